What follows belongs to an exercise in optimizing a design on an open flow for small area; a production flow would make more cautious choices.
Where RTL was checked, it was by simulation tests only, not by an equivalence proof against the original.
The runs stand in the order in which they began. Some may have run side by side, so a run need not build on the results above it, and the first need not be the original design.
The series may have gaps, and a smaller design here may also do less where the tests do not look.
Only the layout flow was run in runs 2, 4 to 6, 24, 25, 27, 28, 34, 37, 39 and 40; the RTL was not checked for function there.
Power is estimated from default activity; no workload was simulated.

**flow/constraint.sdc**
```tcl
create_clock -name core_clock -period 6.0 [get_ports {clk}]
set_input_delay 1.2000 -clock core_clock [delete_from_list [all_inputs] [get_ports {clk}]]
set_output_delay 1.2000 -clock core_clock [all_outputs]
set_load 0.01 [all_outputs]
```
**flow/config.mk**
```make
export PLATFORM = sky130hd
export DESIGN_NAME = moving_average_v5
export DESIGN_NICKNAME = moving_average_v5
export VERILOG_FILES = /design/flow/design.v
export SDC_FILE = /design/flow/constraint.sdc
export NUM_CORES = 4
export LEC_CHECK = 0
export CAP_MARGIN = 20
export CORE_MARGIN = 2
export CORE_UTILIZATION = 40
export SLEW_MARGIN = 20
```
**flow/design.v**
```verilog
`timescale 1ns / 1ps
module moving_average_v5 (
    input wire clk,           
    input wire rst_n,         
    input wire enable,        
    input wire data_refresh,  
    input wire output_refresh_mode,  
    input wire signed [15:0] din,    
    input wire [2:0] mode,    
    output reg signed [15:0] dout,   
    output reg output_pulse   
);
reg signed [27:0] sum;     
reg signed [15:0] history [0:3];  
reg [3:0] cnt;            
reg init_flag;            
wire signed [16:0] din_ext = {din[15], din};  
always @(posedge clk or negedge rst_n) begin
    if (!rst_n) begin
        sum <= 28'b0;
        cnt <= 4'b0;
        for (integer i=0; i<4; i=i+1) begin
            history[i] <= 16'b0;
        end
        init_flag <= 1'b0;
        dout <= 16'b0;
        output_pulse <= 1'b0;
    end else if (enable) begin
        if (data_refresh) begin
            for (integer i=3; i>0; i=i-1) begin
                history[i] <= history[i-1];
            end
            history[0] <= din;
            if (!init_flag) begin
                if (cnt == 0) begin
                sum <= $signed(din) << 12;   
                end else if (cnt <= 15) begin
                    sum <= sum + ($signed(din) << 8);   
                end
                if (cnt == 15) init_flag <= 1'b1;   
                cnt <= cnt + 1;
            end else begin
                sum <= sum + ($signed(din) << 4) - ($signed(history[3]) << 4);   
            end
        end
        output_pulse <= 1'b0;
        if (enable && data_refresh) begin
            if (output_refresh_mode) begin
                output_pulse <= 1'b1;
            end else begin
                case (mode)
                    3'b000: output_pulse <= 1'b1;
                    3'b001: output_pulse <= (cnt[0] == 1'b1);
                    3'b010: output_pulse <= (cnt[1:0] == 2'b10);
                    3'b011: output_pulse <= (cnt[1:0] == 2'b11);
                    3'b100: output_pulse <= (cnt == 4'b0111);
                    3'b101: output_pulse <= (cnt == 4'b1111);
                    default: output_pulse <= 1'b1;
                endcase
            end
        end
        case (mode)
            3'b000: dout <= din;
            3'b001: dout <= ($signed(history[0]) + $signed(history[1])) >>> 1;
            3'b010: dout <= (($signed(history[0]) + 
                           ($signed(history[1]) << 1) + 
                           ($signed(history[2]))) >>> 2);
            3'b011: dout <= ($signed(history[0]) + $signed(history[1]) + 
                          $signed(history[2]) + $signed(sum[27:12])) >>> 2;
            3'b100: dout <= sum[27:12];
            3'b101: dout <= sum[27:12];
            default: dout <= din;
        endcase
    end
end
endmodule
```
**flow/run.sh**
```bash
#!/bin/bash
# synth_recipe.tcl (not shown) runs the flow's synth.tcl, then flattens the netlist and writes it again
# the make line also repeats each setting of config.mk as NAME=value (left out here)
make -C /OpenROAD-flow-scripts/flow DESIGN_CONFIG=/design/flow/config.mk WORK_HOME=/design/flow/orfs CLKGATE_MAP_FILE= SYNTH_SCRIPT=/design/flow/synth_recipe.tcl finish
```
==> results of run 1 <==
[layout make-up]
class                   count  area [µm²]  area share [%]
inverters                 116       435.4           3.822
well taps                 330       412.9           3.624
flip-flops and latches    112        2803           24.60
repair buffers             50       473.0           4.152
multi-input cells         965        6985           61.32
clock buffers              10       239.0           2.098
clock inverters             6       43.79          0.3844
[cells in the mapped netlist (5+ instances only)]
| cell | number | area, µm² |
|---|---|---|
| sky130_fd_sc_hd__nand2_1 | 223 | 837.1 |
| sky130_fd_sc_hd__inv_1 | 115 | 431.7 |
| sky130_fd_sc_hd__dfrtp_1 | 112 | 2803 |
| sky130_fd_sc_hd__a21oi_1 | 91 | 455.4 |
| sky130_fd_sc_hd__ha_1 | 91 | 1139 |
| sky130_fd_sc_hd__o21ai_0 | 88 | 440.4 |
| sky130_fd_sc_hd__nor2_1 | 64 | 240.2 |
| sky130_fd_sc_hd__fa_1 | 55 | 1101 |
| sky130_fd_sc_hd__xnor2_1 | 53 | 464.2 |
| sky130_fd_sc_hd__clkbuf_1 | 39 | 146.4 |
| sky130_fd_sc_hd__a21o_1 | 24 | 180.2 |
| sky130_fd_sc_hd__nand3_1 | 23 | 115.1 |
| sky130_fd_sc_hd__xor2_1 | 23 | 201.4 |
| sky130_fd_sc_hd__a211oi_1 | 11 | 82.58 |
| sky130_fd_sc_hd__nor2b_1 | 11 | 68.82 |
| sky130_fd_sc_hd__nor3_1 | 11 | 55.05 |
| sky130_fd_sc_hd__o211ai_1 | 11 | 82.58 |
| sky130_fd_sc_hd__o21a_1 | 11 | 82.58 |
| sky130_fd_sc_hd__a31oi_1 | 10 | 62.56 |
| sky130_fd_sc_hd__o22ai_1 | 10 | 62.56 |
| sky130_fd_sc_hd__nand2b_1 | 8 | 50.05 |
| sky130_fd_sc_hd__mux2i_1 | 7 | 70.07 |
| sky130_fd_sc_hd__o31ai_1 | 7 | 52.55 |
| sky130_fd_sc_hd__nand4_1 | 6 | 37.54 |
| sky130_fd_sc_hd__nor3b_1 | 6 | 45.04 |
| sky130_fd_sc_hd__o21ai_1 | 6 | 30.03 |
| sky130_fd_sc_hd__o221ai_1 | 6 | 52.55 |
| sky130_fd_sc_hd__a221oi_1 | 5 | 43.79 |
| sky130_fd_sc_hd__mux2_2 | 5 | 56.30 |
| sky130_fd_sc_hd__or3_1 | 5 | 31.28 |
| sky130_fd_sc_hd__or4_1 | 5 | 37.54 |
[state kept, by name, indices dropped and copies added, names as in the netlist]
register	count
history	64
init_flag	1
cnt	4
dout	16
sum	26
output_pulse	1
[worst max path at each step]
| stage | startpoint | end | slack, ns | cells past startpoint |
|---|---|---|---|---|
| 3_5_place_dp | din[15] | sum[26]$_DFFE_PN0P_ | 1.12 | 14 |
| 4_1_cts | history[0][0]$_DFFE_PN0P_ | dout[14]$_DFFE_PN0P_ | 1.41 | 17 |
| 3_3_place_gp | din[1] | sum[26]$_DFFE_PN0P_ | 1.19 | 14 |
| 5_1_grt | history[0][0]$_DFFE_PN0P_ | dout[10]$_DFFE_PN0P_ | 1.14 | 16 |
| 2_1_floorplan | history[0][0]$_DFFE_PN0P_ | dout[7]$_DFFE_PN0P_ | 1.97 | 17 |
| 6_report | history[0][0]$_DFFE_PN0P_ | dout[14]$_DFFE_PN0P_ | 1.40 | 17 |
[power by group]
group / internal, mW / switching, mW
Clock: 0.296 / 0.320
Sequential: 0.963 / 0.298
Combinational: 2.03 / 2.57
Total: 3.29 / 3.18
[worst max-delay path: cells and delay by family, from the launching register on]
family | cells | cell delay, ns
fa+ha+maj | 4 | 1.37
simple gates | 2 | 0.40
xor+xnor | 3 | 0.61
flops | 1 | 0.42
compound gates | 8 | 1.72
[through the flow]
stage                     hold WS, ns  cell area, µm²
after floorplan                0.4485           10360
after detailed placement       0.4764           11110
after global routing           0.5298           11390
after CTS                      0.4954           11390
after global placement         0.4782           11110
final                          0.4930           11390
[kinds of logic after synthesis]
family / count (synthesis) / share of synthesized area (%)
DFF: 112 / 27.05
and+or+nand+nor: 388 / 16.49
adders and majority gates: 146 / 21.62
buffers and inverters: 156 / 5.652
AOI/OAI and AO/OA: 343 / 21.55
xor gates and xnor gates: 76 / 6.425
muxes: 12 / 1.220
[metal layers]
| layer | wire length, µm | vias up |
|---|---|---|
| met5 | 0 | - |
| met4 | 824 | 0 |
| met3 | 1716 | 41 |
| met2 | 13610 | 285 |
| met1 | 13840 | 4357 |
| li1 | - | 4319 |
==> summary.txt, run 1 <==
Status:
- The flow ran to the end and the layout has no timing, DRC or antenna violations.

Clock tree:
- The clock tree synthesis step divided the H-tree into 3 levels.
- The TritonCTS clock tree is yes.
- No sink is reached through more buffers than the 2 on the longest clock path.
- The clock input transition at the sequential cells of the worst setup and hold paths is 0.08 ns.
- Clock tree synthesis inserted a total of 9 buffers.
- The number of sinks on the clock net is 112.
- Clock latency on the worst-skew pair, taken at its later pin, is roughly 0.37 ns.
- The number of hold buffers added after cts is 0.
- The library cell used as clock root buffer is sky130_fd_sc_hd__clkbuf_16.
- The number of gates resized after CTS was 0.
- The setup fix buffers added after clock tree synthesis is 0.

Placed design:
- The number of I/O port buffers is 40.
- The global placement routability congestion is 0.9297.
- Timing analysis after detailed placement gives a worst setup slack of about 1.1 ns.
- The half-perimeter wire length of the detailed placement result is between 20,000 and 25,000 µm.
- In this run, placement finished with an instance count of 1,573.

Flow run:
- Across the run, the number of max-cap violations was 0.

Setup path:
- Along the worst path, the maximum fanout reaches 5.
- The worst register-to-register path begins at history[0][0]$_DFFE_PN0P_.
- The largest individual stage delay along the critical path comes from the cell sky130_fd_sc_hd__fa_1.
- The setup check on the worst reg-to-reg path leaves a slack of 1.40 ns.
- The worst setup path is of the reg2reg kind.
- The worst register-to-register path ends at dout[14]$_DFFE_PN0P_.
- The critical path data arrival time is 4.90 ns.
- STA puts the critical path data required time at 6.30 ns.
- The worst reg2reg path depth is 17.
- The worst setup path is launched from a flip-flop.
- The kind of capture point of the worst setup path is a flip-flop.
- The critical path goes through ha_1 > fa_1 > a21oi_1 > o211ai_1 > o21ai_0 > o21bai_1 > a21oi_1 > o21ai_0 > xor2_1 > fa_1 > ha_1 > or2_2 > o221ai_1 > xnor2_1 > xnor2_1 > nand2_1 > a31oi_1.
- For this run, the slowest stage of the critical path takes 0.49 ns.

Min path:
- The cell count of the worst hold path is 2.
- The min-delay analysis places its worst path in the category reg2reg.
- The destination of the worst hold path is sum[7]$_DFFE_PN0P_.
- In this run the most critical hold path is launched from sum[7]$_DFFE_PN0P_.

Routing:
- The per-cell routed wire length is 18.88 µm.
- The aggregate routed wire length is ~30,000 µm.
- The per-cell via count in the routed design is 5.665.
- In this run, the number of DRC markers left after iteration 0 of detailed routing was 743.
- The number of iterations in the first detailed-routing pass is 5.
- The final route contains about 9,000 vias.
- The remaining routing DRC violations is 0.
- The number of antenna-violating nets in the routed design is 0.

STA:
- The setup-violating endpoint count in the final report is 0.
- The remaining max-slew budget at the tightest pin is 39.16%.
- After layout, the worst path uses 76.71% of the clock period.
- Setup repair after global routing left no endpoint under its margin.
- Summed over all failing endpoints, the final setup total negative slack is 0 ns.
- The count of final max-slew check failures is 0.
- For the final database, setup skew stands at 0.007813 ns.
- The post-layout worst setup margin is ~1.4 ns.
- The transition time at the pin with the least slew margin is between 0.9 and 1 ns.
- The post-route minimum period is 4.602 ns.
- The maximum clock frequency is 217.3 MHz.
- The total count of hold-check failures in the final report was 0.

GRT:
- The met1 track utilization from global routing is 32.87%.
- The number of global-route vias before repair is between 8,000 and 9,000.
- After global routing the overflow that remains totals 0.
- The pin count of the biggest net entering global routing is 90.
- The first global-routing pass estimated a little under 50,000 µm of wire.
- The met2 usage in global routing is 36.63%.
- For this run, global-route usage on met3 was measured as 2.687%.
- The global-route total usage across every layer is 23.19%.
- The busiest layer in global routing is met2.
- The initial antenna violation count was 0.

Cells and area:
- The final standard cell utilization of the core is approximately 45%.
- The filler cells instantiated in the layout total around 2,500.
- The post-synthesis to final-layout area growth is 9.964%.
- 0 antenna diodes ended up in the layout.
- The library cell used most frequently in the layout, excluding fill and tap cells, is sky130_fd_sc_hd__nand2_1.
- The top cell types in the final layout, fill and taps aside, are sky130_fd_sc_hd__nand2_1 (222), sky130_fd_sc_hd__inv_1 (115), sky130_fd_sc_hd__dfrtp_1 (112).
- The final layout contains 1,424 nets.
- Cells with a size suffix above 1 make up 4.607% of the layout.
- The final cell count without fillers is roughly 1,600.

Synthesis:
- The net count after synthesis is 1,403.
- The Yosys step of the flow raised 2 warnings.
- The number of distinct standard cells referenced by the synthesized netlist is 78.
- The sequential share of the synthesized area is ~27%.
- The number of synthesized register bits is between 100 and 150.
- Dividing the synthesized area by the synthesized cell count gives 8.402 µm².
- The post-synth design cell area is just over 0.01 mm².
- The number of enable-type register cells in the synthesized netlist is 0.
- The proportion of synthesized flip-flops having asynchronous set or reset is 100.0%.
- The cell count after synthesis is 1,233.
- The prevailing post-synth register cell is sky130_fd_sc_hd__dfrtp_1.

Power:
- Across the VDD grid, the largest voltage drop is 0.2432 mV.
- The ratio of total power to cell area is 568.1 mW/mm².
- The overall power consumption is ~6.5 mW.
- The analysis attributes to cell leakage a power of about 5.4 nW.

Die:
- The die covers 0.02720 mm².
- In this run the core area contains 58 standard-cell rows.
- 41 I/O pins were placed.
- In this run the vertical extent of the chip is 164.9 µm.
- Once the floorplan was initialized, standard cells occupied 40.91% of the core.
- The core box area is 0.02533 mm².
- The die boundary width is about 160 µm.
==> inputs of run 2 (changes only) <==
==> flow/design.v (replaced) <==
`timescale 1ns / 1ps
module moving_average_v5 (
    input wire clk,
    input wire rst_n,
    input wire enable,
    input wire data_refresh,
    input wire output_refresh_mode,
    input wire signed [15:0] din,
    input wire [2:0] mode,
    output reg signed [15:0] dout,
    output reg output_pulse
);
reg [27:4] acc;
reg [15:0] h0, h1, h2, h3;
reg [3:0] cnt;
reg init_flag;
wire upd  = enable & data_refresh;
wire load = ~init_flag & (cnt == 4'd0);
reg [23:0] opa, opb;    
reg        cin;
reg [23:0] s1, c1, acc_sum;
reg        cy;
integer i;
always @* begin
    if (init_flag) begin
        opa = {{8{din[15]}}, din};
        opb = ~{{8{h3[15]}}, h3};
        cin = 1'b1;
    end else begin
        opa = {{4{din[15]}}, din, 4'b0};
        opb = 24'b0;
        cin = 1'b0;
    end
    for (i = 0; i < 24; i = i + 1) begin
        s1[i] = acc[i+4] ^ opa[i] ^ opb[i];
        c1[i] = (acc[i+4] & opa[i]) | (acc[i+4] & opb[i]) | (opa[i] & opb[i]);
    end
    cy = cin;
    acc_sum[0] = s1[0] ^ cy;
    cy = s1[0] & cy;
    for (i = 1; i < 24; i = i + 1) begin
        acc_sum[i] = s1[i] ^ c1[i-1] ^ cy;
        cy = (s1[i] & c1[i-1]) | (s1[i] & cy) | (c1[i-1] & cy);
    end
end
reg [15:0] u, z, s2, c2, w;
reg        cu, cw;
always @* begin
    cu = 1'b0;
    for (i = 0; i < 16; i = i + 1) begin
        u[i] = h0[i] ^ h1[i] ^ cu;
        cu = (h0[i] & h1[i]) | (h0[i] & cu) | (h1[i] & cu);
    end
    z = (mode[0]) ? acc[27:12] : h1;    
    for (i = 0; i < 16; i = i + 1) begin
        s2[i] = u[i] ^ h2[i] ^ z[i];
        c2[i] = (u[i] & h2[i]) | (u[i] & z[i]) | (h2[i] & z[i]);
    end
    cw = 1'b0;
    w[0] = s2[0];
    for (i = 1; i < 16; i = i + 1) begin
        w[i] = s2[i] ^ c2[i-1] ^ cw;
        cw = (s2[i] & c2[i-1]) | (s2[i] & cw) | (c2[i-1] & cw);
    end
end
reg [15:0] dnext;
always @* begin
    case (mode)
        3'b001:         dnext = {u[15], u[15:1]};
        3'b010, 3'b011: dnext = {{2{w[15]}}, w[15:2]};
        3'b100, 3'b101: dnext = acc[27:12];
        default:        dnext = din;
    endcase
end
reg pnext;
always @* begin
    case (mode)
        3'b001:  pnext = cnt[0];
        3'b010:  pnext = (cnt[1:0] == 2'b10);
        3'b011:  pnext = (cnt[1:0] == 2'b11);
        3'b100:  pnext = (cnt == 4'b0111);
        3'b101:  pnext = (cnt == 4'b1111);
        default: pnext = 1'b1;
    endcase
end
always @(posedge clk or negedge rst_n) begin
    if (!rst_n) begin
        acc <= 24'b0;
        h0 <= 16'b0; h1 <= 16'b0; h2 <= 16'b0; h3 <= 16'b0;
        cnt <= 4'b0;
        init_flag <= 1'b0;
        dout <= 16'b0;
        output_pulse <= 1'b0;
    end else if (enable) begin
        if (data_refresh) begin
            h0 <= din; h1 <= h0; h2 <= h1; h3 <= h2;
            acc <= load ? {din, 8'b0} : acc_sum;
            if (!init_flag) begin
                cnt <= cnt + 4'd1;
                if (cnt == 4'd15) init_flag <= 1'b1;
            end
        end
        output_pulse <= data_refresh & (output_refresh_mode | pnext);
        dout <= dnext;
    end
end
endmodule
==> run 2 against run 1 <==
The layout now fails its checks (setup timing). Sequential power shrank 9%. Clock-buffer cell count grew 1. Non-clock buffer count grew 41. First-iteration DRC count shrank 50%. Flip-flop and latch count shrank 2. Critical path depth grew 18. Sequential share of layout area grew 7.1 points. Total power shrank 28%. Synthesized area shrank 30%. Routed wire length shrank 42%. Core utilization grew 3.5 points. Setup slack lost 5.6 ns. Critical path type is now in2reg. Critical endpoint is now acc[27]$_DFFE_PN0P_.
==> summary.txt, run 2 <==
Synthesis:
- Yosys instantiated no cell more often than sky130_fd_sc_hd__nand2_1.
- In this run, synthesis inferred 0 flip-flops with an integrated enable.
- Among all flip-flop cells after synthesis, the most frequent one is sky130_fd_sc_hd__dfrtp_1.
- The count of synthesis-stage warnings from yosys is 1.
- Yosys attributes the largest share of cell area to sky130_fd_sc_hd__dfrtp_1 (38%), sky130_fd_sc_hd__fa_1 (24%), sky130_fd_sc_hd__nand2_1 (7.8%).
- The top cell type by area accounts for 37.94% of the synthesized area.
- The commonest cells after synthesis are sky130_fd_sc_hd__nand2_1 (150), sky130_fd_sc_hd__dfrtp_1 (110), sky130_fd_sc_hd__o21ai_0 (92), sky130_fd_sc_hd__fa_1 (86), sky130_fd_sc_hd__inv_1 (86).
- The top cell type by total area after synthesis is sky130_fd_sc_hd__dfrtp_1.
- Counting flops and latches in the post-synthesis netlist gives 110.
- In the synthesized netlist the async set-or-reset flop fraction comes to 100.0%.
- The average cell area after synthesis is 10.16 µm².
- When the netlist entered floorplanning its net count stood at 830.
- The number of distinct standard cells referenced by the synthesized netlist is 44.
- The cell count after synthesis is 714.
- The post-synth design cell area is 0.007254 mm².
- The sequential share of the synthesized area is 37.94%.

Cells and area:
- The number of nets at the end of the flow is 891.
- The library cell used most frequently in the layout, excluding fill and tap cells, is sky130_fd_sc_hd__nand2_1.
- The final cell count without fillers is 1,009.
- The number of antenna diodes in the final layout is 0.
- The register with the most flip-flops in the layout has 24 of them.
- Compared with the post-synthesis result, the final layout area differs by 19.75%.
- Cells with a size suffix above 1 make up 20.00% of the layout.
- For this run, the share of the core covered by cells in the final layout is 48.53%.
- The finished cells cover 0.008687 mm².
- In the layout the commonest cells are sky130_fd_sc_hd__nand2_1 (148), sky130_fd_sc_hd__dfrtp_1 (110), sky130_fd_sc_hd__inv_1 (77).
- The largest register by flop count is acc.

Clock tree:
- The number of CTS-inserted buffers is 9.
- The library cell used as clock root buffer is sky130_fd_sc_hd__clkbuf_16.
- The count of H-tree levels built during CTS is 3.
- The clock input transition at the sequential cells of the worst setup and hold paths is 0.07 ns.
- TritonCTS built the clock tree.
- Clock latency on the worst-skew pair, taken at its later pin, is 0.36 ns.
- The largest buffer count on any clock path is 2.
- CTS saw between 100 and 150 sinks.

Setup path:
- The startpoint identified for the worst register-to-register timing path is init_flag$_DFFE_PN0P_.
- The worst setup path is launched from an input pin.
- The start point of the critical path is din[0].
- The critical path endpoint is acc[27]$_DFFE_PN0P_.
- STA classifies the critical path endpoint as a flip-flop.
- The kind of critical path is in2reg.
- The library cell contributing the largest single delay on the critical path is sky130_fd_sc_hd__fa_1.
- The endpoint identified for the worst register-to-register timing path is acc[27]$_DFFE_PN0P_.
- In this run the worst path has a maximum fanout of 2.
- The delay of the slowest critical-path stage is around 0.50 ns.
- The slack of the worst reg-to-reg path is -3.95 ns.
- STA puts the critical path data arrival time at ~10 ns.
- At the worst endpoint, the required time is 6.27 ns.
- The critical path's most frequent cell is sky130_fd_sc_hd__fa_2.
- The worst register-to-register path has a depth of 34.

Routing:
- The number of DRC violations after detailed-routing iteration 0 is 373.
- The number of iterations in the first detailed-routing pass is 7.
- The count of nets left with antenna violations once routing finished came out at 0.
- For this block, the routed nets add up to 17,460 µm of wire.
- For this run, design rule violations remaining after detail routing come to 0.
- Detailed routing inserted a total of 5,178 vias.
- After detailed routing, the average wire length per cell comes to 17.30 µm.
- The per-cell via count in the routed design is 5.132.

STA:
- Setup repair after global routing could not meet its margin everywhere.
- The count of final max-slew check failures was 0.
- At the pin with the least slew margin, the transition time is 0.9569 ns.
- The total count of hold-check failures in the final report is 0.
- On the final layout, the worst clock skew is 0.01216 ns.
- The smallest clock period supported by the final layout is computed as 10.22 ns.
- For this run, the top clock speed supported by timing is between 90 and 100 MHz.
- Once routing completed, OpenROAD measured the worst setup slack at -4.223 ns.
- Setup violations remaining at the end of the flow were counted as 19.
- The final critical-path share of the clock period is 170.4%.
- The remaining max-slew budget at the tightest pin is 36.21%.

Status:
- The flow ran to the end, but the layout failed its checks.
- The run did not pass the layout checks because of setup timing.

Placed design:
- The post-placement cell count is approximately 1,000.
- The number of I/O port buffers is 40.
- The global placement routability congestion is ~0.80.
- Summed over all nets, the half-perimeter wirelength after detailed placement is around 13,000 µm.
- The placed instances occupy a cell area of 0.008252 mm².
- The setup slack after placement is -5.123 ns.

GRT:
- The initial antenna violation count is 0.
- The pin count of the biggest net entering global routing is 77.
- The first-pass GRT wire length is 29,620 µm.
- After global routing the overflow that remains totals 0.
- The global-route total usage across every layer is 19.49%.
- The number of global-route vias before repair was 5,700.

Power:
- The fraction of power consumed by sequential logic is 24.7%.
- The peak ir drop on the vdd network is 0.2646 mV.
- Of the total power, the share spent switching nets is 40.21%.
- Cell internal power was estimated by the tool at ~2.8 mW.
- Dividing total power by cell area gives a power density of 535.7 mW/mm².
- For this design the static power due to leakage is 3.838 nW.
- The net switching power of the design is 1.871 mW.
- Total power for the finished layout comes to between 4 and 5 mW.
- The clock network is responsible for 15.3% of the overall power.
- The combinational power share is 60.0%.

Min path:
- The tightest min-delay check is of the reg2reg type.
- The startpoint of the tightest hold check path is h3[4]$_DFFE_PN0P_.

Die:
- From left edge to right edge, the die measures 138.7 µm.
- The area of the die is between 0.015 and 0.02 mm².
- The core box area is ~0.018 mm².
- In this run the vertical extent of the chip is 138.7 µm.
- The number of placed I/O pins is 41.
- The starting utilization of the core area is 40.52%.
- The floorplan has 49 rows.

Flow run:
- The number of maximum-capacitance violations is 0.
run 2: cell count changes after synthesis, sizes merged, moves of 21 or more:
cell,delta
a21o,-23
a21oi,-90
fa,+31
ha,-85
inv,-29
nand2,-72
nand3,-22
nor2,-58
xnor2,-44
xor2,-21
run 2: worst min-delay path by stage:
stage	to	slack (ns)	cells after the start
detailed placement	h3[4]$_DFFE_PN0P_	0.46	2
floorplan	h3[0]$_DFFE_PN0P_	0.44	2
finish	h3[4]$_DFFE_PN0P_	0.47	2
CTS	h3[0]$_DFFE_PN0P_	0.48	2
global placement	h1[14]$_DFFE_PN0P_	0.46	2
global route	h3[4]$_DFFE_PN0P_	0.50	2
run 2: through the flow:
stage	TNS, ns	hold WS [ns]
floorplan	-31.65	0.4371
global placement	-44.58	0.4580
detailed placement	-47.05	0.4640
CTS	-34.13	0.4806
global route	-37.69	0.5029
finish	-33.35	0.4740
run 2: area by class of cell:
class                   count  area, µm²
clock inverters             5      105.1
multi-input cells         477       4172
clock buffers              11      252.7
inverters                  86      322.8
repair buffers             91      795.8
fillers                  1653       9215
flip-flops and latches    110       2753
well taps                 229      286.5
run 2: timing repair:
action                     in CTS  in global routing
resized for setup              27                  7
setup endpoints to repair      21                 21
buffers inserted                1                  0
hold buffers                    0                  0
pin swaps                      10                  6
run 2: per-layer routing:
metal	vias up	global-route usage (%)	part of all wire, %
li1	2408	-	-
met1	2673	25.12	44
met2	80	34.24	52
met3	17	2.970	3.0
met4	0	5.848	1.6
met5	-	0	0
run 2: cell families after synthesis:
| logic type | after synthesis | synth area share [%] |
|---|---|---|
| compound gates | 148 | 12.16 |
| fa+ha+maj | 93 | 24.91 |
| buf+inv | 127 | 7.123 |
| xor+xnor | 12 | 1.742 |
| simple gates | 189 | 11.06 |
| mux | 35 | 5.071 |
| flops | 110 | 37.94 |
run 2: worst max-delay path: cells and delay by family:
family	cells	cell delay [ns]
fa+ha+maj	24	8.10
buf+inv	5	0.38
xor+xnor	2	0.32
compound gates	2	0.25
simple gates	2	0.24
run 2: power groups by stage:
stage / Clock (mW) / Combinational [mW] / Sequential [mW]
after floorplan: 0 / 2.00 / 1.12
after global placement: 0 / 2.64 / 1.15
after detailed placement: 0 / 2.74 / 1.16
after CTS: 0.730 / 2.81 / 1.15
after global routing: 0.764 / 3.19 / 1.18
final: 0.714 / 2.79 / 1.15
==> inputs of run 3 (changes only) <==
--- a/flow/design.v
+++ b/flow/design.v
@@ -18,49 +18,8 @@
 wire load = ~init_flag & (cnt == 4'd0);
-reg [23:0] opa, opb;    
-reg        cin;
-reg [23:0] s1, c1, acc_sum;
-reg        cy;
-integer i;
-always @* begin
-    if (init_flag) begin
-        opa = {{8{din[15]}}, din};
-        opb = ~{{8{h3[15]}}, h3};
-        cin = 1'b1;
-    end else begin
-        opa = {{4{din[15]}}, din, 4'b0};
-        opb = 24'b0;
-        cin = 1'b0;
-    end
-    for (i = 0; i < 24; i = i + 1) begin
-        s1[i] = acc[i+4] ^ opa[i] ^ opb[i];
-        c1[i] = (acc[i+4] & opa[i]) | (acc[i+4] & opb[i]) | (opa[i] & opb[i]);
-    end
-    cy = cin;
-    acc_sum[0] = s1[0] ^ cy;
-    cy = s1[0] & cy;
-    for (i = 1; i < 24; i = i + 1) begin
-        acc_sum[i] = s1[i] ^ c1[i-1] ^ cy;
-        cy = (s1[i] & c1[i-1]) | (s1[i] & cy) | (c1[i-1] & cy);
-    end
-end
-reg [15:0] u, z, s2, c2, w;
-reg        cu, cw;
-always @* begin
-    cu = 1'b0;
-    for (i = 0; i < 16; i = i + 1) begin
-        u[i] = h0[i] ^ h1[i] ^ cu;
-        cu = (h0[i] & h1[i]) | (h0[i] & cu) | (h1[i] & cu);
-    end
-    z = (mode[0]) ? acc[27:12] : h1;    
-    for (i = 0; i < 16; i = i + 1) begin
-        s2[i] = u[i] ^ h2[i] ^ z[i];
-        c2[i] = (u[i] & h2[i]) | (u[i] & z[i]) | (h2[i] & z[i]);
-    end
-    cw = 1'b0;
-    w[0] = s2[0];
-    for (i = 1; i < 16; i = i + 1) begin
-        w[i] = s2[i] ^ c2[i-1] ^ cw;
-        cw = (s2[i] & c2[i-1]) | (s2[i] & cw) | (c2[i-1] & cw);
-    end
-end
+wire [23:0] opa = init_flag ? {{8{din[15]}}, din} : {{4{din[15]}}, din, 4'b0};
+wire [23:0] opb = init_flag ? ~{{8{h3[15]}}, h3} : 24'b0;
+wire [23:0] acc_sum = acc + opa + opb + {23'b0, init_flag};
+wire [15:0] u = h0 + h1;
+wire [15:0] z = mode[0] ? acc[27:12] : h1;
+wire [15:0] w = u + h2 + z;
 reg [15:0] dnext;
==> run 3 against run 2 <==
The run now finishes clean. Global-route usage increased by 2.1 points. Critical path depth is 17 lower. Clock power is 12% lower. Setup slack improved by 5.2 ns. Synthesized cell count is 31% higher. Critical path type is now reg2reg. Largest power group unchanged.
==> summary.txt, run 3 <==
Die:
- The total area inside the core boundary comes to just over 0.02 mm².
- The die covers 0.02196 mm².
- The height of the chip is roughly 150 µm.
- The die boundary width is 148.2 µm.
- The number of placed I/O pins is 41.
- The initial utilization of the core area, before any placement, comes to 40.98%.
- The row count is 52.

Placed design:
- The HPWL after detailed placement is 17,160 µm.
- The global placement routability congestion is 0.8930.
- The number of I/O port buffers is 40.
- Once placement finished, the instance area stood at ~0.009 mm².

Synthesis:
- The most numerous cell in the Yosys netlist is sky130_fd_sc_hd__nand2_1.
- The synthesized design devotes to its leading area cell type 33.09% of total area.
- Counting every net in the synthesized netlist gives 1,054.
- The post-synth design cell area is 0.008318 mm².
- The number of distinct standard cells referenced by the synthesized netlist is 58.
- After synthesis the netlist holds a flip-flop and latch count of 110.
- The prevailing post-synth register cell is sky130_fd_sc_hd__dfrtp_1.
- Summed over all instances, the cell type with the most area after synthesis is sky130_fd_sc_hd__dfrtp_1.
- The number of enable-type register cells in the synthesized netlist is 0.
- Sorting the synthesized cells by area gives the leading types as sky130_fd_sc_hd__dfrtp_1 (33%), sky130_fd_sc_hd__nand2_1 (10%), sky130_fd_sc_hd__fa_1 (9.6%).
- Sequential elements use 33.09% of the synthesized area.
- Each instance of the synthesized netlist takes up on average 8.906 µm².
- The cell count after synthesis is 934.
- For this run, the number of Yosys warnings is 1.
- By count the netlist is led by sky130_fd_sc_hd__nand2_1 (231), sky130_fd_sc_hd__dfrtp_1 (110), sky130_fd_sc_hd__a21oi_1 (63), sky130_fd_sc_hd__ha_1 (56), sky130_fd_sc_hd__o21ai_0 (46).
- Of all flip-flops after synthesis, the portion carrying an async set or reset was between 90% and 100%.

STA:
- The maximum clock frequency is ~200 MHz.
- The total count of hold-check failures in the final report was 0.
- The remaining max-slew budget at the tightest pin is about two fifths.
- The transition time at the pin with the least slew margin is between 0.9 and 1 ns.
- Setup repair after global routing left no endpoint under its margin.
- For the final database, setup skew stands at 0.01156 ns.
- Setup violations remaining at the end of the flow were counted as 0.
- The count of final max-slew check failures is 0.
- Of the available clock period, the critical path in the final layout requires roughly 83%.
- Setup total negative slack on the finished layout was measured at 0 ns.
- The clock period could shrink to 4.999 ns.

Clock tree:
- Clock latency on the worst-skew pair, taken at its later pin, is approximately 0.37 ns.
- The number of gates resized after CTS was 0.
- The library cell used as clock root buffer is sky130_fd_sc_hd__clkbuf_16.
- The clock input transition at the sequential cells of the worst setup and hold paths is 0.08 ns.
- The TritonCTS clock tree is yes.
- CTS built an H-tree with a depth of 3.
- After clock tree synthesis, the flow added hold-fix buffers numbering 0.
- The number of CTS-inserted buffers is 9.
- Buffers added to address setup during post-CTS repair amount to 0.
- Counting every sink on the clock net gives 110.
- The largest buffer count on any clock path is 2.

Setup path:
- Counting buffers and inverters, the worst setup path is 18 cells deep.
- The required time of the critical path is 6.28 ns.
- STA classifies the critical path startpoint as a flip-flop.
- The start point of the critical path is h1[0]$_DFFE_PN0P_.
- The number of buffers and inverters on the critical path is 0.
- The slack of the worst reg-to-reg path is 1.00 ns.
- STA puts the critical path data arrival time at about 5.3 ns.
- The highest net fanout along the worst path is 4.
- The worst register-to-register path begins at h1[0]$_DFFE_PN0P_.
- For this run, the slowest stage of the critical path takes 0.46 ns.
- The critical path endpoint is dout[13]$_DFFE_PN0P_.
- For this design, the slowest cell found on the critical path is sky130_fd_sc_hd__fa_1.
- The kind of cell with the highest combined delay on the critical path is compound AO/OA/AOI/OAI gates.
- The kind of critical path is reg2reg.
- The worst reg2reg path depth is 18.
- The endpoint identified for the worst register-to-register timing path is dout[13]$_DFFE_PN0P_.
- The worst setup path is captured at a flip-flop.
- The signal on the critical path passes through ha_1 > fa_1 > a211oi_1 > o21ai_0 > nand3b_1 > o211ai_1 > xor2_1 > fa_1 > ha_1 > a21o_1 > a2111oi_2 > o21ai_1 > a31o_2 > a21oi_1 > xnor2_1 > xnor2_1 > a221oi_1 > nor3_1.

Cells and area:
- The number of antenna diodes in the final layout is 0.
- acc holds more flip-flops than any other register.
- The post-route netlist has roughly 8.1% of its cells at a drive strength greater than 1.
- The cell area after layout is 0.009336 mm².
- The commonest non-fill, non-tap cell in the layout is sky130_fd_sc_hd__nand2_1.
- Leaving out fill and tap cells, the most frequent cells in the layout are sky130_fd_sc_hd__nand2_1 (230), sky130_fd_sc_hd__dfrtp_1 (110), sky130_fd_sc_hd__a21oi_1 (63).
- At the end of the flow, the number of nets in the layout was 1,081.
- Compared with the post-synthesis result, the final layout area differs by 12.24%.
- The flip-flop count of the largest register, all copies and words added is 24.
- The number of inserted filler cells in the final layout is 1,989.

GRT:
- The total grt overflow is 0.
- The first global-routing pass estimated 36,920 µm of wire.
- Entering global routing, the biggest net connects 69 pins.
- The number of global-route vias before repair came to 6,565.
- The global-route total usage across every layer is 21.58%.
- The initial antenna violation count is 0.

Routing:
- Wires add up to 22,980 µm.
- The detail route stage leaves a number of antenna-violating nets equal to 0.
- The number of iterations in the first detailed-routing pass is 5.
- In the final routed layout, each cell accounts on average for 18.61 µm.
- The per-cell via count in the routed design is 5.460.
- For this run, design rule violations remaining after detail routing come to 0.
- The routed layout has 6,743 vias.
- The number of DRC violations after detailed-routing iteration 0 is roughly 440.

Min path:
- The class of the most critical hold timing path is reg2reg.

Power:
- The ratio of total power to cell area is 630.4 mW/mm².
- In this run the static leakage power is about 4.4 nW.
- The overall power consumption is 5.886 mW.
- IR analysis of the VDD net gives a maximum drop of 0.3116 mV.

Status:
- The flow ran to the end and the layout has no timing, DRC or antenna violations.

Flow run:
- The number of maximum-capacitance violations is 0.
-- run 3: worst min path at each step --
stage                             from                 end  slack (ns)  depth (start not counted)
floorplan            h3[0]$_DFFE_PN0P_   h3[0]$_DFFE_PN0P_        0.45                          2
global placement    h3[15]$_DFFE_PN0P_  h3[15]$_DFFE_PN0P_        0.46                          2
detailed placement  h3[15]$_DFFE_PN0P_  h3[15]$_DFFE_PN0P_        0.47                          2
CTS                 h3[15]$_DFFE_PN0P_  h3[15]$_DFFE_PN0P_        0.49                          2
global route        h3[11]$_DFFE_PN0P_  h3[11]$_DFFE_PN0P_        0.51                          2
finish               h3[0]$_DFFE_PN0P_   h3[0]$_DFFE_PN0P_        0.49                          2
-- run 3: metal layers --
layer / wire length [µm] / GRT usage [%] / vias up
li1: - / - / 3278
met4: 541 / 6.381 / 0
met5: 0 / 0 / -
met3: 924 / 2.945 / 27
met2: 10550 / 33.77 / 152
met1: 10960 / 31.32 / 3286
-- run 3: power breakdown --
part | total (mW) | switching, mW | leakage [nW] | internal [mW]
Sequential | 1.22 | 0.273 | 1.38 | 0.948
Combinational | 4.04 | 2.19 | 2.93 | 1.85
Clock | 0.629 | 0.304 | 0.142 | 0.325
Total | 5.89 | 2.77 | 4.44 | 3.12
-- run 3: final cells by class --
| type | instances | area (µm²) | share of cell area, % |
|---|---|---|---|
| tap | 270 | 337.8 | 3.618 |
| clock inverter | 6 | 68.82 | 0.7371 |
| multi-input combinational | 752 | 5310 | 56.87 |
| timing repair buffer | 57 | 525.5 | 5.629 |
| sequential | 110 | 2753 | 29.48 |
| clock buffer | 9 | 225.2 | 2.412 |
| inverter | 31 | 116.4 | 1.246 |
-- run 3: tightest hold or removal path, delay by kind of cell (launching register included) --
family           cells  cell delay (ns)
flip-flops           1             0.35
AND/OR/NAND/NOR      2             0.11
-- run 3: logic make-up (layout without fill, tap and decap cells) --
family                     Yosys count  in the layout  synth area share, %
buffers and inverters               72            103                3.249
xor gates and xnor gates            55             55                5.791
and+or+nand+nor                    347            347                17.49
adders and majority gates           96             96                18.05
muxes                               32             32                4.272
DFF                                110            110                33.09
AOI/OAI and AO/OA                  222            222                18.05
-- run 3: metrics by stage --
stage | utilization (%) | std cells | hold WS [ns] | setup WS [ns]
after global placement | 44.55 | 1220 | 0.4618 | 0.8143
after detailed placement | 44.55 | 1220 | 0.4676 | 0.7936
after CTS | 45.99 | 1235 | 0.4870 | 1.065
after global routing | 45.99 | 1235 | 0.5098 | 0.7094
after floorplan | - | 934 | 0.4464 | 1.180
final | 45.99 | 1235 | 0.4859 | 1.001
==> inputs of run 4 (changes only) <==
--- a/flow/design.v
+++ b/flow/design.v
@@ -1,2 +1,37 @@
 `timescale 1ns / 1ps
+module ma5_add #(parameter W = 16, parameter B = 8) (
+    input  wire [W-1:0] a,
+    input  wire [W-1:0] b,
+    input  wire         cin,
+    output wire [W-1:0] s
+);
+    wire [W:0] c0;       
+    wire [W-1:0] s0;     
+    wire [W:0] pa;       
+    wire [W/B:0] bc;     
+    assign bc[0] = cin;
+    genvar i;
+    generate
+        for (i = 0; i < W; i = i + 1) begin : g_bit
+            wire ci = (i % B == 0) ? ((i == 0) ? cin : 1'b0) : c0[i];
+            assign s0[i]   = a[i] ^ b[i] ^ ci;
+            assign c0[i+1] = (a[i] & b[i]) | (a[i] & ci) | (b[i] & ci);
+            if (i < B) begin : g_first
+                assign s[i] = s0[i];
+                assign pa[i+1] = 1'b0;
+            end else begin : g_upper
+                wire p_in = (i % B == 0) ? 1'b1 : pa[i];
+                assign pa[i+1] = p_in & s0[i];
+                assign s[i] = s0[i] ^ (bc[i/B] & p_in);
+            end
+            if (i % B == B - 1) begin : g_bc
+                if (i < B) begin : g_bc0
+                    assign bc[i/B+1] = c0[i+1];
+                end else begin : g_bcn
+                    assign bc[i/B+1] = c0[i+1] | (bc[i/B] & pa[i+1]);
+                end
+            end
+        end
+    endgenerate
+endmodule
 module moving_average_v5 (
@@ -18,8 +53,33 @@
 wire load = ~init_flag & (cnt == 4'd0);
-wire [23:0] opa = init_flag ? {{8{din[15]}}, din} : {{4{din[15]}}, din, 4'b0};
-wire [23:0] opb = init_flag ? ~{{8{h3[15]}}, h3} : 24'b0;
-wire [23:0] acc_sum = acc + opa + opb + {23'b0, init_flag};
-wire [15:0] u = h0 + h1;
-wire [15:0] z = mode[0] ? acc[27:12] : h1;
-wire [15:0] w = u + h2 + z;
+reg [23:0] x, y;
+always @* begin
+    if (!upd)
+        x = 24'b0;
+    else if (init_flag)
+        x = {{8{din[15]}}, din};
+    else if (load)
+        x = {din, 8'b0};
+    else
+        x = {{4{din[15]}}, din, 4'b0};
+    y = (upd & init_flag) ? ~{{8{h3[15]}}, h3} : 24'b0;
+end
+wire cin_a = upd & init_flag;
+wire [23:0] xs = acc ^ x ^ y;
+wire [23:0] xc = (acc & x) | (acc & y) | (x & y);
+wire [23:0] acc_next;
+ma5_add #(.W(24), .B(8)) u_acc_add (
+    .a(xs), .b({xc[22:0], cin_a}), .cin(1'b0), .s(acc_next)
+);
+wire m2 = (mode[1:0] == 2'b10) & ~mode[2];
+wire m3 = (mode[1:0] == 2'b11) & ~mode[2];
+wire [15:0] p = ({16{m2}} & h1) | ({16{m3}} & h2);
+wire [15:0] q = ({16{m2}} & h2) | ({16{m3}} & acc[27:12]);
+wire [15:0] t1s = h0 ^ h1 ^ p;
+wire [15:0] t1c = (h0 & h1) | (h0 & p) | (h1 & p);
+wire [15:0] t2s = t1s ^ {t1c[14:0], 1'b0} ^ q;
+wire [15:0] t2c = (t1s & {t1c[14:0], 1'b0}) | (t1s & q) | ({t1c[14:0], 1'b0} & q);
+wire [15:0] w;
+ma5_add #(.W(16), .B(8)) u_out_add (
+    .a(t2s), .b({t2c[14:0], 1'b0}), .cin(1'b0), .s(w)
+);
 reg [15:0] dnext;
@@ -27,3 +87,3 @@
     case (mode)
-        3'b001:         dnext = {u[15], u[15:1]};
+        3'b001:         dnext = {w[15], w[15:1]};
         3'b010, 3'b011: dnext = {{2{w[15]}}, w[15:2]};
@@ -47,3 +107,9 @@
         acc <= 24'b0;
-        h0 <= 16'b0; h1 <= 16'b0; h2 <= 16'b0; h3 <= 16'b0;
+    end else begin
+        acc <= acc_next;
+    end
+end
+always @(posedge clk or negedge rst_n) begin
+    if (!rst_n) begin
+        h0 <= 16'b0; h1 <= 16'b0; h2 <= 16'b0;
         cnt <= 4'b0;
@@ -54,4 +120,3 @@
         if (data_refresh) begin
-            h0 <= din; h1 <= h0; h2 <= h1; h3 <= h2;
-            acc <= load ? {din, 8'b0} : acc_sum;
+            h0 <= din; h1 <= h0; h2 <= h1;
             if (!init_flag) begin
@@ -65,2 +130,5 @@
 end
+always @(posedge clk) begin
+    if (enable & data_refresh) h3 <= h2;
+end
 endmodule
==> run 4 against run 3 <==
Synthesized area down 9.2%. Largest power group unchanged. Synthesized cell count is 20% lower. Highest routed layer unchanged. Global-route usage shrank 0.64 points. Still clean on timing, DRC and antenna. Maximum frequency decreased by 15%.
==> summary.txt, run 4 <==
Synthesis:
- For this run, the leading register cell type out of synthesis is sky130_fd_sc_hd__dfrtp_1.
- After synthesis, the cell types taking the most area are sky130_fd_sc_hd__dfrtp_1 (31%), sky130_fd_sc_hd__fa_1 (22%), sky130_fd_sc_hd__nand2_1 (8.0%).
- The commonest cells after synthesis are sky130_fd_sc_hd__nand2_1 (161), sky130_fd_sc_hd__inv_1 (103), sky130_fd_sc_hd__dfrtp_1 (94), sky130_fd_sc_hd__fa_1 (84), sky130_fd_sc_hd__nor2_1 (41).
- The count of synthesis-stage warnings from yosys is 1.
- The number of enable-type register cells in the synthesized netlist is 16.
- The number of synthesized register bits is 110.
- The most numerous cell in the Yosys netlist is sky130_fd_sc_hd__nand2_1.
- The sequential share of the synthesized area is between 30% and 40%.
- Counting every instance in the synthesized netlist gives 747.
- A synthesized cell averages 10.11 µm².
- The number of nets handed over by synthesis was 867.
- The proportion of synthesized flip-flops having asynchronous set or reset is 85.45%.
- The synthesized design spends more area on one cell type than any other, namely sky130_fd_sc_hd__dfrtp_1.
- The number of distinct standard cells referenced by the synthesized netlist is between 50 and 60.
- In this run the cell area of the synthesized design comes to 0.007551 mm².
- The top cell type by area accounts for a little under a third of the synthesized area.

GRT:
- Global routing used a little over a fifth of the available tracks.
- The met1 track utilization from global routing is 26.76%.
- The number of global-route vias before repair is 5,976.
- The initial antenna violation count is 0.
- For met2 alone, demand over resource in global routing was 35.97%.
- The pin count of the biggest net entering global routing is 53.
- Global routing used 3.881% of the available met3 tracks.
- After global routing, the most crowded layer is met2.
- The total overflow left after global routing is 0.
- The first global-routing pass estimated 31,780 µm of wire.

Clock tree:
- For the worst-skew pair, the clock arrives at the later sink with an insertion delay of 0.36 ns.
- In this run the clock root is driven by a sky130_fd_sc_hd__clkbuf_16.
- The largest buffer count on any clock path is 2.
- The number of sinks on the clock net is 110.
- Clock tree synthesis inserted a total of 9 buffers.
- TritonCTS built the clock tree.
- The clock input transition at the sequential cells of the worst setup and hold paths is 0.07 ns.
- The count of H-tree levels built during CTS is 3.
- The number of hold buffers added after cts is 0.

Routing:
- Dividing the detail-routed via count by the number of cells gives 5.262.
- The per-cell routed wire length is ~18 µm.
- In this run, the number of DRC markers left after iteration 0 of detailed routing was 359.
- After detailed routing, the number of remaining DRC violations is 0.
- The number of antenna-violating nets in the routed design is 0.
- Summed over all layers, the routed wires come to 19,490 µm.
- Before antenna repair, the detailed router went through 5 iterations.
- The total vias in the final route is 5,688.

Flow run:
- Across the run, the number of max-cap violations was 0.

Min path:
- The startpoint of the tightest hold check path is h0[14]$_DFFE_PN0N_.
- The class of the most critical hold timing path is reg2reg.
- The cell count of the worst hold path is 2.
- The path with the worst hold slack has its endpoint at h1[14]$_DFFE_PN0N_.

STA:
- The maximum clock frequency is ~170 MHz.
- The final critical-path share of the clock period is 97.85%.
- The worst hold-check slack is 0.5000 ns.
- The count of final max-slew check failures is 0.
- Setup violations remaining at the end of the flow were counted as 0.
- Setup repair after global routing could not meet its margin everywhere.
- The clock period could shrink to approximately 5.9 ns.
- The total count of hold-check failures in the final report was 0.
- The clock skew is approximately 0.0086 ns.
- At the pin with the least slew margin, the transition time is roughly 0.76 ns.
- The worst pin sits at a relative slew slack of 49.19%.
- Across all setup checks in the final design, the least slack found is between 0.1 and 0.15 ns.

Setup path:
- In this run the worst setup path begins at mode[1].
- The required time of the critical path is 6.23 ns.
- Counting stages on the worst path, the most repeated cell is sky130_fd_sc_hd__fa_2.
- Data on the critical path arrives at its endpoint at approximately 6.1 ns.
- The critical path in this run is classified as in2reg.
- The worst setup path is launched from an input pin.
- The kind of cell with the highest combined delay on the critical path is adder cells.
- The worst register-to-register path begins at cnt[1]$_DFFE_PN0P_.
- In this run the register-to-register setup slack is 0.28 ns.
- The signal on the critical path passes through buf_8 > inv_6 > nor3_4 > buf_6 > buf_8 > a22o_1 > fa_1 > inv_2 > fa_1 > inv_2 > fa_2 > fa_2 > fa_2 > fa_2 > fa_2 > inv_2 > fa_2 > buf_4 > and4b_1 > nand4_1 > xor2_2 > a221oi_2 > o22ai_1.
- For this run, the slowest stage of the critical path takes 0.56 ns.
- For this design, the slowest cell found on the critical path is sky130_fd_sc_hd__fa_1.
- In this run the critical register-to-register path is captured at acc[26]$_DFF_PN0_.
- The worst setup path is captured at a flip-flop.
- The worst reg2reg path depth is 22.
- The buffer and inverter count on the worst path is 8.
- The highest net fanout along the worst path is 4.

Status:
- The run finished with no timing, DRC or antenna violations.

Cells and area:
- The fraction of layout cells with a size suffix above 1 is 20.19%.
- Cells fill 49.42% of the core in the end.
- The top cell types in the final layout, fill and taps aside, are sky130_fd_sc_hd__nand2_1 (159), sky130_fd_sc_hd__dfrtp_1 (94), sky130_fd_sc_hd__inv_1 (90).
- The number of nets at the end of the flow is 962.
- The flip-flop count of the largest register, all copies and words added is 24.
- The area growth from synthesis to layout is 22.01%.
- The library cell used most frequently in the layout, excluding fill and tap cells, is sky130_fd_sc_hd__nand2_1.
- The antenna diode count is 0.
- The largest register by flop count is acc.

Die:
- The die is 141.4 µm wide.
- The area of the die is 0.01999 mm².
- For this configuration, the core starts out at a cell density of between 40% and 50%.
- The core box area is 0.01864 mm².
- Row generation in the floorplan step produced 50 rows.
- In this run the vertical extent of the chip is between 100 and 150 µm.
- The number of placed I/O pins is 41.

Placed design:
- At the placement stage, the worst setup path has a slack of -0.8524 ns.
- The HPWL after detailed placement is 15,010 µm.
- Routability-driven placement finished with a final weighted congestion of around 0.9.
- Input and output buffers added on the ports amount to 40.

Power:
- The peak ir drop on the vdd network is 0.2344 mV.
- The ratio of total power to cell area is 393.0 mW/mm².
- The leakage power figure is around 4.2 nW.
==> run 4: cell count changes after synthesis, moves of 17 or more <==
cell,delta
sky130_fd_sc_hd__a21oi_1,-51
sky130_fd_sc_hd__a21o_1,-19
sky130_fd_sc_hd__fa_1,+44
sky130_fd_sc_hd__nand2_1,-70
sky130_fd_sc_hd__ha_1,-44
sky130_fd_sc_hd__nor2b_1,-17
sky130_fd_sc_hd__xnor2_1,-19
sky130_fd_sc_hd__mux2_2,-22
sky130_fd_sc_hd__inv_1,+72
==> run 4: where the power goes <==
| part | internal [mW] | switching (mW) |
|---|---|---|
| logic | 0.904 | 0.966 |
| clock network | 0.292 | 0.276 |
| registers | 0.964 | 0.218 |
| total | 2.16 | 1.46 |
==> run 4: area by class of cell <==
class                      count  area (µm²)
inverter                     103       394.1
fill                        1713        9430
sequential                   110        2833
clock inverter                 4       21.27
tap                          234       292.8
clock buffer                  12       246.5
timing repair buffer         120        1046
multi-input combinational    498        4379
==> run 4: tightest hold or removal path, cell delays in order, from the launching register on <==
cell and delay, ns:
sky130_fd_sc_hd__dfrtp_1 0.36, sky130_fd_sc_hd__nand2_1 0.05, sky130_fd_sc_hd__o21ai_0 0.06
==> run 4: worst max path at each step <==
stage	end	cells after the start	slack, ns
after floorplan	dout[13]$_DFFE_PN0P_	18	-0.09
after global placement	dout[12]$_DFFE_PN0P_	20	-0.65
after detailed placement	dout[14]$_DFFE_PN0P_	18	-0.85
after CTS	dout[7]$_DFFE_PN0P_	22	0.009
after global routing	dout[7]$_DFFE_PN0P_	22	-0.09
final	dout[12]$_DFFE_PN0P_	23	0.13
==> run 4: what timing repair did <==
item	4_1_cts	5_1_grt
setup buffers	9	8
resized for setup	33	41
pin swaps	24	39
endpoints found under the setup margin	22	17
==> run 4: cell families after synthesis <==
kind of cell | synth area share, %
adders and majority gates | 24.26
buffers and inverters | 6.976
DFF | 37.51
and+or+nand+nor | 13.92
AOI/OAI and AO/OA | 10.74
muxes | 2.750
xor gates and xnor gates | 3.844
==> run 4: per-stage QoR <==
step / TNS [ns] / cell area (µm²) / instances / power [mW]
finish: 0 / 9213 / 1081 / 3.621
floorplan: -0.1497 / 7686 / 747 / 2.361
global route: -0.3759 / 9213 / 1081 / 3.935
global placement: -11.63 / 8656 / 1048 / 2.897
CTS: 0 / 9057 / 1073 / 3.607
detailed placement: -14.36 / 8656 / 1048 / 2.974
==> run 4: per-layer routing <==
layer,vias to the layer above,share of wire [%]
li1,2598,-
met1,2890,41
met2,162,50
met3,38,5.4
met4,0,3.0
met5,-,0
==> inputs of run 5 (changes only) <==
==> flow/flow/run.sh (new file) <==
#!/bin/bash
export BUFFER_PORTS_ARGS="-buffer_cell sky130_fd_sc_hd__buf_1"
bash standard.sh > standard.log 2>&1
==> flow/standard.sh (new file) <==
#!/bin/bash
# synth_recipe.tcl (not shown) runs the flow's synth.tcl, then flattens the netlist and writes it again
# the make line also repeats each setting of config.mk as NAME=value (left out here)
make -C /OpenROAD-flow-scripts/flow DESIGN_CONFIG=/design/flow/config.mk WORK_HOME=/design/flow/orfs CLKGATE_MAP_FILE= SYNTH_SCRIPT=/design/flow/synth_recipe.tcl "${@:-finish}"
--- a/flow/config.mk
+++ b/flow/config.mk
@@ -10,2 +10,3 @@
 export CORE_UTILIZATION = 40
+export GPL_TIMING_DRIVEN = 0
 export SLEW_MARGIN = 20
removed: flow/run.sh
==> run 5 against run 4 <==
Cell area is 2.6% lower. Critical path type unchanged. Sequential share of layout area rose by 0.82 points. Die area is the same. Critical path depth is 4 lower. Total power decreased by 0.21%. Synthesized area stayed put. Core utilization shrank 1.3 points. Now fails the layout checks on setup timing. Routed wire length increased by 7.3%. Sequential power hardly changed. Non-clock buffer count fell by 16.
==> summary.txt, run 5 <==
Status:
- The run finished, with violations left.
- The layout checks failed on setup timing.

Routing:
- The number of iterations in the first detailed-routing pass is 6.
- Summed over all layers, the routed wires come to 20,910 µm.
- The per-cell via count in the routed design is about 5.3.
- For this block, the via count after detailed routing is 5,663.
- The per-cell routed wire length is 19.63 µm.
- For this block, the initial DRC count from the detailed router was 514.
- The number of antenna-violating nets in the routed design is 0.
- After detailed routing, the number of remaining DRC violations is 0.

GRT:
- The first-pass GRT wire length is 32,460 µm.
- The global-route total usage across every layer is 21.70%.
- The number of global-route vias before repair is 5,754.
- The pin count of the biggest net entering global routing is 31.
- The initial antenna violation count is 0.
- The total grt overflow is 0.

Die:
- Row generation in the floorplan step produced 50 rows.
- The height of the chip is 141.4 µm.
- For this configuration, the core starts out at a cell density of about two fifths.
- The die covers 0.01999 mm².
- In this run the standard cell core region covers about 0.019 mm².
- The die boundary width is 141.4 µm.
- The number of placed I/O pins is 41.

Synthesis:
- The count of synthesis-stage warnings from yosys is 1.
- The prevailing post-synth register cell is sky130_fd_sc_hd__dfrtp_1.
- Summing every instance area after synthesis gives 0.007551 mm².
- In the synthesized netlist the async set-or-reset flop fraction comes to 85.45%.
- Summed over its instances, the top area cell type makes up roughly 31% of the synthesized netlist area.
- In the post-synthesis netlist, the biggest area contributors are sky130_fd_sc_hd__dfrtp_1 (31%), sky130_fd_sc_hd__fa_1 (22%), sky130_fd_sc_hd__nand2_1 (8.0%).
- In this run, distinct cell masters in the synthesized netlist total 55.
- After synthesis, the most frequently instantiated cells are sky130_fd_sc_hd__nand2_1 (161), sky130_fd_sc_hd__inv_1 (103), sky130_fd_sc_hd__dfrtp_1 (94), sky130_fd_sc_hd__fa_1 (84), sky130_fd_sc_hd__nor2_1 (41).
- Synthesis inferred 110 register bits.
- The number of enable-type register cells in the synthesized netlist is 16.
- The average instance in the mapped netlist occupies 10.11 µm².
- The most numerous cell in the Yosys netlist is sky130_fd_sc_hd__nand2_1.
- The net count after synthesis is 867.
- The cell count after synthesis is 747.
- Of all cell types, the one taking the most synthesized area is sky130_fd_sc_hd__dfrtp_1.
- The sequential share of the synthesized area is 37.51%.

Setup path:
- Data on the critical path arrives at its endpoint at 6.28 ns.
- STA classifies the critical path startpoint as an input pin.
- STA classifies the critical path endpoint as a flip-flop.
- At the worst endpoint, the required time is 6.25 ns.
- The worst setup path is of the in2reg kind.
- Of all nets on the critical path, the largest fanout is 10.

Cells and area:
- The total area of multi-input combinational cells is 0.004423 mm².
- The repair_antennas step left the layout with diodes totalling 0.
- Leaving out fill and tap cells, the most frequent cell in the layout is sky130_fd_sc_hd__nand2_1.
- The register with the most flip-flops in the layout has 24 of them.
- The final layout contains 946 nets.
- Excluding fillers, the count of instances in the completed layout stands at 1,065.
- Leaving out fill and tap cells, the most frequent cells in the layout are sky130_fd_sc_hd__nand2_1 (159), sky130_fd_sc_hd__dfrtp_1 (93), sky130_fd_sc_hd__inv_1 (91).
- The post-synthesis to final-layout area growth is 18.87%.
- The number of inserted filler cells in the final layout is 1,747.
- The post-route netlist has 16.97% of its cells at a drive strength greater than 1.
- Summing all flip-flop and latch instances after layout gives 0.002834 mm².
- The largest register by flop count is acc.

STA:
- The maximum clock frequency is 166.0 MHz.
- The transition time at the pin with the least slew margin is a little under 0.7 ns.
- The worst hold-check slack is between 0.4 and 0.5 ns.
- The setup-violating endpoint count in the final report is 1.
- For the final database, setup skew stands at approximately 0.012 ns.
- Subtracting the final worst setup slack from the clock period gives 6.025 ns.
- The count of final max-slew check failures is 0.
- The total count of hold-check failures in the final report is 0.
- Across all setup checks in the final design, the least slack found is -0.02470 ns.
- Setup repair after global routing could not meet its margin everywhere.
- The final critical-path share of the clock period is 100.4%.
- Headroom to the max-slew limit came out at 53.62%.

Placed design:
- The half-perimeter wire length of the detailed placement result is between 15,000 and 20,000 µm.
- The global placement routability congestion is slightly below 0.9.
- The post-placement cell count is around 1,000.
- The number of I/O port buffers is 39.

Clock tree:
- The TritonCTS clock tree is yes.
- The clock passes through at most 2 buffers.
- The later-pin clock latency in the skew report is between 0.3 and 0.4 ns.
- The number of hold buffers added after CTS was 0.
- The H-tree was split into 3 levels.
- The library cell used as clock root buffer is sky130_fd_sc_hd__clkbuf_16.
- The number of clock buffers added by TritonCTS is 9.
- The clock input transition at the sequential cells of the worst setup and hold paths is ~0.07 ns.
- The clock drives 110 sinks.

Flow run:
- Across the run, the number of max-cap violations was 0.

Power:
- The ratio of total power to cell area is 402.5 mW/mm².
- Summed over all cells, the static leakage comes to about 4.0 nW.
- The worst-case IR drop observed on VDD is 0.2658 mV.

Min path:
- The class of the most critical hold timing path is reg2reg.
run 5: report_power, final:
| part | internal, mW | switching [mW] | total [mW] | leakage (nW) |
|---|---|---|---|---|
| clock network | 0.325 | 0.286 | 0.611 | 0.140 |
| registers | 0.964 | 0.206 | 1.17 | 1.31 |
| logic | 0.824 | 1.01 | 1.83 | 2.53 |
run 5: per-stage QoR:
stage	setup WS [ns]	setup TNS (ns)	utilization [%]	power, mW	area (µm²)
finish	-0.02470	-0.02470	48.15	3.613	8976
floorplan	-0.09145	-0.1497	-	2.361	7686
detailed placement	-0.7771	-13.04	43.95	2.823	8194
global route	-0.1771	-0.6694	48.15	3.876	8976
global placement	-0.7521	-62.19	43.58	2.785	8125
CTS	-0.09272	-0.2836	46.77	3.497	8718
run 5: worst max-delay path: stages:
cell                       delay, ns
sky130_fd_sc_hd__buf_12         0.11
sky130_fd_sc_hd__nor3_4         0.25
sky130_fd_sc_hd__clkbuf_1       0.53
sky130_fd_sc_hd__a22oi_1        0.24
sky130_fd_sc_hd__fa_1           0.58
sky130_fd_sc_hd__inv_2          0.05
sky130_fd_sc_hd__fa_2           0.38
sky130_fd_sc_hd__fa_2           0.39
sky130_fd_sc_hd__fa_2           0.38
sky130_fd_sc_hd__fa_2           0.37
sky130_fd_sc_hd__fa_2           0.37
sky130_fd_sc_hd__inv_2          0.06
sky130_fd_sc_hd__fa_2           0.22
sky130_fd_sc_hd__inv_2          0.05
sky130_fd_sc_hd__ha_4           0.15
sky130_fd_sc_hd__xor2_2         0.14
sky130_fd_sc_hd__a222oi_1       0.35
sky130_fd_sc_hd__a21oi_1        0.16
sky130_fd_sc_hd__mux2_4         0.28
run 5: cells by family after synthesis:
family	share of synthesized area (%)
AO/OA/AOI/OAI	10.74
XOR/XNOR	3.844
adder cells (fa/ha/maj)	24.26
buffers and inverters	6.976
flip-flops	37.51
multiplexers	2.750
AND/OR/NAND/NOR	13.92
run 5: layer usage:
metal	up-vias	global-route usage (%)	part of all wire, %
met1	2859	30.26	44
met2	191	34.70	47
met5	-	0	0
met3	39	3.645	6.2
met4	0	7.368	3.1
li1	2574	-	-
run 5: cell type report:
| class | instances | area share (%) |
|---|---|---|
| inverter | 103 | 4.447 |
| tap | 234 | 3.262 |
| clock inverter | 5 | 0.6691 |
| multi-input combinational | 498 | 49.28 |
| clock buffer | 11 | 2.593 |
| sequential | 110 | 31.57 |
| timing repair buffer | 70 | 5.506 |
| buffer | 34 | 2.676 |
run 5: worst paths after layout:
path | startpoint | to | slack [ns] | cells past startpoint
hold reg to reg | h0[0]$_DFFE_PN0N_ | h1[0]$_DFFE_PN0N_ | 0.49 | 2
max in group asynchronous | rst_n | acc[19]$_DFF_PN0_ | 4.49 | 3
min in group asynchronous | rst_n | cnt[1]$_DFFE_PN0P_ | 0.80 | 1
hold / removal | h0[0]$_DFFE_PN0N_ | h1[0]$_DFFE_PN0N_ | 0.49 | 2
setup / recovery | mode[2] | dout[8]$_DFFE_PN0P_ | -0.02 | 19
setup reg to reg | cnt[0]$_DFFE_PN0P_ | acc[27]$_DFF_PN0_ | 0.15 | 22
run 5: repair_timing:
action,CTS,global route
setup endpoints to repair,21,21
gates resized for setup,30,46
cloned,0,1
pin swaps,17,31
buffers inserted,15,12
==> inputs of run 6 (changes only) <==
==> flow/run.sh (new file) <==
#!/bin/bash
# synth_recipe.tcl (not shown) runs the flow's synth.tcl, then flattens the netlist and writes it again
# the make line also repeats each setting of config.mk as NAME=value (left out here)
make -C /OpenROAD-flow-scripts/flow DESIGN_CONFIG=/design/flow/config.mk WORK_HOME=/design/flow/orfs CLKGATE_MAP_FILE= SYNTH_SCRIPT=/design/flow/synth_recipe.tcl finish
removed: flow/flow/run.sh
removed: flow/standard.sh
==> run 6 against run 5 <==
Still fails the layout checks on setup timing. Core utilization rose by 1.7 points. Global-route usage rose by 1.0 points. Synthesized area did not move. Largest cell class unchanged. Critical endpoint is now dout[13]$_DFFE_PN0P_.
==> summary.txt, run 6 <==
Setup path:
- The highest net fanout along the worst path is 6.
- Counting stages on the worst path, the most repeated cell is sky130_fd_sc_hd__fa_2.
- At the worst endpoint, the required time is ~6.2 ns.
- The library cell contributing the largest single delay on the critical path is sky130_fd_sc_hd__fa_1.
- Traced cell by cell, the critical path runs through buf_12 > inv_6 > nor3_4 > buf_4 > buf_8 > buf_4 > a22o_1 > fa_1 > inv_1 > fa_1 > inv_1 > fa_2 > fa_2 > fa_2 > fa_2 > fa_2 > inv_2 > fa_2 > nor4_4 > xnor3_1 > a221oi_2 > a211oi_1.
- The critical path data arrival time is 6.26 ns.
- The launching element type of the critical path is an input pin.
- The worst setup path is of the in2reg kind.
- The worst setup path is captured at a flip-flop.
- The delay of the slowest critical-path stage is 0.47 ns.

Clock tree:
- The largest buffer count on any clock path is 2.
- Counting every sink on the clock net gives 110.
- The clock tree synthesis step divided the H-tree into 3 levels.
- The number of hold buffers added after CTS was 0.
- The number of CTS-inserted buffers is 9.
- After clock tree synthesis, the clock-pin slew on the worst setup and hold paths is about 0.080 ns.
- The later pin in the worst-skew pair is clocked with a latency of 0.37 ns.
- The TritonCTS clock tree is yes.
- The tree is rooted in a sky130_fd_sc_hd__clkbuf_16.

Placed design:
- The global placement routability congestion is slightly below 0.9.
- The placed instance area is approximately 0.0084 mm².
- After legalization and detailed placement, the total HPWL measured about 15,000 µm.
- The number of I/O port buffers is 39.
- The setup slack after placement is -1.209 ns.

Synthesis:
- The number of nets handed over by synthesis was 867.
- Of all cell types, the one taking the most synthesized area is sky130_fd_sc_hd__dfrtp_1.
- Sequential elements use 37.51% of the synthesized area.
- The cell count after synthesis is roughly 750.
- For this run, asynchronously set or reset flops after synthesis account for 85.45%.
- The count of synthesis-stage warnings from yosys is 1.
- The synthesized netlist contains between 50 and 60 unique library cells.
- The commonest cells after synthesis are sky130_fd_sc_hd__nand2_1 (161), sky130_fd_sc_hd__inv_1 (103), sky130_fd_sc_hd__dfrtp_1 (94), sky130_fd_sc_hd__fa_1 (84), sky130_fd_sc_hd__nor2_1 (41).
- The prevailing post-synth register cell is sky130_fd_sc_hd__dfrtp_1.
- The post-synth design cell area is 0.007551 mm².
- The number of enable-type register cells in the synthesized netlist is 16.
- In the post-synthesis netlist, the cell with the most instances is sky130_fd_sc_hd__nand2_1.
- The number of synthesized register bits is 110.
- In the post-synthesis netlist, the biggest area contributors are sky130_fd_sc_hd__dfrtp_1 (31%), sky130_fd_sc_hd__fa_1 (22%), sky130_fd_sc_hd__nand2_1 (8.0%).
- Dividing the synthesized area by the synthesized cell count gives ~10 µm².
- The area share of the largest cell type after synthesis is 31.15%.

STA:
- The post-layout worst setup margin is -0.04205 ns.
- The worst hold-check slack is between 0.4 and 0.5 ns.
- The smallest clock period supported by the final layout is computed as 6.042 ns.
- Measured against its own limit, the worst slew margin works out to 54.98%.
- Clock skew on the completed layout was measured at 0.009169 ns.
- Setup violations remaining at the end of the flow were counted as 2.
- The transition time at the pin with the least slew margin is 0.6753 ns.
- The total count of hold-check failures in the final report is 0.
- Of the available clock period, the critical path in the final layout requires 100.7%.
- Based on the critical path, the design can be clocked at up to 165.5 MHz.
- Setup repair after global routing could not meet its margin everywhere.
- The count of final max-slew check failures came to 0.

Power:
- Power spread over the standard cell area amounts to 395.7 mW/mm².
- The leakage power figure is around 4.2 nW.
- The peak ir drop on the vdd network is 0.2122 mV.
- The overall power consumption is about 3.7 mW.

Die:
- The row count is 50.
- Pin placement for this block handled 41 I/O pins.
- The region available for standard cell placement spans 0.01864 mm².
- The area of the die is roughly 0.020 mm².
- The starting utilization of the core area is 40.50%.
- The height of the chip is 141.4 µm.
- The die boundary width is between 100 and 150 µm.

Flow run:
- The number of maximum-capacitance violations is 0.

Cells and area:
- The final standard cell utilization of the core is around half.
- The antenna diode count is 0.
- The cell area after layout is between 0.009 and 0.01 mm².
- The fraction of layout cells with a size suffix above 1 is 17.74%.
- Ranked by flip-flop count, first place goes to acc.
- The flip-flop count of the largest register, all copies and words added is 24.
- The post-synthesis to final-layout area growth is 23.08%.
- The filler cells instantiated in the layout total 1,752.
- The library cell used most frequently in the layout, excluding fill and tap cells, is sky130_fd_sc_hd__nand2_1.
- Leaving out fill and tap cells, the most frequent cells in the layout are sky130_fd_sc_hd__nand2_1 (159), sky130_fd_sc_hd__inv_1 (92), sky130_fd_sc_hd__dfrtp_1 (92).
- For this run, the post-layout net count is 955.

Routing:
- The remaining routing DRC violations is 0.
- The per-cell via count in the routed design is between 5 and 6.
- Once detail routing completed, the nets flagged for antenna violations numbered 0.
- The number of DRC violations after detailed-routing iteration 0 is roughly 480.
- The per-cell routed wire length is about 20 µm.
- The number of iterations in the first detailed-routing pass is 5.
- The total vias in the final route is 5,692.
- For this block, the routed nets add up to 21,240 µm of wire.

GRT:
- The initial antenna violation count came to 0.
- The total grt overflow is 0.
- The pin count of the biggest net entering global routing is 63.
- The first global-routing pass estimated ~34,000 µm of wire.
- The number of global-route vias before repair is 5,847.
- The global-route total usage across every layer is about 23%.

Status:
- The run finished, with violations left.
- The layout checks failed on setup timing.

Min path:
- The path class of the tightest hold or removal check is reg2reg.
==> run 6: cell count changes in the layout (fill, tap and decap cells not counted), moves of 3 or more <==
cell / previous run / this run
sky130_fd_sc_hd__buf_1: 38 / 3
sky130_fd_sc_hd__clkdlybuf4s50_1: 0 / 27
sky130_fd_sc_hd__buf_4: 26 / 32
sky130_fd_sc_hd__dlymetal6s2s_1: 0 / 6
sky130_fd_sc_hd__clkbuf_2: 0 / 4
sky130_fd_sc_hd__inv_4: 3 / 0
==> run 6: area by class of cell <==
class | count | area (µm²) | share of cell area, %
Clock buffer | 12 | 246.5 | 2.652
Buffer | 35 | 284.0 | 3.056
Timing Repair Buffer | 78 | 774.5 | 8.333
Clock inverter | 4 | 31.28 | 0.3366
Multi-Input combinational cell | 498 | 4420 | 47.56
Sequential cell | 110 | 2835 | 30.51
Tap cell | 234 | 292.8 | 3.150
Inverter | 103 | 409.1 | 4.402
==> run 6: layer usage <==
layer	wire length, µm	GRT usage, %	share of wire [%]	vias to the layer above
met5	0	0	0	-
met4	555	8.421	2.6	0
met3	1367	4.556	6.4	34
met2	10110	35.90	48	177
met1	9208	31.26	43	2889
li1	-	-	-	2592
==> run 6: cell families after synthesis <==
family	synth area share, %
AO/OA/AOI/OAI	10.74
AND/OR/NAND/NOR	13.92
multiplexers	2.750
buffers and inverters	6.976
adder cells (fa/ha/maj)	24.26
flip-flops	37.51
XOR/XNOR	3.844
==> run 6: worst paths after layout <==
path                               startpoint              endpoint  slack, ns  cells past startpoint
setup / recovery                      mode[1]  dout[13]$_DFFE_PN0P_      -0.04                     22
hold / removal             h0[14]$_DFFE_PN0N_    h1[14]$_DFFE_PN0N_       0.49                      2
setup reg to reg           cnt[1]$_DFFE_PN0P_     acc[27]$_DFF_PN0_       0.19                     22
hold reg to reg            h0[14]$_DFFE_PN0N_    h1[14]$_DFFE_PN0N_       0.49                      2
max in group asynchronous               rst_n     acc[20]$_DFF_PN0_       4.64                      2
min in group asynchronous               rst_n   dout[4]$_DFFE_PN0P_       0.72                      1
==> run 6: through the flow <==
stage	cells	TNS (ns)
2_1_floorplan	747	-0.1497
3_3_place_gp	1020	-34.70
3_5_place_dp	1021	-21.75
4_1_cts	1057	-0.3213
5_1_grt	1074	-0.9263
6_report	1074	-0.06036
==> run 6: what timing repair did <==
item,CTS,global route
setup endpoints to repair,26,21
resized for setup,58,54
gates cloned,1,0
buffers inserted,20,17
pin swaps,32,33
==> run 6: power breakdown <==
part	leakage (nW)	total, mW	internal (mW)	switching [mW]
clock	0.125	0.589	0.296	0.293
combinational	2.74	1.92	0.901	1.02
sequential	1.31	1.17	0.965	0.205
total	4.17	3.68	2.16	1.52
==> run 6: critical path: cells and delay by family <==
kind	cells	cell delay (ns)
adders and majority gates	8	3.13
buffers and inverters	8	0.71
AOI/OAI and AO/OA	3	0.59
xor gates and xnor gates	1	0.40
and+or+nand+nor	2	0.21
==> inputs of run 7 (changes only) <==
--- a/flow/design.v
+++ b/flow/design.v
@@ -1,3 +1,3 @@
 `timescale 1ns / 1ps
-module ma5_add #(parameter W = 16, parameter B = 8) (
+module ma5_add #(parameter W = 16, parameter F = 6, parameter B = 5) (
     input  wire [W-1:0] a,
@@ -5,32 +5,26 @@
     input  wire         cin,
-    output wire [W-1:0] s
+    output reg  [W-1:0] s
 );
-    wire [W:0] c0;       
-    wire [W-1:0] s0;     
-    wire [W:0] pa;       
-    wire [W/B:0] bc;     
-    assign bc[0] = cin;
-    genvar i;
-    generate
-        for (i = 0; i < W; i = i + 1) begin : g_bit
-            wire ci = (i % B == 0) ? ((i == 0) ? cin : 1'b0) : c0[i];
-            assign s0[i]   = a[i] ^ b[i] ^ ci;
-            assign c0[i+1] = (a[i] & b[i]) | (a[i] & ci) | (b[i] & ci);
-            if (i < B) begin : g_first
-                assign s[i] = s0[i];
-                assign pa[i+1] = 1'b0;
-            end else begin : g_upper
-                wire p_in = (i % B == 0) ? 1'b1 : pa[i];
-                assign pa[i+1] = p_in & s0[i];
-                assign s[i] = s0[i] ^ (bc[i/B] & p_in);
+    reg [W-1:0] s0;
+    reg c, bc, pa;
+    integer i, k;
+    always @* begin
+        c = cin;
+        for (i = 0; i < F; i = i + 1) begin
+            s[i] = a[i] ^ b[i] ^ c;
+            c = (a[i] & b[i]) | (a[i] & c) | (b[i] & c);
+        end
+        bc = c;
+        for (k = F; k < W; k = k + B) begin
+            c = 1'b0;
+            pa = 1'b1;
+            for (i = k; i < k + B && i < W; i = i + 1) begin
+                s0[i] = a[i] ^ b[i] ^ c;
+                c = (a[i] & b[i]) | (a[i] & c) | (b[i] & c);
+                s[i] = s0[i] ^ (bc & pa);
+                pa = pa & s0[i];
             end
-            if (i % B == B - 1) begin : g_bc
-                if (i < B) begin : g_bc0
-                    assign bc[i/B+1] = c0[i+1];
-                end else begin : g_bcn
-                    assign bc[i/B+1] = c0[i+1] | (bc[i/B] & pa[i+1]);
-                end
-            end
+            bc = c | (bc & pa);
         end
-    endgenerate
+    end
 endmodule
@@ -69,16 +63,17 @@
 wire [23:0] acc_next;
-ma5_add #(.W(24), .B(8)) u_acc_add (
+ma5_add #(.W(24), .F(6), .B(6)) u_acc_add (
     .a(xs), .b({xc[22:0], cin_a}), .cin(1'b0), .s(acc_next)
 );
-wire m2 = (mode[1:0] == 2'b10) & ~mode[2];
-wire m3 = (mode[1:0] == 2'b11) & ~mode[2];
-wire [15:0] p = ({16{m2}} & h1) | ({16{m3}} & h2);
-wire [15:0] q = ({16{m2}} & h2) | ({16{m3}} & acc[27:12]);
-wire [15:0] t1s = h0 ^ h1 ^ p;
-wire [15:0] t1c = (h0 & h1) | (h0 & p) | (h1 & p);
-wire [15:0] t2s = t1s ^ {t1c[14:0], 1'b0} ^ q;
-wire [15:0] t2c = (t1s & {t1c[14:0], 1'b0}) | (t1s & q) | ({t1c[14:0], 1'b0} & q);
+wire m1 = (mode == 3'b001);
+wire m2 = (mode == 3'b010);
+wire m3 = (mode == 3'b011);
+wire [15:0] q = ({16{m1}} & ~h2) | ({16{m2}} & h1) | ({16{m3}} & acc[27:12]);
+wire [15:0] t1s = h0 ^ h1 ^ h2;
+wire [15:0] t1c = (h0 & h1) | (h0 & h2) | (h1 & h2);
+wire [15:0] t1cs = {t1c[14:0], 1'b0};
+wire [15:0] t2s = t1s ^ t1cs ^ q;
+wire [15:0] t2c = (t1s & t1cs) | (t1s & q) | (t1cs & q);
 wire [15:0] w;
-ma5_add #(.W(16), .B(8)) u_out_add (
-    .a(t2s), .b({t2c[14:0], 1'b0}), .cin(1'b0), .s(w)
+ma5_add #(.W(16), .F(6), .B(5)) u_out_add (
+    .a(t2s), .b({t2c[14:0], m1}), .cin(1'b0), .s(w)
 );
==> flow/flow/run.sh (new file) <==
#!/bin/bash
export BUFFER_PORTS_ARGS="-buffer_cell sky130_fd_sc_hd__buf_1"
bash standard.sh > standard.log 2>&1
==> flow/standard.sh (new file) <==
#!/bin/bash
# synth_recipe.tcl (not shown) runs the flow's synth.tcl, then flattens the netlist and writes it again
# the make line also repeats each setting of config.mk as NAME=value (left out here)
make -C /OpenROAD-flow-scripts/flow DESIGN_CONFIG=/design/flow/config.mk WORK_HOME=/design/flow/orfs CLKGATE_MAP_FILE= SYNTH_SCRIPT=/design/flow/synth_recipe.tcl "${@:-finish}"
--- a/flow/config.mk
+++ b/flow/config.mk
@@ -10,3 +10,3 @@
 export CORE_UTILIZATION = 40
-export GPL_TIMING_DRIVEN = 0
+export CTS_BUF_LIST = sky130_fd_sc_hd__clkbuf_8
 export SLEW_MARGIN = 20
removed: flow/run.sh
==> run 7 against run 6 <==
The run now finishes clean. Highest routed layer unchanged. Register-to-register slack better by 0.07 ns. First-iteration DRC count is 24% higher. Synthesized cell count grew 2.3%. Hold slack about the same. Via count shrank 1.8%. Clock-buffer cell count shrank 3. Cell count decreased by 1.6%. Largest cell class unchanged.
==> summary.txt, run 7 <==
Status:
- The run finished with no timing, DRC or antenna violations.

Setup path:
- Together, buffers and inverters on the worst path number 3.
- Data arrives at the worst endpoint at 6.02 ns.
- For this run, the slowest stage of the critical path takes 0.56 ns.
- In this run the critical register-to-register path is launched from cnt[0]$_DFFE_PN0P_.
- The critical path's most frequent cell is sky130_fd_sc_hd__fa_1.
- In this run the worst setup path begins at cnt[0]$_DFFE_PN0P_.
- Traced cell by cell, the critical path runs through inv_1 > ha_1 > nor4b_4 > mux2i_1 > nor2_1 > a21oi_1 > nor2_1 > fa_1 > ha_1 > fa_1 > inv_1 > fa_1 > fa_1 > fa_1 > fa_1 > or4_1 > o31ai_4 > buf_4 > nand3_1 > xor2_1.
- The kind of cell with the highest combined delay on the critical path is adder cells.
- The worst setup path is of the reg2reg kind.
- For the worst setup path, the data required time is between 6 and 7 ns.
- The library cell contributing the largest single delay on the critical path is sky130_fd_sc_hd__fa_1.
- The worst setup path is launched from a flip-flop.
- The worst setup path is captured at a flip-flop.
- Of all nets on the critical path, the largest fanout is 4.

Routing:
- The number of antenna-violating nets in the routed design is 0.
- The per-cell via count in the routed design is around 5.3.
- The total vias in the final route is 5,589.
- The routed design has 20,300 µm of wire.
- The remaining routing DRC violations is 0.
- The number of iterations in the first detailed-routing pass is 5.
- The number of DRC violations after detailed-routing iteration 0 is 593.
- Dividing the detail-routed wire length by the instance count gives 19.20 µm.

Synthesis:
- Sorting the synthesized cells by area gives the leading types as sky130_fd_sc_hd__dfrtp_1 (31%), sky130_fd_sc_hd__fa_1 (22%), sky130_fd_sc_hd__nand2_1 (8.0%).
- Synthesis instantiated 60 different standard cells from the library.
- For this run, the number of Yosys warnings is 3.
- After synthesis, flip-flops and latches occupy 36.80% of the total area.
- Of all cell types, the one taking the most synthesized area is sky130_fd_sc_hd__dfrtp_1.
- Yosys instantiated no cell more often than sky130_fd_sc_hd__nand2_1.
- The number of enable-type register cells in the synthesized netlist is 16.
- The mapped netlist covers 0.007699 mm².
- The area share of the largest cell type after synthesis is just over 30%.
- Counting flops and latches in the post-synthesis netlist gives between 100 and 150.
- For this run, the leading register cell type out of synthesis is sky130_fd_sc_hd__dfrtp_1.
- The commonest cells after synthesis are sky130_fd_sc_hd__nand2_1 (164), sky130_fd_sc_hd__dfrtp_1 (94), sky130_fd_sc_hd__inv_1 (84), sky130_fd_sc_hd__fa_1 (83), sky130_fd_sc_hd__nor2_1 (46).
- Synthesis produced a netlist with a net count of ~890.
- Counting flops with an async set or reset pin after synthesis yields a share of 85.45%.
- The cell count after synthesis is 764.
- The average cell area after synthesis is 10.08 µm².

Power:
- Net switching is 42.61% of the power.
- In this run, the clock network consumes 13.3% of the power.
- The internal portion of the total power is ~1.9 mW.
- For this design the total switching power over the nets is 1.414 mW.
- The fraction of power consumed by sequential logic is 34.8%.
- The combinational power share is 51.8%.
- The ratio of total power to cell area is 389.0 mW/mm².
- The peak ir drop on the vdd network is 0.1625 mV.
- The leakage power figure is 3.916 nW.

Die:
- The die covers 0.02037 mm².
- The floorplan step defined a core boundary enclosing 0.01877 mm².
- For this configuration, the core starts out at a cell density of about two fifths.
- In this run the count of I/O pins placed on the die edge is 41.
- The row count is 50.
- From left edge to right edge, the die measures 142.7 µm.
- The height of the chip is about 140 µm.

STA:
- The clock skew is 0.01527 ns.
- In the finished design, the share of the clock period the worst path needs comes to 95.67%.
- The count of final max-slew check failures was 0.
- The transition time at the pin with the least slew margin is 0.7405 ns.
- The setup-violating endpoint count in the final report is 0.
- Across all setup checks in the final design, the least slack found is 0.2599 ns.
- The remaining max-slew budget at the tightest pin is about half.
- The total negative slack for setup checks is 0 ns.
- The smallest clock period supported by the final layout is computed as 5.740 ns.
- Setup repair after global routing left no endpoint under its margin.
- Derived from the worst setup path, the maximum achievable clock frequency is roughly 170 MHz.
- The total count of hold-check failures in the final report was 0.

Clock tree:
- In this run the deepest clock path goes through 2 buffers.
- The number of hold buffers added after cts is 0.
- The clock input transition at the sequential cells of the worst setup and hold paths is between 0.1 and 0.15 ns.
- The library cell used as clock root buffer is sky130_fd_sc_hd__clkbuf_8.
- The later-pin clock latency in the skew report is approximately 0.40 ns.
- The count of H-tree levels built during CTS is 3.
- In this run, CTS created clock tree buffers numbering 9.
- TritonCTS built the clock tree.
- Clock tree synthesis found a total of 110 sinks.

Cells and area:
- The fraction of layout cells with a size suffix above 1 is between 8 and 9%.
- The register with the most flip-flops in the layout has 24 of them.
- The number of antenna diodes in the final layout is 0.
- The post-synthesis to final-layout area growth is 10.76%.
- More flip-flops sit in one register than any other, and that register is acc.
- The layout has 1,763 filler cells.
- Leaving out fill and tap cells, the most frequent cell in the layout is sky130_fd_sc_hd__nand2_1.
- In the layout the commonest cells are sky130_fd_sc_hd__nand2_1 (163), sky130_fd_sc_hd__dfrtp_1 (94), sky130_fd_sc_hd__inv_1 (84).
- After the last flow step, the layout net total stands at around 940.

Placed design:
- Prior to clock tree synthesis, the placed netlist has a worst setup slack of -0.1043 ns.
- In this run the tool buffered the top-level ports with 40 buffer cells.
- The congestion estimate from routability-driven global placement came to 0.8515.
- Detailed placement finished with a half-perimeter wire length of roughly 15,000 µm.

GRT:
- Summed over all layers, the global routing overflow is 0.
- The global-route total usage across every layer is around a fifth.
- The first global-routing pass estimated 32,260 µm of wire.
- The initial antenna violation count is 0.
- Entering global routing, the biggest net connects 56 pins.
- The number of global-route vias before repair is 5,650.

Min path:
- The class of the most critical hold timing path is reg2reg.
- In this run the most critical hold path is launched from dout[6]$_DFFE_PN0P_.

Flow run:
- The number of maximum-capacitance violations is 0.
[run 7: layer usage]
metal | track usage, % | vias up | routed length [µm]
met4 | 9.484 | 0 | 654
met5 | 0 | - | 0
li1 | - | 2603 | -
met1 | 30.70 | 2791 | 9485
met2 | 31.43 | 153 | 9128
met3 | 3.454 | 42 | 1031
[run 7: worst paths after layout]
kind	end	slack [ns]	depth (start not counted)
max	acc[24]$_DFF_PN0_	0.26	20
min	dout[6]$_DFFE_PN0P_	0.49	1
max reg2reg	acc[24]$_DFF_PN0_	0.26	20
min reg2reg	dout[6]$_DFFE_PN0P_	0.49	1
max in group asynchronous	h0[15]$_DFFE_PN0N_	4.04	2
min in group asynchronous	acc[6]$_DFF_PN0_	0.81	1
[run 7: per-stage QoR]
step                      hold WS [ns]  power (mW)  std cells  instance area [µm²]  util (%)
after floorplan                 0.4472       2.396        764                 7699         -
after global placement          0.4580       2.858       1041                 8338     44.43
after detailed placement        0.4706       2.884       1041                 8338     44.43
after CTS                       0.4948       3.338       1057                 8518     45.39
after global routing            0.5026       3.635       1057                 8527     45.43
final                           0.4918       3.317       1057                 8527     45.43
[run 7: repair_timing]
action	in CTS	in global routing
setup endpoints to repair	0	4
buffers inserted	0	0
resized for setup	0	1
[run 7: cell type report]
type                            count  area [µm²]  share of cell area [%]
Multi-Input combinational cell    532        4410                   51.72
Sequential cell                   110        2833                   33.22
Timing Repair Buffer               80       491.7                   5.767
Inverter                           85       319.1                   3.742
Tap cell                          234       292.8                   3.434
Clock buffer                        9       123.9                   1.453
Clock inverter                      7       56.30                  0.6603
[run 7: cells by family (layout without fill, tap and decap cells)]
family	Yosys count	after routing	share of synthesized area (%)
compound gates	107	107	9.833
fa+ha+maj	99	99	24.18
buf+inv	122	181	6.143
flops	110	110	36.80
xor+xnor	31	31	3.705
mux	33	33	4.339
simple gates	262	262	15.00
[run 7: power by group through the flow]
stage | registers (mW) | logic, mW | clock network (mW)
floorplan | 1.10 | 1.29 | 0
global placement | 1.17 | 1.69 | 0
detailed placement | 1.17 | 1.71 | 0
CTS | 1.16 | 1.73 | 0.451
global route | 1.18 | 1.97 | 0.484
finish | 1.16 | 1.72 | 0.443
==> inputs of run 8 (changes only) <==
==> flow/flow/run.sh (replaced) <==
#!/bin/bash
# The standard layout, with two changes:
#  * each port gets the smallest buffer (buf_1) instead of the default choice;
#  * after the standard synthesis, fa_polarity.py picks each full adder's
#    polarity (a full adder is self-dual) to drop the inverters synthesis
#    left around them. Registers and logic function are unchanged.
set -euo pipefail
export BUFFER_PORTS_ARGS="-buffer_cell sky130_fd_sc_hd__buf_1"
R=orfs/results/sky130hd/moving_average_v5/base
bash standard.sh synth > synth.log 2>&1
cp $R/1_2_yosys.v yosys_standard.v
python3 flow/fa_polarity.py yosys_standard.v yosys_fapol.v > fa_polarity.log 2>&1
cp yosys_fapol.v $R/1_2_yosys.v
rm -f $R/1_synth.odb
bash standard.sh > standard.log 2>&1
==> flow/flow/fa_polarity.py (new file) <==
#!/usr/bin/env python3
"""Remove inverters around full adders by choosing each full adder's polarity.

A full adder is self-dual: FA(~a, ~b, ~c) gives ~SUM and ~COUT. Synthesis
often maps adder chains with every input inverted; this picks, for each
sky130 fa cell, whether to use it as is or with all pins complemented, so
that the fewest inverters are needed, and rewrites the netlist. Buffers and
inverters are dissolved and one inverter is put back per net that needs its
complement. The logic function and every register are unchanged.

usage: fa_polarity.py in.v out.v
"""
import math
import random
import re
import sys

OUT_PINS = {'X', 'Y', 'Q', 'Q_N', 'SUM', 'COUT', 'HI', 'LO', 'GCLK'}
INV_RE = re.compile(r'^sky130_fd_sc_hd__(inv|clkinv)_\d+$')
BUF_RE = re.compile(r'^sky130_fd_sc_hd__(buf|clkbuf)_\d+$')
FA_RE = re.compile(r'^sky130_fd_sc_hd__fa_\d+$')
CONST = {"1'h0": "1'h1", "1'h1": "1'h0", "1'b0": "1'b1", "1'b1": "1'b0"}

src = open(sys.argv[1]).read()
cell_re = re.compile(r'^(\s*)(sky130_fd_sc_hd__\w+)\s+(\S+)\s*\((.*?)\);\n', re.S | re.M)
pin_re = re.compile(r'\.(\w+)\(([^()]*)\)')

cells = []
for m in cell_re.finditer(src):
    pins = [(p, n.strip()) for p, n in pin_re.findall(m.group(4))]
    cells.append({'type': m.group(2), 'name': m.group(3), 'pins': pins,
                  'span': m.span()})

# output ports (their nets keep their drivers)
hdr = src[:src.index(');')]
out_ports = set()
for m in re.finditer(r'^\s*output\s+(\[(\d+):(\d+)\]\s+)?(\S+?)\s*;', src, re.M):
    if m.group(1):
        hi, lo = int(m.group(2)), int(m.group(3))
        for i in range(min(hi, lo), max(hi, lo) + 1):
            out_ports.add('%s[%d]' % (m.group(4), i))
    else:
        out_ports.add(m.group(4))

driver = {}
for idx, c in enumerate(cells):
    for p, n in c['pins']:
        if p in OUT_PINS:
            driver[n] = (idx, p)

def transparent(c):
    if INV_RE.match(c['type']) or BUF_RE.match(c['type']):
        outn = [n for p, n in c['pins'] if p in OUT_PINS][0]
        return outn not in out_ports
    return False

trans = [transparent(c) for c in cells]
inv_par = [1 if INV_RE.match(c['type']) else 0 for c in cells]

root_cache = {}
def root(n):
    if n in root_cache:
        return root_cache[n]
    par = 0
    cur = n
    seen = 0
    while cur in driver and trans[driver[cur][0]] and seen < 1000:
        idx = driver[cur][0]
        par ^= inv_par[idx]
        cur = [x for p, x in cells[idx]['pins'] if p == 'A'][0]
        seen += 1
    root_cache[n] = (cur, par)
    return root_cache[n]

fa_idx = [i for i, c in enumerate(cells) if FA_RE.match(c['type'])]
fa_var = {i: k for k, i in enumerate(fa_idx)}

# consumers: (cell idx, pin, root, parity)
consumers = []
for idx, c in enumerate(cells):
    if trans[idx]:
        continue
    for p, n in c['pins']:
        if p in OUT_PINS:
            continue
        r, par = root(n)
        consumers.append((idx, p, r, par))
for n in sorted(out_ports):
    if n in driver and trans[driver[n][0]]:
        pass  # cannot happen: such drivers are kept
    r, par = root(n)
    if r != n:
        consumers.append((-1, n, r, par))

roots = sorted(set(x[2] for x in consumers))
root_id = {r: i for i, r in enumerate(roots)}
root_cons = [[] for _ in roots]
for k, (idx, p, r, par) in enumerate(consumers):
    root_cons[root_id[r]].append(k)
root_drv_fa = []
for r in roots:
    d = driver.get(r)
    root_drv_fa.append(fa_var.get(d[0]) if d else None)

fa_roots = [set() for _ in fa_idx]
for k, (idx, p, r, par) in enumerate(consumers):
    if idx in fa_var:
        fa_roots[fa_var[idx]].add(root_id[r])
for ri, v in enumerate(root_drv_fa):
    if v is not None:
        fa_roots[v].add(ri)

flip = [0] * len(fa_idx)

def need(k):
    idx, p, r, par = consumers[k]
    v = fa_var.get(idx)
    return par ^ (flip[v] if v is not None else 0)

def root_cost(ri):
    r = roots[ri]
    if r in CONST:
        return 0
    v = root_drv_fa[ri]
    prov = flip[v] if v is not None else 0
    for k in root_cons[ri]:
        if need(k) != prov:
            return 1
    return 0

def total():
    return sum(root_cost(i) for i in range(len(roots)))

def delta(v):
    rs = fa_roots[v]
    before = sum(root_cost(i) for i in rs)
    flip[v] ^= 1
    after = sum(root_cost(i) for i in rs)
    flip[v] ^= 1
    return after - before

orig_inv = sum(1 for i, c in enumerate(cells) if trans[i] and inv_par[i])
orig_buf = sum(1 for i, c in enumerate(cells) if trans[i] and not inv_par[i])
cost = total()
start = cost
best = cost
best_flip = flip[:]
random.seed(1)
n = len(fa_idx)
if n:
    T = 2.0
    steps = 40000
    for s in range(steps):
        T = 2.0 * (1 - s / steps) + 0.01
        v = random.randrange(n)
        d = delta(v)
        if d <= 0 or random.random() < math.exp(-d / T):
            flip[v] ^= 1
            cost += d
            if cost < best:
                best = cost
                best_flip = flip[:]
    flip = best_flip[:]
    # final greedy descent
    improved = True
    while improved:
        improved = False
        for v in range(n):
            if delta(v) < 0:
                flip[v] ^= 1
                improved = True
    best = total()

sys.stderr.write('fa_polarity: %d full adders, %d flipped; inverters %d -> %d '
                 '(buffers dissolved: %d)\n' % (n, sum(flip), orig_inv, best, orig_buf))

# ---- rewrite ----
inv_net = {}
new_cells = []
ninv = 0
def inv_of(r):
    global ninv
    if r in CONST:
        return CONST[r]
    if r not in inv_net:
        name = '_fapol_n%d_' % ninv
        inv_net[r] = name
        new_cells.append('  sky130_fd_sc_hd__inv_1 _fapol_i%d_ (\n    .A(%s),\n    .Y(%s)\n  );\n'
                         % (ninv, r if r.startswith('\\') is False else r + ' ', name))
        ninv += 1
    return inv_net[r]

def ref(r):
    return r + ' ' if r.startswith('\\') else r

new_pins = {}
for k, (idx, p, r, par) in enumerate(consumers):
    ri = root_id[r]
    v = root_drv_fa[ri]
    prov = flip[v] if v is not None else 0
    net = ref(r) if need(k) == prov else inv_of(r)
    new_pins[(idx, p)] = net

out = []
pos = 0
extra_assign = []
for idx, c in enumerate(cells):
    a, b = c['span']
    out.append(src[pos:a])
    pos = b
    if trans[idx]:
        continue
    lines = []
    for p, nn in c['pins']:
        if p in OUT_PINS:
            lines.append('    .%s(%s)' % (p, ref(nn) if not nn.startswith('\\') else nn + ' '))
        else:
            lines.append('    .%s(%s)' % (p, new_pins[(idx, p)]))
    out.append('  %s %s (\n%s\n  );\n' % (c['type'], c['name'], ',\n'.join(lines)))
out.append(src[pos:])
text = ''.join(out)
# output ports fed through a dissolved buffer/inverter chain
for k, (idx, p, r, par) in enumerate(consumers):
    if idx == -1:
        extra_assign.append('  assign %s = %s;\n' % (p, new_pins[(idx, p)]))
decl = ''.join('  wire %s;\n' % n for n in inv_net.values())
ins = text.index('  sky130_fd_sc_hd__')
text = text[:ins] + decl + ''.join(new_cells) + ''.join(extra_assign) + text[ins:]
open(sys.argv[2], 'w').write(text)
--- a/flow/config.mk
+++ b/flow/config.mk
@@ -7,2 +7,3 @@
 export LEC_CHECK = 0
+export ABC_AREA = 1
 export CAP_MARGIN = 20
==> run 8 against run 7 <==
Synthesized cell count decreased by 3.1%. Highest routed layer unchanged. Register-to-register slack improved by 0.55 ns. Still clean on timing, DRC and antenna. Clock skew increased by 0.0037 ns. Sequential power decreased by 3%. Critical path depth unchanged. Largest power group unchanged. Die area decreased by 5.6%. Total power decreased by 2.3%. Critical endpoint is now dout[11]$_DFFE_PN0P_. Cell count increased by 0.57%. Synthesized area decreased by 5.8%.
==> summary.txt, run 8 <==
Status:
- The run finished with no timing, DRC or antenna violations.

Clock tree:
- The setup fix buffers added after clock tree synthesis is 0.
- The cell sitting at the root of the clock tree is a sky130_fd_sc_hd__clkbuf_8.
- The post-cts repair resize count is 0.
- In this run the number of H-tree levels came out at 3.
- The clock reaches the later pin of the worst-skew pair after 0.40 ns.
- The TritonCTS clock tree is yes.
- The clock input transition at the sequential cells of the worst setup and hold paths is 0.12 ns.
- The number of sinks on the clock net is 110.
- No sink is reached through more buffers than the 2 on the longest clock path.
- The number of hold buffers added after cts is 0.
- The number of CTS-inserted buffers is 9.

Setup path:
- Of all nets on the critical path, the largest fanout is 5.
- The worst reg2reg path depth is 19.
- The slack of the worst reg-to-reg path is 0.81 ns.
- The worst setup path is captured at a flip-flop.
- The launching element type of the critical path is an input pin.
- In this run the critical register-to-register path is launched from init_flag$_DFFE_PN0N_.
- At the worst endpoint, the required time is ~6.3 ns.
- Data on the critical path arrives at its endpoint at 5.93 ns.
- The critical path in this run is classified as in2reg.
- In this run the critical register-to-register path is captured at acc[27]$_DFF_PN0_.

STA:
- The total count of hold-check failures in the final report is 0.
- The final critical path takes up about 94% of the cycle.
- The post-route minimum period is about 5.6 ns.
- The clock skew is 0.01897 ns.
- The setup-violating endpoint count in the final report is 0.
- The transition time at the pin with the least slew margin is a little under 0.9 ns.
- Setup repair after global routing left no endpoint under its margin.
- The count of final max-slew check failures was 0.
- Summed over all failing endpoints, the final setup total negative slack is 0 ns.
- The maximum clock frequency is roughly 180 MHz.
- The remaining max-slew budget at the tightest pin is roughly 42%.

Cells and area:
- The fraction of layout cells with a size suffix above 1 is under 10%.
- The repair_antennas step left the layout with diodes totalling 0.
- From synthesis to final layout, the design area changed by 13.47%.
- The final layout contains 952 nets.
- The filler cells instantiated in the layout total 1,722.
- The flip-flop count of the largest register, all copies and words added is 24.
- In the layout the commonest cells are sky130_fd_sc_hd__nand2_1 (168), sky130_fd_sc_hd__inv_1 (111), sky130_fd_sc_hd__dfrtp_1 (94).
- The commonest non-fill, non-tap cell in the layout is sky130_fd_sc_hd__nand2_1.
- Summing all multi-input logic gate instances after layout gives 0.004015 mm².
- Counting flops per register, the top entry is acc.
- In the final layout, flip-flops and latches occupy 0.002833 mm².

Die:
- Row generation in the floorplan step produced 49 rows.
- The floorplan step set the die width to 138.7 µm.
- The core box area is 0.01790 mm².
- The starting utilization of the core area is 40.52%.
- The floorplan step defined a die boundary enclosing between 0.015 and 0.02 mm².
- During I/O placement, the number of pins put on the boundary was 41.
- The height of the chip is 138.7 µm.

Routing:
- In this run, the number of DRC markers left after iteration 0 of detailed routing was 475.
- The per-cell via count in the routed design is 5.177.
- Before antenna repair, the detailed router went through 5 iterations.
- In the routed design, unresolved DRC markers number 0.
- The detail route stage leaves a number of antenna-violating nets equal to 0.
- The per-cell routed wire length is between 15 and 20 µm.
- Across all layers, the routed design uses ~5,500 vias.
- The aggregate routed wire length is 19,600 µm.

Power:
- The ratio of total power to cell area is 393.8 mW/mm².
- In this run the static leakage power is 3.888 nW.
- The overall power consumption is 3.242 mW.
- IR analysis of the VDD net gives a maximum drop of 0.1802 mV.

Synthesis:
- The net count after synthesis is roughly 860.
- The post-synth design cell area is 0.007254 mm².
- The cell count after synthesis came out at 740.
- A synthesized cell averages 9.803 µm².
- Yosys printed 3 warnings.

Placed design:
- The global placement routability congestion is 0.9136.
- Summed over all nets, the half-perimeter wirelength after detailed placement is 14,950 µm.
- The number of I/O port buffers is 40.

Flow run:
- The number of maximum-capacitance violations is 0.

GRT:
- Global routing used 21.62% of the available tracks across all layers.
- Entering global routing, the biggest net connects about 60 pins.
- For this run the aggregate overflow at the end of global routing stands at 0.
- The initial antenna violation count came to 0.
- The first-pass GRT wire length is 31,790 µm.
- The number of global-route vias before repair is 5,678.

Min path:
- The cell count of the worst hold path is 2.
- The destination of the worst hold path is dout[8]$_DFFE_PN0P_.
- The path class of the tightest hold or removal check is reg2reg.
- The startpoint identified for the worst hold timing path is dout[8]$_DFFE_PN0P_.
run 8: cell count changes in the layout (fill, tap and decap cells not counted), sizes merged, moves of 7 or more:
| cell | previous run | this run |
|---|---|---|
| inv | 88 | 112 |
| o21ai | 30 | 76 |
| xor2 | 10 | 19 |
| a21oi | 13 | 23 |
| xnor2 | 20 | 7 |
| nand3 | 7 | 22 |
| or3 | 10 | 0 |
| mux2i | 30 | 0 |
| o221ai | 1 | 15 |
| o22a | 12 | 0 |
| a211oi | 7 | 0 |
run 8: power by group:
part	switching, mW	internal [mW]
logic	0.944	0.701
clock network	0.281	0.194
registers	0.172	0.949
run 8: stage by stage:
stage	util (%)	setup WS [ns]	std cells	hold slack [ns]	cell area [µm²]
2_1_floorplan	-	0.1125	740	0.4530	7272
4_1_cts	45.98	0.3804	1063	0.4920	8232
6_report	45.98	0.3727	1063	0.4878	8232
3_3_place_gp	44.88	0.01294	1047	0.4635	8035
3_5_place_dp	44.88	-0.08987	1047	0.4649	8035
5_1_grt	45.98	0.02719	1063	0.5291	8232
run 8: worst max-delay path by stage:
stage / from / end / cells past startpoint
2_1_floorplan: enable / acc[23]$_DFF_PN0_ / 20
3_3_place_gp: mode[0] / dout[11]$_DFFE_PN0P_ / 20
3_5_place_dp: mode[0] / dout[11]$_DFFE_PN0P_ / 20
4_1_cts: mode[0] / dout[11]$_DFFE_PN0P_ / 20
5_1_grt: mode[0] / dout[10]$_DFFE_PN0P_ / 21
6_report: mode[0] / dout[11]$_DFFE_PN0P_ / 20
run 8: layer usage:
| layer | up-vias | track usage [%] | wire, µm |
|---|---|---|---|
| li1 | 2583 | - | - |
| met1 | 2684 | 30.99 | 8615 |
| met2 | 201 | 33.95 | 9104 |
| met3 | 35 | 4.247 | 1445 |
| met4 | 0 | 5.954 | 434 |
| met5 | - | 0 | 0 |
run 8: area by class of cell:
| type | count | area share (%) |
|---|---|---|
| repair buffers | 78 | 5.791 |
| clock inverters | 7 | 0.8816 |
| flip-flops and latches | 110 | 34.41 |
| inverters | 112 | 5.153 |
| multi-input cells | 518 | 48.78 |
| well taps | 229 | 3.481 |
| clock buffers | 9 | 1.505 |
run 8: critical path, stage by stage:
cell and delay, ns:
sky130_fd_sc_hd__buf_1 0.20, sky130_fd_sc_hd__inv_1 0.11, sky130_fd_sc_hd__nor3_2 0.25, sky130_fd_sc_hd__nand2_1 0.09
sky130_fd_sc_hd__o221ai_1 0.11, sky130_fd_sc_hd__fa_1 0.46, sky130_fd_sc_hd__fa_1 0.40, sky130_fd_sc_hd__fa_1 0.46
sky130_fd_sc_hd__fa_1 0.46, sky130_fd_sc_hd__fa_1 0.46, sky130_fd_sc_hd__fa_1 0.48, sky130_fd_sc_hd__nand4_1 0.14
sky130_fd_sc_hd__nor2_1 0.07, sky130_fd_sc_hd__nand2_1 0.09, sky130_fd_sc_hd__nand2_1 0.11, sky130_fd_sc_hd__ha_1 0.21
sky130_fd_sc_hd__xnor2_1 0.14, sky130_fd_sc_hd__a221oi_1 0.28, sky130_fd_sc_hd__a21o_1 0.16, sky130_fd_sc_hd__nand2_1 0.05
==> inputs of run 9 (changes only) <==
--- a/flow/config.mk
+++ b/flow/config.mk
@@ -7,3 +7,2 @@
 export LEC_CHECK = 0
-export ABC_AREA = 1
 export CAP_MARGIN = 20
==> run 9 against run 8 <==
Via count rose by 1.0%. Core utilization rose by 0.61 points. Cell area rose by 2.7%. Flip-flop and latch count did not move. Clock power fell by 13%. Non-clock buffer count rose by 3. Global-route usage rose by 0.32 points. Die area rose by 2.8%. Maximum frequency fell by 1.8%. Cell count fell by 2.9%. Routed wire length rose by 3.8%. Sequential share of layout area fell by 0.91 points. Critical endpoint is now dout[10]$_DFFE_PN0P_.
==> summary.txt, run 9 <==
Setup path:
- The highest net fanout along the worst path is 5.
- The kind of capture point of the worst setup path is a flip-flop.
- The worst setup path is of the in2reg kind.
- The required time of the critical path is 6.34 ns.
- STA classifies the critical path startpoint as an input pin.
- Data on the critical path arrives at its endpoint at 6.08 ns.

Die:
- The core box area is 0.01815 mm².
- The area of the die is about 0.020 mm².
- 41 I/O pins were placed.
- The die boundary width is 140.6 µm.
- The starting utilization of the core area is 41.14%.
- The floorplan step set the die height to 140.6 µm.
- The floorplan has roughly 50 rows.

Routing:
- Wires add up to a little over 20,000 µm.
- The number of DRC violations after detailed-routing iteration 0 is ~500.
- In the final routed layout, each cell accounts on average for 19.71 µm.
- The routed layout has between 5,000 and 6,000 vias.
- The per-cell via count in the routed design is 5.387.
- Once detail routing completed, the nets flagged for antenna violations numbered 0.
- Before antenna repair, the detailed router went through 5 iterations.
- The remaining routing DRC violations is 0.

Power:
- Power spread over the standard cell area amounts to about 390 mW/mm².
- The analysis attributes to cell leakage a power of 3.931 nW.
- The overall power consumption is 3.283 mW.
- The worst-case IR drop observed on VDD is 0.1631 mV.

STA:
- In this run the tightest slew margin relative to its limit is 51.29%.
- The clock skew is 0.01021 ns.
- The clock period could shrink to 5.732 ns.
- The count of final max-slew check failures is 0.
- The maximum clock frequency is approximately 170 MHz.
- The final critical-path share of the clock period is 95.54%.
- The total count of hold-check failures in the final report is 0.
- Setup violations remaining at the end of the flow were counted as 0.
- For the pin with the worst max-slew slack, the measured transition is ~0.73 ns.
- Setup repair after global routing left no endpoint under its margin.

Cells and area:
- The number of nets at the end of the flow is 921.
- The post-synthesis to final-layout area growth is 13.24%.
- The final standard cell utilization of the core is 46.59%.
- For this run, the number of standard cells in the final layout without fillers is just over 1,000.
- The antenna diode count is 0.
- The commonest non-fill, non-tap cell in the layout is sky130_fd_sc_hd__nand2_1.
- The fraction of layout cells with a size suffix above 1 is 10.46%.
- In the layout the commonest cells are sky130_fd_sc_hd__nand2_1 (162), sky130_fd_sc_hd__dfrtp_1 (94), sky130_fd_sc_hd__fa_1 (75).
- The register with the most flip-flops in the layout has 24 of them.
- The largest register by flop count is acc.
- Counting the fill cells in the layout gives 1,713.

GRT:
- The first global-routing pass estimated roughly 33,000 µm of wire.
- The total grt overflow is 0.
- The pin count of the biggest net entering global routing is 50.
- The number of global-route vias before repair is 5,953.
- The initial antenna violation count is 0.
- The global-route total usage across every layer is 21.94%.

Min path:
- In this run the worst hold path is classified as reg2reg.

Placed design:
- The half-perimeter wire length of the detailed placement result is 15,570 µm.
- The number of I/O port buffers is 40.
- The global placement routability congestion is 0.8865.
- Counting tap cells, the placed design contains a total of just over 1,000 instances.

Synthesis:
- The synthesized netlist occupies a cell area of 0.007466 mm².
- The cell count after synthesis is 706.
- The count of synthesis-stage warnings from yosys is 3.
- Counting every net in the synthesized netlist gives 829.
- The average cell area after synthesis is 10.57 µm².

Clock tree:
- At the later pin of the worst-skew pair, clock insertion delay measures ~0.40 ns.
- The number of sinks on the clock net is 110.
- CTS built an H-tree with a depth of 3.
- Clock tree synthesis selected as its root buffer the cell sky130_fd_sc_hd__clkbuf_8.
- The number of CTS-inserted buffers is 9.
- The number of hold buffers added after cts is 0.
- The TritonCTS clock tree is yes.
- The largest buffer count on any clock path is 2.
- The clock input transition at the sequential cells of the worst setup and hold paths is 0.11 ns.

Flow run:
- Across the run, the number of max-cap violations was 0.

Status:
- The flow ran to the end and the layout has no timing, DRC or antenna violations.
-- run 9: worst max-delay path, stage by stage --
cell                       delay, ns
sky130_fd_sc_hd__clkbuf_2       0.14
sky130_fd_sc_hd__buf_4          0.17
sky130_fd_sc_hd__mux2i_1        0.18
sky130_fd_sc_hd__o22a_1         0.15
sky130_fd_sc_hd__nor2_1         0.05
sky130_fd_sc_hd__fa_1           0.52
sky130_fd_sc_hd__fa_1           0.41
sky130_fd_sc_hd__fa_1           0.46
sky130_fd_sc_hd__fa_1           0.47
sky130_fd_sc_hd__fa_1           0.46
sky130_fd_sc_hd__fa_1           0.46
sky130_fd_sc_hd__inv_1          0.08
sky130_fd_sc_hd__nand3b_1       0.13
sky130_fd_sc_hd__or3_4          0.15
sky130_fd_sc_hd__nand2_1        0.07
sky130_fd_sc_hd__ha_1           0.20
sky130_fd_sc_hd__xnor2_1        0.19
sky130_fd_sc_hd__a22o_1         0.18
sky130_fd_sc_hd__mux2i_1        0.07
sky130_fd_sc_hd__a211oi_1       0.24
sky130_fd_sc_hd__a21o_1         0.11
-- run 9: repair_timing --
action,4_1_cts,5_1_grt
setup buffers,0,0
endpoints found under the hold margin,0,0
endpoints found under the setup margin,0,3
resized for setup,0,2
-- run 9: final cells by class --
class                           instances  area, µm²  share of cell area (%)
Multi-Input combinational cell        532       4464                   52.80
Sequential cell                       110       2833                   33.51
Timing Repair Buffer                   81      462.9                   5.476
Tap cell                              229      286.5                   3.389
Inverter                               64      244.0                   2.886
Clock buffer                            9      123.9                   1.465
Clock inverter                          7      40.04                  0.4736
-- run 9: final timing paths --
| path | slack, ns | depth (start not counted) | end | start |
|---|---|---|---|---|
| setup / recovery | 0.27 | 21 | dout[10]$_DFFE_PN0P_ | mode[0] |
| hold / removal | 0.49 | 1 | dout[2]$_DFFE_PN0P_ | dout[2]$_DFFE_PN0P_ |
| setup reg to reg | 0.36 | 19 | acc[23]$_DFF_PN0_ | cnt[0]$_DFFE_PN0P_ |
| hold reg to reg | 0.49 | 1 | dout[2]$_DFFE_PN0P_ | dout[2]$_DFFE_PN0P_ |
| max in group asynchronous | 4.03 | 2 | dout[7]$_DFFE_PN0P_ | rst_n |
| min in group asynchronous | 0.84 | 1 | acc[5]$_DFF_PN0_ | rst_n |
-- run 9: where the power goes --
part | internal [mW] | total, mW | switching, mW
clock | 0.149 | 0.414 | 0.266
sequential | 0.954 | 1.17 | 0.214
combinational | 0.782 | 1.70 | 0.920
-- run 9: stage by stage --
step	TNS (ns)	hold slack [ns]	instance area [µm²]	setup slack, ns
2_1_floorplan	-2.902	0.4809	7527	-0.3604
3_3_place_gp	-0.4244	0.4629	8284	-0.1660
3_5_place_dp	-1.038	0.4768	8284	-0.2539
4_1_cts	0	0.5021	8448	0.1772
5_1_grt	0	0.5200	8454	0.002505
6_report	0	0.4942	8454	0.2679
-- run 9: routing by layer --
metal,up-vias,share of wire (%),track usage [%]
met4,0,2.9,6.842
li1,2553,-,-
met2,160,48,35.82
met5,-,0,0
met3,43,5.9,5.265
met1,2803,43,29.19
==> inputs of run 10 (changes only) <==
==> flow/flow/run.sh (replaced) <==
#!/bin/bash
# The standard layout with an area pass after its standard synthesis:
#  * each port gets the smallest buffer (buf_1);
#  * the synthesized netlist is improved without touching its registers:
#    fa_polarity.py picks each full adder's polarity (a full adder is
#    self-dual) to drop inverters, and abc re-maps the remaining logic for
#    area (reabc.ys), twice over; the result replaces 1_2_yosys.v and the
#    standard flow continues from there. Timing is then repaired by the flow.
set -euo pipefail
export BUFFER_PORTS_ARGS="-buffer_cell sky130_fd_sc_hd__buf_1"
R=orfs/results/sky130hd/moving_average_v5/base
L=orfs/logs/sky130hd/moving_average_v5/base
LIB=$FLOW_HOME/platforms/sky130hd/lib/sky130_fd_sc_hd__tt_025C_1v80.lib
bash standard.sh synth > synth.log 2>&1
cp $R/1_2_yosys.v yosys_standard.v
DONTUSE=$(grep -o -- "-dont_use [^ ]*" $L/1_2_yosys.log | sort -u | tr '\n' ' ')
cur=yosys_standard.v
for i in 1 2 3; do
  python3 flow/fa_polarity.py $cur pol$i.v >> fa_polarity.log 2>&1
  sed -e "s#@LIB@#$LIB#g" -e "s#@IN@#pol$i.v#" -e "s#@OUT@#abc$i.v#" \
      -e "s#@SCRIPT@#flow/amap.script#" -e "s#@TOP@#$FLOW_TOP#" \
      -e "s#@DONTUSE@#$DONTUSE#" flow/reabc.ys > reabc$i.ys
  yosys -l reabc$i.log reabc$i.ys > /dev/null
  cur=abc$i.v
done
python3 flow/fa_polarity.py $cur yosys_final.v >> fa_polarity.log 2>&1
cp yosys_final.v $R/1_2_yosys.v
rm -f $R/1_synth.odb
bash standard.sh > standard.log 2>&1
==> flow/flow/amap.script (new file) <==
strash
dch -f
amap
==> flow/flow/reabc.ys (new file) <==
# Re-map the logic between registers and adder cells for area.
# Registers, full and half adders and tie cells stay as they are (black boxes);
# every other cell is read as its liberty function and mapped again by abc.
read_liberty -overwrite -ignore_miss_func @LIB@
blackbox sky130_fd_sc_hd__fa_* sky130_fd_sc_hd__ha_* sky130_fd_sc_hd__df* sky130_fd_sc_hd__edf* sky130_fd_sc_hd__sdf* sky130_fd_sc_hd__dl* sky130_fd_sc_hd__conb_*
read_verilog @IN@
hierarchy -check -top @TOP@
flatten
rename -hide w:*.*
opt_clean -purge
abc -script @SCRIPT@ -liberty @LIB@ @DONTUSE@
splitnets
opt_clean -purge
write_verilog -noattr -nohex -nodec -selected @OUT@.tmp.v
design -reset
read_liberty -lib @LIB@
read_verilog @OUT@.tmp.v
hierarchy -check -top @TOP@
hilomap -singleton -hicell sky130_fd_sc_hd__conb_1 HI -locell sky130_fd_sc_hd__conb_1 LO
opt_clean -purge
check -assert -mapped
stat -liberty @LIB@
write_verilog -noattr -nohex -nodec @OUT@
--- a/flow/config.mk
+++ b/flow/config.mk
@@ -7,2 +7,3 @@
 export LEC_CHECK = 0
+export ABC_AREA = 1
 export CAP_MARGIN = 20
==> run 10 against run 9 <==
Now fails the layout checks on setup timing. Clock power is 4% higher. Maximum frequency is 8.5% lower. Die area is 9.3% lower. Register-to-register slack worse by 0.28 ns. Critical path depth is 5 higher. Via count is 1.0% lower. Critical endpoint is now dout[12]$_DFFE_PN0P_. Largest power group unchanged.
==> summary.txt, run 10 <==
Status:
- The run finished, with violations left.
- The checks that failed: setup timing.

Clock tree:
- TritonCTS built the clock tree.
- The number of CTS-inserted buffers is 9.
- After clock tree synthesis, the clock-pin slew on the worst setup and hold paths is 0.09 ns.
- The cell sitting at the root of the clock tree is a sky130_fd_sc_hd__clkbuf_8.
- The number of hold buffers added after cts is 0.
- The largest buffer count on any clock path is 2.
- The number of sinks on the clock net is 109.
- The later-pin clock latency in the skew report is 0.41 ns.
- The H-tree was split into 3 levels.

GRT:
- The total grt overflow is 0.
- Global routing used 23.92% of the available tracks.
- The first-pass GRT wire length is 32,350 µm.
- The number of global-route vias before repair is 5,866.
- The initial antenna violation count is 0.
- Entering global routing, the biggest net connects 61 pins.

Routing:
- The number of iterations in the first detailed-routing pass is 5.
- The total vias in the final route is 5,502.
- In this run, the number of DRC markers left after iteration 0 of detailed routing was 469.
- Dividing the detail-routed via count by the number of cells gives 5.552.
- The detail route stage leaves a number of antenna-violating nets equal to 0.
- The aggregate routed wire length is slightly above 20,000 µm.
- The remaining routing DRC violations is 0.
- The per-cell routed wire length is 20.57 µm.

Die:
- The core box area is 0.01652 mm².
- The starting utilization of the core area is approximately 40%.
- The number of placed I/O pins is 41.
- The row count is 47.
- The floorplan step defined a die boundary enclosing 0.01794 mm².
- The height of the chip is 133.9 µm.
- From left edge to right edge, the die measures 133.9 µm.

Cells and area:
- The largest register by flop count is acc.
- The number of nets at the end of the flow is ~890.
- The fraction of layout cells with a size suffix above 1 is 28.02%.
- Leaving out fill and tap cells, the most frequent cells in the layout are sky130_fd_sc_hd__dfrtp_1 (94), sky130_fd_sc_hd__buf_4 (88), sky130_fd_sc_hd__nor2_1 (74).
- After filler insertion, the fill cell instance count of the layout stands at 1,481.
- The library cell used most frequently in the layout, excluding fill and tap cells, is sky130_fd_sc_hd__dfrtp_1.
- The repair_antennas step left the layout with diodes totalling 0.
- The area growth from synthesis to layout is 29.03%.
- The count of cells in the finished layout, fillers not included, comes to roughly 990.
- The flip-flop count of the largest register, all copies and words added is 24.

STA:
- Setup repair after global routing could not meet its margin everywhere.
- The count of final max-slew check failures is 0.
- Across all setup checks in the final design, the least slack found is -0.2643 ns.
- At the pin with the least slew margin, the transition time is 0.7953 ns.
- The final critical-path share of the clock period is 104.4%.
- Final hold analysis gives a worst-case slack of around 0.47 ns.
- The post-route minimum period is 6.264 ns.
- Setup violations remaining at the end of the flow were counted as 8.
- The total count of hold-check failures in the final report was 0.
- Derived from the worst setup path, the maximum achievable clock frequency is 159.6 MHz.
- The remaining max-slew budget at the tightest pin is 46.98%.
- For the final database, setup skew stands at ~0.013 ns.

Setup path:
- The critical path data arrival time is 6.59 ns.
- The worst setup path is launched from an input pin.
- In this run the critical register-to-register path is launched from cnt[0]$_DFFE_PN0P_.
- The worst reg2reg path depth is 31.
- The critical path in this run is classified as in2reg.
- The setup check on the worst reg-to-reg path leaves a slack of 0.08 ns.
- The capture point of the worst reg-to-reg path is acc[27]$_DFF_PN0_.
- Along the worst path, the maximum fanout reaches 5.
- The worst setup path is captured at a flip-flop.
- The required time of the critical path is 6.33 ns.

Placed design:
- The setup slack after placement is -1.043 ns.
- The wire-length estimate of the detail-placed layout is between 15,000 and 20,000 µm.
- Including well taps, the total number of placed cells is around 950.
- Routability-driven placement finished with a final weighted congestion of 0.9696.
- Buffers placed on the I/O ports in this run total 40.

Synthesis:
- The number of nets handed over by synthesis was 738.
- The average cell area after synthesis is 10.98 µm².
- In the synthesized netlist, the number of instances is about 620.
- Yosys printed 3 warnings.
- The post-synth design cell area is 0.006753 mm².

Min path:
- The cell count of the worst hold path is 0.
- The class of the most critical hold timing path is reg2reg.
- In this run the most critical hold path is launched from h2[15]$_DFFE_PN0N_.
- The destination of the worst hold path is h3[15]$_DFFE_PN_.

Power:
- The share of total power in the clock network is 9.8%.
- The peak ir drop on the vdd network is between 0.2 and 0.3 mV.
- The overall power consumption is 4.415 mW.
- In this run switching power makes up 43.20% of total power.
- Per report_power, the sequential group accounts for between 20% and 30% of the total.
- Dividing total power by cell area gives a power density of 506.7 mW/mm².
- The combinational power share is 64.4%.
- The analysis attributes to cell leakage a power of 3.598 nW.
- The internal power of the cells totals 2.508 mW.
- The net switching power of the design is 1.908 mW.

Flow run:
- Across the run, the number of max-cap violations was 0.
==> run 10: cell count changes in the layout (fill, tap and decap cells not counted), sizes merged, moves of 27 or more <==
| cell | before | now |
|---|---|---|
| o21ai | 30 | 60 |
| mux2i | 30 | 0 |
| a21oi | 13 | 40 |
| nand2 | 165 | 39 |
| nor2 | 46 | 96 |
| buf | 79 | 139 |
==> run 10: how the worst max path moves through the flow <==
stage,start,endpoint,depth (start not counted)
finish,mode[1],dout[12]$_DFFE_PN0P_,26
global route,mode[1],dout[11]$_DFFE_PN0P_,23
CTS,mode[1],dout[12]$_DFFE_PN0P_,25
detailed placement,mode[1],dout[14]$_DFFE_PN0P_,24
global placement,mode[1],dout[11]$_DFFE_PN0P_,23
floorplan,enable,acc[27]$_DFF_PN0_,27
==> run 10: area by class of cell <==
cell class              count  area, µm²  share of cell area, %
clock inverters             5      26.28                 0.3016
well taps                 220      275.3                  3.159
inverters                  66      257.7                  2.958
clock buffers              11      151.4                  1.738
flip-flops and latches    109       2803                  32.17
multi-input cells         440       4168                  47.83
repair buffers            140       1032                  11.85
==> run 10: critical path, cell delays in order <==
cell and delay, ns:
sky130_fd_sc_hd__buf_8 0.08, sky130_fd_sc_hd__clkinvlp_4 0.10, sky130_fd_sc_hd__buf_6 0.13, sky130_fd_sc_hd__nor2_4 0.15, sky130_fd_sc_hd__a22oi_2 0.08, sky130_fd_sc_hd__o21ai_2 0.07
sky130_fd_sc_hd__fa_1 0.45, sky130_fd_sc_hd__ha_2 0.20, sky130_fd_sc_hd__fa_2 0.34, sky130_fd_sc_hd__fa_2 0.34, sky130_fd_sc_hd__inv_2 0.08, sky130_fd_sc_hd__fa_1 0.43
sky130_fd_sc_hd__ha_2 0.20, sky130_fd_sc_hd__fa_2 0.34, sky130_fd_sc_hd__fa_2 0.35, sky130_fd_sc_hd__fa_2 0.34, sky130_fd_sc_hd__fa_1 0.45, sky130_fd_sc_hd__a31o_1 0.21
sky130_fd_sc_hd__and3_4 0.16, sky130_fd_sc_hd__nand2_4 0.07, sky130_fd_sc_hd__nor2_4 0.04, sky130_fd_sc_hd__buf_6 0.11, sky130_fd_sc_hd__or3_1 0.34, sky130_fd_sc_hd__o211ai_1 0.10
sky130_fd_sc_hd__o211ai_1 0.11, sky130_fd_sc_hd__o21ai_1 0.11
==> run 10: layer usage <==
metal | up-vias | GRT usage [%] | routed length, µm
met5 | - | 0 | 0
met4 | 0 | 7.683 | 554
met3 | 45 | 4.119 | 1145
met2 | 209 | 40.74 | 10340
met1 | 2796 | 31.29 | 8345
li1 | 2452 | - | -
==> run 10: repair_timing <==
| action | in CTS | in global routing |
|---|---|---|
| setup buffers | 14 | 17 |
| cloned | 0 | 0 |
| resized for setup | 46 | 65 |
| pin swaps | 29 | 51 |
| endpoints found under the setup margin | 12 | 14 |
==> run 10: per-stage QoR <==
| step | cell area (µm²) | utilization [%] | setup TNS, ns |
|---|---|---|---|
| CTS | 8406 | 50.87 | -1.896 |
| detailed placement | 7948 | 48.10 | -11.97 |
| global placement | 7948 | 48.10 | -9.915 |
| global route | 8713 | 52.73 | -3.145 |
| floorplan | 6925 | - | -5.654 |
| finish | 8713 | 52.73 | -1.573 |
==> run 10: power by group through the flow <==
stage	combinational (mW)	sequential, mW	clock [mW]
after floorplan	1.61	1.11	0
after global placement	2.28	1.15	0
after detailed placement	2.37	1.15	0
after CTS	2.64	1.14	0.448
after global routing	3.15	1.16	0.472
final	2.84	1.14	0.431
==> inputs of run 11 (changes only) <==
==> flow/flow/run.sh (replaced) <==
#!/bin/bash
# The standard layout, with two changes:
#  * each port gets the smallest buffer (buf_1) instead of the default choice;
#  * after the standard synthesis, fa_polarity.py picks each full adder's
#    polarity (a full adder is self-dual) to drop the inverters synthesis
#    left around them. Registers and logic function are unchanged.
set -euo pipefail
export BUFFER_PORTS_ARGS="-buffer_cell sky130_fd_sc_hd__buf_1"
R=orfs/results/sky130hd/moving_average_v5/base
bash standard.sh synth > synth.log 2>&1
cp $R/1_2_yosys.v yosys_standard.v
python3 flow/fa_polarity.py yosys_standard.v yosys_fapol.v > fa_polarity.log 2>&1
cp yosys_fapol.v $R/1_2_yosys.v
rm -f $R/1_synth.odb
bash standard.sh > standard.log 2>&1
--- a/flow/config.mk
+++ b/flow/config.mk
@@ -12,2 +12,3 @@
 export CTS_BUF_LIST = sky130_fd_sc_hd__clkbuf_8
+export GPL_TIMING_DRIVEN = 0
 export SLEW_MARGIN = 20
removed: flow/flow/amap.script
removed: flow/flow/reabc.ys
==> run 11 against run 10 <==
The run now finishes clean. Clock power up 23%. Cell count up 5.7%. Die area up 7.2%. Core utilization down 6.5 points. Sequential power about the same. Routed wire length up 1.6%. Critical path type unchanged.
==> summary.txt, run 11 <==
Cells and area:
- The multi-input combinational cells in the finished layout cover a total of 0.004120 mm².
- Measured on the finished design, the core utilization comes to a little under half.
- The area growth from synthesis to layout is 14.19%.
- The register with the most flip-flops in the layout has 24 of them.
- Registers take 0.002833 mm².
- The number of nets at the end of the flow is 936.
- In the final layout, the share of cells above drive strength 1 is under 10%.
- The cell area after layout is 0.008284 mm².
- The number of inserted filler cells in the final layout is 1,709.
- acc holds more flip-flops than any other register.
- In the layout the commonest cells are sky130_fd_sc_hd__nand2_1 (167), sky130_fd_sc_hd__inv_1 (106), sky130_fd_sc_hd__dfrtp_1 (94).
- The antenna diode count is 0.
- The commonest non-fill, non-tap cell in the layout is sky130_fd_sc_hd__nand2_1.

Synthesis:
- Averaged over all synthesized cells, the footprint is 9.803 µm².
- Synthesis handed over a netlist of 740 instances.
- During synthesis, Yosys emitted a total of 3 warnings.
- The net count after synthesis is 863.
- The post-synth design cell area is around 0.0073 mm².

Die:
- The row count is between 40 and 50.
- The core box area is between 0.015 and 0.02 mm².
- For this configuration, the core starts out at a cell density of 40.52%.
- The height of the chip is about 140 µm.
- The die boundary width is 138.7 µm.
- The number of placed I/O pins is 41.
- The area of the die is 0.01923 mm².

STA:
- The remaining max-slew budget at the tightest pin is 43.54%.
- The maximum clock frequency is 173.1 MHz.
- The total count of hold-check failures in the final report is 0.
- Setup repair after global routing left no endpoint under its margin.
- The setup-violating endpoint count in the final report is 0.
- The worst path meets setup with 0.2222 ns of slack.
- The count of final max-slew check failures came to 0.
- The worst hold-check slack is 0.4871 ns.
- The post-route minimum period is 5.778 ns.
- The final critical-path share of the clock period is 96.30%.
- The transition time at the pin with the least slew margin is 0.8422 ns.
- For the final database, setup skew stands at just over 0.01 ns.

Min path:
- In this run the most critical hold path is launched from output_pulse$_DFFE_PN0P_.
- The destination of the worst hold path is output_pulse$_DFFE_PN0P_.
- The min-delay analysis places its worst path in the category reg2reg.
- Along the worst hold path, the cell count comes to 2.

Setup path:
- Among all stages on the critical path, the largest delay is contributed by sky130_fd_sc_hd__fa_1.
- The worst register-to-register path has a setup slack of 0.38 ns.
- The cell count along the critical path is 21.
- Counting cells, the worst reg-to-reg path comes to 19.
- The capture point of the worst reg-to-reg path is acc[27]$_DFF_PN0_.
- The kind of cell with the highest combined delay on the critical path is adder cells.
- In this design, the critical path's most frequently occurring cell is sky130_fd_sc_hd__fa_1.
- The signal on the critical path passes through clkbuf_2 > inv_2 > nor3_4 > clkinvlp_4 > buf_4 > o22ai_1 > a21oi_1 > inv_1 > fa_1 > ha_1 > fa_1 > fa_1 > fa_1 > fa_1 > nand2_1 > nand2_2 > ha_1 > xnor2_2 > a221oi_1 > a21o_1 > nand2_1.
- In this design, the stage delay of the slowest critical-path cell is 0.50 ns.
- The critical path data arrival time is 6.07 ns.
- The worst register-to-register path begins at init_flag$_DFFE_PN0N_.
- The critical path in this run is classified as in2reg.
- The kind of capture point of the worst setup path is a flip-flop.
- The required time of the critical path is 6.29 ns.
- The launching element type of the critical path is an input pin.
- Counting both buffers and inverters, the worst setup path holds a total of 5.
- The highest net fanout along the worst path is 8.

GRT:
- Entering global routing, the biggest net connects 37 pins.
- The number of global-route vias before repair was ~5,800.
- The global-route total usage across every layer is 22.80%.
- The initial antenna violation count was 0.
- The total overflow left after global routing is 0.
- The first-pass GRT wire length is 33,340 µm.

Placed design:
- Once detailed placement completed, the half-perimeter wirelength came to 13,840 µm.
- The number of I/O port buffers is 40.
- Routability-driven placement finished with a final weighted congestion of 0.8780.
- Before CTS, the worst setup slack after placement is -1.463 ns.
- The placed instance area is roughly 0.008 mm².

Clock tree:
- The count of H-tree levels built during CTS is 3.
- TritonCTS built the clock tree.
- The clock input transition at the sequential cells of the worst setup and hold paths is 0.11 ns.
- The tree is rooted in a sky130_fd_sc_hd__clkbuf_8.
- Clock tree synthesis inserted a total of 9 buffers.
- The later-pin clock latency in the skew report is 0.40 ns.
- The largest buffer count on any clock path is 2.
- Buffers inserted to repair hold after CTS numbered 0.
- The clock drives 110 sinks.

Routing:
- The number of DRC violations after detailed-routing iteration 0 is 457.
- Summing over every cut layer, the via total after detailed routing is 5,630.
- Wires add up to 20,710 µm.
- After detailed routing, the average wire length per cell comes to 19.78 µm.
- The number of iterations in the first detailed-routing pass is 5.
- The detail route stage leaves a number of antenna-violating nets equal to 0.
- For this run, design rule violations remaining after detail routing come to 0.
- The per-cell via count in the routed design is 5.377.

Flow run:
- The tool flagged a number of max-cap violations equal to 0.

Power:
- The peak ir drop on the vdd network is between 0.2 and 0.25 mV.
- The ratio of total power to cell area is 395.7 mW/mm².
- Summed over all cells, the static leakage comes to just under 4 nW.

Status:
- The run finished with no timing, DRC or antenna violations.
==> run 11: cell count changes in the layout (fill, tap and decap cells not counted), moves of 14 or more <==
cell,delta
sky130_fd_sc_hd__nor2_4,-14
sky130_fd_sc_hd__nand3_1,+19
sky130_fd_sc_hd__nor2_1,-36
sky130_fd_sc_hd__o22a_1,-28
sky130_fd_sc_hd__buf_4,-77
sky130_fd_sc_hd__fa_1,+17
sky130_fd_sc_hd__o21ai_0,+29
sky130_fd_sc_hd__fa_2,-17
sky130_fd_sc_hd__inv_1,+50
sky130_fd_sc_hd__xor2_1,+17
sky130_fd_sc_hd__nand2_1,+134
==> run 11: layout make-up <==
type                            count  share of cell area (%)
Inverter                          112                   5.256
Sequential cell                   110                   34.19
Timing Repair Buffer               55                   4.350
Multi-Input combinational cell    522                   49.74
Clock buffer                       10                   1.661
Tap cell                          229                   3.459
Timing Repair inverter              3                  0.2114
Clock inverter                      6                   1.133
==> run 11: routing by layer <==
layer | GRT usage (%) | vias up | wire [µm]
met2 | 36.01 | 223 | 9639
met5 | 0 | - | 0
li1 | - | 2563 | -
met4 | 8.134 | 0 | 677
met3 | 4.040 | 53 | 1473
met1 | 31.96 | 2791 | 8915
==> run 11: timing repair <==
action,in CTS,in global routing
endpoints found under the setup margin,31,13
buffers inserted,5,6
gates cloned,7,0
gates resized for setup,13,14
pin swaps,5,4
==> run 11: worst reg2reg max path: stages, from the launching register on <==
cell	delay, ns
sky130_fd_sc_hd__dfrtp_1	0.53
sky130_fd_sc_hd__inv_1	0.48
sky130_fd_sc_hd__nand4_1	0.27
sky130_fd_sc_hd__inv_1	0.44
sky130_fd_sc_hd__a221oi_1	0.13
sky130_fd_sc_hd__fa_1	0.46
sky130_fd_sc_hd__ha_1	0.23
sky130_fd_sc_hd__fa_1	0.45
sky130_fd_sc_hd__fa_1	0.45
sky130_fd_sc_hd__fa_1	0.38
sky130_fd_sc_hd__fa_1	0.50
sky130_fd_sc_hd__inv_1	0.07
sky130_fd_sc_hd__nor4_2	0.32
sky130_fd_sc_hd__nand2_1	0.12
sky130_fd_sc_hd__nand2_2	0.12
sky130_fd_sc_hd__nand3_1	0.11
sky130_fd_sc_hd__nand2_2	0.13
sky130_fd_sc_hd__nand2_1	0.09
sky130_fd_sc_hd__nor2_1	0.13
sky130_fd_sc_hd__xor2_1	0.15
==> run 11: worst max path at each step <==
stage | to | from
finish | dout[11]$_DFFE_PN0P_ | mode[1]
CTS | acc[23]$_DFF_PN0_ | data_refresh
global route | acc[27]$_DFF_PN0_ | data_refresh
floorplan | acc[23]$_DFF_PN0_ | enable
detailed placement | dout[10]$_DFFE_PN0P_ | mode[1]
global placement | acc[27]$_DFF_PN0_ | enable
==> run 11: power by group <==
group	leakage [nW]	switching (mW)	total (mW)	internal (mW)
Combinational	2.44	0.949	1.63	0.677
Clock	0.113	0.283	0.532	0.250
Sequential	1.30	0.171	1.12	0.949
==> run 11: through the flow <==
| stage | power (mW) | TNS (ns) | instances |
|---|---|---|---|
| floorplan | 2.266 | 0 | 740 |
| global placement | 2.662 | -94.42 | 1009 |
| detailed placement | 2.711 | -31.83 | 1013 |
| CTS | 3.280 | 0 | 1041 |
| global route | 3.579 | 0 | 1047 |
| finish | 3.278 | 0 | 1047 |
==> inputs of run 12 (changes only) <==
==> flow/flow/run.sh (replaced) <==
#!/bin/bash
# The standard layout with an area pass after its standard synthesis:
#  * each port gets the smallest buffer (buf_1);
#  * the synthesized netlist is improved without touching its registers:
#    fa_polarity.py picks each full adder's polarity (a full adder is
#    self-dual) to drop inverters, and abc re-maps the remaining logic for
#    area (reabc.ys), twice over; the result replaces 1_2_yosys.v and the
#    standard flow continues from there. Timing is then repaired by the flow.
set -euo pipefail
export BUFFER_PORTS_ARGS="-buffer_cell sky130_fd_sc_hd__buf_1"
R=orfs/results/sky130hd/moving_average_v5/base
L=orfs/logs/sky130hd/moving_average_v5/base
LIB=$FLOW_HOME/platforms/sky130hd/lib/sky130_fd_sc_hd__tt_025C_1v80.lib
bash standard.sh synth > synth.log 2>&1
cp $R/1_2_yosys.v yosys_standard.v
DONTUSE=$(grep -o -- "-dont_use [^ ]*" $L/1_2_yosys.log | sort -u | tr '\n' ' ')
cur=yosys_standard.v
for i in 1 2 3; do
  python3 flow/fa_polarity.py $cur pol$i.v >> fa_polarity.log 2>&1
  sed -e "s#@LIB@#$LIB#g" -e "s#@IN@#pol$i.v#" -e "s#@OUT@#abc$i.v#" \
      -e "s#@SCRIPT@#flow/amap.script#" -e "s#@TOP@#$FLOW_TOP#" \
      -e "s#@DONTUSE@#$DONTUSE#" flow/reabc.ys > reabc$i.ys
  yosys -l reabc$i.log reabc$i.ys > /dev/null
  cur=abc$i.v
done
python3 flow/fa_polarity.py $cur yosys_final.v >> fa_polarity.log 2>&1
cp yosys_final.v $R/1_2_yosys.v
rm -f $R/1_synth.odb
bash standard.sh > standard.log 2>&1
==> flow/flow/amap.script (new file) <==
strash
dch -f
map
==> flow/flow/reabc.ys (new file) <==
# Re-map the logic between registers and adder cells for area.
# Registers, full and half adders and tie cells stay as they are (black boxes);
# every other cell is read as its liberty function and mapped again by abc.
read_liberty -overwrite -ignore_miss_func @LIB@
blackbox sky130_fd_sc_hd__fa_* sky130_fd_sc_hd__ha_* sky130_fd_sc_hd__df* sky130_fd_sc_hd__edf* sky130_fd_sc_hd__sdf* sky130_fd_sc_hd__dl* sky130_fd_sc_hd__conb_*
read_verilog @IN@
hierarchy -check -top @TOP@
flatten
rename -hide w:*.*
opt_clean -purge
abc -script @SCRIPT@ -liberty @LIB@ @DONTUSE@
splitnets
opt_clean -purge
write_verilog -noattr -nohex -nodec -selected @OUT@.tmp.v
design -reset
read_liberty -lib @LIB@
read_verilog @OUT@.tmp.v
hierarchy -check -top @TOP@
hilomap -singleton -hicell sky130_fd_sc_hd__conb_1 HI -locell sky130_fd_sc_hd__conb_1 LO
opt_clean -purge
check -assert -mapped
stat -liberty @LIB@
write_verilog -noattr -nohex -nodec @OUT@
--- a/flow/config.mk
+++ b/flow/config.mk
@@ -12,3 +12,2 @@
 export CTS_BUF_LIST = sky130_fd_sc_hd__clkbuf_8
-export GPL_TIMING_DRIVEN = 0
 export SLEW_MARGIN = 20
==> run 12 against run 11 <==
Cell count is 5.9% lower. Setup slack better by 0.099 ns. Hold slack better by 0.013 ns. Critical path type unchanged.
==> summary.txt, run 12 <==
Setup path:
- STA puts the critical path data arrival time at 5.97 ns.
- Counting buffers and inverters, the worst setup path is 21 cells deep.
- Across all register-to-register paths, the minimum setup slack is about 0.66 ns.
- The kind of cell with the highest combined delay on the critical path is adder cells.
- The required time of the critical path is 6.29 ns.
- Among all stages on the critical path, the largest delay is contributed by sky130_fd_sc_hd__fa_1.
- The critical path goes through buf_1 > inv_1 > nand2_1 > nor2_4 > a22oi_1 > o21ai_0 > fa_1 > fa_1 > fa_1 > fa_1 > fa_1 > fa_1 > nand4_1 > nor2_1 > nand2_1 > nand2_1 > ha_1 > xor2_1 > a221oi_1 > o21ai_0 > a22o_2.
- The critical path's most frequent cell is sky130_fd_sc_hd__fa_1.
- On the worst path, the slowest cell contributes a delay of ~0.52 ns.
- The worst reg2reg path depth is 18.
- The kind of capture point of the worst setup path is a flip-flop.
- In this run the worst path has a maximum fanout of 4.
- The kind of critical path is in2reg.
- STA classifies the critical path startpoint as an input pin.
- The buffer and inverter count on the worst path is 2.

STA:
- Setup total negative slack on the finished layout was measured at 0 ns.
- The final critical-path share of the clock period is between 90% and 100%.
- Static timing analysis puts the maximum clock frequency at 176.1 MHz.
- The total count of hold-check failures in the final report is 0.
- At the pin with the least slew margin, the transition time is a little under 0.8 ns.
- The remaining max-slew budget at the tightest pin is between 40% and 50%.
- Setup violations remaining at the end of the flow were counted as 0.
- Setup repair after global routing left no endpoint under its margin.
- The count of final max-slew check failures is 0.
- The clock skew is approximately 0.011 ns.
- The routed design could run at a clock period as short as 5.679 ns.

Clock tree:
- For this design, the sink count on the clock tree is 107.
- The number of CTS-inserted buffers is 9.
- Buffers added to address setup during post-CTS repair amount to 0.
- The library cell used as clock root buffer is sky130_fd_sc_hd__clkbuf_8.
- In this run the number of H-tree levels came out at 3.
- The TritonCTS clock tree is yes.
- The clock passes through at most 2 buffers.
- The later-pin clock latency in the skew report is 0.39 ns.
- The number of hold buffers added after cts is 0.
- The post-cts repair resize count is 0.
- Clock-pin slew was measured on the worst setup and hold paths at 0.10 ns.

Routing:
- For this block, the via count after detailed routing is 5,357.
- The remaining routing DRC violations is 0.
- Dividing the detail-routed wire length by the instance count gives 18.84 µm.
- The final layout contains routed wiring with a total length of 18,560 µm.
- The first TritonRoute pass finished after 5 iterations.
- The number of DRC violations after detailed-routing iteration 0 is 516.
- The number of antenna-violating nets in the routed design is 0.
- The per-cell via count in the routed design is between 5 and 6.

Die:
- From left edge to right edge, the die measures 135.7 µm.
- The height of the chip is between 100 and 150 µm.
- The number of placed I/O pins is 41.
- The floorplan has 48 rows.
- The starting utilization of the core area is around 41%.
- The floorplan step defined a core boundary enclosing 0.01712 mm².
- The die covers roughly 0.018 mm².

Min path:
- The class of the most critical hold timing path is reg2reg.
- The cell count of the worst hold path is 2.

Power:
- After layout, the design draws a total of 3.842 mW.
- VDD sags by at most between 0.3 and 0.4 mV.
- The leakage power figure is ~3.6 nW.
- The ratio of total power to cell area is ~490 mW/mm².

GRT:
- The initial antenna violation count is 0.
- For this run the aggregate overflow at the end of global routing stands at 0.
- The number of global-route vias before repair is 5,649.
- The global-route total usage across every layer is about 22%.
- The first-pass GRT wire length is ~30,000 µm.
- Entering global routing, the biggest net connects 53 pins.

Synthesis:
- The cell count after synthesis is 674.
- The Yosys step of the flow raised 3 warnings.
- In this run the cell area of the synthesized design comes to 0.006935 mm².
- A synthesized cell averages 10.29 µm².
- The net count after synthesis is 797.

Cells and area:
- In the layout the commonest cells are sky130_fd_sc_hd__nand2_1 (117), sky130_fd_sc_hd__dfrtp_1 (94), sky130_fd_sc_hd__fa_1 (83), sky130_fd_sc_hd__inv_1 (83), sky130_fd_sc_hd__o21ai_0 (57).
- The library cell used most frequently in the layout, excluding fill and tap cells, is sky130_fd_sc_hd__nand2_1.
- The fraction of layout cells with a size suffix above 1 is under 10%.
- The number of antenna diodes in the final layout is 0.
- The largest register by flop count is acc.
- The register with the most flip-flops in the layout has 24 of them.
- The number of nets at the end of the flow is 878.
- The final cell count without fillers is just under 1,000.
- The post-synthesis to final-layout area growth is 12.72%.
- The number of inserted filler cells in the final layout is about 1,700.
- The final standard cell utilization of the core is a little under half.

Flow run:
- Across the run, the number of max-cap violations was 0.

Placed design:
- The global placement routability congestion is 0.9243.
- Counting tap cells, the placed design contains a total of between 900 and 1,000 instances.
- The HPWL after detailed placement is around 15,000 µm.
- During placement, the flow inserted port buffers numbering 40.

Status:
- The flow ran to the end and the layout has no timing, DRC or antenna violations.
-- run 12: changes by cell type in the layout (fill, tap and decap cells not counted), sizes merged, moves of 14 or more --
cell and delta:
nand2 -55, inv -24, o21ai -19, buf +17
a22oi +14
-- run 12: path summary, 6_finish.rpt --
kind                                     start                   end
max                                    mode[2]  dout[11]$_DFFE_PN0P_
min                        dout[6]$_DFFE_PN0P_   dout[6]$_DFFE_PN0P_
max reg2reg                 cnt[3]$_DFFE_PN0P_     acc[27]$_DFF_PN0_
min reg2reg                dout[6]$_DFFE_PN0P_   dout[6]$_DFFE_PN0P_
max in group asynchronous                rst_n     acc[22]$_DFF_PN0_
min in group asynchronous                rst_n      acc[6]$_DFF_PN0_
-- run 12: worst register-to-register path: stages (launching register included) --
cell	delay, ns
sky130_fd_sc_hd__dfrtp_1	0.40
sky130_fd_sc_hd__inv_1	0.27
sky130_fd_sc_hd__inv_1	0.17
sky130_fd_sc_hd__buf_4	0.22
sky130_fd_sc_hd__o21ai_0	0.34
sky130_fd_sc_hd__fa_1	0.49
sky130_fd_sc_hd__ha_1	0.22
sky130_fd_sc_hd__fa_1	0.45
sky130_fd_sc_hd__fa_1	0.44
sky130_fd_sc_hd__fa_1	0.39
sky130_fd_sc_hd__fa_1	0.39
sky130_fd_sc_hd__fa_1	0.54
sky130_fd_sc_hd__nand4_1	0.11
sky130_fd_sc_hd__nand2_1	0.23
sky130_fd_sc_hd__a31oi_1	0.12
sky130_fd_sc_hd__nor2_1	0.27
sky130_fd_sc_hd__nand2_1	0.09
sky130_fd_sc_hd__nand3_1	0.07
sky130_fd_sc_hd__nand2_1	0.05
-- run 12: final cells by class --
| class | count | area [µm²] | area share (%) |
|---|---|---|---|
| Inverter | 82 | 307.8 | 3.937 |
| Clock inverter | 6 | 63.81 | 0.8163 |
| Sequential cell | 107 | 2743 | 35.08 |
| Tap cell | 225 | 281.5 | 3.601 |
| Clock buffer | 10 | 137.6 | 1.761 |
| Multi-Input combinational cell | 485 | 3905 | 49.95 |
| Timing Repair Buffer | 70 | 379.1 | 4.850 |
-- run 12: where the power goes --
| group | switching [mW] | internal (mW) |
|---|---|---|
| Combinational | 1.28 | 0.990 |
| Sequential | 0.176 | 0.930 |
| Clock | 0.264 | 0.206 |
| Total | 1.72 | 2.13 |
-- run 12: per-layer routing --
| metal | global-route usage [%] | share of wire [%] | vias to the layer above |
|---|---|---|---|
| met4 | 6.076 | 2.1 | 0 |
| li1 | - | - | 2444 |
| met2 | 36.00 | 48 | 202 |
| met1 | 29.55 | 42 | 2684 |
| met3 | 5.874 | 7.2 | 27 |
| met5 | 0 | 0 | - |
-- run 12: metrics by stage --
stage               hold slack, ns  setup WS, ns  instance area [µm²]
finish                      0.5002        0.3209                 7818
global route                0.5320       0.06298                 7818
CTS                         0.5033        0.3192                 7818
floorplan                   0.4668       0.02365                 6955
global placement            0.4692       0.01957                 7616
detailed placement          0.4777      -0.09227                 7616
==> inputs of run 13 (changes only) <==
==> flow/flow/amap.script (replaced) <==
&get -n
&st
&dch
&nf
&put
--- a/flow/flow/fa_polarity.py
+++ b/flow/flow/fa_polarity.py
@@ -180,2 +180,6 @@
 ninv = 0
+tag = 0
+while ('_fapol%d_' % tag) in src:
+    tag += 1
+prefix = '_fapol%d_' % tag
 def inv_of(r):
@@ -185,6 +189,6 @@
     if r not in inv_net:
-        name = '_fapol_n%d_' % ninv
+        name = '%sn%d_' % (prefix, ninv)
         inv_net[r] = name
-        new_cells.append('  sky130_fd_sc_hd__inv_1 _fapol_i%d_ (\n    .A(%s),\n    .Y(%s)\n  );\n'
-                         % (ninv, r if r.startswith('\\') is False else r + ' ', name))
+        new_cells.append('  sky130_fd_sc_hd__inv_1 %si%d_ (\n    .A(%s),\n    .Y(%s)\n  );\n'
+                         % (prefix, ninv, ref(r), name))
         ninv += 1
==> run 13 against run 12 <==
Maximum frequency fell by 1.4%. Synthesized cell count fell by 4.3%. Critical path depth fell by 5. Global-route usage rose by 1.0 points. Die area rose by 0.37%. Sequential share of layout area fell by 0.81 points. Clock skew rose by 0.0021 ns. Synthesized area rose by 0.38%. Sequential power rose by 7%. Register-to-register slack got worse by 0.29 ns. Critical path type unchanged. Largest power group unchanged.
==> summary.txt, run 13 <==
Synthesis:
- The post-synth design cell area is 0.006962 mm².
- For this run, the number of Yosys warnings is 3.
- The average cell area after synthesis is 10.79 µm².
- Synthesis produced a netlist with a net count of 768.
- The cell count after synthesis is 645.

Cells and area:
- The flip-flop count of the largest register, all copies and words added is 24.
- The final standard cell utilization of the core is around half.
- With fillers left out, the area of the finished cells amounts to 0.008265 mm².
- The fraction of layout cells with a size suffix above 1 is about 15%.
- The number of inserted filler cells in the final layout is approximately 1,600.
- In the layout the commonest cells are sky130_fd_sc_hd__nand2_1 (155), sky130_fd_sc_hd__dfrtp_1 (94), sky130_fd_sc_hd__fa_1 (73).
- After the last flow step, the layout net total stands at 888.
- Relative to the synthesized area, the layout overhead comes to 18.73%.
- The repair_antennas step left the layout with diodes totalling 0.
- The largest register by flop count is acc.
- The commonest non-fill, non-tap cell in the layout is sky130_fd_sc_hd__nand2_1.

Clock tree:
- TritonCTS created 9 clock buffers.
- Clock latency on the worst-skew pair, taken at its later pin, is 0.40 ns.
- Clock-pin slew was measured on the worst setup and hold paths at 0.11 ns.
- The largest buffer count on any clock path is 2.
- TritonCTS built the clock tree.
- The library cell used as clock root buffer is sky130_fd_sc_hd__clkbuf_8.
- The number of sinks on the clock net is 110.
- In this run the number of H-tree levels came out at 3.
- After clock tree synthesis, the setup repair step added 0 buffers.

Routing:
- The number of antenna-violating nets in the routed design is 0.
- In the routed design, unresolved DRC markers number 0.
- The number of iterations in the first detailed-routing pass is 5.
- For this block, the routed nets add up to ~20,000 µm of wire.
- For this block, wires on met1 add up to between 8000 and 9000 µm.
- The sum of met2 wire segment lengths after detailed routing is 9966 µm.
- In the final routed layout, each cell accounts on average for around 20 µm.
- The number of DRC violations after detailed-routing iteration 0 is 461.
- The wire length on met3 is 942 µm.
- The total vias in the final route is roughly 5,500.
- The per-cell via count in the routed design is between 5 and 6.
- The top layer reached by signal wires is met4.

GRT:
- The global-route total usage across every layer is between 20 and 25%.
- Entering global routing, the biggest net connects 62 pins.
- The first-pass GRT wire length is 32,090 µm.
- The initial antenna violation count came to 0.
- The total overflow left after global routing is 0.
- The number of global-route vias before repair is a little under 6,000.

Die:
- The core box area is about 0.017 mm².
- The die boundary width is 135.9 µm.
- The area of the die is 0.01848 mm².
- The initial utilization of the core area, before any placement, comes to a little over 40%.
- In this run the vertical extent of the chip is 135.9 µm.
- Row generation in the floorplan step produced 48 rows.
- The number of placed I/O pins is 41.

STA:
- The setup-violating endpoint count in the final report is 0.
- The remaining max-slew budget at the tightest pin is approximately two fifths.
- The transition time at the pin with the least slew margin is 0.8977 ns.
- The count of final max-slew check failures came to 0.
- The total negative slack for setup checks is 0 ns.
- The total count of hold-check failures in the final report is 0.
- The clock skew is 0.01344 ns.
- The worst hold-check slack is ~0.51 ns.
- Setup repair after global routing left no endpoint under its margin.
- The final critical-path share of the clock period is a little over nine tenths.
- The maximum clock frequency is 173.6 MHz.
- The post-route minimum period is 5.761 ns.

Setup path:
- Setup slack on the worst reg-to-reg path comes out at 0.37 ns.
- The worst setup path is launched from an input pin.
- By instance count, the cell type seen most on the critical path is sky130_fd_sc_hd__fa_1.
- The kind of critical path is in2reg.
- In this design, the largest share of critical-path delay is due to adder cells.
- Together, buffers and inverters on the worst path number 2.
- Traced cell by cell, the critical path runs through buf_1 > and3b_1 > buf_4 > a221o_1 > fa_1 > ha_1 > fa_1 > fa_1 > fa_1 > fa_1 > a21oi_2 > nor4_1 > nor2_1 > a221o_1 > a21oi_1 > o22ai_1.
- Along the worst path, the maximum fanout reaches 5.
- The library cell contributing the largest single delay on the critical path is sky130_fd_sc_hd__fa_1.
- For this run, the slowest stage of the critical path takes 0.61 ns.
- Measured in cells, the most critical reg-to-reg path has a length of 18.
- The capture point of the worst reg-to-reg path is acc[27]$_DFF_PN0_.
- The kind of capture point of the worst setup path is a flip-flop.
- STA puts the critical path data arrival time at 6.05 ns.
- The required time of the critical path is between 6 and 7 ns.
- The startpoint of the worst-slack reg-to-reg timing path is cnt[0]$_DFFE_PN0P_.

Placed design:
- The half-perimeter wire length of the detailed placement result is about 15,000 µm.
- Summing all placed instances gives a cell area of 0.008056 mm².
- At the end of routability-driven placement, the weighted congestion stood at 0.8926.
- Port buffering added 40 buffers.

Power:
- Overall power consumption after layout is estimated at between 3 and 4 mW.
- Power spread over the standard cell area amounts to 450.5 mW/mm².
- Across the VDD grid, the largest voltage drop is 0.2969 mV.
- The leakage power figure is 3.716 nW.

Min path:
- The class of the most critical hold timing path is reg2reg.
- The cell count of the worst hold path is 1.
- The path with the worst hold slack has its endpoint at dout[6]$_DFFE_PN0P_.
- The startpoint of the tightest hold check path is dout[6]$_DFFE_PN0P_.

Status:
- The run finished with no timing, DRC or antenna violations.

Flow run:
- The number of maximum-capacitance violations is 0.
run 13: worst register-to-register path: cells and delay by family (launching register included):
kind | cells | cell delay, ns
AO/OA/AOI/OAI | 3 | 0.87
buffers and inverters | 2 | 0.29
AND/OR/NAND/NOR | 4 | 0.83
XOR/XNOR | 1 | 0.15
adder cells (fa/ha/maj) | 8 | 3.01
flip-flops | 1 | 0.42
run 13: worst max path at each step:
| stage | slack (ns) | from | end | cells after the start |
|---|---|---|---|---|
| finish | 0.24 | mode[2] | dout[13]$_DFFE_PN0P_ | 16 |
| global route | 0.02 | mode[2] | dout[15]$_DFFE_PN0P_ | 15 |
| CTS | 0.12 | mode[2] | dout[11]$_DFFE_PN0P_ | 18 |
| detailed placement | -0.30 | mode[2] | dout[11]$_DFFE_PN0P_ | 18 |
| global placement | -0.12 | mode[2] | dout[11]$_DFFE_PN0P_ | 16 |
| floorplan | -0.60 | enable | acc[27]$_DFF_PN0_ | 17 |
run 13: area by class of cell:
cell class / instances / area [µm²] / area share [%]
Clock buffer: 9 / 123.9 / 1.499
Clock inverter: 7 / 60.06 / 0.7266
Inverter: 34 / 135.1 / 1.635
Multi-Input combinational cell: 501 / 4146 / 50.17
Sequential cell: 110 / 2833 / 34.27
Tap cell: 225 / 281.5 / 3.406
Timing Repair Buffer: 109 / 685.7 / 8.295
run 13: timing repair:
action                     in CTS  in global routing
gates resized for setup         0                  6
hold buffers                    0                  0
setup endpoints to repair       0                  8
run 13: stage by stage:
stage                     worst slack [ns]  instances
after floorplan                    -0.6038        645
after CTS                           0.1236        995
after global placement             -0.1166        979
after detailed placement           -0.2997        979
after global routing               0.02017        995
final                               0.2395        995
run 13: per-layer routing:
layer  global-route usage (%)  up-vias
met2                    39.53      172
met5                        0        -
li1                         -     2447
met4                    8.623        0
met3                    3.095       48
met1                    30.28     2797
run 13: where the power goes:
part	internal [mW]	switching (mW)	leakage [nW]
clock network	0.189	0.267	0.107
logic	0.966	1.11	2.30
registers	0.969	0.219	1.31
==> inputs of run 14 (changes only) <==
==> flow/flow/amap.script (replaced) <==
strash
dch -f
map
==> run 14 against run 13 <==
Die area rose by 2.1%. Cell area is 1.7% lower. Still clean. Highest routed layer unchanged. Total power down 7.0%. Largest power group unchanged. Core utilization fell by 1.3 points. Setup slack improved by 0.069 ns. Synthesized area is 2.2% higher. Global-route usage fell by 0.25 points. Clock-buffer cell count unchanged. First-iteration DRC count shrank 25%. Hold slack got worse by 0.014 ns.
==> summary.txt, run 14 <==
Die:
- The floorplan step set the die height to 137.4 µm.
- After floorplanning, the core was divided into 48 placement rows.
- The area of the die is around 0.019 mm².
- The die is 137.4 µm wide.
- The core region is about 0.017 mm².
- The initial utilization of the core area, before any placement, comes to 40.99%.
- The number of placed I/O pins is 41.

Cells and area:
- The register with the most flip-flops in the layout has 24 of them.
- Leaving out fill and tap cells, the most frequent cell in the layout is sky130_fd_sc_hd__nand2_1.
- Relative to the synthesized area, the layout overhead comes to 14.23%.
- Leaving out fill and tap cells, the most frequent cells in the layout are sky130_fd_sc_hd__nand2_1 (110), sky130_fd_sc_hd__dfrtp_1 (94), sky130_fd_sc_hd__fa_1 (82).
- The repair_antennas step left the layout with diodes totalling 0.
- At the end of the flow, the number of nets in the layout was 914.
- Of the cells placed in the final design, the portion with a size suffix greater than 1 is 10.43%.
- The register with the most flip-flops in the final layout is acc.

Setup path:
- The kind of capture point of the worst setup path is a flip-flop.
- In this design, the critical path's most frequently occurring cell is sky130_fd_sc_hd__fa_1.
- The signal on the critical path passes through clkbuf_2 > inv_1 > nor3_4 > a22oi_1 > o21ai_1 > fa_1 > fa_1 > fa_1 > fa_1 > fa_1 > fa_2 > nand4_1 > nor2_1 > nand2_1 > nand2_1 > ha_1 > xor2_1 > a221oi_1 > o21ai_0 > a22o_2.
- The kind of cell with the highest combined delay on the critical path is adder cells.
- The critical path data arrival time is approximately 6 ns.
- The slack of the worst reg-to-reg path is ~0.52 ns.
- The worst reg2reg path depth is 19.
- The worst register-to-register path ends at acc[21]$_DFF_PN0_.
- The required time of the critical path is 6.30 ns.
- The critical path is of the in2reg type.
- The library cell contributing the largest single delay on the critical path is sky130_fd_sc_hd__fa_1.
- Together, buffers and inverters on the worst path number 2.
- The launching element type of the critical path is an input pin.
- In this design, the stage delay of the slowest critical-path cell is 0.47 ns.
- In this run the worst path has a maximum fanout of 4.
- The startpoint of the worst-slack reg-to-reg timing path is cnt[0]$_DFFE_PN0P_.

Clock tree:
- The H-tree was split into 3 levels.
- In this run, CTS created clock tree buffers numbering 9.
- The later pin in the worst-skew pair is clocked with a latency of approximately 0.40 ns.
- The largest buffer count on any clock path is 2.
- After clock tree synthesis, the clock-pin slew on the worst setup and hold paths is around 0.11 ns.
- Counting every sink on the clock net gives 110.
- TritonCTS built the clock tree.
- The library cell used as clock root buffer is sky130_fd_sc_hd__clkbuf_8.

STA:
- Setup repair after global routing left no endpoint under its margin.
- The post-route minimum period is about 5.7 ns.
- Setup violations remaining at the end of the flow were counted as 0.
- The total negative slack for setup checks is 0 ns.
- The final critical-path share of the clock period is 94.86%.
- The clock skew is 0.01342 ns.
- The post-layout worst setup margin is 0.3081 ns.
- The total count of hold-check failures in the final report is 0.
- For the pin with the worst max-slew slack, the measured transition is 0.7315 ns.
- The remaining max-slew budget at the tightest pin is 51.18%.
- The count of final max-slew check failures came to 0.
- The maximum clock frequency is 175.7 MHz.

GRT:
- For this run the aggregate overflow at the end of global routing stands at 0.
- Entering global routing, the biggest net connects 53 pins.
- Across every metal layer, demand over resource in global routing totals 22.94%.
- The first global-routing pass estimated between 30,000 and 40,000 µm of wire.
- The initial antenna violation count is 0.
- The number of global-route vias before repair came to 5,761.

Placed design:
- Routability-driven placement finished with a final weighted congestion of between 0.9 and 1.
- The number of I/O port buffers is 40.
- The setup slack after placement is -0.1561 ns.
- Detailed placement ended at an HPWL of ~16,000 µm.

Synthesis:
- The post-synth design cell area is slightly above 0.007 mm².
- The net count after synthesis is 818.
- The count of synthesis-stage warnings from yosys is 3.
- The cell count after synthesis is a little under 700.
- The average cell area after synthesis is 10.24 µm².

Routing:
- The number of iterations in the first detailed-routing pass is 6.
- The aggregate routed wire length is roughly 20,000 µm.
- In the routed layout, each cell is associated on average with a via count of 5.395.
- Detailed routing inserted a total of 5,508 vias.
- In this run, the number of DRC markers left after iteration 0 of detailed routing was 347.
- After detailed routing, the number of remaining DRC violations is 0.
- Once detail routing completed, the nets flagged for antenna violations numbered 0.
- The per-cell routed wire length is slightly below 20 µm.

Min path:
- The class of the most critical hold timing path is reg2reg.
- The worst hold path terminates at dout[7]$_DFFE_PN0P_.
- The startpoint identified for the worst hold timing path is dout[7]$_DFFE_PN0P_.
- The worst hold path passes through 2 cells.

Power:
- The peak ir drop on the vdd network is just under 0.2 mV.
- In this run the static leakage power is 3.701 nW.
- For this design the ratio of total power to cell area is roughly 430 mW/mm².

Flow run:
- The number of maximum-capacitance violations is 0.

Status:
- The flow ran to the end and the layout has no timing, DRC or antenna violations.
-- run 14: stage by stage --
step | total power [mW] | utilization (%) | hold slack (ns) | cell area, µm² | cells
2_1_floorplan | 2.399 | - | 0.4824 | 7167 | 695
3_3_place_gp | 2.966 | 45.66 | 0.4675 | 7925 | 1003
3_5_place_dp | 3.035 | 45.66 | 0.4687 | 7925 | 1003
4_1_cts | 3.489 | 46.70 | 0.4981 | 8105 | 1019
5_1_grt | 3.788 | 46.82 | 0.5404 | 8127 | 1021
6_report | 3.464 | 46.82 | 0.4955 | 8127 | 1021
-- run 14: report_power, final --
group          internal (mW)  switching, mW
Clock                  0.157          0.287
Combinational          0.818           1.05
Sequential             0.955          0.202
-- run 14: area by class of cell --
class                      instances  area [µm²]
clock inverter                     7       56.30
fill                            1638        9230
timing repair buffer              85       498.0
inverter                          81       307.8
multi-input combinational        504        4026
clock buffer                       9       123.9
sequential                       110        2833
tap                              225       281.5
-- run 14: worst register-to-register path, stage by stage, from the launching register on --
cell and delay, ns:
sky130_fd_sc_hd__dfrtp_1 0.46, sky130_fd_sc_hd__inv_1 0.13, sky130_fd_sc_hd__ha_1 0.15, sky130_fd_sc_hd__nand4_1 0.35, sky130_fd_sc_hd__nand2_1 0.24, sky130_fd_sc_hd__nand2_1 0.07
sky130_fd_sc_hd__nand2_1 0.05, sky130_fd_sc_hd__o21ai_0 0.13, sky130_fd_sc_hd__fa_1 0.47, sky130_fd_sc_hd__ha_1 0.21, sky130_fd_sc_hd__fa_1 0.46, sky130_fd_sc_hd__fa_1 0.44
sky130_fd_sc_hd__fa_1 0.40, sky130_fd_sc_hd__fa_1 0.39, sky130_fd_sc_hd__fa_1 0.53, sky130_fd_sc_hd__nand4_1 0.11, sky130_fd_sc_hd__nand2_1 0.19, sky130_fd_sc_hd__nand3_1 0.16
sky130_fd_sc_hd__nor3_1 0.29, sky130_fd_sc_hd__xor2_1 0.17
-- run 14: what timing repair did --
action	in CTS	in global routing
setup buffers	0	2
hold endpoints to repair	0	0
gates resized for setup	0	3
hold buffers	0	0
endpoints found under the setup margin	0	1
-- run 14: how the worst max path moves through the flow --
stage	depth (start not counted)	slack (ns)	end	startpoint
after floorplan	19	0.007	dout[11]$_DFFE_PN0P_	mode[1]
after global placement	19	-0.06	dout[11]$_DFFE_PN0P_	mode[2]
after detailed placement	19	-0.16	dout[11]$_DFFE_PN0P_	mode[0]
after CTS	20	0.26	dout[11]$_DFFE_PN0P_	mode[0]
after global routing	20	0.04	dout[11]$_DFFE_PN0P_	mode[0]
final	20	0.31	dout[11]$_DFFE_PN0P_	mode[0]
-- run 14: per-layer routing --
| metal | share of wire (%) | GRT usage (%) |
|---|---|---|
| met5 | 0 | 0 |
| met4 | 2.4 | 6.529 |
| met3 | 6.3 | 4.820 |
| met2 | 48 | 36.93 |
| met1 | 44 | 31.52 |
==> inputs of run 15 (changes only) <==
--- a/flow/config.mk
+++ b/flow/config.mk
@@ -10,3 +10,3 @@
 export CORE_MARGIN = 2
-export CORE_UTILIZATION = 40
+export CORE_UTILIZATION = 65
 export CTS_BUF_LIST = sky130_fd_sc_hd__clkbuf_8
==> run 15 against run 14 <==
Synthesized area unchanged. Clock power decreased by 1%. Via count increased by 3.7%. Register-to-register slack improved by 0.11 ns. Synthesized cell count unchanged. Hold slack got worse by 0.0087 ns. Critical path depth unchanged. Flip-flop and latch count unchanged. First-iteration DRC count increased by 53%. Die area decreased by 37%. Routed wire length decreased by 3.7%. Cell count decreased by 8.6%.
==> summary.txt, run 15 <==
Status:
- The run finished with no timing, DRC or antenna violations.

Routing:
- The total vias in the final route is 5,711.
- The per-cell via count in the routed design is 6.121.
- The number of antenna-violating nets in the routed design is 0.
- The first routing iteration left 530 violations.
- The wire length on met3 is 1644 µm.
- The sum of met2 wire segment lengths after detailed routing is 8925 µm.
- The aggregate routed wire length is 18,940 µm.
- After detailed routing, the wire length on met1 is 7444 µm.
- The number of iterations in the first detailed-routing pass is 7.
- The per-cell routed wire length is 20.30 µm.
- The detailed router used layers up to and including met4.
- In the routed design, unresolved DRC markers number 0.

GRT:
- The number of global-route vias before repair came to 5,794.
- The total grt overflow is 0.
- The initial antenna violation count is 0.
- The first-pass GRT wire length is roughly 31,000 µm.
- The global-route total usage across every layer is 35.79%.
- Entering global routing, the biggest net connects 49 pins.

STA:
- The setup-violating endpoint count in the final report is 0.
- The post-route minimum period is 5.742 ns.
- The total count of hold-check failures in the final report is 0.
- The count of final max-slew check failures is 0.
- Setup repair after global routing left no endpoint under its margin.
- The clock arrives with around 0.015 ns of skew.
- Of the available clock period, the critical path in the final layout requires 95.70%.
- Setup slack on the critical path of the routed design comes to ~0.26 ns.
- At the pin with the least slew margin, the transition time is 0.6860 ns.
- Headroom to the max-slew limit came out at 54.22%.
- The maximum clock frequency is 174.1 MHz.

Clock tree:
- TritonCTS built the clock tree.
- The post-cts repair resize count is 0.
- The setup fix buffers added after clock tree synthesis is 0.
- The number of CTS-inserted buffers is 9.
- The number of sinks on the clock net is 110.
- The clock passes through at most 2 buffers.
- The count of H-tree levels built during CTS is 3.
- The later-pin clock latency in the skew report is 0.40 ns.
- The number of hold buffers added after cts is 0.
- The clock input transition at the sequential cells of the worst setup and hold paths is 0.10 ns.
- The root buffer cell chosen for the clock tree is sky130_fd_sc_hd__clkbuf_8.

Cells and area:
- The sequential cell area is between 0.002 and 0.003 mm².
- The library cell used most frequently in the layout, excluding fill and tap cells, is sky130_fd_sc_hd__nand2_1.
- The post-route netlist has ~10% of its cells at a drive strength greater than 1.
- The flip-flop count of the largest register, all copies and words added is 24.
- In the layout the commonest cells are sky130_fd_sc_hd__nand2_1 (110), sky130_fd_sc_hd__dfrtp_1 (94), sky130_fd_sc_hd__fa_1 (82).
- Summing all multi-input logic gate instances after layout gives a little over 0.004 mm².
- The number of nets at the end of the flow is 911.
- The largest register by flop count is acc.
- The antenna diode count is 0.
- The number of inserted filler cells in the final layout is roughly 800.
- The post-synthesis to final-layout area growth is 12.36%.
- The final standard cell utilization of the core is 74.39%.

Die:
- The floorplan step set the die height to 108.6 µm.
- The area of the die is 0.01180 mm².
- The core box area is 0.01075 mm².
- For this design the top-level I/O count stands at just over 40.
- For this configuration, the core starts out at a cell density of between 60% and 70%.
- The die boundary width is around 110 µm.
- The row count is 38.

Placed design:
- The setup slack after placement is -0.1478 ns.
- The global placement routability congestion is 0.9308.
- The half-perimeter wire length of the detailed placement result is 14,870 µm.
- The number of I/O port buffers is 40.

Min path:
- The destination of the worst hold path is dout[13]$_DFFE_PN0P_.
- The worst hold path was traced through 2 stages.
- The path class of the tightest hold or removal check is reg2reg.
- The startpoint identified for the worst hold timing path is dout[13]$_DFFE_PN0P_.

Setup path:
- The setup path with the least slack is of type in2reg.
- The worst reg2reg path depth is 19.
- The cell that appears most often on the critical path is sky130_fd_sc_hd__fa_1.
- The slack of the worst reg-to-reg path is about 0.63 ns.
- Broken down by cell family, the worst path's largest delay share belongs to adder cells.
- The worst setup path is launched from an input pin.
- The delay of the slowest critical-path stage is between 0.4 and 0.5 ns.
- The start point of the critical path is mode[0].
- The required time of the critical path is 6.29 ns.
- The kind of capture point of the worst setup path is a flip-flop.
- The library cell contributing the largest single delay on the critical path is sky130_fd_sc_hd__fa_1.
- The endpoint identified for the worst register-to-register timing path is acc[21]$_DFF_PN0_.
- The highest net fanout along the worst path is 5.
- The startpoint of the worst-slack reg-to-reg timing path is cnt[0]$_DFFE_PN0P_.
- For the worst setup path, the data arrival time is 6.03 ns.
- Traced cell by cell, the critical path runs through buf_1 > inv_1 > nor3_4 > a22oi_1 > o21ai_1 > fa_1 > fa_1 > fa_1 > fa_1 > fa_1 > fa_2 > nand4_1 > nor2_1 > nand2_1 > nand2_1 > ha_1 > xor2_1 > a221oi_1 > o21ai_0 > a22o_2.
- The buffer and inverter count on the worst path is 2.

Synthesis:
- The post-synth design cell area is 0.007114 mm².
- The cell count after synthesis is 695.
- The net count after synthesis is 818.
- After synthesis, the mean cell area works out to 10.24 µm².
- The count of synthesis-stage warnings from yosys is 3.

Power:
- The overall power consumption is 3.432 mW.
- The ratio of total power to cell area is 429.4 mW/mm².
- The peak ir drop on the vdd network is 0.2983 mV.
- The leakage power figure is around 3.7 nW.

Flow run:
- The number of maximum-capacitance violations is 0.
## run 15: power by group
| group | internal (mW) | switching, mW | leakage, nW |
|---|---|---|---|
| registers | 0.955 | 0.202 | 1.27 |
| clock network | 0.173 | 0.264 | 0.0955 |
| logic | 0.810 | 1.03 | 2.32 |
## run 15: how the worst max path moves through the flow
| stage | endpoint | cells past startpoint |
|---|---|---|
| CTS | dout[11]$_DFFE_PN0P_ | 20 |
| detailed placement | dout[11]$_DFFE_PN0P_ | 20 |
| global route | dout[11]$_DFFE_PN0P_ | 20 |
| finish | dout[11]$_DFFE_PN0P_ | 20 |
| global placement | dout[11]$_DFFE_PN0P_ | 20 |
| floorplan | dout[11]$_DFFE_PN0P_ | 19 |
## run 15: cell type report
type / instances / share of cell area, %
inverters: 81 / 3.850
well taps: 140 / 2.191
repair buffers: 82 / 5.869
clock buffers: 11 / 1.894
clock inverters: 5 / 0.3913
flip-flops and latches: 110 / 35.44
multi-input cells: 504 / 50.37
## run 15: per-stage QoR
stage / hold slack [ns] / TNS [ns] / cell area, µm² / cells
floorplan: 0.4824 / 0 / 7167 / 695
global placement: 0.4627 / 0 / 7811 / 917
detailed placement: 0.4647 / -0.3377 / 7811 / 917
CTS: 0.4911 / 0 / 7994 / 933
global route: 0.5389 / 0 / 7994 / 933
finish: 0.4867 / 0 / 7994 / 933
## run 15: metal layers
metal / up-vias / global-route usage, %
met1: 2815 / 47.13
li1: 2555 / -
met2: 278 / 55.49
met3: 63 / 9.683
met4: 0 / 17.58
met5: - / 0
## run 15: worst reg2reg max path, delay by kind of cell, from the launching register on
kind	cells	cell delay (ns)
DFF	1	0.44
and+or+nand+nor	8	1.37
adders and majority gates	8	3.02
AOI/OAI and AO/OA	1	0.15
xor gates and xnor gates	1	0.18
buffers and inverters	1	0.12
==> inputs of run 16 (changes only) <==
--- a/flow/design.v
+++ b/flow/design.v
@@ -63,3 +63,3 @@
 wire [23:0] acc_next;
-ma5_add #(.W(24), .F(6), .B(6)) u_acc_add (
+ma5_add #(.W(24), .F(4), .B(5)) u_acc_add (
     .a(xs), .b({xc[22:0], cin_a}), .cin(1'b0), .s(acc_next)
@@ -76,3 +76,3 @@
 wire [15:0] w;
-ma5_add #(.W(16), .F(6), .B(5)) u_out_add (
+ma5_add #(.W(16), .F(4), .B(4)) u_out_add (
     .a(t2s), .b({t2c[14:0], m1}), .cin(1'b0), .s(w)
--- a/flow/config.mk
+++ b/flow/config.mk
@@ -10,3 +10,3 @@
 export CORE_MARGIN = 2
-export CORE_UTILIZATION = 65
+export CORE_UTILIZATION = 40
 export CTS_BUF_LIST = sky130_fd_sc_hd__clkbuf_8
==> run 16 against run 15 <==
Sequential power about the same. Clock power is 11% higher. Synthesized cell count increased by 2.9%. Combinational power is 3% lower. Highest routed layer unchanged. Routed wire length increased by 0.53%. Critical path depth unchanged. Clock-buffer cell count decreased by 2.
==> summary.txt, run 16 <==
Routing:
- The total vias in the final route is 5,479.
- After detailed routing, the average wire length per cell comes to 18.68 µm.
- The first detailed-routing pass ran for 4 iterations.
- The per-cell via count in the routed design is 5.377.
- After detailed routing, the number of remaining DRC violations is 0.
- The number of DRC violations after detailed-routing iteration 0 is 517.
- The count of nets left with antenna violations once routing finished came out at 0.
- The aggregate routed wire length is approximately 19,000 µm.

Placed design:
- After detailed placement, the design holds a cell count of 1,003.
- The placed instance area is 0.007789 mm².
- Once detailed placement completed, the half-perimeter wirelength came to roughly 15,000 µm.
- The number of I/O port buffers is 40.
- The global placement routability congestion is between 0.9 and 1.

GRT:
- The initial antenna violation count is 0.
- The total overflow left after global routing is 0.
- The number of global-route vias before repair is 5,500.
- In the global route stage, overall resource usage came out at 21.13%.
- The pin count of the biggest net entering global routing is 61.
- The first global-routing pass estimated between 30,000 and 40,000 µm of wire.

Setup path:
- The delay of the slowest critical-path stage is approximately 0.56 ns.
- The worst register-to-register path ends at acc[24]$_DFF_PN0_.
- The cell family contributing the most delay on the critical path is adder cells.
- Along the worst path, the maximum fanout reaches 7.
- The slack of the worst reg-to-reg path is 0.87 ns.
- The cell that appears most often on the critical path is sky130_fd_sc_hd__fa_1.
- The worst register-to-register path has a depth of 19.
- STA classifies the critical path startpoint as an input pin.
- The kind of critical path is in2reg.
- The buffer and inverter count on the worst path is 4.
- The library cell contributing the largest single delay on the critical path is sky130_fd_sc_hd__fa_1.
- The signal on the critical path passes through buf_1 > inv_1 > nand3_1 > buf_4 > o221ai_1 > fa_1 > ha_1 > fa_1 > fa_1 > fa_1 > inv_1 > or2_2 > nand2_1 > nand4_1 > nand2_1 > ha_1 > xnor2_1 > o221ai_1 > a31oi_1 > o21ai_0.
- The startpoint of the worst-slack reg-to-reg timing path is cnt[0]$_DFFE_PN0P_.
- The critical path data arrival time is between 5 and 6 ns.
- STA classifies the critical path endpoint as a flip-flop.
- The required time of the critical path is 6.28 ns.

Power:
- The internal portion of the total power is 1.910 mW.
- Registers are responsible for between 30% and 40% of the overall power.
- Summed over all nets, the switching power comes to 1.495 mW.
- VDD sags by at most 0.1746 mV.
- After layout, the design draws a total of 3.405 mW.
- The clock network burns 14.2% of the power.
- The switching part of the total power is 43.90%.
- The ratio of total power to cell area is 425.9 mW/mm².
- Per report_power, the combinational group accounts for 52.3% of the total.
- The leakage power figure is 3.675 nW.

Die:
- The starting utilization of the core area is 40.44%.
- In this run the core area contains ~50 standard-cell rows.
- The number of placed I/O pins is between 40 and 50.
- The area of the die is 0.01906 mm².
- The core box area is about 0.018 mm².
- Measured along the x axis, the die boundary spans 138.1 µm.
- The height of the chip is ~140 µm.

Clock tree:
- At the later pin of the worst-skew pair, clock insertion delay measures approximately 0.4 ns.
- Clock-pin slew was measured on the worst setup and hold paths at 0.12 ns.
- The TritonCTS clock tree is yes.
- The number of CTS-inserted buffers is 9.
- The root buffer cell chosen for the clock tree is sky130_fd_sc_hd__clkbuf_8.
- No sink is reached through more buffers than the 2 on the longest clock path.
- The post-cts repair resize count is 0.
- The setup fix buffers added after clock tree synthesis is 0.
- After clock tree synthesis, the flow added hold-fix buffers numbering 0.
- The H-tree generated during clock tree synthesis spans 3 levels.
- Clock tree synthesis found a total of 110 sinks.

STA:
- The final critical-path share of the clock period is 89.91%.
- The transition time at the pin with the least slew margin is slightly below 0.9 ns.
- The setup-violating endpoint count in the final report is 0.
- The worst path needs 5.394 ns of the cycle, external delays included.
- Setup repair after global routing left no endpoint under its margin.
- The total count of hold-check failures in the final report is 0.
- The maximum clock frequency is 185.4 MHz.
- The clock skew is 0.02158 ns.
- The total negative slack for setup checks is 0 ns.
- The count of final max-slew check failures is 0.
- The remaining max-slew budget at the tightest pin is 41.60%.

Flow run:
- Max-cap violations in this run came to 0.

Cells and area:
- The post-synthesis to final-layout area growth is 11.19%.
- The largest register by flop count is acc.
- The final standard cell utilization of the core is 44.96%.
- The register with the most flip-flops in the layout has 24 of them.
- The commonest non-fill, non-tap cell in the layout is sky130_fd_sc_hd__nand2_1.
- Cells with a size suffix above 1 make up 6.709% of the layout.
- For this run, the post-layout net count is 910.
- The final cell count without fillers is around 1,000.
- Summing all non-filler instances in the final layout gives an area of 0.007994 mm².
- In the layout the commonest cells are sky130_fd_sc_hd__nand2_1 (119), sky130_fd_sc_hd__dfrtp_1 (94), sky130_fd_sc_hd__inv_1 (84).
- The antenna diode count is 0.

Min path:
- The class of the most critical hold timing path is reg2reg.
- The path with the worst hold slack has its endpoint at dout[5]$_DFFE_PN0P_.
- The worst hold path was traced through 2 stages.
- The worst hold path begins at dout[5]$_DFFE_PN0P_.

Synthesis:
- The count of synthesis-stage warnings from yosys is 3.
- The net count after synthesis is 840.
- The average cell area after synthesis is about 10 µm².
- The cell count after synthesis is around 720.
- The post-synth design cell area is 0.007189 mm².

Status:
- The flow ran to the end and the layout has no timing, DRC or antenna violations.
run 16: final cells by class:
| class | instances | area, µm² |
|---|---|---|
| clock buffer | 9 | 123.9 |
| clock inverter | 7 | 81.33 |
| fill | 1715 | 9786 |
| inverter | 85 | 322.8 |
| multi-input combinational | 520 | 4050 |
| sequential | 110 | 2833 |
| tap | 229 | 286.5 |
| timing repair buffer | 59 | 296.5 |
run 16: worst register-to-register path, delay by kind of cell (launching register included):
| family | cells | cell delay [ns] |
|---|---|---|
| compound gates | 4 | 0.61 |
| buf+inv | 3 | 0.46 |
| fa+ha+maj | 8 | 2.71 |
| xor+xnor | 1 | 0.15 |
| simple gates | 3 | 0.67 |
| flops | 1 | 0.48 |
run 16: power by group through the flow:
stage | Sequential [mW] | Combinational (mW) | Clock (mW)
after floorplan | 1.10 | 1.34 | 0
after detailed placement | 1.16 | 1.77 | 0
after CTS | 1.15 | 1.79 | 0.501
after global placement | 1.17 | 1.74 | 0
final | 1.14 | 1.78 | 0.483
after global routing | 1.16 | 2.07 | 0.527
run 16: worst max path at each step:
stage	start	endpoint	slack, ns	depth (start not counted)
final	mode[2]	dout[12]$_DFFE_PN0P_	0.61	20
after global routing	mode[1]	dout[10]$_DFFE_PN0P_	0.24	20
after CTS	mode[2]	dout[12]$_DFFE_PN0P_	0.68	20
after detailed placement	mode[2]	dout[10]$_DFFE_PN0P_	0.24	20
after global placement	mode[2]	dout[12]$_DFFE_PN0P_	0.35	20
after floorplan	data_refresh	acc[24]$_DFF_PN0_	0.22	16
run 16: stage by stage:
step	hold WS [ns]	worst slack (ns)
after floorplan	0.4873	0.2247
after detailed placement	0.4756	0.2370
final	0.4959	0.6055
after CTS	0.5051	0.6796
after global routing	0.5356	0.2382
after global placement	0.4679	0.3475
run 16: routing by layer:
| layer | vias up | part of all wire [%] | track usage (%) | wire length [µm] |
|---|---|---|---|---|
| met5 | - | 0 | 0 | 0 |
| met4 | 0 | 2.5 | 6.337 | 473 |
| met3 | 27 | 5.5 | 4.330 | 1055 |
| met2 | 186 | 47 | 33.04 | 8882 |
| met1 | 2692 | 45 | 30.04 | 8628 |
| li1 | 2574 | - | - | - |
==> inputs of run 17 (changes only) <==
--- a/flow/config.mk
+++ b/flow/config.mk
@@ -10,3 +10,3 @@
 export CORE_MARGIN = 2
-export CORE_UTILIZATION = 40
+export CORE_UTILIZATION = 60
 export CTS_BUF_LIST = sky130_fd_sc_hd__clkbuf_8
==> run 17 against run 16 <==
First-iteration DRC count grew 2.3%. Setup slack improved by 0.030 ns. Sequential power about the same. Sequential share of layout area increased by 0.56 points. Clock power fell by 7.7%. Critical path depth unchanged. Routed wire length increased by 2.4%. Cell count shrank 8.4%. Register-to-register slack got worse by 0.02 ns. Core utilization up 23 points. Critical path type unchanged. Largest cell class unchanged. Highest routed layer unchanged.
==> summary.txt, run 17 <==
Die:
- After floorplanning, the core was sized to cover 0.01156 mm².
- Measured along the x axis, the die boundary spans 113.5 µm.
- The floorplan has 39 rows.
- The die covers roughly 0.013 mm².
- Once the floorplan was initialized, standard cells occupied approximately 62% of the core.
- The die is 113.5 µm tall.
- In this run the count of I/O pins placed on the die edge is 41.

Min path:
- The startpoint of the tightest hold check path is dout[2]$_DFFE_PN0P_.
- The worst hold path terminates at dout[2]$_DFFE_PN0P_.
- The worst hold path belongs to the class reg2reg.
- The cell count of the worst hold path is 2.

Setup path:
- The required time of the critical path is around 6.3 ns.
- STA classifies the critical path startpoint as an input pin.
- The kind of critical path is in2reg.
- For flop-to-flop paths, the worst setup slack is 0.85 ns.
- The kind of capture point of the worst setup path is a flip-flop.
- STA puts the critical path data arrival time at 5.65 ns.
- The worst register-to-register path begins at cnt[0]$_DFFE_PN0P_.
- The worst reg2reg path depth is 18.
- The library cell contributing the largest single delay on the critical path is sky130_fd_sc_hd__fa_1.
- The endpoint identified for the worst register-to-register timing path is acc[24]$_DFF_PN0_.
- On the worst path, the slowest cell contributes a delay of roughly 0.55 ns.
- Along the worst path, the maximum fanout reaches 5.
- The signal on the critical path passes through buf_1 > inv_1 > nor3_2 > nand2_1 > o221ai_1 > fa_1 > ha_1 > fa_1 > fa_1 > fa_1 > inv_1 > or2_2 > nand2_1 > nand4_1 > nand2_1 > ha_1 > nand2_1 > o21ai_0 > a311oi_1 > o21ai_0.

Synthesis:
- The count of synthesis-stage warnings from yosys is 3.
- When the netlist entered floorplanning its net count stood at 840.
- The cell count after synthesis is 715.
- The average cell area after synthesis is slightly above 10 µm².
- The post-synth design cell area is 0.007189 mm².

Cells and area:
- The register with the most flip-flops in the final layout is acc.
- The flip-flop count of the largest register, all copies and words added is 24.
- The post-route netlist has approximately 6.7% of its cells at a drive strength greater than 1.
- In the layout the commonest cells are sky130_fd_sc_hd__nand2_1 (119), sky130_fd_sc_hd__dfrtp_1 (94), sky130_fd_sc_hd__inv_1 (84).
- The library cell used most frequently in the layout, excluding fill and tap cells, is sky130_fd_sc_hd__nand2_1.
- 0 antenna diodes ended up in the layout.
- At the end of the flow, the number of nets in the layout was between 900 and 1,000.
- The post-synthesis to final-layout area growth is 9.467%.

Placed design:
- The number of I/O port buffers is 40.
- Routability-driven placement finished with a final weighted congestion of approximately 0.93.
- The half-perimeter wire length of the detailed placement result is 15,510 µm.

Clock tree:
- The number of sinks on the clock net is 110.
- After clock tree synthesis, the setup repair step added 0 buffers.
- TritonCTS built the clock tree.
- The count of H-tree levels built during CTS is 3.
- The clock input transition at the sequential cells of the worst setup and hold paths is 0.11 ns.
- Post-CTS repair changed the size of 0 cells.
- Clock tree synthesis inserted a total of 9 buffers.
- The library cell used as clock root buffer is sky130_fd_sc_hd__clkbuf_8.
- The number of hold buffers added after cts is 0.
- Clock latency on the worst-skew pair, taken at its later pin, is approximately 0.40 ns.
- No sink is reached through more buffers than the 2 on the longest clock path.

Routing:
- The per-cell routed wire length is 20.90 µm.
- The per-cell via count in the routed design is 6.094.
- For this run, design rule violations remaining after detail routing come to 0.
- The aggregate routed wire length is 19,500 µm.
- The final route contains 5,686 vias.
- Once detail routing completed, the nets flagged for antenna violations numbered 0.
- In this run, the number of DRC markers left after iteration 0 of detailed routing was ~530.
- Before antenna repair, the detailed router went through 5 iterations.

STA:
- The count of final max-slew check failures is 0.
- Setup repair after global routing left no endpoint under its margin.
- The total count of hold-check failures in the final report is 0.
- The total negative slack for setup checks is 0 ns.
- After layout, the minimum clock period comes to roughly 5.4 ns.
- The worst hold-check slack is 0.4969 ns.
- The clock skew is 0.01241 ns.
- The remaining max-slew budget at the tightest pin is 44.68%.
- For the pin with the worst max-slew slack, the measured transition is 0.8289 ns.
- The maximum clock frequency is 186.4 MHz.
- Setup violations remaining at the end of the flow were counted as 0.
- The final critical path takes up 89.41% of the cycle.

Power:
- Net switching is between 40% and 50% of the power.
- The ratio of total power to cell area is 431.5 mW/mm².
- The share of total power in the clock network is 13.1%.
- The total internal power is 1.878 mW.
- The share of total power dissipated in combinational logic is 53.2%.
- The leakage power figure is 3.682 nW.
- Summing internal, switching and leakage power gives 3.396 mW.
- The peak ir drop on the vdd network is 0.3127 mV.
- The net switching power of the design is 1.518 mW.
- The fraction of power consumed by sequential logic is between 30 and 40%.

GRT:
- The global-route total usage across every layer is about 34%.
- Entering global routing, the biggest net connects 54 pins.
- The first global-routing pass estimated 31,910 µm of wire.
- The number of global-route vias before repair is 5,949.
- The total grt overflow is 0.
- The initial antenna violation count is 0.

Status:
- The run finished with no timing, DRC or antenna violations.

Flow run:
- The number of maximum-capacitance violations is 0.
[run 17: worst max-delay path: cells and delay by family]
family                   cells  cell delay, ns
AO/OA/AOI/OAI                4            0.55
adder cells (fa/ha/maj)      6            2.35
buffers and inverters        3            0.40
AND/OR/NAND/NOR              7            1.16
[run 17: how the worst max path moves through the flow]
stage,endpoint,cells after the start,from,slack (ns)
2_1_floorplan,acc[24]$_DFF_PN0_,16,data_refresh,0.22
3_3_place_gp,dout[12]$_DFFE_PN0P_,18,mode[0],0.38
3_5_place_dp,dout[12]$_DFFE_PN0P_,19,mode[2],0.23
4_1_cts,dout[10]$_DFFE_PN0P_,19,mode[2],0.68
5_1_grt,dout[10]$_DFFE_PN0P_,19,mode[2],0.38
6_report,dout[10]$_DFFE_PN0P_,20,mode[1],0.64
[run 17: metrics by stage]
stage,area [µm²],worst slack (ns),cells,utilization [%]
after global routing,7870,0.3754,933,68.05
final,7870,0.6356,933,68.05
after floorplan,7201,0.2247,715,-
after detailed placement,7681,0.2308,917,66.42
after global placement,7681,0.3773,917,66.42
after CTS,7870,0.6771,933,68.05
[run 17: layout make-up]
cell class                      instances  area [µm²]
Timing Repair Buffer                   59       296.5
Tap cell                              143       178.9
Inverter                               85       322.8
Sequential cell                       110        2833
Fill cell                             952        3695
Clock buffer                            9       123.9
Multi-Input combinational cell        520        4050
Clock inverter                          7       65.06
[run 17: routing by layer]
layer  track usage [%]  part of all wire (%)
met1             43.24                    39
met2             55.29                    49
met3             7.226                   7.2
met4             14.80                   4.5
met5                 0                     0
[run 17: power by group through the flow]
stage                     clock network, mW  logic (mW)  registers (mW)
after floorplan                           0        1.34            1.10
after global placement                    0        1.74            1.15
after detailed placement                  0        1.80            1.16
after CTS                             0.460        1.81            1.14
after global routing                  0.488        2.08            1.16
final                                 0.446        1.81            1.14
==> inputs of run 18 (changes only) <==
--- a/flow/config.mk
+++ b/flow/config.mk
@@ -10,4 +10,5 @@
 export CORE_MARGIN = 2
-export CORE_UTILIZATION = 60
+export CORE_UTILIZATION = 40
 export CTS_BUF_LIST = sky130_fd_sc_hd__clkbuf_8
+export CTS_CLUSTER_DIAMETER = 40
 export SLEW_MARGIN = 20
==> run 18 against run 17 <==
Still clean on timing, DRC and antenna. Die area up 48%. Setup slack worse by 0.030 ns. Cell count up 9.2%. Via count down 3.6%. Critical path depth unchanged. Register-to-register slack better by 0.02 ns. Synthesized cell count unchanged. Critical path type unchanged. Critical endpoint is now dout[12]$_DFFE_PN0P_. Largest cell class unchanged.
==> summary.txt, run 18 <==
Setup path:
- STA classifies the critical path startpoint as an input pin.
- The critical path data arrival time is 5.67 ns.
- The critical path runs through a total of 20 cells.
- The capture point of the worst reg-to-reg path is acc[24]$_DFF_PN0_.
- Walking the worst path, the cells encountered are buf_1 > inv_1 > nand3_1 > buf_4 > o221ai_1 > fa_1 > ha_1 > fa_1 > fa_1 > fa_1 > inv_1 > or2_2 > nand2_1 > nand4_1 > nand2_1 > ha_1 > xnor2_1 > o221ai_1 > a31oi_1 > o21ai_0.
- Counting cells, the worst reg-to-reg path comes to 19.
- The kind of cell with the highest combined delay on the critical path is adder cells.
- The required time of the critical path is between 6 and 7 ns.
- Together, buffers and inverters on the worst path number 4.
- The kind of capture point of the worst setup path is a flip-flop.
- The library cell contributing the largest single delay on the critical path is sky130_fd_sc_hd__fa_1.
- The worst setup path is of the in2reg kind.
- The most numerous cell type found on the critical path is sky130_fd_sc_hd__fa_1.
- The worst register-to-register path has a setup slack of 0.87 ns.
- The start point of the critical path is mode[2].
- The highest net fanout along the worst path is 7.
- The startpoint identified for the worst register-to-register timing path is cnt[0]$_DFFE_PN0P_.
- The largest single stage delay on the critical path is 0.56 ns.
- In this run the worst setup path terminates at dout[12]$_DFFE_PN0P_.

Cells and area:
- Of the cells placed in the final design, the portion with a size suffix greater than 1 is approximately 6.7%.
- acc holds more flip-flops than any other register.
- The sequential cell area is 0.002833 mm².
- The final layout contains between 900 and 1,000 nets.
- The library cells used most frequently in the layout, excluding fill and tap cells, are sky130_fd_sc_hd__nand2_1 (119), sky130_fd_sc_hd__dfrtp_1 (94), sky130_fd_sc_hd__inv_1 (84).
- From synthesis to final layout, the design area changed by 11.19%.
- The cell area after layout is 0.007994 mm².
- The repair_antennas step left the layout with diodes totalling 0.
- The total area of multi-input combinational cells is 0.004050 mm².
- Leaving out fill and tap cells, the most frequent cell in the layout is sky130_fd_sc_hd__nand2_1.
- After filler insertion, the fill cell instance count of the layout stands at 1,715.
- The flip-flop count of the largest register, all copies and words added is 24.

Routing:
- Once detail routing completed, the nets flagged for antenna violations numbered 0.
- The number of DRC violations after detailed-routing iteration 0 is 517.
- The first TritonRoute pass finished after 4 iterations.
- The total vias in the final route is 5,479.
- After detailed routing, the total wire length is ~19,000 µm.
- The remaining routing DRC violations is 0.
- After detailed routing, the average wire length per cell comes to 18.68 µm.
- After detailed routing, the number of vias per cell comes to 5.377.

GRT:
- The first global-routing pass estimated slightly above 30,000 µm of wire.
- The initial antenna violation count is 0.
- The number of global-route vias before repair is 5,500.
- For this run the aggregate overflow at the end of global routing stands at 0.
- Global routing used around a fifth of the available tracks across all layers.
- Entering global routing, the biggest net connects a little over 60 pins.

Die:
- Measured along the x axis, the die boundary spans 138.1 µm.
- The height of the chip is 138.1 µm.
- The die covers 0.01906 mm².
- The starting utilization of the core area is 40.44%.
- The row count is 49.
- The core box area is 0.01778 mm².
- For this design the top-level I/O count stands at 41.

STA:
- Dividing the final minimum period by the clock period gives 89.91%.
- Setup repair after global routing left no endpoint under its margin.
- Across all setup checks in the final design, the least slack found is 0.6055 ns.
- On the final layout, the worst hold slack is 0.4959 ns.
- The post-route minimum period is 5.394 ns.
- Setup violations remaining at the end of the flow were counted as 0.
- For this run, the top clock speed supported by timing is 185.4 MHz.
- In the final timing run, aggregate negative setup slack is 0 ns.
- The total count of hold-check failures in the final report came to 0.
- Headroom to the max-slew limit came out at approximately two fifths.
- The count of final max-slew check failures is 0.
- For the final database, setup skew stands at around 0.022 ns.
- The transition time at the pin with the least slew margin is 0.8750 ns.

Clock tree:
- No sink is reached through more buffers than the 2 on the longest clock path.
- The number of sinks on the clock net is between 100 and 150.
- Once the clock tree was built, the resizer swapped 0 gates to a different size.
- The number of hold buffers added after cts is 0.
- For the worst-skew pair, the clock arrives at the later sink with an insertion delay of 0.40 ns.
- Clock-pin slew was measured on the worst setup and hold paths at 0.12 ns.
- The count of H-tree levels built during CTS is 3.
- The library cell used as clock root buffer is sky130_fd_sc_hd__clkbuf_8.
- The number of CTS-inserted buffers is 9.
- The TritonCTS clock tree is yes.
- The setup fix buffers added after clock tree synthesis is 0.

Placed design:
- The count of buffers added on input and output ports is 40.
- The congestion estimate from routability-driven global placement came to 0.9261.
- Once detailed placement completed, the half-perimeter wirelength came to 14,930 µm.
- The placed instance area is 0.007789 mm².
- The setup slack after placement is 0.2370 ns.

Synthesis:
- After synthesis the cells add up to 0.007189 mm².
- The cell count after synthesis is 715.
- The average cell area after synthesis is 10.06 µm².
- For this run, the number of Yosys warnings is 3.
- When the netlist entered floorplanning its net count stood at 840.

Power:
- The combinational power share is a little over half.
- The internal power of the cells totals 1.910 mW.
- The net switching power of the design is 1.495 mW.
- Per report_power, the clock group accounts for 14.2% of the total.
- The switching part of the total power is between 40% and 50%.
- The fraction of power consumed by sequential logic is 33.5%.
- The ratio of total power to cell area is roughly 430 mW/mm².
- The leakage power figure is ~3.7 nW.
- The peak ir drop on the vdd network is around 0.17 mV.

Flow run:
- The number of maximum-capacitance violations is 0.

Min path:
- The tightest min-delay check is of the reg2reg type.
- In this run the most critical hold path is launched from dout[5]$_DFFE_PN0P_.
- The cell count of the worst hold path is 2.

Status:
- The flow ran to the end and the layout has no timing, DRC or antenna violations.
-- run 18: stage by stage --
stage / power [mW] / utilization, % / cells
after floorplan: 2.444 / - / 715
after global placement: 2.909 / 43.81 / 1003
after detailed placement: 2.930 / 43.81 / 1003
after CTS: 3.441 / 44.96 / 1019
after global routing: 3.757 / 44.96 / 1019
final: 3.405 / 44.96 / 1019
-- run 18: area by class of cell --
cell class              count  share of cell area (%)
multi-input cells         520                   50.67
flip-flops and latches    110                   35.44
repair buffers             59                   3.709
well taps                 229                   3.584
inverters                  85                   4.038
clock buffers               9                   1.550
clock inverters             7                   1.017
-- run 18: worst min-delay path by stage --
stage	end	slack, ns
floorplan	h3[0]$_DFFE_PN_	0.49
global placement	dout[5]$_DFFE_PN0P_	0.47
detailed placement	dout[1]$_DFFE_PN0P_	0.48
CTS	dout[5]$_DFFE_PN0P_	0.51
global route	dout[4]$_DFFE_PN0P_	0.54
finish	dout[5]$_DFFE_PN0P_	0.50
-- run 18: worst reg2reg max path: cells and delay by family, from the launching register on --
kind,cells,cell delay (ns)
buffers and inverters,3,0.46
XOR/XNOR,1,0.15
AO/OA/AOI/OAI,4,0.61
adder cells (fa/ha/maj),8,2.71
flip-flops,1,0.48
AND/OR/NAND/NOR,3,0.67
-- run 18: power by group through the flow --
stage               sequential (mW)  combinational (mW)  clock, mW
floorplan                      1.10                1.34          0
global placement               1.17                1.74          0
detailed placement             1.16                1.77          0
CTS                            1.15                1.79      0.501
global route                   1.16                2.07      0.527
finish                         1.14                1.78      0.483
-- run 18: per-layer routing --
metal  GRT usage (%)  part of all wire, %  vias up
li1                -                    -     2574
met1           30.04                   45     2692
met2           33.04                   47      186
met3           4.330                  5.5       27
met4           6.337                  2.5        0
met5               0                    0        -
==> inputs of run 19 (changes only) <==
--- a/flow/flow/run.sh
+++ b/flow/flow/run.sh
@@ -3,2 +3,3 @@
 #  * each port gets the smallest buffer (buf_1);
+#  * clock tree synthesis inserts no dummy loads;
 #  * the synthesized netlist is improved without touching its registers:
@@ -10,2 +11,3 @@
 export BUFFER_PORTS_ARGS="-buffer_cell sky130_fd_sc_hd__buf_1"
+export CTS_ARGS="-sink_clustering_enable -repair_clock_nets -buf_list sky130_fd_sc_hd__clkbuf_8 -dont_use_dummy_load"
 R=orfs/results/sky130hd/moving_average_v5/base
--- a/flow/config.mk
+++ b/flow/config.mk
@@ -12,3 +12,2 @@
 export CTS_BUF_LIST = sky130_fd_sc_hd__clkbuf_8
-export CTS_CLUSTER_DIAMETER = 40
 export SLEW_MARGIN = 20
==> run 19 against run 18 <==
Synthesized cell count unchanged. Clock skew rose by 0.018 ns. Synthesized area stayed put. First-iteration DRC count decreased by 14%. Combinational power is essentially flat. Core utilization fell by 0.46 points.
==> summary.txt, run 19 <==
STA:
- Hold timing on the final database bottoms out at a slack of around 0.49 ns.
- The transition time at the pin with the least slew margin is 0.8652 ns.
- The setup-violating endpoint count in the final report is 0.
- For this run, the top clock speed supported by timing is 185.4 MHz.
- The clock arrives with approximately 0.040 ns of skew.
- Of the available clock period, the critical path in the final layout requires 89.92%.
- Setup repair after global routing left no endpoint under its margin.
- The post-layout worst setup margin is between 0.6 and 0.7 ns.
- The count of final max-slew check failures is 0.
- In the final timing run, aggregate negative setup slack is 0 ns.
- The post-route minimum period is approximately 5.4 ns.
- The worst pin sits at a relative slew slack of 42.25%.
- The total count of hold-check failures in the final report came to 0.

GRT:
- The global-route total usage across every layer is between 20% and 30%.
- The pin count of the biggest net entering global routing is 61.
- For met2 alone, demand over resource in global routing was 32.99%.
- The busiest layer in global routing is met2.
- The global-route met3 utilization is 4.330%.
- The met1 track utilization from global routing is 29.89%.
- The number of global-route vias before repair is approximately 5,500.
- The total overflow left after global routing is 0.
- The first global-routing pass estimated 31,040 µm of wire.
- The initial antenna violation count is 0.

Placed design:
- Prior to clock tree synthesis, the placed netlist has a worst setup slack of about 0.24 ns.
- The global placement routability congestion is between 0.9 and 1.
- The number of I/O port buffers is 40.
- The HPWL after detailed placement is roughly 15,000 µm.

Synthesis:
- During synthesis, Yosys emitted a total of 3 warnings.
- In this run the mean area of a mapped cell was 10.06 µm².
- Synthesis produced a netlist with a net count of between 800 and 900.
- The post-synth design cell area is 0.007189 mm².
- Counting every instance in the synthesized netlist gives around 700.

Setup path:
- STA classifies the critical path startpoint as an input pin.
- At the worst endpoint, the arrival time is 5.66 ns.
- The kind of critical path is in2reg.
- The required time of the critical path is 6.26 ns.
- STA classifies the critical path endpoint as a flip-flop.
- The highest net fanout along the worst path is 7.

Cells and area:
- The fraction of layout cells with a size suffix above 1 is under 10%.
- The library cells used most frequently in the layout, excluding fill and tap cells, are sky130_fd_sc_hd__nand2_1 (119), sky130_fd_sc_hd__dfrtp_1 (94), sky130_fd_sc_hd__inv_1 (84).
- The commonest non-fill, non-tap cell in the layout is sky130_fd_sc_hd__nand2_1.
- The flip-flop count of the largest register, all copies and words added is 24.
- For this run, the post-layout net count is 910.
- The post-synthesis to final-layout area growth is 10.06%.
- Ranked by flip-flop count, first place goes to acc.
- 0 antenna diodes ended up in the layout.

Clock tree:
- TritonCTS built the clock tree.
- The number of CTS-inserted buffers is 9.
- The later-pin clock latency in the skew report is roughly 0.40 ns.
- Clock tree synthesis selected as its root buffer the cell sky130_fd_sc_hd__clkbuf_8.
- Hold repair after CTS inserted 0 buffers.
- The clock net in this run drives a total of 110 sinks.
- Once the clock tree was built, the resizer swapped 0 gates to a different size.
- The count of H-tree levels built during CTS is 3.
- The largest buffer count on any clock path is 2.
- After clock tree synthesis, the clock-pin slew on the worst setup and hold paths is 0.09 ns.
- In this run the post-CTS setup repair buffer count came out at 0.

Die:
- The die covers 0.01906 mm².
- After floorplanning, the core was sized to cover 0.01778 mm².
- Measured along the y axis, the die boundary spans 138.1 µm.
- After floorplanning, the core was divided into 49 placement rows.
- The initial utilization of the core area, before any placement, comes to 40.44%.
- The die boundary width is roughly 140 µm.
- The number of placed I/O pins is 41.

Min path:
- In this run the worst hold path is classified as reg2reg.

Routing:
- The per-cell via count in the routed design is 5.403.
- The number of antenna-violating nets in the routed design is 0.
- The aggregate routed wire length is roughly 19,000 µm.
- The number of DRC violations after detailed-routing iteration 0 is ~450.
- The per-cell routed wire length is 18.71 µm.
- For this block, the via count after detailed routing is 5,468.
- The number of iterations in the first detailed-routing pass is 5.
- The remaining routing DRC violations is 0.

Power:
- In this run the power density over the cells is 416.6 mW/mm².
- In this run the static leakage power is 3.646 nW.
- After layout, the design draws a total of roughly 3.3 mW.
- Across the VDD grid, the largest voltage drop is 0.1767 mV.

Flow run:
- The number of maximum-capacitance violations is 0.

Status:
- The run finished with no timing, DRC or antenna violations.
run 19: metrics by stage:
stage | area [µm²] | instances | utilization, %
finish | 7913 | 1012 | 44.50
CTS | 7913 | 1012 | 44.50
floorplan | 7201 | 715 | -
global placement | 7789 | 1003 | 43.81
global route | 7913 | 1012 | 44.50
detailed placement | 7789 | 1003 | 43.81
run 19: final timing paths:
kind                       depth (start not counted)              endpoint  slack, ns                 from
setup / recovery                                  20  dout[12]$_DFFE_PN0P_       0.60              mode[2]
hold / removal                                     2   dout[7]$_DFFE_PN0P_       0.49  dout[7]$_DFFE_PN0P_
setup reg to reg                                  19     acc[24]$_DFF_PN0_       0.86   cnt[0]$_DFFE_PN0P_
hold reg to reg                                    2   dout[7]$_DFFE_PN0P_       0.49  dout[7]$_DFFE_PN0P_
max in group asynchronous                          2     acc[27]$_DFF_PN0_       4.04                rst_n
min in group asynchronous                          1     h2[3]$_DFFE_PN0N_       0.93                rst_n
run 19: critical path: stages:
cell and delay, ns:
sky130_fd_sc_hd__buf_1 0.22, sky130_fd_sc_hd__inv_1 0.10, sky130_fd_sc_hd__nand3_1 0.15, sky130_fd_sc_hd__buf_4 0.18, sky130_fd_sc_hd__o221ai_1 0.15, sky130_fd_sc_hd__fa_1 0.45, sky130_fd_sc_hd__ha_1 0.23, sky130_fd_sc_hd__fa_1 0.45
sky130_fd_sc_hd__fa_1 0.46, sky130_fd_sc_hd__fa_1 0.56, sky130_fd_sc_hd__inv_1 0.06, sky130_fd_sc_hd__or2_2 0.30, sky130_fd_sc_hd__nand2_1 0.14, sky130_fd_sc_hd__nand4_1 0.17, sky130_fd_sc_hd__nand2_1 0.11, sky130_fd_sc_hd__ha_1 0.16
sky130_fd_sc_hd__xnor2_1 0.14, sky130_fd_sc_hd__o221ai_1 0.13, sky130_fd_sc_hd__a31oi_1 0.20, sky130_fd_sc_hd__o21ai_0 0.09
run 19: power breakdown:
group | total [mW] | internal, mW | switching, mW
Combinational | 1.78 | 0.759 | 1.02
Clock | 0.375 | 0.136 | 0.240
Sequential | 1.14 | 0.953 | 0.186
run 19: area by class of cell:
cell class,count,area [µm²]
well taps,229,286.5
fillers,1721,9867
flip-flops and latches,110,2833
inverters,85,322.8
multi-input cells,520,4050
clock buffers,9,123.9
repair buffers,59,296.5
run 19: routing by layer:
| layer | up-vias | wire [µm] |
|---|---|---|
| li1 | 2564 | - |
| met1 | 2677 | 8398 |
| met2 | 200 | 8852 |
| met3 | 27 | 1203 |
| met4 | 0 | 483 |
| met5 | - | 0 |
==> inputs of run 20 (changes only) <==
==> flow/flow/amap.script (replaced) <==
strash
dch -f
map -a
--- a/flow/config.mk
+++ b/flow/config.mk
@@ -10,3 +10,3 @@
 export CORE_MARGIN = 2
-export CORE_UTILIZATION = 40
+export CORE_UTILIZATION = 60
 export CTS_BUF_LIST = sky130_fd_sc_hd__clkbuf_8
==> run 20 against run 19 <==
Still clean on timing, DRC and antenna. Sequential share of layout area barely moved. Total power rose by 2.5%. Hold slack improved by 0.00085 ns. Clock power fell by 1%. Combinational power rose by 4%. Cell area barely moved. Routed wire length fell by 0.81%. Core utilization rose by 25 points. Synthesized area fell by 2.9%. Register-to-register slack got worse by 0.51 ns. Clock-buffer cell count did not move. Largest cell class unchanged.
==> summary.txt, run 20 <==
Cells and area:
- Measured on the finished design, the core utilization comes to between 60% and 70%.
- The number of nets at the end of the flow is 896.
- The cell area after layout is approximately 0.0079 mm².
- The commonest non-fill, non-tap cell in the layout is sky130_fd_sc_hd__dfrtp_1.
- The post-synthesis to final-layout area growth is 13.28%.
- The antenna diode count is 0.
- The register with the most flip-flops in the layout has 24 of them.
- The register with the most flip-flops in the final layout is acc.
- Cells with a size suffix above 1 make up 11.96% of the layout.
- Leaving out fill and tap cells, the most frequent cells in the layout are sky130_fd_sc_hd__dfrtp_1 (94), sky130_fd_sc_hd__nand2_1 (87), sky130_fd_sc_hd__inv_1 (81).

GRT:
- The number of global-route vias before repair is approximately 5,700.
- The initial antenna violation count is 0.
- Across every metal layer, demand over resource in global routing totals 33.01%.
- The total grt overflow is 0.
- Entering global routing, the biggest net connects 57 pins.
- The first-pass GRT wire length is slightly above 30,000 µm.

Setup path:
- Of all nets on the critical path, the largest fanout is 7.
- Across all register-to-register paths, the minimum setup slack is around 0.35 ns.
- By startpoint and endpoint, the worst setup path is classified as in2reg.
- The worst setup path is launched from an input pin.
- Among all stages on the critical path, the largest delay is contributed by sky130_fd_sc_hd__fa_1.
- The required time of the critical path is 6.30 ns.
- The worst setup path is captured at a flip-flop.
- The largest single stage delay on the critical path is 0.55 ns.
- The critical path's most frequent cell is sky130_fd_sc_hd__inv_1.
- Data on the critical path arrives at its endpoint at 5.99 ns.

Placed design:
- The congestion estimate from routability-driven global placement came to 0.9521.
- The placed instance area is 0.007732 mm².
- The count of buffers added on input and output ports is 40.
- The wire-length estimate of the detail-placed layout is 14,950 µm.

Routing:
- The number of DRC violations after detailed-routing iteration 0 is 417.
- The remaining routing DRC violations is 0.
- The detail route stage leaves a number of antenna-violating nets equal to 0.
- Using the TritonRoute via totals, the vias-per-cell ratio works out to 5.929.
- The per-cell routed wire length is 20.60 µm.
- The pre-antenna-repair detailed-routing pass consisted of 6 iterations.
- The total vias in the final route is 5,407.
- The aggregate routed wire length is ~19,000 µm.

Clock tree:
- In this run the post-CTS setup repair buffer count came out at 0.
- The TritonCTS clock tree is yes.
- The number of hold buffers added after cts is 0.
- The tree built by TritonCTS fans out to 110 sinks.
- The clock input transition at the sequential cells of the worst setup and hold paths is ~0.090 ns.
- The number of CTS-inserted buffers is 9.
- The count of H-tree levels built during CTS is 3.
- Gates resized during post-CTS repair numbered 0.
- The largest buffer count on any clock path is 2.
- The later-pin clock latency in the skew report is 0.40 ns.
- Clock tree synthesis selected as its root buffer the cell sky130_fd_sc_hd__clkbuf_8.

STA:
- The maximum clock frequency is 175.8 MHz.
- Of the available clock period, the critical path in the final layout requires 94.82%.
- The worst hold-check slack is 0.4952 ns.
- The count of final max-slew check failures came to 0.
- Setup repair after global routing could not meet its margin everywhere.
- The total count of hold-check failures in the final report is 0.
- The transition time at the pin with the least slew margin is 0.8586 ns.
- The setup-violating endpoint count in the final report is 0.
- On the final layout, the worst clock skew is ~0.025 ns.
- The remaining max-slew budget at the tightest pin is 42.62%.
- The total negative slack for setup checks is 0 ns.
- The worst path in the final design needs a cycle of 5.689 ns, including I/O delays and setup.

Synthesis:
- Synthesis produced between 600 and 700 cells.
- The post-synth design cell area is 0.006982 mm².
- The average cell area after synthesis is 10.39 µm².
- The count of synthesis-stage warnings from yosys is 3.
- Counting every net in the synthesized netlist gives 797.

Die:
- The height of the chip is 111.9 µm.
- The number of placed I/O pins is just over 40.
- The die covers 0.01251 mm².
- From left edge to right edge, the die measures between 100 and 150 µm.
- In this run the standard cell core region covers 0.01137 mm².
- The row count is 39.
- For this configuration, the core starts out at a cell density of between 60% and 70%.

Power:
- VDD sags by at most between 0.3 and 0.4 mV.
- The design draws 3.379 mW.
- The leakage power figure is about 3.6 nW.
- The ratio of total power to cell area is approximately 430 mW/mm².

Min path:
- The class of the most critical hold timing path is reg2reg.

Status:
- The run finished with no timing, DRC or antenna violations.

Flow run:
- The number of maximum-capacitance violations is 0.
-- run 20: metrics by stage --
stage	std cells	setup WS [ns]
2_1_floorplan	672	-0.1704
3_3_place_gp	903	-0.1175
3_5_place_dp	903	-0.3482
4_1_cts	912	0.02772
5_1_grt	912	-0.002380
6_report	912	0.3108
-- run 20: cell type report --
cell class | instances | area, µm²
flip-flops and latches | 110 | 2833
fillers | 878 | 3461
multi-input cells | 479 | 3936
clock buffers | 9 | 123.9
inverters | 83 | 315.3
repair buffers | 88 | 521.8
well taps | 143 | 178.9
-- run 20: power by group --
| group | internal, mW | switching [mW] | total (mW) | leakage [nW] |
|---|---|---|---|---|
| Clock | 0.135 | 0.235 | 0.370 | 0.0647 |
| Combinational | 0.805 | 1.06 | 1.86 | 2.30 |
| Sequential | 0.957 | 0.187 | 1.14 | 1.27 |
| Total | 1.90 | 1.48 | 3.38 | 3.64 |
-- run 20: worst max-delay path, delay by kind of cell --
family | cells | cell delay, ns
and+or+nand+nor | 13 | 1.47
buffers and inverters | 6 | 0.61
xor gates and xnor gates | 1 | 0.19
AOI/OAI and AO/OA | 2 | 0.26
adders and majority gates | 6 | 2.24
-- run 20: routing by layer --
metal / share of wire, % / vias to the layer above / GRT usage [%]
li1: - / 2432 / -
met1: 38 / 2676 / 43.17
met2: 50 / 243 / 55.31
met3: 6.9 / 56 / 5.716
met4: 4.6 / 0 / 13.50
met5: 0 / - / 0
-- run 20: worst paths after layout --
kind	start	depth (start not counted)	end
worst min register to register	dout[0]$_DFFE_PN0P_	2	dout[0]$_DFFE_PN0P_
min in group asynchronous	rst_n	1	h1[1]$_DFFE_PN0N_
max in group asynchronous	rst_n	2	h1[8]$_DFFE_PN0N_
worst max register to register	cnt[0]$_DFFE_PN0P_	27	acc[27]$_DFF_PN0_
worst min-delay path	dout[0]$_DFFE_PN0P_	2	dout[0]$_DFFE_PN0P_
worst max-delay path	enable	28	acc[27]$_DFF_PN0_
==> inputs of run 21 (changes only) <==
==> flow/flow/amap.script (replaced) <==
strash
dch -f
map
==> run 21 against run 20 <==
Still clean on timing, DRC and antenna. Maximum frequency up 5.9%. First-iteration DRC count up 42%. Register-to-register slack better by 0.50 ns. Cell area down 1.3%. Critical path type unchanged.
==> summary.txt, run 21 <==
Synthesis:
- The net count after synthesis is 840.
- After technology mapping, the gate count stands at 715.
- The Yosys step of the flow raised 3 warnings.
- The average cell area after synthesis is 10.06 µm².
- After synthesis the cells add up to 0.007189 mm².

Placed design:
- The global placement routability congestion is 0.9341.
- The setup slack after placement is 0.2308 ns.
- Once placement finished, the instance area stood at between 0.007 and 0.008 mm².
- The half-perimeter wire length of the detailed placement result is roughly 16,000 µm.
- The number of I/O port buffers is 40.
- The post-placement cell count is 917.

Setup path:
- The required time of the critical path is 6.27 ns.
- The kind of critical path is in2reg.
- The startpoint identified for the worst register-to-register timing path is cnt[0]$_DFFE_PN0P_.
- The kind of capture point of the worst setup path is a flip-flop.
- The critical path data arrival time is 5.64 ns.
- The worst reg2reg path depth is 18.
- The launching element type of the critical path is an input pin.
- Setup slack on the worst reg-to-reg path comes out at 0.85 ns.
- The capture point of the worst reg-to-reg path is acc[24]$_DFF_PN0_.
- In this run the worst path has a maximum fanout of 7.

Min path:
- The cell count of the worst hold path is 2.
- The class of the most critical hold timing path is reg2reg.
- The worst hold path terminates at dout[2]$_DFFE_PN0P_.
- The worst hold path begins at dout[2]$_DFFE_PN0P_.

Cells and area:
- The largest register by flop count is acc.
- The commonest non-fill, non-tap cell in the layout is sky130_fd_sc_hd__nand2_1.
- For this run, the number of standard cells in the final layout without fillers is 926.
- The antenna diode count is 0.
- The register with the most flip-flops in the layout has 24 of them.
- After filler insertion, the fill cell instance count of the layout stands at 956.
- After routing the design area is about 0.0078 mm².
- The library cells used most frequently in the layout, excluding fill and tap cells, are sky130_fd_sc_hd__nand2_1 (119), sky130_fd_sc_hd__dfrtp_1 (94), sky130_fd_sc_hd__inv_1 (84).
- The number of nets at the end of the flow is 910.
- At the end of the flow the core is filled with cells to 67.49%.
- The area growth from synthesis to layout is 8.563%.
- The post-route netlist has between 5 and 6% of its cells at a drive strength greater than 1.
- The total area of multi-input combinational cells is 0.004050 mm².
- The sequential cell area is 0.002833 mm².

STA:
- The total count of hold-check failures in the final report is 0.
- The setup-violating endpoint count in the final report is 0.
- The final critical path takes up 89.57% of the cycle.
- The total negative slack for setup checks is 0 ns.
- At the pin with the least slew margin, the transition time is between 0.8 and 0.9 ns.
- The post-route minimum period is roughly 5.4 ns.
- The count of final max-slew check failures was 0.
- Setup repair after global routing left no endpoint under its margin.
- The worst hold-check slack is approximately 0.5 ns.
- The clock skew is 0.02251 ns.
- Static timing analysis puts the maximum clock frequency at 186.1 MHz.
- Once routing completed, OpenROAD measured the worst setup slack at about 0.63 ns.
- The remaining max-slew budget at the tightest pin is around 46%.

Die:
- The number of placed I/O pins is 41.
- From bottom edge to top edge, the die measures 113.5 µm.
- The initial utilization of the core area, before any placement, comes to roughly 62%.
- The die boundary width is 113.5 µm.
- The floorplan has 39 rows.
- The die covers 0.01287 mm².
- The core region is 0.01156 mm².

Clock tree:
- The largest buffer count on any clock path is 2.
- The clock input transition at the sequential cells of the worst setup and hold paths is 0.10 ns.
- The count of H-tree levels built during CTS is 3.
- The TritonCTS clock tree is yes.
- The setup fix buffers added after clock tree synthesis is 0.
- In this run, post-CTS hold repair placed 0 buffers.
- The number of sinks on the clock net is 110.
- Once the clock tree was built, the resizer swapped 0 gates to a different size.
- At the later pin of the worst-skew pair, clock insertion delay measures around 0.4 ns.
- The number of CTS-inserted buffers is 9.
- The cell sitting at the root of the clock tree is a sky130_fd_sc_hd__clkbuf_8.

Routing:
- In this run the remaining antenna-violating nets after routing total 0.
- The aggregate routed wire length is 19,560 µm.
- The number of iterations in the first detailed-routing pass is 5.
- After the first detailed-routing iteration, the DRC count stood at a little under 600.
- The total vias in the final route is 5,646.
- The remaining routing DRC violations is 0.
- The per-cell routed wire length is 21.13 µm.
- Dividing the detail-routed via count by the number of cells gives 6.097.

Power:
- The overall power consumption is ~3.3 mW.
- The ratio of total power to cell area is 425.9 mW/mm².
- Summed over all cells, the static leakage comes to 3.647 nW.
- Across the VDD grid, the largest voltage drop is 0.2926 mV.

Status:
- The run finished with no timing, DRC or antenna violations.

GRT:
- The first-pass GRT wire length is 31,950 µm.
- The total grt overflow is 0.
- Global routing used about a third of the available tracks across all layers.
- In the global route stage, met3 resource usage came out at 7.279%.
- Entering global routing, the biggest net connects 54 pins.
- The number of global-route vias before repair is roughly 5,900.
- The busiest layer in global routing is met2.
- The met1 track utilization from global routing is 43.66%.
- The initial antenna violation count is 0.
- For this run, global-route usage on met2 was measured as 55.21%.

Flow run:
- The number of maximum-capacitance violations is 0.
## run 21: power by group
part | switching [mW] | internal [mW]
clock network | 0.235 | 0.135
logic | 1.05 | 0.765
registers | 0.190 | 0.953
## run 21: how the worst max path moves through the flow
stage | startpoint | end
floorplan | data_refresh | acc[24]$_DFF_PN0_
global placement | mode[0] | dout[12]$_DFFE_PN0P_
detailed placement | mode[2] | dout[12]$_DFFE_PN0P_
CTS | mode[2] | dout[10]$_DFFE_PN0P_
global route | mode[2] | dout[10]$_DFFE_PN0P_
finish | mode[2] | dout[10]$_DFFE_PN0P_
## run 21: per-layer routing
| layer | up-vias | part of all wire, % |
|---|---|---|
| met5 | - | 0 |
| met4 | 0 | 4.4 |
| met3 | 54 | 7.0 |
| met2 | 237 | 49 |
| met1 | 2795 | 40 |
| li1 | 2560 | - |
## run 21: layout make-up
cell class                 instances  share of cell area [%]
timing repair buffer              59                   3.799
sequential                       110                   36.29
clock buffer                       9                   1.587
multi-input combinational        520                   51.89
tap                              143                   2.292
inverter                          85                   4.136
## run 21: critical path, stage by stage
cell                       delay, ns
sky130_fd_sc_hd__buf_1          0.22
sky130_fd_sc_hd__nor2_1         0.11
sky130_fd_sc_hd__nand2_1        0.25
sky130_fd_sc_hd__o221ai_1       0.19
sky130_fd_sc_hd__fa_1           0.50
sky130_fd_sc_hd__ha_1           0.22
sky130_fd_sc_hd__fa_1           0.45
sky130_fd_sc_hd__fa_1           0.46
sky130_fd_sc_hd__fa_1           0.55
sky130_fd_sc_hd__inv_1          0.06
sky130_fd_sc_hd__or2_2          0.30
sky130_fd_sc_hd__nand2_1        0.13
sky130_fd_sc_hd__nand4_1        0.16
sky130_fd_sc_hd__nand2_1        0.10
sky130_fd_sc_hd__ha_1           0.24
sky130_fd_sc_hd__nand2_1        0.07
sky130_fd_sc_hd__o21ai_0        0.09
sky130_fd_sc_hd__a311oi_1       0.22
sky130_fd_sc_hd__o21ai_0        0.13
==> inputs of run 22 (changes only) <==
--- a/flow/flow/run.sh
+++ b/flow/flow/run.sh
@@ -7,3 +7,3 @@
 #    self-dual) to drop inverters, and abc re-maps the remaining logic for
-#    area (reabc.ys), twice over; the result replaces 1_2_yosys.v and the
+#    area (reabc.ys), three times over; the result replaces 1_2_yosys.v and the
 #    standard flow continues from there. Timing is then repaired by the flow.
--- a/flow/config.mk
+++ b/flow/config.mk
@@ -12,2 +12,3 @@
 export CTS_BUF_LIST = sky130_fd_sc_hd__clkbuf_8
+export GPL_TIMING_DRIVEN = 0
 export SLEW_MARGIN = 20
==> run 22 against run 21 <==
Clock power up 2%. Core utilization grew 1.1 points. Routed wire length increased by 1.9%. Largest power group unchanged. Highest routed layer unchanged. Clock skew down 0.0086 ns. Critical path depth is 1 lower.
==> summary.txt, run 22 <==
STA:
- Dividing the final minimum period by the clock period gives between 90% and 100%.
- The transition time at the pin with the least slew margin is 0.9191 ns.
- The total count of hold-check failures in the final report is 0.
- The maximum clock frequency is 171.5 MHz.
- The routed design could run at a clock period as short as 5.830 ns.
- The setup-violating endpoint count in the final report is 0.
- Setup slack closes at 0.1703 ns.
- The count of final max-slew check failures is 0.
- The worst hold-check slack is 0.4928 ns.
- The clock skew is 0.01393 ns.
- The remaining max-slew budget at the tightest pin is 38.39%.

Cells and area:
- The commonest non-fill, non-tap cell in the layout is sky130_fd_sc_hd__nand2_1.
- The multi-input combinational cells in the finished layout cover a total of 0.004140 mm².
- Counting flops per register, the top entry is acc.
- The cell area after layout is 0.007930 mm².
- The flip-flop count of the largest register, all copies and words added is 24.
- The top cell types in the final layout, fill and taps aside, are sky130_fd_sc_hd__nand2_1 (118), sky130_fd_sc_hd__dfrtp_1 (94), sky130_fd_sc_hd__inv_1 (83).
- The fraction of layout cells with a size suffix above 1 is 7.407%.
- The number of inserted filler cells in the final layout is 930.
- The post-synthesis to final-layout area growth is 10.30%.
- The sequential cell area is ~0.0028 mm².
- The final standard cell utilization of the core is 68.57%.
- The final cell count without fillers is a little over 900.
- The number of nets at the end of the flow is 910.
- The antenna diode count is 0.

Routing:
- For this run, the detailed router's first-pass iteration total came to 7.
- The remaining routing DRC violations is 0.
- The number of DRC violations after detailed-routing iteration 0 is approximately 400.
- Dividing the detail-routed via count by the number of cells gives 6.230.
- The number of antenna-violating nets in the routed design is 0.
- The total vias in the final route is about 5,800.
- The per-cell routed wire length is 21.52 µm.
- The aggregate routed wire length is around 20,000 µm.

Die:
- The area of the die is 0.01287 mm².
- The row count is 39.
- The core box area is 0.01156 mm².
- From bottom edge to top edge, the die measures 113.5 µm.
- From left edge to right edge, the die measures approximately 110 µm.
- The number of placed I/O pins is 41.
- Once the floorplan was initialized, standard cells occupied between 60% and 70% of the core.

Clock tree:
- TritonCTS built the clock tree.
- The number of sinks on the clock net is 110.
- The later pin in the worst-skew pair is clocked with a latency of 0.40 ns.
- The longest clock path from root to sink contains 2 buffers.
- The count of H-tree levels built during CTS is 3.
- For this design, the CTS-stage hold fixing added 0 buffers.
- The clock input transition at the sequential cells of the worst setup and hold paths is 0.10 ns.
- The library cell used as clock root buffer is sky130_fd_sc_hd__clkbuf_8.
- The number of CTS-inserted buffers is 9.

Synthesis:
- The net count after synthesis is 840.
- After synthesis, the mean cell area works out to 10.06 µm².
- Synthesis produced a netlist whose cell count is roughly 720.
- The count of synthesis-stage warnings from yosys is 3.
- The synthesized netlist occupies a cell area of 0.007189 mm².

Power:
- Combinational logic burns 55.6% of the power.
- Summed over all cells, the static leakage comes to 3.678 nW.
- VDD sags by at most 0.2562 mV.
- Cell internal power was estimated by the tool at roughly 1.9 mW.
- The fraction of power consumed by sequential logic is 33.2%.
- The net switching power of the design is 1.511 mW.
- The ratio of total power to cell area is between 400 and 500 mW/mm².
- Of the total power, the share spent switching nets is between 40% and 50%.
- The share of total power in the clock network is 11.2%.

Placed design:
- Counting tap cells, the placed design contains a total of 902 instances.
- Detailed placement finished with a half-perimeter wire length of 14,240 µm.
- The global placement routability congestion is ~0.88.
- In this run the cell area measured after placement is 0.007622 mm².
- Port buffering added 40 buffers.
- Before CTS, the worst setup slack after placement is -1.382 ns.

Status:
- The run finished with no timing, DRC or antenna violations.

Setup path:
- The required time of the critical path is between 6 and 7 ns.
- The kind of capture point of the worst setup path is a flip-flop.
- Along the worst path, the maximum fanout reaches 23.
- Data arrives at the worst endpoint at 6.11 ns.
- STA classifies the critical path startpoint as an input pin.
- By startpoint and endpoint, the worst setup path is classified as in2reg.
- The worst register-to-register path has a depth of 17.

GRT:
- The number of global-route vias before repair was 5,978.
- The first global-routing pass estimated 31,250 µm of wire.
- The pin count of the biggest net entering global routing is between 90 and 100.
- The global-route total usage across every layer is 32.40%.
- The initial antenna violation count was 0.
- For this run the aggregate overflow at the end of global routing stands at 0.

Min path:
- The cell count of the worst hold path is 2.
- In this run the worst hold path is classified as reg2reg.

Flow run:
- The number of maximum-capacitance violations is 0.
run 22: per-layer routing:
metal  track usage, %  vias to the layer above  part of all wire [%]
met5                0                        -                     0
met4            13.01                        0                   4.3
met3            6.642                       62                   7.4
met2            53.49                      265                    49
met1            42.58                     2874                    39
li1                 -                     2568                     -
run 22: layout make-up:
class	count	area share, %
Sequential cell	110	35.72
Timing Repair Buffer	54	4.008
Tap cell	143	2.256
Multi-Input combinational cell	523	52.21
Timing Repair inverter	2	0.1262
Inverter	85	4.118
Clock buffer	9	1.562
run 22: power groups by stage:
| stage | sequential (mW) | combinational (mW) | clock [mW] |
|---|---|---|---|
| 4_1_cts | 1.12 | 1.87 | 0.387 |
| 3_5_place_dp | 1.13 | 1.85 | 0 |
| 2_1_floorplan | 1.10 | 1.34 | 0 |
| 3_3_place_gp | 1.13 | 1.76 | 0 |
| 6_report | 1.12 | 1.88 | 0.378 |
| 5_1_grt | 1.14 | 2.14 | 0.409 |
run 22: per-stage QoR:
stage / TNS, ns / power (mW)
5_1_grt: -0.01292 / 3.688
2_1_floorplan: 0 / 2.444
3_3_place_gp: -47.13 / 2.884
4_1_cts: 0 / 3.370
3_5_place_dp: -22.88 / 2.982
6_report: 0 / 3.376
run 22: path summary, 6_finish.rpt:
| check | startpoint | endpoint | slack, ns |
|---|---|---|---|
| worst max-delay path | enable | acc[24]$_DFF_PN0_ | 0.17 |
| worst min-delay path | dout[6]$_DFFE_PN0P_ | dout[6]$_DFFE_PN0P_ | 0.49 |
| worst max register to register | init_flag$_DFFE_PN0N_ | acc[24]$_DFF_PN0_ | 0.83 |
| worst min register to register | dout[6]$_DFFE_PN0P_ | dout[6]$_DFFE_PN0P_ | 0.49 |
| max in group asynchronous | rst_n | h2[9]$_DFFE_PN0N_ | 4.42 |
| min in group asynchronous | rst_n | dout[0]$_DFFE_PN0P_ | 0.80 |
run 22: timing repair:
| item | CTS | global route |
|---|---|---|
| resized for setup | 10 | 9 |
| setup buffers | 2 | 8 |
| cloned | 2 | 3 |
| endpoints found under the setup margin | 21 | 13 |
| pin swaps | 2 | 5 |
run 22: critical path: stages:
cell,delay (ns)
sky130_fd_sc_hd__buf_2,0.34
sky130_fd_sc_hd__nand2_8,0.26
sky130_fd_sc_hd__nor2_4,0.33
sky130_fd_sc_hd__clkinvlp_4,0.15
sky130_fd_sc_hd__buf_4,0.19
sky130_fd_sc_hd__nor2_2,0.12
sky130_fd_sc_hd__fa_1,0.43
sky130_fd_sc_hd__ha_1,0.22
sky130_fd_sc_hd__fa_1,0.44
sky130_fd_sc_hd__fa_1,0.39
sky130_fd_sc_hd__fa_1,0.39
sky130_fd_sc_hd__fa_1,0.48
sky130_fd_sc_hd__a21oi_1,0.33
sky130_fd_sc_hd__o21ai_0,0.17
sky130_fd_sc_hd__nand4_1,0.14
sky130_fd_sc_hd__nand2_1,0.14
sky130_fd_sc_hd__ha_1,0.23
sky130_fd_sc_hd__xor2_1,0.14
==> inputs of run 23 (changes only) <==
--- a/flow/config.mk
+++ b/flow/config.mk
@@ -12,3 +12,2 @@
 export CTS_BUF_LIST = sky130_fd_sc_hd__clkbuf_8
-export GPL_TIMING_DRIVEN = 0
 export SLEW_MARGIN = 20
==> run 23 against run 22 <==
Still clean. Clock-buffer cell count did not move. Clock skew is 0.0086 ns higher. Synthesized area is the same. First-iteration DRC count increased by 48%. Synthesized cell count stayed put. Critical endpoint is now dout[10]$_DFFE_PN0P_. Largest power group unchanged.
==> summary.txt, run 23 <==
Synthesis:
- The cell area that synthesis handed to floorplanning was 0.007189 mm².
- The count of synthesis-stage warnings from yosys is 3.
- The net count after synthesis is 840.
- Synthesis handed over a netlist of 715 instances.
- The average cell area after synthesis is 10.06 µm².

Die:
- The area of the die is ~0.013 mm².
- The row count is 39.
- For this design the top-level I/O count stands at 41.
- The floorplan step set the die width to 113.5 µm.
- The height of the chip is between 100 and 150 µm.
- The starting utilization of the core area is roughly 62%.
- The core box area is 0.01156 mm².

GRT:
- The first global-routing pass estimated approximately 32,000 µm of wire.
- The initial antenna violation count is 0.
- The pin count of the biggest net entering global routing is 54.
- Summed over all layers, the global routing overflow is 0.
- The number of global-route vias before repair is 5,935.
- The global-route total usage across every layer is 33.60%.

STA:
- The worst hold-check slack is 0.4916 ns.
- The count of final max-slew check failures is 0.
- Across the routed clock network, the largest skew measured is approximately 0.023 ns.
- The worst pin sits at a relative slew slack of 45.70%.
- In the final timing run, aggregate negative setup slack is 0 ns.
- At the pin with the least slew margin, the transition time is 0.8137 ns.
- The maximum clock frequency is 186.1 MHz.
- The final critical-path share of the clock period is between 80% and 90%.
- Subtracting the final worst setup slack from the clock period gives 5.374 ns.
- Setup repair after global routing left no endpoint under its margin.
- Setup violations remaining at the end of the flow were counted as 0.
- The total count of hold-check failures in the final report is 0.

Power:
- The peak ir drop on the vdd network is 0.2926 mV.
- Per report_power, the sequential group accounts for approximately a third of the total.
- The ratio of total power to cell area is 425.9 mW/mm².
- The clock network is responsible for ~11% of the overall power.
- The combinational power share is a little over half.
- The leakage power figure is around 3.6 nW.
- The total internal power is 1.853 mW.
- The switching part of the total power is approximately 44%.
- In this run the power spent charging and discharging nets is 1.471 mW.
- The overall power consumption is 3.324 mW.

Clock tree:
- The number of sinks on the clock net is 110.
- The post-cts repair resize count is 0.
- The TritonCTS clock tree is yes.
- The count of H-tree levels built during CTS is 3.
- The setup fix buffers added after clock tree synthesis is 0.
- The largest buffer count on any clock path is 2.
- The number of hold buffers added after cts is 0.
- The clock reaches the later pin of the worst-skew pair after roughly 0.4 ns.
- The library cell used as clock root buffer is sky130_fd_sc_hd__clkbuf_8.
- Clock-pin slew was measured on the worst setup and hold paths at 0.10 ns.
- Clock tree synthesis inserted a total of 9 buffers.

Setup path:
- At the worst endpoint, the required time is about 6.3 ns.
- In this run the worst path has a maximum fanout of 7.
- The launching element type of the critical path is an input pin.
- The signal on the critical path passes through buf_1 > nor2_1 > nand2_1 > o221ai_1 > fa_1 > ha_1 > fa_1 > fa_1 > fa_1 > inv_1 > or2_2 > nand2_1 > nand4_1 > nand2_1 > ha_1 > nand2_1 > o21ai_0 > a311oi_1 > o21ai_0.
- The delay of the slowest critical-path stage is 0.55 ns.
- Data arrives at the worst endpoint at ~5.6 ns.
- The kind of capture point of the worst setup path is a flip-flop.
- The slowest stage of the critical path belongs to the cell sky130_fd_sc_hd__fa_1.
- The kind of critical path is in2reg.

Min path:
- The class of the most critical hold timing path is reg2reg.

Cells and area:
- The library cell used most frequently in the layout, excluding fill and tap cells, is sky130_fd_sc_hd__nand2_1.
- The fraction of layout cells with a size suffix above 1 is 5.875%.
- The register with the most flip-flops in the layout has 24 of them.
- Summing all flip-flop and latch instances after layout gives approximately 0.0028 mm².
- The post-synthesis to final-layout area growth is 8.563%.
- Leaving out fill and tap cells, the most frequent cells in the layout are sky130_fd_sc_hd__nand2_1 (119), sky130_fd_sc_hd__dfrtp_1 (94), sky130_fd_sc_hd__inv_1 (84).
- The largest register by flop count is acc.
- 0 antenna diodes ended up in the layout.
- The multi-input combinational cells in the finished layout cover a total of between 0.004 and 0.005 mm².
- The number of inserted filler cells in the final layout is 956.
- For this run, the post-layout net count is 910.
- Cells fill 67.49% of the core in the end.

Placed design:
- The number of I/O port buffers is 40.
- The half-perimeter wire length of the detailed placement result is about 16,000 µm.
- The global placement routability congestion is roughly 0.93.

Routing:
- The final layout contains routed wiring with a total length of 19,560 µm.
- Once detail routing completed, the nets flagged for antenna violations numbered 0.
- The per-cell via count in the routed design is 6.097.
- Before antenna repair, the detailed router went through 5 iterations.
- Dividing the detail-routed wire length by the instance count gives 21.13 µm.
- The number of DRC violations after detailed-routing iteration 0 is 594.
- The remaining routing DRC violations is 0.
- The total vias in the final route is between 5,000 and 6,000.

Flow run:
- The tool flagged a number of max-cap violations equal to 0.

Status:
- The flow ran to the end and the layout has no timing, DRC or antenna violations.
==> run 23: power by group through the flow <==
stage / Clock, mW / Combinational [mW] / Sequential [mW]
after CTS: 0.380 / 1.82 / 1.14
final: 0.370 / 1.81 / 1.14
after floorplan: 0 / 1.34 / 1.10
after global placement: 0 / 1.74 / 1.15
after global routing: 0.408 / 2.08 / 1.16
after detailed placement: 0 / 1.80 / 1.16
==> run 23: area by class of cell <==
cell class              instances  share of cell area [%]
clock buffers                   9                   1.587
inverters                      85                   4.136
multi-input cells             520                   51.89
flip-flops and latches        110                   36.29
well taps                     143                   2.292
repair buffers                 59                   3.799
==> run 23: final timing paths <==
kind	startpoint	end	slack [ns]	cells past startpoint
max in group asynchronous	rst_n	acc[18]$_DFF_PN0_	4.03	2
min in group asynchronous	rst_n	h0[13]$_DFFE_PN0N_	0.84	1
min	dout[2]$_DFFE_PN0P_	dout[2]$_DFFE_PN0P_	0.49	2
min reg2reg	dout[2]$_DFFE_PN0P_	dout[2]$_DFFE_PN0P_	0.49	2
max reg2reg	cnt[0]$_DFFE_PN0P_	acc[24]$_DFF_PN0_	0.85	18
max	mode[2]	dout[10]$_DFFE_PN0P_	0.63	19
==> run 23: worst max-delay path: cells and delay by family <==
family | cells | cell delay, ns
and+or+nand+nor | 7 | 1.12
adders and majority gates | 6 | 2.42
buffers and inverters | 2 | 0.28
AOI/OAI and AO/OA | 4 | 0.63
==> run 23: layer usage <==
metal,share of wire (%),GRT usage (%)
met5,0,0
met4,4.4,14.47
met3,7.0,7.279
met2,49,55.21
met1,40,43.66
==> run 23: stage by stage <==
step / setup slack [ns] / area (µm²) / std cells
2_1_floorplan: 0.2247 / 7201 / 715
3_3_place_gp: 0.3773 / 7681 / 917
3_5_place_dp: 0.2308 / 7681 / 917
4_1_cts: 0.6455 / 7805 / 926
5_1_grt: 0.3395 / 7805 / 926
6_report: 0.6259 / 7805 / 926
==> inputs of run 24 (changes only) <==
--- a/flow/design.v
+++ b/flow/design.v
@@ -63,3 +63,3 @@
 wire [23:0] acc_next;
-ma5_add #(.W(24), .F(4), .B(5)) u_acc_add (
+ma5_add #(.W(24), .F(4), .B(4)) u_acc_add (
     .a(xs), .b({xc[22:0], cin_a}), .cin(1'b0), .s(acc_next)
==> run 24 against run 23 <==
Clock skew down 0.0025 ns. Synthesized area up 0.31%. Critical path type unchanged. Largest power group unchanged. Maximum frequency decreased by 1.3%. Hold slack worse by 0.0019 ns. Highest routed layer unchanged.
==> summary.txt, run 24 <==
STA:
- Timing would allow up to 183.6 MHz.
- The post-route minimum period is ~5.4 ns.
- The worst hold-check slack is 0.4897 ns.
- After layout, the worst path uses between 90% and 100% of the clock period.
- The total count of hold-check failures in the final report is 0.
- Setup violations remaining at the end of the flow were counted as 0.
- Setup repair after global routing left no endpoint under its margin.
- The clock skew is 0.02004 ns.
- The count of final max-slew check failures came to 0.
- The remaining max-slew budget at the tightest pin is 42.47%.
- For the pin with the worst max-slew slack, the measured transition is 0.8609 ns.
- After routing, the total negative slack on setup checks comes to 0 ns.

Placed design:
- The half-perimeter wire length of the detailed placement result is about 15,000 µm.
- The count of buffers added on input and output ports is 40.
- Routability-driven placement finished with a final weighted congestion of 0.9605.
- The post-placement cell count is 916.

Routing:
- Using the TritonRoute via totals, the vias-per-cell ratio works out to 6.097.
- Summed over all layers, the routed wires come to 19,400 µm.
- After detailed routing, the number of remaining DRC violations is 0.
- For this block, the via count after detailed routing is 5,640.
- In the final routed layout, each cell accounts on average for between 20 and 25 µm.
- The count of nets left with antenna violations once routing finished came out at 0.
- In this run, the number of DRC markers left after iteration 0 of detailed routing was 411.
- The number of iterations in the first detailed-routing pass is 5.

GRT:
- Global routing used 32.70% of the available tracks.
- After global routing the overflow that remains totals 0.
- The initial antenna violation count was 0.
- Entering global routing, the biggest net connects slightly below 80 pins.
- The first-pass GRT wire length is roughly 32,000 µm.
- The number of global-route vias before repair is 5,970.

Min path:
- The class of the most critical hold timing path is reg2reg.
- The worst hold path passes through 2 cells.

Synthesis:
- The count of synthesis-stage warnings from yosys is 3.
- Dividing the synthesized area by the synthesized cell count gives 10.17 µm².
- The net count after synthesis is roughly 840.
- The synthesized netlist occupies a cell area of 0.007212 mm².
- The cell count after synthesis is 709.

Setup path:
- The kind of critical path is in2reg.
- The worst setup path is launched from an input pin.
- By instance count, the cell type seen most on the critical path is sky130_fd_sc_hd__fa_1.
- The buffer and inverter count on the worst path is 6.
- In this design, the stage delay of the slowest critical-path cell is 0.54 ns.
- In this run the number of cells on the critical path is 21.
- The library cell contributing the largest single delay on the critical path is sky130_fd_sc_hd__fa_1.
- The worst reg2reg path depth is 17.
- Grouping stages by cell kind, the critical path spends the most delay in adder cells.
- Along the worst path, the maximum fanout reaches 8.
- STA puts the critical path data required time at 6.26 ns.
- Traced cell by cell, the critical path runs through buf_1 > inv_1 > nor3_2 > buf_4 > buf_4 > nand2_1 > o221ai_1 > fa_1 > fa_1 > fa_1 > fa_1 > inv_1 > o21ai_0 > nand4_1 > or2_2 > nand2_1 > ha_1 > inv_1 > o221ai_1 > a31oi_1 > o21ai_0.
- The kind of capture point of the worst setup path is a flip-flop.
- The critical path data arrival time is 5.70 ns.

Cells and area:
- After the flow finishes, the layout carries non-filler instances totaling 925.
- Of the cells placed in the final design, the portion with a size suffix greater than 1 is under 10%.
- The register with the most flip-flops in the layout has 24 of them.
- The top cell types in the final layout, fill and taps aside, are sky130_fd_sc_hd__nand2_1 (107), sky130_fd_sc_hd__dfrtp_1 (94), sky130_fd_sc_hd__inv_1 (92).
- The final layout contains 906 nets.
- Compared with the post-synthesis result, the final layout area differs by 8.709%.
- The commonest non-fill, non-tap cell in the layout is sky130_fd_sc_hd__nand2_1.
- The number of antenna diodes in the final layout is 0.
- Counting flops per register, the top entry is acc.
- The number of inserted filler cells in the final layout is roughly 1,000.

Die:
- The starting utilization of the core area is 60.80%.
- The area of the die is 0.01291 mm².
- After floorplanning, the core was divided into 40 placement rows.
- The number of placed I/O pins is 41.
- The core box area is approximately 0.012 mm².
- The die is 113.6 µm wide.
- Measured along the y axis, the die boundary spans roughly 110 µm.

Clock tree:
- CTS built an H-tree with a depth of 3.
- After clock tree synthesis, the setup repair step added 0 buffers.
- Post-CTS repair changed the size of 0 cells.
- The later pin in the worst-skew pair is clocked with a latency of between 0.3 and 0.4 ns.
- CTS placed an instance of sky130_fd_sc_hd__clkbuf_8 at the clock tree root.
- The TritonCTS clock tree is yes.
- The clock passes through at most 2 buffers.
- The number of CTS-inserted buffers is 9.
- Clock-pin slew was measured on the worst setup and hold paths at roughly 0.09 ns.
- The number of hold buffers added after cts is 0.
- The clock drives 110 sinks.

Power:
- The analysis attributes to cell leakage a power of 3.638 nW.
- The ratio of total power to cell area is 422.4 mW/mm².
- The peak ir drop on the vdd network is between 0.2 and 0.25 mV.
- The design draws 3.312 mW.

Flow run:
- The number of maximum-capacitance violations is 0.

Status:
- The flow ran to the end and the layout has no timing, DRC or antenna violations.
[run 24: power breakdown]
group	internal, mW	total [mW]	switching (mW)
Sequential	0.953	1.13	0.178
Clock	0.135	0.365	0.229
Combinational	0.774	1.82	1.04
[run 24: cell type report]
type / count / area, µm² / area share (%)
Tap cell: 147 / 183.9 / 2.346
Sequential cell: 110 / 2833 / 36.13
Multi-Input combinational cell: 506 / 4043 / 51.56
Timing Repair Buffer: 60 / 304.0 / 3.878
Clock buffer: 9 / 123.9 / 1.580
Inverter: 93 / 352.8 / 4.500
[run 24: final timing paths]
path / slack [ns] / from / to
max in group asynchronous: 4.04 / rst_n / acc[9]$_DFF_PN0_
min in group asynchronous: 0.80 / rst_n / h1[1]$_DFFE_PN0N_
worst min-delay path: 0.49 / dout[0]$_DFFE_PN0P_ / dout[0]$_DFFE_PN0P_
worst max-delay path: 0.55 / mode[1] / dout[10]$_DFFE_PN0P_
worst min register to register: 0.49 / dout[0]$_DFFE_PN0P_ / dout[0]$_DFFE_PN0P_
worst max register to register: 1.00 / cnt[0]$_DFFE_PN0P_ / acc[25]$_DFF_PN0_
[run 24: worst register-to-register path, cell delays in order (launching register included)]
cell and delay, ns:
sky130_fd_sc_hd__dfrtp_1 0.47, sky130_fd_sc_hd__inv_1 0.09, sky130_fd_sc_hd__ha_1 0.14, sky130_fd_sc_hd__nand4_1 0.35, sky130_fd_sc_hd__nand2_1 0.20, sky130_fd_sc_hd__inv_1 0.13
sky130_fd_sc_hd__a221oi_1 0.46, sky130_fd_sc_hd__fa_1 0.52, sky130_fd_sc_hd__fa_1 0.45, sky130_fd_sc_hd__fa_1 0.39, sky130_fd_sc_hd__fa_1 0.47, sky130_fd_sc_hd__nand3_1 0.09
sky130_fd_sc_hd__nor2_1 0.05, sky130_fd_sc_hd__a21oi_1 0.29, sky130_fd_sc_hd__o21ai_0 0.19, sky130_fd_sc_hd__a31o_2 0.27, sky130_fd_sc_hd__ha_1 0.19, sky130_fd_sc_hd__xor2_1 0.13
[run 24: routing by layer]
metal,up-vias,wire (µm),part of all wire [%],track usage [%]
li1,2545,-,-,-
met1,2802,7888,41,43.41
met2,235,9334,48,52.73
met3,58,1235,6.4,6.801
met4,0,945,4.9,14.39
met5,-,0,0,0
[run 24: stage by stage]
| stage | area, µm² | utilization [%] | setup WS, ns |
|---|---|---|---|
| floorplan | 7223 | - | 0.06403 |
| global placement | 7716 | 65.05 | 0.3128 |
| detailed placement | 7716 | 65.05 | 0.2055 |
| CTS | 7840 | 66.10 | 0.6102 |
| global route | 7840 | 66.10 | 0.2254 |
| finish | 7840 | 66.10 | 0.5530 |
==> inputs of run 25 (changes only) <==
--- a/flow/design.v
+++ b/flow/design.v
@@ -63,3 +63,3 @@
 wire [23:0] acc_next;
-ma5_add #(.W(24), .F(4), .B(4)) u_acc_add (
+ma5_add #(.W(24), .F(5), .B(5)) u_acc_add (
     .a(xs), .b({xc[22:0], cin_a}), .cin(1'b0), .s(acc_next)
==> run 25 against run 24 <==
Sequential share of layout area increased by 0.12 points. Setup slack got worse by 0.21 ns. First-iteration DRC count increased by 51%. Synthesized cell count decreased by 0.14%. Combinational power about the same. Largest cell class unchanged. Highest routed layer unchanged.
==> summary.txt, run 25 <==
Setup path:
- Data on the critical path arrives at its endpoint at 5.92 ns.
- The launching element type of the critical path is an input pin.
- Counting cells, the worst reg-to-reg path comes to 22.
- The highest net fanout along the worst path is 7.
- The startpoint identified for the worst register-to-register timing path is cnt[0]$_DFFE_PN0P_.
- The required time of the critical path is approximately 6.3 ns.
- The slack of the worst reg-to-reg path is 0.62 ns.
- In this run the critical register-to-register path is captured at acc[25]$_DFF_PN0_.
- The setup path with the least slack is of type in2reg.
- STA classifies the critical path endpoint as a flip-flop.

Placed design:
- Timing analysis after detailed placement gives a worst setup slack of -0.05081 ns.
- In this run, placement finished with an instance count of 913.
- The half-perimeter wire length of the detailed placement result is roughly 15,000 µm.
- After detailed placement, the total cell area comes to 0.007687 mm².
- Input and output buffers added on the ports amount to 40.
- The global placement routability congestion is 0.9242.

Die:
- The core region is 0.01152 mm².
- From left edge to right edge, the die measures 113.3 µm.
- The row count is 39.
- The starting utilization of the core area is between 60% and 70%.
- The area of the die is 0.01283 mm².
- The die is around 110 µm tall.
- In this run the count of I/O pins placed on the die edge is 41.

Clock tree:
- The number of CTS-inserted buffers is 9.
- The root buffer cell chosen for the clock tree is sky130_fd_sc_hd__clkbuf_8.
- The H-tree was split into 3 levels.
- The setup fix buffers added after clock tree synthesis is 0.
- After clock tree synthesis, the flow added hold-fix buffers numbering 0.
- The later-pin clock latency in the skew report is 0.39 ns.
- The number of sinks on the clock net is 110.
- The clock passes through at most 2 buffers.
- The TritonCTS clock tree is yes.
- The clock input transition at the sequential cells of the worst setup and hold paths is 0.09 ns.

STA:
- The remaining max-slew budget at the tightest pin is roughly half.
- The total count of hold-check failures in the final report is 0.
- The tightest hold path in the finished design has a slack of 0.5157 ns.
- At the pin with the least slew margin, the transition time is 0.7254 ns.
- Between clock sinks in the finished design, the worst skew comes to 0.01781 ns.
- The final critical-path share of the clock period is 94.29%.
- The total negative slack for setup checks is 0 ns.
- The maximum clock frequency is 176.8 MHz.
- Setup repair after global routing left no endpoint under its margin.
- The post-layout worst setup margin is 0.3428 ns.
- The setup-violating endpoint count in the final report is 0.
- The count of final max-slew check failures is 0.
- The post-route minimum period is 5.657 ns.

Power:
- The peak ir drop on the vdd network is about 0.26 mV.
- The leakage power figure is around 3.6 nW.
- Dividing total power by cell area gives a power density of ~430 mW/mm².
- The overall power consumption is 3.339 mW.
- The net switching power of the design is 1.477 mW.
- Of the total power, the share spent switching nets is 44.23%.
- The share of total power dissipated in combinational logic is a little under three fifths.
- The internal power of the cells totals ~1.9 mW.
- Of the total power, registers draw about 34%.
- The clock network is responsible for between 10% and 20% of the overall power.

Routing:
- After the first detailed-routing iteration, the DRC count stood at 620.
- The met1 layer wirelength in the final routing is 7623 µm.
- In the routed design, unresolved DRC markers number 0.
- The aggregate routed wire length is 18,830 µm.
- Wire segments on met3 add up to roughly 1400 µm in the final route.
- The detailed router placed 5,544 vias in this run.
- Using the TritonRoute via totals, the vias-per-cell ratio works out to 6.013.
- The number of antenna-violating nets in the routed design is 0.
- After detailed routing, the average wire length per cell comes to 20.42 µm.
- For this run, the detailed router's first-pass iteration total came to 5.
- In this run the top signal layer used is met4.
- The sum of met2 wire segment lengths after detailed routing is 9010 µm.

Cells and area:
- More flip-flops sit in one register than any other, and that register is acc.
- Leaving out fill and tap cells, the most frequent cells in the layout are sky130_fd_sc_hd__nand2_1 (136), sky130_fd_sc_hd__dfrtp_1 (94), sky130_fd_sc_hd__inv_1 (87).
- The fraction of layout cells with a size suffix above 1 is about 6%.
- Cells fill 67.86% of the core in the end.
- In the final design database the tool counted 906 nets.
- The flip-flop count of the largest register, all copies and words added is 24.
- The commonest non-fill, non-tap cell in the layout is sky130_fd_sc_hd__nand2_1.
- The cell area after layout is 0.007815 mm².
- The finished layout holds slightly above 900 standard cells, fillers aside.
- The repair_antennas step left the layout with diodes totalling 0.
- Fill cells in the final layout number 913.
- Compared with the post-synthesis result, the final layout area differs by 9.081%.

Synthesis:
- The count of synthesis-stage warnings from yosys is 3.
- Synthesis produced 708 cells.
- The post-synth design cell area is 0.007164 mm².
- The average cell area after synthesis is 10.12 µm².
- The net count after synthesis is 833.

GRT:
- The first global-routing pass estimated a little over 30,000 µm of wire.
- The initial antenna violation count is 0.
- For this run the aggregate overflow at the end of global routing stands at 0.
- Global routing used 32.39% of the available tracks across all layers.
- Entering global routing, the biggest net connects 50 pins.
- The number of global-route vias before repair is 5,745.

Min path:
- The class of the most critical hold timing path is reg2reg.
- The destination of the worst hold path is dout[13]$_DFFE_PN0P_.
- The startpoint identified for the worst hold timing path is dout[13]$_DFFE_PN0P_.
- The cell count of the worst hold path is 2.

Flow run:
- The number of maximum-capacitance violations is 0.

Status:
- The flow ran to the end and the layout has no timing, DRC or antenna violations.
[run 25: changes by cell type in the layout (fill, tap and decap cells not counted), moves of 3 or more]
cell	delta
sky130_fd_sc_hd__a221oi_1	-4
sky130_fd_sc_hd__xor2_1	-5
sky130_fd_sc_hd__xnor2_1	+3
sky130_fd_sc_hd__nand2_1	+29
sky130_fd_sc_hd__nand4_1	-3
sky130_fd_sc_hd__inv_1	-5
sky130_fd_sc_hd__nor2_1	-6
sky130_fd_sc_hd__o221ai_1	+3
sky130_fd_sc_hd__o21ai_0	-11
[run 25: area by class of cell]
| type | instances | area, µm² | area share, % |
|---|---|---|---|
| multi-input combinational | 510 | 4026 | 51.52 |
| sequential | 110 | 2833 | 36.25 |
| inverter | 88 | 334.1 | 4.275 |
| timing repair buffer | 62 | 319.1 | 4.083 |
| tap | 143 | 178.9 | 2.289 |
| clock buffer | 9 | 123.9 | 1.585 |
[run 25: what timing repair did]
| action | in CTS | in global routing |
|---|---|---|
| resized for setup | 0 | 1 |
| setup endpoints to repair | 0 | 2 |
| endpoints found under the hold margin | 0 | 0 |
[run 25: critical path, stage by stage]
cell                       delay, ns
sky130_fd_sc_hd__buf_1          0.27
sky130_fd_sc_hd__nand3_1        0.50
sky130_fd_sc_hd__o221ai_1       0.53
sky130_fd_sc_hd__fa_1           0.48
sky130_fd_sc_hd__ha_1           0.22
sky130_fd_sc_hd__fa_1           0.45
sky130_fd_sc_hd__fa_1           0.46
sky130_fd_sc_hd__fa_1           0.54
sky130_fd_sc_hd__a21oi_1        0.23
sky130_fd_sc_hd__nor2_1         0.06
sky130_fd_sc_hd__nand2_1        0.10
sky130_fd_sc_hd__nand2_1        0.06
sky130_fd_sc_hd__ha_1           0.29
sky130_fd_sc_hd__nand2_1        0.07
sky130_fd_sc_hd__o21ai_0        0.09
sky130_fd_sc_hd__a311oi_1       0.23
sky130_fd_sc_hd__o21ai_0        0.13
[run 25: power by group through the flow]
stage	Clock [mW]	Sequential [mW]	Combinational, mW
finish	0.371	1.13	1.84
global route	0.401	1.15	2.08
CTS	0.379	1.13	1.83
detailed placement	0	1.14	1.81
global placement	0	1.15	1.76
floorplan	0	1.10	1.32
[run 25: worst max-delay path by stage]
stage	from	end	depth (start not counted)
after floorplan	data_refresh	acc[25]$_DFF_PN0_	20
after CTS	enable	acc[25]$_DFF_PN0_	22
after detailed placement	enable	acc[25]$_DFF_PN0_	22
final	mode[0]	dout[10]$_DFFE_PN0P_	17
after global placement	enable	acc[25]$_DFF_PN0_	21
after global routing	enable	acc[25]$_DFF_PN0_	23
[run 25: routing by layer]
layer / track usage [%] / up-vias
li1: - / 2542
met1: 44.32 / 2698
met2: 50.58 / 256
met3: 7.284 / 48
met4: 13.90 / 0
met5: 0 / -
==> inputs of run 26 (changes only) <==
--- a/flow/design.v
+++ b/flow/design.v
@@ -63,3 +63,3 @@
 wire [23:0] acc_next;
-ma5_add #(.W(24), .F(5), .B(5)) u_acc_add (
+ma5_add #(.W(24), .F(4), .B(5)) u_acc_add (
     .a(xs), .b({xc[22:0], cin_a}), .cin(1'b0), .s(acc_next)
--- a/flow/flow/run.sh
+++ b/flow/flow/run.sh
@@ -4,2 +4,4 @@
 #  * clock tree synthesis inserts no dummy loads;
+#  * after global routing, cells off the critical paths are downsized
+#    (RECOVER_POWER);
 #  * the synthesized netlist is improved without touching its registers:
@@ -12,2 +14,3 @@
 export CTS_ARGS="-sink_clustering_enable -repair_clock_nets -buf_list sky130_fd_sc_hd__clkbuf_8 -dont_use_dummy_load"
+export RECOVER_POWER=100
 R=orfs/results/sky130hd/moving_average_v5/base
==> run 26 against run 25 <==
Non-clock buffer count down 3. Highest routed layer unchanged. Setup slack better by 0.18 ns. Cell area decreased by 0.48%. Clock-buffer cell count unchanged. Via count up 2.2%. Core utilization fell by 0.61 points. Clock skew increased by 0.0048 ns. Flip-flop and latch count is the same. First-iteration DRC count is 4.5% lower. Synthesized area rose by 0.35%. Sequential power barely moved. Now fails the layout checks on capacitance limit, slew limit. Sequential share of layout area rose by 0.17 points. Largest cell class unchanged.
==> summary.txt, run 26 <==
GRT:
- The total grt overflow is 0.
- The first global-routing pass estimated between 30,000 and 40,000 µm of wire.
- Entering global routing, the biggest net connects 54 pins.
- The number of global-route vias before repair is 5,935.
- The initial antenna violation count is 0.
- For this run, the total global-route usage over all layers was measured as 33.60%.

Setup path:
- The critical path's most frequent cell is sky130_fd_sc_hd__fa_1.
- For this run, the slowest stage of the critical path takes 0.53 ns.
- The worst reg2reg path depth is 18.
- The number of buffers and inverters on the critical path is 2.
- Along the worst path, the maximum fanout reaches 8.
- The kind of critical path is in2reg.
- The critical path data arrival time is 5.78 ns.
- Traced cell by cell, the critical path runs through buf_1 > nand2_1 > clkinvlp_2 > nand2_1 > o22ai_1 > fa_1 > ha_1 > fa_1 > fa_1 > fa_1 > fa_1 > a21oi_1 > o21ai_0 > nand4_1 > nand2_1 > ha_1 > xor2_1.
- STA classifies the critical path startpoint as an input pin.
- On the critical path, the stage with the largest delay is an instance of sky130_fd_sc_hd__fa_1.
- Grouping stages by cell kind, the critical path spends the most delay in adder cells.
- STA classifies the critical path endpoint as a flip-flop.
- For the worst setup path, the data required time is 6.30 ns.
- The critical path crosses 17 cells after its start point.

Placed design:
- Including well taps, the total number of placed cells is 917.
- During placement, the flow inserted port buffers numbering 40.
- The congestion estimate from routability-driven global placement came to 0.9341.
- Prior to clock tree synthesis, the placed netlist has a worst setup slack of 0.2308 ns.
- The placed instance area is ~0.0077 mm².
- The half-perimeter wire length of the detailed placement result is 15,510 µm.

Clock tree:
- Hold repair after CTS inserted 0 buffers.
- The tree built by TritonCTS fans out to 110 sinks.
- In this run the clock root is driven by a sky130_fd_sc_hd__clkbuf_8.
- The count of H-tree levels built during CTS is 3.
- The clock input transition at the sequential cells of the worst setup and hold paths is 0.08 ns.
- The number of CTS-inserted buffers is 9.
- TritonCTS built the clock tree.
- The largest buffer count on any clock path is 2.
- Clock latency on the worst-skew pair, taken at its later pin, is between 0.3 and 0.4 ns.
- Post-CTS timing repair inserted 0 buffers for setup.
- Gates resized during post-CTS repair numbered 0.

Status:
- The flow ran to the end, but the layout failed its checks.
- The checks that failed were capacitance limit, slew limit.

STA:
- Static timing analysis puts the maximum clock frequency at 182.6 MHz.
- The setup-violating endpoint count in the final report is 0.
- Setup repair after global routing left no endpoint under its margin.
- The remaining max-slew budget at the tightest pin is -56.71%.
- The transition time at the pin with the least slew margin is 2.351 ns.
- The count of final max-slew check failures is 92.
- The total negative slack for setup checks is 0 ns.
- The post-layout worst setup margin is 0.5230 ns.
- The tightest hold path in the finished design has a slack of roughly 0.49 ns.
- The total count of hold-check failures in the final report is 0.
- Between clock sinks in the finished design, the worst skew comes to 0.02264 ns.
- The clock period could shrink to 5.477 ns.
- The final critical-path share of the clock period is 91.28%.

Routing:
- The aggregate routed wire length is ~20,000 µm.
- The number of antenna-violating nets in the routed design is 0.
- Wire segments on met3 add up to ~1400 µm in the final route.
- Dividing the detail-routed wire length by the instance count gives between 20 and 25 µm.
- The routed design uses 9530 µm of met2 wire.
- The per-cell via count in the routed design is 6.120.
- The routed layout has 5,667 vias.
- The met1 layer wirelength in the final routing is 7755 µm.
- The top layer reached by signal wires is met4.
- The remaining routing DRC violations is 0.
- The first detailed-routing pass ran for 5 iterations.
- The number of DRC violations after detailed-routing iteration 0 is 592.

Cells and area:
- The number of nets at the end of the flow is between 900 and 1,000.
- In the layout the commonest cells are sky130_fd_sc_hd__nand2_1 (120), sky130_fd_sc_hd__dfrtp_1 (94), sky130_fd_sc_hd__inv_1 (84).
- The post-route netlist has 5.236% of its cells at a drive strength greater than 1.
- The flip-flop count of the largest register, all copies and words added is 24.
- The commonest non-fill, non-tap cell in the layout is sky130_fd_sc_hd__nand2_1.
- Once layout is complete, the cells apart from fillers number 926.
- The final standard cell utilization of the core is 67.25%.
- From synthesis to final layout, the design area changed by 8.180%.
- With fillers left out, the area of the finished cells amounts to 0.007777 mm².
- The number of antenna diodes in the final layout is 0.
- acc holds more flip-flops than any other register.

Flow run:
- The tool flagged a number of max-cap violations equal to 2.

Die:
- The starting utilization of the core area is between 60% and 70%.
- The number of placed I/O pins is just over 40.
- The core box area is 0.01156 mm².
- The die is 113.5 µm wide.
- The die covers 0.01287 mm².
- The floorplan has 39 rows.
- The height of the chip is roughly 110 µm.

Synthesis:
- Each instance of the synthesized netlist takes up on average 10.06 µm².
- The post-synth design cell area is 0.007189 mm².
- The cell count after synthesis is 715.
- The net count after synthesis is 840.
- During synthesis, Yosys emitted a total of 3 warnings.

Power:
- The overall power consumption is approximately 3.3 mW.
- The peak ir drop on the vdd network is 0.2926 mV.
- For this design the static power due to leakage is 3.628 nW.
- The ratio of total power to cell area is 426.7 mW/mm².

Min path:
- The worst hold path was traced through 2 stages.
- The class of the most critical hold timing path is reg2reg.
run 26: tightest hold or removal path: stages, from the launching register on:
cell and delay, ns:
sky130_fd_sc_hd__dfrtp_1 0.35, sky130_fd_sc_hd__nand2_1 0.05, sky130_fd_sc_hd__o21ai_0 0.06
run 26: final timing paths:
path	slack [ns]	to	from
min in group asynchronous	1.52	h0[13]$_DFFE_PN0N_	rst_n
worst min-delay path	0.49	dout[2]$_DFFE_PN0P_	dout[2]$_DFFE_PN0P_
worst max-delay path	0.52	acc[24]$_DFF_PN0_	enable
worst max register to register	0.85	acc[24]$_DFF_PN0_	cnt[0]$_DFFE_PN0P_
max in group asynchronous	2.12	acc[18]$_DFF_PN0_	rst_n
worst min register to register	0.49	dout[2]$_DFFE_PN0P_	dout[2]$_DFFE_PN0P_
run 26: routing by layer:
layer / vias up / global-route usage (%)
li1: 2563 / -
met5: - / 0
met4: 0 / 14.47
met2: 225 / 55.21
met1: 2826 / 43.66
met3: 53 / 7.279
run 26: final cells by class:
type,count,area [µm²]
Timing Repair Buffer,59,279.0
Tap cell,143,178.9
Fill cell,964,3787
Clock buffer,9,123.9
Sequential cell,110,2833
Inverter,85,320.3
Multi-Input combinational cell,520,4043
run 26: where the power goes:
part	switching [mW]	internal (mW)
clock	0.233	0.135
combinational	1.05	0.763
sequential	0.188	0.953
==> inputs of run 27 (changes only) <==
--- a/flow/design.v
+++ b/flow/design.v
@@ -69,5 +69,9 @@
 wire m3 = (mode == 3'b011);
-wire [15:0] q = ({16{m1}} & ~h2) | ({16{m2}} & h1) | ({16{m3}} & acc[27:12]);
-wire [15:0] t1s = h0 ^ h1 ^ h2;
-wire [15:0] t1c = (h0 & h1) | (h0 & h2) | (h1 & h2);
+wire [2:0] hv = {3{init_flag}} | {cnt > 4'd2, cnt > 4'd1, cnt != 4'd0};
+wire [15:0] g0 = h0 & {16{hv[0]}};
+wire [15:0] g1 = h1 & {16{hv[1]}};
+wire [15:0] g2 = h2 & {16{hv[2]}};
+wire [15:0] q = ({16{m1}} & ~g2) | ({16{m2}} & g1) | ({16{m3}} & acc[27:12]);
+wire [15:0] t1s = g0 ^ g1 ^ g2;
+wire [15:0] t1c = (g0 & g1) | (g0 & g2) | (g1 & g2);
 wire [15:0] t1cs = {t1c[14:0], 1'b0};
@@ -108,3 +112,2 @@
     if (!rst_n) begin
-        h0 <= 16'b0; h1 <= 16'b0; h2 <= 16'b0;
         cnt <= 4'b0;
@@ -115,3 +118,2 @@
         if (data_refresh) begin
-            h0 <= din; h1 <= h0; h2 <= h1;
             if (!init_flag) begin
@@ -126,3 +128,5 @@
 always @(posedge clk) begin
-    if (enable & data_refresh) h3 <= h2;
+    if (enable & data_refresh) begin
+        h0 <= din; h1 <= h0; h2 <= h1; h3 <= h2;
+    end
 end
--- a/flow/flow/run.sh
+++ b/flow/flow/run.sh
@@ -4,4 +4,2 @@
 #  * clock tree synthesis inserts no dummy loads;
-#  * after global routing, cells off the critical paths are downsized
-#    (RECOVER_POWER);
 #  * the synthesized netlist is improved without touching its registers:
@@ -14,3 +12,2 @@
 export CTS_ARGS="-sink_clustering_enable -repair_clock_nets -buf_list sky130_fd_sc_hd__clkbuf_8 -dont_use_dummy_load"
-export RECOVER_POWER=100
 R=orfs/results/sky130hd/moving_average_v5/base
==> run 27 against run 26 <==
The run now finishes clean. Cell count shrank 0.86%. Maximum frequency shrank 2.5%. Synthesized area grew 0.96%. Non-clock buffer count grew 20.
==> summary.txt, run 27 <==
Setup path:
- The delay of the slowest critical-path stage is 0.51 ns.
- The buffer and inverter count on the worst path is 5.
- In this run the worst path has a maximum fanout of 5.
- By startpoint and endpoint, the worst setup path is classified as in2reg.
- In this run the critical register-to-register path is captured at dout[15]$_DFFE_PN0P_.
- The worst reg2reg path depth is 23.
- The required time of the critical path is 6.29 ns.
- The critical path goes through buf_1 > nor3b_1 > inv_1 > o22ai_1 > a21oi_1 > fa_1 > inv_1 > ha_1 > inv_1 > fa_1 > fa_1 > fa_1 > nor2_1 > nand3_1 > o211ai_1 > buf_4 > nand4_1 > nand3b_1 > nand3_1 > nand3_1 > o2bb2ai_1.
- The launching element type of the critical path is an input pin.
- In this run the number of cells on the critical path is 21.
- Data on the critical path arrives at its endpoint at approximately 6 ns.
- Among cell families on the critical path, the largest total delay comes from adder cells.
- The startpoint identified for the worst register-to-register timing path is cnt[0]$_DFFE_PN0P_.
- For this design, the slowest cell found on the critical path is sky130_fd_sc_hd__fa_1.
- Tracing the worst setup path back leads to its startpoint at mode[1].
- The critical path's most frequent cell is sky130_fd_sc_hd__fa_1.
- The setup check on the worst reg-to-reg path leaves a slack of about 0.46 ns.
- Following the worst setup path forward leads to its endpoint at dout[15]$_DFFE_PN0P_.
- The kind of capture point of the worst setup path is a flip-flop.

STA:
- The total count of hold-check failures in the final report is 0.
- The count of final max-slew check failures is 0.
- Based on the critical path, the design can be clocked at up to 178.0 MHz.
- The final critical-path share of the clock period is around 94%.
- The setup-violating endpoint count in the final report is 0.
- The total negative slack for setup checks is 0 ns.
- Hold is met by between 0.4 and 0.5 ns.
- The clock skew is 0.02273 ns.
- The post-layout worst setup margin is 0.3819 ns.
- The remaining max-slew budget at the tightest pin is 54.59%.
- The post-route minimum period is ~5.6 ns.
- For the pin with the worst max-slew slack, the measured transition is 0.6812 ns.
- Setup repair after global routing left no endpoint under its margin.

Synthesis:
- Yosys printed 3 warnings.
- The cell count after synthesis is 683.
- The average cell area after synthesis is 10.63 µm².
- Synthesis produced a netlist with a net count of 810.
- After synthesis the cells add up to about 0.0073 mm².

Clock tree:
- The number of CTS-inserted buffers is 9.
- After clock tree synthesis, the clock-pin slew on the worst setup and hold paths is ~0.1 ns.
- The later-pin clock latency in the skew report is roughly 0.4 ns.
- CTS placed an instance of sky130_fd_sc_hd__clkbuf_8 at the clock tree root.
- The largest buffer count on any clock path is 2.
- The number of hold buffers added after cts is 0.
- TritonCTS built the clock tree.
- The H-tree generated during clock tree synthesis spans 3 levels.
- The clock net in this run drives a total of 110 sinks.

Routing:
- The number of iterations in the first detailed-routing pass is 7.
- The per-cell routed wire length is 22.90 µm.
- The per-cell via count in the routed design is 6.241.
- The detailed router finished its first iteration with 462 violations.
- The detail route stage leaves a number of antenna-violating nets equal to 0.
- The remaining routing DRC violations is 0.
- The total vias in the final route is 5,729.
- The aggregate routed wire length is 21,030 µm.

Die:
- The die boundary width is 114.0 µm.
- The core region is 0.01191 mm².
- The floorplan step set the die height to 114.0 µm.
- Row generation in the floorplan step produced 40 rows.
- The die covers 0.01299 mm².
- The number of placed I/O pins is between 40 and 50.
- Once the floorplan was initialized, standard cells occupied 60.93% of the core.

GRT:
- The pin count of the biggest net entering global routing is 47.
- The initial antenna violation count is 0.
- The first-pass GRT wire length is 33,240 µm.
- The total grt overflow is 0.
- Global routing used 35.34% of the available tracks.
- The number of global-route vias before repair is 6,008.

Status:
- The flow ran to the end and the layout has no timing, DRC or antenna violations.

Cells and area:
- The final layout contains 900 nets.
- Cells with a size suffix above 1 make up 9.468% of the layout.
- The number of antenna diodes in the final layout is 0.
- Relative to the synthesized area, the layout overhead comes to 11.91%.
- Excluding fillers, the count of instances in the completed layout stands at 918.
- The largest register by flop count is acc.
- The register with the most flip-flops in the layout has 24 of them.
- Summing all non-filler instances in the final layout gives an area of 0.008123 mm².
- Cells fill about two thirds of the core in the end.
- In the layout the commonest cells are sky130_fd_sc_hd__nand2_1 (106), sky130_fd_sc_hd__inv_1 (79), sky130_fd_sc_hd__fa_1 (74).
- Leaving out fill and tap cells, the most frequent cell in the layout is sky130_fd_sc_hd__nand2_1.

Power:
- The overall power consumption is 2.617 mW.
- The ratio of total power to cell area is 322.1 mW/mm².
- The leakage power figure is 3.512 nW.
- The peak ir drop on the vdd network is around 0.22 mV.

Placed design:
- The half-perimeter wire length of the detailed placement result is 16,530 µm.
- At the placement stage, the worst setup path has a slack of -0.02753 ns.
- Buffers placed on the I/O ports in this run total 40.
- The post-placement cell count is slightly above 900.
- The global placement routability congestion is 0.9862.
- The placed instance area is 0.007974 mm².

Flow run:
- Max-cap violations in this run came to 0.

Min path:
- The class of the most critical hold timing path is reg2reg.
## run 27: worst min-delay path by stage
| stage | from | cells past startpoint | end |
|---|---|---|---|
| 2_1_floorplan | h0[0]$_DFFE_PP_ | 0 | h1[0]$_DFFE_PP_ |
| 4_1_cts | h2[9]$_DFFE_PP_ | 0 | h3[9]$_DFFE_PP_ |
| 3_3_place_gp | h0[0]$_DFFE_PP_ | 0 | h1[0]$_DFFE_PP_ |
| 5_1_grt | h1[12]$_DFFE_PP_ | 0 | h2[12]$_DFFE_PP_ |
| 3_5_place_dp | h2[13]$_DFFE_PP_ | 0 | h3[13]$_DFFE_PP_ |
| 6_report | h2[9]$_DFFE_PP_ | 0 | h3[9]$_DFFE_PP_ |
## run 27: power by group
part	internal (mW)	total, mW	switching [mW]
clock	0.135	0.377	0.242
combinational	0.487	1.17	0.685
sequential	0.942	1.07	0.125
total	1.56	2.62	1.05
## run 27: metal layers
| layer | GRT usage, % | wire length [µm] | vias up |
|---|---|---|---|
| met4 | 20.57 | 1258 | 0 |
| met5 | 0 | 0 | - |
| met3 | 5.951 | 1789 | 75 |
| met1 | 46.33 | 8026 | 2819 |
| li1 | - | - | 2523 |
| met2 | 56.07 | 9950 | 312 |
## run 27: what timing repair did
item	in CTS	in global routing
endpoints found under the setup margin	0	10
gates resized for setup	0	3
setup buffers	0	2
endpoints found under the hold margin	0	0
## run 27: area by class of cell
class                      instances  area, µm²
fill                             948       3789
tap                              147      183.9
clock buffer                       9      123.9
multi-input combinational        492       3965
inverter                          81      307.8
timing repair buffer              79      469.2
sequential                       110       3073
==> inputs of run 28 (changes only) <==
--- a/flow/design.v
+++ b/flow/design.v
@@ -45,4 +45,5 @@
 reg init_flag;
+reg [2:0] hv;
 wire upd  = enable & data_refresh;
-wire load = ~init_flag & (cnt == 4'd0);
+wire load = ~hv[0];    
 reg [23:0] x, y;
@@ -69,3 +70,2 @@
 wire m3 = (mode == 3'b011);
-wire [2:0] hv = {3{init_flag}} | {cnt > 4'd2, cnt > 4'd1, cnt != 4'd0};
 wire [15:0] g0 = h0 & {16{hv[0]}};
@@ -114,2 +114,3 @@
         init_flag <= 1'b0;
+        hv <= 3'b0;
         dout <= 16'b0;
@@ -118,2 +119,3 @@
         if (data_refresh) begin
+            hv <= {hv[1:0], 1'b1};
             if (!init_flag) begin
--- a/flow/flow/run.sh
+++ b/flow/flow/run.sh
@@ -7,3 +7,3 @@
 #    self-dual) to drop inverters, and abc re-maps the remaining logic for
-#    area (reabc.ys), three times over; the result replaces 1_2_yosys.v and the
+#    area (reabc.ys), three times over, keeping the smallest; the result replaces 1_2_yosys.v and the
 #    standard flow continues from there. Timing is then repaired by the flow.
@@ -19,2 +19,4 @@
 cur=yosys_standard.v
+best=""
+best_area=""
 for i in 1 2 3; do
@@ -25,5 +27,11 @@
   yosys -l reabc$i.log reabc$i.ys > /dev/null
+  area=$(grep "Chip area" reabc$i.log | tail -1 | awk '{print $NF}')
+  if [[ -z "$best" ]] || awk "BEGIN{exit !($area < $best_area)}"; then
+    best=abc$i.v
+    best_area=$area
+  fi
   cur=abc$i.v
 done
-python3 flow/fa_polarity.py $cur yosys_final.v >> fa_polarity.log 2>&1
+echo "kept $best ($best_area um2)" >> fa_polarity.log
+python3 flow/fa_polarity.py $best yosys_final.v >> fa_polarity.log 2>&1
 cp yosys_final.v $R/1_2_yosys.v
==> run 28 against run 27 <==
Still clean. Clock skew down 0.0088 ns. Combinational power increased by 13%. Setup slack better by 0.090 ns. Routed wire length fell by 9.7%. Cell count is 3.7% lower. Maximum frequency rose by 1.6%. Highest routed layer unchanged.
==> summary.txt, run 28 <==
STA:
- The count of final max-slew check failures is 0.
- The total count of hold-check failures in the final report is 0.
- The remaining max-slew budget at the tightest pin is between 50% and 60%.
- Setup repair after global routing left no endpoint under its margin.
- For the pin with the worst max-slew slack, the measured transition is 0.7425 ns.
- The routed design could run at a clock period as short as about 5.5 ns.
- Setup violations remaining at the end of the flow were counted as 0.
- Once routing completed, OpenROAD measured the worst setup slack at 0.4718 ns.
- After layout, the worst path uses 92.14% of the clock period.
- On the final layout, the worst clock skew is roughly 0.014 ns.
- Timing would allow up to roughly 180 MHz.

Clock tree:
- Clock tree synthesis found a total of 113 sinks.
- The number of hold buffers added after cts is 0.
- The number of CTS-inserted buffers is 17.
- No sink is reached through more buffers than the 2 on the longest clock path.
- TritonCTS built the clock tree.
- In this run the number of H-tree levels came out at 4.
- Clock latency on the worst-skew pair, taken at its later pin, is 0.44 ns.
- Post-CTS timing repair inserted 0 buffers for setup.
- The post-cts repair resize count is 0.
- The tree is rooted in a sky130_fd_sc_hd__clkbuf_8.
- The clock input transition at the sequential cells of the worst setup and hold paths is approximately 0.07 ns.

Power:
- The peak ir drop on the vdd network is 0.2205 mV.
- For this design the static power due to leakage is ~3.4 nW.
- For this design the ratio of total power to cell area is 363.4 mW/mm².
- The overall power consumption is between 2 and 3 mW.

Routing:
- The first detailed-routing pass took 7 iterations.
- After detailed routing, the total wire length is between 15,000 and 20,000 µm.
- The per-cell via count in the routed design is 6.026.
- The total vias in the final route is 5,327.
- In the routed design, unresolved DRC markers number 0.
- The count of nets left with antenna violations once routing finished came out at 0.
- The number of DRC violations after detailed-routing iteration 0 is 431.
- The per-cell routed wire length is 21.47 µm.

GRT:
- The number of global-route vias before repair was 5,571.
- The initial antenna violation count was 0.
- Entering global routing, the biggest net connects 50 pins.
- After global routing the overflow that remains totals 0.
- The first-pass GRT wire length is 30,370 µm.
- The global-route total usage across every layer is roughly a third.

Min path:
- Counting instances, the worst hold path has a depth of 0.
- The class of the most critical hold timing path is reg2reg.

Die:
- The row count is 40.
- The initial utilization of the core area, before any placement, comes to 60.82%.
- The height of the chip is 113.7 µm.
- The die covers 0.01292 mm².
- Pin placement for this block handled just over 40 I/O pins.
- The die boundary width is 113.7 µm.
- The core box area is 0.01186 mm².

Setup path:
- The kind of critical path is in2reg.
- The launching element type of the critical path is an input pin.
- The slack of the worst reg-to-reg path is 0.64 ns.
- The highest net fanout along the worst path is 10.
- The required time of the critical path is 6.33 ns.
- The kind of capture point of the worst setup path is a flip-flop.
- The worst reg2reg path depth is 18.
- Data on the critical path arrives at its endpoint at 5.86 ns.

Cells and area:
- The number of nets at the end of the flow is 863.
- In the layout the commonest cells are sky130_fd_sc_hd__nand2_1 (93), sky130_fd_sc_hd__inv_1 (90), sky130_fd_sc_hd__fa_1 (78).
- The cell area after layout is 0.008038 mm².
- The final standard cell utilization of the core is 67.76%.
- The commonest non-fill, non-tap cell in the layout is sky130_fd_sc_hd__nand2_1.
- Ranked by flip-flop count, first place goes to acc.
- The post-synthesis to final-layout area growth is 11.41%.
- The flip-flop count of the largest register, all copies and words added is 24.
- The post-route netlist has 9.227% of its cells at a drive strength greater than 1.
- The antenna diode count is 0.

Placed design:
- The setup slack after placement is 0.08051 ns.
- At the end of routability-driven placement, the weighted congestion stood at approximately 0.89.
- Summed over all nets, the half-perimeter wirelength after detailed placement is 14,400 µm.
- The number of I/O port buffers is 40.
- After detailed placement, the total cell area comes to 0.007804 mm².

Flow run:
- The tool flagged a number of max-cap violations equal to 0.

Synthesis:
- The synthesized netlist occupies a cell area of 0.007214 mm².
- Synthesis produced a netlist with a net count of 782.
- The average cell area after synthesis is 10.96 µm².
- The cell count after synthesis is around 660.
- The count of synthesis-stage warnings from yosys is 3.

Status:
- The run finished with no timing, DRC or antenna violations.
[run 28: final timing paths]
| kind | from | end |
|---|---|---|
| min in group asynchronous | rst_n | dout[0]$_DFFE_PN0P_ |
| worst min register to register | h1[9]$_DFFE_PN_ | h2[9]$_DFFE_PN_ |
| max in group asynchronous | rst_n | acc[16]$_DFF_PN0_ |
| worst max register to register | hv[1]$_DFFE_PN0N_ | dout[10]$_DFFE_PN0P_ |
| worst min-delay path | h1[9]$_DFFE_PN_ | h2[9]$_DFFE_PN_ |
| worst max-delay path | mode[1] | dout[10]$_DFFE_PN0P_ |
[run 28: through the flow]
stage               TNS, ns  std cells  hold slack [ns]
floorplan            -4.657        658           0.4262
global placement          0        867           0.4351
detailed placement        0        867           0.4345
CTS                       0        884           0.4353
global route              0        884           0.4500
finish                    0        884           0.4387
[run 28: final cells by class]
| cell class | count | area, µm² |
|---|---|---|
| multi-input combinational | 453 | 3804 |
| fill | 937 | 3824 |
| tap | 147 | 183.9 |
| clock buffer | 17 | 234.0 |
| sequential | 113 | 3148 |
| inverter | 92 | 351.6 |
| timing repair buffer | 62 | 316.6 |
[run 28: metal layers]
| layer | GRT usage (%) | wire, µm | part of all wire, % |
|---|---|---|---|
| met1 | 42.29 | 7672 | 40 |
| met2 | 51.42 | 9186 | 48 |
| met3 | 8.714 | 1472 | 7.8 |
| met4 | 13.41 | 646 | 3.4 |
| met5 | 0 | 0 | 0 |
[run 28: worst max-delay path, cell delays in order]
cell                       delay, ns
sky130_fd_sc_hd__buf_1          0.23
sky130_fd_sc_hd__inv_1          0.12
sky130_fd_sc_hd__nor3_1         0.15
sky130_fd_sc_hd__inv_1          0.15
sky130_fd_sc_hd__buf_4          0.21
sky130_fd_sc_hd__o22ai_1        0.11
sky130_fd_sc_hd__a21oi_1        0.08
sky130_fd_sc_hd__fa_1           0.49
sky130_fd_sc_hd__inv_1          0.07
sky130_fd_sc_hd__ha_1           0.13
sky130_fd_sc_hd__inv_1          0.05
sky130_fd_sc_hd__fa_1           0.44
sky130_fd_sc_hd__fa_1           0.46
sky130_fd_sc_hd__fa_1           0.50
sky130_fd_sc_hd__inv_1          0.07
sky130_fd_sc_hd__nand4_1        0.07
sky130_fd_sc_hd__a21oi_1        0.28
sky130_fd_sc_hd__nor2_1         0.09
sky130_fd_sc_hd__inv_1          0.06
sky130_fd_sc_hd__ha_1           0.23
sky130_fd_sc_hd__a221oi_1       0.29
sky130_fd_sc_hd__o21ai_0        0.14
sky130_fd_sc_hd__a22o_2         0.22
[run 28: where the power goes]
part / internal, mW / total, mW / leakage [nW] / switching (mW)
combinational: 0.552 / 1.32 / 2.14 / 0.771
sequential: 0.967 / 1.08 / 1.17 / 0.117
clock: 0.248 / 0.514 / 0.122 / 0.266
==> inputs of run 29 (changes only) <==
--- a/flow/design.v
+++ b/flow/design.v
@@ -45,5 +45,4 @@
 reg init_flag;
-reg [2:0] hv;
 wire upd  = enable & data_refresh;
-wire load = ~hv[0];    
+wire load = ~init_flag & (cnt == 4'd0);
 reg [23:0] x, y;
@@ -70,8 +69,5 @@
 wire m3 = (mode == 3'b011);
-wire [15:0] g0 = h0 & {16{hv[0]}};
-wire [15:0] g1 = h1 & {16{hv[1]}};
-wire [15:0] g2 = h2 & {16{hv[2]}};
-wire [15:0] q = ({16{m1}} & ~g2) | ({16{m2}} & g1) | ({16{m3}} & acc[27:12]);
-wire [15:0] t1s = g0 ^ g1 ^ g2;
-wire [15:0] t1c = (g0 & g1) | (g0 & g2) | (g1 & g2);
+wire [15:0] q = ({16{m1}} & ~h2) | ({16{m2}} & h1) | ({16{m3}} & acc[27:12]);
+wire [15:0] t1s = h0 ^ h1 ^ h2;
+wire [15:0] t1c = (h0 & h1) | (h0 & h2) | (h1 & h2);
 wire [15:0] t1cs = {t1c[14:0], 1'b0};
@@ -112,5 +108,5 @@
     if (!rst_n) begin
+        h0 <= 16'b0; h1 <= 16'b0; h2 <= 16'b0;
         cnt <= 4'b0;
         init_flag <= 1'b0;
-        hv <= 3'b0;
         dout <= 16'b0;
@@ -119,3 +115,3 @@
         if (data_refresh) begin
-            hv <= {hv[1:0], 1'b1};
+            h0 <= din; h1 <= h0; h2 <= h1;
             if (!init_flag) begin
@@ -130,5 +126,3 @@
 always @(posedge clk) begin
-    if (enable & data_refresh) begin
-        h0 <= din; h1 <= h0; h2 <= h1; h3 <= h2;
-    end
+    if (enable & data_refresh) h3 <= h2;
 end
==> flow/flow/amap.script (replaced) <==
strash
dch -f
map
strash
dch -f
map
==> run 29 against run 28 <==
Still clean on timing, DRC and antenna. Hold slack improved by 0.063 ns. Routed wire length grew 0.66%. Register-to-register slack better by 0.26 ns. Combinational power up 36%. Critical path type unchanged. Largest power group unchanged. Highest routed layer unchanged.
==> summary.txt, run 29 <==
Status:
- The flow ran to the end and the layout has no timing, DRC or antenna violations.

STA:
- The total count of hold-check failures in the final report was 0.
- The transition time at the pin with the least slew margin is 0.7746 ns.
- The maximum clock frequency is between 150 and 200 MHz.
- Across the routed clock network, the largest skew measured is ~0.022 ns.
- Setup repair after global routing left no endpoint under its margin.
- The final critical-path share of the clock period is ~90%.
- Measured against its own limit, the worst slew margin works out to 48.36%.
- The count of final max-slew check failures came to 0.
- Setup violations remaining at the end of the flow were counted as 0.
- Setup total negative slack on the finished layout was measured at 0 ns.
- The post-route minimum period is 5.401 ns.

Cells and area:
- The top cell types in the final layout, fill and taps aside, are sky130_fd_sc_hd__nand2_1 (116), sky130_fd_sc_hd__dfrtp_1 (94), sky130_fd_sc_hd__inv_1 (84).
- The flip-flop count of the largest register, all copies and words added is 24.
- The repair_antennas step left the layout with diodes totalling 0.
- For this run, the post-layout net count is around 910.
- After routing the design area is between 0.007 and 0.008 mm².
- The post-synthesis to final-layout area growth is 8.406%.
- The largest register by flop count is acc.
- The fraction of layout cells with a size suffix above 1 is approximately 4.7%.
- The final standard cell utilization of the core is approximately two thirds.
- Fill cells in the final layout number 941.
- The library cell used most frequently in the layout, excluding fill and tap cells, is sky130_fd_sc_hd__nand2_1.

Die:
- The area of the die is roughly 0.013 mm².
- The starting utilization of the core area is ~62%.
- The initialized floorplan defines 39 standard-cell rows.
- The core box area is 0.01156 mm².
- The die is 113.4 µm tall.
- The number of placed I/O pins is 41.
- The die boundary width is roughly 110 µm.

Setup path:
- The highest net fanout along the worst path is 10.
- The worst reg2reg path depth is 18.
- At the worst endpoint, the required time is about 6.3 ns.
- STA classifies the critical path endpoint as a flip-flop.
- The kind of critical path is in2reg.
- The critical path data arrival time is 5.66 ns.
- The launching element type of the critical path is an input pin.

Synthesis:
- The average cell area after synthesis is between 10 and 15 µm².
- Synthesis produced a netlist with a net count of 837.
- In this run the cell area of the synthesized design comes to 0.007174 mm².
- The count of synthesis-stage warnings from yosys is 3.
- The cell count after synthesis is 712.

Routing:
- The number of DRC violations after detailed-routing iteration 0 is ~450.
- The per-cell routed wire length is 20.72 µm.
- After detailed routing, the number of vias per cell comes to 6.034.
- The final layout contains routed wiring with a total length of ~19,000 µm.
- The number of iterations in the first detailed-routing pass is 5.
- For this block, the via count after detailed routing is 5,563.
- In this run the remaining antenna-violating nets after routing total 0.
- In the routed design, unresolved DRC markers number 0.

Power:
- The switching part of the total power is between 40 and 50%.
- In this run, the combinational gates consume 54.1% of the power.
- The net switching power of the design is 1.466 mW.
- The leakage power figure is 3.534 nW.
- Dividing total power by cell area gives a power density of about 430 mW/mm².
- The total internal power is 1.850 mW.
- Summing internal, switching and leakage power gives approximately 3.3 mW.
- The share of total power in the clock network is 11.1%.
- Registers are responsible for between 30% and 40% of the overall power.
- The peak ir drop on the vdd network is approximately 0.23 mV.

Clock tree:
- TritonCTS built the clock tree.
- In this run, post-CTS repair resized a total of 0 instances.
- The clock net in this run drives a total of 110 sinks.
- The tree is rooted in a sky130_fd_sc_hd__clkbuf_8.
- The clock input transition at the sequential cells of the worst setup and hold paths is around 0.080 ns.
- The longest clock path from root to sink contains 2 buffers.
- The setup fix buffers added after clock tree synthesis is 0.
- The number of hold buffers added after CTS was 0.
- CTS built an H-tree with a depth of 3.
- In this run, CTS created clock tree buffers numbering 9.
- The later-pin clock latency in the skew report is 0.39 ns.

Flow run:
- The number of maximum-capacitance violations is 0.

GRT:
- Entering global routing, the biggest net connects 82 pins.
- For this run the aggregate overflow at the end of global routing stands at 0.
- The initial antenna violation count is 0.
- The global-route total usage across every layer is 32.45%.
- The number of global-route vias before repair was 5,885.
- The first-pass GRT wire length is 31,120 µm.

Placed design:
- The global placement routability congestion is 0.9553.
- The placed instance area is 0.007654 mm².
- The half-perimeter wire length of the detailed placement result is 14,820 µm.
- The number of I/O port buffers is 40.

Min path:
- The cell count of the worst hold path is 2.
- The class of the most critical hold timing path is reg2reg.
run 29: through the flow:
| stage | setup slack (ns) | std cells | hold slack [ns] |
|---|---|---|---|
| finish | 0.5993 | 922 | 0.5016 |
| global route | 0.2484 | 922 | 0.5265 |
| CTS | 0.6172 | 922 | 0.5010 |
| detailed placement | 0.2342 | 913 | 0.4781 |
| global placement | 0.2848 | 913 | 0.4644 |
| floorplan | 0.01812 | 712 | 0.4873 |
run 29: path summary, 6_finish.rpt:
| check | slack (ns) | startpoint | to |
|---|---|---|---|
| setup / recovery | 0.60 | mode[1] | dout[14]$_DFFE_PN0P_ |
| hold / removal | 0.50 | output_pulse$_DFFE_PN0P_ | output_pulse$_DFFE_PN0P_ |
| setup reg to reg | 0.90 | cnt[0]$_DFFE_PN0P_ | acc[24]$_DFF_PN0_ |
| hold reg to reg | 0.50 | output_pulse$_DFFE_PN0P_ | output_pulse$_DFFE_PN0P_ |
| max in group asynchronous | 4.02 | rst_n | acc[5]$_DFF_PN0_ |
| min in group asynchronous | 0.85 | rst_n | dout[1]$_DFFE_PN0P_ |
run 29: metal layers:
layer | vias to the layer above | share of wire, % | GRT usage [%]
met3 | 42 | 7.2 | 7.284
met4 | 0 | 3.7 | 13.09
met2 | 217 | 50 | 53.25
met5 | - | 0 | 0
li1 | 2545 | - | -
met1 | 2759 | 39 | 42.40
run 29: worst max-delay path, stage by stage:
cell                        delay, ns
sky130_fd_sc_hd__buf_1           0.23
sky130_fd_sc_hd__nand3_1         0.24
sky130_fd_sc_hd__inv_1           0.33
sky130_fd_sc_hd__buf_4           0.27
sky130_fd_sc_hd__nand2_1         0.07
sky130_fd_sc_hd__o221ai_1        0.10
sky130_fd_sc_hd__fa_1            0.45
sky130_fd_sc_hd__ha_1            0.22
sky130_fd_sc_hd__fa_1            0.47
sky130_fd_sc_hd__fa_1            0.46
sky130_fd_sc_hd__fa_1            0.56
sky130_fd_sc_hd__nand2_1         0.12
sky130_fd_sc_hd__nor2_1          0.05
sky130_fd_sc_hd__a31oi_1         0.37
sky130_fd_sc_hd__nand3_1         0.16
sky130_fd_sc_hd__nand3_1         0.13
sky130_fd_sc_hd__nand3_1         0.08
sky130_fd_sc_hd__o2bb2ai_1       0.15
run 29: power groups by stage:
stage                     Clock (mW)  Combinational [mW]  Sequential, mW
after global placement             0                1.74            1.16
after CTS                      0.376                1.81            1.15
after global routing           0.403                2.04            1.17
after floorplan                    0                1.31            1.11
after detailed placement           0                1.79            1.17
final                          0.369                1.79            1.15
run 29: layout make-up:
class	instances	area [µm²]	share of cell area, %
clock buffer	9	123.9	1.593
inverter	85	322.8	4.151
multi-input combinational	517	4030	51.82
sequential	110	2833	36.42
tap	143	178.9	2.301
timing repair buffer	58	289.0	3.716
==> inputs of run 30 (changes only) <==
==> flow/flow/amap.script (replaced) <==
strash
dch -f
map
--- a/flow/config.mk
+++ b/flow/config.mk
@@ -10,3 +10,3 @@
 export CORE_MARGIN = 2
-export CORE_UTILIZATION = 60
+export CORE_UTILIZATION = 70
 export CTS_BUF_LIST = sky130_fd_sc_hd__clkbuf_8
==> run 30 against run 29 <==
Sequential power is essentially flat. Register-to-register slack lost 0.04 ns. Clock-buffer cell count did not move. Die area fell by 14%. Setup slack got worse by 0.085 ns. Total power up 2.0%. First-iteration DRC count is 23% higher. Highest routed layer unchanged. Routed wire length up 4.4%.
==> summary.txt, run 30 <==
Min path:
- Along the worst hold path, the cell count comes to 2.
- The startpoint identified for the worst hold timing path is dout[0]$_DFFE_PN0P_.
- The class of the most critical hold timing path is reg2reg.

GRT:
- The global-route total usage across every layer is 39.30%.
- The number of global-route vias before repair is 6,036.
- The first global-routing pass estimated approximately 32,000 µm of wire.
- The pin count of the biggest net entering global routing is 65.
- The initial antenna violation count is 0.
- The total grt overflow is 0.

Setup path:
- At the worst endpoint, the arrival time is 5.78 ns.
- The critical path goes through buf_1 > nor2_1 > nand2_1 > o221ai_1 > fa_1 > ha_1 > fa_1 > fa_1 > fa_1 > inv_1 > or2_2 > nand2_1 > nand4_1 > nand2_1 > ha_1 > xnor2_1 > o221ai_1 > a31oi_1 > o21ai_0.
- STA classifies the critical path endpoint as a flip-flop.
- The highest net fanout along the worst path is 9.
- The slowest stage of the critical path is the sky130_fd_sc_hd__fa_1 cell.
- The startpoint of the worst-slack reg-to-reg timing path is cnt[0]$_DFFE_PN0P_.
- The worst reg2reg path depth is 18.
- Counting both buffers and inverters, the worst setup path holds a total of 2.
- The kind of critical path is in2reg.
- The start point of the critical path is mode[2].
- STA puts the critical path data required time at 6.30 ns.
- The cell count along the critical path is 19.
- The most numerous cell type found on the critical path is sky130_fd_sc_hd__fa_1.
- The kind of cell with the highest combined delay on the critical path is adder cells.
- The worst setup path is launched from an input pin.
- The largest single stage delay on the critical path is ~0.55 ns.

Power:
- The ratio of total power to cell area is 435.0 mW/mm².
- The analysis attributes to cell leakage a power of between 3 and 4 nW.
- The overall power consumption is between 3 and 4 mW.
- The share of total power in the clock network is approximately 11%.
- Net switching is between 40% and 50% of the power.
- IR analysis of the VDD net gives a maximum drop of 0.2869 mV.
- The analysis attributes to net switching a power of about 1.5 mW.
- Internal power comes to 1.866 mW.
- The combinational power share is 55.0%.
- Per report_power, the sequential group accounts for 33.9% of the total.

Cells and area:
- Compared with the post-synthesis result, the final layout area differs by 8.180%.
- The library cell used most frequently in the layout, excluding fill and tap cells, is sky130_fd_sc_hd__nand2_1.
- Leaving out filler cells and counting taps, the final layout contains 914.
- The largest register by flop count is acc.
- The fraction of layout cells with a size suffix above 1 is between 5 and 6%.
- For this run, the post-layout net count is approximately 900.
- The antenna diode count is 0.
- Leaving out fill and tap cells, the most frequent cells in the layout are sky130_fd_sc_hd__nand2_1 (119), sky130_fd_sc_hd__dfrtp_1 (94), sky130_fd_sc_hd__inv_1 (84).
- The flip-flop count of the largest register, all copies and words added is 24.
- Cells fill 78.84% of the core in the end.
- After filler insertion, the fill cell instance count of the layout stands at 666.

Die:
- The starting utilization of the core area is 72.88%.
- The die boundary width is 105.3 µm.
- The floorplan step defined a die boundary enclosing ~0.011 mm².
- The row count is 36.
- The height of the chip is 105.3 µm.
- The number of placed I/O pins is 41.
- The core box area is 0.009864 mm².

Routing:
- Dividing the detail-routed via count by the number of cells gives 6.461.
- Wires add up to around 20,000 µm.
- The number of antenna-violating nets in the routed design is 0.
- Dividing the detail-routed wire length by the instance count gives approximately 22 µm.
- The total vias in the final route is 5,905.
- The remaining routing DRC violations is 0.
- In this run, the number of DRC markers left after iteration 0 of detailed routing was 549.
- The pre-antenna-repair detailed-routing pass consisted of 6 iterations.

Synthesis:
- The count of synthesis-stage warnings from yosys is 3.
- Summing every instance area after synthesis gives slightly above 0.007 mm².
- The cell count after synthesis is 715.
- The average cell area after synthesis is around 10 µm².
- The net count after synthesis is 840.

Clock tree:
- The later-pin clock latency in the skew report is 0.41 ns.
- The setup fix buffers added after clock tree synthesis is 0.
- The number of CTS-inserted buffers is 9.
- The library cell used as clock root buffer is sky130_fd_sc_hd__clkbuf_8.
- The post-cts repair resize count is 0.
- Hold repair after CTS inserted 0 buffers.
- TritonCTS built the clock tree.
- Clock-pin slew was measured on the worst setup and hold paths at approximately 0.1 ns.
- The largest buffer count on any clock path is 2.
- The H-tree was split into 3 levels.
- The clock drives 110 sinks.

STA:
- The post-route minimum period is 5.485 ns.
- The total count of hold-check failures in the final report was 0.
- The setup-violating endpoint count in the final report is 0.
- For the pin with the worst max-slew slack, the measured transition is 0.8419 ns.
- In the final timing run, aggregate negative setup slack is 0 ns.
- Clock skew on the completed layout was measured at approximately 0.016 ns.
- Static timing analysis puts the maximum clock frequency at 182.3 MHz.
- Of the available clock period, the critical path in the final layout requires between 90% and 100%.
- The count of final max-slew check failures is 0.
- Setup repair after global routing left no endpoint under its margin.
- The remaining max-slew budget at the tightest pin is 43.81%.

Flow run:
- The number of maximum-capacitance violations is 0.

Placed design:
- At the end of routability-driven placement, the weighted congestion stood at 0.9504.
- The number of I/O port buffers is 40.
- In this run, placement finished with an instance count of roughly 910.
- Detailed placement ended at an HPWL of 15,170 µm.

Status:
- The flow ran to the end and the layout has no timing, DRC or antenna violations.
==> run 30: path summary, 6_finish.rpt <==
path,end,slack [ns]
setup reg to reg,acc[24]$_DFF_PN0_,0.86
setup / recovery,dout[12]$_DFFE_PN0P_,0.51
hold / removal,dout[0]$_DFFE_PN0P_,0.49
hold reg to reg,dout[0]$_DFFE_PN0P_,0.49
max in group asynchronous,acc[9]$_DFF_PN0_,4.05
min in group asynchronous,dout[14]$_DFFE_PN0P_,0.82
==> run 30: routing by layer <==
metal	up-vias	track usage, %	wire, µm
met3	89	8.472	1883
met1	2891	50.67	7242
met5	-	0	0
met2	365	63.69	9653
met4	0	19.33	1156
li1	2560	-	-
==> run 30: cell type report <==
class                   instances  area [µm²]  share of cell area [%]
clock buffers                   9       123.9                   1.593
inverters                      85       322.8                   4.151
multi-input cells             520        4050                   52.08
flip-flops and latches        110        2833                   36.42
well taps                     133       166.4                   2.140
repair buffers                 57       281.5                   3.620
==> run 30: power groups by stage <==
stage               registers [mW]  logic (mW)  clock network (mW)
floorplan                     1.10        1.34                   0
global placement              1.15        1.72                   0
detailed placement            1.15        1.83                   0
CTS                           1.14        1.84               0.377
global route                  1.16        2.11               0.400
finish                        1.15        1.86               0.376
==> run 30: tightest hold or removal path: stages (launching register included) <==
cell	delay [ns]
sky130_fd_sc_hd__dfrtp_1	0.35
sky130_fd_sc_hd__nand2_1	0.05
sky130_fd_sc_hd__o21ai_0	0.06
==> run 30: metrics by stage <==
step                      instance area [µm²]  hold WS [ns]  setup slack [ns]
final                                    7777        0.4936            0.5148
after global routing                     7777        0.5172            0.2550
after CTS                                7777        0.4960            0.5492
after detailed placement                 7654        0.4757            0.1533
after global placement                   7654        0.4690            0.3490
after floorplan                          7201        0.4873            0.2247
==> inputs of run 31 (changes only) <==
==> flow/flow/amap.script (replaced) <==
strash
dch -f
map
strash
dch -f
map
==> run 31 against run 30 <==
Cell area fell by 0.19%. Sequential power barely moved. Register-to-register slack got worse by 0.20 ns. Still clean on timing, DRC and antenna. Combinational power barely moved. Clock-buffer cell count did not move. Global-route usage rose by 0.55 points. Hold slack improved by 0.0037 ns.
==> summary.txt, run 31 <==
Clock tree:
- The number of hold buffers added after cts is 0.
- The clock input transition at the sequential cells of the worst setup and hold paths is 0.10 ns.
- The TritonCTS clock tree is yes.
- The number of CTS-inserted buffers is 9.
- The setup fix buffers added after clock tree synthesis is 0.
- The library cell used as clock root buffer is sky130_fd_sc_hd__clkbuf_8.
- The largest buffer count on any clock path is 2.
- The post-cts repair resize count is 0.
- The number of sinks on the clock net is 110.
- The later-pin clock latency in the skew report is 0.41 ns.
- The count of H-tree levels built during CTS is 3.

Status:
- The run finished with no timing, DRC or antenna violations.

Setup path:
- The worst reg2reg path depth is 19.
- The kind of cell with the highest combined delay on the critical path is adder cells.
- The signal on the critical path passes through buf_1 > nand3_1 > inv_1 > nand2_1 > o221ai_1 > fa_1 > ha_1 > fa_1 > fa_1 > fa_1 > inv_1 > o21ai_0 > nand4_1 > nand2_1 > ha_1 > xnor2_1 > o221ai_1 > o21ai_0 > o21ai_0.
- The launching element type of the critical path is an input pin.
- On the worst path, the slowest cell contributes a delay of 0.55 ns.
- The worst register-to-register path begins at cnt[0]$_DFFE_PN0P_.
- The critical path's most frequent cell is sky130_fd_sc_hd__fa_1.
- Of all nets on the critical path, the largest fanout is 7.
- The critical path is of the in2reg type.
- The start point of the critical path is mode[1].
- The largest individual stage delay along the critical path comes from the cell sky130_fd_sc_hd__fa_1.
- Data on the critical path arrives at its endpoint at 5.70 ns.
- The buffer and inverter count on the worst path is 3.
- The slack of the worst reg-to-reg path is 0.66 ns.
- The kind of capture point of the worst setup path is a flip-flop.
- The capture point of the worst reg-to-reg path is acc[26]$_DFF_PN0_.
- The required time of the critical path is 6.30 ns.

GRT:
- The global-route total usage across every layer is 39.85%.
- Summed over all layers, the global routing overflow is 0.
- The initial antenna violation count was 0.
- The number of global-route vias before repair is between 6,000 and 7,000.
- Entering global routing, the biggest net connects just over 80 pins.
- The first-pass GRT wire length is 33,170 µm.

Die:
- The floorplan has 36 rows.
- The starting utilization of the core area is 72.73%.
- The area of the die is 0.01107 mm².
- In this run the vertical extent of the chip is about 110 µm.
- The core region is roughly 0.0099 mm².
- From left edge to right edge, the die measures 105.2 µm.
- For this design the top-level I/O count stands at 41.

STA:
- Setup violations remaining at the end of the flow were counted as 0.
- Subtracting the final worst setup slack from the clock period gives 5.399 ns.
- Timing would allow up to 185.2 MHz.
- The count of final max-slew check failures is 0.
- Hold timing on the final database bottoms out at a slack of 0.4974 ns.
- The total count of hold-check failures in the final report is 0.
- For the pin with the worst max-slew slack, the measured transition is slightly below 0.8 ns.
- In this run the tightest slew margin relative to its limit is between 40% and 50%.
- Setup repair after global routing left no endpoint under its margin.
- After layout, the worst path uses 89.99% of the clock period.
- The clock skew is approximately 0.026 ns.
- Across all setup checks in the final design, the least slack found is 0.6007 ns.
- After routing, the total negative slack on setup checks comes to 0 ns.

Cells and area:
- The final standard cell utilization of the core is 78.69%.
- The post-synthesis to final-layout area growth is 8.197%.
- Cells with a size suffix above 1 make up 4.505% of the layout.
- The sequential cell area is 0.002833 mm².
- The final cell count without fillers is 910.
- The flip-flop count of the largest register, all copies and words added is 24.
- The multi-input combinational cells in the finished layout cover a total of 0.004030 mm².
- The largest register by flop count is acc.
- In the final design database the tool counted 904 nets.
- The layout has 648 filler cells.
- The library cells used most frequently in the layout, excluding fill and tap cells, are sky130_fd_sc_hd__nand2_1 (116), sky130_fd_sc_hd__dfrtp_1 (94), sky130_fd_sc_hd__inv_1 (84).
- The commonest non-fill, non-tap cell in the layout is sky130_fd_sc_hd__nand2_1.
- The antenna diode count is 0.
- Once layout is done, the placed cells without fillers occupy 0.007762 mm².

Synthesis:
- After synthesis the cells add up to slightly above 0.007 mm².
- The cell count after synthesis is about 700.
- The net count after synthesis is about 840.
- Each instance of the synthesized netlist takes up on average around 10 µm².
- The count of synthesis-stage warnings from yosys is 3.

Placed design:
- Once detailed placement completed, the half-perimeter wirelength came to 15,510 µm.
- After detailed placement, the design holds a cell count of 901.
- The global placement routability congestion is 0.9349.
- Summing all placed instances gives a cell area of 0.007639 mm².
- At the placement stage, the worst setup path has a slack of around 0.26 ns.
- During placement, the flow inserted port buffers numbering 40.

Min path:
- The destination of the worst hold path is dout[4]$_DFFE_PN0P_.
- The startpoint of the tightest hold check path is dout[4]$_DFFE_PN0P_.
- The class of the most critical hold timing path is reg2reg.
- The worst hold path passes through 2 cells.

Routing:
- The total vias in the final route is 5,953.
- The number of antenna-violating nets in the routed design is 0.
- Using the TritonRoute via totals, the vias-per-cell ratio works out to roughly 6.5.
- For this run, the detailed router's first-pass iteration total came to 6.
- The detailed router finished its first iteration with between 500 and 600 violations.
- Dividing the detail-routed wire length by the instance count gives 22.04 µm.
- After detailed routing, the number of remaining DRC violations is 0.
- The aggregate routed wire length is 20,050 µm.

Power:
- Cell internal power was estimated by the tool at 1.868 mW.
- The clock network burns between 10% and 20% of the power.
- The switching part of the total power is between 40 and 50%.
- The leakage power figure is 3.527 nW.
- In this run, flip-flops and latches consume about a third of the power.
- Combinational logic burns 55.0% of the power.
- The peak ir drop on the vdd network is 0.2850 mV.
- Power spread over the standard cell area amounts to around 440 mW/mm².
- Total power for the finished layout comes to 3.394 mW.
- In this run the power spent charging and discharging nets is about 1.5 mW.

Flow run:
- The tool flagged a number of max-cap violations equal to 0.
[run 31: layout make-up]
| class | instances | share of cell area, % |
|---|---|---|
| Multi-Input combinational cell | 517 | 51.92 |
| Sequential cell | 110 | 36.49 |
| Timing Repair Buffer | 56 | 3.691 |
| Clock buffer | 9 | 1.596 |
| Tap cell | 133 | 2.144 |
| Inverter | 85 | 4.159 |
[run 31: how the worst max path moves through the flow]
stage / to / slack [ns] / cells after the start
finish: dout[12]$_DFFE_PN0P_ / 0.60 / 19
global route: dout[11]$_DFFE_PN0P_ / 0.29 / 19
CTS: dout[12]$_DFFE_PN0P_ / 0.65 / 18
detailed placement: dout[12]$_DFFE_PN0P_ / 0.26 / 18
global placement: dout[13]$_DFFE_PN0P_ / 0.38 / 18
floorplan: acc[24]$_DFF_PN0_ / 0.02 / 15
[run 31: tightest hold or removal path, cell delays in order (launching register included)]
cell	delay [ns]
sky130_fd_sc_hd__dfrtp_1	0.36
sky130_fd_sc_hd__nand2_1	0.05
sky130_fd_sc_hd__o21ai_0	0.06
[run 31: per-layer routing]
metal / global-route usage, % / share of wire (%) / up-vias
li1: - / - / 2539
met1: 50.17 / 36 / 2951
met2: 64.47 / 49 / 365
met3: 10.33 / 9.5 / 98
met4: 19.81 / 5.3 / 0
met5: 0 / 0 / -
[run 31: power groups by stage]
stage / clock network, mW / logic [mW] / registers (mW)
floorplan: 0 / 1.31 / 1.11
global placement: 0 / 1.73 / 1.15
detailed placement: 0 / 1.83 / 1.16
CTS: 0.371 / 1.85 / 1.15
global route: 0.397 / 2.10 / 1.17
finish: 0.372 / 1.87 / 1.16
==> inputs of run 32 (changes only) <==
==> flow/flow/amap.script (replaced) <==
strash
dc2
dch -f
map
--- a/flow/config.mk
+++ b/flow/config.mk
@@ -10,3 +10,3 @@
 export CORE_MARGIN = 2
-export CORE_UTILIZATION = 70
+export CORE_UTILIZATION = 60
 export CTS_BUF_LIST = sky130_fd_sc_hd__clkbuf_8
==> run 32 against run 31 <==
Still clean. Core utilization fell by 10 points. Cell area rose by 1.6%. Global-route usage is 5.9 points lower.
==> summary.txt, run 32 <==
Clock tree:
- The clock reaches the later pin of the worst-skew pair after about 0.40 ns.
- The largest buffer count on any clock path is 2.
- The library cell used as clock root buffer is sky130_fd_sc_hd__clkbuf_8.
- The TritonCTS clock tree is yes.
- The number of clock buffers added by TritonCTS is 9.
- The post-cts repair resize count is 0.
- The clock input transition at the sequential cells of the worst setup and hold paths is roughly 0.090 ns.
- Counting every sink on the clock net gives 110.
- The number of hold buffers added after cts is 0.
- The setup fix buffers added after clock tree synthesis is 0.
- The count of H-tree levels built during CTS is 3.

Placed design:
- Routability-driven placement finished with a final weighted congestion of 1.008.
- The half-perimeter wire length of the detailed placement result is 15,740 µm.
- The number of I/O port buffers is 40.
- The post-placement cell count is 907.
- Before CTS, the worst setup slack after placement is -0.1751 ns.

STA:
- The maximum clock frequency is approximately 170 MHz.
- Subtracting the final worst setup slack from the clock period gives 5.767 ns.
- The count of final max-slew check failures is 0.
- The transition time at the pin with the least slew margin is 0.8227 ns.
- Setup repair after global routing left no endpoint under its margin.
- The worst pin sits at a relative slew slack of 45.15%.
- For the final database, setup skew stands at 0.01913 ns.
- The worst path meets setup with roughly 0.23 ns of slack.
- Setup violations remaining at the end of the flow were counted as 0.
- The final critical-path share of the clock period is 96.11%.
- The total count of hold-check failures in the final report is 0.

Cells and area:
- acc holds more flip-flops than any other register.
- The register with the most flip-flops in the layout has 24 of them.
- The final cell count without fillers is between 900 and 1,000.
- The number of nets at the end of the flow is 900.
- In the final layout, the share of cells above drive strength 1 is 8.021%.
- 0 antenna diodes ended up in the layout.
- The post-synthesis to final-layout area growth is 10.34%.
- Leaving out fill and tap cells, the most frequent cell in the layout is sky130_fd_sc_hd__nand2_1.
- The library cells used most frequently in the layout, excluding fill and tap cells, are sky130_fd_sc_hd__nand2_1 (94), sky130_fd_sc_hd__dfrtp_1 (93), sky130_fd_sc_hd__inv_1 (85).

Flow run:
- Max-cap violations in this run came to 0.

Setup path:
- The critical path data arrival time is 6.05 ns.
- The critical path's most frequent cell is sky130_fd_sc_hd__fa_2.
- The critical path goes through buf_1 > clkinvlp_4 > nor2_4 > inv_1 > nor2_4 > inv_2 > a221oi_2 > fa_1 > fa_2 > fa_2 > fa_2 > fa_1 > inv_1 > o31ai_2 > nand4_1 > o21bai_1 > nand4_1 > o21bai_4 > nand3_1 > nor2_1 > nor2_1.
- The critical path is of the in2reg type.
- The library cell contributing the largest single delay on the critical path is sky130_fd_sc_hd__fa_1.
- The required time of the critical path is 6.29 ns.
- The buffer and inverter count on the worst path is 5.
- The delay of the slowest critical-path stage is 0.51 ns.
- Of all nets on the critical path, the largest fanout is 7.
- STA classifies the critical path endpoint as a flip-flop.
- STA classifies the critical path startpoint as an input pin.
- The kind of cell with the highest combined delay on the critical path is adder cells.

Status:
- The run finished with no timing, DRC or antenna violations.

Synthesis:
- Yosys printed 3 warnings.
- The number of nets handed over by synthesis was 823.
- The average instance in the mapped netlist occupies 10.24 µm².
- The mapped netlist covers 0.007151 mm².
- The cell count after synthesis is 698.

Power:
- The leakage power figure is 3.555 nW.
- The worst-case IR drop observed on VDD is about 0.35 mV.
- In this run the power density over the cells is 430.6 mW/mm².

GRT:
- The first global-routing pass estimated between 30,000 and 40,000 µm of wire.
- The initial antenna violation count is 0.
- The pin count of the biggest net entering global routing is 62.
- Global routing finished with a remaining overflow of 0.
- The number of global-route vias before repair is about 6,000.
- Global routing consumed, over all layers together, 33.98% of the routing resources.

Die:
- The die boundary width is 113.2 µm.
- The starting utilization of the core area is around 62%.
- The floorplan step defined a die boundary enclosing 0.01281 mm².
- In this run the count of I/O pins placed on the die edge is 41.
- The height of the chip is about 110 µm.
- The floorplan has 39 rows.
- The core box area is about 0.012 mm².

Routing:
- The first routing iteration left 617 violations.
- The per-cell routed wire length is 21.95 µm.
- The aggregate routed wire length is just over 20,000 µm.
- The count of nets left with antenna violations once routing finished came out at 0.
- The number of iterations in the first detailed-routing pass is 16.
- The remaining routing DRC violations is 0.
- The per-cell via count in the routed design is 6.246.
- The routed layout has approximately 5,700 vias.

Min path:
- In this run the worst hold path is classified as reg2reg.
[run 32: worst register-to-register path, stage by stage (launching register included)]
cell and delay (ns):
sky130_fd_sc_hd__dfrtp_2 0.49, sky130_fd_sc_hd__inv_1 0.22, sky130_fd_sc_hd__nand4_1 0.20, sky130_fd_sc_hd__inv_1 0.07
sky130_fd_sc_hd__nor2_1 0.24, sky130_fd_sc_hd__inv_1 0.20, sky130_fd_sc_hd__o22ai_1 0.24, sky130_fd_sc_hd__fa_1 0.47
sky130_fd_sc_hd__ha_1 0.22, sky130_fd_sc_hd__fa_2 0.39, sky130_fd_sc_hd__fa_2 0.35, sky130_fd_sc_hd__fa_2 0.34
sky130_fd_sc_hd__fa_1 0.51, sky130_fd_sc_hd__inv_1 0.06, sky130_fd_sc_hd__o31ai_2 0.23, sky130_fd_sc_hd__nand4_1 0.20
sky130_fd_sc_hd__o21bai_1 0.30, sky130_fd_sc_hd__nand4_1 0.24, sky130_fd_sc_hd__o21bai_4 0.26, sky130_fd_sc_hd__nand3_1 0.13
sky130_fd_sc_hd__nor2_1 0.11, sky130_fd_sc_hd__nor2_1 0.05
[run 32: through the flow]
step | hold WS (ns) | power [mW] | cell area [µm²] | setup TNS (ns) | utilization (%)
2_1_floorplan | 0.4873 | 2.469 | 7212 | -12.35 | -
3_3_place_gp | 0.4710 | 2.943 | 7757 | -0.3196 | 67.36
3_5_place_dp | 0.4742 | 3.018 | 7757 | -0.7007 | 67.36
4_1_cts | 0.4943 | 3.399 | 7881 | 0 | 68.44
5_1_grt | 0.5549 | 3.702 | 7890 | 0 | 68.51
6_report | 0.4920 | 3.397 | 7890 | 0 | 68.51
[run 32: routing by layer]
metal / part of all wire (%) / vias up / GRT usage, %
met5: 0 / - / 0
met4: 5.0 / 0 / 17.40
met3: 6.9 / 77 / 6.802
met2: 49 / 282 / 55.37
met1: 39 / 2847 / 43.62
li1: - / 2515 / -
[run 32: where the power goes]
part           internal [mW]  switching (mW)  leakage, nW
combinational          0.799            1.08         2.24
clock                  0.136           0.240       0.0647
sequential             0.957           0.184         1.26
[run 32: layout make-up]
| type | instances | area (µm²) |
|---|---|---|
| clock buffers | 9 | 123.9 |
| fillers | 929 | 3626 |
| inverters | 87 | 330.3 |
| multi-input cells | 501 | 4061 |
| flip-flops and latches | 110 | 2834 |
| well taps | 143 | 178.9 |
| repair buffers | 66 | 361.6 |
[run 32: worst paths after layout]
kind                                             from                   end  slack, ns  cells after the start
worst max-delay path                           enable     acc[26]$_DFF_PN0_       0.23                     21
worst min-delay path             dout[15]$_DFFE_PN0P_  dout[15]$_DFFE_PN0P_       0.49                      2
worst max register to register  init_flag$_DFFE_PN0N_     acc[26]$_DFF_PN0_       0.37                     21
worst min register to register   dout[15]$_DFFE_PN0P_  dout[15]$_DFFE_PN0P_       0.49                      2
max in group asynchronous                       rst_n  dout[10]$_DFFE_PN0P_       4.01                      2
min in group asynchronous                       rst_n     h0[1]$_DFFE_PN0N_       0.78                      1
==> inputs of run 33 (changes only) <==
==> flow/flow/amap.script (replaced) <==
&get -n
&st
&dch -f
&nf -R 1000
&put
==> run 33 against run 32 <==
Clock skew is 0.0027 ns higher. Largest cell class unchanged. Clock power is 2% lower. Via count shrank 8.3%. Critical endpoint is now dout[10]$_DFFE_PN0P_. First-iteration DRC count is 10% lower. Still clean. Largest power group unchanged. Highest routed layer unchanged. Synthesized area shrank 2.4%.
==> summary.txt, run 33 <==
Min path:
- The class of the most critical hold timing path is reg2reg.

Setup path:
- The worst reg2reg path depth is 18.
- The critical path endpoint is dout[10]$_DFFE_PN0P_.
- The critical path is of the in2reg type.
- The kind of capture point of the worst setup path is a flip-flop.
- Tracing the worst setup path back leads to its startpoint at mode[2].
- The slack of the worst reg-to-reg path is 0.72 ns.
- The startpoint of the worst-slack reg-to-reg timing path is cnt[0]$_DFFE_PN0P_.
- The critical path data arrival time is 5.83 ns.
- For the worst setup path, the data required time is 6.27 ns.
- The worst setup path is launched from an input pin.
- Along the worst path, the maximum fanout reaches 5.
- In this run the critical register-to-register path is captured at acc[27]$_DFF_PN0_.

Synthesis:
- Synthesis handed over a netlist of 658 instances.
- For this run, the number of Yosys warnings is 3.
- The net count after synthesis is 783.
- The cell area that synthesis handed to floorplanning was about 0.007 mm².
- The average cell area after synthesis is 10.60 µm².

Clock tree:
- After clock tree synthesis, the setup repair step added 0 buffers.
- The number of CTS-inserted buffers is 9.
- The clock input transition at the sequential cells of the worst setup and hold paths is 0.10 ns.
- The later-pin clock latency in the skew report is 0.40 ns.
- The TritonCTS clock tree is yes.
- The number of hold buffers added after cts is 0.
- Once the clock tree was built, the resizer swapped 0 gates to a different size.
- The tree is rooted in a sky130_fd_sc_hd__clkbuf_8.
- The largest buffer count on any clock path is 2.
- The tree built by TritonCTS fans out to 110 sinks.
- The H-tree generated during clock tree synthesis spans 3 levels.

Routing:
- The routed layout has 5,249 vias.
- The per-cell via count in the routed design is between 6 and 7.
- The per-cell routed wire length is between 20 and 25 µm.
- The first routing iteration left roughly 550 violations.
- In this run the remaining antenna-violating nets after routing total 0.
- The routed design has ~18,000 µm of wire.
- The remaining routing DRC violations is 0.
- The number of iterations in the first detailed-routing pass is 5.

STA:
- The clock skew is about 0.022 ns.
- The maximum clock frequency is around 180 MHz.
- Setup violations remaining at the end of the flow were counted as 0.
- At the pin with the least slew margin, the transition time is 0.9284 ns.
- Setup repair after global routing left no endpoint under its margin.
- The post-route minimum period is ~5.6 ns.
- The total count of hold-check failures in the final report is 0.
- Across all setup checks in the final design, the least slack found is 0.4446 ns.
- Setup total negative slack on the finished layout was measured at 0 ns.
- The count of final max-slew check failures is 0.
- The remaining max-slew budget at the tightest pin is 38.07%.
- The final critical-path share of the clock period is 92.59%.

Placed design:
- The number of I/O port buffers is 40.
- The half-perimeter wire length of the detailed placement result is around 14,000 µm.
- OpenSTA, run right after detailed placement, puts the worst setup slack at 0.06011 ns.
- The post-placement cell count is 863.
- The global placement routability congestion is 0.9143.

Cells and area:
- The antenna diode count is 0.
- The final layout contains 856 nets.
- Of the cells placed in the final design, the portion with a size suffix greater than 1 is 6.584%.
- The final cell count without fillers is 872.
- Counting flops per register, the top entry is acc.
- The flip-flop count of the largest register, all copies and words added is 24.
- The final standard cell utilization of the core is 67.43%.
- The library cells used most frequently in the layout, excluding fill and tap cells, are sky130_fd_sc_hd__nor2_1 (148), sky130_fd_sc_hd__dfrtp_1 (94), sky130_fd_sc_hd__fa_1 (76).
- The post-synthesis to final-layout area growth is 9.882%.
- Counting the fill cells in the layout gives 910.
- Leaving out fill and tap cells, the most frequent cell in the layout is sky130_fd_sc_hd__nor2_1.

Die:
- The row count is 39.
- The starting utilization of the core area is 61.36%.
- In this run the count of I/O pins placed on the die edge is 41.
- The area of the die is 0.01251 mm².
- The height of the chip is 111.8 µm.
- The core box area is 0.01137 mm².
- In this run the horizontal extent of the chip is around 110 µm.

Power:
- For this design the ratio of total power to cell area is ~470 mW/mm².
- The leakage power figure is 3.294 nW.
- Summing internal, switching and leakage power gives 3.602 mW.
- The worst-case IR drop observed on VDD is 0.3066 mV.

GRT:
- The first-pass GRT wire length is between 20,000 and 30,000 µm.
- Entering global routing, the biggest net connects 67 pins.
- For this run, the total global-route usage over all layers was measured as 31.10%.
- The number of global-route vias before repair is ~5,400.
- After global routing the overflow that remains totals 0.
- The initial antenna violation count came to 0.

Status:
- The flow ran to the end and the layout has no timing, DRC or antenna violations.

Flow run:
- The number of maximum-capacitance violations is 0.
-- run 33: cell count changes in the layout (fill, tap and decap cells not counted), moves of 7 or more --
| cell | previous run | this run |
|---|---|---|
| sky130_fd_sc_hd__xor2_1 | 22 | 14 |
| sky130_fd_sc_hd__nand4_1 | 12 | 3 |
| sky130_fd_sc_hd__o221ai_1 | 16 | 0 |
| sky130_fd_sc_hd__o22ai_1 | 14 | 7 |
| sky130_fd_sc_hd__nand2_1 | 94 | 74 |
| sky130_fd_sc_hd__nand3_1 | 17 | 3 |
| sky130_fd_sc_hd__nor2_1 | 71 | 148 |
| sky130_fd_sc_hd__a21oi_1 | 42 | 26 |
| sky130_fd_sc_hd__a221o_1 | 0 | 9 |
| sky130_fd_sc_hd__inv_1 | 85 | 27 |
| sky130_fd_sc_hd__o21ai_0 | 54 | 41 |
| sky130_fd_sc_hd__xnor2_1 | 6 | 19 |
-- run 33: worst max-delay path: stages --
cell and delay, ns:
sky130_fd_sc_hd__buf_1 0.16, sky130_fd_sc_hd__inv_1 0.12, sky130_fd_sc_hd__and3_1 0.24, sky130_fd_sc_hd__a22oi_1 0.15, sky130_fd_sc_hd__o21ai_0 0.15, sky130_fd_sc_hd__fa_1 0.50
sky130_fd_sc_hd__ha_1 0.22, sky130_fd_sc_hd__fa_1 0.45, sky130_fd_sc_hd__fa_1 0.46, sky130_fd_sc_hd__fa_1 0.60, sky130_fd_sc_hd__inv_1 0.05, sky130_fd_sc_hd__o21bai_1 0.21
sky130_fd_sc_hd__and3_1 0.26, sky130_fd_sc_hd__a31o_1 0.21, sky130_fd_sc_hd__ha_1 0.25, sky130_fd_sc_hd__a221o_1 0.30, sky130_fd_sc_hd__a21oi_1 0.18, sky130_fd_sc_hd__o22ai_1 0.11
-- run 33: power breakdown --
| part | internal (mW) | total, mW | leakage, nW | switching, mW |
|---|---|---|---|---|
| logic | 0.919 | 2.02 | 1.99 | 1.11 |
| clock network | 0.135 | 0.370 | 0.0647 | 0.234 |
| registers | 0.976 | 1.21 | 1.24 | 0.231 |
-- run 33: metal layers --
layer  GRT usage, %  up-vias  wire length (µm)
met5              0        -                 0
met4          11.52        0               621
met2          52.12      199              9018
met3          6.206       37              1051
li1               -     2382                 -
met1          40.61     2631              7085
-- run 33: area by class of cell --
cell class / count / area, µm² / share of cell area [%]
timing repair buffer: 62 / 319.1 / 4.162
inverter: 29 / 115.1 / 1.502
multi-input combinational: 519 / 4096 / 53.44
tap: 143 / 178.9 / 2.334
clock buffer: 9 / 123.9 / 1.616
sequential: 110 / 2833 / 36.95
-- run 33: worst min-delay path by stage --
| stage | from | end | cells past startpoint |
|---|---|---|---|
| final | dout[3]$_DFFE_PN0P_ | dout[3]$_DFFE_PN0P_ | 1 |
| after global placement | dout[2]$_DFFE_PN0P_ | dout[2]$_DFFE_PN0P_ | 1 |
| after floorplan | h2[0]$_DFFE_PN0N_ | h3[0]$_DFFE_PN_ | 0 |
| after detailed placement | dout[3]$_DFFE_PN0P_ | dout[3]$_DFFE_PN0P_ | 1 |
| after CTS | dout[3]$_DFFE_PN0P_ | dout[3]$_DFFE_PN0P_ | 1 |
| after global routing | dout[3]$_DFFE_PN0P_ | dout[3]$_DFFE_PN0P_ | 1 |
-- run 33: metrics by stage --
stage	hold WS, ns	area, µm²
4_1_cts	0.4871	7666
3_5_place_dp	0.4694	7542
6_report	0.4868	7666
5_1_grt	0.5099	7666
3_3_place_gp	0.4606	7542
2_1_floorplan	0.4828	7044
==> inputs of run 34 (changes only) <==
--- a/flow/design.v
+++ b/flow/design.v
@@ -45,4 +45,5 @@
 reg init_flag;
+reg [2:0] hv;
 wire upd  = enable & data_refresh;
-wire load = ~init_flag & (cnt == 4'd0);
+wire load = ~hv[0];    
 reg [23:0] x, y;
@@ -69,5 +70,8 @@
 wire m3 = (mode == 3'b011);
-wire [15:0] q = ({16{m1}} & ~h2) | ({16{m2}} & h1) | ({16{m3}} & acc[27:12]);
-wire [15:0] t1s = h0 ^ h1 ^ h2;
-wire [15:0] t1c = (h0 & h1) | (h0 & h2) | (h1 & h2);
+wire [15:0] g0 = h0 & {16{hv[0]}};
+wire [15:0] g1 = h1 & {16{hv[1]}};
+wire [15:0] g2 = h2 & {16{hv[2]}};
+wire [15:0] q = ({16{m1}} & ~g2) | ({16{m2}} & g1) | ({16{m3}} & acc[27:12]);
+wire [15:0] t1s = g0 ^ g1 ^ g2;
+wire [15:0] t1c = (g0 & g1) | (g0 & g2) | (g1 & g2);
 wire [15:0] t1cs = {t1c[14:0], 1'b0};
@@ -108,5 +112,5 @@
     if (!rst_n) begin
-        h0 <= 16'b0; h1 <= 16'b0; h2 <= 16'b0;
         cnt <= 4'b0;
         init_flag <= 1'b0;
+        hv <= 3'b0;
         dout <= 16'b0;
@@ -115,3 +119,3 @@
         if (data_refresh) begin
-            h0 <= din; h1 <= h0; h2 <= h1;
+            hv <= {hv[1:0], 1'b1};
             if (!init_flag) begin
@@ -126,3 +130,5 @@
 always @(posedge clk) begin
-    if (enable & data_refresh) h3 <= h2;
+    if (enable & data_refresh) begin
+        h0 <= din; h1 <= h0; h2 <= h1; h3 <= h2;
+    end
 end
==> run 34 against run 33 <==
Register-to-register slack got worse by 0.05 ns. Setup slack got worse by 0.21 ns. Routed wire length is 4.0% higher.
==> summary.txt, run 34 <==
Clock tree:
- At the later pin of the worst-skew pair, clock insertion delay measures ~0.44 ns.
- The count of H-tree levels built during CTS is 4.
- The setup fix buffers added after clock tree synthesis is 0.
- Counting the buffers created by CTS gives 17.
- The longest clock path from root to sink contains 2 buffers.
- Clock-pin slew was measured on the worst setup and hold paths at around 0.06 ns.
- The TritonCTS clock tree is yes.
- Clock tree synthesis found a total of approximately 110 sinks.
- For this design, the CTS-stage hold fixing added 0 buffers.
- Post-CTS repair changed the size of 0 cells.
- CTS placed an instance of sky130_fd_sc_hd__clkbuf_8 at the clock tree root.

Routing:
- The top layer reached by signal wires is met5.
- Dividing the detail-routed wire length by the instance count gives 22.55 µm.
- The count of nets left with antenna violations once routing finished came out at 0.
- The aggregate routed wire length is 18,490 µm.
- The remaining routing DRC violations is 0.
- The number of DRC violations after detailed-routing iteration 0 is around 450.
- Using the TritonRoute via totals, the vias-per-cell ratio works out to 6.143.
- The total vias in the final route is approximately 5,000.
- The wire length on met3 is about 1600 µm.
- The detailed router put a total of 7291 µm of wire on met1.
- The number of iterations in the first detailed-routing pass is 6.
- In the detailed route, the total length drawn on met2 is 8837 µm.

Setup path:
- The kind of critical path is in2reg.
- The kind of cell with the highest combined delay on the critical path is adder cells.
- The launching element type of the critical path is an input pin.
- The slowest stage of the critical path is the sky130_fd_sc_hd__fa_1 cell.
- The highest net fanout along the worst path is 4.
- Traced cell by cell, the critical path runs through buf_1 > buf_4 > nand2_8 > clkinvlp_4 > nand2_1 > nor2_1 > a22o_1 > fa_1 > ha_2 > fa_2 > fa_2 > fa_2 > fa_1 > a21o_1 > and3_4 > and3_4 > a21oi_2 > or3_4 > o31ai_4 > nand3b_1 > nor3_2 > xnor2_1.
- The critical path data arrival time is ~6.1 ns.
- On the worst path, the slowest cell contributes a delay of 0.54 ns.
- The buffer and inverter count on the worst path is 3.
- The worst reg2reg path depth is 22.
- In this run the number of cells on the critical path is 22.
- The worst setup path is captured at a flip-flop.
- In this design, the critical path's most frequently occurring cell is sky130_fd_sc_hd__fa_2.
- The required time of the critical path is 6.35 ns.

STA:
- The transition time at the pin with the least slew margin is roughly 0.95 ns.
- Based on the critical path, the design can be clocked at up to around 170 MHz.
- The clock skew is 0.01462 ns.
- The post-route minimum period is 5.763 ns.
- The count of final max-slew check failures is 0.
- The total negative slack for setup checks is 0 ns.
- The remaining max-slew budget at the tightest pin is 36.78%.
- Setup violations remaining at the end of the flow were counted as 0.
- The post-layout worst setup margin is 0.2369 ns.
- The total count of hold-check failures in the final report was 0.
- Of the available clock period, the critical path in the final layout requires 96.05%.

GRT:
- The initial antenna violation count is 1.
- Global routing consumed, over all layers together, about 32% of the routing resources.
- The total grt overflow is 0.
- The number of global-route vias before repair was 5,409.
- The first global-routing pass estimated 29,370 µm of wire.
- The pin count of the biggest net entering global routing is 50.

Cells and area:
- The number of nets at the end of the flow is 803.
- The largest register by flop count is acc.
- Of the cells placed in the final design, the portion with a size suffix greater than 1 is 14.33%.
- The final cell count without fillers is roughly 800.
- The number of antenna diodes in the final layout is 0.
- The register with the most flip-flops in the layout has 24 of them.
- The cell area after layout is 0.008054 mm².
- The post-synthesis to final-layout area growth is 16.30%.
- The top cell types in the final layout, fill and taps aside, are sky130_fd_sc_hd__fa_1 (78), sky130_fd_sc_hd__nand2_1 (76), sky130_fd_sc_hd__edfxtp_1 (64).
- The number of inserted filler cells in the final layout is around 850.
- Cells fill 71.14% of the core in the end.
- The commonest non-fill, non-tap cell in the layout is sky130_fd_sc_hd__fa_1.

Placed design:
- The global placement routability congestion is slightly above 0.9.
- The half-perimeter wire length of the detailed placement result is ~14,000 µm.
- The placed instance area is between 0.007 and 0.008 mm².
- The number of I/O port buffers is 40.
- The setup slack after placement is -0.2082 ns.
- The post-placement cell count is between 800 and 900.

Min path:
- The worst hold path was traced through 0 stages.
- In this run the worst hold path is classified as reg2reg.

Status:
- The run finished with no timing, DRC or antenna violations.

Synthesis:
- Averaged over all synthesized cells, the footprint is 12.30 µm².
- The post-synth design cell area is between 0.006 and 0.007 mm².
- Synthesis produced 563 cells.
- The Yosys step of the flow raised 3 warnings.
- The net count after synthesis is around 690.

Die:
- The core box area is 0.01132 mm².
- The die boundary width is 111.4 µm.
- The die covers roughly 0.012 mm².
- The height of the chip is 111.4 µm.
- For this configuration, the core starts out at a cell density of 61.17%.
- The number of placed I/O pins is 41.
- After floorplanning, the core was divided into 39 placement rows.

Power:
- The ratio of total power to cell area is 392.7 mW/mm².
- Across the VDD grid, the largest voltage drop is between 0.2 and 0.25 mV.
- Summed over all cells, the static leakage comes to 3.245 nW.

Flow run:
- The number of maximum-capacitance violations is 0.
[run 34: final timing paths]
path | slack [ns] | end | startpoint
max in group asynchronous | 4.63 | acc[21]$_DFF_PN0_ | rst_n
worst min register to register | 0.44 | h1[11]$_DFFE_PN_ | h0[11]$_DFFE_PN_
worst max-delay path | 0.24 | acc[27]$_DFF_PN0_ | data_refresh
worst min-delay path | 0.44 | h1[11]$_DFFE_PN_ | h0[11]$_DFFE_PN_
min in group asynchronous | 0.90 | acc[6]$_DFF_PN0_ | rst_n
worst max register to register | 0.67 | dout[14]$_DFFE_PN0P_ | hv[2]$_DFFE_PN0N_
[run 34: report_power, final]
part           total, mW  switching, mW  internal, mW
sequential          1.14          0.154         0.988
combinational       1.51          0.802         0.705
clock              0.514          0.266         0.248
total               3.16           1.22          1.94
[run 34: cell type report]
cell class / instances / area [µm²] / area share [%]
inverters: 42 / 165.2 / 2.051
multi-input cells: 408 / 3735 / 46.37
flip-flops and latches: 113 / 3148 / 39.09
well taps: 143 / 178.9 / 2.222
repair buffers: 97 / 593.1 / 7.364
clock buffers: 17 / 234.0 / 2.905
[run 34: worst register-to-register path: cells and delay by family, from the launching register on]
family | cells | cell delay, ns
adders and majority gates | 6 | 2.44
buffers and inverters | 5 | 0.66
and+or+nand+nor | 5 | 0.64
xor gates and xnor gates | 1 | 0.15
DFF | 1 | 0.38
AOI/OAI and AO/OA | 5 | 0.96
[run 34: metrics by stage]
stage          hold WS, ns  power (mW)
2_1_floorplan       0.4262       2.139
3_3_place_gp        0.4285       2.570
3_5_place_dp        0.4352       2.631
4_1_cts             0.4459       3.150
5_1_grt             0.4599       3.384
6_report            0.4420       3.163
[run 34: layer usage]
| layer | up-vias | GRT usage [%] |
|---|---|---|
| li1 | 2208 | - |
| met1 | 2510 | 41.94 |
| met2 | 255 | 50.89 |
| met3 | 62 | 9.145 |
| met4 | 2 | 13.83 |
| met5 | - | 0 |
==> inputs of run 35 (changes only) <==
--- a/flow/design.v
+++ b/flow/design.v
@@ -45,5 +45,4 @@
 reg init_flag;
-reg [2:0] hv;
 wire upd  = enable & data_refresh;
-wire load = ~hv[0];    
+wire load = ~init_flag & (cnt == 4'd0);
 reg [23:0] x, y;
@@ -70,8 +69,5 @@
 wire m3 = (mode == 3'b011);
-wire [15:0] g0 = h0 & {16{hv[0]}};
-wire [15:0] g1 = h1 & {16{hv[1]}};
-wire [15:0] g2 = h2 & {16{hv[2]}};
-wire [15:0] q = ({16{m1}} & ~g2) | ({16{m2}} & g1) | ({16{m3}} & acc[27:12]);
-wire [15:0] t1s = g0 ^ g1 ^ g2;
-wire [15:0] t1c = (g0 & g1) | (g0 & g2) | (g1 & g2);
+wire [15:0] q = ({16{m1}} & ~h2) | ({16{m2}} & h1) | ({16{m3}} & acc[27:12]);
+wire [15:0] t1s = h0 ^ h1 ^ h2;
+wire [15:0] t1c = (h0 & h1) | (h0 & h2) | (h1 & h2);
 wire [15:0] t1cs = {t1c[14:0], 1'b0};
@@ -112,5 +108,5 @@
     if (!rst_n) begin
+        h0 <= 16'b0; h1 <= 16'b0; h2 <= 16'b0;
         cnt <= 4'b0;
         init_flag <= 1'b0;
-        hv <= 3'b0;
         dout <= 16'b0;
@@ -119,3 +115,3 @@
         if (data_refresh) begin
-            hv <= {hv[1:0], 1'b1};
+            h0 <= din; h1 <= h0; h2 <= h1;
             if (!init_flag) begin
@@ -130,5 +126,3 @@
 always @(posedge clk) begin
-    if (enable & data_refresh) begin
-        h0 <= din; h1 <= h0; h2 <= h1; h3 <= h2;
-    end
+    if (enable & data_refresh) h3 <= h2;
 end
--- a/flow/config.mk
+++ b/flow/config.mk
@@ -12,2 +12,3 @@
 export CTS_BUF_LIST = sky130_fd_sc_hd__clkbuf_8
+export GPL_TIMING_DRIVEN = 0
 export SLEW_MARGIN = 20
==> run 35 against run 34 <==
Still clean on timing, DRC and antenna. Via count up 4.0%. Non-clock buffer count down 45. Clock-buffer cell count down 8. Synthesized cell count up 17%. Combinational power up 37%. Clock power down 28%. Register-to-register slack worse by 0.16 ns. Sequential power up 4%. Clock skew up 0.00076 ns. Largest cell class unchanged. Highest routed layer is now met4.
==> summary.txt, run 35 <==
Setup path:
- Data on the critical path arrives at its endpoint at 6.02 ns.
- The most critical setup path has its startpoint at mode[1].
- The worst setup path is launched from an input pin.
- Along the worst path, the maximum fanout reaches 7.
- The worst register-to-register path has a setup slack of 0.51 ns.
- The startpoint of the worst-slack reg-to-reg timing path is init_flag$_DFFE_PN0N_.
- The capture point of the worst reg-to-reg path is acc[27]$_DFF_PN0_.
- The required time of the critical path is roughly 6.3 ns.
- The worst setup path is of the in2reg kind.
- The worst setup path is captured at a flip-flop.
- The worst register-to-register path has a depth of 18.

Routing:
- The remaining routing DRC violations is 0.
- Once detail routing completed, the nets flagged for antenna violations numbered 0.
- The routed design uses 1107 µm of met3 wire.
- The number of iterations in the first detailed-routing pass is 5.
- The per-cell routed wire length is 20.40 µm.
- The sum of met2 wire segment lengths after detailed routing is 8858 µm.
- In the final routing, the length of wire on met1 measures 7229 µm.
- For this block, the initial DRC count from the detailed router was 438.
- In this run the top signal layer used is met4.
- The per-cell via count in the routed design is between 6 and 7.
- The aggregate routed wire length is 17,620 µm.
- For this block, the via count after detailed routing is about 5,200.

GRT:
- The initial antenna violation count was 0.
- The number of global-route vias before repair is 5,578.
- The pin count of the biggest net entering global routing is 38.
- Summed over all layers, the global routing overflow is 0.
- The first-pass GRT wire length is 28,770 µm.
- The global-route total usage across every layer is 30.20%.

STA:
- The clock skew is 0.01538 ns.
- The post-route minimum period is between 5 and 6 ns.
- The setup-violating endpoint count in the final report is 0.
- Setup repair after global routing left no endpoint under its margin.
- The total negative slack for setup checks is 0 ns.
- Based on the critical path, the design can be clocked at up to 174.1 MHz.
- The final critical-path share of the clock period is between 90% and 100%.
- At the pin with the least slew margin, the transition time is 1.076 ns.
- The count of final max-slew check failures is 0.
- Headroom to the max-slew limit came out at between 20% and 30%.
- The total count of hold-check failures in the final report is 0.

Placed design:
- Input and output buffers added on the ports amount to 40.
- The placed instances occupy a cell area of 0.007482 mm².
- The congestion estimate from routability-driven global placement came to 0.8412.
- The half-perimeter wire length of the detailed placement result is 12,010 µm.

Clock tree:
- Clock tree synthesis selected as its root buffer the cell sky130_fd_sc_hd__clkbuf_8.
- The number of clock buffers added by TritonCTS is 9.
- The number of sinks on the clock net is 110.
- The count of H-tree levels built during CTS is 3.
- After clock tree synthesis, the clock-pin slew on the worst setup and hold paths is 0.09 ns.
- The clock passes through at most 2 buffers.
- The number of hold buffers added after cts is 0.
- TritonCTS built the clock tree.
- The later-pin clock latency in the skew report is between 0.3 and 0.4 ns.

Power:
- The total internal power is 2.042 mW.
- The share of total power dissipated in sequential elements is 32.9%.
- The peak ir drop on the vdd network is between 0.2 and 0.3 mV.
- In this run the power spent charging and discharging nets is 1.585 mW.
- The switching part of the total power is 43.71%.
- The ratio of total power to cell area is 466.9 mW/mm².
- The share of total power in the clock network is 10.1%.
- Combinational cells account for 57.0% of the total power.
- The analysis attributes to cell leakage a power of 3.301 nW.

Die:
- During I/O placement, the number of pins put on the boundary was between 40 and 50.
- The height of the chip is 111.8 µm.
- The die covers 0.01251 mm².
- For this configuration, the core starts out at a cell density of 61.36%.
- From left edge to right edge, the die measures 111.8 µm.
- The row count is 39.
- The core box area is 0.01137 mm².

Status:
- The flow ran to the end and the layout has no timing, DRC or antenna violations.

Min path:
- The min-delay analysis places its worst path in the category reg2reg.
- The startpoint of the tightest hold check path is dout[2]$_DFFE_PN0P_.
- The destination of the worst hold path is dout[2]$_DFFE_PN0P_.
- Counting instances, the worst hold path has a depth of 1.

Cells and area:
- The final standard cell utilization of the core is 68.32%.
- The post-synthesis to final-layout area growth is 11.33%.
- The fraction of layout cells with a size suffix above 1 is 6.935%.
- For this run, the post-layout net count is 848.
- The flip-flop count of the largest register, all copies and words added is 24.
- In the layout the commonest cells are sky130_fd_sc_hd__nor2_1 (145), sky130_fd_sc_hd__dfrtp_1 (94), sky130_fd_sc_hd__fa_1 (76).
- The largest register by flop count is acc.
- The commonest non-fill, non-tap cell in the layout is sky130_fd_sc_hd__nor2_1.
- The finished cells cover between 0.007 and 0.008 mm².
- 0 antenna diodes ended up in the layout.

Synthesis:
- After technology mapping, the gate count stands at 658.
- The average cell area after synthesis is 10.60 µm².
- The net count after synthesis is 783.
- The synthesized netlist occupies a cell area of 0.006977 mm².
- The count of synthesis-stage warnings from yosys is 3.

Flow run:
- The number of maximum-capacitance violations is 0.
-- run 35: worst max-delay path by stage --
| stage | endpoint | slack [ns] | depth (start not counted) |
|---|---|---|---|
| final | dout[11]$_DFFE_PN0P_ | 0.25 | 20 |
| after global routing | dout[13]$_DFFE_PN0P_ | 0.007 | 19 |
| after CTS | acc[27]$_DFF_PN0_ | 0.04 | 21 |
| after detailed placement | acc[27]$_DFF_PN0_ | -1.40 | 20 |
| after global placement | acc[27]$_DFF_PN0_ | -2.45 | 20 |
| after floorplan | acc[27]$_DFF_PN0_ | -0.33 | 19 |
-- run 35: critical path, cell delays in order --
cell,delay (ns)
sky130_fd_sc_hd__buf_1,0.12
sky130_fd_sc_hd__inv_2,0.14
sky130_fd_sc_hd__nor3_4,0.08
sky130_fd_sc_hd__buf_4,0.18
sky130_fd_sc_hd__a22oi_1,0.19
sky130_fd_sc_hd__o21ai_0,0.15
sky130_fd_sc_hd__fa_1,0.44
sky130_fd_sc_hd__ha_1,0.23
sky130_fd_sc_hd__fa_1,0.46
sky130_fd_sc_hd__fa_1,0.47
sky130_fd_sc_hd__fa_1,0.58
sky130_fd_sc_hd__inv_1,0.05
sky130_fd_sc_hd__o21bai_1,0.26
sky130_fd_sc_hd__and3_1,0.27
sky130_fd_sc_hd__a31o_1,0.24
sky130_fd_sc_hd__ha_1,0.28
sky130_fd_sc_hd__a222oi_1,0.32
sky130_fd_sc_hd__nand2_1,0.08
sky130_fd_sc_hd__o21ai_0,0.14
sky130_fd_sc_hd__a21oi_1,0.11
-- run 35: cell type report --
cell class / count / area, µm²
inverters: 29 / 115.1
multi-input cells: 521 / 4174
clock buffers: 9 / 123.9
fillers: 911 / 3602
repair buffers: 52 / 342.8
well taps: 143 / 178.9
flip-flops and latches: 110 / 2833
-- run 35: stage by stage --
| step | power, mW | hold slack (ns) | setup WS (ns) | std cells |
|---|---|---|---|---|
| 2_1_floorplan | 2.690 | 0.4828 | -0.3273 | 658 |
| 3_3_place_gp | 3.129 | 0.4604 | -2.448 | 841 |
| 3_5_place_dp | 3.220 | 0.4694 | -1.403 | 846 |
| 4_1_cts | 3.627 | 0.4884 | 0.04241 | 859 |
| 5_1_grt | 3.959 | 0.5022 | 0.006696 | 864 |
| 6_report | 3.627 | 0.4844 | 0.2547 | 864 |
-- run 35: per-layer routing --
| layer | global-route usage, % | up-vias |
|---|---|---|
| met5 | 0 | - |
| met4 | 8.642 | 0 |
| met3 | 6.913 | 29 |
| met2 | 51.39 | 172 |
| met1 | 39.28 | 2662 |
| li1 | - | 2373 |
-- run 35: repair_timing --
action,4_1_cts,5_1_grt
setup endpoints to repair,19,11
gates cloned,2,1
buffers inserted,2,4
endpoints found under the hold margin,0,0
pin swaps,2,2
resized for setup,12,8
-- run 35: power groups by stage --
stage / clock network (mW) / registers, mW / logic [mW]
3_5_place_dp: 0 / 1.20 / 2.02
3_3_place_gp: 0 / 1.20 / 1.93
2_1_floorplan: 0 / 1.16 / 1.53
6_report: 0.368 / 1.19 / 2.07
4_1_cts: 0.382 / 1.19 / 2.05
5_1_grt: 0.404 / 1.23 / 2.33
==> inputs of run 36 (changes only) <==
==> flow/flow/amap.script (replaced) <==
&get -n
&st
&dch -f
&nf -R 1000 -F 8 -C 32
&put
--- a/flow/config.mk
+++ b/flow/config.mk
@@ -12,3 +12,2 @@
 export CTS_BUF_LIST = sky130_fd_sc_hd__clkbuf_8
-export GPL_TIMING_DRIVEN = 0
 export SLEW_MARGIN = 20
==> run 36 against run 35 <==
Still clean on timing, DRC and antenna. Combinational power fell by 2%. First-iteration DRC count decreased by 11%. Synthesized area is 0.63% lower. Clock-buffer cell count unchanged. Clock power up 1%. Largest cell class unchanged.
==> summary.txt, run 36 <==
Die:
- Measured along the x axis, the die boundary spans between 100 and 150 µm.
- The area of the die is 0.01243 mm².
- The starting utilization of the core area is 60.98%.
- The initialized floorplan defines 39 standard-cell rows.
- Measured along the y axis, the die boundary spans 111.5 µm.
- The total area inside the core boundary comes to 0.01137 mm².
- The number of placed I/O pins is 41.

Clock tree:
- The setup fix buffers added after clock tree synthesis is 0.
- The clock input transition at the sequential cells of the worst setup and hold paths is 0.09 ns.
- The library cell used as clock root buffer is sky130_fd_sc_hd__clkbuf_8.
- The largest buffer count on any clock path is 2.
- The TritonCTS clock tree is yes.
- The later-pin clock latency in the skew report is 0.39 ns.
- The count of H-tree levels built during CTS is 3.
- Buffers inserted during clock tree synthesis total 9.
- The number of hold buffers added after cts is 0.
- For this design, the sink count on the clock tree is between 100 and 150.

Cells and area:
- The layout has 907 filler cells.
- The final standard cell utilization of the core is 68.71%.
- The largest register by flop count is acc.
- The commonest non-fill, non-tap cell in the layout is sky130_fd_sc_hd__nor2_1.
- 0 antenna diodes ended up in the layout.
- For this run, the post-layout net count is 869.
- The register with the most flip-flops in the layout has 24 of them.
- From synthesis to final layout, the design area changed by 12.69%.
- The total area of multi-input combinational cells is roughly 0.0041 mm².
- In the layout the commonest cells are sky130_fd_sc_hd__nor2_1 (148), sky130_fd_sc_hd__dfrtp_1 (94), sky130_fd_sc_hd__fa_1 (74).
- The sequential cell area is 0.002833 mm².
- After routing the design area is 0.007812 mm².
- The fraction of layout cells with a size suffix above 1 is 10.11%.

GRT:
- The number of global-route vias before repair is 5,491.
- The initial antenna violation count is 0.
- The global-route total usage across every layer is 31.13%.
- The first global-routing pass estimated 29,560 µm of wire.
- The total grt overflow is 0.
- The pin count of the biggest net entering global routing is 66.

Status:
- The run finished with no timing, DRC or antenna violations.

Power:
- The ratio of total power to cell area is 460.5 mW/mm².
- The combinational power share is about 56%.
- For this design the total switching power over the nets is 1.551 mW.
- The leakage power figure is approximately 3.4 nW.
- The switching part of the total power is around 43%.
- The peak ir drop on the vdd network is 0.3264 mV.
- The share of total power in the clock network is 10.3%.
- Sequential cells account for 33.4% of the total power.
- The total internal power is 2.046 mW.
- Total power for the finished layout comes to 3.597 mW.

STA:
- Setup violations remaining at the end of the flow were counted as 0.
- Of the available clock period, the critical path in the final layout requires 94.81%.
- Setup repair after global routing left no endpoint under its margin.
- The remaining max-slew budget at the tightest pin is 43.94%.
- The clock skew is about 0.013 ns.
- The post-route minimum period is 5.689 ns.
- The total count of hold-check failures in the final report was 0.
- The transition time at the pin with the least slew margin is 0.8408 ns.
- The count of final max-slew check failures was 0.
- The maximum clock frequency is approximately 180 MHz.

Setup path:
- The worst setup path is of the in2reg kind.
- Walking the worst path, the cells encountered are buf_1 > nand2_8 > clkinvlp_4 > nand2_4 > nor2_1 > fa_1 > ha_2 > fa_2 > fa_2 > fa_2 > fa_1 > a31o_1 > and3_4 > and3_4 > a21oi_2 > or3_4 > o31ai_4 > nand3_2 > nor3_2 > xnor2_1.
- In this design, the critical path's most frequently occurring cell is sky130_fd_sc_hd__fa_2.
- On the worst path, the slowest cell contributes a delay of 0.54 ns.
- Counting buffers and inverters, the worst setup path is 20 cells deep.
- The launching element type of the critical path is an input pin.
- The highest net fanout along the worst path is 8.
- The kind of cell with the highest combined delay on the critical path is adder cells.
- The required time of the critical path is 6.31 ns.
- The kind of capture point of the worst setup path is a flip-flop.
- Measured in cells, the most critical reg-to-reg path has a length of 16.
- The buffer and inverter count on the worst path is 2.
- For this design, the slowest cell found on the critical path is sky130_fd_sc_hd__fa_1.
- The critical path data arrival time is 6.00 ns.

Min path:
- The path class of the tightest hold or removal check is reg2reg.
- The cell count of the worst hold path is 1.

Synthesis:
- The net count after synthesis is slightly below 800.
- The cell count after synthesis is about 650.
- The average cell area after synthesis is 10.65 µm².
- For this run, the number of Yosys warnings is 3.
- The post-synth design cell area is around 0.0069 mm².

Routing:
- The number of DRC violations after detailed-routing iteration 0 is 388.
- In this run the remaining antenna-violating nets after routing total 0.
- The per-cell routed wire length is approximately 20 µm.
- Before antenna repair, the detailed router went through 6 iterations.
- The remaining routing DRC violations is 0.
- Summed over all layers, the routed wires come to 17,610 µm.
- The total vias in the final route is 5,309.
- After detailed routing, the number of vias per cell comes to 5.999.

Placed design:
- The number of I/O port buffers is 40.
- The global placement routability congestion is 0.8959.
- Detailed placement finished with a half-perimeter wire length of 13,480 µm.
- The placed instance area is 0.007685 mm².

Flow run:
- Across the run, the number of max-cap violations was 0.
-- run 36: cell types whose count changed in the layout (fill, tap and decap cells not counted), moves of 3 or more --
cell                       change
sky130_fd_sc_hd__a22oi_1       +6
sky130_fd_sc_hd__nand3_1       +3
sky130_fd_sc_hd__nor2_1        +3
sky130_fd_sc_hd__nand2_1       -7
sky130_fd_sc_hd__o31ai_1       +3
sky130_fd_sc_hd__o21ai_0      +10
sky130_fd_sc_hd__buf_12        -6
sky130_fd_sc_hd__buf_4        +35
sky130_fd_sc_hd__a21oi_1       -3
sky130_fd_sc_hd__a221o_1       -6
sky130_fd_sc_hd__o211ai_1      -3
sky130_fd_sc_hd__inv_1         -3
-- run 36: per-layer routing --
layer | GRT usage [%] | up-vias | part of all wire, %
li1 | - | 2398 | -
met1 | 41.48 | 2699 | 40
met2 | 52.28 | 177 | 52
met3 | 5.444 | 35 | 5.4
met4 | 11.03 | 0 | 2.9
met5 | 0 | - | 0
-- run 36: cell type report --
class                   count  area share [%]
well taps                 143           2.290
repair buffers             82           6.070
inverters                  25           1.281
multi-input cells         516           52.51
clock buffers               9           1.586
flip-flops and latches    110           36.26
-- run 36: path summary, 6_finish.rpt --
check	start	to	slack [ns]
setup reg to reg	init_flag$_DFFE_PN0N_	acc[27]$_DFF_PN0_	0.46
min in group asynchronous	rst_n	h2[0]$_DFFE_PN0N_	0.76
hold / removal	dout[9]$_DFFE_PN0P_	dout[9]$_DFFE_PN0P_	0.51
setup / recovery	data_refresh	acc[27]$_DFF_PN0_	0.31
max in group asynchronous	rst_n	dout[10]$_DFFE_PN0P_	4.03
hold reg to reg	dout[9]$_DFFE_PN0P_	dout[9]$_DFFE_PN0P_	0.51
-- run 36: repair_timing --
action / in CTS / in global routing
hold endpoints to repair: 0 / 0
setup endpoints to repair: 0 / 1
gates resized for setup: 0 / 1
-- run 36: stage by stage --
stage	hold slack (ns)	setup slack (ns)	instances	TNS, ns
global placement	0.4687	-0.07663	876	-0.1538
floorplan	0.4828	-0.6891	651	-3.531
finish	0.5130	0.3113	885	0
detailed placement	0.4818	-0.08965	876	-0.2020
global route	0.5227	0.05356	885	0
CTS	0.5010	0.3113	885	0
-- run 36: power groups by stage --
stage                     combinational (mW)  clock, mW  sequential [mW]
final                                   2.03      0.372             1.20
after CTS                               2.04      0.380             1.20
after detailed placement                2.01          0             1.21
after global routing                    2.28      0.402             1.23
after floorplan                         1.46          0             1.16
after global placement                  1.94          0             1.20
==> inputs of run 37 (changes only) <==
--- a/flow/design.v
+++ b/flow/design.v
@@ -46,3 +46,4 @@
 wire upd  = enable & data_refresh;
-wire load = ~init_flag & (cnt == 4'd0);
+reg seen;              
+wire load = ~seen;
 reg [23:0] x, y;
@@ -111,2 +112,3 @@
         init_flag <= 1'b0;
+        seen <= 1'b0;
         dout <= 16'b0;
@@ -116,2 +118,3 @@
             h0 <= din; h1 <= h0; h2 <= h1;
+            seen <= 1'b1;
             if (!init_flag) begin
==> flow/flow/amap.script (replaced) <==
&get -n
&st
&dch -f
&nf -R 1000
&put
==> run 37 against run 36 <==
Critical path depth is 1 lower. Global-route usage is essentially flat. Via count fell by 3.4%. Combinational power decreased by 5%. Sequential share of layout area up 0.98 points. Synthesized cell count down 1.4%. Total power down 2.4%. Critical path type unchanged. Highest routed layer unchanged.
==> summary.txt, run 37 <==
Clock tree:
- TritonCTS built the clock tree.
- The post-cts repair resize count is 0.
- CTS saw 111 sinks.
- The later-pin clock latency in the skew report is approximately 0.40 ns.
- After clock tree synthesis, the clock-pin slew on the worst setup and hold paths is 0.11 ns.
- The library cell used as clock root buffer is sky130_fd_sc_hd__clkbuf_8.
- Counting the buffers created by CTS gives 9.
- The H-tree was split into 3 levels.
- The largest buffer count on any clock path is 2.
- The number of hold buffers added after cts is 0.
- The setup fix buffers added after clock tree synthesis is 0.

Placed design:
- The congestion estimate from routability-driven global placement came to 0.9199.
- In this run the cell area measured after placement is 0.007551 mm².
- In this run the tool buffered the top-level ports with 40 buffer cells.
- The setup slack after placement is -0.06442 ns.
- The half-perimeter wire length of the detailed placement result is 13,820 µm.

STA:
- The routed design could run at a clock period as short as 5.662 ns.
- The total negative slack for setup checks is 0 ns.
- For the pin with the worst max-slew slack, the measured transition is 1.047 ns.
- The remaining max-slew budget at the tightest pin is between 30 and 40%.
- Setup repair after global routing left no endpoint under its margin.
- Static timing analysis puts the maximum clock frequency at ~180 MHz.
- The final critical-path share of the clock period is about 94%.
- The total count of hold-check failures in the final report is 0.
- The setup-violating endpoint count in the final report is 0.
- The clock skew is roughly 0.026 ns.
- The count of final max-slew check failures is 0.
- The post-layout worst setup margin is 0.3380 ns.

Power:
- Power spread over the standard cell area amounts to 457.3 mW/mm².
- The peak ir drop on the vdd network is 0.2654 mV.
- The leakage power figure is 3.351 nW.

Setup path:
- The buffer and inverter count on the worst path is 3.
- At the worst endpoint, the arrival time is 5.94 ns.
- The critical path starts at mode[2].
- Walking the worst path, the cells encountered are buf_1 > inv_1 > and3_1 > buf_4 > a221o_1 > fa_1 > fa_1 > fa_1 > fa_1 > nand4_1 > o21bai_1 > and3_1 > and3_1 > or2_0 > ha_1 > xor2_1 > a221o_1 > a31oi_1 > o22ai_1.
- The worst setup path is launched from an input pin.
- The startpoint of the worst-slack reg-to-reg timing path is h0[4]$_DFFE_PN0N_.
- The number of cells on the worst reg-to-reg path is 16.
- The worst setup path is captured at a flip-flop.
- The critical path runs through a total of 19 cells.
- The required time of the critical path is 6.28 ns.
- For this run, the slowest stage of the critical path takes 0.50 ns.
- The kind of cell with the highest combined delay on the critical path is adder cells.
- The highest net fanout along the worst path is 10.
- The slowest stage of the critical path belongs to the cell sky130_fd_sc_hd__fa_1.
- The kind of critical path is in2reg.
- The most numerous cell type found on the critical path is sky130_fd_sc_hd__fa_1.

GRT:
- Entering global routing, the biggest net connects 52 pins.
- The total overflow left after global routing is 0.
- For met1 alone, demand over resource in global routing was 41.81%.
- The met2 usage in global routing is 53.54%.
- Across every metal layer, demand over resource in global routing totals 31.15%.
- For met3 alone, demand over resource in global routing was 5.226%.
- The number of global-route vias before repair is 5,344.
- The initial antenna violation count is 0.
- The first-pass GRT wire length is slightly below 30,000 µm.
- In this run the most used layer during global routing was met2.

Routing:
- The number of iterations in the first detailed-routing pass is 6.
- In the final routed layout, each cell accounts on average for 20.94 µm.
- The remaining routing DRC violations is 0.
- The per-cell via count in the routed design is between 5 and 6.
- Once detail routing completed, the nets flagged for antenna violations numbered 0.
- Summed over all layers, the routed wires come to 17,900 µm.
- For this block, the via count after detailed routing is approximately 5,100.
- The number of DRC violations after detailed-routing iteration 0 is 407.

Cells and area:
- The flip-flop count of the largest register, all copies and words added is 24.
- The commonest non-fill, non-tap cell in the layout is sky130_fd_sc_hd__nor2_1.
- In the layout the commonest cells are sky130_fd_sc_hd__nor2_1 (162), sky130_fd_sc_hd__dfrtp_1 (95), sky130_fd_sc_hd__fa_1 (71).
- The final layout contains 838 nets.
- The cell area after layout is 0.007675 mm².
- The antenna diode count is 0.
- acc holds more flip-flops than any other register.
- In the final layout, the share of cells above drive strength 1 is slightly above 8%.
- The number of inserted filler cells in the final layout is 910.
- The post-synthesis to final-layout area growth is 10.24%.

Die:
- The row count is 39.
- The area of the die is roughly 0.012 mm².
- In this run the standard cell core region covers 0.01137 mm².
- The initial utilization of the core area, before any placement, comes to 61.23%.
- The number of placed I/O pins is 41.
- The floorplan step set the die height to between 100 and 150 µm.
- The die boundary width is 111.7 µm.

Min path:
- The min-delay analysis places its worst path in the category reg2reg.
- The startpoint of the tightest hold check path is dout[4]$_DFFE_PN0P_.
- Counting instances, the worst hold path has a depth of 1.

Flow run:
- Across the run, the number of max-cap violations was 0.

Synthesis:
- The cell count after synthesis is 642.
- The count of synthesis-stage warnings from yosys is 3.
- The average cell area after synthesis is 10.84 µm².
- Synthesis produced a netlist with a net count of 766.
- The mapped netlist covers between 0.006 and 0.007 mm².

Status:
- The run finished with no timing, DRC or antenna violations.
-- run 37: worst register-to-register path: stages, from the launching register on --
cell and delay (ns):
sky130_fd_sc_hd__dfrtp_1 0.43, sky130_fd_sc_hd__fa_1 0.57, sky130_fd_sc_hd__fa_1 0.43, sky130_fd_sc_hd__ha_1 0.22, sky130_fd_sc_hd__fa_1 0.46, sky130_fd_sc_hd__fa_1 0.48, sky130_fd_sc_hd__fa_1 0.52, sky130_fd_sc_hd__inv_1 0.07
sky130_fd_sc_hd__o21bai_1 0.09, sky130_fd_sc_hd__and3_1 0.20, sky130_fd_sc_hd__and3_1 0.19, sky130_fd_sc_hd__or2_0 0.27, sky130_fd_sc_hd__ha_1 0.22, sky130_fd_sc_hd__xor2_1 0.18, sky130_fd_sc_hd__a221o_1 0.33, sky130_fd_sc_hd__a31oi_1 0.14
sky130_fd_sc_hd__o22ai_1 0.10
-- run 37: layout make-up --
class	instances	area, µm²	area share (%)
multi-input cells	508	4109	53.54
flip-flops and latches	111	2858	37.24
repair buffers	61	311.5	4.059
well taps	143	178.9	2.331
clock buffers	9	123.9	1.614
inverters	23	93.84	1.223
-- run 37: final timing paths --
path / slack, ns / to
hold reg to reg: 0.50 / dout[4]$_DFFE_PN0P_
hold / removal: 0.50 / dout[4]$_DFFE_PN0P_
max in group asynchronous: 4.03 / acc[12]$_DFF_PN0_
setup / recovery: 0.34 / dout[12]$_DFFE_PN0P_
min in group asynchronous: 0.84 / dout[4]$_DFFE_PN0P_
setup reg to reg: 1.02 / dout[12]$_DFFE_PN0P_
-- run 37: report_power, final --
part	internal [mW]	switching [mW]	total, mW
sequential	0.981	0.243	1.22
clock	0.136	0.235	0.371
combinational	0.872	1.04	1.92
-- run 37: metrics by stage --
stage / util [%] / cells / total power, mW / hold WS, ns
2_1_floorplan: - / 642 / 2.598 / 0.4828
3_3_place_gp: 66.41 / 846 / 3.064 / 0.4646
3_5_place_dp: 66.41 / 846 / 3.142 / 0.4793
4_1_cts: 67.50 / 855 / 3.522 / 0.5041
5_1_grt: 67.50 / 855 / 3.815 / 0.5434
6_report: 67.50 / 855 / 3.510 / 0.5025
-- run 37: layer usage --
layer  up-vias  share of wire (%)
met5         -                  0
met4         0                1.9
met3        23                5.3
met2       162                 53
met1      2611                 40
li1       2331                  -
==> inputs of run 38 (changes only) <==
--- a/flow/design.v
+++ b/flow/design.v
@@ -46,4 +46,3 @@
 wire upd  = enable & data_refresh;
-reg seen;              
-wire load = ~seen;
+wire load = ~init_flag & (cnt == 4'd0);
 reg [23:0] x, y;
@@ -112,3 +111,2 @@
         init_flag <= 1'b0;
-        seen <= 1'b0;
         dout <= 16'b0;
@@ -118,3 +116,2 @@
             h0 <= din; h1 <= h0; h2 <= h1;
-            seen <= 1'b1;
             if (!init_flag) begin
--- a/flow/config.mk
+++ b/flow/config.mk
@@ -10,4 +10,5 @@
 export CORE_MARGIN = 2
-export CORE_UTILIZATION = 60
+export CORE_UTILIZATION = 75
 export CTS_BUF_LIST = sky130_fd_sc_hd__clkbuf_8
+export PLACE_DENSITY = 0.85
 export SLEW_MARGIN = 20
==> run 38 against run 37 <==
Critical path depth unchanged. Synthesized cell count is 2.5% higher. Routed wire length grew 3.1%. Highest routed layer unchanged.
==> summary.txt, run 38 <==
Status:
- The flow ran to the end and the layout has no timing, DRC or antenna violations.

STA:
- Setup repair after global routing left no endpoint under its margin.
- The setup-violating endpoint count in the final report is 0.
- The routed design could run at a clock period as short as about 5.7 ns.
- For the final database, setup skew stands at 0.02533 ns.
- Static timing analysis puts the maximum clock frequency at 176.7 MHz.
- Once routing completed, OpenROAD measured the worst setup slack at 0.3411 ns.
- The count of final max-slew check failures is 0.
- The transition time at the pin with the least slew margin is 1.025 ns.
- The worst path uses between 90% and 100% of the clock period.
- In this run the tightest slew margin relative to its limit is 31.63%.
- The total count of hold-check failures in the final report is 0.

Clock tree:
- The longest clock path from root to sink contains 2 buffers.
- Clock tree synthesis found a total of between 100 and 150 sinks.
- The TritonCTS clock tree is yes.
- TritonCTS created 9 clock buffers.
- The number of hold buffers added after cts is 0.
- The setup fix buffers added after clock tree synthesis is 0.
- The tree is rooted in a sky130_fd_sc_hd__clkbuf_8.
- The count of H-tree levels built during CTS is 3.
- The clock input transition at the sequential cells of the worst setup and hold paths is 0.10 ns.
- The post-cts repair resize count is 0.
- Clock latency on the worst-skew pair, taken at its later pin, is 0.39 ns.

Die:
- The starting utilization of the core area is 76.23%.
- The number of placed I/O pins is 41.
- The floorplan step set the die width to 100.5 µm.
- After floorplanning, the core was sized to cover between 0.009 and 0.01 mm².
- The height of the chip is 100.5 µm.
- The area of the die is about 0.010 mm².
- Row generation in the floorplan step produced 35 rows.

Setup path:
- The kind of critical path is in2reg.
- In this run the register-to-register setup slack is 0.61 ns.
- Data on the critical path arrives at its endpoint at just under 6 ns.
- STA puts the critical path data required time at about 6.3 ns.
- The launching element type of the critical path is an input pin.
- The highest net fanout along the worst path is 5.
- STA classifies the critical path endpoint as a flip-flop.

Cells and area:
- The number of nets at the end of the flow is between 800 and 900.
- Cells fill between 80 and 90% of the core in the end.
- The library cells used most frequently in the layout, excluding fill and tap cells, are sky130_fd_sc_hd__nor2_1 (148), sky130_fd_sc_hd__dfrtp_1 (94), sky130_fd_sc_hd__fa_1 (76).
- The finished cells cover 0.007626 mm².
- The flip-flop count of the largest register, all copies and words added is 24.
- The fraction of layout cells with a size suffix above 1 is 6.584%.
- The commonest non-fill, non-tap cell in the layout is sky130_fd_sc_hd__nor2_1.
- The antenna diode count is 0.
- From synthesis to final layout, the design area changed by 9.308%.
- The largest register by flop count is acc.

Power:
- Dividing total power by cell area gives a power density of 483.5 mW/mm².
- After layout, the design draws a total of 3.687 mW.
- For this design the static power due to leakage is 3.295 nW.
- VDD sags by at most 0.3082 mV.

Min path:
- The min-delay analysis places its worst path in the category reg2reg.

Synthesis:
- When the netlist entered floorplanning its net count stood at 783.
- The mapped netlist covers between 0.006 and 0.007 mm².
- In the synthesized netlist, the number of instances is ~660.
- The Yosys step of the flow raised 3 warnings.
- The average cell area after synthesis is 10.60 µm².

GRT:
- The number of global-route vias before repair is 5,749.
- The total grt overflow is 0.
- The initial antenna violation count came to 0.
- Entering global routing, the biggest net connects 65 pins.
- The first global-routing pass estimated 30,000 µm of wire.
- The global-route total usage across every layer is approximately two fifths.

Routing:
- After detailed routing, the number of vias per cell comes to 6.539.
- The number of antenna-violating nets in the routed design is 0.
- The per-cell routed wire length is between 20 and 25 µm.
- For this block, the initial DRC count from the detailed router was 507.
- The remaining routing DRC violations is 0.
- The number of iterations in the first detailed-routing pass is 6.
- The final layout contains routed wiring with a total length of ~18,000 µm.
- Across all layers, the routed design uses about 5,500 vias.

Placed design:
- Routability-driven placement finished with a final weighted congestion of roughly 0.97.
- The placed instance area is about 0.0075 mm².
- The half-perimeter wire length of the detailed placement result is 14,040 µm.
- The setup slack after placement is -0.008719 ns.
- During placement, the flow inserted port buffers numbering 40.

Flow run:
- The number of maximum-capacitance violations is 0.
[run 38: changes by cell type in the layout (fill, tap and decap cells not counted), moves of 3 or more]
cell | before | now
sky130_fd_sc_hd__nand2_1 | 57 | 74
sky130_fd_sc_hd__a22oi_1 | 4 | 12
sky130_fd_sc_hd__fa_2 | 10 | 5
sky130_fd_sc_hd__inv_1 | 21 | 27
sky130_fd_sc_hd__fa_1 | 71 | 76
sky130_fd_sc_hd__xnor2_1 | 15 | 19
sky130_fd_sc_hd__o21a_1 | 1 | 5
sky130_fd_sc_hd__o21ai_0 | 31 | 41
sky130_fd_sc_hd__xor2_1 | 17 | 14
sky130_fd_sc_hd__mux2i_1 | 11 | 0
sky130_fd_sc_hd__nor2_1 | 162 | 148
sky130_fd_sc_hd__nor3_1 | 2 | 5
sky130_fd_sc_hd__a221o_1 | 17 | 9
[run 38: final timing paths]
check,to,from,depth (start not counted)
hold reg to reg,dout[3]$_DFFE_PN0P_,dout[3]$_DFFE_PN0P_,1
hold / removal,dout[3]$_DFFE_PN0P_,dout[3]$_DFFE_PN0P_,1
setup / recovery,dout[15]$_DFFE_PN0P_,mode[2],19
setup reg to reg,acc[27]$_DFF_PN0_,cnt[0]$_DFFE_PN0P_,18
max in group asynchronous,acc[9]$_DFF_PN0_,rst_n,2
min in group asynchronous,dout[2]$_DFFE_PN0P_,rst_n,1
[run 38: area by class of cell]
type                       count  area, µm²
multi-input combinational    519       4096
sequential                   110       2833
fill                         531       1526
timing repair buffer          62      319.1
tap                          111      138.9
clock buffer                   9      123.9
inverter                      29      115.1
[run 38: report_power, final]
part / total [mW] / switching (mW) / internal (mW)
clock: 0.365 / 0.229 / 0.135
combinational: 2.11 / 1.18 / 0.931
sequential: 1.21 / 0.233 / 0.976
total: 3.69 / 1.64 / 2.04
[run 38: worst max-delay path: stages]
cell and delay [ns]:
sky130_fd_sc_hd__buf_1 0.15, sky130_fd_sc_hd__inv_1 0.12, sky130_fd_sc_hd__and3_1 0.24, sky130_fd_sc_hd__a22oi_1 0.16, sky130_fd_sc_hd__o21ai_0 0.17, sky130_fd_sc_hd__fa_1 0.50
sky130_fd_sc_hd__ha_1 0.21, sky130_fd_sc_hd__fa_1 0.45, sky130_fd_sc_hd__fa_1 0.46, sky130_fd_sc_hd__fa_1 0.59, sky130_fd_sc_hd__inv_1 0.05, sky130_fd_sc_hd__o21bai_1 0.20
sky130_fd_sc_hd__and3_1 0.26, sky130_fd_sc_hd__a31o_1 0.22, sky130_fd_sc_hd__and4_1 0.28, sky130_fd_sc_hd__xnor2_1 0.16, sky130_fd_sc_hd__o21ai_0 0.16, sky130_fd_sc_hd__a21oi_1 0.20
sky130_fd_sc_hd__o22ai_1 0.12
[run 38: metrics by stage]
stage                TNS (ns)  hold slack (ns)  std cells
global route                0           0.4976        840
CTS                         0           0.4865        840
global placement            0           0.4601        831
finish                      0           0.4836        840
floorplan              -1.253           0.4828        658
detailed placement  -0.008719           0.4654        831
[run 38: metal layers]
metal,share of wire (%),vias to the layer above,GRT usage (%)
li1,-,2370,-
met1,35,2735,50.42
met2,51,315,66.65
met3,8.8,73,9.847
met4,5.4,0,20.65
met5,0,-,0
==> inputs of run 39 (changes only) <==
--- a/flow/design.v
+++ b/flow/design.v
@@ -46,3 +46,4 @@
 wire upd  = enable & data_refresh;
-wire load = ~init_flag & (cnt == 4'd0);
+reg seen;              
+wire load = ~seen;
 reg [23:0] x, y;
@@ -63,3 +64,3 @@
 wire [23:0] acc_next;
-ma5_add #(.W(24), .F(4), .B(5)) u_acc_add (
+ma5_add #(.W(24), .F(4), .B(4)) u_acc_add (
     .a(xs), .b({xc[22:0], cin_a}), .cin(1'b0), .s(acc_next)
@@ -76,3 +77,3 @@
 wire [15:0] w;
-ma5_add #(.W(16), .F(4), .B(4)) u_out_add (
+ma5_add #(.W(16), .F(3), .B(4)) u_out_add (
     .a(t2s), .b({t2c[14:0], m1}), .cin(1'b0), .s(w)
@@ -111,2 +112,3 @@
         init_flag <= 1'b0;
+        seen <= 1'b0;
         dout <= 16'b0;
@@ -116,2 +118,3 @@
             h0 <= din; h1 <= h0; h2 <= h1;
+            seen <= 1'b1;
             if (!init_flag) begin
--- a/flow/config.mk
+++ b/flow/config.mk
@@ -10,5 +10,4 @@
 export CORE_MARGIN = 2
-export CORE_UTILIZATION = 75
+export CORE_UTILIZATION = 60
 export CTS_BUF_LIST = sky130_fd_sc_hd__clkbuf_8
-export PLACE_DENSITY = 0.85
 export SLEW_MARGIN = 20
==> run 39 against run 38 <==
Still clean on timing, DRC and antenna. Register-to-register slack improved by 0.46 ns. Critical path depth rose by 2. Setup slack got worse by 0.0055 ns. Critical endpoint unchanged.
==> summary.txt, run 39 <==
Min path:
- The class of the most critical hold timing path is reg2reg.

Routing:
- The per-cell via count in the routed design is 5.959.
- The aggregate routed wire length is 17,000 µm.
- The count of nets left with antenna violations once routing finished came out at 0.
- The per-cell routed wire length is 19.79 µm.
- For this run, design rule violations remaining after detail routing come to 0.
- The number of DRC violations after detailed-routing iteration 0 is 361.
- The total vias in the final route is approximately 5,100.
- The number of iterations in the first detailed-routing pass is 5.

Setup path:
- The kind of capture point of the worst setup path is a flip-flop.
- The critical path data arrival time is around 5.9 ns.
- STA puts the critical path data required time at roughly 6.3 ns.
- The kind of critical path is in2reg.
- STA classifies the critical path startpoint as an input pin.
- The highest net fanout along the worst path is 6.

Cells and area:
- In the layout the commonest cells are sky130_fd_sc_hd__nor2_1 (146), sky130_fd_sc_hd__dfrtp_1 (95), sky130_fd_sc_hd__fa_1 (75).
- The post-route netlist has 8.101% of its cells at a drive strength greater than 1.
- The library cell used most frequently in the layout, excluding fill and tap cells, is sky130_fd_sc_hd__nor2_1.
- The post-synthesis to final-layout area growth is 10.73%.
- In the final design database the tool counted 843 nets.
- The register with the most flip-flops in the layout has 24 of them.
- The largest register by flop count is acc.
- 0 antenna diodes ended up in the layout.

GRT:
- Entering global routing, the biggest net connects 67 pins.
- The first global-routing pass estimated 28,480 µm of wire.
- The total overflow left after global routing is 0.
- Global routing used 29.95% of the available tracks across all layers.
- The number of global-route vias before repair was 5,363.
- The initial antenna violation count is 0.

Placed design:
- The half-perimeter wire length of the detailed placement result is 13,100 µm.
- Port buffering added 40 buffers.
- At the end of routability-driven placement, the weighted congestion stood at 0.9312.
- Before CTS, the worst setup slack after placement is -0.03942 ns.

Synthesis:
- During synthesis, Yosys emitted a total of 3 warnings.
- The net count after synthesis is 764.
- The average instance in the mapped netlist occupies 10.88 µm².
- After technology mapping, the gate count stands at 639.
- The post-synth design cell area is 0.006949 mm².

Die:
- The area of the die is around 0.012 mm².
- In this run the horizontal extent of the chip is 111.6 µm.
- The height of the chip is 111.6 µm.
- The initialized floorplan defines 39 standard-cell rows.
- For this configuration, the core starts out at a cell density of 61.12%.
- The number of placed I/O pins is 41.
- After floorplanning, the core was sized to cover 0.01137 mm².

STA:
- The count of final max-slew check failures is 0.
- The remaining max-slew budget at the tightest pin is 44.70%.
- At the pin with the least slew margin, the transition time is 0.8290 ns.
- In the finished design, the share of the clock period the worst path needs comes to 94.41%.
- The total count of hold-check failures in the final report is 0.
- Once routing completed, OpenROAD measured the worst setup slack at roughly 0.34 ns.
- Setup repair after global routing left no endpoint under its margin.
- The worst hold-check slack is ~0.5 ns.
- The clock skew is 0.02158 ns.
- The post-route minimum period is between 5 and 6 ns.
- The setup-violating endpoint count in the final report is 0.
- The maximum clock frequency is around 180 MHz.

Clock tree:
- The number of CTS-inserted buffers is 9.
- The number of sinks on the clock net is 111.
- The largest buffer count on any clock path is 2.
- The TritonCTS clock tree is yes.
- The H-tree was split into 3 levels.
- The later-pin clock latency in the skew report is 0.39 ns.
- Clock-pin slew was measured on the worst setup and hold paths at roughly 0.1 ns.
- The cell sitting at the root of the clock tree is a sky130_fd_sc_hd__clkbuf_8.
- The number of hold buffers added after cts is 0.
- The post-cts repair resize count is 0.
- The setup fix buffers added after clock tree synthesis is 0.

Power:
- The peak ir drop on the vdd network is 0.2918 mV.
- The leakage power figure is roughly 3.4 nW.
- The ratio of total power to cell area is roughly 450 mW/mm².

Status:
- The run finished with no timing, DRC or antenna violations.

Flow run:
- Across the run, the number of max-cap violations was 0.
## run 39: changes by cell type in the layout (fill, tap and decap cells not counted), sizes merged, moves of 6 or more
cell,previous run,this run
a22oi,12,22
a221o,9,2
nand2,76,57
mux2i,0,10
buf,61,67
inv,28,17
## run 39: through the flow
| stage | power [mW] | std cells | setup TNS [ns] | cell area [µm²] | utilization (%) |
|---|---|---|---|---|---|
| final | 3.495 | 859 | 0 | 7695 | 67.68 |
| after global routing | 3.826 | 859 | 0 | 7695 | 67.68 |
| after CTS | 3.520 | 859 | 0 | 7695 | 67.68 |
| after detailed placement | 3.133 | 850 | -0.05584 | 7571 | 66.59 |
| after global placement | 3.066 | 850 | 0 | 7571 | 66.59 |
| after floorplan | 2.558 | 639 | -3.995 | 7028 | - |
## run 39: layout make-up
| class | instances | area [µm²] |
|---|---|---|
| Clock buffer | 9 | 123.9 |
| Timing Repair Buffer | 68 | 364.1 |
| Tap cell | 143 | 178.9 |
| Sequential cell | 111 | 2858 |
| Inverter | 19 | 78.83 |
| Fill cell | 917 | 3675 |
| Multi-Input combinational cell | 509 | 4091 |
## run 39: routing by layer
metal,up-vias,GRT usage [%],part of all wire [%]
met5,-,0,0
met4,0,11.52,3.6
met3,35,6.424,5.2
met2,158,48.97,50
met1,2595,39.80,41
li1,2331,-,-
## run 39: report_power, final
part           switching, mW  total [mW]  leakage [nW]  internal (mW)
sequential             0.230        1.21          1.24          0.981
clock                  0.230       0.365        0.0647          0.135
combinational           1.04        1.92          2.09          0.884
## run 39: final timing paths
| path | start | end | cells past startpoint | slack [ns] |
|---|---|---|---|---|
| worst max register to register | h0[3]$_DFFE_PN0N_ | dout[15]$_DFFE_PN0P_ | 17 | 1.07 |
| worst min-delay path | dout[4]$_DFFE_PN0P_ | dout[4]$_DFFE_PN0P_ | 2 | 0.52 |
| min in group asynchronous | rst_n | h1[0]$_DFFE_PN0N_ | 1 | 0.83 |
| worst max-delay path | mode[1] | dout[15]$_DFFE_PN0P_ | 21 | 0.34 |
| max in group asynchronous | rst_n | acc[15]$_DFF_PN0_ | 2 | 4.04 |
| worst min register to register | dout[4]$_DFFE_PN0P_ | dout[4]$_DFFE_PN0P_ | 2 | 0.52 |
## run 39: critical path: stages
cell and delay, ns:
sky130_fd_sc_hd__buf_1 0.09, sky130_fd_sc_hd__inv_1 0.08, sky130_fd_sc_hd__nor3_2 0.44, sky130_fd_sc_hd__a22oi_1 0.15
sky130_fd_sc_hd__o21ai_0 0.15, sky130_fd_sc_hd__fa_1 0.46, sky130_fd_sc_hd__ha_1 0.22, sky130_fd_sc_hd__fa_1 0.45
sky130_fd_sc_hd__fa_1 0.46, sky130_fd_sc_hd__fa_1 0.57, sky130_fd_sc_hd__a21o_1 0.15, sky130_fd_sc_hd__and3_1 0.24
sky130_fd_sc_hd__nand3_1 0.12, sky130_fd_sc_hd__nand2b_1 0.12, sky130_fd_sc_hd__and3_1 0.22, sky130_fd_sc_hd__and3_1 0.19
sky130_fd_sc_hd__nor2_1 0.06, sky130_fd_sc_hd__xnor2_1 0.13, sky130_fd_sc_hd__a21o_1 0.19, sky130_fd_sc_hd__a21oi_1 0.14
sky130_fd_sc_hd__o22ai_1 0.09
==> inputs of run 40 (changes only) <==
--- a/flow/design.v
+++ b/flow/design.v
@@ -45,5 +45,5 @@
 reg init_flag;
+reg [2:0] hv;
 wire upd  = enable & data_refresh;
-reg seen;              
-wire load = ~seen;
+wire load = ~hv[0];    
 reg [23:0] x, y;
@@ -64,3 +64,3 @@
 wire [23:0] acc_next;
-ma5_add #(.W(24), .F(4), .B(4)) u_acc_add (
+ma5_add #(.W(24), .F(4), .B(5)) u_acc_add (
     .a(xs), .b({xc[22:0], cin_a}), .cin(1'b0), .s(acc_next)
@@ -70,5 +70,8 @@
 wire m3 = (mode == 3'b011);
-wire [15:0] q = ({16{m1}} & ~h2) | ({16{m2}} & h1) | ({16{m3}} & acc[27:12]);
-wire [15:0] t1s = h0 ^ h1 ^ h2;
-wire [15:0] t1c = (h0 & h1) | (h0 & h2) | (h1 & h2);
+wire [15:0] g0 = h0 & {16{hv[0]}};
+wire [15:0] g1 = h1 & {16{hv[1]}};
+wire [15:0] g2 = h2 & {16{hv[2]}};
+wire [15:0] q = ({16{m1}} & ~g2) | ({16{m2}} & g1) | ({16{m3}} & acc[27:12]);
+wire [15:0] t1s = g0 ^ g1 ^ g2;
+wire [15:0] t1c = (g0 & g1) | (g0 & g2) | (g1 & g2);
 wire [15:0] t1cs = {t1c[14:0], 1'b0};
@@ -77,3 +80,3 @@
 wire [15:0] w;
-ma5_add #(.W(16), .F(3), .B(4)) u_out_add (
+ma5_add #(.W(16), .F(4), .B(4)) u_out_add (
     .a(t2s), .b({t2c[14:0], m1}), .cin(1'b0), .s(w)
@@ -109,6 +112,5 @@
     if (!rst_n) begin
-        h0 <= 16'b0; h1 <= 16'b0; h2 <= 16'b0;
         cnt <= 4'b0;
         init_flag <= 1'b0;
-        seen <= 1'b0;
+        hv <= 3'b0;
         dout <= 16'b0;
@@ -117,4 +119,3 @@
         if (data_refresh) begin
-            h0 <= din; h1 <= h0; h2 <= h1;
-            seen <= 1'b1;
+            hv <= {hv[1:0], 1'b1};
             if (!init_flag) begin
@@ -129,3 +130,5 @@
 always @(posedge clk) begin
-    if (enable & data_refresh) h3 <= h2;
+    if (enable & data_refresh) begin
+        h0 <= din; h1 <= h0; h2 <= h1; h3 <= h2;
+    end
 end
--- a/flow/flow/run.sh
+++ b/flow/flow/run.sh
@@ -11,3 +11,3 @@
 export BUFFER_PORTS_ARGS="-buffer_cell sky130_fd_sc_hd__buf_1"
-export CTS_ARGS="-sink_clustering_enable -repair_clock_nets -buf_list sky130_fd_sc_hd__clkbuf_8 -dont_use_dummy_load"
+export CTS_ARGS="-sink_clustering_enable -repair_clock_nets -buf_list sky130_fd_sc_hd__clkbuf_8 -dont_use_dummy_load -sink_clustering_size 16 -sink_clustering_max_diameter 80"
 R=orfs/results/sky130hd/moving_average_v5/base
==> run 40 against run 39 <==
Clock-buffer cell count grew 8. Clock power is 41% higher. Still clean on timing, DRC and antenna. First-iteration DRC count is 26% higher. Cell area grew 4.7%.
==> summary.txt, run 40 <==
Die:
- The die is 111.4 µm tall.
- The area of the die is 0.01242 mm².
- The die boundary width is 111.4 µm.
- The row count is 39.
- The starting utilization of the core area is 61.17%.
- The number of placed I/O pins is 41.
- The core box area is 0.01132 mm².

Min path:
- The destination of the worst hold path is h1[11]$_DFFE_PN_.
- The cell count of the worst hold path is 0.
- The class of the most critical hold timing path is reg2reg.
- The worst hold path begins at h0[11]$_DFFE_PN_.

STA:
- The total count of hold-check failures in the final report is 0.
- The count of final max-slew check failures is 0.
- The routed design could run at a clock period as short as 5.763 ns.
- Setup slack closes at 0.2369 ns.
- For the final database, setup skew stands at 0.01462 ns.
- Derived from the worst setup path, the maximum achievable clock frequency is 173.5 MHz.
- In the finished design, the share of the clock period the worst path needs comes to 96.05%.
- Setup violations remaining at the end of the flow were counted as 0.
- The transition time at the pin with the least slew margin is 0.9478 ns.
- The remaining max-slew budget at the tightest pin is between 30 and 40%.

Setup path:
- Along the worst path, the maximum fanout reaches 4.
- For this design, the slowest cell found on the critical path is sky130_fd_sc_hd__fa_1.
- Data on the critical path is required at its endpoint by roughly 6.4 ns.
- The startpoint of the worst-slack reg-to-reg timing path is hv[2]$_DFFE_PN0N_.
- STA classifies the critical path startpoint as an input pin.
- The delay of the slowest critical-path stage is 0.54 ns.
- In this design, the largest share of critical-path delay is due to adder cells.
- In this run the critical register-to-register path is captured at dout[14]$_DFFE_PN0P_.
- The worst setup path is captured at a flip-flop.
- Traced cell by cell, the critical path runs through buf_1 > buf_4 > nand2_8 > clkinvlp_4 > nand2_1 > nor2_1 > a22o_1 > fa_1 > ha_2 > fa_2 > fa_2 > fa_2 > fa_1 > a21o_1 > and3_4 > and3_4 > a21oi_2 > or3_4 > o31ai_4 > nand3b_1 > nor3_2 > xnor2_1.
- The cell count along the critical path is 22.
- The worst reg2reg path depth is 22.
- The setup path with the least slack is of type in2reg.
- The slack of the worst reg-to-reg path is 0.67 ns.
- Counting stages on the worst path, the most repeated cell is sky130_fd_sc_hd__fa_2.
- The critical path contains buffers and inverters numbering 3 combined.
- Data arrives at the worst endpoint at 6.12 ns.

Synthesis:
- Synthesis handed over a netlist of 563 instances.
- Summing every instance area after synthesis gives 0.006925 mm².
- The count of synthesis-stage warnings from yosys is 3.
- The net count after synthesis is between 600 and 700.
- A synthesized cell averages 12.30 µm².

Cells and area:
- The sequential cells in the finished layout cover a total of between 0.003 and 0.004 mm².
- From synthesis to final layout, the design area changed by 16.30%.
- The cell area after layout is 0.008054 mm².
- The layout has 845 filler cells.
- The repair_antennas step left the layout with diodes totalling 0.
- Of the cells placed in the final design, the portion with a size suffix greater than 1 is 14.33%.
- The total area of multi-input combinational cells is 0.003735 mm².
- The largest register by flop count is acc.
- The flip-flop count of the largest register, all copies and words added is 24.
- In the layout the commonest cells are sky130_fd_sc_hd__fa_1 (78), sky130_fd_sc_hd__nand2_1 (76), sky130_fd_sc_hd__edfxtp_1 (64).
- The commonest non-fill, non-tap cell in the layout is sky130_fd_sc_hd__fa_1.
- The number of nets at the end of the flow is 803.

Routing:
- In the routed layout, each cell is associated on average with a via count of 6.143.
- For this run, design rule violations remaining after detail routing come to 0.
- After detailed routing, the total wire length is 18,490 µm.
- Dividing the detail-routed wire length by the instance count gives around 23 µm.
- For this run, the detailed router's first-pass iteration total came to 6.
- The total vias in the final route is 5,037.
- In this run, the number of DRC markers left after iteration 0 of detailed routing was 454.
- In this run the remaining antenna-violating nets after routing total 0.

Placed design:
- The setup slack after placement is -0.2082 ns.
- The number of I/O port buffers is 40.
- The HPWL after detailed placement is 13,850 µm.
- The congestion estimate from routability-driven global placement came to 0.9322.
- The placed instance area is 0.007790 mm².

Clock tree:
- The largest buffer count on any clock path is 2.
- For the worst-skew pair, the clock arrives at the later sink with an insertion delay of 0.44 ns.
- The clock input transition at the sequential cells of the worst setup and hold paths is 0.06 ns.
- TritonCTS created 17 clock buffers.
- The tree built by TritonCTS fans out to roughly 110 sinks.
- The TritonCTS clock tree is yes.
- The count of H-tree levels built during CTS is 4.
- The number of hold buffers added after cts is 0.
- CTS placed an instance of sky130_fd_sc_hd__clkbuf_8 at the clock tree root.

Power:
- In this run the power density over the cells is 392.7 mW/mm².
- The peak ir drop on the vdd network is 0.2318 mV.
- The leakage power figure is ~3.2 nW.

Status:
- The flow ran to the end and the layout has no timing, DRC or antenna violations.

GRT:
- Summed over all layers, the global routing overflow is 0.
- The initial antenna violation count is 1.
- The global-route total usage across every layer is 32.04%.
- The number of global-route vias before repair is 5,409.
- The first global-routing pass estimated 29,370 µm of wire.
- Entering global routing, the biggest net connects 50 pins.

Flow run:
- Across the run, the number of max-cap violations was 0.
-- run 40: cell count changes in the layout (fill, tap and decap cells not counted), sizes merged, moves of 5 or more --
cell    change
mux2i      -10
dfrtp      -46
buf        +28
and3        -5
nand2      +21
o21ai      -22
a221oi     +12
clkbuf      +9
inv        +23
a22oi       -9
nor2       -92
edfxtp     +48
-- run 40: what timing repair did --
item                       in CTS  in global routing
setup buffers                   0                  0
hold endpoints to repair        0                  0
resized for setup               0                  5
setup endpoints to repair       0                  6
-- run 40: report_power, final --
group          internal [mW]  total, mW  switching, mW
clock network          0.248      0.514          0.266
logic                  0.705       1.51          0.802
registers              0.988       1.14          0.154
-- run 40: routing by layer --
| layer | global-route usage (%) | part of all wire [%] | up-vias |
|---|---|---|---|
| li1 | - | - | 2208 |
| met1 | 41.94 | 39 | 2510 |
| met2 | 50.89 | 48 | 255 |
| met3 | 9.145 | 8.5 | 62 |
| met4 | 13.83 | 4.2 | 2 |
| met5 | 0 | 0.070 | - |
-- run 40: worst max-delay path by stage --
stage	endpoint	from
CTS	dout[14]$_DFFE_PN0P_	mode[2]
floorplan	acc[27]$_DFF_PN0_	data_refresh
finish	acc[27]$_DFF_PN0_	data_refresh
detailed placement	dout[14]$_DFFE_PN0P_	mode[2]
global placement	acc[27]$_DFF_PN0_	data_refresh
global route	dout[14]$_DFFE_PN0P_	mode[1]
-- run 40: per-stage QoR --
step / total power, mW / instances / TNS, ns / hold slack, ns / util [%]
3_3_place_gp: 2.570 / 803 / -0.2876 / 0.4285 / 68.81
4_1_cts: 3.150 / 820 / 0 / 0.4459 / 70.88
2_1_floorplan: 2.139 / 563 / -7.443 / 0.4262 / -
3_5_place_dp: 2.631 / 803 / -1.487 / 0.4352 / 68.81
5_1_grt: 3.384 / 820 / -0.01578 / 0.4599 / 71.14
6_report: 3.163 / 820 / 0 / 0.4420 / 71.14
-- run 40: worst reg2reg max path: stages (launching register included) --
cell	delay, ns
sky130_fd_sc_hd__dfrtp_1	0.38
sky130_fd_sc_hd__buf_4	0.22
sky130_fd_sc_hd__nand2_1	0.13
sky130_fd_sc_hd__fa_1	0.51
sky130_fd_sc_hd__fa_1	0.41
sky130_fd_sc_hd__inv_1	0.06
sky130_fd_sc_hd__ha_1	0.14
sky130_fd_sc_hd__inv_1	0.05
sky130_fd_sc_hd__fa_1	0.45
sky130_fd_sc_hd__fa_1	0.45
sky130_fd_sc_hd__fa_1	0.48
sky130_fd_sc_hd__o41ai_2	0.33
sky130_fd_sc_hd__buf_4	0.17
sky130_fd_sc_hd__nand3b_1	0.13
sky130_fd_sc_hd__o31ai_2	0.23
sky130_fd_sc_hd__buf_4	0.16
sky130_fd_sc_hd__nand3b_1	0.11
sky130_fd_sc_hd__nor2_1	0.13
sky130_fd_sc_hd__xnor2_1	0.15
sky130_fd_sc_hd__o21ai_0	0.14
sky130_fd_sc_hd__nand2_1	0.14
sky130_fd_sc_hd__a21oi_1	0.07
sky130_fd_sc_hd__o22ai_1	0.19
-- run 40: cell type report --
class                           instances  share of cell area, %
Multi-Input combinational cell        408                  46.37
Tap cell                              143                  2.222
Sequential cell                       113                  39.09
Clock buffer                           17                  2.905
Timing Repair Buffer                   97                  7.364
Inverter                               42                  2.051
==> inputs of run 41 (changes only) <==
--- a/flow/design.v
+++ b/flow/design.v
@@ -45,5 +45,4 @@
 reg init_flag;
-reg [2:0] hv;
 wire upd  = enable & data_refresh;
-wire load = ~hv[0];    
+wire load = ~init_flag & (cnt == 4'd0);
 reg [23:0] x, y;
@@ -70,8 +69,5 @@
 wire m3 = (mode == 3'b011);
-wire [15:0] g0 = h0 & {16{hv[0]}};
-wire [15:0] g1 = h1 & {16{hv[1]}};
-wire [15:0] g2 = h2 & {16{hv[2]}};
-wire [15:0] q = ({16{m1}} & ~g2) | ({16{m2}} & g1) | ({16{m3}} & acc[27:12]);
-wire [15:0] t1s = g0 ^ g1 ^ g2;
-wire [15:0] t1c = (g0 & g1) | (g0 & g2) | (g1 & g2);
+wire [15:0] q = ({16{m1}} & ~h2) | ({16{m2}} & h1) | ({16{m3}} & acc[27:12]);
+wire [15:0] t1s = h0 ^ h1 ^ h2;
+wire [15:0] t1c = (h0 & h1) | (h0 & h2) | (h1 & h2);
 wire [15:0] t1cs = {t1c[14:0], 1'b0};
@@ -112,5 +108,5 @@
     if (!rst_n) begin
+        h0 <= 16'b0; h1 <= 16'b0; h2 <= 16'b0;
         cnt <= 4'b0;
         init_flag <= 1'b0;
-        hv <= 3'b0;
         dout <= 16'b0;
@@ -119,3 +115,3 @@
         if (data_refresh) begin
-            hv <= {hv[1:0], 1'b1};
+            h0 <= din; h1 <= h0; h2 <= h1;
             if (!init_flag) begin
@@ -130,5 +126,3 @@
 always @(posedge clk) begin
-    if (enable & data_refresh) begin
-        h0 <= din; h1 <= h0; h2 <= h1; h3 <= h2;
-    end
+    if (enable & data_refresh) h3 <= h2;
 end
--- a/flow/flow/run.sh
+++ b/flow/flow/run.sh
@@ -11,3 +11,3 @@
 export BUFFER_PORTS_ARGS="-buffer_cell sky130_fd_sc_hd__buf_1"
-export CTS_ARGS="-sink_clustering_enable -repair_clock_nets -buf_list sky130_fd_sc_hd__clkbuf_8 -dont_use_dummy_load -sink_clustering_size 16 -sink_clustering_max_diameter 80"
+export CTS_ARGS="-sink_clustering_enable -repair_clock_nets -buf_list sky130_fd_sc_hd__clkbuf_8 -dont_use_dummy_load"
 R=orfs/results/sky130hd/moving_average_v5/base
--- a/flow/config.mk
+++ b/flow/config.mk
@@ -7,3 +7,2 @@
 export LEC_CHECK = 0
-export ABC_AREA = 1
 export CAP_MARGIN = 20
==> run 41 against run 40 <==
Critical path type unchanged. Sequential power increased by 5%. Clock-buffer cell count is 8 lower. Register-to-register slack got worse by 0.17 ns. First-iteration DRC count fell by 12%. Largest power group unchanged. Via count increased by 3.5%. Maximum frequency is 0.42% higher. Non-clock buffer count shrank 15. Core utilization down 2.4 points. Routed wire length shrank 3.7%. Synthesized cell count grew 14%. Synthesized area rose by 0.18%. Flip-flop and latch count is 3 lower.
==> summary.txt, run 41 <==
Synthesis:
- The net count after synthesis is 765.
- The cell count after synthesis is 640.
- The count of synthesis-stage warnings from yosys is 3.
- The average cell area after synthesis is 10.84 µm².
- After synthesis the cells add up to 0.006938 mm².

GRT:
- Global routing used 30.89% of the available tracks across all layers.
- The initial antenna violation count was 0.
- The number of global-route vias before repair was 5,524.
- The pin count of the biggest net entering global routing is 60.
- The first-pass GRT wire length is 29,130 µm.
- The total grt overflow is 0.

STA:
- Setup repair after global routing left no endpoint under its margin.
- For the pin with the worst max-slew slack, the measured transition is about 1.0 ns.
- The final critical path takes up 95.65% of the cycle.
- The setup-violating endpoint count in the final report is 0.
- The total count of hold-check failures in the final report is 0.
- The count of final max-slew check failures is 0.
- The clock skew is 0.01633 ns.
- Measured against its own limit, the worst slew margin works out to 29.85%.
- Timing would allow up to ~170 MHz.
- The worst path needs ~5.7 ns of the cycle, external delays included.

Clock tree:
- The TritonCTS clock tree is yes.
- The post-cts repair resize count is 0.
- The setup fix buffers added after clock tree synthesis is 0.
- Clock latency on the worst-skew pair, taken at its later pin, is 0.39 ns.
- The largest buffer count on any clock path is 2.
- The number of hold buffers added after cts is 0.
- The H-tree generated during clock tree synthesis spans 3 levels.
- After clock tree synthesis, the clock-pin slew on the worst setup and hold paths is ~0.080 ns.
- The clock drives 110 sinks.
- Clock tree synthesis selected as its root buffer the cell sky130_fd_sc_hd__clkbuf_8.
- Buffers inserted during clock tree synthesis total 9.

Cells and area:
- The number of nets at the end of the flow is 858.
- The library cell used most frequently in the layout, excluding fill and tap cells, is sky130_fd_sc_hd__nor2_1.
- The final cell count without fillers is roughly 870.
- The flip-flop count of the largest register, all copies and words added is 24.
- The fraction of layout cells with a size suffix above 1 is 9.986%.
- The library cells used most frequently in the layout, excluding fill and tap cells, are sky130_fd_sc_hd__nor2_1 (153), sky130_fd_sc_hd__dfrtp_1 (94), sky130_fd_sc_hd__fa_1 (77).
- acc holds more flip-flops than any other register.
- The number of antenna diodes in the final layout is 0.
- The post-synthesis to final-layout area growth is 12.70%.

Power:
- In this run, the combinational gates consume 58.7% of the power.
- The overall power consumption is 3.811 mW.
- The worst-case IR drop observed on VDD is 0.3323 mV.
- The share of total power in the clock network is 9.9%.
- Cell internal power was estimated by the tool at 2.159 mW.
- The analysis attributes to net switching a power of 1.652 mW.
- Registers are responsible for 31.5% of the overall power.
- The ratio of total power to cell area is 487.5 mW/mm².
- The analysis attributes to cell leakage a power of 3.342 nW.
- Net switching is 43.36% of the power.

Min path:
- The class of the most critical hold timing path is reg2reg.
- The cell count of the worst hold path is 1.

Placed design:
- Once detailed placement completed, the half-perimeter wirelength came to 13,470 µm.
- Routability-driven placement finished with a final weighted congestion of between 0.8 and 0.9.
- The number of I/O port buffers is 40.
- The post-placement cell count is 865.

Status:
- The flow ran to the end and the layout has no timing, DRC or antenna violations.

Setup path:
- STA classifies the critical path endpoint as a flip-flop.
- The cell count along the critical path is 21.
- The critical path goes through buf_1 > nand2_8 > clkinvlp_4 > nand2_1 > nor2_1 > fa_1 > ha_4 > fa_2 > fa_2 > fa_2 > fa_1 > a31o_1 > and3_4 > nand3_2 > o21ai_2 > nand3_2 > or3_4 > o21ai_2 > and3_4 > nor3b_4 > xnor2_1.
- The library cell contributing the largest single delay on the critical path is sky130_fd_sc_hd__fa_1.
- The delay of the slowest critical-path stage is 0.54 ns.
- Counting stages on the worst path, the most repeated cell is sky130_fd_sc_hd__fa_2.
- The worst reg2reg path depth is 19.
- The required time of the critical path is 6.31 ns.
- The cell family contributing the most delay on the critical path is adder cells.
- The critical path data arrival time is 6.05 ns.
- Along the worst path, the maximum fanout reaches 4.
- The number of buffers and inverters on the critical path is 2.
- The launching element type of the critical path is an input pin.
- The worst setup path is of the in2reg kind.

Die:
- From left edge to right edge, the die measures 111.5 µm.
- The starting utilization of the core area is 61.02%.
- The floorplan step defined a die boundary enclosing 0.01244 mm².
- The core box area is 0.01137 mm².
- The floorplan step set the die height to approximately 110 µm.
- The number of placed I/O pins is slightly above 40.
- The initialized floorplan defines 39 standard-cell rows.

Routing:
- The per-cell via count in the routed design is 5.967.
- The met1 layer wirelength in the final routing is between 7000 and 8000 µm.
- The aggregate routed wire length is 17,810 µm.
- The number of DRC violations after detailed-routing iteration 0 is 399.
- The top layer reached by signal wires is met4.
- The per-cell routed wire length is 20.38 µm.
- The number of antenna-violating nets in the routed design is 0.
- Summed over all nets, wire length on met2 after detailed routing comes to 9182 µm.
- After detailed routing, the met3 layer carries 812 µm of wire.
- Before antenna repair, the detailed router went through 5 iterations.
- The remaining routing DRC violations is 0.
- For this block, the via count after detailed routing is 5,215.

Flow run:
- The number of maximum-capacitance violations is 0.
## run 41: cell types whose count changed in the layout (fill, tap and decap cells not counted), moves of 8 or more
cell,previous run,this run
sky130_fd_sc_hd__a221oi_1,16,3
sky130_fd_sc_hd__buf_4,56,42
sky130_fd_sc_hd__clkbuf_8,17,9
sky130_fd_sc_hd__dfrtp_1,49,94
sky130_fd_sc_hd__edfxtp_1,64,16
sky130_fd_sc_hd__inv_1,40,20
sky130_fd_sc_hd__nand2_1,76,58
sky130_fd_sc_hd__nor2_1,54,153
sky130_fd_sc_hd__o21ai_0,22,33
## run 41: final timing paths
kind	from	end	slack [ns]
max in group asynchronous	rst_n	cnt[3]$_DFFE_PN0P_	4.04
min reg2reg	output_pulse$_DFFE_PN0P_	output_pulse$_DFFE_PN0P_	0.51
max reg2reg	cnt[0]$_DFFE_PN0P_	acc[27]$_DFF_PN0_	0.50
min	output_pulse$_DFFE_PN0P_	output_pulse$_DFFE_PN0P_	0.51
max	enable	acc[27]$_DFF_PN0_	0.26
min in group asynchronous	rst_n	h2[1]$_DFFE_PN0N_	0.83
## run 41: per-stage QoR
step / cell area (µm²) / util, % / TNS [ns] / setup WS (ns) / hold WS [ns]
5_1_grt: 7819 / 68.77 / 0 / 0.02253 / 0.5419
4_1_cts: 7819 / 68.77 / 0 / 0.2682 / 0.5121
3_5_place_dp: 7695 / 67.68 / -0.2098 / -0.1172 / 0.4918
2_1_floorplan: 7047 / - / -3.436 / -0.7304 / 0.4787
6_report: 7819 / 68.77 / 0 / 0.2612 / 0.5097
3_3_place_gp: 7695 / 67.68 / -0.004031 / -0.004031 / 0.4714
## run 41: layout make-up
class                   instances  area (µm²)
flip-flops and latches        110        2833
inverters                      22       88.84
clock buffers                   9       123.9
well taps                     143       178.9
multi-input cells             508        4125
repair buffers                 82       469.2
fillers                       903        3551
## run 41: per-layer routing
layer  up-vias  track usage (%)
li1       2373                -
met1      2654            40.20
met2       152            53.50
met3        36            5.063
met4         0            10.37
met5         -                0
## run 41: power groups by stage
stage	clock, mW	combinational, mW	sequential [mW]
after floorplan	0	1.60	1.18
after global placement	0	2.13	1.21
after detailed placement	0	2.22	1.21
after CTS	0.381	2.24	1.20
after global routing	0.404	2.50	1.23
final	0.376	2.24	1.20
## run 41: worst register-to-register path, stage by stage (launching register included)
cell	delay (ns)
sky130_fd_sc_hd__dfrtp_1	0.43
sky130_fd_sc_hd__inv_1	0.13
sky130_fd_sc_hd__ha_1	0.20
sky130_fd_sc_hd__and2_0	0.54
sky130_fd_sc_hd__nor2_1	0.09
sky130_fd_sc_hd__o21ai_0	0.27
sky130_fd_sc_hd__fa_1	0.45
sky130_fd_sc_hd__ha_1	0.23
sky130_fd_sc_hd__fa_1	0.39
sky130_fd_sc_hd__fa_1	0.40
sky130_fd_sc_hd__fa_1	0.36
sky130_fd_sc_hd__inv_1	0.07
sky130_fd_sc_hd__fa_1	0.45
sky130_fd_sc_hd__o21ai_2	0.18
sky130_fd_sc_hd__nand3_2	0.10
sky130_fd_sc_hd__or3_4	0.42
sky130_fd_sc_hd__o21ai_2	0.17
sky130_fd_sc_hd__and3_4	0.19
sky130_fd_sc_hd__nor3b_4	0.20
sky130_fd_sc_hd__xnor2_1	0.14
==> inputs of run 42 (changes only) <==
--- a/flow/config.mk
+++ b/flow/config.mk
@@ -7,2 +7,3 @@
 export LEC_CHECK = 0
+export ABC_AREA = 1
 export CAP_MARGIN = 20
@@ -12 +13,2 @@
 export SLEW_MARGIN = 20
+export TNS_END_PERCENT = 0
==> run 42 against run 41 <==
Combinational power is 8% lower. Setup slack worse by 0.0028 ns. Clock skew is 0.0031 ns lower. Hold slack worse by 0.029 ns. Sequential share of layout area is 0.50 points higher. Global-route usage is 0.21 points higher. First-iteration DRC count is 6.8% higher. Clock-buffer cell count stayed put. Routed wire length is 0.67% lower. Synthesized cell count is 2.8% higher. Critical endpoint is now dout[12]$_DFFE_PN0P_.
==> summary.txt, run 42 <==
Routing:
- The total vias in the final route is 5,315.
- The number of iterations in the first detailed-routing pass is 9.
- The number of DRC violations after detailed-routing iteration 0 is 426.
- Summed over all layers, the routed wires come to approximately 18,000 µm.
- The remaining routing DRC violations is 0.
- The per-cell routed wire length is approximately 20 µm.
- The per-cell via count in the routed design is about 6.
- In this run the remaining antenna-violating nets after routing total 0.

Cells and area:
- In the layout the commonest cells are sky130_fd_sc_hd__nor2_1 (148), sky130_fd_sc_hd__dfrtp_1 (94), sky130_fd_sc_hd__fa_1 (77).
- The largest register by flop count is acc.
- 0 antenna diodes ended up in the layout.
- The post-synthesis to final-layout area growth is 10.55%.
- The sequential cell area is 0.002833 mm².
- After filler insertion, the fill cell instance count of the layout stands at between 900 and 1,000.
- The commonest non-fill, non-tap cell in the layout is sky130_fd_sc_hd__nor2_1.
- The final standard cell utilization of the core is between 60% and 70%.
- The total area of multi-input combinational cells is approximately 0.0041 mm².
- The flip-flop count of the largest register, all copies and words added is 24.
- The final cell count without fillers is 878.
- For this run, the post-layout net count is 862.
- In the final layout, the share of cells above drive strength 1 is 7.075%.
- Once layout is done, the placed cells without fillers occupy 0.007712 mm².

STA:
- The final critical-path share of the clock period is 95.69%.
- The total count of hold-check failures in the final report was 0.
- Setup repair after global routing left no endpoint under its margin.
- The setup-violating endpoint count in the final report is 0.
- The count of final max-slew check failures is 0.
- The post-route minimum period is between 5 and 6 ns.
- Derived from the worst setup path, the maximum achievable clock frequency is around 170 MHz.
- Across all setup checks in the final design, the least slack found is 0.2583 ns.
- The transition time at the pin with the least slew margin is 0.6963 ns.
- After routing, the total negative slack on setup checks comes to 0 ns.
- The remaining max-slew budget at the tightest pin is 53.58%.
- The clock skew is 0.01320 ns.
- The worst hold-check slack is a little under 0.5 ns.

GRT:
- The pin count of the biggest net entering global routing is 56.
- For this run, the total global-route usage over all layers was measured as 31.10%.
- After global routing the overflow that remains totals 0.
- The number of global-route vias before repair is approximately 5,700.
- The first global-routing pass estimated 29,660 µm of wire.
- The initial antenna violation count is 0.

Die:
- In this run the vertical extent of the chip is 111.8 µm.
- The number of placed I/O pins is 41.
- After floorplanning, the core was divided into 39 placement rows.
- The core box area is 0.01137 mm².
- The area of the die is 0.01251 mm².
- The die boundary width is 111.8 µm.
- For this configuration, the core starts out at a cell density of 61.36%.

Synthesis:
- Summing every instance area after synthesis gives 0.006977 mm².
- Dividing the synthesized area by the synthesized cell count gives roughly 11 µm².
- The cell count after synthesis came out at between 600 and 700.
- During synthesis, Yosys emitted a total of 3 warnings.
- The number of nets handed over by synthesis was 783.

Status:
- The run finished with no timing, DRC or antenna violations.

Clock tree:
- The later-pin clock latency in the skew report is around 0.39 ns.
- TritonCTS built the clock tree.
- The number of CTS-inserted buffers is 9.
- In this run the number of H-tree levels came out at 3.
- The number of sinks on the clock net is 110.
- The library cell used as clock root buffer is sky130_fd_sc_hd__clkbuf_8.
- The clock input transition at the sequential cells of the worst setup and hold paths is about 0.090 ns.
- The largest buffer count on any clock path is 2.
- The number of hold buffers added after cts is 0.

Power:
- In this run switching power makes up 43.60% of total power.
- The combinational power share is 56.6%.
- The share of total power in the clock network is 10.4%.
- The analysis attributes to cell leakage a power of 3.327 nW.
- The internal power of the cells totals ~2.0 mW.
- The fraction of power consumed by sequential logic is 33.0%.
- Overall power consumption after layout is estimated at between 3 and 4 mW.
- The ratio of total power to cell area is around 470 mW/mm².
- The peak ir drop on the vdd network is about 0.28 mV.
- The net switching power of the design is 1.574 mW.

Setup path:
- The launching element type of the critical path is an input pin.
- The kind of critical path is in2reg.
- The kind of capture point of the worst setup path is a flip-flop.
- The highest net fanout along the worst path is 7.
- The critical path data arrival time is 6.00 ns.
- The required time of the critical path is between 6 and 7 ns.

Placed design:
- The global placement routability congestion is 0.9317.
- Before CTS, the worst setup slack after placement is -0.1331 ns.
- After legalization and detailed placement, the total HPWL measured about 14,000 µm.
- Once placement completed, the tool counted placed cells totaling 869.
- The number of I/O port buffers is 40.
- Once placement finished, the instance area stood at 0.007582 mm².

Flow run:
- The tool flagged a number of max-cap violations equal to 0.

Min path:
- The class of the most critical hold timing path is reg2reg.
==> run 42: cell count changes in the layout (fill, tap and decap cells not counted), sizes merged, moves of 5 or more <==
| cell | previous run | this run |
|---|---|---|
| o21ai | 35 | 42 |
| o21a | 0 | 5 |
| inv | 21 | 28 |
| buf | 81 | 67 |
| nor2 | 154 | 148 |
| nand2 | 60 | 76 |
==> run 42: area by class of cell <==
| class | instances | area share [%] |
|---|---|---|
| clock buffers | 9 | 1.606 |
| inverters | 29 | 1.493 |
| multi-input cells | 519 | 53.13 |
| flip-flops and latches | 110 | 36.73 |
| well taps | 143 | 2.320 |
| repair buffers | 68 | 4.721 |
==> run 42: path summary, 6_finish.rpt <==
check                                    startpoint  slack [ns]  cells after the start                    to
worst max-delay path                        mode[2]        0.26                     19  dout[12]$_DFFE_PN0P_
worst min-delay path            dout[2]$_DFFE_PN0P_        0.48                      1   dout[2]$_DFFE_PN0P_
worst max register to register   cnt[0]$_DFFE_PN0P_        1.02                     18     acc[27]$_DFF_PN0_
worst min register to register  dout[2]$_DFFE_PN0P_        0.48                      1   dout[2]$_DFFE_PN0P_
max in group asynchronous                     rst_n        4.05                      2     acc[19]$_DFF_PN0_
min in group asynchronous                     rst_n        0.84                      1      acc[4]$_DFF_PN0_
==> run 42: critical path, cell delays in order <==
cell and delay (ns):
sky130_fd_sc_hd__buf_1 0.20, sky130_fd_sc_hd__inv_1 0.13, sky130_fd_sc_hd__and3_1 0.28, sky130_fd_sc_hd__buf_4 0.21, sky130_fd_sc_hd__a22oi_1 0.14, sky130_fd_sc_hd__o21ai_0 0.15
sky130_fd_sc_hd__fa_1 0.53, sky130_fd_sc_hd__fa_1 0.41, sky130_fd_sc_hd__fa_1 0.46, sky130_fd_sc_hd__fa_1 0.49, sky130_fd_sc_hd__nand4_1 0.19, sky130_fd_sc_hd__o21bai_1 0.12
sky130_fd_sc_hd__and3_1 0.24, sky130_fd_sc_hd__a31o_1 0.27, sky130_fd_sc_hd__ha_1 0.20, sky130_fd_sc_hd__xor2_1 0.18, sky130_fd_sc_hd__a221oi_1 0.33, sky130_fd_sc_hd__o31a_1 0.19
sky130_fd_sc_hd__o22ai_1 0.08
==> run 42: power by group through the flow <==
| stage | Sequential (mW) | Combinational [mW] | Clock (mW) |
|---|---|---|---|
| 3_3_place_gp | 1.20 | 1.97 | 0 |
| 4_1_cts | 1.19 | 2.06 | 0.382 |
| 6_report | 1.19 | 2.05 | 0.375 |
| 2_1_floorplan | 1.16 | 1.53 | 0 |
| 5_1_grt | 1.21 | 2.33 | 0.404 |
| 3_5_place_dp | 1.20 | 2.04 | 0 |
==> run 42: metal layers <==
layer / share of wire, % / GRT usage (%) / up-vias / wire length, µm
met2: 48 / 48.85 / 219 / 8423
li1: - / - / 2390 / -
met1: 40 / 41.48 / 2650 / 7139
met4: 5.2 / 16.95 / 0 / 913
met5: 0 / 0 / - / 0
met3: 6.8 / 5.825 / 56 / 1211
==> run 42: repair_timing <==
| action | CTS | global route |
|---|---|---|
| setup buffers | 0 | 0 |
| setup endpoints to repair | 0 | 4 |
| resized for setup | 0 | 2 |

re-timing with driven ports:
How much do the figures lean on ideal ports? The routed layouts below were timed once more, with nothing changed but the port constraints. Step 1: set_driving_cell puts a clkbuf_16 on clk and a buf_2 on each other input, an assumption about the parent block. Step 2 times the ports against the registers' clock, not the clock port: input delays grow and output delays shrink by t, the midpoint of the rising clock arrivals with the driver on. Three values: no drivers, after step 1, after step 2; two values: the first two.
run | shift t [ns] | slack for setup (ns) | hold slack, ns
run 1 | 0.411 | 1.398 / 1.398 / 1.127 | 0.493 / 0.493 / 0.493
run 2 | 0.402 | -4.223 / -4.241 / -4.643 | 0.474 / 0.474 / 0.474
run 3 | 0.405 | 1.001 / 1.001 / 0.764 | 0.486 / 0.486 / 0.486
run 4 | 0.400 | 0.129 / 0.126 / -0.274 | 0.500 / 0.500 / 0.500
run 5 | 0.405 | -0.025 / -0.041 / -0.446 | 0.494 / 0.494 / 0.494
run 6 | 0.405 | -0.042 / -0.046 / -0.451 | 0.492 / 0.492 / 0.492
run 7 | 0.432 | 0.260 / 0.260 / -0.084 | 0.492 / 0.492 / 0.492
run 8 | 0.429 | 0.373 / 0.382 / -0.047 | 0.488 / 0.488 / 0.488
run 9 | 0.430 | 0.268 / 0.220 / -0.210 | 0.494 / 0.494 / 0.494
run 10 | 0.440 | -0.264 / -0.275 / -0.714 | 0.468 / 0.468 / 0.468
run 11 | 0.434 | 0.222 / 0.237 / -0.197 | 0.487 / 0.487 / 0.487
run 12 | 0.424 | 0.321 / 0.325 / -0.099 | 0.500 / 0.500 / 0.500
run 13 | 0.431 | 0.239 / 0.253 / -0.178 | 0.510 / 0.510 / 0.510
run 14 | 0.431 | 0.308 / 0.319 / -0.112 | 0.495 / 0.495 / 0.495
run 15 | 0.434 | 0.258 / 0.273 / -0.161 | 0.487 / 0.487 / 0.487
run 16 | 0.426 | 0.606 / 0.618 / 0.191 | 0.496 / 0.496 / 0.496
run 17 | 0.435 | 0.636 / 0.647 / 0.212 | 0.497 / 0.497 / 0.497
run 18 | 0.426 | 0.606 / 0.618 / 0.191 | 0.496 / 0.496 / 0.496
run 19 | 0.414 | 0.605 / 0.617 / 0.202 | 0.494 / 0.494 / 0.494
run 20 | 0.424 | 0.311 / 0.323 / -0.102 | 0.495 / 0.495 / 0.495
run 21 | 0.421 | 0.626 / 0.640 / 0.219 | 0.492 / 0.492 / 0.492
run 22 | 0.432 | 0.170 / 0.189 / -0.243 | 0.493 / 0.493 / 0.493
run 23 | 0.421 | 0.626 / 0.640 / 0.219 | 0.492 / 0.492 / 0.492
run 24 | 0.416 | 0.553 / 0.568 / 0.152 | 0.490 / 0.490 / 0.490
run 25 | 0.421 | 0.343 / 0.358 / -0.064 | 0.516 / 0.516 / 0.516
run 26 | 0.419 | 0.523 / 0.538 / 0.118 | 0.492 / 0.492 / 0.492
run 27 | 0.433 | 0.382 / 0.393 / -0.040 | 0.453 / 0.453 / 0.453
run 28 | 0.475 | 0.472 / 0.484 / 0.009 | 0.439 / 0.439 / 0.439
run 29 | 0.418 | 0.599 / 0.607 / 0.189 | 0.502 / 0.502 / 0.502
run 30 | 0.436 | 0.515 / 0.529 / 0.093 | 0.494 / 0.494 / 0.494
run 31 | 0.424 | 0.601 / 0.608 / 0.184 | 0.497 / 0.497 / 0.497
run 32 | 0.430 | 0.233 / 0.245 / -0.185 | 0.492 / 0.492 / 0.492
run 33 | 0.425 | 0.445 / 0.462 / 0.037 | 0.487 / 0.487 / 0.487
run 34 | 0.469 | 0.237 / 0.250 / -0.219 | 0.442 / 0.442 / 0.442
run 35 | 0.419 | 0.255 / 0.238 / -0.181 | 0.484 / 0.484 / 0.484
run 36 | 0.420 | 0.311 / 0.322 / -0.098 | 0.513 / 0.513 / 0.513
run 37 | 0.422 | 0.338 / 0.355 / -0.067 | 0.503 / 0.503 / 0.503
run 38 | 0.410 | 0.341 / 0.349 / -0.061 | 0.484 / 0.484 / 0.484
run 39 | 0.415 | 0.336 / 0.347 / -0.068 | 0.515 / 0.515 / 0.515
run 40 | 0.469 | 0.237 / 0.250 / -0.219 | 0.442 / 0.442 / 0.442
run 41 | 0.420 | 0.261 / 0.266 / -0.155 | 0.510 / 0.510 / 0.510
run 42 | 0.422 | 0.258 / 0.272 / -0.150 | 0.481 / 0.481 / 0.481
Met with ideal ports but missed after step 2: setup timing in 23 of these runs. For run 9, which loses most, drivers alone change the setup slack by -0.048 ns; drivers and shift together by -0.478 ns.
